Source: an optimization exercise on an open RTL-to-GDS flow (aim: small area, a short achievable clock period and few clock cycles per item). Production flows keep margins and buffers that such runs may drop.
RTL that was checked went through simulation tests only; none was proved equivalent to the original.
The runs stand in the order in which they began. Some may have run side by side, so a run need not build on the results above it, and the first need not be the original design.
The series may have gaps, and a smaller design here may also do less where the tests do not look.
The RTL of runs 3, 4, 8, 9, 12 to 14, 19, 20, 22 and 23 was laid out without a check of its function.
Power and IR drop assume default switching activity.

### design/flow/run.sh
#!/bin/bash
# synth_recipe.tcl (not shown) runs the flow's synth.tcl, then flattens the netlist and writes it again
# the make line also repeats each setting of config.mk as NAME=value (left out here)
make -C /OpenROAD-flow-scripts/flow DESIGN_CONFIG=/design/flow/config.mk WORK_HOME=/design/flow/orfs CLKGATE_MAP_FILE= SYNTH_SCRIPT=/design/flow/synth_recipe.tcl finish
### design/flow/config.mk
export PLATFORM = sky130hd
export DESIGN_NAME = multiplier
export DESIGN_NICKNAME = multiplier
export VERILOG_FILES = /design/flow/design.v
export SDC_FILE = /design/flow/constraint.sdc
export NUM_CORES = 4
export LEC_CHECK = 0
export ABC_AREA = 1
export CAP_MARGIN = 20
export CORE_MARGIN = 2
export CORE_UTILIZATION = 40
export GPL_TIMING_DRIVEN = 0
export SLEW_MARGIN = 20
export SYNTH_HIERARCHICAL = 1
export SYNTH_MINIMUM_KEEP_SIZE = 0
### design/flow/constraint.sdc
create_clock -name core_clock -period 5.0 [get_ports {clk}]
set_input_delay 1.0000 -clock core_clock [delete_from_list [all_inputs] [get_ports {clk}]]
set_output_delay 1.0000 -clock core_clock [all_outputs]
set_load 0.01 [all_outputs]
### design/flow/design.v
module multiplier #(
    parameter WIDTH = 32
)(
    input  logic                   clk,
    input  logic                   rst_n,
    input  logic                   start,
    input  logic [WIDTH-1:0]       a,
    input  logic [WIDTH-1:0]       b,
    output logic [2*WIDTH-1:0]     result,
    output logic                   done
);
  wire [34:0] bz = {2'b00, b, 1'b0};
  wire [15:0] bo, bt, bn;
  wire [32:0] ax = {1'b0, a};
  wire [32:0] ax2 = {a, 1'b0};
  wire [32:0] bp [0:15];
  genvar gi;
  generate
    for (gi = 0; gi < 16; gi = gi + 1) begin : g_booth
      assign bo[gi] = bz[2*gi+1] ^ bz[2*gi];
      assign bt[gi] = (bz[2*gi+2] & ~bz[2*gi+1] & ~bz[2*gi]) | (~bz[2*gi+2] & bz[2*gi+1] & bz[2*gi]);
      assign bn[gi] = bz[2*gi+2];
      assign bp[gi] = ({33{bo[gi]}} & ax | {33{bt[gi]}} & ax2) ^ {33{bn[gi]}};
    end
  endgenerate
  wire s1_s0, s1_c0;
  mul_fa s1_u0 (.x(bn[1]), .y(bp[0][2]), .z(bp[1][0]), .s(s1_s0), .c(s1_c0));
  wire s1_s1, s1_c1;
  mul_fa s1_u1 (.x(bp[0][3]), .y(bp[1][1]), .z(s1_c0), .s(s1_s1), .c(s1_c1));
  wire s1_s2, s1_c2;
  mul_fa s1_u2 (.x(bn[2]), .y(bp[0][4]), .z(bp[1][2]), .s(s1_s2), .c(s1_c2));
  wire s1_s3, s1_c3;
  mul_fa s1_u3 (.x(bp[2][0]), .y(s1_s2), .z(s1_c1), .s(s1_s3), .c(s1_c3));
  wire s1_s4, s1_c4;
  mul_fa s1_u4 (.x(bp[0][5]), .y(bp[1][3]), .z(bp[2][1]), .s(s1_s4), .c(s1_c4));
  wire s1_s5, s1_c5;
  mul_fa s1_u5 (.x(s1_c2), .y(s1_s4), .z(s1_c3), .s(s1_s5), .c(s1_c5));
  wire s1_s6, s1_c6;
  mul_fa s1_u6 (.x(bn[3]), .y(bp[0][6]), .z(bp[1][4]), .s(s1_s6), .c(s1_c6));
  wire s1_s7, s1_c7;
  mul_fa s1_u7 (.x(bp[2][2]), .y(bp[3][0]), .z(s1_c4), .s(s1_s7), .c(s1_c7));
  wire s1_s8, s1_c8;
  mul_fa s1_u8 (.x(s1_s6), .y(s1_s7), .z(s1_c5), .s(s1_s8), .c(s1_c8));
  wire s1_s9, s1_c9;
  mul_fa s1_u9 (.x(bp[0][7]), .y(bp[1][5]), .z(bp[2][3]), .s(s1_s9), .c(s1_c9));
  wire s1_s10, s1_c10;
  mul_fa s1_u10 (.x(bp[3][1]), .y(s1_c6), .z(s1_s9), .s(s1_s10), .c(s1_c10));
  wire s1_s11, s1_c11;
  mul_fa s1_u11 (.x(bn[4]), .y(bp[0][8]), .z(bp[1][6]), .s(s1_s11), .c(s1_c11));
  wire s1_s12, s1_c12;
  mul_fa s1_u12 (.x(bp[2][4]), .y(bp[3][2]), .z(bp[4][0]), .s(s1_s12), .c(s1_c12));
  wire s1_s13, s1_c13;
  mul_fa s1_u13 (.x(s1_c9), .y(s1_s11), .z(s1_s12), .s(s1_s13), .c(s1_c13));
  wire s1_s14, s1_c14;
  mul_fa s1_u14 (.x(bp[0][9]), .y(bp[1][7]), .z(bp[2][5]), .s(s1_s14), .c(s1_c14));
  wire s1_s15, s1_c15;
  mul_fa s1_u15 (.x(bp[3][3]), .y(bp[4][1]), .z(s1_c11), .s(s1_s15), .c(s1_c15));
  wire s1_s16, s1_c16;
  mul_fa s1_u16 (.x(s1_c12), .y(s1_s14), .z(s1_c13), .s(s1_s16), .c(s1_c16));
  wire s1_s17, s1_c17;
  mul_fa s1_u17 (.x(bn[5]), .y(bp[0][10]), .z(bp[1][8]), .s(s1_s17), .c(s1_c17));
  wire s1_s18, s1_c18;
  mul_fa s1_u18 (.x(bp[2][6]), .y(bp[3][4]), .z(bp[4][2]), .s(s1_s18), .c(s1_c18));
  wire s1_s19, s1_c19;
  mul_fa s1_u19 (.x(bp[5][0]), .y(s1_c14), .z(s1_s17), .s(s1_s19), .c(s1_c19));
  wire s1_s20, s1_c20;
  mul_fa s1_u20 (.x(s1_s18), .y(s1_c15), .z(s1_s19), .s(s1_s20), .c(s1_c20));
  wire s1_s21, s1_c21;
  mul_fa s1_u21 (.x(bp[0][11]), .y(bp[1][9]), .z(bp[2][7]), .s(s1_s21), .c(s1_c21));
  wire s1_s22, s1_c22;
  mul_fa s1_u22 (.x(bp[3][5]), .y(bp[4][3]), .z(bp[5][1]), .s(s1_s22), .c(s1_c22));
  wire s1_s23, s1_c23;
  mul_fa s1_u23 (.x(s1_c17), .y(s1_c18), .z(s1_s21), .s(s1_s23), .c(s1_c23));
  wire s1_s24, s1_c24;
  mul_fa s1_u24 (.x(s1_s22), .y(s1_c19), .z(s1_s23), .s(s1_s24), .c(s1_c24));
  wire s1_s25, s1_c25;
  mul_fa s1_u25 (.x(bn[6]), .y(bp[0][12]), .z(bp[1][10]), .s(s1_s25), .c(s1_c25));
  wire s1_s26, s1_c26;
  mul_fa s1_u26 (.x(bp[2][8]), .y(bp[3][6]), .z(bp[4][4]), .s(s1_s26), .c(s1_c26));
  wire s1_s27, s1_c27;
  mul_fa s1_u27 (.x(bp[5][2]), .y(bp[6][0]), .z(s1_c21), .s(s1_s27), .c(s1_c27));
  wire s1_s28, s1_c28;
  mul_fa s1_u28 (.x(s1_c22), .y(s1_s25), .z(s1_s26), .s(s1_s28), .c(s1_c28));
  wire s1_s29, s1_c29;
  mul_fa s1_u29 (.x(s1_c23), .y(s1_s27), .z(s1_s28), .s(s1_s29), .c(s1_c29));
  wire s1_s30, s1_c30;
  mul_fa s1_u30 (.x(bp[0][13]), .y(bp[1][11]), .z(bp[2][9]), .s(s1_s30), .c(s1_c30));
  wire s1_s31, s1_c31;
  mul_fa s1_u31 (.x(bp[3][7]), .y(bp[4][5]), .z(bp[5][3]), .s(s1_s31), .c(s1_c31));
  wire s1_s32, s1_c32;
  mul_fa s1_u32 (.x(bp[6][1]), .y(s1_c25), .z(s1_c26), .s(s1_s32), .c(s1_c32));
  wire s1_s33, s1_c33;
  mul_fa s1_u33 (.x(s1_s30), .y(s1_s31), .z(s1_c27), .s(s1_s33), .c(s1_c33));
  wire s1_s34, s1_c34;
  mul_fa s1_u34 (.x(s1_c28), .y(s1_s32), .z(s1_s33), .s(s1_s34), .c(s1_c34));
  wire s1_s35, s1_c35;
  mul_fa s1_u35 (.x(bn[7]), .y(bp[0][14]), .z(bp[1][12]), .s(s1_s35), .c(s1_c35));
  wire s1_s36, s1_c36;
  mul_fa s1_u36 (.x(bp[2][10]), .y(bp[3][8]), .z(bp[4][6]), .s(s1_s36), .c(s1_c36));
  wire s1_s37, s1_c37;
  mul_fa s1_u37 (.x(bp[5][4]), .y(bp[6][2]), .z(bp[7][0]), .s(s1_s37), .c(s1_c37));
  wire s1_s38, s1_c38;
  mul_fa s1_u38 (.x(s1_c30), .y(s1_c31), .z(s1_s35), .s(s1_s38), .c(s1_c38));
  wire s1_s39, s1_c39;
  mul_fa s1_u39 (.x(s1_s36), .y(s1_s37), .z(s1_c32), .s(s1_s39), .c(s1_c39));
  wire s1_s40, s1_c40;
  mul_fa s1_u40 (.x(s1_s38), .y(s1_c33), .z(s1_s39), .s(s1_s40), .c(s1_c40));
  wire s1_s41, s1_c41;
  mul_fa s1_u41 (.x(bp[0][15]), .y(bp[1][13]), .z(bp[2][11]), .s(s1_s41), .c(s1_c41));
  wire s1_s42, s1_c42;
  mul_fa s1_u42 (.x(bp[3][9]), .y(bp[4][7]), .z(bp[5][5]), .s(s1_s42), .c(s1_c42));
  wire s1_s43, s1_c43;
  mul_fa s1_u43 (.x(bp[6][3]), .y(bp[7][1]), .z(s1_c35), .s(s1_s43), .c(s1_c43));
  wire s1_s44, s1_c44;
  mul_fa s1_u44 (.x(s1_c36), .y(s1_c37), .z(s1_s41), .s(s1_s44), .c(s1_c44));
  wire s1_s45, s1_c45;
  mul_fa s1_u45 (.x(s1_s42), .y(s1_c38), .z(s1_s43), .s(s1_s45), .c(s1_c45));
  wire s1_s46, s1_c46;
  mul_fa s1_u46 (.x(s1_s44), .y(s1_c39), .z(s1_s45), .s(s1_s46), .c(s1_c46));
  wire s1_s47, s1_c47;
  mul_fa s1_u47 (.x(bn[8]), .y(bp[0][16]), .z(bp[1][14]), .s(s1_s47), .c(s1_c47));
  wire s1_s48, s1_c48;
  mul_fa s1_u48 (.x(bp[2][12]), .y(bp[3][10]), .z(bp[4][8]), .s(s1_s48), .c(s1_c48));
  wire s1_s49, s1_c49;
  mul_fa s1_u49 (.x(bp[5][6]), .y(bp[6][4]), .z(bp[7][2]), .s(s1_s49), .c(s1_c49));
  wire s1_s50, s1_c50;
  mul_fa s1_u50 (.x(bp[8][0]), .y(s1_c41), .z(s1_c42), .s(s1_s50), .c(s1_c50));
  wire s1_s51, s1_c51;
  mul_fa s1_u51 (.x(s1_s47), .y(s1_s48), .z(s1_s49), .s(s1_s51), .c(s1_c51));
  wire s1_s52, s1_c52;
  mul_fa s1_u52 (.x(s1_c43), .y(s1_c44), .z(s1_s50), .s(s1_s52), .c(s1_c52));
  wire s1_s53, s1_c53;
  mul_fa s1_u53 (.x(s1_s51), .y(s1_c45), .z(s1_s52), .s(s1_s53), .c(s1_c53));
  wire s1_s54, s1_c54;
  mul_fa s1_u54 (.x(bp[0][17]), .y(bp[1][15]), .z(bp[2][13]), .s(s1_s54), .c(s1_c54));
  wire s1_s55, s1_c55;
  mul_fa s1_u55 (.x(bp[3][11]), .y(bp[4][9]), .z(bp[5][7]), .s(s1_s55), .c(s1_c55));
  wire s1_s56, s1_c56;
  mul_fa s1_u56 (.x(bp[6][5]), .y(bp[7][3]), .z(bp[8][1]), .s(s1_s56), .c(s1_c56));
  wire s1_s57, s1_c57;
  mul_fa s1_u57 (.x(s1_c47), .y(s1_c48), .z(s1_c49), .s(s1_s57), .c(s1_c57));
  wire s1_s58, s1_c58;
  mul_fa s1_u58 (.x(s1_s54), .y(s1_s55), .z(s1_s56), .s(s1_s58), .c(s1_c58));
  wire s1_s59, s1_c59;
  mul_fa s1_u59 (.x(s1_c50), .y(s1_c51), .z(s1_s57), .s(s1_s59), .c(s1_c59));
  wire s1_s60, s1_c60;
  mul_fa s1_u60 (.x(s1_s58), .y(s1_c52), .z(s1_s59), .s(s1_s60), .c(s1_c60));
  wire s1_s61, s1_c61;
  mul_fa s1_u61 (.x(bn[9]), .y(bp[0][18]), .z(bp[1][16]), .s(s1_s61), .c(s1_c61));
  wire s1_s62, s1_c62;
  mul_fa s1_u62 (.x(bp[2][14]), .y(bp[3][12]), .z(bp[4][10]), .s(s1_s62), .c(s1_c62));
  wire s1_s63, s1_c63;
  mul_fa s1_u63 (.x(bp[5][8]), .y(bp[6][6]), .z(bp[7][4]), .s(s1_s63), .c(s1_c63));
  wire s1_s64, s1_c64;
  mul_fa s1_u64 (.x(bp[8][2]), .y(bp[9][0]), .z(s1_c54), .s(s1_s64), .c(s1_c64));
  wire s1_s65, s1_c65;
  mul_fa s1_u65 (.x(s1_c55), .y(s1_c56), .z(s1_s61), .s(s1_s65), .c(s1_c65));
  wire s1_s66, s1_c66;
  mul_fa s1_u66 (.x(s1_s62), .y(s1_s63), .z(s1_c57), .s(s1_s66), .c(s1_c66));
  wire s1_s67, s1_c67;
  mul_fa s1_u67 (.x(s1_c58), .y(s1_s64), .z(s1_s65), .s(s1_s67), .c(s1_c67));
  wire s1_s68, s1_c68;
  mul_fa s1_u68 (.x(s1_c59), .y(s1_s66), .z(s1_s67), .s(s1_s68), .c(s1_c68));
  wire s1_s69, s1_c69;
  mul_fa s1_u69 (.x(bp[0][19]), .y(bp[1][17]), .z(bp[2][15]), .s(s1_s69), .c(s1_c69));
  wire s1_s70, s1_c70;
  mul_fa s1_u70 (.x(bp[3][13]), .y(bp[4][11]), .z(bp[5][9]), .s(s1_s70), .c(s1_c70));
  wire s1_s71, s1_c71;
  mul_fa s1_u71 (.x(bp[6][7]), .y(bp[7][5]), .z(bp[8][3]), .s(s1_s71), .c(s1_c71));
  wire s1_s72, s1_c72;
  mul_fa s1_u72 (.x(bp[9][1]), .y(s1_c61), .z(s1_c62), .s(s1_s72), .c(s1_c72));
  wire s1_s73, s1_c73;
  mul_fa s1_u73 (.x(s1_c63), .y(s1_s69), .z(s1_s70), .s(s1_s73), .c(s1_c73));
  wire s1_s74, s1_c74;
  mul_fa s1_u74 (.x(s1_s71), .y(s1_c64), .z(s1_c65), .s(s1_s74), .c(s1_c74));
  wire s1_s75, s1_c75;
  mul_fa s1_u75 (.x(s1_s72), .y(s1_s73), .z(s1_c66), .s(s1_s75), .c(s1_c75));
  wire s1_s76, s1_c76;
  mul_fa s1_u76 (.x(s1_c67), .y(s1_s74), .z(s1_s75), .s(s1_s76), .c(s1_c76));
  wire s1_s77, s1_c77;
  mul_fa s1_u77 (.x(bn[10]), .y(bp[0][20]), .z(bp[10][0]), .s(s1_s77), .c(s1_c77));
  wire s1_s78, s1_c78;
  mul_fa s1_u78 (.x(bp[1][18]), .y(bp[2][16]), .z(bp[3][14]), .s(s1_s78), .c(s1_c78));
  wire s1_s79, s1_c79;
  mul_fa s1_u79 (.x(bp[4][12]), .y(bp[5][10]), .z(bp[6][8]), .s(s1_s79), .c(s1_c79));
  wire s1_s80, s1_c80;
  mul_fa s1_u80 (.x(bp[7][6]), .y(bp[8][4]), .z(bp[9][2]), .s(s1_s80), .c(s1_c80));
  wire s1_s81, s1_c81;
  mul_fa s1_u81 (.x(s1_c69), .y(s1_c70), .z(s1_c71), .s(s1_s81), .c(s1_c81));
  wire s1_s82, s1_c82;
  mul_fa s1_u82 (.x(s1_s77), .y(s1_s78), .z(s1_s79), .s(s1_s82), .c(s1_c82));
  wire s1_s83, s1_c83;
  mul_fa s1_u83 (.x(s1_s80), .y(s1_c72), .z(s1_c73), .s(s1_s83), .c(s1_c83));
  wire s1_s84, s1_c84;
  mul_fa s1_u84 (.x(s1_s81), .y(s1_s82), .z(s1_c74), .s(s1_s84), .c(s1_c84));
  wire s1_s85, s1_c85;
  mul_fa s1_u85 (.x(s1_s83), .y(s1_c75), .z(s1_s84), .s(s1_s85), .c(s1_c85));
  wire s1_s86, s1_c86;
  mul_fa s1_u86 (.x(bp[0][21]), .y(bp[10][1]), .z(bp[1][19]), .s(s1_s86), .c(s1_c86));
  wire s1_s87, s1_c87;
  mul_fa s1_u87 (.x(bp[2][17]), .y(bp[3][15]), .z(bp[4][13]), .s(s1_s87), .c(s1_c87));
  wire s1_s88, s1_c88;
  mul_fa s1_u88 (.x(bp[5][11]), .y(bp[6][9]), .z(bp[7][7]), .s(s1_s88), .c(s1_c88));
  wire s1_s89, s1_c89;
  mul_fa s1_u89 (.x(bp[8][5]), .y(bp[9][3]), .z(s1_c77), .s(s1_s89), .c(s1_c89));
  wire s1_s90, s1_c90;
  mul_fa s1_u90 (.x(s1_c78), .y(s1_c79), .z(s1_c80), .s(s1_s90), .c(s1_c90));
  wire s1_s91, s1_c91;
  mul_fa s1_u91 (.x(s1_s86), .y(s1_s87), .z(s1_s88), .s(s1_s91), .c(s1_c91));
  wire s1_s92, s1_c92;
  mul_fa s1_u92 (.x(s1_c81), .y(s1_c82), .z(s1_s89), .s(s1_s92), .c(s1_c92));
  wire s1_s93, s1_c93;
  mul_fa s1_u93 (.x(s1_s90), .y(s1_s91), .z(s1_c83), .s(s1_s93), .c(s1_c93));
  wire s1_s94, s1_c94;
  mul_fa s1_u94 (.x(s1_s92), .y(s1_c84), .z(s1_s93), .s(s1_s94), .c(s1_c94));
  wire s1_s95, s1_c95;
  mul_fa s1_u95 (.x(bn[11]), .y(bp[0][22]), .z(bp[10][2]), .s(s1_s95), .c(s1_c95));
  wire s1_s96, s1_c96;
  mul_fa s1_u96 (.x(bp[11][0]), .y(bp[1][20]), .z(bp[2][18]), .s(s1_s96), .c(s1_c96));
  wire s1_s97, s1_c97;
  mul_fa s1_u97 (.x(bp[3][16]), .y(bp[4][14]), .z(bp[5][12]), .s(s1_s97), .c(s1_c97));
  wire s1_s98, s1_c98;
  mul_fa s1_u98 (.x(bp[6][10]), .y(bp[7][8]), .z(bp[8][6]), .s(s1_s98), .c(s1_c98));
  wire s1_s99, s1_c99;
  mul_fa s1_u99 (.x(bp[9][4]), .y(s1_c86), .z(s1_c87), .s(s1_s99), .c(s1_c99));
  wire s1_s100, s1_c100;
  mul_fa s1_u100 (.x(s1_c88), .y(s1_s95), .z(s1_s96), .s(s1_s100), .c(s1_c100));
  wire s1_s101, s1_c101;
  mul_fa s1_u101 (.x(s1_s97), .y(s1_s98), .z(s1_c89), .s(s1_s101), .c(s1_c101));
  wire s1_s102, s1_c102;
  mul_fa s1_u102 (.x(s1_c90), .y(s1_c91), .z(s1_s99), .s(s1_s102), .c(s1_c102));
  wire s1_s103, s1_c103;
  mul_fa s1_u103 (.x(s1_s100), .y(s1_c92), .z(s1_s101), .s(s1_s103), .c(s1_c103));
  wire s1_s104, s1_c104;
  mul_fa s1_u104 (.x(s1_s102), .y(s1_c93), .z(s1_s103), .s(s1_s104), .c(s1_c104));
  wire s1_s105, s1_c105;
  mul_fa s1_u105 (.x(bp[0][23]), .y(bp[10][3]), .z(bp[11][1]), .s(s1_s105), .c(s1_c105));
  wire s1_s106, s1_c106;
  mul_fa s1_u106 (.x(bp[1][21]), .y(bp[2][19]), .z(bp[3][17]), .s(s1_s106), .c(s1_c106));
  wire s1_s107, s1_c107;
  mul_fa s1_u107 (.x(bp[4][15]), .y(bp[5][13]), .z(bp[6][11]), .s(s1_s107), .c(s1_c107));
  wire s1_s108, s1_c108;
  mul_fa s1_u108 (.x(bp[7][9]), .y(bp[8][7]), .z(bp[9][5]), .s(s1_s108), .c(s1_c108));
  wire s1_s109, s1_c109;
  mul_fa s1_u109 (.x(s1_c95), .y(s1_c96), .z(s1_c97), .s(s1_s109), .c(s1_c109));
  wire s1_s110, s1_c110;
  mul_fa s1_u110 (.x(s1_c98), .y(s1_s105), .z(s1_s106), .s(s1_s110), .c(s1_c110));
  wire s1_s111, s1_c111;
  mul_fa s1_u111 (.x(s1_s107), .y(s1_s108), .z(s1_c99), .s(s1_s111), .c(s1_c111));
  wire s1_s112, s1_c112;
  mul_fa s1_u112 (.x(s1_c100), .y(s1_s109), .z(s1_s110), .s(s1_s112), .c(s1_c112));
  wire s1_s113, s1_c113;
  mul_fa s1_u113 (.x(s1_c101), .y(s1_c102), .z(s1_s111), .s(s1_s113), .c(s1_c113));
  wire s1_s114, s1_c114;
  mul_fa s1_u114 (.x(s1_s112), .y(s1_c103), .z(s1_s113), .s(s1_s114), .c(s1_c114));
  wire s1_s115, s1_c115;
  mul_fa s1_u115 (.x(bn[12]), .y(bp[0][24]), .z(bp[10][4]), .s(s1_s115), .c(s1_c115));
  wire s1_s116, s1_c116;
  mul_fa s1_u116 (.x(bp[11][2]), .y(bp[12][0]), .z(bp[1][22]), .s(s1_s116), .c(s1_c116));
  wire s1_s117, s1_c117;
  mul_fa s1_u117 (.x(bp[2][20]), .y(bp[3][18]), .z(bp[4][16]), .s(s1_s117), .c(s1_c117));
  wire s1_s118, s1_c118;
  mul_fa s1_u118 (.x(bp[5][14]), .y(bp[6][12]), .z(bp[7][10]), .s(s1_s118), .c(s1_c118));
  wire s1_s119, s1_c119;
  mul_fa s1_u119 (.x(bp[8][8]), .y(bp[9][6]), .z(s1_c105), .s(s1_s119), .c(s1_c119));
  wire s1_s120, s1_c120;
  mul_fa s1_u120 (.x(s1_c106), .y(s1_c107), .z(s1_c108), .s(s1_s120), .c(s1_c120));
  wire s1_s121, s1_c121;
  mul_fa s1_u121 (.x(s1_s115), .y(s1_s116), .z(s1_s117), .s(s1_s121), .c(s1_c121));
  wire s1_s122, s1_c122;
  mul_fa s1_u122 (.x(s1_s118), .y(s1_c109), .z(s1_c110), .s(s1_s122), .c(s1_c122));
  wire s1_s123, s1_c123;
  mul_fa s1_u123 (.x(s1_s119), .y(s1_s120), .z(s1_s121), .s(s1_s123), .c(s1_c123));
  wire s1_s124, s1_c124;
  mul_fa s1_u124 (.x(s1_c111), .y(s1_c112), .z(s1_s122), .s(s1_s124), .c(s1_c124));
  wire s1_s125, s1_c125;
  mul_fa s1_u125 (.x(s1_s123), .y(s1_c113), .z(s1_s124), .s(s1_s125), .c(s1_c125));
  wire s1_s126, s1_c126;
  mul_fa s1_u126 (.x(bp[0][25]), .y(bp[10][5]), .z(bp[11][3]), .s(s1_s126), .c(s1_c126));
  wire s1_s127, s1_c127;
  mul_fa s1_u127 (.x(bp[12][1]), .y(bp[1][23]), .z(bp[2][21]), .s(s1_s127), .c(s1_c127));
  wire s1_s128, s1_c128;
  mul_fa s1_u128 (.x(bp[3][19]), .y(bp[4][17]), .z(bp[5][15]), .s(s1_s128), .c(s1_c128));
  wire s1_s129, s1_c129;
  mul_fa s1_u129 (.x(bp[6][13]), .y(bp[7][11]), .z(bp[8][9]), .s(s1_s129), .c(s1_c129));
  wire s1_s130, s1_c130;
  mul_fa s1_u130 (.x(bp[9][7]), .y(s1_c115), .z(s1_c116), .s(s1_s130), .c(s1_c130));
  wire s1_s131, s1_c131;
  mul_fa s1_u131 (.x(s1_c117), .y(s1_c118), .z(s1_s126), .s(s1_s131), .c(s1_c131));
  wire s1_s132, s1_c132;
  mul_fa s1_u132 (.x(s1_s127), .y(s1_s128), .z(s1_s129), .s(s1_s132), .c(s1_c132));
  wire s1_s133, s1_c133;
  mul_fa s1_u133 (.x(s1_c119), .y(s1_c120), .z(s1_c121), .s(s1_s133), .c(s1_c133));
  wire s1_s134, s1_c134;
  mul_fa s1_u134 (.x(s1_s130), .y(s1_s131), .z(s1_s132), .s(s1_s134), .c(s1_c134));
  wire s1_s135, s1_c135;
  mul_fa s1_u135 (.x(s1_c122), .y(s1_c123), .z(s1_s133), .s(s1_s135), .c(s1_c135));
  wire s1_s136, s1_c136;
  mul_fa s1_u136 (.x(s1_s134), .y(s1_c124), .z(s1_s135), .s(s1_s136), .c(s1_c136));
  wire s1_s137, s1_c137;
  mul_fa s1_u137 (.x(bn[13]), .y(bp[0][26]), .z(bp[10][6]), .s(s1_s137), .c(s1_c137));
  wire s1_s138, s1_c138;
  mul_fa s1_u138 (.x(bp[11][4]), .y(bp[12][2]), .z(bp[13][0]), .s(s1_s138), .c(s1_c138));
  wire s1_s139, s1_c139;
  mul_fa s1_u139 (.x(bp[1][24]), .y(bp[2][22]), .z(bp[3][20]), .s(s1_s139), .c(s1_c139));
  wire s1_s140, s1_c140;
  mul_fa s1_u140 (.x(bp[4][18]), .y(bp[5][16]), .z(bp[6][14]), .s(s1_s140), .c(s1_c140));
  wire s1_s141, s1_c141;
  mul_fa s1_u141 (.x(bp[7][12]), .y(bp[8][10]), .z(bp[9][8]), .s(s1_s141), .c(s1_c141));
  wire s1_s142, s1_c142;
  mul_fa s1_u142 (.x(s1_c126), .y(s1_c127), .z(s1_c128), .s(s1_s142), .c(s1_c142));
  wire s1_s143, s1_c143;
  mul_fa s1_u143 (.x(s1_c129), .y(s1_s137), .z(s1_s138), .s(s1_s143), .c(s1_c143));
  wire s1_s144, s1_c144;
  mul_fa s1_u144 (.x(s1_s139), .y(s1_s140), .z(s1_s141), .s(s1_s144), .c(s1_c144));
  wire s1_s145, s1_c145;
  mul_fa s1_u145 (.x(s1_c130), .y(s1_c131), .z(s1_c132), .s(s1_s145), .c(s1_c145));
  wire s1_s146, s1_c146;
  mul_fa s1_u146 (.x(s1_s142), .y(s1_s143), .z(s1_s144), .s(s1_s146), .c(s1_c146));
  wire s1_s147, s1_c147;
  mul_fa s1_u147 (.x(s1_c133), .y(s1_c134), .z(s1_s145), .s(s1_s147), .c(s1_c147));
  wire s1_s148, s1_c148;
  mul_fa s1_u148 (.x(s1_s146), .y(s1_c135), .z(s1_s147), .s(s1_s148), .c(s1_c148));
  wire s1_s149, s1_c149;
  mul_fa s1_u149 (.x(bp[0][27]), .y(bp[10][7]), .z(bp[11][5]), .s(s1_s149), .c(s1_c149));
  wire s1_s150, s1_c150;
  mul_fa s1_u150 (.x(bp[12][3]), .y(bp[13][1]), .z(bp[1][25]), .s(s1_s150), .c(s1_c150));
  wire s1_s151, s1_c151;
  mul_fa s1_u151 (.x(bp[2][23]), .y(bp[3][21]), .z(bp[4][19]), .s(s1_s151), .c(s1_c151));
  wire s1_s152, s1_c152;
  mul_fa s1_u152 (.x(bp[5][17]), .y(bp[6][15]), .z(bp[7][13]), .s(s1_s152), .c(s1_c152));
  wire s1_s153, s1_c153;
  mul_fa s1_u153 (.x(bp[8][11]), .y(bp[9][9]), .z(s1_c137), .s(s1_s153), .c(s1_c153));
  wire s1_s154, s1_c154;
  mul_fa s1_u154 (.x(s1_c138), .y(s1_c139), .z(s1_c140), .s(s1_s154), .c(s1_c154));
  wire s1_s155, s1_c155;
  mul_fa s1_u155 (.x(s1_c141), .y(s1_s149), .z(s1_s150), .s(s1_s155), .c(s1_c155));
  wire s1_s156, s1_c156;
  mul_fa s1_u156 (.x(s1_s151), .y(s1_s152), .z(s1_c142), .s(s1_s156), .c(s1_c156));
  wire s1_s157, s1_c157;
  mul_fa s1_u157 (.x(s1_c143), .y(s1_c144), .z(s1_s153), .s(s1_s157), .c(s1_c157));
  wire s1_s158, s1_c158;
  mul_fa s1_u158 (.x(s1_s154), .y(s1_s155), .z(s1_c145), .s(s1_s158), .c(s1_c158));
  wire s1_s159, s1_c159;
  mul_fa s1_u159 (.x(s1_s156), .y(s1_c146), .z(s1_s157), .s(s1_s159), .c(s1_c159));
  wire s1_s160, s1_c160;
  mul_fa s1_u160 (.x(s1_c147), .y(s1_s158), .z(s1_s159), .s(s1_s160), .c(s1_c160));
  wire s1_s161, s1_c161;
  mul_fa s1_u161 (.x(bn[14]), .y(bp[0][28]), .z(bp[10][8]), .s(s1_s161), .c(s1_c161));
  wire s1_s162, s1_c162;
  mul_fa s1_u162 (.x(bp[11][6]), .y(bp[12][4]), .z(bp[13][2]), .s(s1_s162), .c(s1_c162));
  wire s1_s163, s1_c163;
  mul_fa s1_u163 (.x(bp[14][0]), .y(bp[1][26]), .z(bp[2][24]), .s(s1_s163), .c(s1_c163));
  wire s1_s164, s1_c164;
  mul_fa s1_u164 (.x(bp[3][22]), .y(bp[4][20]), .z(bp[5][18]), .s(s1_s164), .c(s1_c164));
  wire s1_s165, s1_c165;
  mul_fa s1_u165 (.x(bp[6][16]), .y(bp[7][14]), .z(bp[8][12]), .s(s1_s165), .c(s1_c165));
  wire s1_s166, s1_c166;
  mul_fa s1_u166 (.x(bp[9][10]), .y(s1_c149), .z(s1_c150), .s(s1_s166), .c(s1_c166));
  wire s1_s167, s1_c167;
  mul_fa s1_u167 (.x(s1_c151), .y(s1_c152), .z(s1_s161), .s(s1_s167), .c(s1_c167));
  wire s1_s168, s1_c168;
  mul_fa s1_u168 (.x(s1_s162), .y(s1_s163), .z(s1_s164), .s(s1_s168), .c(s1_c168));
  wire s1_s169, s1_c169;
  mul_fa s1_u169 (.x(s1_s165), .y(s1_c153), .z(s1_c154), .s(s1_s169), .c(s1_c169));
  wire s1_s170, s1_c170;
  mul_fa s1_u170 (.x(s1_c155), .y(s1_s166), .z(s1_s167), .s(s1_s170), .c(s1_c170));
  wire s1_s171, s1_c171;
  mul_fa s1_u171 (.x(s1_s168), .y(s1_c156), .z(s1_c157), .s(s1_s171), .c(s1_c171));
  wire s1_s172, s1_c172;
  mul_fa s1_u172 (.x(s1_s169), .y(s1_s170), .z(s1_c158), .s(s1_s172), .c(s1_c172));
  wire s1_s173, s1_c173;
  mul_fa s1_u173 (.x(bp[0][29]), .y(bp[10][9]), .z(bp[11][7]), .s(s1_s173), .c(s1_c173));
  wire s1_s174, s1_c174;
  mul_fa s1_u174 (.x(bp[12][5]), .y(bp[13][3]), .z(bp[14][1]), .s(s1_s174), .c(s1_c174));
  wire s1_s175, s1_c175;
  mul_fa s1_u175 (.x(bp[1][27]), .y(bp[2][25]), .z(bp[3][23]), .s(s1_s175), .c(s1_c175));
  wire s1_s176, s1_c176;
  mul_fa s1_u176 (.x(bp[4][21]), .y(bp[5][19]), .z(bp[6][17]), .s(s1_s176), .c(s1_c176));
  wire s1_s177, s1_c177;
  mul_fa s1_u177 (.x(bp[7][15]), .y(bp[8][13]), .z(bp[9][11]), .s(s1_s177), .c(s1_c177));
  wire s1_s178, s1_c178;
  mul_fa s1_u178 (.x(s1_c161), .y(s1_c162), .z(s1_c163), .s(s1_s178), .c(s1_c178));
  wire s1_s179, s1_c179;
  mul_fa s1_u179 (.x(s1_c164), .y(s1_c165), .z(s1_s173), .s(s1_s179), .c(s1_c179));
  wire s1_s180, s1_c180;
  mul_fa s1_u180 (.x(s1_s174), .y(s1_s175), .z(s1_s176), .s(s1_s180), .c(s1_c180));
  wire s1_s181, s1_c181;
  mul_fa s1_u181 (.x(s1_s177), .y(s1_c166), .z(s1_c167), .s(s1_s181), .c(s1_c181));
  wire s1_s182, s1_c182;
  mul_fa s1_u182 (.x(s1_c168), .y(s1_s178), .z(s1_s179), .s(s1_s182), .c(s1_c182));
  wire s1_s183, s1_c183;
  mul_fa s1_u183 (.x(s1_s180), .y(s1_c169), .z(s1_c170), .s(s1_s183), .c(s1_c183));
  wire s1_s184, s1_c184;
  mul_fa s1_u184 (.x(s1_s181), .y(s1_s182), .z(s1_c171), .s(s1_s184), .c(s1_c184));
  wire s1_s185, s1_c185;
  mul_fa s1_u185 (.x(bn[15]), .y(bp[0][30]), .z(bp[10][10]), .s(s1_s185), .c(s1_c185));
  wire s1_s186, s1_c186;
  mul_fa s1_u186 (.x(bp[11][8]), .y(bp[12][6]), .z(bp[13][4]), .s(s1_s186), .c(s1_c186));
  wire s1_s187, s1_c187;
  mul_fa s1_u187 (.x(bp[14][2]), .y(bp[15][0]), .z(bp[1][28]), .s(s1_s187), .c(s1_c187));
  wire s1_s188, s1_c188;
  mul_fa s1_u188 (.x(bp[2][26]), .y(bp[3][24]), .z(bp[4][22]), .s(s1_s188), .c(s1_c188));
  wire s1_s189, s1_c189;
  mul_fa s1_u189 (.x(bp[5][20]), .y(bp[6][18]), .z(bp[7][16]), .s(s1_s189), .c(s1_c189));
  wire s1_s190, s1_c190;
  mul_fa s1_u190 (.x(bp[8][14]), .y(bp[9][12]), .z(s1_c173), .s(s1_s190), .c(s1_c190));
  wire s1_s191, s1_c191;
  mul_fa s1_u191 (.x(s1_c174), .y(s1_c175), .z(s1_c176), .s(s1_s191), .c(s1_c191));
  wire s1_s192, s1_c192;
  mul_fa s1_u192 (.x(s1_c177), .y(s1_s185), .z(s1_s186), .s(s1_s192), .c(s1_c192));
  wire s1_s193, s1_c193;
  mul_fa s1_u193 (.x(s1_s187), .y(s1_s188), .z(s1_s189), .s(s1_s193), .c(s1_c193));
  wire s1_s194, s1_c194;
  mul_fa s1_u194 (.x(s1_c178), .y(s1_c179), .z(s1_c180), .s(s1_s194), .c(s1_c194));
  wire s1_s195, s1_c195;
  mul_fa s1_u195 (.x(s1_s190), .y(s1_s191), .z(s1_s192), .s(s1_s195), .c(s1_c195));
  wire s1_s196, s1_c196;
  mul_fa s1_u196 (.x(s1_s193), .y(s1_c181), .z(s1_c182), .s(s1_s196), .c(s1_c196));
  wire s1_s197, s1_c197;
  mul_fa s1_u197 (.x(s1_s194), .y(s1_s195), .z(s1_c183), .s(s1_s197), .c(s1_c197));
  wire s1_s198, s1_c198;
  mul_fa s1_u198 (.x(bp[0][31]), .y(bp[10][11]), .z(bp[11][9]), .s(s1_s198), .c(s1_c198));
  wire s1_s199, s1_c199;
  mul_fa s1_u199 (.x(bp[12][7]), .y(bp[13][5]), .z(bp[14][3]), .s(s1_s199), .c(s1_c199));
  wire s1_s200, s1_c200;
  mul_fa s1_u200 (.x(bp[15][1]), .y(bp[1][29]), .z(bp[2][27]), .s(s1_s200), .c(s1_c200));
  wire s1_s201, s1_c201;
  mul_fa s1_u201 (.x(bp[3][25]), .y(bp[4][23]), .z(bp[5][21]), .s(s1_s201), .c(s1_c201));
  wire s1_s202, s1_c202;
  mul_fa s1_u202 (.x(bp[6][19]), .y(bp[7][17]), .z(bp[8][15]), .s(s1_s202), .c(s1_c202));
  wire s1_s203, s1_c203;
  mul_fa s1_u203 (.x(bp[9][13]), .y(s1_c185), .z(s1_c186), .s(s1_s203), .c(s1_c203));
  wire s1_s204, s1_c204;
  mul_fa s1_u204 (.x(s1_c187), .y(s1_c188), .z(s1_c189), .s(s1_s204), .c(s1_c204));
  wire s1_s205, s1_c205;
  mul_fa s1_u205 (.x(s1_s198), .y(s1_s199), .z(s1_s200), .s(s1_s205), .c(s1_c205));
  wire s1_s206, s1_c206;
  mul_fa s1_u206 (.x(s1_s201), .y(s1_s202), .z(s1_c190), .s(s1_s206), .c(s1_c206));
  wire s1_s207, s1_c207;
  mul_fa s1_u207 (.x(s1_c191), .y(s1_c192), .z(s1_c193), .s(s1_s207), .c(s1_c207));
  wire s1_s208, s1_c208;
  mul_fa s1_u208 (.x(s1_s203), .y(s1_s204), .z(s1_s205), .s(s1_s208), .c(s1_c208));
  wire s1_s209, s1_c209;
  mul_fa s1_u209 (.x(s1_c194), .y(s1_s206), .z(s1_c195), .s(s1_s209), .c(s1_c209));
  wire s1_s210, s1_c210;
  mul_fa s1_u210 (.x(s1_s207), .y(s1_s208), .z(s1_c196), .s(s1_s210), .c(s1_c210));
  wire s1_s211, s1_c211;
  mul_fa s1_u211 (.x((a[0] & b[31])), .y(bp[0][32]), .z(bp[10][12]), .s(s1_s211), .c(s1_c211));
  wire s1_s212, s1_c212;
  mul_fa s1_u212 (.x(bp[11][10]), .y(bp[12][8]), .z(bp[13][6]), .s(s1_s212), .c(s1_c212));
  wire s1_s213, s1_c213;
  mul_fa s1_u213 (.x(bp[14][4]), .y(bp[15][2]), .z(bp[1][30]), .s(s1_s213), .c(s1_c213));
  wire s1_s214, s1_c214;
  mul_fa s1_u214 (.x(bp[2][28]), .y(bp[3][26]), .z(bp[4][24]), .s(s1_s214), .c(s1_c214));
  wire s1_s215, s1_c215;
  mul_fa s1_u215 (.x(bp[5][22]), .y(bp[6][20]), .z(bp[7][18]), .s(s1_s215), .c(s1_c215));
  wire s1_s216, s1_c216;
  mul_fa s1_u216 (.x(bp[8][16]), .y(bp[9][14]), .z(s1_c198), .s(s1_s216), .c(s1_c216));
  wire s1_s217, s1_c217;
  mul_fa s1_u217 (.x(s1_c199), .y(s1_c200), .z(s1_c201), .s(s1_s217), .c(s1_c217));
  wire s1_s218, s1_c218;
  mul_fa s1_u218 (.x(s1_c202), .y(s1_s211), .z(s1_s212), .s(s1_s218), .c(s1_c218));
  wire s1_s219, s1_c219;
  mul_fa s1_u219 (.x(s1_s213), .y(s1_s214), .z(s1_s215), .s(s1_s219), .c(s1_c219));
  wire s1_s220, s1_c220;
  mul_fa s1_u220 (.x(s1_c203), .y(s1_c204), .z(s1_c205), .s(s1_s220), .c(s1_c220));
  wire s1_s221, s1_c221;
  mul_fa s1_u221 (.x(s1_s216), .y(s1_s217), .z(s1_s218), .s(s1_s221), .c(s1_c221));
  wire s1_s222, s1_c222;
  mul_fa s1_u222 (.x(s1_s219), .y(s1_c206), .z(s1_c207), .s(s1_s222), .c(s1_c222));
  wire s1_s223, s1_c223;
  mul_fa s1_u223 (.x(s1_c208), .y(s1_s220), .z(s1_s221), .s(s1_s223), .c(s1_c223));
  wire s1_s224, s1_c224;
  mul_fa s1_u224 (.x(s1_c209), .y(s1_s222), .z(s1_s223), .s(s1_s224), .c(s1_c224));
  wire s1_s225, s1_c225;
  mul_fa s1_u225 (.x(1'b1), .y((a[1] & b[31])), .z(bp[10][13]), .s(s1_s225), .c(s1_c225));
  wire s1_s226, s1_c226;
  mul_fa s1_u226 (.x(bp[11][11]), .y(bp[12][9]), .z(bp[13][7]), .s(s1_s226), .c(s1_c226));
  wire s1_s227, s1_c227;
  mul_fa s1_u227 (.x(bp[14][5]), .y(bp[15][3]), .z(bp[1][31]), .s(s1_s227), .c(s1_c227));
  wire s1_s228, s1_c228;
  mul_fa s1_u228 (.x(bp[2][29]), .y(bp[3][27]), .z(bp[4][25]), .s(s1_s228), .c(s1_c228));
  wire s1_s229, s1_c229;
  mul_fa s1_u229 (.x(bp[5][23]), .y(bp[6][21]), .z(bp[7][19]), .s(s1_s229), .c(s1_c229));
  wire s1_s230, s1_c230;
  mul_fa s1_u230 (.x(bp[8][17]), .y(bp[9][15]), .z(~bn[0]), .s(s1_s230), .c(s1_c230));
  wire s1_s231, s1_c231;
  mul_fa s1_u231 (.x(s1_c211), .y(s1_c212), .z(s1_c213), .s(s1_s231), .c(s1_c231));
  wire s1_s232, s1_c232;
  mul_fa s1_u232 (.x(s1_c214), .y(s1_c215), .z(s1_s225), .s(s1_s232), .c(s1_c232));
  wire s1_s233, s1_c233;
  mul_fa s1_u233 (.x(s1_s226), .y(s1_s227), .z(s1_s228), .s(s1_s233), .c(s1_c233));
  wire s1_s234, s1_c234;
  mul_fa s1_u234 (.x(s1_s229), .y(s1_s230), .z(s1_c216), .s(s1_s234), .c(s1_c234));
  wire s1_s235, s1_c235;
  mul_fa s1_u235 (.x(s1_c217), .y(s1_c218), .z(s1_c219), .s(s1_s235), .c(s1_c235));
  wire s1_s236, s1_c236;
  mul_fa s1_u236 (.x(s1_s231), .y(s1_s232), .z(s1_s233), .s(s1_s236), .c(s1_c236));
  wire s1_s237, s1_c237;
  mul_fa s1_u237 (.x(s1_c220), .y(s1_s234), .z(s1_c221), .s(s1_s237), .c(s1_c237));
  wire s1_s238, s1_c238;
  mul_fa s1_u238 (.x(s1_s235), .y(s1_s236), .z(s1_c222), .s(s1_s238), .c(s1_c238));
  wire s1_s239, s1_c239;
  mul_fa s1_u239 (.x(1'b1), .y((a[2] & b[31])), .z(bp[10][14]), .s(s1_s239), .c(s1_c239));
  wire s1_s240, s1_c240;
  mul_fa s1_u240 (.x(bp[11][12]), .y(bp[12][10]), .z(bp[13][8]), .s(s1_s240), .c(s1_c240));
  wire s1_s241, s1_c241;
  mul_fa s1_u241 (.x(bp[14][6]), .y(bp[15][4]), .z(bp[1][32]), .s(s1_s241), .c(s1_c241));
  wire s1_s242, s1_c242;
  mul_fa s1_u242 (.x(bp[2][30]), .y(bp[3][28]), .z(bp[4][26]), .s(s1_s242), .c(s1_c242));
  wire s1_s243, s1_c243;
  mul_fa s1_u243 (.x(bp[5][24]), .y(bp[6][22]), .z(bp[7][20]), .s(s1_s243), .c(s1_c243));
  wire s1_s244, s1_c244;
  mul_fa s1_u244 (.x(bp[8][18]), .y(bp[9][16]), .z(s1_c225), .s(s1_s244), .c(s1_c244));
  wire s1_s245, s1_c245;
  mul_fa s1_u245 (.x(s1_c226), .y(s1_c227), .z(s1_c228), .s(s1_s245), .c(s1_c245));
  wire s1_s246, s1_c246;
  mul_fa s1_u246 (.x(s1_c229), .y(s1_c230), .z(s1_s239), .s(s1_s246), .c(s1_c246));
  wire s1_s247, s1_c247;
  mul_fa s1_u247 (.x(s1_s240), .y(s1_s241), .z(s1_s242), .s(s1_s247), .c(s1_c247));
  wire s1_s248, s1_c248;
  mul_fa s1_u248 (.x(s1_s243), .y(s1_c231), .z(s1_c232), .s(s1_s248), .c(s1_c248));
  wire s1_s249, s1_c249;
  mul_fa s1_u249 (.x(s1_c233), .y(s1_s244), .z(s1_s245), .s(s1_s249), .c(s1_c249));
  wire s1_s250, s1_c250;
  mul_fa s1_u250 (.x(s1_s246), .y(s1_s247), .z(s1_c234), .s(s1_s250), .c(s1_c250));
  wire s1_s251, s1_c251;
  mul_fa s1_u251 (.x(s1_c235), .y(s1_c236), .z(s1_s248), .s(s1_s251), .c(s1_c251));
  wire s1_s252, s1_c252;
  mul_fa s1_u252 (.x(s1_s249), .y(s1_s250), .z(s1_c237), .s(s1_s252), .c(s1_c252));
  wire s1_s253, s1_c253;
  mul_fa s1_u253 (.x((a[3] & b[31])), .y(bp[10][15]), .z(bp[11][13]), .s(s1_s253), .c(s1_c253));
  wire s1_s254, s1_c254;
  mul_fa s1_u254 (.x(bp[12][11]), .y(bp[13][9]), .z(bp[14][7]), .s(s1_s254), .c(s1_c254));
  wire s1_s255, s1_c255;
  mul_fa s1_u255 (.x(bp[15][5]), .y(bp[2][31]), .z(bp[3][29]), .s(s1_s255), .c(s1_c255));
  wire s1_s256, s1_c256;
  mul_fa s1_u256 (.x(bp[4][27]), .y(bp[5][25]), .z(bp[6][23]), .s(s1_s256), .c(s1_c256));
  wire s1_s257, s1_c257;
  mul_fa s1_u257 (.x(bp[7][21]), .y(bp[8][19]), .z(bp[9][17]), .s(s1_s257), .c(s1_c257));
  wire s1_s258, s1_c258;
  mul_fa s1_u258 (.x(~bn[1]), .y(s1_c239), .z(s1_c240), .s(s1_s258), .c(s1_c258));
  wire s1_s259, s1_c259;
  mul_fa s1_u259 (.x(s1_c241), .y(s1_c242), .z(s1_c243), .s(s1_s259), .c(s1_c259));
  wire s1_s260, s1_c260;
  mul_fa s1_u260 (.x(s1_s253), .y(s1_s254), .z(s1_s255), .s(s1_s260), .c(s1_c260));
  wire s1_s261, s1_c261;
  mul_fa s1_u261 (.x(s1_s256), .y(s1_s257), .z(s1_c244), .s(s1_s261), .c(s1_c261));
  wire s1_s262, s1_c262;
  mul_fa s1_u262 (.x(s1_c245), .y(s1_c246), .z(s1_c247), .s(s1_s262), .c(s1_c262));
  wire s1_s263, s1_c263;
  mul_fa s1_u263 (.x(s1_s258), .y(s1_s259), .z(s1_s260), .s(s1_s263), .c(s1_c263));
  wire s1_s264, s1_c264;
  mul_fa s1_u264 (.x(s1_c248), .y(s1_c249), .z(s1_s261), .s(s1_s264), .c(s1_c264));
  wire s1_s265, s1_c265;
  mul_fa s1_u265 (.x(s1_s262), .y(s1_s263), .z(s1_c250), .s(s1_s265), .c(s1_c265));
  wire s1_s266, s1_c266;
  mul_fa s1_u266 (.x(1'b1), .y((a[4] & b[31])), .z(bp[10][16]), .s(s1_s266), .c(s1_c266));
  wire s1_s267, s1_c267;
  mul_fa s1_u267 (.x(bp[11][14]), .y(bp[12][12]), .z(bp[13][10]), .s(s1_s267), .c(s1_c267));
  wire s1_s268, s1_c268;
  mul_fa s1_u268 (.x(bp[14][8]), .y(bp[15][6]), .z(bp[2][32]), .s(s1_s268), .c(s1_c268));
  wire s1_s269, s1_c269;
  mul_fa s1_u269 (.x(bp[3][30]), .y(bp[4][28]), .z(bp[5][26]), .s(s1_s269), .c(s1_c269));
  wire s1_s270, s1_c270;
  mul_fa s1_u270 (.x(bp[6][24]), .y(bp[7][22]), .z(bp[8][20]), .s(s1_s270), .c(s1_c270));
  wire s1_s271, s1_c271;
  mul_fa s1_u271 (.x(bp[9][18]), .y(s1_c253), .z(s1_c254), .s(s1_s271), .c(s1_c271));
  wire s1_s272, s1_c272;
  mul_fa s1_u272 (.x(s1_c255), .y(s1_c256), .z(s1_c257), .s(s1_s272), .c(s1_c272));
  wire s1_s273, s1_c273;
  mul_fa s1_u273 (.x(s1_s266), .y(s1_s267), .z(s1_s268), .s(s1_s273), .c(s1_c273));
  wire s1_s274, s1_c274;
  mul_fa s1_u274 (.x(s1_s269), .y(s1_s270), .z(s1_c258), .s(s1_s274), .c(s1_c274));
  wire s1_s275, s1_c275;
  mul_fa s1_u275 (.x(s1_c259), .y(s1_c260), .z(s1_s271), .s(s1_s275), .c(s1_c275));
  wire s1_s276, s1_c276;
  mul_fa s1_u276 (.x(s1_s272), .y(s1_s273), .z(s1_c261), .s(s1_s276), .c(s1_c276));
  wire s1_s277, s1_c277;
  mul_fa s1_u277 (.x(s1_c262), .y(s1_s274), .z(s1_c263), .s(s1_s277), .c(s1_c277));
  wire s1_s278, s1_c278;
  mul_fa s1_u278 (.x(s1_s275), .y(s1_s276), .z(s1_c264), .s(s1_s278), .c(s1_c278));
  wire s1_s279, s1_c279;
  mul_fa s1_u279 (.x((a[5] & b[31])), .y(bp[10][17]), .z(bp[11][15]), .s(s1_s279), .c(s1_c279));
  wire s1_s280, s1_c280;
  mul_fa s1_u280 (.x(bp[12][13]), .y(bp[13][11]), .z(bp[14][9]), .s(s1_s280), .c(s1_c280));
  wire s1_s281, s1_c281;
  mul_fa s1_u281 (.x(bp[15][7]), .y(bp[3][31]), .z(bp[4][29]), .s(s1_s281), .c(s1_c281));
  wire s1_s282, s1_c282;
  mul_fa s1_u282 (.x(bp[5][27]), .y(bp[6][25]), .z(bp[7][23]), .s(s1_s282), .c(s1_c282));
  wire s1_s283, s1_c283;
  mul_fa s1_u283 (.x(bp[8][21]), .y(bp[9][19]), .z(~bn[2]), .s(s1_s283), .c(s1_c283));
  wire s1_s284, s1_c284;
  mul_fa s1_u284 (.x(s1_c266), .y(s1_c267), .z(s1_c268), .s(s1_s284), .c(s1_c284));
  wire s1_s285, s1_c285;
  mul_fa s1_u285 (.x(s1_c269), .y(s1_c270), .z(s1_s279), .s(s1_s285), .c(s1_c285));
  wire s1_s286, s1_c286;
  mul_fa s1_u286 (.x(s1_s280), .y(s1_s281), .z(s1_s282), .s(s1_s286), .c(s1_c286));
  wire s1_s287, s1_c287;
  mul_fa s1_u287 (.x(s1_s283), .y(s1_c271), .z(s1_c272), .s(s1_s287), .c(s1_c287));
  wire s1_s288, s1_c288;
  mul_fa s1_u288 (.x(s1_c273), .y(s1_s284), .z(s1_s285), .s(s1_s288), .c(s1_c288));
  wire s1_s289, s1_c289;
  mul_fa s1_u289 (.x(s1_s286), .y(s1_c274), .z(s1_c275), .s(s1_s289), .c(s1_c289));
  wire s1_s290, s1_c290;
  mul_fa s1_u290 (.x(s1_s287), .y(s1_s288), .z(s1_c276), .s(s1_s290), .c(s1_c290));
  wire s1_s291, s1_c291;
  mul_fa s1_u291 (.x(1'b1), .y((a[6] & b[31])), .z(bp[10][18]), .s(s1_s291), .c(s1_c291));
  wire s1_s292, s1_c292;
  mul_fa s1_u292 (.x(bp[11][16]), .y(bp[12][14]), .z(bp[13][12]), .s(s1_s292), .c(s1_c292));
  wire s1_s293, s1_c293;
  mul_fa s1_u293 (.x(bp[14][10]), .y(bp[15][8]), .z(bp[3][32]), .s(s1_s293), .c(s1_c293));
  wire s1_s294, s1_c294;
  mul_fa s1_u294 (.x(bp[4][30]), .y(bp[5][28]), .z(bp[6][26]), .s(s1_s294), .c(s1_c294));
  wire s1_s295, s1_c295;
  mul_fa s1_u295 (.x(bp[7][24]), .y(bp[8][22]), .z(bp[9][20]), .s(s1_s295), .c(s1_c295));
  wire s1_s296, s1_c296;
  mul_fa s1_u296 (.x(s1_c279), .y(s1_c280), .z(s1_c281), .s(s1_s296), .c(s1_c296));
  wire s1_s297, s1_c297;
  mul_fa s1_u297 (.x(s1_c282), .y(s1_c283), .z(s1_s291), .s(s1_s297), .c(s1_c297));
  wire s1_s298, s1_c298;
  mul_fa s1_u298 (.x(s1_s292), .y(s1_s293), .z(s1_s294), .s(s1_s298), .c(s1_c298));
  wire s1_s299, s1_c299;
  mul_fa s1_u299 (.x(s1_s295), .y(s1_c284), .z(s1_c285), .s(s1_s299), .c(s1_c299));
  wire s1_s300, s1_c300;
  mul_fa s1_u300 (.x(s1_c286), .y(s1_s296), .z(s1_s297), .s(s1_s300), .c(s1_c300));
  wire s1_s301, s1_c301;
  mul_fa s1_u301 (.x(s1_s298), .y(s1_c287), .z(s1_c288), .s(s1_s301), .c(s1_c301));
  wire s1_s302, s1_c302;
  mul_fa s1_u302 (.x(s1_s299), .y(s1_s300), .z(s1_c289), .s(s1_s302), .c(s1_c302));
  wire s1_s303, s1_c303;
  mul_fa s1_u303 (.x((a[7] & b[31])), .y(bp[10][19]), .z(bp[11][17]), .s(s1_s303), .c(s1_c303));
  wire s1_s304, s1_c304;
  mul_fa s1_u304 (.x(bp[12][15]), .y(bp[13][13]), .z(bp[14][11]), .s(s1_s304), .c(s1_c304));
  wire s1_s305, s1_c305;
  mul_fa s1_u305 (.x(bp[15][9]), .y(bp[4][31]), .z(bp[5][29]), .s(s1_s305), .c(s1_c305));
  wire s1_s306, s1_c306;
  mul_fa s1_u306 (.x(bp[6][27]), .y(bp[7][25]), .z(bp[8][23]), .s(s1_s306), .c(s1_c306));
  wire s1_s307, s1_c307;
  mul_fa s1_u307 (.x(bp[9][21]), .y(~bn[3]), .z(s1_c291), .s(s1_s307), .c(s1_c307));
  wire s1_s308, s1_c308;
  mul_fa s1_u308 (.x(s1_c292), .y(s1_c293), .z(s1_c294), .s(s1_s308), .c(s1_c308));
  wire s1_s309, s1_c309;
  mul_fa s1_u309 (.x(s1_c295), .y(s1_s303), .z(s1_s304), .s(s1_s309), .c(s1_c309));
  wire s1_s310, s1_c310;
  mul_fa s1_u310 (.x(s1_s305), .y(s1_s306), .z(s1_c296), .s(s1_s310), .c(s1_c310));
  wire s1_s311, s1_c311;
  mul_fa s1_u311 (.x(s1_c297), .y(s1_c298), .z(s1_s307), .s(s1_s311), .c(s1_c311));
  wire s1_s312, s1_c312;
  mul_fa s1_u312 (.x(s1_s308), .y(s1_s309), .z(s1_c299), .s(s1_s312), .c(s1_c312));
  wire s1_s313, s1_c313;
  mul_fa s1_u313 (.x(s1_s310), .y(s1_c300), .z(s1_s311), .s(s1_s313), .c(s1_c313));
  wire s1_s314, s1_c314;
  mul_fa s1_u314 (.x(s1_c301), .y(s1_s312), .z(s1_s313), .s(s1_s314), .c(s1_c314));
  wire s1_s315, s1_c315;
  mul_fa s1_u315 (.x(1'b1), .y((a[8] & b[31])), .z(bp[10][20]), .s(s1_s315), .c(s1_c315));
  wire s1_s316, s1_c316;
  mul_fa s1_u316 (.x(bp[11][18]), .y(bp[12][16]), .z(bp[13][14]), .s(s1_s316), .c(s1_c316));
  wire s1_s317, s1_c317;
  mul_fa s1_u317 (.x(bp[14][12]), .y(bp[15][10]), .z(bp[4][32]), .s(s1_s317), .c(s1_c317));
  wire s1_s318, s1_c318;
  mul_fa s1_u318 (.x(bp[5][30]), .y(bp[6][28]), .z(bp[7][26]), .s(s1_s318), .c(s1_c318));
  wire s1_s319, s1_c319;
  mul_fa s1_u319 (.x(bp[8][24]), .y(bp[9][22]), .z(s1_c303), .s(s1_s319), .c(s1_c319));
  wire s1_s320, s1_c320;
  mul_fa s1_u320 (.x(s1_c304), .y(s1_c305), .z(s1_c306), .s(s1_s320), .c(s1_c320));
  wire s1_s321, s1_c321;
  mul_fa s1_u321 (.x(s1_s315), .y(s1_s316), .z(s1_s317), .s(s1_s321), .c(s1_c321));
  wire s1_s322, s1_c322;
  mul_fa s1_u322 (.x(s1_s318), .y(s1_c307), .z(s1_c308), .s(s1_s322), .c(s1_c322));
  wire s1_s323, s1_c323;
  mul_fa s1_u323 (.x(s1_c309), .y(s1_s319), .z(s1_s320), .s(s1_s323), .c(s1_c323));
  wire s1_s324, s1_c324;
  mul_fa s1_u324 (.x(s1_s321), .y(s1_c310), .z(s1_c311), .s(s1_s324), .c(s1_c324));
  wire s1_s325, s1_c325;
  mul_fa s1_u325 (.x(s1_s322), .y(s1_s323), .z(s1_c312), .s(s1_s325), .c(s1_c325));
  wire s1_s326, s1_c326;
  mul_fa s1_u326 (.x((a[9] & b[31])), .y(bp[10][21]), .z(bp[11][19]), .s(s1_s326), .c(s1_c326));
  wire s1_s327, s1_c327;
  mul_fa s1_u327 (.x(bp[12][17]), .y(bp[13][15]), .z(bp[14][13]), .s(s1_s327), .c(s1_c327));
  wire s1_s328, s1_c328;
  mul_fa s1_u328 (.x(bp[15][11]), .y(bp[5][31]), .z(bp[6][29]), .s(s1_s328), .c(s1_c328));
  wire s1_s329, s1_c329;
  mul_fa s1_u329 (.x(bp[7][27]), .y(bp[8][25]), .z(bp[9][23]), .s(s1_s329), .c(s1_c329));
  wire s1_s330, s1_c330;
  mul_fa s1_u330 (.x(~bn[4]), .y(s1_c315), .z(s1_c316), .s(s1_s330), .c(s1_c330));
  wire s1_s331, s1_c331;
  mul_fa s1_u331 (.x(s1_c317), .y(s1_c318), .z(s1_s326), .s(s1_s331), .c(s1_c331));
  wire s1_s332, s1_c332;
  mul_fa s1_u332 (.x(s1_s327), .y(s1_s328), .z(s1_s329), .s(s1_s332), .c(s1_c332));
  wire s1_s333, s1_c333;
  mul_fa s1_u333 (.x(s1_c319), .y(s1_c320), .z(s1_c321), .s(s1_s333), .c(s1_c333));
  wire s1_s334, s1_c334;
  mul_fa s1_u334 (.x(s1_s330), .y(s1_s331), .z(s1_s332), .s(s1_s334), .c(s1_c334));
  wire s1_s335, s1_c335;
  mul_fa s1_u335 (.x(s1_c322), .y(s1_c323), .z(s1_s333), .s(s1_s335), .c(s1_c335));
  wire s1_s336, s1_c336;
  mul_fa s1_u336 (.x(s1_s334), .y(s1_c324), .z(s1_s335), .s(s1_s336), .c(s1_c336));
  wire s1_s337, s1_c337;
  mul_fa s1_u337 (.x(1'b1), .y((a[10] & b[31])), .z(bp[10][22]), .s(s1_s337), .c(s1_c337));
  wire s1_s338, s1_c338;
  mul_fa s1_u338 (.x(bp[11][20]), .y(bp[12][18]), .z(bp[13][16]), .s(s1_s338), .c(s1_c338));
  wire s1_s339, s1_c339;
  mul_fa s1_u339 (.x(bp[14][14]), .y(bp[15][12]), .z(bp[5][32]), .s(s1_s339), .c(s1_c339));
  wire s1_s340, s1_c340;
  mul_fa s1_u340 (.x(bp[6][30]), .y(bp[7][28]), .z(bp[8][26]), .s(s1_s340), .c(s1_c340));
  wire s1_s341, s1_c341;
  mul_fa s1_u341 (.x(bp[9][24]), .y(s1_c326), .z(s1_c327), .s(s1_s341), .c(s1_c341));
  wire s1_s342, s1_c342;
  mul_fa s1_u342 (.x(s1_c328), .y(s1_c329), .z(s1_s337), .s(s1_s342), .c(s1_c342));
  wire s1_s343, s1_c343;
  mul_fa s1_u343 (.x(s1_s338), .y(s1_s339), .z(s1_s340), .s(s1_s343), .c(s1_c343));
  wire s1_s344, s1_c344;
  mul_fa s1_u344 (.x(s1_c330), .y(s1_c331), .z(s1_c332), .s(s1_s344), .c(s1_c344));
  wire s1_s345, s1_c345;
  mul_fa s1_u345 (.x(s1_s341), .y(s1_s342), .z(s1_s343), .s(s1_s345), .c(s1_c345));
  wire s1_s346, s1_c346;
  mul_fa s1_u346 (.x(s1_c333), .y(s1_c334), .z(s1_s344), .s(s1_s346), .c(s1_c346));
  wire s1_s347, s1_c347;
  mul_fa s1_u347 (.x(s1_s345), .y(s1_c335), .z(s1_s346), .s(s1_s347), .c(s1_c347));
  wire s1_s348, s1_c348;
  mul_fa s1_u348 (.x((a[11] & b[31])), .y(bp[10][23]), .z(bp[11][21]), .s(s1_s348), .c(s1_c348));
  wire s1_s349, s1_c349;
  mul_fa s1_u349 (.x(bp[12][19]), .y(bp[13][17]), .z(bp[14][15]), .s(s1_s349), .c(s1_c349));
  wire s1_s350, s1_c350;
  mul_fa s1_u350 (.x(bp[15][13]), .y(bp[6][31]), .z(bp[7][29]), .s(s1_s350), .c(s1_c350));
  wire s1_s351, s1_c351;
  mul_fa s1_u351 (.x(bp[8][27]), .y(bp[9][25]), .z(~bn[5]), .s(s1_s351), .c(s1_c351));
  wire s1_s352, s1_c352;
  mul_fa s1_u352 (.x(s1_c337), .y(s1_c338), .z(s1_c339), .s(s1_s352), .c(s1_c352));
  wire s1_s353, s1_c353;
  mul_fa s1_u353 (.x(s1_c340), .y(s1_s348), .z(s1_s349), .s(s1_s353), .c(s1_c353));
  wire s1_s354, s1_c354;
  mul_fa s1_u354 (.x(s1_s350), .y(s1_s351), .z(s1_c341), .s(s1_s354), .c(s1_c354));
  wire s1_s355, s1_c355;
  mul_fa s1_u355 (.x(s1_c342), .y(s1_c343), .z(s1_s352), .s(s1_s355), .c(s1_c355));
  wire s1_s356, s1_c356;
  mul_fa s1_u356 (.x(s1_s353), .y(s1_c344), .z(s1_s354), .s(s1_s356), .c(s1_c356));
  wire s1_s357, s1_c357;
  mul_fa s1_u357 (.x(s1_c345), .y(s1_s355), .z(s1_c346), .s(s1_s357), .c(s1_c357));
  wire s1_s358, s1_c358;
  mul_fa s1_u358 (.x(1'b1), .y((a[12] & b[31])), .z(bp[10][24]), .s(s1_s358), .c(s1_c358));
  wire s1_s359, s1_c359;
  mul_fa s1_u359 (.x(bp[11][22]), .y(bp[12][20]), .z(bp[13][18]), .s(s1_s359), .c(s1_c359));
  wire s1_s360, s1_c360;
  mul_fa s1_u360 (.x(bp[14][16]), .y(bp[15][14]), .z(bp[6][32]), .s(s1_s360), .c(s1_c360));
  wire s1_s361, s1_c361;
  mul_fa s1_u361 (.x(bp[7][30]), .y(bp[8][28]), .z(bp[9][26]), .s(s1_s361), .c(s1_c361));
  wire s1_s362, s1_c362;
  mul_fa s1_u362 (.x(s1_c348), .y(s1_c349), .z(s1_c350), .s(s1_s362), .c(s1_c362));
  wire s1_s363, s1_c363;
  mul_fa s1_u363 (.x(s1_c351), .y(s1_s358), .z(s1_s359), .s(s1_s363), .c(s1_c363));
  wire s1_s364, s1_c364;
  mul_fa s1_u364 (.x(s1_s360), .y(s1_s361), .z(s1_c352), .s(s1_s364), .c(s1_c364));
  wire s1_s365, s1_c365;
  mul_fa s1_u365 (.x(s1_c353), .y(s1_s362), .z(s1_s363), .s(s1_s365), .c(s1_c365));
  wire s1_s366, s1_c366;
  mul_fa s1_u366 (.x(s1_c354), .y(s1_c355), .z(s1_s364), .s(s1_s366), .c(s1_c366));
  wire s1_s367, s1_c367;
  mul_fa s1_u367 (.x(s1_s365), .y(s1_c356), .z(s1_s366), .s(s1_s367), .c(s1_c367));
  wire s1_s368, s1_c368;
  mul_fa s1_u368 (.x((a[13] & b[31])), .y(bp[10][25]), .z(bp[11][23]), .s(s1_s368), .c(s1_c368));
  wire s1_s369, s1_c369;
  mul_fa s1_u369 (.x(bp[12][21]), .y(bp[13][19]), .z(bp[14][17]), .s(s1_s369), .c(s1_c369));
  wire s1_s370, s1_c370;
  mul_fa s1_u370 (.x(bp[15][15]), .y(bp[7][31]), .z(bp[8][29]), .s(s1_s370), .c(s1_c370));
  wire s1_s371, s1_c371;
  mul_fa s1_u371 (.x(bp[9][27]), .y(~bn[6]), .z(s1_c358), .s(s1_s371), .c(s1_c371));
  wire s1_s372, s1_c372;
  mul_fa s1_u372 (.x(s1_c359), .y(s1_c360), .z(s1_c361), .s(s1_s372), .c(s1_c372));
  wire s1_s373, s1_c373;
  mul_fa s1_u373 (.x(s1_s368), .y(s1_s369), .z(s1_s370), .s(s1_s373), .c(s1_c373));
  wire s1_s374, s1_c374;
  mul_fa s1_u374 (.x(s1_c362), .y(s1_c363), .z(s1_s371), .s(s1_s374), .c(s1_c374));
  wire s1_s375, s1_c375;
  mul_fa s1_u375 (.x(s1_s372), .y(s1_s373), .z(s1_c364), .s(s1_s375), .c(s1_c375));
  wire s1_s376, s1_c376;
  mul_fa s1_u376 (.x(s1_c365), .y(s1_s374), .z(s1_s375), .s(s1_s376), .c(s1_c376));
  wire s1_s377, s1_c377;
  mul_fa s1_u377 (.x(1'b1), .y((a[14] & b[31])), .z(bp[10][26]), .s(s1_s377), .c(s1_c377));
  wire s1_s378, s1_c378;
  mul_fa s1_u378 (.x(bp[11][24]), .y(bp[12][22]), .z(bp[13][20]), .s(s1_s378), .c(s1_c378));
  wire s1_s379, s1_c379;
  mul_fa s1_u379 (.x(bp[14][18]), .y(bp[15][16]), .z(bp[7][32]), .s(s1_s379), .c(s1_c379));
  wire s1_s380, s1_c380;
  mul_fa s1_u380 (.x(bp[8][30]), .y(bp[9][28]), .z(s1_c368), .s(s1_s380), .c(s1_c380));
  wire s1_s381, s1_c381;
  mul_fa s1_u381 (.x(s1_c369), .y(s1_c370), .z(s1_s377), .s(s1_s381), .c(s1_c381));
  wire s1_s382, s1_c382;
  mul_fa s1_u382 (.x(s1_s378), .y(s1_s379), .z(s1_c371), .s(s1_s382), .c(s1_c382));
  wire s1_s383, s1_c383;
  mul_fa s1_u383 (.x(s1_c372), .y(s1_c373), .z(s1_s380), .s(s1_s383), .c(s1_c383));
  wire s1_s384, s1_c384;
  mul_fa s1_u384 (.x(s1_s381), .y(s1_c374), .z(s1_s382), .s(s1_s384), .c(s1_c384));
  wire s1_s385, s1_c385;
  mul_fa s1_u385 (.x(s1_s383), .y(s1_c375), .z(s1_s384), .s(s1_s385), .c(s1_c385));
  wire s1_s386, s1_c386;
  mul_fa s1_u386 (.x((a[15] & b[31])), .y(bp[10][27]), .z(bp[11][25]), .s(s1_s386), .c(s1_c386));
  wire s1_s387, s1_c387;
  mul_fa s1_u387 (.x(bp[12][23]), .y(bp[13][21]), .z(bp[14][19]), .s(s1_s387), .c(s1_c387));
  wire s1_s388, s1_c388;
  mul_fa s1_u388 (.x(bp[15][17]), .y(bp[8][31]), .z(bp[9][29]), .s(s1_s388), .c(s1_c388));
  wire s1_s389, s1_c389;
  mul_fa s1_u389 (.x(~bn[7]), .y(s1_c377), .z(s1_c378), .s(s1_s389), .c(s1_c389));
  wire s1_s390, s1_c390;
  mul_fa s1_u390 (.x(s1_c379), .y(s1_s386), .z(s1_s387), .s(s1_s390), .c(s1_c390));
  wire s1_s391, s1_c391;
  mul_fa s1_u391 (.x(s1_s388), .y(s1_c380), .z(s1_c381), .s(s1_s391), .c(s1_c391));
  wire s1_s392, s1_c392;
  mul_fa s1_u392 (.x(s1_s389), .y(s1_s390), .z(s1_c382), .s(s1_s392), .c(s1_c392));
  wire s1_s393, s1_c393;
  mul_fa s1_u393 (.x(s1_c383), .y(s1_s391), .z(s1_s392), .s(s1_s393), .c(s1_c393));
  wire s1_s394, s1_c394;
  mul_fa s1_u394 (.x(1'b1), .y((a[16] & b[31])), .z(bp[10][28]), .s(s1_s394), .c(s1_c394));
  wire s1_s395, s1_c395;
  mul_fa s1_u395 (.x(bp[11][26]), .y(bp[12][24]), .z(bp[13][22]), .s(s1_s395), .c(s1_c395));
  wire s1_s396, s1_c396;
  mul_fa s1_u396 (.x(bp[14][20]), .y(bp[15][18]), .z(bp[8][32]), .s(s1_s396), .c(s1_c396));
  wire s1_s397, s1_c397;
  mul_fa s1_u397 (.x(bp[9][30]), .y(s1_c386), .z(s1_c387), .s(s1_s397), .c(s1_c397));
  wire s1_s398, s1_c398;
  mul_fa s1_u398 (.x(s1_c388), .y(s1_s394), .z(s1_s395), .s(s1_s398), .c(s1_c398));
  wire s1_s399, s1_c399;
  mul_fa s1_u399 (.x(s1_s396), .y(s1_c389), .z(s1_c390), .s(s1_s399), .c(s1_c399));
  wire s1_s400, s1_c400;
  mul_fa s1_u400 (.x(s1_s397), .y(s1_s398), .z(s1_c391), .s(s1_s400), .c(s1_c400));
  wire s1_s401, s1_c401;
  mul_fa s1_u401 (.x(s1_s399), .y(s1_c392), .z(s1_s400), .s(s1_s401), .c(s1_c401));
  wire s1_s402, s1_c402;
  mul_fa s1_u402 (.x((a[17] & b[31])), .y(bp[10][29]), .z(bp[11][27]), .s(s1_s402), .c(s1_c402));
  wire s1_s403, s1_c403;
  mul_fa s1_u403 (.x(bp[12][25]), .y(bp[13][23]), .z(bp[14][21]), .s(s1_s403), .c(s1_c403));
  wire s1_s404, s1_c404;
  mul_fa s1_u404 (.x(bp[15][19]), .y(bp[9][31]), .z(~bn[8]), .s(s1_s404), .c(s1_c404));
  wire s1_s405, s1_c405;
  mul_fa s1_u405 (.x(s1_c394), .y(s1_c395), .z(s1_c396), .s(s1_s405), .c(s1_c405));
  wire s1_s406, s1_c406;
  mul_fa s1_u406 (.x(s1_s402), .y(s1_s403), .z(s1_s404), .s(s1_s406), .c(s1_c406));
  wire s1_s407, s1_c407;
  mul_fa s1_u407 (.x(s1_c397), .y(s1_c398), .z(s1_s405), .s(s1_s407), .c(s1_c407));
  wire s1_s408, s1_c408;
  mul_fa s1_u408 (.x(s1_s406), .y(s1_c399), .z(s1_s407), .s(s1_s408), .c(s1_c408));
  wire s1_s409, s1_c409;
  mul_fa s1_u409 (.x(1'b1), .y((a[18] & b[31])), .z(bp[10][30]), .s(s1_s409), .c(s1_c409));
  wire s1_s410, s1_c410;
  mul_fa s1_u410 (.x(bp[11][28]), .y(bp[12][26]), .z(bp[13][24]), .s(s1_s410), .c(s1_c410));
  wire s1_s411, s1_c411;
  mul_fa s1_u411 (.x(bp[14][22]), .y(bp[15][20]), .z(bp[9][32]), .s(s1_s411), .c(s1_c411));
  wire s1_s412, s1_c412;
  mul_fa s1_u412 (.x(s1_c402), .y(s1_c403), .z(s1_c404), .s(s1_s412), .c(s1_c412));
  wire s1_s413, s1_c413;
  mul_fa s1_u413 (.x(s1_s409), .y(s1_s410), .z(s1_s411), .s(s1_s413), .c(s1_c413));
  wire s1_s414, s1_c414;
  mul_fa s1_u414 (.x(s1_c405), .y(s1_c406), .z(s1_s412), .s(s1_s414), .c(s1_c414));
  wire s1_s415, s1_c415;
  mul_fa s1_u415 (.x(s1_s413), .y(s1_c407), .z(s1_s414), .s(s1_s415), .c(s1_c415));
  wire s1_s416, s1_c416;
  mul_fa s1_u416 (.x((a[19] & b[31])), .y(bp[10][31]), .z(bp[11][29]), .s(s1_s416), .c(s1_c416));
  wire s1_s417, s1_c417;
  mul_fa s1_u417 (.x(bp[12][27]), .y(bp[13][25]), .z(bp[14][23]), .s(s1_s417), .c(s1_c417));
  wire s1_s418, s1_c418;
  mul_fa s1_u418 (.x(bp[15][21]), .y(~bn[9]), .z(s1_c409), .s(s1_s418), .c(s1_c418));
  wire s1_s419, s1_c419;
  mul_fa s1_u419 (.x(s1_c410), .y(s1_c411), .z(s1_s416), .s(s1_s419), .c(s1_c419));
  wire s1_s420, s1_c420;
  mul_fa s1_u420 (.x(s1_s417), .y(s1_c412), .z(s1_c413), .s(s1_s420), .c(s1_c420));
  wire s1_s421, s1_c421;
  mul_fa s1_u421 (.x(s1_s418), .y(s1_s419), .z(s1_c414), .s(s1_s421), .c(s1_c421));
  wire s1_s422, s1_c422;
  mul_fa s1_u422 (.x(s1_s420), .y(s1_c415), .z(s1_s421), .s(s1_s422), .c(s1_c422));
  wire s1_s423, s1_c423;
  mul_fa s1_u423 (.x(1'b1), .y((a[20] & b[31])), .z(bp[10][32]), .s(s1_s423), .c(s1_c423));
  wire s1_s424, s1_c424;
  mul_fa s1_u424 (.x(bp[11][30]), .y(bp[12][28]), .z(bp[13][26]), .s(s1_s424), .c(s1_c424));
  wire s1_s425, s1_c425;
  mul_fa s1_u425 (.x(bp[14][24]), .y(bp[15][22]), .z(s1_c416), .s(s1_s425), .c(s1_c425));
  wire s1_s426, s1_c426;
  mul_fa s1_u426 (.x(s1_c417), .y(s1_s423), .z(s1_s424), .s(s1_s426), .c(s1_c426));
  wire s1_s427, s1_c427;
  mul_fa s1_u427 (.x(s1_c418), .y(s1_c419), .z(s1_s425), .s(s1_s427), .c(s1_c427));
  wire s1_s428, s1_c428;
  mul_fa s1_u428 (.x(s1_s426), .y(s1_c420), .z(s1_s427), .s(s1_s428), .c(s1_c428));
  wire s1_s429, s1_c429;
  mul_fa s1_u429 (.x((a[21] & b[31])), .y(bp[11][31]), .z(bp[12][29]), .s(s1_s429), .c(s1_c429));
  wire s1_s430, s1_c430;
  mul_fa s1_u430 (.x(bp[13][27]), .y(bp[14][25]), .z(bp[15][23]), .s(s1_s430), .c(s1_c430));
  wire s1_s431, s1_c431;
  mul_fa s1_u431 (.x(~bn[10]), .y(s1_c423), .z(s1_c424), .s(s1_s431), .c(s1_c431));
  wire s1_s432, s1_c432;
  mul_fa s1_u432 (.x(s1_s429), .y(s1_s430), .z(s1_c425), .s(s1_s432), .c(s1_c432));
  wire s1_s433, s1_c433;
  mul_fa s1_u433 (.x(s1_c426), .y(s1_s431), .z(s1_c427), .s(s1_s433), .c(s1_c433));
  wire s1_s434, s1_c434;
  mul_fa s1_u434 (.x(s1_s432), .y(s1_c428), .z(s1_s433), .s(s1_s434), .c(s1_c434));
  wire s1_s435, s1_c435;
  mul_fa s1_u435 (.x(1'b1), .y((a[22] & b[31])), .z(bp[11][32]), .s(s1_s435), .c(s1_c435));
  wire s1_s436, s1_c436;
  mul_fa s1_u436 (.x(bp[12][30]), .y(bp[13][28]), .z(bp[14][26]), .s(s1_s436), .c(s1_c436));
  wire s1_s437, s1_c437;
  mul_fa s1_u437 (.x(bp[15][24]), .y(s1_c429), .z(s1_c430), .s(s1_s437), .c(s1_c437));
  wire s1_s438, s1_c438;
  mul_fa s1_u438 (.x(s1_s435), .y(s1_s436), .z(s1_c431), .s(s1_s438), .c(s1_c438));
  wire s1_s439, s1_c439;
  mul_fa s1_u439 (.x(s1_s437), .y(s1_c432), .z(s1_s438), .s(s1_s439), .c(s1_c439));
  wire s1_s440, s1_c440;
  mul_fa s1_u440 (.x((a[23] & b[31])), .y(bp[12][31]), .z(bp[13][29]), .s(s1_s440), .c(s1_c440));
  wire s1_s441, s1_c441;
  mul_fa s1_u441 (.x(bp[14][27]), .y(bp[15][25]), .z(~bn[11]), .s(s1_s441), .c(s1_c441));
  wire s1_s442, s1_c442;
  mul_fa s1_u442 (.x(s1_c435), .y(s1_c436), .z(s1_s440), .s(s1_s442), .c(s1_c442));
  wire s1_s443, s1_c443;
  mul_fa s1_u443 (.x(s1_s441), .y(s1_c437), .z(s1_s442), .s(s1_s443), .c(s1_c443));
  wire s1_s444, s1_c444;
  mul_fa s1_u444 (.x(s1_c438), .y(s1_s443), .z(s1_c439), .s(s1_s444), .c(s1_c444));
  wire s1_s445, s1_c445;
  mul_fa s1_u445 (.x(1'b1), .y((a[24] & b[31])), .z(bp[12][32]), .s(s1_s445), .c(s1_c445));
  wire s1_s446, s1_c446;
  mul_fa s1_u446 (.x(bp[13][30]), .y(bp[14][28]), .z(bp[15][26]), .s(s1_s446), .c(s1_c446));
  wire s1_s447, s1_c447;
  mul_fa s1_u447 (.x(s1_c440), .y(s1_c441), .z(s1_s445), .s(s1_s447), .c(s1_c447));
  wire s1_s448, s1_c448;
  mul_fa s1_u448 (.x(s1_s446), .y(s1_c442), .z(s1_s447), .s(s1_s448), .c(s1_c448));
  wire s1_s449, s1_c449;
  mul_fa s1_u449 (.x((a[25] & b[31])), .y(bp[13][31]), .z(bp[14][29]), .s(s1_s449), .c(s1_c449));
  wire s1_s450, s1_c450;
  mul_fa s1_u450 (.x(bp[15][27]), .y(~bn[12]), .z(s1_c445), .s(s1_s450), .c(s1_c450));
  wire s1_s451, s1_c451;
  mul_fa s1_u451 (.x(s1_c446), .y(s1_s449), .z(s1_c447), .s(s1_s451), .c(s1_c451));
  wire s1_s452, s1_c452;
  mul_fa s1_u452 (.x(s1_s450), .y(s1_c448), .z(s1_s451), .s(s1_s452), .c(s1_c452));
  wire s1_s453, s1_c453;
  mul_fa s1_u453 (.x(1'b1), .y((a[26] & b[31])), .z(bp[13][32]), .s(s1_s453), .c(s1_c453));
  wire s1_s454, s1_c454;
  mul_fa s1_u454 (.x(bp[14][30]), .y(bp[15][28]), .z(s1_c449), .s(s1_s454), .c(s1_c454));
  wire s1_s455, s1_c455;
  mul_fa s1_u455 (.x(s1_s453), .y(s1_c450), .z(s1_s454), .s(s1_s455), .c(s1_c455));
  wire s1_s456, s1_c456;
  mul_fa s1_u456 (.x(s1_c451), .y(s1_s455), .z(s1_c452), .s(s1_s456), .c(s1_c456));
  wire s1_s457, s1_c457;
  mul_fa s1_u457 (.x((a[27] & b[31])), .y(bp[14][31]), .z(bp[15][29]), .s(s1_s457), .c(s1_c457));
  wire s1_s458, s1_c458;
  mul_fa s1_u458 (.x(~bn[13]), .y(s1_c453), .z(s1_s457), .s(s1_s458), .c(s1_c458));
  wire s1_s459, s1_c459;
  mul_fa s1_u459 (.x(s1_c454), .y(s1_s458), .z(s1_c455), .s(s1_s459), .c(s1_c459));
  wire s1_s460, s1_c460;
  mul_fa s1_u460 (.x(1'b1), .y((a[28] & b[31])), .z(bp[14][32]), .s(s1_s460), .c(s1_c460));
  wire s1_s461, s1_c461;
  mul_fa s1_u461 (.x(bp[15][30]), .y(s1_c457), .z(s1_s460), .s(s1_s461), .c(s1_c461));
  wire s1_s462, s1_c462;
  mul_fa s1_u462 (.x(s1_c458), .y(s1_s461), .z(s1_c459), .s(s1_s462), .c(s1_c462));
  wire s1_s463, s1_c463;
  mul_fa s1_u463 (.x((a[29] & b[31])), .y(bp[15][31]), .z(~bn[14]), .s(s1_s463), .c(s1_c463));
  wire s1_s464, s1_c464;
  mul_fa s1_u464 (.x(s1_c460), .y(s1_s463), .z(s1_c461), .s(s1_s464), .c(s1_c464));
  wire s1_s465, s1_c465;
  mul_fa s1_u465 (.x(1'b1), .y((a[30] & b[31])), .z(bp[15][32]), .s(s1_s465), .c(s1_c465));
  wire s1_s466, s1_c466;
  mul_fa s1_u466 (.x(s1_c463), .y(s1_s465), .z(s1_c464), .s(s1_s466), .c(s1_c466));
  wire s1_s467, s1_c467;
  mul_fa s1_u467 (.x((a[31] & b[31])), .y(~bn[15]), .z(s1_c465), .s(s1_s467), .c(s1_c467));
  logic r0_0;
  logic r0_1;
  logic r1_0;
  logic r2_0;
  logic r3_0;
  logic r4_0;
  logic r5_0;
  logic r6_0;
  logic r7_0;
  logic r7_1;
  logic r7_2;
  logic r8_0;
  logic r8_1;
  logic r9_0;
  logic r9_1;
  logic r10_0;
  logic r10_1;
  logic r11_0;
  logic r11_1;
  logic r12_0;
  logic r12_1;
  logic r13_0;
  logic r13_1;
  logic r14_0;
  logic r14_1;
  logic r15_0;
  logic r15_1;
  logic r16_0;
  logic r16_1;
  logic r17_0;
  logic r17_1;
  logic r18_0;
  logic r18_1;
  logic r19_0;
  logic r19_1;
  logic r20_0;
  logic r20_1;
  logic r21_0;
  logic r21_1;
  logic r22_0;
  logic r22_1;
  logic r23_0;
  logic r23_1;
  logic r24_0;
  logic r24_1;
  logic r25_0;
  logic r25_1;
  logic r26_0;
  logic r26_1;
  logic r27_0;
  logic r27_1;
  logic r28_0;
  logic r28_1;
  logic r28_2;
  logic r28_3;
  logic r29_0;
  logic r29_1;
  logic r29_2;
  logic r30_0;
  logic r30_1;
  logic r30_2;
  logic r31_0;
  logic r31_1;
  logic r31_2;
  logic r32_0;
  logic r32_1;
  logic r33_0;
  logic r33_1;
  logic r33_2;
  logic r33_3;
  logic r34_0;
  logic r34_1;
  logic r34_2;
  logic r35_0;
  logic r35_1;
  logic r35_2;
  logic r35_3;
  logic r36_0;
  logic r36_1;
  logic r36_2;
  logic r37_0;
  logic r37_1;
  logic r37_2;
  logic r37_3;
  logic r38_0;
  logic r38_1;
  logic r38_2;
  logic r39_0;
  logic r39_1;
  logic r40_0;
  logic r40_1;
  logic r40_2;
  logic r40_3;
  logic r41_0;
  logic r41_1;
  logic r42_0;
  logic r42_1;
  logic r43_0;
  logic r43_1;
  logic r43_2;
  logic r44_0;
  logic r44_1;
  logic r45_0;
  logic r45_1;
  logic r45_2;
  logic r46_0;
  logic r46_1;
  logic r47_0;
  logic r47_1;
  logic r47_2;
  logic r48_0;
  logic r48_1;
  logic r49_0;
  logic r49_1;
  logic r49_2;
  logic r50_0;
  logic r50_1;
  logic r51_0;
  logic r52_0;
  logic r52_1;
  logic r52_2;
  logic r53_0;
  logic r54_0;
  logic r54_1;
  logic r54_2;
  logic r55_0;
  logic r56_0;
  logic r56_1;
  logic r56_2;
  logic r57_0;
  logic r58_0;
  logic r59_0;
  logic r59_1;
  logic r60_0;
  logic r61_0;
  logic r61_1;
  logic r62_0;
  logic r63_0;
  logic r63_1;
  always_ff @(posedge clk) begin
    if (start) begin
      r0_0 <= bn[0];
      r0_1 <= bp[0][0];
      r1_0 <= bp[0][1];
      r2_0 <= s1_s0;
      r3_0 <= s1_s1;
      r4_0 <= s1_s3;
      r5_0 <= s1_s5;
      r6_0 <= s1_s8;
      r7_0 <= s1_c7;
      r7_1 <= s1_s10;
      r7_2 <= s1_c8;
      r8_0 <= s1_c10;
      r8_1 <= s1_s13;
      r9_0 <= s1_s15;
      r9_1 <= s1_s16;
      r10_0 <= s1_c16;
      r10_1 <= s1_s20;
      r11_0 <= s1_c20;
      r11_1 <= s1_s24;
      r12_0 <= s1_c24;
      r12_1 <= s1_s29;
      r13_0 <= s1_c29;
      r13_1 <= s1_s34;
      r14_0 <= s1_c34;
      r14_1 <= s1_s40;
      r15_0 <= s1_c40;
      r15_1 <= s1_s46;
      r16_0 <= s1_c46;
      r16_1 <= s1_s53;
      r17_0 <= s1_c53;
      r17_1 <= s1_s60;
      r18_0 <= s1_c60;
      r18_1 <= s1_s68;
      r19_0 <= s1_c68;
      r19_1 <= s1_s76;
      r20_0 <= s1_c76;
      r20_1 <= s1_s85;
      r21_0 <= s1_c85;
      r21_1 <= s1_s94;
      r22_0 <= s1_c94;
      r22_1 <= s1_s104;
      r23_0 <= s1_c104;
      r23_1 <= s1_s114;
      r24_0 <= s1_c114;
      r24_1 <= s1_s125;
      r25_0 <= s1_c125;
      r25_1 <= s1_s136;
      r26_0 <= s1_c136;
      r26_1 <= s1_s148;
      r27_0 <= s1_c148;
      r27_1 <= s1_s160;
      r28_0 <= s1_c159;
      r28_1 <= s1_s171;
      r28_2 <= s1_s172;
      r28_3 <= s1_c160;
      r29_0 <= s1_s183;
      r29_1 <= s1_c172;
      r29_2 <= s1_s184;
      r30_0 <= s1_s196;
      r30_1 <= s1_c184;
      r30_2 <= s1_s197;
      r31_0 <= s1_s209;
      r31_1 <= s1_c197;
      r31_2 <= s1_s210;
      r32_0 <= s1_c210;
      r32_1 <= s1_s224;
      r33_0 <= s1_c223;
      r33_1 <= s1_s237;
      r33_2 <= s1_s238;
      r33_3 <= s1_c224;
      r34_0 <= s1_s251;
      r34_1 <= s1_c238;
      r34_2 <= s1_s252;
      r35_0 <= s1_c251;
      r35_1 <= s1_s264;
      r35_2 <= s1_s265;
      r35_3 <= s1_c252;
      r36_0 <= s1_s277;
      r36_1 <= s1_c265;
      r36_2 <= s1_s278;
      r37_0 <= s1_c277;
      r37_1 <= s1_s289;
      r37_2 <= s1_c278;
      r37_3 <= s1_s290;
      r38_0 <= s1_s301;
      r38_1 <= s1_c290;
      r38_2 <= s1_s302;
      r39_0 <= s1_c302;
      r39_1 <= s1_s314;
      r40_0 <= s1_c313;
      r40_1 <= s1_s324;
      r40_2 <= s1_s325;
      r40_3 <= s1_c314;
      r41_0 <= s1_c325;
      r41_1 <= s1_s336;
      r42_0 <= s1_c336;
      r42_1 <= s1_s347;
      r43_0 <= s1_s356;
      r43_1 <= s1_c347;
      r43_2 <= s1_s357;
      r44_0 <= s1_c357;
      r44_1 <= s1_s367;
      r45_0 <= s1_c366;
      r45_1 <= s1_c367;
      r45_2 <= s1_s376;
      r46_0 <= s1_c376;
      r46_1 <= s1_s385;
      r47_0 <= s1_c384;
      r47_1 <= s1_c385;
      r47_2 <= s1_s393;
      r48_0 <= s1_c393;
      r48_1 <= s1_s401;
      r49_0 <= s1_c400;
      r49_1 <= s1_s408;
      r49_2 <= s1_c401;
      r50_0 <= s1_c408;
      r50_1 <= s1_s415;
      r51_0 <= s1_s422;
      r52_0 <= s1_c421;
      r52_1 <= s1_s428;
      r52_2 <= s1_c422;
      r53_0 <= s1_s434;
      r54_0 <= s1_c433;
      r54_1 <= s1_s439;
      r54_2 <= s1_c434;
      r55_0 <= s1_s444;
      r56_0 <= s1_c443;
      r56_1 <= s1_s448;
      r56_2 <= s1_c444;
      r57_0 <= s1_s452;
      r58_0 <= s1_s456;
      r59_0 <= s1_c456;
      r59_1 <= s1_s459;
      r60_0 <= s1_s462;
      r61_0 <= s1_c462;
      r61_1 <= s1_s464;
      r62_0 <= s1_s466;
      r63_0 <= s1_c466;
      r63_1 <= s1_s467;
    end
  end
  wire s2_s468 = r28_0 ^ r28_1;
  wire s2_c468 = r28_0 & r28_1;
  wire s2_s469 = r29_0 ^ r29_1;
  wire s2_c469 = r29_0 & r29_1;
  wire s2_s470 = r30_0 ^ r30_1;
  wire s2_c470 = r30_0 & r30_1;
  wire s2_s471 = r31_0 ^ r31_1;
  wire s2_c471 = r31_0 & r31_1;
  wire s2_s472 = r33_0 ^ r33_1;
  wire s2_c472 = r33_0 & r33_1;
  wire s2_s473 = r34_0 ^ r34_1;
  wire s2_c473 = r34_0 & r34_1;
  wire s2_s474, s2_c474;
  mul_fa s2_u474 (.x(r35_0), .y(r35_1), .z(r35_2), .s(s2_s474), .c(s2_c474));
  wire s2_s475 = r36_0 ^ r36_1;
  wire s2_c475 = r36_0 & r36_1;
  wire s2_s476, s2_c476;
  mul_fa s2_u476 (.x(r37_0), .y(r37_1), .z(r37_2), .s(s2_s476), .c(s2_c476));
  wire s2_s477 = r38_0 ^ r38_1;
  wire s2_c477 = r38_0 & r38_1;
  wire s2_s478 = r40_0 ^ r40_1;
  wire s2_c478 = r40_0 & r40_1;
  wire s2_s479 = r7_0 ^ r7_1;
  wire s2_c479 = r7_0 & r7_1;
  wire s2_s480 = r8_0 ^ r8_1;
  wire s2_c480 = r8_0 & r8_1;
  wire s2_s481 = r9_0 ^ r9_1;
  wire s2_c481 = r9_0 & r9_1;
  wire s2_s482 = r10_0 ^ r10_1;
  wire s2_c482 = r10_0 & r10_1;
  wire s2_s483 = r11_0 ^ r11_1;
  wire s2_c483 = r11_0 & r11_1;
  wire s2_s484 = r12_0 ^ r12_1;
  wire s2_c484 = r12_0 & r12_1;
  wire s2_s485 = r13_0 ^ r13_1;
  wire s2_c485 = r13_0 & r13_1;
  wire s2_s486 = r14_0 ^ r14_1;
  wire s2_c486 = r14_0 & r14_1;
  wire s2_s487 = r15_0 ^ r15_1;
  wire s2_c487 = r15_0 & r15_1;
  wire s2_s488 = r16_0 ^ r16_1;
  wire s2_c488 = r16_0 & r16_1;
  wire s2_s489 = r17_0 ^ r17_1;
  wire s2_c489 = r17_0 & r17_1;
  wire s2_s490 = r18_0 ^ r18_1;
  wire s2_c490 = r18_0 & r18_1;
  wire s2_s491 = r19_0 ^ r19_1;
  wire s2_c491 = r19_0 & r19_1;
  wire s2_s492 = r20_0 ^ r20_1;
  wire s2_c492 = r20_0 & r20_1;
  wire s2_s493 = r21_0 ^ r21_1;
  wire s2_c493 = r21_0 & r21_1;
  wire s2_s494 = r22_0 ^ r22_1;
  wire s2_c494 = r22_0 & r22_1;
  wire s2_s495 = r23_0 ^ r23_1;
  wire s2_c495 = r23_0 & r23_1;
  wire s2_s496 = r24_0 ^ r24_1;
  wire s2_c496 = r24_0 & r24_1;
  wire s2_s497 = r25_0 ^ r25_1;
  wire s2_c497 = r25_0 & r25_1;
  wire s2_s498 = r26_0 ^ r26_1;
  wire s2_c498 = r26_0 & r26_1;
  wire s2_s499 = r27_0 ^ r27_1;
  wire s2_c499 = r27_0 & r27_1;
  wire s2_s500, s2_c500;
  mul_fa s2_u500 (.x(s2_s468), .y(r28_2), .z(r28_3), .s(s2_s500), .c(s2_c500));
  wire s2_s501, s2_c501;
  mul_fa s2_u501 (.x(s2_s469), .y(r29_2), .z(s2_c468), .s(s2_s501), .c(s2_c501));
  wire s2_s502, s2_c502;
  mul_fa s2_u502 (.x(s2_s470), .y(r30_2), .z(s2_c469), .s(s2_s502), .c(s2_c502));
  wire s2_s503, s2_c503;
  mul_fa s2_u503 (.x(s2_s471), .y(r31_2), .z(s2_c470), .s(s2_s503), .c(s2_c503));
  wire s2_s504, s2_c504;
  mul_fa s2_u504 (.x(r32_0), .y(r32_1), .z(s2_c471), .s(s2_s504), .c(s2_c504));
  wire s2_s505, s2_c505;
  mul_fa s2_u505 (.x(s2_s472), .y(r33_2), .z(r33_3), .s(s2_s505), .c(s2_c505));
  wire s2_s506, s2_c506;
  mul_fa s2_u506 (.x(s2_s473), .y(r34_2), .z(s2_c472), .s(s2_s506), .c(s2_c506));
  wire s2_s507, s2_c507;
  mul_fa s2_u507 (.x(s2_s474), .y(r35_3), .z(s2_c473), .s(s2_s507), .c(s2_c507));
  wire s2_s508, s2_c508;
  mul_fa s2_u508 (.x(s2_s475), .y(r36_2), .z(s2_c474), .s(s2_s508), .c(s2_c508));
  wire s2_s509, s2_c509;
  mul_fa s2_u509 (.x(s2_s476), .y(r37_3), .z(s2_c475), .s(s2_s509), .c(s2_c509));
  wire s2_s510, s2_c510;
  mul_fa s2_u510 (.x(s2_s477), .y(r38_2), .z(s2_c476), .s(s2_s510), .c(s2_c510));
  wire s2_s511, s2_c511;
  mul_fa s2_u511 (.x(r39_0), .y(r39_1), .z(s2_c477), .s(s2_s511), .c(s2_c511));
  wire s2_s512, s2_c512;
  mul_fa s2_u512 (.x(s2_s478), .y(r40_2), .z(r40_3), .s(s2_s512), .c(s2_c512));
  wire s2_s513, s2_c513;
  mul_fa s2_u513 (.x(r41_0), .y(r41_1), .z(s2_c478), .s(s2_s513), .c(s2_c513));
  wire s2_s514 = r42_0 ^ r42_1;
  wire s2_c514 = r42_0 & r42_1;
  wire s2_s515, s2_c515;
  mul_fa s2_u515 (.x(r43_0), .y(r43_1), .z(r43_2), .s(s2_s515), .c(s2_c515));
  wire s2_s516 = r44_0 ^ r44_1;
  wire s2_c516 = r44_0 & r44_1;
  wire s2_s517, s2_c517;
  mul_fa s2_u517 (.x(r45_0), .y(r45_1), .z(r45_2), .s(s2_s517), .c(s2_c517));
  wire s2_s518 = r46_0 ^ r46_1;
  wire s2_c518 = r46_0 & r46_1;
  wire s2_s519, s2_c519;
  mul_fa s2_u519 (.x(r47_0), .y(r47_1), .z(r47_2), .s(s2_s519), .c(s2_c519));
  wire s2_s520 = r48_0 ^ r48_1;
  wire s2_c520 = r48_0 & r48_1;
  wire s2_s521, s2_c521;
  mul_fa s2_u521 (.x(r49_0), .y(r49_1), .z(r49_2), .s(s2_s521), .c(s2_c521));
  wire s2_s522 = r50_0 ^ r50_1;
  wire s2_c522 = r50_0 & r50_1;
  wire s2_s523 = r52_0 ^ r52_1;
  wire s2_c523 = r52_0 & r52_1;
  wire s2_s524 = r54_0 ^ r54_1;
  wire s2_c524 = r54_0 & r54_1;
  wire s2_s525 = r56_0 ^ r56_1;
  wire s2_c525 = r56_0 & r56_1;
  wire [63:0] row0 = {r63_0, r62_0, r61_0, r60_0, r59_0, r58_0, r57_0, s2_s525, r55_0, s2_s524, r53_0, s2_s523, r51_0, s2_s522, s2_s521, s2_s520, s2_s519, s2_s518, s2_s517, s2_s516, s2_s515, s2_s514, s2_s513, s2_s512, s2_s511, s2_s510, s2_s509, s2_s508, s2_s507, s2_s506, s2_s505, s2_s504, s2_s503, s2_s502, s2_s501, s2_s500, s2_s499, s2_s498, s2_s497, s2_s496, s2_s495, s2_s494, s2_s493, s2_s492, s2_s491, s2_s490, s2_s489, s2_s488, s2_s487, s2_s486, s2_s485, s2_s484, s2_s483, s2_s482, s2_s481, s2_s480, s2_s479, r6_0, r5_0, r4_0, r3_0, r2_0, r1_0, r0_0};
  wire [63:0] row1 = {r63_1, 1'b0, r61_1, 1'b0, r59_1, 1'b0, s2_c525, r56_2, s2_c524, r54_2, s2_c523, r52_2, s2_c522, s2_c521, s2_c520, s2_c519, s2_c518, s2_c517, s2_c516, s2_c515, s2_c514, s2_c513, s2_c512, s2_c511, s2_c510, s2_c509, s2_c508, s2_c507, s2_c506, s2_c505, s2_c504, s2_c503, s2_c502, s2_c501, s2_c500, s2_c499, s2_c498, s2_c497, s2_c496, s2_c495, s2_c494, s2_c493, s2_c492, s2_c491, s2_c490, s2_c489, s2_c488, s2_c487, s2_c486, s2_c485, s2_c484, s2_c483, s2_c482, s2_c481, s2_c480, s2_c479, r7_2, 1'b0, 1'b0, 1'b0, 1'b0, 1'b0, 1'b0, r0_1};
  wire [63:0] g0 = row0 & row1;
  wire [63:0] p0 = row0 ^ row1;
  wire bg0 = g0[1] | (p0[1] & g0[0]);
  wire bpp0 = p0[1] & p0[0];
  wire bg1 = g0[3] | (p0[3] & g0[2]);
  wire bpp1 = p0[3] & p0[2];
  wire bg2 = g0[5] | (p0[5] & g0[4]);
  wire bpp2 = p0[5] & p0[4];
  wire bg3 = g0[7] | (p0[7] & g0[6]);
  wire bpp3 = p0[7] & p0[6];
  wire bg4 = g0[9] | (p0[9] & g0[8]);
  wire bpp4 = p0[9] & p0[8];
  wire bg5 = g0[11] | (p0[11] & g0[10]);
  wire bpp5 = p0[11] & p0[10];
  wire bg6 = g0[13] | (p0[13] & g0[12]);
  wire bpp6 = p0[13] & p0[12];
  wire bg7 = g0[15] | (p0[15] & g0[14]);
  wire bpp7 = p0[15] & p0[14];
  wire bg8 = g0[17] | (p0[17] & g0[16]);
  wire bpp8 = p0[17] & p0[16];
  wire bg9 = g0[19] | (p0[19] & g0[18]);
  wire bpp9 = p0[19] & p0[18];
  wire bg10 = g0[21] | (p0[21] & g0[20]);
  wire bpp10 = p0[21] & p0[20];
  wire bg11 = g0[23] | (p0[23] & g0[22]);
  wire bpp11 = p0[23] & p0[22];
  wire bg12 = g0[25] | (p0[25] & g0[24]);
  wire bpp12 = p0[25] & p0[24];
  wire bg13 = g0[27] | (p0[27] & g0[26]);
  wire bpp13 = p0[27] & p0[26];
  wire bg14 = g0[29] | (p0[29] & g0[28]);
  wire bpp14 = p0[29] & p0[28];
  wire bg15 = g0[31] | (p0[31] & g0[30]);
  wire bpp15 = p0[31] & p0[30];
  wire bg16 = g0[33] | (p0[33] & g0[32]);
  wire bpp16 = p0[33] & p0[32];
  wire bg17 = g0[35] | (p0[35] & g0[34]);
  wire bpp17 = p0[35] & p0[34];
  wire bg18 = g0[37] | (p0[37] & g0[36]);
  wire bpp18 = p0[37] & p0[36];
  wire bg19 = g0[39] | (p0[39] & g0[38]);
  wire bpp19 = p0[39] & p0[38];
  wire bg20 = g0[41] | (p0[41] & g0[40]);
  wire bpp20 = p0[41] & p0[40];
  wire bg21 = g0[43] | (p0[43] & g0[42]);
  wire bpp21 = p0[43] & p0[42];
  wire bg22 = g0[45] | (p0[45] & g0[44]);
  wire bpp22 = p0[45] & p0[44];
  wire bg23 = g0[47] | (p0[47] & g0[46]);
  wire bpp23 = p0[47] & p0[46];
  wire bg24 = g0[49] | (p0[49] & g0[48]);
  wire bpp24 = p0[49] & p0[48];
  wire bg25 = g0[51] | (p0[51] & g0[50]);
  wire bpp25 = p0[51] & p0[50];
  wire bg26 = g0[53] | (p0[53] & g0[52]);
  wire bpp26 = p0[53] & p0[52];
  wire bg27 = g0[55] | (p0[55] & g0[54]);
  wire bpp27 = p0[55] & p0[54];
  wire bg28 = g0[57] | (p0[57] & g0[56]);
  wire bpp28 = p0[57] & p0[56];
  wire bg29 = g0[59] | (p0[59] & g0[58]);
  wire bpp29 = p0[59] & p0[58];
  wire bg30 = g0[61] | (p0[61] & g0[60]);
  wire bpp30 = p0[61] & p0[60];
  wire bg31 = g0[63] | (p0[63] & g0[62]);
  wire bpp31 = p0[63] & p0[62];
  wire bg32 = bg1 | (bpp1 & bg0);
  wire bpp32 = bpp1 & bpp0;
  wire bg33 = bg3 | (bpp3 & bg2);
  wire bpp33 = bpp3 & bpp2;
  wire bg34 = bg5 | (bpp5 & bg4);
  wire bpp34 = bpp5 & bpp4;
  wire bg35 = bg7 | (bpp7 & bg6);
  wire bpp35 = bpp7 & bpp6;
  wire bg36 = bg9 | (bpp9 & bg8);
  wire bpp36 = bpp9 & bpp8;
  wire bg37 = bg11 | (bpp11 & bg10);
  wire bpp37 = bpp11 & bpp10;
  wire bg38 = bg13 | (bpp13 & bg12);
  wire bpp38 = bpp13 & bpp12;
  wire bg39 = bg15 | (bpp15 & bg14);
  wire bpp39 = bpp15 & bpp14;
  wire bg40 = bg17 | (bpp17 & bg16);
  wire bpp40 = bpp17 & bpp16;
  wire bg41 = bg19 | (bpp19 & bg18);
  wire bpp41 = bpp19 & bpp18;
  wire bg42 = bg21 | (bpp21 & bg20);
  wire bpp42 = bpp21 & bpp20;
  wire bg43 = bg23 | (bpp23 & bg22);
  wire bpp43 = bpp23 & bpp22;
  wire bg44 = bg25 | (bpp25 & bg24);
  wire bpp44 = bpp25 & bpp24;
  wire bg45 = bg27 | (bpp27 & bg26);
  wire bpp45 = bpp27 & bpp26;
  wire bg46 = bg29 | (bpp29 & bg28);
  wire bpp46 = bpp29 & bpp28;
  wire bg47 = bg31 | (bpp31 & bg30);
  wire bpp47 = bpp31 & bpp30;
  wire bg48 = bg33 | (bpp33 & bg32);
  wire bpp48 = bpp33 & bpp32;
  wire bg49 = bg35 | (bpp35 & bg34);
  wire bpp49 = bpp35 & bpp34;
  wire bg50 = bg37 | (bpp37 & bg36);
  wire bpp50 = bpp37 & bpp36;
  wire bg51 = bg39 | (bpp39 & bg38);
  wire bpp51 = bpp39 & bpp38;
  wire bg52 = bg41 | (bpp41 & bg40);
  wire bpp52 = bpp41 & bpp40;
  wire bg53 = bg43 | (bpp43 & bg42);
  wire bpp53 = bpp43 & bpp42;
  wire bg54 = bg45 | (bpp45 & bg44);
  wire bpp54 = bpp45 & bpp44;
  wire bg55 = bg47 | (bpp47 & bg46);
  wire bpp55 = bpp47 & bpp46;
  wire bg56 = bg49 | (bpp49 & bg48);
  wire bpp56 = bpp49 & bpp48;
  wire bg57 = bg51 | (bpp51 & bg50);
  wire bpp57 = bpp51 & bpp50;
  wire bg58 = bg53 | (bpp53 & bg52);
  wire bpp58 = bpp53 & bpp52;
  wire bg59 = bg55 | (bpp55 & bg54);
  wire bpp59 = bpp55 & bpp54;
  wire bg60 = bg57 | (bpp57 & bg56);
  wire bpp60 = bpp57 & bpp56;
  wire bg61 = bg59 | (bpp59 & bg58);
  wire bpp61 = bpp59 & bpp58;
  wire bg62 = bg61 | (bpp61 & bg60);
  wire bpp62 = bpp61 & bpp60;
  wire bg63 = bg58 | (bpp58 & bg60);
  wire bpp63 = bpp58 & bpp60;
  wire bg64 = bg50 | (bpp50 & bg56);
  wire bpp64 = bpp50 & bpp56;
  wire bg65 = bg52 | (bpp52 & bg60);
  wire bpp65 = bpp52 & bpp60;
  wire bg66 = bg54 | (bpp54 & bg63);
  wire bpp66 = bpp54 & bpp63;
  wire bg67 = bg34 | (bpp34 & bg48);
  wire bpp67 = bpp34 & bpp48;
  wire bg68 = bg36 | (bpp36 & bg56);
  wire bpp68 = bpp36 & bpp56;
  wire bg69 = bg38 | (bpp38 & bg64);
  wire bpp69 = bpp38 & bpp64;
  wire bg70 = bg40 | (bpp40 & bg60);
  wire bpp70 = bpp40 & bpp60;
  wire bg71 = bg42 | (bpp42 & bg65);
  wire bpp71 = bpp42 & bpp65;
  wire bg72 = bg44 | (bpp44 & bg63);
  wire bpp72 = bpp44 & bpp63;
  wire bg73 = bg46 | (bpp46 & bg66);
  wire bpp73 = bpp46 & bpp66;
  wire bg74 = bg2 | (bpp2 & bg32);
  wire bpp74 = bpp2 & bpp32;
  wire bg75 = bg4 | (bpp4 & bg48);
  wire bpp75 = bpp4 & bpp48;
  wire bg76 = bg6 | (bpp6 & bg67);
  wire bpp76 = bpp6 & bpp67;
  wire bg77 = bg8 | (bpp8 & bg56);
  wire bpp77 = bpp8 & bpp56;
  wire bg78 = bg10 | (bpp10 & bg68);
  wire bpp78 = bpp10 & bpp68;
  wire bg79 = bg12 | (bpp12 & bg64);
  wire bpp79 = bpp12 & bpp64;
  wire bg80 = bg14 | (bpp14 & bg69);
  wire bpp80 = bpp14 & bpp69;
  wire bg81 = bg16 | (bpp16 & bg60);
  wire bpp81 = bpp16 & bpp60;
  wire bg82 = bg18 | (bpp18 & bg70);
  wire bpp82 = bpp18 & bpp70;
  wire bg83 = bg20 | (bpp20 & bg65);
  wire bpp83 = bpp20 & bpp65;
  wire bg84 = bg22 | (bpp22 & bg71);
  wire bpp84 = bpp22 & bpp71;
  wire bg85 = bg24 | (bpp24 & bg63);
  wire bpp85 = bpp24 & bpp63;
  wire bg86 = bg26 | (bpp26 & bg72);
  wire bpp86 = bpp26 & bpp72;
  wire bg87 = bg28 | (bpp28 & bg66);
  wire bpp87 = bpp28 & bpp66;
  wire bg88 = bg30 | (bpp30 & bg73);
  wire bpp88 = bpp30 & bpp73;
  wire bg89 = g0[2] | (p0[2] & bg0);
  wire bpp89 = p0[2] & bpp0;
  wire bg90 = g0[4] | (p0[4] & bg32);
  wire bpp90 = p0[4] & bpp32;
  wire bg91 = g0[6] | (p0[6] & bg74);
  wire bpp91 = p0[6] & bpp74;
  wire bg92 = g0[8] | (p0[8] & bg48);
  wire bpp92 = p0[8] & bpp48;
  wire bg93 = g0[10] | (p0[10] & bg75);
  wire bpp93 = p0[10] & bpp75;
  wire bg94 = g0[12] | (p0[12] & bg67);
  wire bpp94 = p0[12] & bpp67;
  wire bg95 = g0[14] | (p0[14] & bg76);
  wire bpp95 = p0[14] & bpp76;
  wire bg96 = g0[16] | (p0[16] & bg56);
  wire bpp96 = p0[16] & bpp56;
  wire bg97 = g0[18] | (p0[18] & bg77);
  wire bpp97 = p0[18] & bpp77;
  wire bg98 = g0[20] | (p0[20] & bg68);
  wire bpp98 = p0[20] & bpp68;
  wire bg99 = g0[22] | (p0[22] & bg78);
  wire bpp99 = p0[22] & bpp78;
  wire bg100 = g0[24] | (p0[24] & bg64);
  wire bpp100 = p0[24] & bpp64;
  wire bg101 = g0[26] | (p0[26] & bg79);
  wire bpp101 = p0[26] & bpp79;
  wire bg102 = g0[28] | (p0[28] & bg69);
  wire bpp102 = p0[28] & bpp69;
  wire bg103 = g0[30] | (p0[30] & bg80);
  wire bpp103 = p0[30] & bpp80;
  wire bg104 = g0[32] | (p0[32] & bg60);
  wire bpp104 = p0[32] & bpp60;
  wire bg105 = g0[34] | (p0[34] & bg81);
  wire bpp105 = p0[34] & bpp81;
  wire bg106 = g0[36] | (p0[36] & bg70);
  wire bpp106 = p0[36] & bpp70;
  wire bg107 = g0[38] | (p0[38] & bg82);
  wire bpp107 = p0[38] & bpp82;
  wire bg108 = g0[40] | (p0[40] & bg65);
  wire bpp108 = p0[40] & bpp65;
  wire bg109 = g0[42] | (p0[42] & bg83);
  wire bpp109 = p0[42] & bpp83;
  wire bg110 = g0[44] | (p0[44] & bg71);
  wire bpp110 = p0[44] & bpp71;
  wire bg111 = g0[46] | (p0[46] & bg84);
  wire bpp111 = p0[46] & bpp84;
  wire bg112 = g0[48] | (p0[48] & bg63);
  wire bpp112 = p0[48] & bpp63;
  wire bg113 = g0[50] | (p0[50] & bg85);
  wire bpp113 = p0[50] & bpp85;
  wire bg114 = g0[52] | (p0[52] & bg72);
  wire bpp114 = p0[52] & bpp72;
  wire bg115 = g0[54] | (p0[54] & bg86);
  wire bpp115 = p0[54] & bpp86;
  wire bg116 = g0[56] | (p0[56] & bg66);
  wire bpp116 = p0[56] & bpp66;
  wire bg117 = g0[58] | (p0[58] & bg87);
  wire bpp117 = p0[58] & bpp87;
  wire bg118 = g0[60] | (p0[60] & bg73);
  wire bpp118 = p0[60] & bpp73;
  wire bg119 = g0[62] | (p0[62] & bg88);
  wire bpp119 = p0[62] & bpp88;
  assign result[0] = p0[0];
  mul_xor u_x1 (.x(p0[1]), .y(g0[0]), .s(result[1]));
  mul_xor u_x2 (.x(p0[2]), .y(bg0), .s(result[2]));
  mul_xor u_x3 (.x(p0[3]), .y(bg89), .s(result[3]));
  mul_xor u_x4 (.x(p0[4]), .y(bg32), .s(result[4]));
  mul_xor u_x5 (.x(p0[5]), .y(bg90), .s(result[5]));
  mul_xor u_x6 (.x(p0[6]), .y(bg74), .s(result[6]));
  mul_xor u_x7 (.x(p0[7]), .y(bg91), .s(result[7]));
  mul_xor u_x8 (.x(p0[8]), .y(bg48), .s(result[8]));
  mul_xor u_x9 (.x(p0[9]), .y(bg92), .s(result[9]));
  mul_xor u_x10 (.x(p0[10]), .y(bg75), .s(result[10]));
  mul_xor u_x11 (.x(p0[11]), .y(bg93), .s(result[11]));
  mul_xor u_x12 (.x(p0[12]), .y(bg67), .s(result[12]));
  mul_xor u_x13 (.x(p0[13]), .y(bg94), .s(result[13]));
  mul_xor u_x14 (.x(p0[14]), .y(bg76), .s(result[14]));
  mul_xor u_x15 (.x(p0[15]), .y(bg95), .s(result[15]));
  mul_xor u_x16 (.x(p0[16]), .y(bg56), .s(result[16]));
  mul_xor u_x17 (.x(p0[17]), .y(bg96), .s(result[17]));
  mul_xor u_x18 (.x(p0[18]), .y(bg77), .s(result[18]));
  mul_xor u_x19 (.x(p0[19]), .y(bg97), .s(result[19]));
  mul_xor u_x20 (.x(p0[20]), .y(bg68), .s(result[20]));
  mul_xor u_x21 (.x(p0[21]), .y(bg98), .s(result[21]));
  mul_xor u_x22 (.x(p0[22]), .y(bg78), .s(result[22]));
  mul_xor u_x23 (.x(p0[23]), .y(bg99), .s(result[23]));
  mul_xor u_x24 (.x(p0[24]), .y(bg64), .s(result[24]));
  mul_xor u_x25 (.x(p0[25]), .y(bg100), .s(result[25]));
  mul_xor u_x26 (.x(p0[26]), .y(bg79), .s(result[26]));
  mul_xor u_x27 (.x(p0[27]), .y(bg101), .s(result[27]));
  mul_xor u_x28 (.x(p0[28]), .y(bg69), .s(result[28]));
  mul_xor u_x29 (.x(p0[29]), .y(bg102), .s(result[29]));
  mul_xor u_x30 (.x(p0[30]), .y(bg80), .s(result[30]));
  mul_xor u_x31 (.x(p0[31]), .y(bg103), .s(result[31]));
  mul_xor u_x32 (.x(p0[32]), .y(bg60), .s(result[32]));
  mul_xor u_x33 (.x(p0[33]), .y(bg104), .s(result[33]));
  mul_xor u_x34 (.x(p0[34]), .y(bg81), .s(result[34]));
  mul_xor u_x35 (.x(p0[35]), .y(bg105), .s(result[35]));
  mul_xor u_x36 (.x(p0[36]), .y(bg70), .s(result[36]));
  mul_xor u_x37 (.x(p0[37]), .y(bg106), .s(result[37]));
  mul_xor u_x38 (.x(p0[38]), .y(bg82), .s(result[38]));
  mul_xor u_x39 (.x(p0[39]), .y(bg107), .s(result[39]));
  mul_xor u_x40 (.x(p0[40]), .y(bg65), .s(result[40]));
  mul_xor u_x41 (.x(p0[41]), .y(bg108), .s(result[41]));
  mul_xor u_x42 (.x(p0[42]), .y(bg83), .s(result[42]));
  mul_xor u_x43 (.x(p0[43]), .y(bg109), .s(result[43]));
  mul_xor u_x44 (.x(p0[44]), .y(bg71), .s(result[44]));
  mul_xor u_x45 (.x(p0[45]), .y(bg110), .s(result[45]));
  mul_xor u_x46 (.x(p0[46]), .y(bg84), .s(result[46]));
  mul_xor u_x47 (.x(p0[47]), .y(bg111), .s(result[47]));
  mul_xor u_x48 (.x(p0[48]), .y(bg63), .s(result[48]));
  mul_xor u_x49 (.x(p0[49]), .y(bg112), .s(result[49]));
  mul_xor u_x50 (.x(p0[50]), .y(bg85), .s(result[50]));
  mul_xor u_x51 (.x(p0[51]), .y(bg113), .s(result[51]));
  mul_xor u_x52 (.x(p0[52]), .y(bg72), .s(result[52]));
  mul_xor u_x53 (.x(p0[53]), .y(bg114), .s(result[53]));
  mul_xor u_x54 (.x(p0[54]), .y(bg86), .s(result[54]));
  mul_xor u_x55 (.x(p0[55]), .y(bg115), .s(result[55]));
  mul_xor u_x56 (.x(p0[56]), .y(bg66), .s(result[56]));
  mul_xor u_x57 (.x(p0[57]), .y(bg116), .s(result[57]));
  mul_xor u_x58 (.x(p0[58]), .y(bg87), .s(result[58]));
  mul_xor u_x59 (.x(p0[59]), .y(bg117), .s(result[59]));
  mul_xor u_x60 (.x(p0[60]), .y(bg73), .s(result[60]));
  mul_xor u_x61 (.x(p0[61]), .y(bg118), .s(result[61]));
  mul_xor u_x62 (.x(p0[62]), .y(bg88), .s(result[62]));
  mul_xor u_x63 (.x(p0[63]), .y(bg119), .s(result[63]));
  always_ff @(posedge clk or negedge rst_n) begin
    if (!rst_n) done <= 1'b0;
    else        done <= start;
  end
endmodule
module mul_fa (
    input  logic x,
    input  logic y,
    input  logic z,
    output logic s,
    output logic c
);
  assign s = x ^ y ^ z;
  assign c = (x & y) | (x & z) | (y & z);
endmodule
module mul_xor (
    input  logic x,
    input  logic y,
    output logic s
);
  assign s = x ^ y;
endmodule
==> results of run 1 <==
==> cell usage after synthesis (all sizes together) <==
master	instances
xor2	513
o22ai	496
fa	488
nand2	377
inv	281
clkbuf	200
edfxtp	139
ha	92
nor2	67
buf	62
a21oi	29
a21o	23
o21ai	20
nand3	12
nand4	7
a31o	5
o21bai	5
a21boi	2
nor3	2
a211oi	1
a31oi	1
clkinv	1
conb	1
dfrtp	1
nor3b	1
==> final timing paths <==
check	cells past startpoint	to	from	slack (ns)
max in group asynchronous	1	done	rst_n	4.26
max	10	r32_1	a[15]	-0.07
min in group core_clock	1	r0_0	b[1]	0.92
min	1	done	rst_n	0.64
==> cells by family after synthesis <==
kind of cell | Yosys count
xor+xnor | 513
other cells | 1
buf+inv | 544
fa+ha+maj | 580
simple gates | 466
flops | 140
compound gates | 582
==> per-stage QoR <==
step	utilization [%]	worst slack, ns	hold WS (ns)
floorplan	-	0.1723	0.7044
global placement	44.11	-1.668	1.155
detailed placement	44.16	-1.627	1.153
CTS	46.85	-0.1475	0.6120
global route	47.84	-0.2197	0.6224
finish	47.84	-0.07391	0.6444
==> repair_timing <==
action	4_1_cts	5_1_grt
setup buffers	34	16
resized for setup	376	280
endpoints found under the setup margin	136	80
pin swaps	21	45
cloned	0	1
==> critical path, delay by kind of cell <==
family                     cells  cell delay [ns]
adders and majority gates      5             2.53
buffers and inverters          3             1.34
AOI/OAI and AO/OA              1             0.22
xor gates and xnor gates       1             0.21
==> modules after synthesis (local to each module, per instance) <==
module      cells  copies in the design  flops+latches  cell area, sq um
multiplier   2023                     1            140             16280
mul_xor         5                    63              0             18.77
mul_fa          1                   488              0             20.02
==> report_power, final <==
group / internal (W) / switching, W / total [W]
Sequential: 0.00283 / 0.000229 / 0.00305
Clock: 0.000646 / 0.000584 / 0.00123
Combinational: 0.00919 / 0.0108 / 0.0200
==> routing by layer <==
metal | vias to the layer above | track usage (%)
met2 | 1420 | 47.75
met4 | 0 | 16.61
met1 | 11540 | 40.02
li1 | 9749 | -
met5 | - | 0
met3 | 344 | 6.307
==> cell type report <==
cell class | count | area (sq um)
clock buffer | 17 | 425.4
buffer | 260 | 1695
sequential | 140 | 4199
inverter | 282 | 1062
multi-input combinational | 2157 | 21850
clock inverter | 15 | 126.4
fill | 6487 | 35090
tap | 873 | 1092
timing repair buffer | 181 | 1734
==> load_flow_metrics.sql, run 1 <==
INSERT INTO impl_metrics (metric_group, metric, value, unit) VALUES
('synthesis', 'synth-compound-area-share', '13.39', '%'),
('sta', 'grt_setup_unrepaired', 'yes', ''),
('critical_path', 'cp_slowest_stage_delay', '0.61', 'ns'),
('run_status', 'outcome', 'complete, but fails checks', ''),
('global_route', 'grt.total_usage', '30.60', '%'),
('die', 'die_height', '264.9', 'um'),
('cells_and_area', 'layoutNonFillerInstCount', '3925', ''),
('drt', 'met2_wirelength', '48230', 'um'),
('critical_path', 'crit_path_cells', 'clkdlybuf4s50_1, inv_1, buf_1, o22ai_1, xor2_1, fa_1, fa_2, fa_1, fa_1, fa_1', ''),
('die', 'initial_util', '40.48', '%'),
('drt', 'wirelength_met1', '41130', 'um'),
('run_status', 'failed_layout_checks', 'setup timing', ''),
('synthesis', 'mappedNetlistArea', '0.02724', 'sq mm'),
('cells_and_area', 'antenna-diode-count', '0', ''),
('die', 'die_area', '0.07019', 'sq mm'),
('cells_and_area', 'commonest_cells_after_routing_fill_and_taps_aside', 'sky130_fd_sc_hd__xor2_1, sky130_fd_sc_hd__o22ai_1, sky130_fd_sc_hd__fa_1', ''),
('synthesis', 'flop_and_latch_count_out_of_synthesis', '140', ''),
('sta', 'layout_setup_ws', '-0.07391', 'ns'),
('die', 'rows', '95', ''),
('placed_design', 'place.gp.congestion', '1.050', ''),
('drt', 'drc_errors', '0', ''),
('synthesis', 'synth_top_area_share', '35.87', '%'),
('critical_path', 'crit_type', 'in -> reg', ''),
('pwr', 'cellLeakagePower', '14.13', 'nW'),
('drt', 'totalWireLength', '106300', 'um'),
('placed_design', 'numPortBuffers', '129', ''),
('critical_path', 'required', '5.23', 'ns'),
('global_route', 'number_of_global_route_vias_before_repair', '23930', ''),
('critical_path', 'timing.critical_path.from_type', 'primary input', ''),
('critical_path', 'crit_path_max_fanout', '10', ''),
('cts', 'clock_tree.htree_level_count', '4', ''),
('critical_path', 'path_common_cell', 'sky130_fd_sc_hd__fa_1', ''),
('sta', 'relSlewSlack', '33.41', '%'),
('synthesis', 'synthCells', '2826', ''),
('global_route', 'antenna_violations_before_repair', '0', ''),
('placed_design', 'post-dp-hpwl', '83400', 'um'),
('global_route', 'grt_max_degree', '75', ''),
('synthesis', 'yosys_warnings', '7', ''),
('drt', 'post_drt_wl_per_cell', '27.07', 'um'),
('pwr', 'power_density', '754.1', 'mW/mm^2'),
('synthesis', 'synth_xor_area_share', '16.50', '%'),
('sta', 'drv_slew', '0', ''),
('cts', 'cts-hold-fix-buffers', '0', ''),
('sta', 'setup-violations-final', '2', ''),
('drt', 'antenna_left', '0', ''),
('cts', 'ctsRootBufferMaster', 'sky130_fd_sc_hd__clkbuf_16', ''),
('global_route', 'grt_first_pass_wirelength', '155300', 'um'),
('critical_path', 'end_kind', 'register', ''),
('drt', 'post_drt_via_cell_ratio', '5.873', ''),
('cells_and_area', 'most_common_library_cell_in_the_layout_ignoring_fill_and_taps', 'sky130_fd_sc_hd__xor2_1', ''),
('sta', 'post-route-min-period', '5.074', 'ns'),
('synthesis', 'synth_adder_area_share', '40.10', '%'),
('drt', 'initial_drc_count', '2583', ''),
('sta', 'timing_hold_violations_final', '0', ''),
('synthesis', 'syn_area_per_cell', '9.638', 'sq um'),
('sta', 'timing_worst_slew_pin_value', '0.9989', 'ns'),
('synthesis', 'seq_area_frac_synth', '15.42', '%'),
('drt', 'vias', '23050', ''),
('synthesis', 'synth_top_area_cell', 'sky130_fd_sc_hd__fa_1', ''),
('cts', 'clk_pin_slew', '0.07', 'ns'),
('pwr', 'design_power_total', '0.02427', 'W'),
('synthesis', 'synth.top_cells.by_area', 'sky130_fd_sc_hd__fa_1, sky130_fd_sc_hd__xor2_1, sky130_fd_sc_hd__edfxtp_1', ''),
('critical_path', 'arrival', '5.31', 'ns'),
('die', 'core_region_area', '0.06728', 'sq mm'),
('run', 'max_cap_viol_count', '0', ''),
('sta', 'max_clock_freq', '197.1', 'MHz'),
('cells_and_area', 'post_route_design_area', '0.03219', 'sq mm'),
('sta', 'final.setup.tns', '-0.09329', 'ns'),
('cells_and_area', 'fin_nets', '3686', ''),
('placed_design', 'post_dp_cell_area', '0.02971', 'sq mm'),
('sta', 'timing.final.crit_share', '101.5', '%');
Testbench counts, summed over its fixed seeds: cycles 1,280, items 1,280.
==> run 2, diff against run 1 <==
--- a/design/flow/config.mk
+++ b/design/flow/config.mk
@@ -11,3 +11,2 @@
 export CORE_UTILIZATION = 40
-export GPL_TIMING_DRIVEN = 0
 export SLEW_MARGIN = 20
==> run 2 against run 1 <==
The run now finishes clean. Highest routed layer is now met5. Count of clock-buffer cells in the layout unchanged. First-iteration DRC count down 4.1%. Critical endpoint is now r51_0. Die area unchanged. Design area up 1.5%. Non-clock buffer count down 5. Clock power up 8%. Power up 0.90%. Sequential share of layout area down 0.19 points. Cell count down 0.13%. Critical path depth up 3. Worst hold slack better by 0.0023 ns.
==> load_flow_metrics.sql, run 2 <==
INSERT INTO impl_metrics (metric_group, metric, value, unit) VALUES
('sta', 'timing.final.crit_share', '98.70', '%'),
('pwr', 'comb_power_share', '82.0', '%'),
('critical_path', 'end_kind', 'register', ''),
('die', 'die_area', '0.07019', 'sq mm'),
('cells_and_area', 'antenna-diode-count', '0', ''),
('synthesis', 'synth_edf_count', '139', ''),
('synthesis', 'flop_and_latch_count_out_of_synthesis', '140', ''),
('placed_design', 'numPortBuffers', '131', ''),
('cts', 'clk_path_buf_depth', '2', ''),
('die', 'rows', '95', ''),
('synthesis', 'async_reset_ff_share', '0.7143', '%'),
('global_route', 'antenna_violations_before_repair', '2', ''),
('pwr', 'p_sw', '0.01171', 'W'),
('synthesis', 'synthCells', '2826', ''),
('die', 'die_height', '264.9', 'um'),
('sta', 'max_clock_freq', '202.6', 'MHz'),
('cts', 'cts_num_sinks', '140', ''),
('synthesis', 'synth_top_area_cell', 'sky130_fd_sc_hd__fa_1', ''),
('global_route', 'grt_overflow_total', '0', ''),
('sta', 'grt_setup_unrepaired', 'yes', ''),
('die', 'initial_util', '40.48', '%'),
('critical_path', 'timing.critical_path.from_type', 'primary input', ''),
('sta', 'timing_hold_violations_final', '0', ''),
('cells_and_area', 'finalCoreUtilization', '48.56', '%'),
('synthesis', 'ys.flop_type', 'sky130_fd_sc_hd__edfxtp_1', ''),
('sta', 'final.setup.tns', '0', 'ns'),
('critical_path', 'required', '5.24', 'ns'),
('synthesis', 'mappedNetlistArea', '0.02724', 'sq mm'),
('drt', 'post_drt_via_cell_ratio', '5.881', ''),
('cells_and_area', 'fin_nets', '3682', ''),
('synthesis', 'synth.top_cells.by_area', 'sky130_fd_sc_hd__fa_1, sky130_fd_sc_hd__xor2_1, sky130_fd_sc_hd__edfxtp_1', ''),
('cts', 'cts_made_buffers', '17', ''),
('cts', 'clock_tree.htree_level_count', '4', ''),
('sta', 'relSlewSlack', '46.94', '%'),
('drt', 'vias', '23050', ''),
('drt', 'post_drt_wl_per_cell', '25.27', 'um'),
('drt', 'drc_errors', '0', ''),
('drt', 'initial_drc_count', '2478', ''),
('pwr', 'power.share.clock', '5.4', '%'),
('pwr', 'cellLeakagePower', '14.44', 'nW'),
('die', 'io-pin-count', '132', ''),
('cells_and_area', 'area_growth_syn_to_layout', '19.96', '%'),
('pwr', 'seq_power_share', '12.6', '%'),
('drt', 'antenna_left', '0', ''),
('sta', 'post-route-min-period', '4.935', 'ns'),
('global_route', 'grt.total_usage', '28.68', '%'),
('synthesis', 'seq_area_frac_synth', '15.42', '%'),
('pwr', 'power_density', '749.6', 'mW/mm^2'),
('run_status', 'outcome', 'complete, no violations', ''),
('critical_path', 'arrival', '5.17', 'ns'),
('synthesis', 'synth_top_area_share', '35.87', '%'),
('synthesis', 'syn_area_per_cell', '9.638', 'sq um'),
('cells_and_area', 'final.fill_count', '6162', ''),
('critical_path', 'crit_type', 'in -> reg', ''),
('drt', 'drt_pre_antenna_iters', '6', ''),
('sta', 'timing_worst_slew_pin_value', '0.7959', 'ns'),
('synthesis', 'yosys.cell_types.count', '35', ''),
('cells_and_area', 'commonest_cells_after_routing_fill_and_taps_aside', 'sky130_fd_sc_hd__xor2_1, sky130_fd_sc_hd__o22ai_1, sky130_fd_sc_hd__fa_1', ''),
('die', 'fp.dieW', '264.9', 'um'),
('global_route', 'grt_max_degree', '75', ''),
('hold_path', 'hp-class', 'in -> async', ''),
('cts', 'clk_pin_slew', '0.06', 'ns'),
('cts', 'cts_tree', 'yes', ''),
('cts', 'ctsRootBufferMaster', 'sky130_fd_sc_hd__clkbuf_16', ''),
('critical_path', 'crit_path_max_fanout', '20', ''),
('synthesis', 'yosysMostFrequentCell', 'sky130_fd_sc_hd__xor2_1', ''),
('global_route', 'number_of_global_route_vias_before_repair', '24230', ''),
('pwr', 'internal-power', '0.01278', 'W'),
('cells_and_area', 'layout-drive-gt1-share', '14.54', '%'),
('sta', 'drv_slew', '0', ''),
('pwr', 'power_switching_share', '47.81', '%'),
('sta', 'setup-violations-final', '0', ''),
('run', 'max_cap_viol_count', '0', ''),
('cells_and_area', 'most_common_library_cell_in_the_layout_ignoring_fill_and_taps', 'sky130_fd_sc_hd__xor2_1', ''),
('pwr', 'worst_ir_drop_vdd', '0.9157', 'mV'),
('drt', 'totalWireLength', '99040', 'um'),
('placed_design', 'post-dp-hpwl', '73780', 'um'),
('synthesis', 'yosys_warnings', '7', ''),
('placed_design', 'place.gp.congestion', '0.9857', ''),
('global_route', 'grt_first_pass_wirelength', '149900', 'um'),
('synthesis', 'netlist_top_cells_count', 'sky130_fd_sc_hd__xor2_1, sky130_fd_sc_hd__o22ai_1, sky130_fd_sc_hd__fa_1', ''),
('die', 'core_region_area', '0.06728', 'sq mm');
-- run 2: cell counts after synthesis --
Identical to the previous run, type by type.
-- run 2: cell families after synthesis --
group | synth area share [%]
AND/OR/NAND/NOR | 6.997
flip-flops | 15.42
buffers and inverters | 7.594
AO/OA/AOI/OAI | 13.39
XOR/XNOR | 16.50
adder cells (fa/ha/maj) | 40.10
other | 0.01377
-- run 2: critical path: stages --
cell and delay [ns]:
sky130_fd_sc_hd__clkdlybuf4s50_1 0.59, sky130_fd_sc_hd__nor2_4 0.12, sky130_fd_sc_hd__nor2_4 0.19, sky130_fd_sc_hd__inv_1 0.09, sky130_fd_sc_hd__buf_12 0.18, sky130_fd_sc_hd__buf_4 0.18
sky130_fd_sc_hd__o22ai_1 0.22, sky130_fd_sc_hd__xor2_1 0.22, sky130_fd_sc_hd__fa_1 0.47, sky130_fd_sc_hd__fa_1 0.44, sky130_fd_sc_hd__fa_1 0.49, sky130_fd_sc_hd__fa_1 0.57
sky130_fd_sc_hd__fa_1 0.41
-- run 2: final timing paths --
| path | cells past startpoint | slack (ns) | endpoint | startpoint |
|---|---|---|---|---|
| setup / recovery | 13 | 0.07 | r51_0 | b[22] |
| max in group asynchronous | 1 | 4.26 | done | rst_n |
| hold / removal | 1 | 0.65 | done | rst_n |
| min in group core_clock | 1 | 1.01 | r56_2 | start |
-- run 2: metrics by stage --
step | instances | area [sq um] | setup WS, ns | power [W] | hold WS (ns)
2_1_floorplan | 2841 | 27290 | 0.1723 | 0.01507 | 0.7044
3_3_place_gp | 3878 | 31700 | -0.7328 | 0.02190 | 1.154
3_5_place_dp | 3878 | 31710 | -0.5586 | 0.02247 | 1.153
4_1_cts | 3912 | 32410 | -0.01144 | 0.02411 | 0.5899
5_1_grt | 3920 | 32670 | -0.08992 | 0.02729 | 0.6267
6_report | 3920 | 32670 | 0.06509 | 0.02449 | 0.6467
-- run 2: final cells by class --
| type | count | area (sq um) | area share (%) |
|---|---|---|---|
| clock buffers | 17 | 425.4 | 1.302 |
| flip-flops and latches | 140 | 4199 | 12.85 |
| well taps | 873 | 1092 | 3.343 |
| multi-input cells | 2158 | 21440 | 65.62 |
| inverters | 282 | 1059 | 3.240 |
| clock inverters | 14 | 143.9 | 0.4404 |
| repair buffers | 436 | 4313 | 13.20 |
-- run 2: metal layers --
metal  part of all wire [%]  global-route usage (%)
met5                 0.0091                       0
met1                     38                   36.28
met3                    9.6                   7.125
met4                    5.5                   13.24
met2                     47                   46.34
-- run 2: per-module statistics from Yosys (local to each module, per instance) --
module,flip-flops and latches,copies in the design
multiplier,140,1
mul_fa,0,488
mul_xor,0,63
-- run 2: repair_timing --
item | 4_1_cts | 5_1_grt
gates cloned | 0 | 1
gates resized for setup | 59 | 54
buffers inserted | 3 | 7
setup endpoints to repair | 31 | 41
hold buffers | 0 | 0
pin swaps | 11 | 29
-- run 2: power by group through the flow --
stage / Combinational [W] / Clock (W) / Sequential (W)
2_1_floorplan: 0.0120 / 0 / 0.00302
3_3_place_gp: 0.0188 / 0 / 0.00311
3_5_place_dp: 0.0194 / 0 / 0.00312
4_1_cts: 0.0196 / 0.00138 / 0.00310
5_1_grt: 0.0227 / 0.00141 / 0.00315
6_report: 0.0201 / 0.00133 / 0.00309
==> run 3, diff against run 2 <==
--- a/design/flow/design.v
+++ b/design/flow/design.v
@@ -475,4 +475,4 @@
   mul_fa s1_u224 (.x(s1_c209), .y(s1_s222), .z(s1_s223), .s(s1_s224), .c(s1_c224));
-  wire s1_s225, s1_c225;
-  mul_fa s1_u225 (.x(1'b1), .y((a[1] & b[31])), .z(bp[10][13]), .s(s1_s225), .c(s1_c225));
+  wire s1_s225 = ~((a[1] & b[31]) ^ bp[10][13]);
+  wire s1_c225 = (a[1] & b[31]) | bp[10][13];
   wire s1_s226, s1_c226;
@@ -503,4 +503,4 @@
   mul_fa s1_u238 (.x(s1_s235), .y(s1_s236), .z(s1_c222), .s(s1_s238), .c(s1_c238));
-  wire s1_s239, s1_c239;
-  mul_fa s1_u239 (.x(1'b1), .y((a[2] & b[31])), .z(bp[10][14]), .s(s1_s239), .c(s1_c239));
+  wire s1_s239 = ~((a[2] & b[31]) ^ bp[10][14]);
+  wire s1_c239 = (a[2] & b[31]) | bp[10][14];
   wire s1_s240, s1_c240;
@@ -557,4 +557,4 @@
   mul_fa s1_u265 (.x(s1_s262), .y(s1_s263), .z(s1_c250), .s(s1_s265), .c(s1_c265));
-  wire s1_s266, s1_c266;
-  mul_fa s1_u266 (.x(1'b1), .y((a[4] & b[31])), .z(bp[10][16]), .s(s1_s266), .c(s1_c266));
+  wire s1_s266 = ~((a[4] & b[31]) ^ bp[10][16]);
+  wire s1_c266 = (a[4] & b[31]) | bp[10][16];
   wire s1_s267, s1_c267;
@@ -607,4 +607,4 @@
   mul_fa s1_u290 (.x(s1_s287), .y(s1_s288), .z(s1_c276), .s(s1_s290), .c(s1_c290));
-  wire s1_s291, s1_c291;
-  mul_fa s1_u291 (.x(1'b1), .y((a[6] & b[31])), .z(bp[10][18]), .s(s1_s291), .c(s1_c291));
+  wire s1_s291 = ~((a[6] & b[31]) ^ bp[10][18]);
+  wire s1_c291 = (a[6] & b[31]) | bp[10][18];
   wire s1_s292, s1_c292;
@@ -655,4 +655,4 @@
   mul_fa s1_u314 (.x(s1_c301), .y(s1_s312), .z(s1_s313), .s(s1_s314), .c(s1_c314));
-  wire s1_s315, s1_c315;
-  mul_fa s1_u315 (.x(1'b1), .y((a[8] & b[31])), .z(bp[10][20]), .s(s1_s315), .c(s1_c315));
+  wire s1_s315 = ~((a[8] & b[31]) ^ bp[10][20]);
+  wire s1_c315 = (a[8] & b[31]) | bp[10][20];
   wire s1_s316, s1_c316;
@@ -699,4 +699,4 @@
   mul_fa s1_u336 (.x(s1_s334), .y(s1_c324), .z(s1_s335), .s(s1_s336), .c(s1_c336));
-  wire s1_s337, s1_c337;
-  mul_fa s1_u337 (.x(1'b1), .y((a[10] & b[31])), .z(bp[10][22]), .s(s1_s337), .c(s1_c337));
+  wire s1_s337 = ~((a[10] & b[31]) ^ bp[10][22]);
+  wire s1_c337 = (a[10] & b[31]) | bp[10][22];
   wire s1_s338, s1_c338;
@@ -741,4 +741,4 @@
   mul_fa s1_u357 (.x(s1_c345), .y(s1_s355), .z(s1_c346), .s(s1_s357), .c(s1_c357));
-  wire s1_s358, s1_c358;
-  mul_fa s1_u358 (.x(1'b1), .y((a[12] & b[31])), .z(bp[10][24]), .s(s1_s358), .c(s1_c358));
+  wire s1_s358 = ~((a[12] & b[31]) ^ bp[10][24]);
+  wire s1_c358 = (a[12] & b[31]) | bp[10][24];
   wire s1_s359, s1_c359;
@@ -779,4 +779,4 @@
   mul_fa s1_u376 (.x(s1_c365), .y(s1_s374), .z(s1_s375), .s(s1_s376), .c(s1_c376));
-  wire s1_s377, s1_c377;
-  mul_fa s1_u377 (.x(1'b1), .y((a[14] & b[31])), .z(bp[10][26]), .s(s1_s377), .c(s1_c377));
+  wire s1_s377 = ~((a[14] & b[31]) ^ bp[10][26]);
+  wire s1_c377 = (a[14] & b[31]) | bp[10][26];
   wire s1_s378, s1_c378;
@@ -813,4 +813,4 @@
   mul_fa s1_u393 (.x(s1_c383), .y(s1_s391), .z(s1_s392), .s(s1_s393), .c(s1_c393));
-  wire s1_s394, s1_c394;
-  mul_fa s1_u394 (.x(1'b1), .y((a[16] & b[31])), .z(bp[10][28]), .s(s1_s394), .c(s1_c394));
+  wire s1_s394 = ~((a[16] & b[31]) ^ bp[10][28]);
+  wire s1_c394 = (a[16] & b[31]) | bp[10][28];
   wire s1_s395, s1_c395;
@@ -843,4 +843,4 @@
   mul_fa s1_u408 (.x(s1_s406), .y(s1_c399), .z(s1_s407), .s(s1_s408), .c(s1_c408));
-  wire s1_s409, s1_c409;
-  mul_fa s1_u409 (.x(1'b1), .y((a[18] & b[31])), .z(bp[10][30]), .s(s1_s409), .c(s1_c409));
+  wire s1_s409 = ~((a[18] & b[31]) ^ bp[10][30]);
+  wire s1_c409 = (a[18] & b[31]) | bp[10][30];
   wire s1_s410, s1_c410;
@@ -871,4 +871,4 @@
   mul_fa s1_u422 (.x(s1_s420), .y(s1_c415), .z(s1_s421), .s(s1_s422), .c(s1_c422));
-  wire s1_s423, s1_c423;
-  mul_fa s1_u423 (.x(1'b1), .y((a[20] & b[31])), .z(bp[10][32]), .s(s1_s423), .c(s1_c423));
+  wire s1_s423 = ~((a[20] & b[31]) ^ bp[10][32]);
+  wire s1_c423 = (a[20] & b[31]) | bp[10][32];
   wire s1_s424, s1_c424;
@@ -895,4 +895,4 @@
   mul_fa s1_u434 (.x(s1_s432), .y(s1_c428), .z(s1_s433), .s(s1_s434), .c(s1_c434));
-  wire s1_s435, s1_c435;
-  mul_fa s1_u435 (.x(1'b1), .y((a[22] & b[31])), .z(bp[11][32]), .s(s1_s435), .c(s1_c435));
+  wire s1_s435 = ~((a[22] & b[31]) ^ bp[11][32]);
+  wire s1_c435 = (a[22] & b[31]) | bp[11][32];
   wire s1_s436, s1_c436;
@@ -915,4 +915,4 @@
   mul_fa s1_u444 (.x(s1_c438), .y(s1_s443), .z(s1_c439), .s(s1_s444), .c(s1_c444));
-  wire s1_s445, s1_c445;
-  mul_fa s1_u445 (.x(1'b1), .y((a[24] & b[31])), .z(bp[12][32]), .s(s1_s445), .c(s1_c445));
+  wire s1_s445 = ~((a[24] & b[31]) ^ bp[12][32]);
+  wire s1_c445 = (a[24] & b[31]) | bp[12][32];
   wire s1_s446, s1_c446;
@@ -931,4 +931,4 @@
   mul_fa s1_u452 (.x(s1_s450), .y(s1_c448), .z(s1_s451), .s(s1_s452), .c(s1_c452));
-  wire s1_s453, s1_c453;
-  mul_fa s1_u453 (.x(1'b1), .y((a[26] & b[31])), .z(bp[13][32]), .s(s1_s453), .c(s1_c453));
+  wire s1_s453 = ~((a[26] & b[31]) ^ bp[13][32]);
+  wire s1_c453 = (a[26] & b[31]) | bp[13][32];
   wire s1_s454, s1_c454;
@@ -945,4 +945,4 @@
   mul_fa s1_u459 (.x(s1_c454), .y(s1_s458), .z(s1_c455), .s(s1_s459), .c(s1_c459));
-  wire s1_s460, s1_c460;
-  mul_fa s1_u460 (.x(1'b1), .y((a[28] & b[31])), .z(bp[14][32]), .s(s1_s460), .c(s1_c460));
+  wire s1_s460 = ~((a[28] & b[31]) ^ bp[14][32]);
+  wire s1_c460 = (a[28] & b[31]) | bp[14][32];
   wire s1_s461, s1_c461;
@@ -955,4 +955,4 @@
   mul_fa s1_u464 (.x(s1_c460), .y(s1_s463), .z(s1_c461), .s(s1_s464), .c(s1_c464));
-  wire s1_s465, s1_c465;
-  mul_fa s1_u465 (.x(1'b1), .y((a[30] & b[31])), .z(bp[15][32]), .s(s1_s465), .c(s1_c465));
+  wire s1_s465 = ~((a[30] & b[31]) ^ bp[15][32]);
+  wire s1_c465 = (a[30] & b[31]) | bp[15][32];
   wire s1_s466, s1_c466;
==> run 3 against run 2 <==
Combinational power is essentially flat. Power grew 0.20%. Clock power grew 4%. Sequential cell count is the same. Synthesized area shrank 0.22%. Cell count grew 0.18%. Setup slack gained 0.034 ns. Critical endpoint is now result[63]. Largest cell class unchanged.
==> load_flow_metrics.sql, run 3 <==
INSERT INTO impl_metrics (metric_group, metric, value, unit) VALUES
('cts', 'clock_tree.htree_level_count', '4', ''),
('drt', 'totalWireLength', '99020', 'um'),
('drt', 'vias', '22900', ''),
('critical_path', 'crit_type', 'reg -> out', ''),
('global_route', 'grt.total_usage', '28.81', '%'),
('cells_and_area', 'layout-drive-gt1-share', '14.87', '%'),
('sta', 'max_clock_freq', '204.0', 'MHz'),
('placed_design', 'post-dp-hpwl', '72650', 'um'),
('drt', 'drt_pre_antenna_iters', '6', ''),
('sta', 'setup-violations-final', '0', ''),
('die', 'rows', '95', ''),
('cts', 'cts_num_sinks', '140', ''),
('critical_path', 'crit_path_max_fanout', '5', ''),
('synthesis', 'synth_top_area_share', '34.77', '%'),
('pwr', 'p_sw', '0.01176', 'W'),
('cts', 'clk_pin_slew', '0.07', 'ns'),
('cts', 'cts-hold-fix-buffers', '0', ''),
('hold_path', 'hp-class', 'in -> async', ''),
('cts', 'clk_path_buf_depth', '2', ''),
('global_route', 'grt_first_pass_wirelength', '149900', 'um'),
('critical_path', 'timing.critical_path.from_type', 'register', ''),
('synthesis', 'seq_area_frac_synth', '15.45', '%'),
('synthesis', 'netlist_top_cells_count', 'sky130_fd_sc_hd__xor2_1, sky130_fd_sc_hd__o22ai_1, sky130_fd_sc_hd__fa_1', ''),
('cells_and_area', 'antenna-diode-count', '0', ''),
('placed_design', 'dp.cells', '3888', ''),
('global_route', 'grt_max_degree', '74', ''),
('die', 'core_region_area', '0.06728', 'sq mm'),
('pwr', 'power.share.clock', '5.6', '%'),
('cells_and_area', 'area_growth_syn_to_layout', '20.16', '%'),
('placed_design', 'numPortBuffers', '131', ''),
('drt', 'post_drt_wl_per_cell', '25.21', 'um'),
('synthesis', 'synth_top_area_cell', 'sky130_fd_sc_hd__fa_1', ''),
('cells_and_area', 'most_common_library_cell_in_the_layout_ignoring_fill_and_taps', 'sky130_fd_sc_hd__xor2_1', ''),
('sta', 'grt_setup_unrepaired', 'yes', ''),
('sta', 'post-route-min-period', '4.901', 'ns'),
('critical_path', 'required', '4.00', 'ns'),
('cells_and_area', 'layoutNonFillerInstCount', '3927', ''),
('die', 'io-pin-count', '132', ''),
('critical_path', 'end_kind', 'primary output', ''),
('cts', 'cts_tree', 'yes', ''),
('pwr', 'power_density', '751.4', 'mW/mm^2'),
('pwr', 'worst_ir_drop_vdd', '0.7501', 'mV'),
('critical_path', 'critical-path-slowest-cell', 'sky130_fd_sc_hd__fa_2', ''),
('drt', 'antenna_left', '0', ''),
('synthesis', 'synth.top_cells.by_area', 'sky130_fd_sc_hd__fa_1, sky130_fd_sc_hd__xor2_1, sky130_fd_sc_hd__edfxtp_1', ''),
('cells_and_area', 'fin_nets', '3688', ''),
('critical_path', 'cp_slowest_stage_delay', '0.59', 'ns'),
('die', 'die_area', '0.07004', 'sq mm'),
('synthesis', 'ys.flop_type', 'sky130_fd_sc_hd__edfxtp_1', ''),
('synthesis', 'yosys.cell_types.count', '36', ''),
('run_status', 'outcome', 'complete, no violations', ''),
('critical_path', 'path_common_cell', 'sky130_fd_sc_hd__nand2_4', ''),
('drt', 'initial_drc_count', '2362', ''),
('pwr', 'internal-power', '0.01278', 'W'),
('sta', 'timing.final.crit_share', '98.02', '%'),
('pwr', 'power_switching_share', '47.93', '%'),
('synthesis', 'mappedNetlistArea', '0.02718', 'sq mm'),
('synthesis', 'synthCells', '2836', ''),
('synthesis', 'flop_and_latch_count_out_of_synthesis', '140', ''),
('run', 'max_cap_viol_count', '0', ''),
('placed_design', 'place.gp.congestion', '0.9771', ''),
('sta', 'timing_worst_slew_pin_value', '0.7722', 'ns'),
('critical_path', 'arrival', '3.90', 'ns'),
('cells_and_area', 'commonest_cells_after_routing_fill_and_taps_aside', 'sky130_fd_sc_hd__xor2_1, sky130_fd_sc_hd__o22ai_1, sky130_fd_sc_hd__fa_1', ''),
('synthesis', 'syn_area_per_cell', '9.583', 'sq um'),
('cells_and_area', 'finalCoreUtilization', '48.54', '%'),
('pwr', 'seq_power_share', '12.6', '%'),
('synthesis', 'async_reset_ff_share', '0.7143', '%'),
('sta', 'timing_hold_violations_final', '0', ''),
('cts', 'ctsRootBufferMaster', 'sky130_fd_sc_hd__clkbuf_16', ''),
('critical_path', 'crit_path_cells', 'fa_2, fa_2, ha_4, nand2_4, nor2_4, nand4_1, nor3_2, nand2_4, nand2_8, nand2_4, nand2_8, nand2_4, nand2_4, nand2_2, a21oi_2, inv_1, nand2_1, nand2_1, clkbuf_2', ''),
('global_route', 'antenna_violations_before_repair', '0', ''),
('synthesis', 'yosys_warnings', '7', ''),
('pwr', 'cellLeakagePower', '14.50', 'nW'),
('drt', 'post_drt_via_cell_ratio', '5.831', ''),
('global_route', 'grt_overflow_total', '0', ''),
('synthesis', 'synth_edf_count', '139', ''),
('sta', 'drv_slew', '0', ''),
('die', 'fp.dieW', '264.7', 'um'),
('synthesis', 'yosysMostFrequentCell', 'sky130_fd_sc_hd__xor2_1', ''),
('sta', 'relSlewSlack', '48.52', '%'),
('pwr', 'comb_power_share', '81.8', '%'),
('drt', 'drc_errors', '0', ''),
('die', 'initial_util', '40.40', '%'),
('die', 'die_height', '264.7', 'um'),
('global_route', 'number_of_global_route_vias_before_repair', '24230', ''),
('cts', 'cts_made_buffers', '17', '');
-- run 3: cell types whose count changed in the layout (fill, tap and decap cells not counted), sizes merged, moves of 10 or more --
| cell | before | now |
|---|---|---|
| ha | 92 | 108 |
| inv | 286 | 310 |
| buf | 326 | 336 |
| fa | 488 | 472 |
| nand2 | 377 | 363 |
| conb | 16 | 0 |
-- run 3: cells by family after synthesis --
group	synth area share, %
adders and majority gates	39.74
xor gates and xnor gates	16.69
DFF	15.45
and+or+nand+nor	6.874
buffers and inverters	7.863
AOI/OAI and AO/OA	13.38
-- run 3: critical path: cells and delay by family, from the launching register on --
family / cells / cell delay, ns
compound gates: 1 / 0.15
fa+ha+maj: 3 / 1.35
flops: 1 / 0.41
simple gates: 13 / 1.30
buf+inv: 2 / 0.17
-- run 3: stage by stage --
step,instance area (sq um),setup WS (ns),total power (W),TNS (ns),hold WS (ns)
global route,32660,-0.1198,0.02719,-0.2720,0.6037
detailed placement,31800,-0.5586,0.02252,-18.28,1.154
global placement,31800,-0.4897,0.02196,-16.88,1.153
floorplan,27180,0.1846,0.01502,0,0.7044
finish,32660,0.09912,0.02454,0,0.6275
CTS,32540,-0.1635,0.02441,-0.2341,0.5846
-- run 3: layout make-up --
type / count / area [sq um]
fill: 6188 / 34620
multi-input combinational: 2134 / 21150
timing repair buffer: 447 / 4483
sequential: 140 / 4199
inverter: 301 / 1130
tap: 873 / 1092
clock buffer: 17 / 425.4
clock inverter: 15 / 176.4
-- run 3: worst max-delay path by stage --
stage / to / slack (ns) / cells past startpoint / start
2_1_floorplan: r32_1 / 0.18 / 12 / b[19]
3_3_place_gp: r27_1 / -0.49 / 11 / b[18]
3_5_place_dp: r51_0 / -0.56 / 11 / b[18]
4_1_cts: result[63] / -0.16 / 19 / r37_1
5_1_grt: result[55] / -0.12 / 20 / r37_0
6_report: result[63] / 0.1 / 19 / r37_0
-- run 3: timing repair --
action	in CTS	in global routing
gates cloned	0	0
setup buffers	2	5
gates resized for setup	59	40
endpoints found under the setup margin	30	40
pin swaps	8	16
-- run 3: routing by layer --
metal  part of all wire (%)  track usage [%]
met4                    5.6            14.74
met2                     47            46.11
met1                     39            36.40
met5                      0                0
met3                    9.2            6.986
-- run 3: power by group through the flow --
stage	Sequential (W)	Clock, W	Combinational, W
CTS	0.00309	0.00143	0.0199
floorplan	0.00301	0	0.0120
global placement	0.00310	0	0.0189
global route	0.00315	0.00146	0.0226
finish	0.00308	0.00138	0.0201
detailed placement	0.00312	0	0.0194
-- run 3: modules after synthesis, one instance, submodules excluded --
| module | flip-flops and latches | cells inside |
|---|---|---|
| multiplier | 140 | 2049 |
| mul_xor | 0 | 5 |
| mul_fa | 0 | 1 |
==> run 4, diff against run 3 <==
--- a/design/flow/config.mk
+++ b/design/flow/config.mk
@@ -10,3 +10,3 @@
 export CORE_MARGIN = 2
-export CORE_UTILIZATION = 40
+export CORE_UTILIZATION = 60
 export SLEW_MARGIN = 20
==> run 4 against run 3 <==
Highest routed layer is now met5. Critical path type unchanged. Non-clock buffer count down 5. Still clean on timing, DRC and antenna. Critical path depth down 2. First-iteration DRC count up 20%. Power up 1.0%. Combinational power about the same. Sequential power about the same. Sequential share of layout area up 0.16 points. Sequential cell count unchanged. Largest cell class unchanged.
==> load_flow_metrics.sql, run 4 <==
INSERT INTO impl_metrics (metric_group, metric, value, unit) VALUES
('synthesis', 'synth_top_area_share', '34.77', '%'),
('synthesis', 'muxShareOfSynthArea', '0', '%'),
('synthesis', 'ys.flop_type', 'sky130_fd_sc_hd__edfxtp_1', ''),
('cts', 'ctsRootBufferMaster', 'sky130_fd_sc_hd__clkbuf_16', ''),
('placed_design', 'post-dp-hpwl', '70560', 'um'),
('pwr', 'worst_ir_drop_vdd', '1.394', 'mV'),
('cells_and_area', 'seq_area', '0.004199', 'sq mm'),
('synthesis', 'async_reset_ff_share', '0.7143', '%'),
('die', 'core_region_area', '0.04451', 'sq mm'),
('cts', 'clock_tree.htree_level_count', '4', ''),
('drt', 'antenna_left', '0', ''),
('pwr', 'power.share.clock', '5.4', '%'),
('synthesis', 'seq_area_frac_synth', '15.45', '%'),
('critical_path', 'critical-path-slowest-cell', 'sky130_fd_sc_hd__fa_2', ''),
('cells_and_area', 'antenna-diode-count', '0', ''),
('drt', 'vias', '23380', ''),
('global_route', 'number_of_global_route_vias_before_repair', '24610', ''),
('pwr', 'internal-power', '0.01283', 'W'),
('sta', 'timing.final.crit_share', '98.46', '%'),
('global_route', 'grt.total_usage', '41.62', '%'),
('pwr', 'cellLeakagePower', '14.47', 'nW'),
('global_route', 'grt_first_pass_wirelength', '144400', 'um'),
('synthesis', 'yosys.cell_types.count', '36', ''),
('die', 'fp.dieW', '216.8', 'um'),
('synthesis', 'yosys_warnings', '7', ''),
('cts', 'cts-hold-fix-buffers', '0', ''),
('hold_path', 'hp-class', 'in -> async', ''),
('run', 'max_cap_viol_count', '0', ''),
('synthesis', 'yosys.area_share.simple', '6.874', '%'),
('sta', 'max_clock_freq', '203.1', 'MHz'),
('critical_path', 'required', '4.00', 'ns'),
('synthesis', 'syn_area_per_cell', '9.583', 'sq um'),
('pwr', 'seq_power_share', '12.5', '%'),
('cells_and_area', 'layout-drive-gt1-share', '14.79', '%'),
('drt', 'post_drt_wl_per_cell', '26.15', 'um'),
('synthesis', 'synth_top_family_by_area', 'adder cells', ''),
('synthesis', 'synth.top_cells.by_area', 'sky130_fd_sc_hd__fa_1, sky130_fd_sc_hd__xor2_1, sky130_fd_sc_hd__edfxtp_1', ''),
('critical_path', 'arrival', '3.92', 'ns'),
('critical_path', 'end_kind', 'primary output', ''),
('pwr', 'power_density', '768.7', 'mW/mm^2'),
('die', 'die_height', '216.8', 'um'),
('placed_design', 'place.gp.congestion', '0.9964', ''),
('cells_and_area', 'area_growth_syn_to_layout', '18.69', '%'),
('synthesis', 'synth_top_area_cell', 'sky130_fd_sc_hd__fa_1', ''),
('die', 'rows', '77', ''),
('drt', 'detailroute.wirelength.met3', '10490', 'um'),
('drt', 'highest_routing_layer_actually_used', 'met5', ''),
('die', 'die_area', '0.04701', 'sq mm'),
('sta', 'final.hold.worst_slack', '0.6403', 'ns'),
('cells_and_area', 'fin_nets', '3683', ''),
('cts', 'cts_made_buffers', '17', ''),
('sta', 'drv_slew', '0', ''),
('drt', 'post_drt_via_cell_ratio', '6.420', ''),
('pwr', 'comb_power_share', '82.1', '%'),
('placed_design', 'numPortBuffers', '131', ''),
('drt', 'met2_wirelength', '44860', 'um'),
('critical_path', 'cp_slowest_stage_delay', '0.62', 'ns'),
('cells_and_area', 'commonest_cells_after_routing_fill_and_taps_aside', 'sky130_fd_sc_hd__xor2_1, sky130_fd_sc_hd__o22ai_1, sky130_fd_sc_hd__fa_1', ''),
('sta', 'setup-violations-final', '0', ''),
('cells_and_area', 'final.fill_count', '3261', ''),
('synthesis', 'synth_edf_count', '139', ''),
('synthesis', 'synthCells', '2836', ''),
('sta', 'post-route-min-period', '4.923', 'ns'),
('die', 'initial_util', '61.06', '%'),
('critical_path', 'path_common_cell', 'sky130_fd_sc_hd__nand2_1', ''),
('critical_path', 'timing.critical_path.from_type', 'register', ''),
('pwr', 'power_switching_share', '48.27', '%'),
('cts', 'cts_tree', 'yes', ''),
('cts', 'cts_num_sinks', '140', ''),
('synthesis', 'mappedNetlistArea', '0.02718', 'sq mm'),
('cells_and_area', 'most_common_library_cell_in_the_layout_ignoring_fill_and_taps', 'sky130_fd_sc_hd__xor2_1', ''),
('cts', 'clk_path_buf_depth', '2', ''),
('synthesis', 'netlist_top_cells_count', 'sky130_fd_sc_hd__xor2_1, sky130_fd_sc_hd__o22ai_1, sky130_fd_sc_hd__fa_1', ''),
('global_route', 'grt_max_degree', '83', ''),
('cts', 'clk_pin_slew', '0.06', 'ns'),
('sta', 'relSlewSlack', '50.89', '%'),
('drt', 'wirelength_met1', '33290', 'um'),
('synthesis', 'synth-compound-area-share', '13.38', '%'),
('synthesis', 'synth_xor_area_share', '16.69', '%'),
('drt', 'initial_drc_count', '2828', ''),
('run_status', 'outcome', 'complete, no violations', ''),
('drt', 'totalWireLength', '95200', 'um'),
('global_route', 'antenna_violations_before_repair', '2', ''),
('drt', 'drc_errors', '0', ''),
('pwr', 'p_sw', '0.01197', 'W'),
('cells_and_area', 'multi_input_area', '0.02118', 'sq mm'),
('pwr', 'design_power_total', '0.02480', 'W'),
('critical_path', 'critPathLaunch', 'r31_0', ''),
('drt', 'drt_pre_antenna_iters', '7', ''),
('synthesis', 'yosysMostFrequentCell', 'sky130_fd_sc_hd__xor2_1', ''),
('critical_path', 'crit_type', 'reg -> out', ''),
('critical_path', 'crit_path_max_fanout', '4', ''),
('cells_and_area', 'finalCoreUtilization', '72.47', '%'),
('synthesis', 'synth_adder_area_share', '39.74', '%'),
('die', 'io-pin-count', '132', ''),
('synthesis', 'flop_and_latch_count_out_of_synthesis', '140', ''),
('critical_path', 'crit_path_cells', 'ha_4, fa_2, ha_4, nand2_1, nor2_1, nor2_1, nand2_1, a21oi_4, nand2_8, nand2_1, nand3_4, nand2_2, nand2_2, inv_1, nand2_1, nand2_1, clkdlybuf4s50_1', ''),
('global_route', 'grt_overflow_total', '0', ''),
('sta', 'grt_setup_unrepaired', 'yes', ''),
('sta', 'timing_worst_slew_pin_value', '0.7367', 'ns'),
('sta', 'timing_hold_violations_final', '0', '');
-- run 4: changes by cell type in the layout (fill, tap and decap cells not counted), moves of 3 or more --
cell,previous run,this run
sky130_fd_sc_hd__buf_4,240,237
sky130_fd_sc_hd__nand2_4,10,7
sky130_fd_sc_hd__clkdlybuf4s50_1,90,87
sky130_fd_sc_hd__clkbuf_2,7,10
sky130_fd_sc_hd__inv_8,3,0
sky130_fd_sc_hd__buf_12,74,71
sky130_fd_sc_hd__inv_6,6,3
-- run 4: repair_timing --
| action | in CTS | in global routing |
|---|---|---|
| pin swaps | 5 | 19 |
| setup endpoints to repair | 28 | 22 |
| buffers inserted | 4 | 1 |
| gates resized for setup | 48 | 61 |
-- run 4: worst max-delay path: cells and delay by family, from the launching register on --
kind,cells,cell delay (ns)
buf+inv,2,0.57
compound gates,1,0.18
simple gates,11,1.13
fa+ha+maj,3,1.12
flops,1,0.42
-- run 4: per-stage QoR --
step                      std cells  TNS (ns)  setup WS, ns  instance area, sq um
final                          3641         0       0.07717                 32260
after global routing           3641   -0.5682       -0.1311                 32260
after CTS                      3640  -0.03426      -0.02777                 32130
after detailed placement       3604    -9.083       -0.2862                 31390
after global placement         3604    -6.248       -0.2376                 31390
after floorplan                2836         0        0.1846                 27180
-- run 4: final cells by class --
cell class | count | share of cell area (%)
clock buffer | 19 | 1.342
clock inverter | 13 | 0.5120
inverter | 301 | 3.503
multi-input combinational | 2134 | 65.68
sequential | 140 | 13.02
tap | 592 | 2.296
timing repair buffer | 442 | 13.65
-- run 4: per-module statistics from Yosys (local to each module, per instance) --
module      cell area [sq um]  times used  cells inside  flops+latches
mul_fa                  20.02         472             1              0
mul_xor                 18.77          63             5              0
multiplier              16550           1          2049            140
-- run 4: metal layers --
layer,GRT usage (%),vias to the layer above
li1,-,9804
met1,49.62,11490
met2,67.26,1610
met3,12.24,470
met4,24.52,4
met5,0,-
-- run 4: power by group through the flow --
stage	combinational (W)	clock (W)	sequential (W)
2_1_floorplan	0.0120	0	0.00301
3_3_place_gp	0.0186	0	0.00308
3_5_place_dp	0.0194	0	0.00311
4_1_cts	0.0198	0.00136	0.00310
5_1_grt	0.0226	0.00140	0.00316
6_report	0.0204	0.00134	0.00309
-- run 4: worst max path at each step --
| stage | slack [ns] | to |
|---|---|---|
| 2_1_floorplan | 0.18 | r32_1 |
| 3_3_place_gp | -0.24 | r25_1 |
| 3_5_place_dp | -0.29 | r27_1 |
| 4_1_cts | -0.03 | result[63] |
| 5_1_grt | -0.13 | result[62] |
| 6_report | 0.08 | result[44] |
-- run 4: cell families after synthesis --
| logic type | count (synthesis) |
|---|---|
| compound gates | 580 |
| fa+ha+maj | 580 |
| buf+inv | 562 |
| xor+xnor | 518 |
| simple gates | 456 |
| flops | 140 |
==> run 5: too many edits to list; what changed since run 4 <==
design/flow/design.v: 1689 -> 1687 lines; modules unchanged: 2
  multiplier: edited, 1672 -> 1670 lines, shown in part
==> module multiplier, changes in run 5, first 29 of 1777 lines <==
@@ -48,915 +48,917 @@
   wire s1_s11, s1_c11;
-  mul_fa s1_u11 (.x(bn[4]), .y(bp[0][8]), .z(bp[1][6]), .s(s1_s11), .c(s1_c11));
+  mul_fa s1_u11 (.x(s1_c7), .y(s1_s10), .z(s1_c8), .s(s1_s11), .c(s1_c11));
   wire s1_s12, s1_c12;
-  mul_fa s1_u12 (.x(bp[2][4]), .y(bp[3][2]), .z(bp[4][0]), .s(s1_s12), .c(s1_c12));
+  mul_fa s1_u12 (.x(bn[4]), .y(bp[0][8]), .z(bp[1][6]), .s(s1_s12), .c(s1_c12));
   wire s1_s13, s1_c13;
-  mul_fa s1_u13 (.x(s1_c9), .y(s1_s11), .z(s1_s12), .s(s1_s13), .c(s1_c13));
+  mul_fa s1_u13 (.x(bp[2][4]), .y(bp[3][2]), .z(bp[4][0]), .s(s1_s13), .c(s1_c13));
   wire s1_s14, s1_c14;
-  mul_fa s1_u14 (.x(bp[0][9]), .y(bp[1][7]), .z(bp[2][5]), .s(s1_s14), .c(s1_c14));
+  mul_fa s1_u14 (.x(s1_c9), .y(s1_s12), .z(s1_s13), .s(s1_s14), .c(s1_c14));
   wire s1_s15, s1_c15;
-  mul_fa s1_u15 (.x(bp[3][3]), .y(bp[4][1]), .z(s1_c11), .s(s1_s15), .c(s1_c15));
+  mul_fa s1_u15 (.x(bp[0][9]), .y(bp[1][7]), .z(bp[2][5]), .s(s1_s15), .c(s1_c15));
   wire s1_s16, s1_c16;
-  mul_fa s1_u16 (.x(s1_c12), .y(s1_s14), .z(s1_c13), .s(s1_s16), .c(s1_c16));
+  mul_fa s1_u16 (.x(bp[3][3]), .y(bp[4][1]), .z(s1_c12), .s(s1_s16), .c(s1_c16));
   wire s1_s17, s1_c17;
-  mul_fa s1_u17 (.x(bn[5]), .y(bp[0][10]), .z(bp[1][8]), .s(s1_s17), .c(s1_c17));
+  mul_fa s1_u17 (.x(s1_c13), .y(s1_s15), .z(s1_c14), .s(s1_s17), .c(s1_c17));
   wire s1_s18, s1_c18;
-  mul_fa s1_u18 (.x(bp[2][6]), .y(bp[3][4]), .z(bp[4][2]), .s(s1_s18), .c(s1_c18));
+  mul_fa s1_u18 (.x(bn[5]), .y(bp[0][10]), .z(bp[1][8]), .s(s1_s18), .c(s1_c18));
   wire s1_s19, s1_c19;
-  mul_fa s1_u19 (.x(bp[5][0]), .y(s1_c14), .z(s1_s17), .s(s1_s19), .c(s1_c19));
+  mul_fa s1_u19 (.x(bp[2][6]), .y(bp[3][4]), .z(bp[4][2]), .s(s1_s19), .c(s1_c19));
   wire s1_s20, s1_c20;
--- a/design/flow/config.mk
+++ b/design/flow/config.mk
@@ -10,3 +10,3 @@
 export CORE_MARGIN = 2
-export CORE_UTILIZATION = 60
+export CORE_UTILIZATION = 40
 export SLEW_MARGIN = 20
==> run 5 against run 4 <==
Critical path depth is 2 higher. Largest cell class unchanged. Sequential power hardly changed. Maximum frequency up 1.8%. Still clean. Setup slack better by 0.086 ns.
==> load_flow_metrics.sql, run 5 <==
INSERT INTO impl_metrics (metric_group, metric, value, unit) VALUES
('hold_path', 'hp-class', 'in -> async', ''),
('synthesis', 'mappedNetlistArea', '0.02713', 'sq mm'),
('sta', 'timing_worst_slew_pin_value', '0.8003', 'ns'),
('cts', 'cts_tree', 'yes', ''),
('sta', 'setup-violations-final', '0', ''),
('critical_path', 'required', '4.00', 'ns'),
('drt', 'post_drt_via_cell_ratio', '5.823', ''),
('drt', 'antenna_left', '0', ''),
('sta', 'grt_setup_unrepaired', 'yes', ''),
('drt', 'totalWireLength', '97710', 'um'),
('drt', 'detailroute.wirelength.met3', '8347', 'um'),
('synthesis', 'yosys_warnings', '7', ''),
('cells_and_area', 'final.fill_count', '6189', ''),
('critical_path', 'path_common_cell', 'sky130_fd_sc_hd__nand2_4', ''),
('run_status', 'outcome', 'complete, no violations', ''),
('cells_and_area', 'finalCoreUtilization', '48.45', '%'),
('drt', 'drt_pre_antenna_iters', '8', ''),
('cells_and_area', 'layout-drive-gt1-share', '14.34', '%'),
('cells_and_area', 'multi_input_area', '0.02115', 'sq mm'),
('critical_path', 'timing.critical_path.from_type', 'register', ''),
('die', 'initial_util', '40.40', '%'),
('cells_and_area', 'seq_area', '0.004169', 'sq mm'),
('critical_path', 'arrival', '3.84', 'ns'),
('cts', 'clock_tree.htree_level_count', '4', ''),
('pwr', 'cellLeakagePower', '14.43', 'nW'),
('die', 'core_region_area', '0.06716', 'sq mm'),
('cts', 'clk_pin_slew', '0.07', 'ns'),
('die', 'die_area', '0.06992', 'sq mm'),
('drt', 'wirelength_met1', '37970', 'um'),
('synthesis', 'synth_top_area_share', '34.90', '%'),
('critical_path', 'end_kind', 'primary output', ''),
('die', 'fp.dieW', '264.4', 'um'),
('sta', 'post-route-min-period', '4.836', 'ns'),
('synthesis', 'synth_top_area_cell', 'sky130_fd_sc_hd__fa_1', ''),
('global_route', 'antenna_violations_before_repair', '2', ''),
('cts', 'cts_num_sinks', '139', ''),
('global_route', 'grt_overflow_total', '0', ''),
('drt', 'met2_wirelength', '46180', 'um'),
('placed_design', 'place.gp.congestion', '0.9789', ''),
('cells_and_area', 'area_growth_syn_to_layout', '19.94', '%'),
('global_route', 'grt_first_pass_wirelength', '148000', 'um'),
('synthesis', 'yosys.cell_types.count', '33', ''),
('sta', 'timing.final.crit_share', '96.73', '%'),
('synthesis', 'netlist_top_cells_count', 'sky130_fd_sc_hd__xor2_1, sky130_fd_sc_hd__o22ai_1, sky130_fd_sc_hd__fa_1', ''),
('placed_design', 'numPortBuffers', '131', ''),
('sta', 'drv_slew', '0', ''),
('drt', 'drc_errors', '0', ''),
('synthesis', 'flop_and_latch_count_out_of_synthesis', '139', ''),
('pwr', 'power_density', '748.4', 'mW/mm^2'),
('sta', 'relSlewSlack', '46.65', '%'),
('placed_design', 'post-dp-hpwl', '72810', 'um'),
('cts', 'clk_path_buf_depth', '2', ''),
('sta', 'timing_hold_violations_final', '0', ''),
('die', 'io-pin-count', '132', ''),
('critical_path', 'crit_path_cells', 'ha_4, fa_2, ha_4, a21o_1, nor2_4, nand2_4, a21oi_4, nand2_8, buf_4, nand2_4, nand2_8, nand2_4, nand2_8, nand2_4, nand2_4, inv_1, nand2_1, nand2_1, dlygate4sd2_1', ''),
('synthesis', 'synthCells', '2835', ''),
('cells_and_area', 'layoutNonFillerInstCount', '3914', ''),
('synthesis', 'seq_area_frac_synth', '15.37', '%'),
('synthesis', 'syn_area_per_cell', '9.570', 'sq um'),
('drt', 'vias', '22790', ''),
('cells_and_area', 'commonest_cells_after_routing_fill_and_taps_aside', 'sky130_fd_sc_hd__xor2_1, sky130_fd_sc_hd__o22ai_1, sky130_fd_sc_hd__fa_1', ''),
('critical_path', 'crit_type', 'reg -> out', ''),
('pwr', 'worst_ir_drop_vdd', '0.7281', 'mV'),
('critical_path', 'crit_path_max_fanout', '6', ''),
('critical_path', 'critical-path-slowest-cell', 'sky130_fd_sc_hd__fa_2', ''),
('placed_design', 'dp.cells', '3871', ''),
('drt', 'post_drt_wl_per_cell', '24.96', 'um'),
('sta', 'max_clock_freq', '206.8', 'MHz'),
('cts', 'ctsRootBufferMaster', 'sky130_fd_sc_hd__clkbuf_16', ''),
('cells_and_area', 'most_common_library_cell_in_the_layout_ignoring_fill_and_taps', 'sky130_fd_sc_hd__xor2_1', ''),
('cells_and_area', 'post_route_design_area', '0.03254', 'sq mm'),
('cts', 'cts_made_buffers', '17', ''),
('synthesis', 'yosysMostFrequentCell', 'sky130_fd_sc_hd__xor2_1', ''),
('global_route', 'grt_max_degree', '76', ''),
('sta', 'final.setup.tns', '0', 'ns'),
('cells_and_area', 'fin_nets', '3673', ''),
('placed_design', 'post_dp_cell_area', '0.03163', 'sq mm'),
('global_route', 'number_of_global_route_vias_before_repair', '23870', ''),
('synthesis', 'synth_edf_count', '138', ''),
('global_route', 'grt.total_usage', '28.38', '%'),
('synthesis', 'ys.flop_type', 'sky130_fd_sc_hd__edfxtp_1', ''),
('critical_path', 'cp_slowest_stage_delay', '0.64', 'ns'),
('synthesis', 'async_reset_ff_share', '0.7194', '%'),
('die', 'rows', '95', ''),
('die', 'die_height', '264.4', 'um'),
('drt', 'highest_routing_layer_actually_used', 'met5', ''),
('run', 'max_cap_viol_count', '0', ''),
('synthesis', 'synth.top_cells.by_area', 'sky130_fd_sc_hd__fa_1, sky130_fd_sc_hd__xor2_1, sky130_fd_sc_hd__edfxtp_1', ''),
('drt', 'initial_drc_count', '2455', '');
run 5: cell types whose count changed after synthesis, moves of 3 or more:
cell,before,now
sky130_fd_sc_hd__a21o_2,4,0
sky130_fd_sc_hd__buf_1,37,43
sky130_fd_sc_hd__clkbuf_1,204,198
sky130_fd_sc_hd__inv_1,301,304
sky130_fd_sc_hd__nand2_4,10,6
run 5: worst max-delay path: cells and delay by family, from the launching register on:
family / cells / cell delay (ns)
buffers and inverters: 3 / 0.50
AOI/OAI and AO/OA: 2 / 0.37
and+or+nand+nor: 11 / 0.89
adders and majority gates: 3 / 1.13
DFF: 1 / 0.42
run 5: final cells by class:
class | instances | area share (%)
sequential | 139 | 12.81
antenna | 1 | 0.007691
multi-input combinational | 2131 | 64.99
inverter | 304 | 3.507
timing repair buffer | 434 | 13.45
tap | 873 | 3.357
clock buffer | 18 | 1.350
clock inverter | 14 | 0.5230
run 5: through the flow:
stage / hold WS (ns) / setup WS [ns] / power [W]
final: 0.6255 / 0.1635 / 0.02435
after global routing: 0.6048 / -0.08758 / 0.02709
after CTS: 0.5975 / -0.01482 / 0.02405
after detailed placement: 1.152 / -0.5378 / 0.02227
after global placement: 1.153 / -0.5224 / 0.02176
after floorplan: 0.7044 / 0.1846 / 0.01497
run 5: worst max-delay path by stage:
stage           from  depth (start not counted)  slack, ns          to
3_5_place_dp   b[18]                         10      -0.54       r27_1
6_report       r31_0                         19       0.16  result[60]
4_1_cts        r37_0                         19      -0.01  result[63]
2_1_floorplan  b[19]                         12       0.18       r32_1
3_3_place_gp   b[18]                         11      -0.52       r39_1
5_1_grt        r28_1                         22      -0.09  result[63]
run 5: modules after synthesis (local to each module, per instance):
| module | area [sq um] | cells |
|---|---|---|
| mul_fa | 20.02 | 1 |
| multiplier | 16480 | 2047 |
| mul_xor | 18.77 | 5 |
run 5: power by group:
group          internal [W]  leakage [nW]  switching, W  total [W]
sequential          0.00282          1.36      0.000268    0.00308
clock              0.000794         0.288      0.000596    0.00139
combinational       0.00923          12.8        0.0106     0.0199
run 5: what timing repair did:
action	CTS	global route
hold buffers	0	0
pin swaps	9	12
setup buffers	3	7
resized for setup	64	33
setup endpoints to repair	30	56
run 5: logic make-up after synthesis:
family	count (synthesis)	share of synthesized area (%)
adders and majority gates	579	39.79
AOI/OAI and AO/OA	577	13.33
buffers and inverters	565	7.919
xor gates and xnor gates	518	16.72
and+or+nand+nor	457	6.867
DFF	139	15.37
run 5: metal layers:
layer / vias up / GRT usage, %
li1: 9786 / -
met1: 11360 / 35.91
met2: 1312 / 46.08
met3: 327 / 6.066
met4: 2 / 14.24
met5: - / 0
Testbench counts for the RTL of run 5, summed over its fixed seeds: cycles 1,280, items 1,280.
==> run 6, diff against run 5 <==
--- a/design/flow/config.mk
+++ b/design/flow/config.mk
@@ -11,2 +11,3 @@
 export CORE_UTILIZATION = 40
+export SETUP_SLACK_MARGIN = 0.3
 export SLEW_MARGIN = 20
==> run 6 against run 5 <==
Sequential share of layout area shrank 0.43 points. Design area grew 3.5%. Synthesized area is the same. Non-clock buffer count grew 53. Critical path depth is the same. Critical endpoint is now result[63]. Highest routed layer unchanged.
==> load_flow_metrics.sql, run 6 <==
INSERT INTO impl_metrics (metric_group, metric, value, unit) VALUES
('cts', 'ctsRootBufferMaster', 'sky130_fd_sc_hd__clkbuf_16', ''),
('sta', 'timing_worst_slew_pin_value', '0.8447', 'ns'),
('cts', 'clk_path_buf_depth', '2', ''),
('cells_and_area', 'layout-drive-gt1-share', '20.30', '%'),
('sta', 'relSlewSlack', '43.50', '%'),
('pwr', 'cellLeakagePower', '14.89', 'nW'),
('sta', 'drv_slew', '0', ''),
('cts', 'cts_made_buffers', '17', ''),
('synthesis', 'mappedNetlistArea', '0.02713', 'sq mm'),
('placed_design', 'post-dp-hpwl', '74310', 'um'),
('drt', 'initial_drc_count', '1782', ''),
('global_route', 'number_of_global_route_vias_before_repair', '23910', ''),
('synthesis', 'seq_area_frac_synth', '15.37', '%'),
('critical_path', 'worstSetupPathDepth', '19', ''),
('sta', 'post-route-min-period', '4.949', 'ns'),
('cells_and_area', 'finalCoreUtilization', '50.13', '%'),
('sta', 'timing.final.crit_share', '98.99', '%'),
('global_route', 'grt_overflow_total', '0', ''),
('synthesis', 'synthCells', '2835', ''),
('die', 'die_height', '264.4', 'um'),
('synthesis', 'yosysMostFrequentCell', 'sky130_fd_sc_hd__xor2_1', ''),
('synthesis', 'async_reset_ff_share', '0.7194', '%'),
('critical_path', 'arrival', '3.95', 'ns'),
('cells_and_area', 'area_growth_syn_to_layout', '24.09', '%'),
('critical_path', 'required', '4.00', 'ns'),
('run', 'max_cap_viol_count', '0', ''),
('cts', 'clock_tree.htree_level_count', '4', ''),
('drt', 'antenna_left', '0', ''),
('die', 'io-pin-count', '132', ''),
('critical_path', 'crit_type', 'reg -> out', ''),
('cells_and_area', 'commonest_cells_after_routing_fill_and_taps_aside', 'sky130_fd_sc_hd__xor2_1, sky130_fd_sc_hd__o22ai_1, sky130_fd_sc_hd__fa_1', ''),
('critical_path', 'cp_slowest_stage_delay', '0.55', 'ns'),
('global_route', 'grt_max_degree', '74', ''),
('die', 'fp.dieW', '264.4', 'um'),
('drt', 'vias', '22850', ''),
('synthesis', 'flop_and_latch_count_out_of_synthesis', '139', ''),
('placed_design', 'numPortBuffers', '131', ''),
('drt', 'drt_pre_antenna_iters', '6', ''),
('sta', 'max_clock_freq', '202.0', 'MHz'),
('sta', 'final.setup.tns', '0', 'ns'),
('synthesis', 'ys.flop_type', 'sky130_fd_sc_hd__edfxtp_1', ''),
('critical_path', 'end_kind', 'primary output', ''),
('die', 'core_region_area', '0.06716', 'sq mm'),
('global_route', 'antenna_violations_before_repair', '1', ''),
('cts', 'clk_pin_slew', '0.06', 'ns'),
('global_route', 'grt_first_pass_wirelength', '147300', 'um'),
('die', 'initial_util', '40.40', '%'),
('synthesis', 'synth_top_area_cell', 'sky130_fd_sc_hd__fa_1', ''),
('pwr', 'power_density', '760.8', 'mW/mm^2'),
('critical_path', 'timing.critical_path.max_delay_family', 'adder cells', ''),
('cells_and_area', 'antenna-diode-count', '0', ''),
('cells_and_area', 'final.fill_count', '6077', ''),
('drt', 'totalWireLength', '97900', 'um'),
('synthesis', 'yosys.cell_types.count', '33', ''),
('critical_path', 'crit_path_max_fanout', '4', ''),
('die', 'rows', '95', ''),
('critical_path', 'critical-path-slowest-cell', 'sky130_fd_sc_hd__fa_1', ''),
('run_status', 'outcome', 'complete, no violations', ''),
('synthesis', 'yosys_warnings', '7', ''),
('cells_and_area', 'fin_nets', '3726', ''),
('cts', 'cts_num_sinks', '139', ''),
('placed_design', 'place.gp.congestion', '0.9842', ''),
('pwr', 'worst_ir_drop_vdd', '0.8283', 'mV'),
('synthesis', 'netlist_top_cells_count', 'sky130_fd_sc_hd__xor2_1, sky130_fd_sc_hd__o22ai_1, sky130_fd_sc_hd__fa_1', ''),
('critical_path', 'timing.critical_path.from_type', 'register', ''),
('critical_path', 'crit_path_cells', 'fa_1, fa_1, ha_4, nand2_4, inv_2, nand4_1, nor3_2, nand2_2, nand2_8, nand2_4, nand2_8, nand2_4, nand2_4, nand2_4, a21oi_2, inv_1, nand2_1, nand2_1, buf_2', ''),
('critical_path', 'path_common_cell', 'sky130_fd_sc_hd__nand2_4', ''),
('cts', 'cts_tree', 'yes', ''),
('synthesis', 'syn_area_per_cell', '9.570', 'sq um'),
('drt', 'post_drt_via_cell_ratio', '5.760', ''),
('drt', 'drc_errors', '0', ''),
('sta', 'setup-violations-final', '0', ''),
('synthesis', 'synth.top_cells.by_area', 'sky130_fd_sc_hd__fa_1, sky130_fd_sc_hd__xor2_1, sky130_fd_sc_hd__edfxtp_1', ''),
('cells_and_area', 'most_common_library_cell_in_the_layout_ignoring_fill_and_taps', 'sky130_fd_sc_hd__xor2_1', ''),
('drt', 'post_drt_wl_per_cell', '24.69', 'um'),
('die', 'die_area', '0.06992', 'sq mm'),
('sta', 'grt_setup_unrepaired', 'yes', ''),
('global_route', 'grt.total_usage', '28.29', '%'),
('cells_and_area', 'multi_input_area', '0.02170', 'sq mm'),
('hold_path', 'hp-class', 'in -> async', ''),
('cells_and_area', 'seq_area', '0.004169', 'sq mm'),
('sta', 'timing_hold_violations_final', '0', ''),
('synthesis', 'synth_edf_count', '138', ''),
('synthesis', 'synth_top_area_share', '34.90', '%'),
('critical_path', 'critical_path.n_buffers_inverters', '3', '');
==> run 6: Yosys stat by module (local to each module, per instance) <==
module	cells	cell area, sq um	flops+latches	copies in the design
mul_xor	5	18.77	0	63
multiplier	2047	16480	139	1
mul_fa	1	20.02	0	473
==> run 6: timing repair <==
action                     4_1_cts  5_1_grt
resized for setup              151      176
setup endpoints to repair       80       77
pin swaps                       46       97
setup buffers                   13       22
hold buffers                     0        0
==> run 6: worst max-delay path by stage <==
stage          startpoint          to
6_report            r35_0  result[63]
5_1_grt             r35_0  result[63]
4_1_cts             r37_0  result[51]
3_5_place_dp        b[18]       r51_0
3_3_place_gp        b[18]       r27_1
2_1_floorplan       b[25]       r32_1
==> run 6: area by class of cell <==
cell class | count | share of cell area, %
Multi-Input combinational cell | 2131 | 64.45
Timing Repair Buffer | 487 | 14.82
Sequential cell | 139 | 12.38
Inverter | 304 | 3.404
Tap cell | 873 | 3.245
Clock buffer | 19 | 1.345
Clock inverter | 13 | 0.3531
==> run 6: report_power, final <==
| part | total, W | switching, W | internal [W] |
|---|---|---|---|
| registers | 0.00308 | 0.000267 | 0.00282 |
| logic | 0.0212 | 0.0113 | 0.00989 |
| clock network | 0.00129 | 0.000585 | 0.000709 |
==> run 6: per-stage QoR <==
stage	power [W]	hold WS, ns	setup WS (ns)	std cells	area, sq um
2_1_floorplan	0.01498	0.7044	0.2719	2835	27220
3_3_place_gp	0.02181	1.151	-0.6391	3899	32050
3_5_place_dp	0.02230	1.151	-0.6249	3899	32050
4_1_cts	0.02439	0.6111	0.0005205	3944	32960
5_1_grt	0.02827	0.6102	-0.1579	3966	33660
6_report	0.02561	0.6358	0.05058	3966	33660
==> run 6: routing by layer <==
layer  global-route usage [%]  vias up  share of wire, %
met2                    46.91     1168                48
met5                        0        -             0.012
met3                    6.001      288               8.2
li1                         -     9877                 -
met4                    12.32        2               4.7
met1                    35.72    11510                39
==> run 6: kinds of logic after synthesis <==
family                     after synthesis  synth area share (%)
AOI/OAI and AO/OA                      577                 13.33
adders and majority gates              579                 39.79
buffers and inverters                  565                 7.919
DFF                                    139                 15.37
and+or+nand+nor                        457                 6.867
xor gates and xnor gates               518                 16.72
==> run 7, diff against run 6 <==
==> design/flow/flow/run.sh (new file) <==
#!/bin/bash
# The standard layout (standard.sh, unchanged synthesis), except that
# the input and output ports are buffered with sky130_fd_sc_hd__buf_2 cells
# instead of the delay cells that buffer_ports picks by default.
set -o pipefail
export BUFFER_PORTS_ARGS="-buffer_cell sky130_fd_sc_hd__buf_2"
bash standard.sh > standard.log 2>&1
==> design/flow/standard.sh (new file) <==
#!/bin/bash
# synth_recipe.tcl (not shown) runs the flow's synth.tcl, then flattens the netlist and writes it again
# the make line also repeats each setting of config.mk as NAME=value (left out here)
make -C /OpenROAD-flow-scripts/flow DESIGN_CONFIG=/design/flow/config.mk WORK_HOME=/design/flow/orfs CLKGATE_MAP_FILE= SYNTH_SCRIPT=/design/flow/synth_recipe.tcl "${@:-finish}"
--- a/design/flow/config.mk
+++ b/design/flow/config.mk
@@ -11,3 +11,2 @@
 export CORE_UTILIZATION = 40
-export SETUP_SLACK_MARGIN = 0.3
 export SLEW_MARGIN = 20
removed: design/flow/run.sh
==> run 7 against run 6 <==
Still clean. Global-route usage fell by 0.69 points. Count of clock-buffer cells in the layout fell by 2. Sequential cell count did not move. Sequential share of layout area rose by 1.2 points. Clock power barely moved. Wire length fell by 2.8%. Via count fell by 0.65%. Non-clock buffer count fell by 194. Core utilization fell by 4.3 points. Design area fell by 8.6%. Critical path type unchanged. Critical endpoint is now result[62].
==> load_flow_metrics.sql, run 7 <==
INSERT INTO impl_metrics (metric_group, metric, value, unit) VALUES
('run_status', 'outcome', 'complete, no violations', ''),
('synthesis', 'ys.flop_type', 'sky130_fd_sc_hd__edfxtp_1', ''),
('pwr', 'power_density', '741.6', 'mW/mm^2'),
('global_route', 'antenna_violations_before_repair', '0', ''),
('sta', 'max_clock_freq', '206.0', 'MHz'),
('cells_and_area', 'most_common_library_cell_in_the_layout_ignoring_fill_and_taps', 'sky130_fd_sc_hd__xor2_1', ''),
('critical_path', 'crit_type', 'reg -> out', ''),
('die', 'die_height', '264.4', 'um'),
('sta', 'timing_worst_slew_pin_value', '0.7584', 'ns'),
('die', 'io-pin-count', '132', ''),
('sta', 'relSlewSlack', '49.44', '%'),
('drt', 'totalWireLength', '95120', 'um'),
('synthesis', 'seq_area_frac_synth', '15.37', '%'),
('synthesis', 'async_reset_ff_share', '0.7194', '%'),
('run', 'max_cap_viol_count', '0', ''),
('critical_path', 'critical_path.n_buffers_inverters', '2', ''),
('synthesis', 'synth_top_area_share', '34.90', '%'),
('cells_and_area', 'commonest_cells_after_routing_fill_and_taps_aside', 'sky130_fd_sc_hd__xor2_1, sky130_fd_sc_hd__o22ai_1, sky130_fd_sc_hd__fa_1', ''),
('cts', 'clk_pin_slew', '0.07', 'ns'),
('global_route', 'number_of_global_route_vias_before_repair', '23660', ''),
('synthesis', 'mappedNetlistArea', '0.02713', 'sq mm'),
('synthesis', 'flop_and_latch_count_out_of_synthesis', '139', ''),
('synthesis', 'syn_area_per_cell', '9.570', 'sq um'),
('sta', 'grt_setup_unrepaired', 'yes', ''),
('die', 'initial_util', '40.40', '%'),
('synthesis', 'yosys.cell_types.count', '33', ''),
('cts', 'clock_tree.htree_level_count', '4', ''),
('pwr', 'comb_power_share', '80.8', '%'),
('sta', 'post-route-min-period', '4.855', 'ns'),
('sta', 'layout_setup_ws', '0.1449', 'ns'),
('pwr', 'internal-power', '0.01143', 'W'),
('critical_path', 'timing.critical_path.max_delay_family', 'adder cells', ''),
('sta', 'setup-violations-final', '0', ''),
('die', 'die_area', '0.06992', 'sq mm'),
('critical_path', 'timing.critical_path.from_type', 'register', ''),
('cts', 'cts_tree', 'yes', ''),
('global_route', 'grt.total_usage', '27.59', '%'),
('placed_design', 'place.gp.congestion', '0.9411', ''),
('sta', 'timing.final.crit_share', '97.10', '%'),
('cells_and_area', 'area_growth_syn_to_layout', '13.39', '%'),
('sta', 'timing_hold_violations_final', '0', ''),
('sta', 'final.setup.tns', '0', 'ns'),
('pwr', 'design_power_total', '0.02281', 'W'),
('synthesis', 'synth.top_cells.by_area', 'sky130_fd_sc_hd__fa_1, sky130_fd_sc_hd__xor2_1, sky130_fd_sc_hd__edfxtp_1', ''),
('drt', 'vias', '22700', ''),
('pwr', 'seq_power_share', '13.5', '%'),
('critical_path', 'end_kind', 'primary output', ''),
('pwr', 'power_switching_share', '49.90', '%'),
('drt', 'antenna_left', '0', ''),
('cells_and_area', 'layout-drive-gt1-share', '13.49', '%'),
('critical_path', 'path_common_cell', 'sky130_fd_sc_hd__nand2_4', ''),
('placed_design', 'numPortBuffers', '131', ''),
('critical_path', 'arrival', '3.86', 'ns'),
('critical_path', 'critical-path-slowest-cell', 'sky130_fd_sc_hd__fa_1', ''),
('synthesis', 'yosys_warnings', '7', ''),
('cts', 'cts-hold-fix-buffers', '0', ''),
('synthesis', 'synth_top_area_cell', 'sky130_fd_sc_hd__fa_1', ''),
('placed_design', 'pre_cts_ws', '0.02660', 'ns'),
('synthesis', 'netlist_top_cells_count', 'sky130_fd_sc_hd__xor2_1, sky130_fd_sc_hd__o22ai_1, sky130_fd_sc_hd__fa_1', ''),
('sta', 'drv_slew', '0', ''),
('global_route', 'grt_first_pass_wirelength', '145000', 'um'),
('die', 'rows', '95', ''),
('synthesis', 'yosysMostFrequentCell', 'sky130_fd_sc_hd__xor2_1', ''),
('drt', 'initial_drc_count', '2531', ''),
('cts', 'ctsRootBufferMaster', 'sky130_fd_sc_hd__clkbuf_16', ''),
('global_route', 'grt_overflow_total', '0', ''),
('pwr', 'power.share.clock', '5.7', '%'),
('hold_path', 'hp-class', 'in -> async', ''),
('global_route', 'grt_max_degree', '68', ''),
('synthesis', 'synth_edf_count', '138', ''),
('pwr', 'p_sw', '0.01139', 'W'),
('critical_path', 'crit_path_cells', 'fa_1, fa_1, ha_4, a21oi_2, nor2_1, nor3_2, nand2_2, a21oi_4, nand2_8, nand2_4, nand2_8, nand2_4, nand2_4, nand2_4, nand2_1, inv_1, nand2_1, nand2_1, buf_2', ''),
('pwr', 'cellLeakagePower', '13.68', 'nW'),
('cells_and_area', 'fin_nets', '3532', ''),
('pwr', 'worst_ir_drop_vdd', '0.6567', 'mV'),
('critical_path', 'cp_slowest_stage_delay', '0.57', 'ns'),
('cts', 'clk_path_buf_depth', '2', ''),
('die', 'core_region_area', '0.06716', 'sq mm'),
('drt', 'drc_errors', '0', ''),
('drt', 'post_drt_via_cell_ratio', '6.015', ''),
('cts', 'cts_made_buffers', '17', ''),
('drt', 'post_drt_wl_per_cell', '25.21', 'um'),
('drt', 'drt_pre_antenna_iters', '8', ''),
('placed_design', 'post-dp-hpwl', '67150', 'um'),
('die', 'fp.dieW', '264.4', 'um'),
('synthesis', 'synthCells', '2835', ''),
('cts', 'cts_num_sinks', '139', ''),
('critical_path', 'crit_path_max_fanout', '4', ''),
('critical_path', 'required', '4.00', 'ns');
==> run 7: cell type report <==
type / instances / area [sq um]
diodes: 1 / 2.502
clock buffers: 17 / 425.4
clock inverters: 15 / 160.2
fillers: 6248 / 36390
inverters: 304 / 1141
multi-input cells: 2131 / 21080
flip-flops and latches: 139 / 4169
well taps: 873 / 1092
repair buffers: 293 / 2691
==> run 7: repair_timing <==
action	CTS	global route
setup endpoints to repair	13	10
gates resized for setup	14	22
pin swaps	9	16
setup buffers	3	4
==> run 7: worst paths after layout <==
path	startpoint	endpoint	depth (start not counted)
min in group core_clock	b[1]	r0_0	1
max in group asynchronous	rst_n	done	1
worst max-delay path	r37_1	result[62]	19
worst min-delay path	rst_n	done	1
==> run 7: layer usage <==
metal | vias up | share of wire, % | track usage (%)
li1 | 9508 | - | -
met1 | 11250 | 39 | 35.17
met2 | 1543 | 47 | 44.22
met5 | - | 0 | 0
met3 | 398 | 9.3 | 5.787
met4 | 0 | 5.6 | 14.60
==> run 7: cells by family after synthesis <==
kind of cell,Yosys count,share of synthesized area (%)
xor gates and xnor gates,518,16.72
buffers and inverters,565,7.919
DFF,139,15.37
adders and majority gates,579,39.79
and+or+nand+nor,457,6.867
AOI/OAI and AO/OA,577,13.33
==> run 7: through the flow <==
stage | hold WS (ns) | instances | cell area (sq um) | util, %
3_5_place_dp | 0.7758 | 3733 | 29920 | 44.55
3_3_place_gp | 0.7756 | 3733 | 29920 | 44.55
2_1_floorplan | 0.7044 | 2835 | 27130 | -
5_1_grt | 0.2373 | 3772 | 30760 | 45.80
4_1_cts | 0.2090 | 3768 | 30610 | 45.58
6_report | 0.2604 | 3773 | 30760 | 45.81
==> run 7: power by group through the flow <==
stage                     clock network (W)  logic [W]  registers [W]
final                               0.00131     0.0184        0.00307
after floorplan                           0     0.0120        0.00301
after CTS                           0.00136     0.0182        0.00308
after global placement                    0     0.0172        0.00308
after detailed placement                  0     0.0176        0.00310
after global routing                0.00139     0.0210        0.00313
==> run 7: modules after synthesis, one instance, submodules excluded <==
module,cells,times used
mul_fa,1,473
mul_xor,5,63
multiplier,2047,1
## Run 8: large edit since run 7, in outline
design/flow/design.v: 1687 -> 1709 lines; modules unchanged: 2
  multiplier: edited, 1670 -> 1672 lines, shown in part
  mul_faf: new, 12 lines
  mul_maj: new, 8 lines
==> module multiplier, changes in run 8, first 29 of 1777 lines <==
@@ -48,917 +48,915 @@
   wire s1_s11, s1_c11;
-  mul_fa s1_u11 (.x(s1_c7), .y(s1_s10), .z(s1_c8), .s(s1_s11), .c(s1_c11));
+  mul_fa s1_u11 (.x(bn[4]), .y(bp[0][8]), .z(bp[1][6]), .s(s1_s11), .c(s1_c11));
   wire s1_s12, s1_c12;
-  mul_fa s1_u12 (.x(bn[4]), .y(bp[0][8]), .z(bp[1][6]), .s(s1_s12), .c(s1_c12));
+  mul_fa s1_u12 (.x(bp[2][4]), .y(bp[3][2]), .z(bp[4][0]), .s(s1_s12), .c(s1_c12));
   wire s1_s13, s1_c13;
-  mul_fa s1_u13 (.x(bp[2][4]), .y(bp[3][2]), .z(bp[4][0]), .s(s1_s13), .c(s1_c13));
+  mul_fa s1_u13 (.x(s1_c9), .y(s1_s11), .z(s1_s12), .s(s1_s13), .c(s1_c13));
   wire s1_s14, s1_c14;
-  mul_fa s1_u14 (.x(s1_c9), .y(s1_s12), .z(s1_s13), .s(s1_s14), .c(s1_c14));
+  mul_fa s1_u14 (.x(bp[0][9]), .y(bp[1][7]), .z(bp[2][5]), .s(s1_s14), .c(s1_c14));
   wire s1_s15, s1_c15;
-  mul_fa s1_u15 (.x(bp[0][9]), .y(bp[1][7]), .z(bp[2][5]), .s(s1_s15), .c(s1_c15));
+  mul_fa s1_u15 (.x(bp[3][3]), .y(bp[4][1]), .z(s1_c11), .s(s1_s15), .c(s1_c15));
   wire s1_s16, s1_c16;
-  mul_fa s1_u16 (.x(bp[3][3]), .y(bp[4][1]), .z(s1_c12), .s(s1_s16), .c(s1_c16));
+  mul_fa s1_u16 (.x(s1_c12), .y(s1_s14), .z(s1_c13), .s(s1_s16), .c(s1_c16));
   wire s1_s17, s1_c17;
-  mul_fa s1_u17 (.x(s1_c13), .y(s1_s15), .z(s1_c14), .s(s1_s17), .c(s1_c17));
+  mul_fa s1_u17 (.x(bn[5]), .y(bp[0][10]), .z(bp[1][8]), .s(s1_s17), .c(s1_c17));
   wire s1_s18, s1_c18;
-  mul_fa s1_u18 (.x(bn[5]), .y(bp[0][10]), .z(bp[1][8]), .s(s1_s18), .c(s1_c18));
+  mul_fa s1_u18 (.x(bp[2][6]), .y(bp[3][4]), .z(bp[4][2]), .s(s1_s18), .c(s1_c18));
   wire s1_s19, s1_c19;
-  mul_fa s1_u19 (.x(bp[2][6]), .y(bp[3][4]), .z(bp[4][2]), .s(s1_s19), .c(s1_c19));
+  mul_fa s1_u19 (.x(bp[5][0]), .y(s1_c14), .z(s1_s17), .s(s1_s19), .c(s1_c19));
   wire s1_s20, s1_c20;
==> module mul_faf as of run 8 <==
module mul_faf (
    input  logic x,
    input  logic y,
    input  logic z,
    output logic s,
    output logic c
);
  logic p;
  mul_xor u_p (.x(x), .y(y), .s(p));
  mul_xor u_s (.x(p), .y(z), .s(s));
  mul_maj u_c (.x(x), .y(y), .z(z), .c(c));
endmodule
==> module mul_maj as of run 8 <==
module mul_maj (
    input  logic x,
    input  logic y,
    input  logic z,
    output logic c
);
  assign c = (x & y) | (z & (x | y));
endmodule
--- a/design/flow/config.mk
+++ b/design/flow/config.mk
@@ -11,2 +11,3 @@
 export CORE_UTILIZATION = 40
+export GPL_TIMING_DRIVEN = 0
 export SLEW_MARGIN = 20
==> run 8 against run 7 <==
Now fails the layout checks on setup timing. Clock power rose by 3%. Combinational power fell by 2%. Setup slack lost 0.23 ns. Design area is 2.0% lower. Cell count rose by 2.7%. Critical path depth fell by 9. Count of clock-buffer cells in the layout stayed put. Core utilization shrank 0.98 points. Critical endpoint is now r32_0.
==> load_flow_metrics.sql, run 8 <==
INSERT INTO impl_metrics (metric_group, metric, value, unit) VALUES
('placed_design', 'pre_cts_ws', '-1.324', 'ns'),
('placed_design', 'dp.cells', '3840', ''),
('drt', 'post_drt_via_cell_ratio', '5.875', ''),
('die', 'io-pin-count', '132', ''),
('global_route', 'grt.total_usage', '30.95', '%'),
('cells_and_area', 'commonest_cells_after_routing_fill_and_taps_aside', 'sky130_fd_sc_hd__xor2_1, sky130_fd_sc_hd__o22ai_1, sky130_fd_sc_hd__fa_1', ''),
('synthesis', 'yosysMostFrequentCell', 'sky130_fd_sc_hd__xor2_1', ''),
('hold_path', 'hp-class', 'in -> async', ''),
('cts', 'cts_made_buffers', '17', ''),
('cells_and_area', 'area_growth_syn_to_layout', '10.98', '%'),
('drt', 'vias', '22770', ''),
('cts', 'clk_path_buf_depth', '2', ''),
('die', 'initial_util', '40.40', '%'),
('global_route', 'grt_overflow_total', '0', ''),
('critical_path', 'end_kind', 'register', ''),
('cells_and_area', 'most_common_library_cell_in_the_layout_ignoring_fill_and_taps', 'sky130_fd_sc_hd__xor2_1', ''),
('cts', 'clk_pin_slew', '0.06', 'ns'),
('drt', 'drt_pre_antenna_iters', '5', ''),
('cells_and_area', 'layoutNonFillerInstCount', '3876', ''),
('critical_path', 'required', '5.17', 'ns'),
('synthesis', 'seq_area_frac_synth', '15.45', '%'),
('die', 'die_height', '264.7', 'um'),
('global_route', 'number_of_global_route_vias_before_repair', '23010', ''),
('synthesis', 'synth_top_area_share', '34.77', '%'),
('placed_design', 'place.gp.congestion', '1.031', ''),
('sta', 'timing_worst_slew_pin_value', '1.088', 'ns'),
('synthesis', 'mappedNetlistArea', '0.02718', 'sq mm'),
('synthesis', 'flop_and_latch_count_out_of_synthesis', '140', ''),
('run', 'max_cap_viol_count', '0', ''),
('global_route', 'antenna_violations_before_repair', '1', ''),
('cells_and_area', 'fin_nets', '3637', ''),
('synthesis', 'async_reset_ff_share', '0.7143', '%'),
('sta', 'relSlewSlack', '27.48', '%'),
('cts', 'clock_tree.htree_level_count', '4', ''),
('sta', 'max_clock_freq', '196.7', 'MHz'),
('run_status', 'failed_layout_checks', 'setup timing', ''),
('global_route', 'grt_first_pass_wirelength', '155500', 'um'),
('critical_path', 'timing.critical_path.from_type', 'primary input', ''),
('synthesis', 'synth_edf_count', '139', ''),
('sta', 'grt_setup_unrepaired', 'yes', ''),
('synthesis', 'netlist_top_cells_count', 'sky130_fd_sc_hd__xor2_1, sky130_fd_sc_hd__o22ai_1, sky130_fd_sc_hd__fa_1', ''),
('placed_design', 'post-dp-hpwl', '85050', 'um'),
('die', 'rows', '95', ''),
('pwr', 'cellLeakagePower', '13.26', 'nW'),
('drt', 'initial_drc_count', '2725', ''),
('die', 'fp.dieW', '264.7', 'um'),
('cells_and_area', 'antenna-diode-count', '0', ''),
('cts', 'cts_tree', 'yes', ''),
('sta', 'layout_setup_ws', '-0.08421', 'ns'),
('critical_path', 'crit_type', 'in -> reg', ''),
('synthesis', 'yosys_warnings', '7', ''),
('sta', 'post-route-min-period', '5.084', 'ns'),
('synthesis', 'synth_top_area_cell', 'sky130_fd_sc_hd__fa_1', ''),
('pwr', 'worst_ir_drop_vdd', '0.6699', 'mV'),
('synthesis', 'synth.top_cells.by_area', 'sky130_fd_sc_hd__fa_1, sky130_fd_sc_hd__xor2_1, sky130_fd_sc_hd__edfxtp_1', ''),
('sta', 'timing_hold_violations_final', '0', ''),
('placed_design', 'numPortBuffers', '130', ''),
('drt', 'drc_errors', '0', ''),
('cts', 'ctsRootBufferMaster', 'sky130_fd_sc_hd__clkbuf_16', ''),
('sta', 'setup-violations-final', '7', ''),
('sta', 'timing.final.crit_share', '101.7', '%'),
('die', 'die_area', '0.07004', 'sq mm'),
('synthesis', 'yosys.cell_types.count', '36', ''),
('drt', 'totalWireLength', '106900', 'um'),
('critical_path', 'arrival', '5.25', 'ns'),
('synthesis', 'ys.flop_type', 'sky130_fd_sc_hd__edfxtp_1', ''),
('critical_path', 'crit_path_max_fanout', '10', ''),
('global_route', 'grt_max_degree', '74', ''),
('placed_design', 'post_dp_cell_area', '0.02896', 'sq mm'),
('sta', 'drv_slew', '0', ''),
('run_status', 'outcome', 'complete, but fails checks', ''),
('die', 'core_region_area', '0.06728', 'sq mm'),
('pwr', 'power_density', '741.4', 'mW/mm^2'),
('drt', 'post_drt_wl_per_cell', '27.58', 'um'),
('drt', 'antenna_left', '0', ''),
('synthesis', 'synthCells', '2836', ''),
('synthesis', 'syn_area_per_cell', '9.583', 'sq um'),
('cells_and_area', 'post_route_design_area', '0.03016', 'sq mm'),
('cells_and_area', 'layout-drive-gt1-share', '11.75', '%'),
('cts', 'cts_num_sinks', '140', ''),
('sta', 'final.setup.tns', '-0.2667', 'ns');
-- run 8: routing by layer --
layer	vias up	global-route usage, %	share of wire (%)
met5	-	0	0.013
met4	2	17.06	6.4
met3	352	7.812	10
met2	1455	47.40	44
met1	11270	40.26	39
li1	9690	-	-
-- run 8: where the power goes --
group | total, W | switching [W] | internal (W)
Clock | 0.00135 | 0.000566 | 0.000789
Combinational | 0.0180 | 0.0104 | 0.00757
Sequential | 0.00304 | 0.000227 | 0.00282
Total | 0.0224 | 0.0112 | 0.0112
-- run 8: path summary, 6_finish.rpt --
path	from	end	slack, ns	cells past startpoint
max in group asynchronous	rst_n	done	4.64	1
min	rst_n	done	0.28	1
max	a[15]	r32_0	-0.08	10
min in group core_clock	b[1]	r0_0	0.88	1
-- run 8: what timing repair did --
action / 4_1_cts / 5_1_grt
setup endpoints to repair: 91 / 68
hold buffers: 0 / 0
buffers inserted: 2 / 6
resized for setup: 83 / 146
cloned: 0 / 0
pin swaps: 5 / 8
-- run 8: Yosys stat by module, one instance, submodules excluded --
module      area, sq um  copies in the design  flip-flops and latches  cells inside
mul_xor           18.77                    63                       0             5
multiplier        16550                     1                     140          2049
mul_fa            20.02                   472                       0             1
-- run 8: cell type report --
cell class	instances	area (sq um)
fill	6569	37120
multi-input combinational	2134	21220
sequential	140	4199
buffer	257	1135
inverter	301	1130
tap	873	1092
timing repair buffer	139	769.5
clock buffer	17	425.4
clock inverter	15	186.4
-- run 8: kinds of logic (layout without fill, tap and decap cells) --
group                      count (synthesis)  after routing  synth area share, %
AOI/OAI and AO/OA                        580            580                13.38
adders and majority gates                580            580                39.74
DFF                                      140            140                15.45
and+or+nand+nor                          456            456                6.874
buffers and inverters                    562            729                7.863
xor gates and xnor gates                 518            518                16.69
-- run 8: through the flow --
step                      utilization [%]  hold slack, ns  total power [W]
after floorplan                         -          0.7044          0.01500
after global placement              42.99          0.7752          0.02027
after detailed placement            43.04          0.7759          0.02060
after CTS                           44.32          0.2118          0.02234
after global routing                44.83          0.2448          0.02517
final                               44.83          0.2763          0.02236
-- run 8: critical path, stage by stage --
cell                       delay, ns
sky130_fd_sc_hd__buf_2          0.12
sky130_fd_sc_hd__inv_1          0.29
sky130_fd_sc_hd__clkbuf_1       0.82
sky130_fd_sc_hd__o22ai_1        0.30
sky130_fd_sc_hd__xor2_1         0.23
sky130_fd_sc_hd__fa_1           0.54
sky130_fd_sc_hd__fa_1           0.47
sky130_fd_sc_hd__fa_1           0.44
sky130_fd_sc_hd__fa_1           0.45
sky130_fd_sc_hd__fa_1           0.58
==> run 9: too many edits to list; what changed since run 8 <==
design/flow/design.v: 1709 -> 1671 lines; modules unchanged: 4
  multiplier: edited, 1672 -> 1634 lines, shown in part
==> module multiplier, changes in run 9, first 29 of 1981 lines <==
@@ -48,915 +48,953 @@
   wire s1_s11, s1_c11;
-  mul_fa s1_u11 (.x(bn[4]), .y(bp[0][8]), .z(bp[1][6]), .s(s1_s11), .c(s1_c11));
+  mul_fa s1_u11 (.x(s1_c7), .y(s1_s10), .z(s1_c8), .s(s1_s11), .c(s1_c11));
   wire s1_s12, s1_c12;
-  mul_fa s1_u12 (.x(bp[2][4]), .y(bp[3][2]), .z(bp[4][0]), .s(s1_s12), .c(s1_c12));
+  mul_fa s1_u12 (.x(bn[4]), .y(bp[0][8]), .z(bp[1][6]), .s(s1_s12), .c(s1_c12));
   wire s1_s13, s1_c13;
-  mul_fa s1_u13 (.x(s1_c9), .y(s1_s11), .z(s1_s12), .s(s1_s13), .c(s1_c13));
+  mul_fa s1_u13 (.x(bp[2][4]), .y(bp[3][2]), .z(bp[4][0]), .s(s1_s13), .c(s1_c13));
   wire s1_s14, s1_c14;
-  mul_fa s1_u14 (.x(bp[0][9]), .y(bp[1][7]), .z(bp[2][5]), .s(s1_s14), .c(s1_c14));
+  mul_fa s1_u14 (.x(s1_c9), .y(s1_s12), .z(s1_s13), .s(s1_s14), .c(s1_c14));
   wire s1_s15, s1_c15;
-  mul_fa s1_u15 (.x(bp[3][3]), .y(bp[4][1]), .z(s1_c11), .s(s1_s15), .c(s1_c15));
+  mul_fa s1_u15 (.x(bp[0][9]), .y(bp[1][7]), .z(bp[2][5]), .s(s1_s15), .c(s1_c15));
   wire s1_s16, s1_c16;
-  mul_fa s1_u16 (.x(s1_c12), .y(s1_s14), .z(s1_c13), .s(s1_s16), .c(s1_c16));
+  mul_fa s1_u16 (.x(bp[3][3]), .y(bp[4][1]), .z(s1_c12), .s(s1_s16), .c(s1_c16));
   wire s1_s17, s1_c17;
-  mul_fa s1_u17 (.x(bn[5]), .y(bp[0][10]), .z(bp[1][8]), .s(s1_s17), .c(s1_c17));
+  mul_fa s1_u17 (.x(s1_c13), .y(s1_s15), .z(s1_c14), .s(s1_s17), .c(s1_c17));
   wire s1_s18, s1_c18;
-  mul_fa s1_u18 (.x(bp[2][6]), .y(bp[3][4]), .z(bp[4][2]), .s(s1_s18), .c(s1_c18));
+  mul_fa s1_u18 (.x(bn[5]), .y(bp[0][10]), .z(bp[1][8]), .s(s1_s18), .c(s1_c18));
   wire s1_s19, s1_c19;
-  mul_fa s1_u19 (.x(bp[5][0]), .y(s1_c14), .z(s1_s17), .s(s1_s19), .c(s1_c19));
+  mul_fa s1_u19 (.x(bp[2][6]), .y(bp[3][4]), .z(bp[4][2]), .s(s1_s19), .c(s1_c19));
   wire s1_s20, s1_c20;
--- a/design/flow/config.mk
+++ b/design/flow/config.mk
@@ -11,3 +11,2 @@
 export CORE_UTILIZATION = 40
-export GPL_TIMING_DRIVEN = 0
 export SLEW_MARGIN = 20
==> run 9 against run 8 <==
The run now finishes clean. Count of clock-buffer cells in the layout rose by 1. Design area rose by 4.5%. First-iteration DRC count fell by 27%. Critical path type unchanged. Critical endpoint is now r34_1. Largest cell class unchanged. Largest power group unchanged.
==> load_flow_metrics.sql, run 9 <==
INSERT INTO impl_metrics (metric_group, metric, value, unit) VALUES
('hold_path', 'hp-class', 'in -> async', ''),
('cells_and_area', 'commonest_cells_after_routing_fill_and_taps_aside', 'sky130_fd_sc_hd__xor2_1, sky130_fd_sc_hd__o22ai_1, sky130_fd_sc_hd__fa_1', ''),
('pwr', 'power_density', '676.7', 'mW/mm^2'),
('cells_and_area', 'post_route_design_area', '0.03151', 'sq mm'),
('drt', 'drc_errors', '0', ''),
('placed_design', 'numPortBuffers', '131', ''),
('global_route', 'grt_overflow_total', '0', ''),
('sta', 'relSlewSlack', '36.67', '%'),
('pwr', 'worst_ir_drop_vdd', '0.4800', 'mV'),
('drt', 'vias', '22580', ''),
('sta', 'grt_setup_unrepaired', 'yes', ''),
('drt', 'drt_pre_antenna_iters', '6', ''),
('cells_and_area', 'most_common_library_cell_in_the_layout_ignoring_fill_and_taps', 'sky130_fd_sc_hd__xor2_1', ''),
('synthesis', 'yosys.cell_types.count', '36', ''),
('global_route', 'grt_max_degree', '122', ''),
('pwr', 'design_power_total', '0.02132', 'W'),
('critical_path', 'crit_type', 'in -> reg', ''),
('cells_and_area', 'area_growth_syn_to_layout', '18.62', '%'),
('cts', 'cts-hold-fix-buffers', '0', ''),
('sta', 'timing_worst_slew_pin_value', '0.9499', 'ns'),
('synthesis', 'seq_area_frac_synth', '13.66', '%'),
('synthesis', 'synth_edf_count', '120', ''),
('placed_design', 'pre_cts_ws', '-0.6685', 'ns'),
('die', 'rows', '94', ''),
('sta', 'timing.final.crit_share', '98.14', '%'),
('sta', 'final.hold.worst_slack', '0.2626', 'ns'),
('pwr', 'cellLeakagePower', '14.34', 'nW'),
('placed_design', 'place.gp.congestion', '0.9844', ''),
('placed_design', 'post_dp_cell_area', '0.03088', 'sq mm'),
('pwr', 'comb_power_share', '80.0', '%'),
('pwr', 'p_sw', '0.01042', 'W'),
('run_status', 'outcome', 'complete, no violations', ''),
('placed_design', 'dp.cells', '3892', ''),
('critical_path', 'critical-path-slowest-cell', 'sky130_fd_sc_hd__fa_1', ''),
('global_route', 'met2_usage', '46.78', '%'),
('pwr', 'power_switching_share', '48.85', '%'),
('critical_path', 'required', '5.24', 'ns'),
('critical_path', 'critical_path.n_buffers_inverters', '4', ''),
('synthesis', 'async_reset_ff_share', '0.8264', '%'),
('synthesis', 'flop_and_latch_count_out_of_synthesis', '121', ''),
('cells_and_area', 'layout-drive-gt1-share', '18.23', '%'),
('synthesis', 'syn_area_per_cell', '9.455', 'sq um'),
('synthesis', 'netlist_top_cells_count', 'sky130_fd_sc_hd__xor2_1, sky130_fd_sc_hd__o22ai_1, sky130_fd_sc_hd__fa_1', ''),
('critical_path', 'arrival', '5.14', 'ns'),
('cells_and_area', 'seq_area', '0.003628', 'sq mm'),
('cts', 'cts_tree', 'yes', ''),
('die', 'die_area', '0.06848', 'sq mm'),
('die', 'initial_util', '40.40', '%'),
('cts', 'clk_path_buf_depth', '2', ''),
('drt', 'post_drt_wl_per_cell', '24.37', 'um'),
('die', 'die_height', '261.7', 'um'),
('cts', 'ctsRootBufferMaster', 'sky130_fd_sc_hd__clkbuf_16', ''),
('critical_path', 'end_kind', 'register', ''),
('synthesis', 'synth.top_cells.by_area', 'sky130_fd_sc_hd__fa_1, sky130_fd_sc_hd__xor2_1, sky130_fd_sc_hd__edfxtp_1', ''),
('cells_and_area', 'final.fill_count', '6097', ''),
('die', 'core_region_area', '0.06575', 'sq mm'),
('run', 'max_cap_viol_count', '0', ''),
('cells_and_area', 'layoutNonFillerInstCount', '3928', ''),
('critical_path', 'timing.critical_path.max_delay_family', 'adder cells', ''),
('global_route', 'grt.total_usage', '28.42', '%'),
('critical_path', 'timing.critical_path.from_type', 'primary input', ''),
('synthesis', 'yosysMostFrequentCell', 'sky130_fd_sc_hd__xor2_1', ''),
('die', 'io-pin-count', '132', ''),
('drt', 'initial_drc_count', '1979', ''),
('cts', 'clock_tree.htree_level_count', '4', ''),
('synthesis', 'yosys_warnings', '7', ''),
('placed_design', 'post-dp-hpwl', '75130', 'um'),
('drt', 'post_drt_via_cell_ratio', '5.747', ''),
('critical_path', 'crit_path_max_fanout', '14', ''),
('die', 'fp.dieW', '261.7', 'um'),
('synthesis', 'ys.flop_type', 'sky130_fd_sc_hd__edfxtp_1', ''),
('global_route', 'groute.layer.met1.usage', '36.17', '%'),
('synthesis', 'synth_top_area_share', '35.88', '%'),
('pwr', 'power.share.clock', '6.0', '%'),
('cts', 'cts_made_buffers', '17', ''),
('critical_path', 'cp_slowest_stage_delay', '0.57', 'ns'),
('pwr', 'seq_power_share', '14.0', '%'),
('sta', 'timing_hold_violations_final', '0', ''),
('drt', 'antenna_left', '0', ''),
('cts', 'clk_pin_slew', '0.06', 'ns'),
('synthesis', 'mappedNetlistArea', '0.02656', 'sq mm'),
('global_route', 'busiest_layer', 'met2', ''),
('critical_path', 'crit_path_cells', 'buf_2, nor2_1, nor2_1, inv_1, buf_12, buf_12, o22ai_1, xor2_1, fa_1, fa_1, fa_1, fa_1, fa_1, fa_1', ''),
('pwr', 'internal-power', '0.01091', 'W'),
('global_route', 'antenna_violations_before_repair', '3', ''),
('cells_and_area', 'multi_input_area', '0.02087', 'sq mm'),
('synthesis', 'synth_top_area_cell', 'sky130_fd_sc_hd__fa_1', ''),
('sta', 'layout_setup_ws', '0.09297', 'ns'),
('cells_and_area', 'fin_nets', '3691', ''),
('sta', 'max_clock_freq', '203.8', 'MHz'),
('drt', 'totalWireLength', '95710', 'um'),
('global_route', 'grt_first_pass_wirelength', '143500', 'um'),
('sta', 'setup-violations-final', '0', ''),
('synthesis', 'synthCells', '2809', ''),
('global_route', 'number_of_global_route_vias_before_repair', '23210', ''),
('sta', 'drv_slew', '0', ''),
('cts', 'cts_num_sinks', '121', ''),
('critical_path', 'path_common_cell', 'sky130_fd_sc_hd__fa_1', ''),
('sta', 'post-route-min-period', '4.907', 'ns'),
('global_route', 'globalRouteMet3Util', '5.334', '%');
run 9: cell count changes in the layout (fill, tap and decap cells not counted), sizes merged, moves of 2 or more:
cell    before  now
a21oi       33   30
diode        0    3
o21ai       13   11
fa         472  476
nand2      363  358
buf        199  479
a21o        25   23
clkinv       4    8
a21boi       2    5
edfxtp     139  120
ha         108  100
clkbuf     214   20
run 9: power by group through the flow:
stage | sequential (W) | clock [W] | combinational [W]
after global placement | 0.00299 | 0 | 0.0165
after floorplan | 0.00292 | 0 | 0.0115
after global routing | 0.00304 | 0.00135 | 0.0193
final | 0.00298 | 0.00128 | 0.0171
after CTS | 0.00299 | 0.00131 | 0.0173
after detailed placement | 0.00301 | 0 | 0.0171
run 9: final cells by class:
class,count,area share [%]
Inverter,303,3.610
Clock inverter,14,0.4726
Tap cell,864,3.431
Sequential cell,121,11.52
Multi-Input combinational cell,2124,66.23
Antenna cell,3,0.02383
Timing Repair Buffer,481,13.36
Clock buffer,18,1.362
run 9: through the flow:
step                util, %  setup TNS [ns]
finish                47.92               0
global placement      46.98          -19.04
floorplan                 -        -0.04304
global route          47.91       -0.005229
detailed placement    46.98          -18.65
CTS                   47.87               0
run 9: per-module statistics from Yosys, one instance, submodules excluded:
module      cells inside  flip-flops and latches  copies in the design  area (sq um)
mul_fa                 1                       0                   476         20.02
mul_xor                5                       0                    63         18.77
multiplier          2018                     121                     1         15850
run 9: cells by family (layout without fill, tap and decap cells):
group	Yosys count	count (layout)	synth area share [%]
AND/OR/NAND/NOR	453	453	6.963
flip-flops	121	121	13.66
other	0	3	0
AO/OA/AOI/OAI	577	577	13.63
adder cells (fa/ha/maj)	576	576	40.59
buffers and inverters	564	816	8.074
XOR/XNOR	518	518	17.08
run 9: timing repair:
item                       CTS  global route
pin swaps                    0             2
setup endpoints to repair    3             7
setup buffers                0             1
resized for setup            1            10
run 9: path summary, 6_finish.rpt:
path | start | end | slack (ns) | cells after the start
worst max-delay path | b[11] | r34_1 | 0.09 | 14
worst min-delay path | rst_n | done | 0.26 | 1
max in group asynchronous | rst_n | done | 4.66 | 1
min in group core_clock | b[1] | r0_0 | 0.84 | 2
run 9: metal layers:
metal | wire length (um) | vias up
met3 | 7122 | 283
met5 | 0 | -
met4 | 5072 | 0
met2 | 45750 | 1220
met1 | 37760 | 11310
li1 | - | 9760
==> run 10, diff against run 9 <==
==> design/flow/design.v: back to that of run 5 <==
==> design/flow/flow/run.sh (replaced) <==
#!/bin/bash
# The standard layout (standard.sh, unchanged synthesis), except that
# the input and output ports are buffered with sky130_fd_sc_hd__buf_2 cells
# instead of the delay cells that buffer_ports picks by default, and that
# after global routing the gates off the critical paths are sized down again
# (ORFS's power recovery).
set -o pipefail
export BUFFER_PORTS_ARGS="-buffer_cell sky130_fd_sc_hd__buf_2"
export RECOVER_POWER=100
bash standard.sh > standard.log 2>&1
==> run 10 against run 9 <==
The layout now fails its checks (capacitance limit, slew limit). Combinational power is 7% higher. Maximum frequency grew 0.68%. Power increased by 6.5%. Via count up 0.40%. Sequential power up 3%. Core utilization decreased by 2.3 points. Non-clock buffer count decreased by 188. Global-route usage is 0.83 points lower. Synthesized cell count up 0.93%. Critical path depth up 5. Synthesized area grew 2.1%. Clock power about the same. Critical path type is now reg -> out. Largest power group unchanged.
==> load_flow_metrics.sql, run 10 <==
INSERT INTO impl_metrics (metric_group, metric, value, unit) VALUES
('run_status', 'outcome', 'complete, but fails checks', ''),
('run_status', 'failed_layout_checks', 'capacitance limit, slew limit', ''),
('cells_and_area', 'commonest_cells_after_routing_fill_and_taps_aside', 'sky130_fd_sc_hd__xor2_1, sky130_fd_sc_hd__o22ai_1, sky130_fd_sc_hd__fa_1', ''),
('cts', 'cts_tree', 'yes', ''),
('sta', 'drv_slew', '68', ''),
('critical_path', 'cp_slowest_stage_delay', '0.57', 'ns'),
('global_route', 'grt_overflow_total', '0', ''),
('sta', 'setup-violations-final', '0', ''),
('synthesis', 'flop_and_latch_count_out_of_synthesis', '139', ''),
('synthesis', 'synthCells', '2835', ''),
('cells_and_area', 'layout-drive-gt1-share', '11.90', '%'),
('placed_design', 'numPortBuffers', '131', ''),
('pwr', 'design_power_total', '0.02270', 'W'),
('cts', 'cts-hold-fix-buffers', '0', ''),
('synthesis', 'async_reset_ff_share', '0.7194', '%'),
('placed_design', 'pre_cts_ws', '0.02660', 'ns'),
('synthesis', 'yosys.cell_types.count', '33', ''),
('sta', 'grt_setup_unrepaired', 'yes', ''),
('critical_path', 'crit_path_cells', 'fa_1, fa_1, ha_4, a21oi_2, nor2_1, nor3_2, nand2_1, a21oi_4, nand2_8, nand2_4, nand2_8, nand2_4, nand2_4, nand2_4, nand2_1, inv_1, nand2_1, nand2_1, buf_2', ''),
('cells_and_area', 'area_growth_syn_to_layout', '13.00', '%'),
('drt', 'antenna_left', '0', ''),
('critical_path', 'critical-path-slowest-cell', 'sky130_fd_sc_hd__fa_1', ''),
('drt', 'drc_errors', '0', ''),
('cts', 'clock_tree.htree_level_count', '4', ''),
('synthesis', 'synth.top_cells.by_area', 'sky130_fd_sc_hd__fa_1, sky130_fd_sc_hd__xor2_1, sky130_fd_sc_hd__edfxtp_1', ''),
('drt', 'initial_drc_count', '2687', ''),
('sta', 'post-route-min-period', '4.874', 'ns'),
('critical_path', 'critical_path.n_buffers_inverters', '2', ''),
('global_route', 'groute.layer.met1.usage', '35.17', '%'),
('drt', 'drt_pre_antenna_iters', '6', ''),
('critical_path', 'crit_type', 'reg -> out', ''),
('die', 'rows', '95', ''),
('sta', 'timing.final.crit_share', '97.48', '%'),
('die', 'initial_util', '40.40', '%'),
('critical_path', 'end_kind', 'primary output', ''),
('critical_path', 'crit_path_max_fanout', '4', ''),
('synthesis', 'mappedNetlistArea', '0.02713', 'sq mm'),
('sta', 'layout_setup_ws', '0.1260', 'ns'),
('die', 'fp.dieW', '264.4', 'um'),
('cts', 'clk_path_buf_depth', '2', ''),
('sta', 'relSlewSlack', '-167.2', '%'),
('hold_path', 'hp-class', 'in -> async', ''),
('cells_and_area', 'finalCoreUtilization', '45.65', '%'),
('global_route', 'grt_max_degree', '68', ''),
('sta', 'timing_hold_violations_final', '0', ''),
('critical_path', 'timing.critical_path.from_type', 'register', ''),
('cts', 'cts_made_buffers', '17', ''),
('synthesis', 'synth_top_area_cell', 'sky130_fd_sc_hd__fa_1', ''),
('placed_design', 'place.gp.congestion', '0.9411', ''),
('global_route', 'grt_first_pass_wirelength', '145000', 'um'),
('critical_path', 'timing.critical_path.max_delay_family', 'adder cells', ''),
('critical_path', 'arrival', '3.87', 'ns'),
('drt', 'post_drt_wl_per_cell', '25.21', 'um'),
('cells_and_area', 'fin_nets', '3532', ''),
('drt', 'totalWireLength', '95130', 'um'),
('sta', 'max_clock_freq', '205.2', 'MHz'),
('synthesis', 'seq_area_frac_synth', '15.37', '%'),
('global_route', 'busiest_layer', 'met2', ''),
('synthesis', 'ys.flop_type', 'sky130_fd_sc_hd__edfxtp_1', ''),
('die', 'die_area', '0.06992', 'sq mm'),
('die', 'core_region_area', '0.06716', 'sq mm'),
('pwr', 'worst_ir_drop_vdd', '0.6563', 'mV'),
('synthesis', 'yosys_warnings', '7', ''),
('global_route', 'number_of_global_route_vias_before_repair', '23660', ''),
('synthesis', 'syn_area_per_cell', '9.570', 'sq um'),
('synthesis', 'synth_top_area_share', '34.90', '%'),
('die', 'io-pin-count', '132', ''),
('pwr', 'power_density', '740.4', 'mW/mm^2'),
('global_route', 'met2_usage', '44.22', '%'),
('critical_path', 'required', '4.00', 'ns'),
('sta', 'timing_worst_slew_pin_value', '4.009', 'ns'),
('cts', 'clk_pin_slew', '0.07', 'ns'),
('cells_and_area', 'most_common_library_cell_in_the_layout_ignoring_fill_and_taps', 'sky130_fd_sc_hd__xor2_1', ''),
('cts', 'ctsRootBufferMaster', 'sky130_fd_sc_hd__clkbuf_16', ''),
('drt', 'vias', '22670', ''),
('pwr', 'cellLeakagePower', '13.55', 'nW'),
('synthesis', 'yosysMostFrequentCell', 'sky130_fd_sc_hd__xor2_1', ''),
('placed_design', 'post-dp-hpwl', '67150', 'um'),
('die', 'die_height', '264.4', 'um'),
('drt', 'post_drt_via_cell_ratio', '6.007', ''),
('global_route', 'globalRouteMet3Util', '5.787', '%'),
('cells_and_area', 'final.fill_count', '6266', ''),
('synthesis', 'netlist_top_cells_count', 'sky130_fd_sc_hd__xor2_1, sky130_fd_sc_hd__o22ai_1, sky130_fd_sc_hd__fa_1', ''),
('global_route', 'antenna_violations_before_repair', '0', ''),
('run', 'max_cap_viol_count', '1', ''),
('global_route', 'grt.total_usage', '27.59', '%'),
('cts', 'cts_num_sinks', '139', ''),
('synthesis', 'synth_edf_count', '138', '');
run 10: cell types whose count changed in the layout (fill, tap and decap cells not counted), sizes merged, moves of 4 or more:
cell    previous run  this run
buf              479       255
clkbuf            20        55
edfxtp           120       138
ha               100       106
inv              305       309
run 10: where the power goes:
part	total [W]	leakage (nW)	switching, W	internal (W)
logic	0.0183	11.9	0.0105	0.00778
clock network	0.00131	0.279	0.000614	0.000699
registers	0.00307	1.36	0.000253	0.00282
run 10: through the flow:
step / TNS, ns / cell area [sq um] / cells / hold slack, ns
floorplan: 0 / 27130 / 2835 / 0.7044
global placement: 0 / 29920 / 3733 / 0.7756
detailed placement: 0 / 29920 / 3733 / 0.7758
CTS: -0.009648 / 30610 / 3768 / 0.2090
global route: -0.5595 / 30650 / 3772 / 0.2373
finish: 0 / 30660 / 3773 / 0.2621
run 10: repair_timing:
item                                    4_1_cts  5_1_grt
endpoints found under the setup margin       13       10
buffers inserted                              3        4
resized for setup                            14       22
pin swaps                                     9       16
hold endpoints to repair                      0        0
run 10: per-module statistics from Yosys, one instance, submodules excluded:
module / flops+latches / copies in the design / cells
mul_fa: 0 / 473 / 1
mul_xor: 0 / 63 / 5
multiplier: 139 / 1 / 2047
run 10: kinds of logic after synthesis:
kind of cell,count (synthesis),share of synthesized area (%)
adder cells (fa/ha/maj),579,39.79
AND/OR/NAND/NOR,457,6.867
XOR/XNOR,518,16.72
flip-flops,139,15.37
AO/OA/AOI/OAI,577,13.33
buffers and inverters,565,7.919
run 10: final cells by class:
type	count	area [sq um]	area share, %
sequential	139	4169	13.60
clock buffer	17	425.4	1.388
clock inverter	15	160.2	0.5224
multi-input combinational	2131	21050	68.67
inverter	304	1141	3.722
timing repair buffer	293	2613	8.522
tap	873	1092	3.563
antenna	1	2.502	0.008163
run 10: worst paths after layout:
kind                       slack (ns)   from    endpoint  depth (start not counted)
max                              0.13  r37_1  result[62]                         19
min                              0.26  rst_n        done                          1
max in group asynchronous        4.66  rst_n        done                          1
min in group core_clock          0.82   b[1]        r0_0                          1
run 10: metal layers:
| metal | part of all wire (%) | wire length [um] |
|---|---|---|
| met3 | 9.4 | 8972 |
| met1 | 38 | 36520 |
| met4 | 5.5 | 5257 |
| met5 | 0 | 0 |
| met2 | 47 | 44380 |
Testbench counts for the RTL of run 10, summed over its fixed seeds: cycles 1,280, items 1,280.
==> run 11, diff against run 10 <==
==> design/flow/flow/run.sh (replaced) <==
#!/bin/bash
# The standard layout (standard.sh, unchanged synthesis), except that
# the input and output ports are buffered with sky130_fd_sc_hd__buf_1 cells
# instead of the delay cells that buffer_ports picks by default.
set -o pipefail
export BUFFER_PORTS_ARGS="-buffer_cell sky130_fd_sc_hd__buf_1"
bash standard.sh > standard.log 2>&1
==> run 11 against run 10 <==
Now clean on timing, DRC and antenna. Sequential cell count did not move. Power rose by 1.5%. Setup slack improved by 0.020 ns. Non-clock buffer count rose by 20. Count of clock-buffer cells in the layout rose by 1. Synthesized area did not move. Clock power rose by 11%. Combinational power barely moved. Global-route usage rose by 0.82 points. Worst hold slack got worse by 0.021 ns. Sequential power barely moved. Maximum frequency rose by 0.41%. Largest cell class unchanged.
==> load_flow_metrics.sql, run 11 <==
INSERT INTO impl_metrics (metric_group, metric, value, unit) VALUES
('run_status', 'outcome', 'complete, no violations', ''),
('drt', 'vias', '22720', ''),
('sta', 'layout_setup_ws', '0.1460', 'ns'),
('sta', 'setup-violations-final', '0', ''),
('synthesis', 'async_reset_ff_share', '0.7194', '%'),
('synthesis', 'yosys_warnings', '7', ''),
('cts', 'cts_tree', 'yes', ''),
('pwr', 'power_density', '745.8', 'mW/mm^2'),
('cts', 'ctsRootBufferMaster', 'sky130_fd_sc_hd__clkbuf_16', ''),
('cells_and_area', 'post_route_design_area', '0.03090', 'sq mm'),
('sta', 'post-route-min-period', '4.854', 'ns'),
('drt', 'wirelength_met1', '36180', 'um'),
('cells_and_area', 'multi_input_area', '0.02110', 'sq mm'),
('sta', 'drv_slew', '0', ''),
('synthesis', 'netlist_top_cells_count', 'sky130_fd_sc_hd__xor2_1, sky130_fd_sc_hd__o22ai_1, sky130_fd_sc_hd__fa_1', ''),
('sta', 'grt_setup_unrepaired', 'yes', ''),
('hold_path', 'hp-class', 'in -> async', ''),
('sta', 'max_clock_freq', '206.0', 'MHz'),
('cts', 'cts_num_sinks', '139', ''),
('placed_design', 'post_dp_cell_area', '0.02994', 'sq mm'),
('die', 'die_area', '0.06992', 'sq mm'),
('critical_path', 'crit_path_cells', 'fa_2, fa_1, ha_4, nand2_4, nor2_4, nand4_1, nor3_2, nand2_2, nand2_8, nand2_8, nand2_8, nand2_4, nand2_4, nand2_4, a21oi_4, inv_1, nand2_1, nand2_1, buf_2', ''),
('global_route', 'grt_max_degree', '140', ''),
('drt', 'highest_routing_layer_actually_used', 'met5', ''),
('synthesis', 'synthCells', '2835', ''),
('drt', 'drt_pre_antenna_iters', '6', ''),
('critical_path', 'arrival', '3.85', 'ns'),
('sta', 'timing_worst_slew_pin_value', '0.9475', 'ns'),
('die', 'initial_util', '40.40', '%'),
('cts', 'cts_made_buffers', '17', ''),
('cells_and_area', 'layout-drive-gt1-share', '10.48', '%'),
('cts', 'clk_pin_slew', '0.07', 'ns'),
('synthesis', 'flop_and_latch_count_out_of_synthesis', '139', ''),
('critical_path', 'timing.critical_path.from_type', 'register', ''),
('drt', 'post_drt_via_cell_ratio', '5.990', ''),
('synthesis', 'ys.flop_type', 'sky130_fd_sc_hd__edfxtp_1', ''),
('run', 'max_cap_viol_count', '0', ''),
('drt', 'detailroute.wirelength.met3', '10190', 'um'),
('global_route', 'antenna_violations_before_repair', '3', ''),
('cells_and_area', 'fin_nets', '3552', ''),
('pwr', 'worst_ir_drop_vdd', '0.6466', 'mV'),
('synthesis', 'syn_area_per_cell', '9.570', 'sq um'),
('cells_and_area', 'final.fill_count', '6292', ''),
('critical_path', 'end_kind', 'primary output', ''),
('global_route', 'grt_overflow_total', '0', ''),
('drt', 'post_drt_wl_per_cell', '25.78', 'um'),
('synthesis', 'yosysMostFrequentCell', 'sky130_fd_sc_hd__xor2_1', ''),
('cells_and_area', 'seq_area', '0.004169', 'sq mm'),
('synthesis', 'synth_edf_count', '138', ''),
('die', 'die_height', '264.4', 'um'),
('synthesis', 'yosys.cell_types.count', '33', ''),
('global_route', 'grt.total_usage', '28.41', '%'),
('placed_design', 'place.gp.congestion', '0.9707', ''),
('synthesis', 'synth_top_area_share', '34.90', '%'),
('cts', 'cts-hold-fix-buffers', '0', ''),
('die', 'core_region_area', '0.06716', 'sq mm'),
('placed_design', 'post-dp-hpwl', '68600', 'um'),
('sta', 'relSlewSlack', '36.83', '%'),
('placed_design', 'numPortBuffers', '131', ''),
('cells_and_area', 'most_common_library_cell_in_the_layout_ignoring_fill_and_taps', 'sky130_fd_sc_hd__xor2_1', ''),
('cells_and_area', 'commonest_cells_after_routing_fill_and_taps_aside', 'sky130_fd_sc_hd__xor2_1, sky130_fd_sc_hd__o22ai_1, sky130_fd_sc_hd__fa_1', ''),
('drt', 'drc_errors', '0', ''),
('placed_design', 'pre_cts_ws', '-0.1942', 'ns'),
('pwr', 'cellLeakagePower', '13.50', 'nW'),
('critical_path', 'crit_type', 'reg -> out', ''),
('cts', 'clk_path_buf_depth', '2', ''),
('critical_path', 'required', '4.00', 'ns'),
('critical_path', 'path_common_cell', 'sky130_fd_sc_hd__nand2_4', ''),
('global_route', 'grt_first_pass_wirelength', '148100', 'um'),
('die', 'rows', '95', ''),
('synthesis', 'synth.top_cells.by_area', 'sky130_fd_sc_hd__fa_1, sky130_fd_sc_hd__xor2_1, sky130_fd_sc_hd__edfxtp_1', ''),
('critical_path', 'critical-path-slowest-cell', 'sky130_fd_sc_hd__fa_2', ''),
('sta', 'timing.final.crit_share', '97.08', '%'),
('cts', 'clock_tree.htree_level_count', '4', ''),
('critical_path', 'crit_path_max_fanout', '4', ''),
('synthesis', 'seq_area_frac_synth', '15.37', '%'),
('die', 'io-pin-count', '132', ''),
('sta', 'timing_hold_violations_final', '0', ''),
('global_route', 'number_of_global_route_vias_before_repair', '23760', ''),
('cells_and_area', 'area_growth_syn_to_layout', '13.89', '%'),
('drt', 'antenna_left', '0', ''),
('drt', 'totalWireLength', '97770', 'um'),
('drt', 'met2_wirelength', '45570', 'um'),
('die', 'fp.dieW', '264.4', 'um'),
('synthesis', 'synth_top_area_cell', 'sky130_fd_sc_hd__fa_1', ''),
('drt', 'initial_drc_count', '2533', ''),
('critical_path', 'cp_slowest_stage_delay', '0.58', 'ns'),
('synthesis', 'mappedNetlistArea', '0.02713', 'sq mm');
run 11: cell counts after synthesis:
Identical to the previous run, type by type.
run 11: metal layers:
layer / vias up / track usage [%]
met5: - / 0
met2: 1527 / 45.31
met1: 11270 / 35.14
li1: 9534 / -
met3: 391 / 7.209
met4: 4 / 16.19
run 11: worst max-delay path, delay by kind of cell, from the launching register on:
kind            cells  cell delay [ns]
flops               1             0.40
simple gates       13             1.25
fa+ha+maj           3             1.35
buf+inv             2             0.18
compound gates      1             0.14
run 11: layout make-up:
| type | count | area share, % |
|---|---|---|
| diodes | 1 | 0.008099 |
| clock inverters | 14 | 0.6601 |
| repair buffers | 313 | 8.901 |
| clock buffers | 18 | 1.421 |
| flip-flops and latches | 139 | 13.49 |
| multi-input cells | 2131 | 68.29 |
| well taps | 873 | 3.535 |
| inverters | 304 | 3.693 |
run 11: cells by family after synthesis:
group | Yosys count | synth area share [%]
AOI/OAI and AO/OA | 577 | 13.33
xor gates and xnor gates | 518 | 16.72
adders and majority gates | 579 | 39.79
buffers and inverters | 565 | 7.919
DFF | 139 | 15.37
and+or+nand+nor | 457 | 6.867
run 11: worst paths after layout:
path / endpoint / from
max: result[63] / r37_1
min: done / rst_n
max in group asynchronous: done / rst_n
min in group core_clock: r0_0 / b[1]
run 11: metrics by stage:
step / std cells / setup TNS (ns) / hold WS, ns / total power [W] / util [%]
after floorplan: 2835 / 0 / 0.7044 / 0.01497 / -
after global placement: 3749 / -20.76 / 0.7634 / 0.01999 / 44.55
after detailed placement: 3750 / -2.744 / 0.7652 / 0.02061 / 44.59
after CTS: 3786 / 0 / 0.2063 / 0.02261 / 45.71
after global routing: 3792 / -0.1682 / 0.2292 / 0.02569 / 46.00
final: 3793 / 0 / 0.2414 / 0.02304 / 46.01
run 11: per-module statistics from Yosys (local to each module, per instance):
module | cells inside | area, sq um | copies in the design
mul_xor | 5 | 18.77 | 63
mul_fa | 1 | 20.02 | 473
multiplier | 2047 | 16480 | 1
run 11: repair_timing:
action / CTS / global route
pin swaps: 8 / 23
gates resized for setup: 18 / 28
cloned: 0 / 0
endpoints found under the setup margin: 7 / 15
buffers inserted: 4 / 6
run 11: power by group:
group / switching [W] / total [W] / leakage, nW / internal [W]
Combinational: 0.0107 / 0.0185 / 11.8 / 0.00775
Clock: 0.000606 / 0.00146 / 0.305 / 0.000856
Sequential: 0.000281 / 0.00310 / 1.36 / 0.00282
## Run 12: large edit since run 11, in outline
design/flow/design.v: 1687 -> 1679 lines; modules unchanged: 2
  multiplier: edited, 1670 -> 1642 lines, shown in part
  mul_faf: new, 12 lines
  mul_maj: new, 8 lines
==> module multiplier, changes in run 12, first 27 of 1387 lines <==
@@ -374,519 +374,519 @@
   wire s1_s174, s1_c174;
-  mul_fa s1_u174 (.x(bp[0][29]), .y(bp[10][9]), .z(bp[11][7]), .s(s1_s174), .c(s1_c174));
+  mul_fa s1_u174 (.x(s1_c160), .y(s1_s172), .z(s1_s173), .s(s1_s174), .c(s1_c174));
   wire s1_s175, s1_c175;
-  mul_fa s1_u175 (.x(bp[12][5]), .y(bp[13][3]), .z(bp[14][1]), .s(s1_s175), .c(s1_c175));
+  mul_fa s1_u175 (.x(bp[0][29]), .y(bp[10][9]), .z(bp[11][7]), .s(s1_s175), .c(s1_c175));
   wire s1_s176, s1_c176;
-  mul_fa s1_u176 (.x(bp[1][27]), .y(bp[2][25]), .z(bp[3][23]), .s(s1_s176), .c(s1_c176));
+  mul_fa s1_u176 (.x(bp[12][5]), .y(bp[13][3]), .z(bp[14][1]), .s(s1_s176), .c(s1_c176));
   wire s1_s177, s1_c177;
-  mul_fa s1_u177 (.x(bp[4][21]), .y(bp[5][19]), .z(bp[6][17]), .s(s1_s177), .c(s1_c177));
+  mul_fa s1_u177 (.x(bp[1][27]), .y(bp[2][25]), .z(bp[3][23]), .s(s1_s177), .c(s1_c177));
   wire s1_s178, s1_c178;
-  mul_fa s1_u178 (.x(bp[7][15]), .y(bp[8][13]), .z(bp[9][11]), .s(s1_s178), .c(s1_c178));
+  mul_fa s1_u178 (.x(bp[4][21]), .y(bp[5][19]), .z(bp[6][17]), .s(s1_s178), .c(s1_c178));
   wire s1_s179, s1_c179;
-  mul_fa s1_u179 (.x(s1_c162), .y(s1_c163), .z(s1_c164), .s(s1_s179), .c(s1_c179));
+  mul_fa s1_u179 (.x(bp[7][15]), .y(bp[8][13]), .z(bp[9][11]), .s(s1_s179), .c(s1_c179));
   wire s1_s180, s1_c180;
-  mul_fa s1_u180 (.x(s1_c165), .y(s1_c166), .z(s1_s174), .s(s1_s180), .c(s1_c180));
+  mul_fa s1_u180 (.x(s1_c162), .y(s1_c163), .z(s1_c164), .s(s1_s180), .c(s1_c180));
   wire s1_s181, s1_c181;
-  mul_fa s1_u181 (.x(s1_s175), .y(s1_s176), .z(s1_s177), .s(s1_s181), .c(s1_c181));
+  mul_fa s1_u181 (.x(s1_c165), .y(s1_c166), .z(s1_s175), .s(s1_s181), .c(s1_c181));
   wire s1_s182, s1_c182;
-  mul_fa s1_u182 (.x(s1_s178), .y(s1_c167), .z(s1_c168), .s(s1_s182), .c(s1_c182));
==> module mul_faf as of run 12 <==
module mul_faf (
    input  logic x,
    input  logic y,
    input  logic z,
    output logic s,
    output logic c
);
  logic p;
  mul_xor u_p (.x(x), .y(y), .s(p));
  mul_xor u_s (.x(p), .y(z), .s(s));
  mul_maj u_c (.x(x), .y(y), .z(z), .c(c));
endmodule
==> module mul_maj as of run 12 <==
module mul_maj (
    input  logic x,
    input  logic y,
    input  logic z,
    output logic c
);
  assign c = (x & y) | (z & (x | y));
endmodule
==> design/flow/flow/run.sh (replaced) <==
#!/bin/bash
# The standard layout (standard.sh, unchanged synthesis), except that
# the input and output ports are buffered with sky130_fd_sc_hd__buf_2 cells
# instead of the delay cells that buffer_ports picks by default.
set -o pipefail
export BUFFER_PORTS_ARGS="-buffer_cell sky130_fd_sc_hd__buf_2"
bash standard.sh > standard.log 2>&1
==> run 12 against run 11 <==
Design area up 2.1%. Critical path depth down 7. Synthesized area down 1.7%. Wire length down 2.6%. Critical endpoint is now r28_1.
==> load_flow_metrics.sql, run 12 <==
INSERT INTO impl_metrics (metric_group, metric, value, unit) VALUES
('synthesis', 'seq_area_frac_synth', '14.05', '%'),
('synthesis', 'async_reset_ff_share', '0.8000', '%'),
('cts', 'ctsRootBufferMaster', 'sky130_fd_sc_hd__clkbuf_16', ''),
('critical_path', 'end_kind', 'register', ''),
('global_route', 'number_of_global_route_vias_before_repair', '23970', ''),
('sta', 'grt_setup_unrepaired', 'no', ''),
('die', 'initial_util', '40.51', '%'),
('sta', 'timing_hold_violations_final', '0', ''),
('sta', 'timing.final.crit_share', '97.54', '%'),
('critical_path', 'arrival', '5.09', 'ns'),
('sta', 'setup-violations-final', '0', ''),
('hold_path', 'hp-class', 'in -> async', ''),
('placed_design', 'numPortBuffers', '131', ''),
('die', 'core_region_area', '0.06586', 'sq mm'),
('global_route', 'antenna_violations_before_repair', '2', ''),
('cts', 'cts-hold-fix-buffers', '0', ''),
('sta', 'timing_worst_slew_pin_value', '0.7622', 'ns'),
('placed_design', 'post-dp-hpwl', '73380', 'um'),
('pwr', 'p_sw', '0.01061', 'W'),
('critical_path', 'path_common_cell', 'sky130_fd_sc_hd__fa_1', ''),
('cells_and_area', 'antenna-diode-count', '0', ''),
('cts', 'cts_num_sinks', '125', ''),
('die', 'rows', '94', ''),
('synthesis', 'synthCells', '2813', ''),
('pwr', 'cellLeakagePower', '14.28', 'nW'),
('sta', 'max_clock_freq', '205.0', 'MHz'),
('cts', 'clk_path_buf_depth', '2', ''),
('cts', 'cts_made_buffers', '17', ''),
('pwr', 'power.share.clock', '6.1', '%'),
('die', 'die_height', '262.3', 'um'),
('run_status', 'outcome', 'complete, no violations', ''),
('critical_path', 'crit_path_max_fanout', '12', ''),
('synthesis', 'synth.top_cells.by_area', 'sky130_fd_sc_hd__fa_1, sky130_fd_sc_hd__xor2_1, sky130_fd_sc_hd__edfxtp_1', ''),
('critical_path', 'required', '5.22', 'ns'),
('pwr', 'power_switching_share', '48.95', '%'),
('drt', 'drc_errors', '0', ''),
('cells_and_area', 'most_common_library_cell_in_the_layout_ignoring_fill_and_taps', 'sky130_fd_sc_hd__xor2_1', ''),
('die', 'die_area', '0.06878', 'sq mm'),
('pwr', 'internal-power', '0.01106', 'W'),
('drt', 'post_drt_via_cell_ratio', '5.773', ''),
('drt', 'vias', '22590', ''),
('synthesis', 'yosys.cell_types.count', '35', ''),
('synthesis', 'synth_edf_count', '124', ''),
('synthesis', 'ys.flop_type', 'sky130_fd_sc_hd__edfxtp_1', ''),
('drt', 'antenna_left', '0', ''),
('global_route', 'grt_first_pass_wirelength', '145700', 'um'),
('cts', 'clock_tree.htree_level_count', '4', ''),
('die', 'fp.dieW', '262.3', 'um'),
('sta', 'post-route-min-period', '4.877', 'ns'),
('cells_and_area', 'final.fill_count', '6121', ''),
('critical_path', 'critical-path-slowest-cell', 'sky130_fd_sc_hd__fa_1', ''),
('global_route', 'grt.total_usage', '27.84', '%'),
('global_route', 'grt_max_degree', '68', ''),
('cells_and_area', 'layout-drive-gt1-share', '18.30', '%'),
('placed_design', 'pre_cts_ws', '-0.5569', 'ns'),
('drt', 'initial_drc_count', '1942', ''),
('sta', 'final.hold.worst_slack', '0.2800', 'ns'),
('pwr', 'comb_power_share', '80.1', '%'),
('critical_path', 'crit_path_cells', 'buf_2, nor2_1, a21oi_4, buf_4, o22ai_1, xor2_1, fa_1, fa_1, fa_1, fa_1, fa_1, fa_1', ''),
('critical_path', 'crit_type', 'in -> reg', ''),
('pwr', 'seq_power_share', '13.8', '%'),
('synthesis', 'flop_and_latch_count_out_of_synthesis', '125', ''),
('synthesis', 'synth_top_area_cell', 'sky130_fd_sc_hd__fa_1', ''),
('sta', 'layout_setup_ws', '0.1229', 'ns'),
('critical_path', 'timing.critical_path.max_delay_family', 'adder cells', ''),
('sta', 'relSlewSlack', '49.01', '%'),
('pwr', 'design_power_total', '0.02167', 'W'),
('global_route', 'grt_overflow_total', '0', ''),
('cts', 'clk_pin_slew', '0.06', 'ns'),
('synthesis', 'synth_top_area_share', '35.72', '%'),
('synthesis', 'yosys_warnings', '7', ''),
('drt', 'totalWireLength', '95220', 'um'),
('synthesis', 'syn_area_per_cell', '9.485', 'sq um'),
('critical_path', 'cp_slowest_stage_delay', '0.56', 'ns'),
('pwr', 'power_density', '686.7', 'mW/mm^2'),
('synthesis', 'mappedNetlistArea', '0.02668', 'sq mm'),
('pwr', 'worst_ir_drop_vdd', '0.5731', 'mV'),
('die', 'io-pin-count', '132', ''),
('critical_path', 'critical_path.n_buffers_inverters', '2', ''),
('critical_path', 'timing.critical_path.from_type', 'primary input', ''),
('cts', 'cts_tree', 'yes', ''),
('sta', 'drv_slew', '0', ''),
('run', 'max_cap_viol_count', '0', ''),
('synthesis', 'netlist_top_cells_count', 'sky130_fd_sc_hd__xor2_1, sky130_fd_sc_hd__o22ai_1, sky130_fd_sc_hd__fa_1', ''),
('placed_design', 'place.gp.congestion', '0.9885', ''),
('cells_and_area', 'area_growth_syn_to_layout', '18.26', '%'),
('drt', 'drt_pre_antenna_iters', '6', ''),
('cells_and_area', 'commonest_cells_after_routing_fill_and_taps_aside', 'sky130_fd_sc_hd__xor2_1, sky130_fd_sc_hd__o22ai_1, sky130_fd_sc_hd__fa_1', ''),
('cells_and_area', 'fin_nets', '3679', ''),
('drt', 'post_drt_wl_per_cell', '24.33', 'um'),
('synthesis', 'yosysMostFrequentCell', 'sky130_fd_sc_hd__xor2_1', '');
[run 12: cell count changes in the layout (fill, tap and decap cells not counted), moves of 3 or more]
cell,previous run,this run
sky130_fd_sc_hd__buf_1,106,0
sky130_fd_sc_hd__buf_2,4,130
sky130_fd_sc_hd__nand2_1,343,339
sky130_fd_sc_hd__nand2_4,5,8
sky130_fd_sc_hd__buf_4,113,269
sky130_fd_sc_hd__edfxtp_1,138,124
sky130_fd_sc_hd__clkbuf_2,20,0
sky130_fd_sc_hd__ha_4,8,2
sky130_fd_sc_hd__inv_6,7,2
sky130_fd_sc_hd__buf_12,68,65
[run 12: cell families after synthesis]
family | synth area share (%)
AOI/OAI and AO/OA | 13.57
DFF | 14.05
xor gates and xnor gates | 17.00
and+or+nand+nor | 6.931
adders and majority gates | 40.41
buffers and inverters | 8.038
[run 12: Yosys stat by module (local to each module, per instance)]
| module | cells | flip-flops and latches |
|---|---|---|
| multiplier | 2022 | 125 |
| mul_fa | 1 | 0 |
| mul_xor | 5 | 0 |
[run 12: cell type report]
type / instances / area, sq um / area share, %
Tap cell: 864 / 1081 / 3.426
Sequential cell: 125 / 3749 / 11.88
Clock inverter: 13 / 166.4 / 0.5274
Multi-Input combinational cell: 2124 / 21000 / 66.57
Clock buffer: 19 / 432.9 / 1.372
Inverter: 303 / 1137 / 3.605
Timing Repair Buffer: 465 / 3983 / 12.62
[run 12: how the worst max path moves through the flow]
stage	start	endpoint	slack, ns	depth (start not counted)
global route	r31_1	result[47]	0.009	21
finish	b[11]	r28_1	0.12	12
detailed placement	b[9]	r28_1	-0.56	13
CTS	r31_1	result[63]	0.003	19
floorplan	b[21]	r54_0	-0.03	13
global placement	b[9]	r29_1	-0.56	12
[run 12: power by group through the flow]
stage | clock network (W) | logic, W | registers, W
global route | 0.00140 | 0.0198 | 0.00305
finish | 0.00132 | 0.0174 | 0.00299
detailed placement | 0 | 0.0172 | 0.00302
global placement | 0 | 0.0166 | 0.00301
CTS | 0.00135 | 0.0175 | 0.00300
floorplan | 0 | 0.0115 | 0.00293
[run 12: what timing repair did]
action	CTS	global route
endpoints found under the setup margin	17	17
buffers inserted	0	2
pin swaps	0	7
gates resized for setup	12	20
gates cloned	0	0
[run 12: layer usage]
metal | wire length [um] | part of all wire, % | global-route usage [%]
met3 | 8779 | 9.2 | 6.514
met5 | 25 | 0.026 | 0
met2 | 45510 | 48 | 46.20
met1 | 36380 | 38 | 34.59
met4 | 4518 | 4.7 | 12.22
[run 12: metrics by stage]
stage,cells,utilization [%],area [sq um],TNS (ns)
after floorplan,2813,-,26840,-0.1157
after global placement,3879,46.74,30780,-14.83
after detailed placement,3879,46.74,30780,-15.20
after CTS,3911,47.75,31450,0
after global routing,3913,47.90,31550,0
final,3913,47.90,31550,0
==> run 13: too many edits to list; what changed since run 12 <==
design/flow/design.v: 1679 -> 1687 lines; modules unchanged: 4
  multiplier: edited, 1642 -> 1650 lines, shown in part
==> module multiplier, changes in run 13, first 29 of 1880 lines <==
@@ -48,381 +48,381 @@
   wire s1_s11, s1_c11;
-  mul_fa s1_u11 (.x(s1_c7), .y(s1_s10), .z(s1_c8), .s(s1_s11), .c(s1_c11));
+  mul_fa s1_u11 (.x(bn[4]), .y(bp[0][8]), .z(bp[1][6]), .s(s1_s11), .c(s1_c11));
   wire s1_s12, s1_c12;
-  mul_fa s1_u12 (.x(bn[4]), .y(bp[0][8]), .z(bp[1][6]), .s(s1_s12), .c(s1_c12));
+  mul_fa s1_u12 (.x(bp[2][4]), .y(bp[3][2]), .z(bp[4][0]), .s(s1_s12), .c(s1_c12));
   wire s1_s13, s1_c13;
-  mul_fa s1_u13 (.x(bp[2][4]), .y(bp[3][2]), .z(bp[4][0]), .s(s1_s13), .c(s1_c13));
+  mul_fa s1_u13 (.x(s1_c9), .y(s1_s11), .z(s1_s12), .s(s1_s13), .c(s1_c13));
   wire s1_s14, s1_c14;
-  mul_fa s1_u14 (.x(s1_c9), .y(s1_s12), .z(s1_s13), .s(s1_s14), .c(s1_c14));
+  mul_fa s1_u14 (.x(bp[0][9]), .y(bp[1][7]), .z(bp[2][5]), .s(s1_s14), .c(s1_c14));
   wire s1_s15, s1_c15;
-  mul_fa s1_u15 (.x(bp[0][9]), .y(bp[1][7]), .z(bp[2][5]), .s(s1_s15), .c(s1_c15));
+  mul_fa s1_u15 (.x(bp[3][3]), .y(bp[4][1]), .z(s1_c11), .s(s1_s15), .c(s1_c15));
   wire s1_s16, s1_c16;
-  mul_fa s1_u16 (.x(bp[3][3]), .y(bp[4][1]), .z(s1_c12), .s(s1_s16), .c(s1_c16));
+  mul_fa s1_u16 (.x(s1_c12), .y(s1_s14), .z(s1_c13), .s(s1_s16), .c(s1_c16));
   wire s1_s17, s1_c17;
-  mul_fa s1_u17 (.x(s1_c13), .y(s1_s15), .z(s1_c14), .s(s1_s17), .c(s1_c17));
+  mul_fa s1_u17 (.x(bn[5]), .y(bp[0][10]), .z(bp[1][8]), .s(s1_s17), .c(s1_c17));
   wire s1_s18, s1_c18;
-  mul_fa s1_u18 (.x(bn[5]), .y(bp[0][10]), .z(bp[1][8]), .s(s1_s18), .c(s1_c18));
+  mul_fa s1_u18 (.x(bp[2][6]), .y(bp[3][4]), .z(bp[4][2]), .s(s1_s18), .c(s1_c18));
   wire s1_s19, s1_c19;
-  mul_fa s1_u19 (.x(bp[2][6]), .y(bp[3][4]), .z(bp[4][2]), .s(s1_s19), .c(s1_c19));
+  mul_fa s1_u19 (.x(bp[5][0]), .y(s1_c14), .z(s1_s17), .s(s1_s19), .c(s1_c19));
   wire s1_s20, s1_c20;
==> run 13 against run 12 <==
First-iteration DRC count increased by 28%. Non-clock buffer count is 22 lower. Maximum frequency rose by 0.68%. Via count increased by 1.3%. Sequential cell count grew 4. Highest routed layer unchanged. Power down 0.84%. Global-route usage rose by 1.7 points. Largest power group unchanged. Cell count decreased by 0.23%. Worst hold slack worse by 0.015 ns. Sequential power barely moved.
==> load_flow_metrics.sql, run 13 <==
INSERT INTO impl_metrics (metric_group, metric, value, unit) VALUES
('run_status', 'outcome', 'complete, no violations', ''),
('sta', 'grt_setup_unrepaired', 'no', ''),
('synthesis', 'synth_edf_count', '128', ''),
('global_route', 'grt_max_degree', '68', ''),
('pwr', 'power_density', '684.5', 'mW/mm^2'),
('critical_path', 'critical-path-slowest-cell', 'sky130_fd_sc_hd__fa_1', ''),
('placed_design', 'post-dp-hpwl', '78200', 'um'),
('global_route', 'number_of_global_route_vias_before_repair', '24090', ''),
('cells_and_area', 'post_route_design_area', '0.03139', 'sq mm'),
('cts', 'ctsRootBufferMaster', 'sky130_fd_sc_hd__clkbuf_16', ''),
('global_route', 'grt.total_usage', '29.53', '%'),
('drt', 'post_drt_via_cell_ratio', '5.860', ''),
('synthesis', 'syn_area_per_cell', '9.499', 'sq um'),
('drt', 'drt_pre_antenna_iters', '6', ''),
('critical_path', 'cp_slowest_stage_delay', '0.55', 'ns'),
('sta', 'setup-violations-final', '0', ''),
('drt', 'totalWireLength', '101100', 'um'),
('die', 'core_region_area', '0.06610', 'sq mm'),
('die', 'die_height', '263.0', 'um'),
('die', 'die_area', '0.06917', 'sq mm'),
('synthesis', 'yosysMostFrequentCell', 'sky130_fd_sc_hd__xor2_1', ''),
('synthesis', 'yosys.cell_types.count', '35', ''),
('synthesis', 'synth.top_cells.by_area', 'sky130_fd_sc_hd__fa_1, sky130_fd_sc_hd__xor2_1, sky130_fd_sc_hd__edfxtp_1', ''),
('pwr', 'power.share.clock', '6.3', '%'),
('drt', 'post_drt_wl_per_cell', '25.91', 'um'),
('global_route', 'grt_first_pass_wirelength', '151900', 'um'),
('die', 'rows', '94', ''),
('placed_design', 'post_dp_cell_area', '0.03077', 'sq mm'),
('global_route', 'antenna_violations_before_repair', '3', ''),
('drt', 'initial_drc_count', '2480', ''),
('placed_design', 'numPortBuffers', '131', ''),
('pwr', 'internal-power', '0.01090', 'W'),
('sta', 'timing_hold_violations_final', '0', ''),
('critical_path', 'crit_type', 'in -> reg', ''),
('synthesis', 'yosys_warnings', '7', ''),
('critical_path', 'crit_path_max_fanout', '7', ''),
('sta', 'max_clock_freq', '206.4', 'MHz'),
('cts', 'cts_num_sinks', '129', ''),
('placed_design', 'place.gp.congestion', '0.9959', ''),
('pwr', 'worst_ir_drop_vdd', '0.5372', 'mV'),
('synthesis', 'synth_top_area_cell', 'sky130_fd_sc_hd__fa_1', ''),
('cells_and_area', 'most_common_library_cell_in_the_layout_ignoring_fill_and_taps', 'sky130_fd_sc_hd__xor2_1', ''),
('drt', 'drc_errors', '0', ''),
('cells_and_area', 'final.fill_count', '6268', ''),
('synthesis', 'seq_area_frac_synth', '14.42', '%'),
('pwr', 'p_sw', '0.01059', 'W'),
('sta', 'timing_worst_slew_pin_value', '0.7025', 'ns'),
('cts', 'cts_tree', 'yes', ''),
('drt', 'detailroute.wirelength.met3', '8992', 'um'),
('cells_and_area', 'fin_nets', '3673', ''),
('cells_and_area', 'layout-drive-gt1-share', '17.05', '%'),
('die', 'initial_util', '40.60', '%'),
('synthesis', 'mappedNetlistArea', '0.02683', 'sq mm'),
('cts', 'cts_made_buffers', '17', ''),
('cts', 'clk_pin_slew', '0.06', 'ns'),
('run', 'max_cap_viol_count', '0', ''),
('global_route', 'grt_overflow_total', '0', ''),
('cells_and_area', 'finalCoreUtilization', '47.48', '%'),
('critical_path', 'path_common_cell', 'sky130_fd_sc_hd__fa_1', ''),
('sta', 'post-route-min-period', '4.844', 'ns'),
('sta', 'drv_slew', '0', ''),
('drt', 'met2_wirelength', '46330', 'um'),
('cts', 'clk_path_buf_depth', '2', ''),
('die', 'fp.dieW', '263.0', 'um'),
('cts', 'clock_tree.htree_level_count', '4', ''),
('pwr', 'power_switching_share', '49.28', '%'),
('synthesis', 'netlist_top_cells_count', 'sky130_fd_sc_hd__xor2_1, sky130_fd_sc_hd__o22ai_1, sky130_fd_sc_hd__fa_1', ''),
('synthesis', 'synthCells', '2825', ''),
('pwr', 'design_power_total', '0.02149', 'W'),
('drt', 'highest_routing_layer_actually_used', 'met5', ''),
('cells_and_area', 'area_growth_syn_to_layout', '16.96', '%'),
('critical_path', 'critPathLaunch', 'b[11]', ''),
('drt', 'antenna_left', '0', ''),
('pwr', 'seq_power_share', '14.0', '%'),
('critical_path', 'end_kind', 'register', ''),
('pwr', 'cellLeakagePower', '14.26', 'nW'),
('synthesis', 'async_reset_ff_share', '0.7752', '%'),
('die', 'io-pin-count', '132', ''),
('hold_path', 'hp-class', 'in -> async', ''),
('synthesis', 'synth_top_area_share', '35.21', '%'),
('critical_path', 'worst_setup_path_endpoint', 'r33_1', ''),
('critical_path', 'arrival', '5.08', 'ns'),
('critical_path', 'timing.critical_path.from_type', 'primary input', ''),
('sta', 'final.setup.tns', '0', 'ns'),
('synthesis', 'ys.flop_type', 'sky130_fd_sc_hd__edfxtp_1', ''),
('critical_path', 'required', '5.23', 'ns'),
('drt', 'vias', '22880', ''),
('sta', 'relSlewSlack', '53.17', '%'),
('drt', 'wirelength_met1', '39840', 'um'),
('cells_and_area', 'commonest_cells_after_routing_fill_and_taps_aside', 'sky130_fd_sc_hd__xor2_1, sky130_fd_sc_hd__o22ai_1, sky130_fd_sc_hd__fa_1', ''),
('pwr', 'comb_power_share', '79.6', '%'),
('sta', 'timing.final.crit_share', '96.88', '%'),
('synthesis', 'flop_and_latch_count_out_of_synthesis', '129', ''),
('critical_path', 'crit_path_cells', 'buf_2, nand2_1, inv_1, nor2_1, inv_1, buf_4, o22ai_1, xor2_1, fa_1, fa_1, fa_1, fa_1, fa_1, fa_1', '');
==> run 13: cell types whose count changed after synthesis, moves of 3 or more <==
cell,delta
sky130_fd_sc_hd__edfxtp_1,+4
sky130_fd_sc_hd__o21ai_0,+4
sky130_fd_sc_hd__nand2_2,+3
sky130_fd_sc_hd__ha_1,+8
sky130_fd_sc_hd__a21oi_1,+3
sky130_fd_sc_hd__fa_1,-4
==> run 13: kinds of logic (layout without fill, tap and decap cells) <==
logic type | count (synthesis) | after routing | synth area share (%)
AO/OA/AOI/OAI | 580 | 580 | 13.53
XOR/XNOR | 518 | 518 | 16.91
adder cells (fa/ha/maj) | 580 | 580 | 40.25
buffers and inverters | 562 | 776 | 7.964
flip-flops | 129 | 129 | 14.42
other | 0 | 1 | 0
AND/OR/NAND/NOR | 456 | 456 | 6.933
==> run 13: critical path: cells and delay by family <==
family	cells	cell delay, ns
compound gates	1	0.19
xor+xnor	1	0.24
fa+ha+maj	6	2.78
buf+inv	4	0.64
simple gates	2	0.21
==> run 13: layout make-up <==
type	instances	area, sq um	area share (%)
Clock buffer	17	425.4	1.355
Antenna cell	1	2.502	0.007973
Multi-Input combinational cell	2134	20890	66.56
Clock inverter	15	181.4	0.5780
Sequential cell	129	3869	12.33
Tap cell	864	1081	3.444
Timing Repair Buffer	443	3807	12.13
Inverter	301	1130	3.600
==> run 13: what timing repair did <==
action,in CTS,in global routing
endpoints found under the hold margin,0,0
hold buffers,0,0
cloned,0,0
gates resized for setup,0,3
endpoints found under the setup margin,6,11
buffers inserted,1,0
pin swaps,1,0
==> run 13: per-module statistics from Yosys, one instance, submodules excluded <==
module	cells inside	flip-flops and latches	times used
multiplier	2038	129	1
mul_fa	1	0	472
mul_xor	5	0	63
==> run 13: worst min-delay path by stage <==
stage / startpoint / end / slack [ns] / cells past startpoint
global placement: rst_n / done / 0.77 / 1
finish: rst_n / done / 0.26 / 1
floorplan: rst_n / done / 0.70 / 0
CTS: rst_n / done / 0.23 / 1
global route: rst_n / done / 0.24 / 1
detailed placement: rst_n / done / 0.78 / 1
==> run 13: power by group through the flow <==
stage	registers [W]	logic (W)	clock network (W)
final	0.00302	0.0171	0.00136
after global routing	0.00308	0.0195	0.00143
after CTS	0.00303	0.0174	0.00139
after detailed placement	0.00305	0.0173	0
after global placement	0.00304	0.0166	0
after floorplan	0.00297	0.0116	0
==> run 13: metal layers <==
| metal | global-route usage (%) | vias to the layer above |
|---|---|---|
| met5 | 0 | - |
| met2 | 46.68 | 1362 |
| met1 | 37.86 | 11470 |
| met4 | 15.97 | 2 |
| met3 | 6.435 | 292 |
| li1 | - | 9752 |
==> run 13: stage by stage <==
step                      setup slack [ns]  std cells  hold WS (ns)
after floorplan                   -0.02456       2825        0.7044
after detailed placement           -0.5062       3870        0.7763
final                               0.1558       3904        0.2646
after global placement             -0.4567       3870        0.7749
after CTS                          0.02955       3903        0.2277
after global routing               0.02653       3904        0.2418
==> run 14: too many edits to list; what changed since run 13 <==
design/flow/design.v: 1687 -> 1853 lines; modules unchanged: 4
  multiplier: edited, 1650 -> 1816 lines, shown in part
==> module multiplier, changes in run 14, first 27 of 1854 lines <==
@@ -372,341 +372,341 @@
   wire s1_s173, s1_c173;
-  mul_fa s1_u173 (.x(s1_c159), .y(s1_s171), .z(s1_s172), .s(s1_s173), .c(s1_c173));
+  mul_fa s1_u173 (.x(bp[0][29]), .y(bp[10][9]), .z(bp[11][7]), .s(s1_s173), .c(s1_c173));
   wire s1_s174, s1_c174;
-  mul_fa s1_u174 (.x(bp[0][29]), .y(bp[10][9]), .z(bp[11][7]), .s(s1_s174), .c(s1_c174));
+  mul_fa s1_u174 (.x(bp[12][5]), .y(bp[13][3]), .z(bp[14][1]), .s(s1_s174), .c(s1_c174));
   wire s1_s175, s1_c175;
-  mul_fa s1_u175 (.x(bp[12][5]), .y(bp[13][3]), .z(bp[14][1]), .s(s1_s175), .c(s1_c175));
+  mul_fa s1_u175 (.x(bp[1][27]), .y(bp[2][25]), .z(bp[3][23]), .s(s1_s175), .c(s1_c175));
   wire s1_s176, s1_c176;
-  mul_fa s1_u176 (.x(bp[1][27]), .y(bp[2][25]), .z(bp[3][23]), .s(s1_s176), .c(s1_c176));
+  mul_fa s1_u176 (.x(bp[4][21]), .y(bp[5][19]), .z(bp[6][17]), .s(s1_s176), .c(s1_c176));
   wire s1_s177, s1_c177;
-  mul_fa s1_u177 (.x(bp[4][21]), .y(bp[5][19]), .z(bp[6][17]), .s(s1_s177), .c(s1_c177));
+  mul_fa s1_u177 (.x(bp[7][15]), .y(bp[8][13]), .z(bp[9][11]), .s(s1_s177), .c(s1_c177));
   wire s1_s178, s1_c178;
-  mul_fa s1_u178 (.x(bp[7][15]), .y(bp[8][13]), .z(bp[9][11]), .s(s1_s178), .c(s1_c178));
+  mul_fa s1_u178 (.x(s1_c161), .y(s1_c162), .z(s1_c163), .s(s1_s178), .c(s1_c178));
   wire s1_s179, s1_c179;
-  mul_fa s1_u179 (.x(s1_c161), .y(s1_c162), .z(s1_c163), .s(s1_s179), .c(s1_c179));
+  mul_fa s1_u179 (.x(s1_c164), .y(s1_c165), .z(s1_s173), .s(s1_s179), .c(s1_c179));
   wire s1_s180, s1_c180;
-  mul_fa s1_u180 (.x(s1_c164), .y(s1_c165), .z(s1_s174), .s(s1_s180), .c(s1_c180));
+  mul_fa s1_u180 (.x(s1_s174), .y(s1_s175), .z(s1_s176), .s(s1_s180), .c(s1_c180));
   wire s1_s181, s1_c181;
-  mul_fa s1_u181 (.x(s1_s175), .y(s1_s176), .z(s1_s177), .s(s1_s181), .c(s1_c181));
==> run 14 against run 13 <==
Still clean. Cell count grew 3.0%. Critical path depth shrank 2. Maximum frequency increased by 0.40%. Sequential cell count is 11 higher. Wire length shrank 7.1%. Sequential share of layout area increased by 1.2 points. Combinational power grew 9%. Via count rose by 2.1%. Global-route usage down 3.6 points. Sequential power is 2% higher. Die area rose by 5.1%. Critical path type unchanged. Critical endpoint is now r51_0.
==> load_flow_metrics.sql, run 14 <==
INSERT INTO impl_metrics (metric_group, metric, value, unit) VALUES
('synthesis', 'yosysMostFrequentCell', 'sky130_fd_sc_hd__xor2_1', ''),
('sta', 'timing_hold_violations_final', '0', ''),
('critical_path', 'arrival', '5.07', 'ns'),
('global_route', 'grt_first_pass_wirelength', '143500', 'um'),
('cells_and_area', 'layout-drive-gt1-share', '11.36', '%'),
('cells_and_area', 'area_growth_syn_to_layout', '10.16', '%'),
('synthesis', 'synth_top_area_cell', 'sky130_fd_sc_hd__fa_1', ''),
('global_route', 'grt_overflow_total', '0', ''),
('drt', 'post_drt_via_cell_ratio', '5.809', ''),
('placed_design', 'numPortBuffers', '131', ''),
('sta', 'timing.final.crit_share', '96.50', '%'),
('drt', 'drc_errors', '0', ''),
('pwr', 'seq_power_share', '13.3', '%'),
('die', 'die_height', '269.6', 'um'),
('pwr', 'comb_power_share', '81.2', '%'),
('pwr', 'worst_ir_drop_vdd', '0.5513', 'mV'),
('drt', 'initial_drc_count', '2616', ''),
('placed_design', 'post-dp-hpwl', '65850', 'um'),
('sta', 'setup-violations-final', '0', ''),
('pwr', 'design_power_total', '0.02303', 'W'),
('sta', 'relSlewSlack', '26.74', '%'),
('pwr', 'power_density', '740.6', 'mW/mm^2'),
('run', 'max_cap_viol_count', '0', ''),
('pwr', 'internal-power', '0.01096', 'W'),
('run_status', 'outcome', 'complete, no violations', ''),
('synthesis', 'syn_area_per_cell', '9.230', 'sq um'),
('critical_path', 'required', '5.24', 'ns'),
('global_route', 'number_of_global_route_vias_before_repair', '23570', ''),
('synthesis', 'ys.flop_type', 'sky130_fd_sc_hd__edfxtp_1', ''),
('pwr', 'p_sw', '0.01206', 'W'),
('synthesis', 'synth_edf_count', '139', ''),
('die', 'fp.dieW', '269.6', 'um'),
('critical_path', 'crit_type', 'in -> reg', ''),
('sta', 'grt_setup_unrepaired', 'no', ''),
('drt', 'antenna_left', '0', ''),
('cts', 'clock_tree.htree_level_count', '4', ''),
('sta', 'max_clock_freq', '207.3', 'MHz'),
('drt', 'totalWireLength', '93950', 'um'),
('global_route', 'antenna_violations_before_repair', '3', ''),
('cts', 'cts_num_sinks', '140', ''),
('sta', 'drv_slew', '0', ''),
('drt', 'post_drt_wl_per_cell', '23.35', 'um'),
('synthesis', 'synthCells', '3058', ''),
('synthesis', 'synth_top_area_share', '33.48', '%'),
('hold_path', 'hp-class', 'in -> async', ''),
('global_route', 'grt_max_degree', '79', ''),
('cells_and_area', 'commonest_cells_after_routing_fill_and_taps_aside', 'sky130_fd_sc_hd__xor2_1, sky130_fd_sc_hd__o22ai_1, sky130_fd_sc_hd__nand2_1', ''),
('synthesis', 'synth.top_cells.by_area', 'sky130_fd_sc_hd__fa_1, sky130_fd_sc_hd__xor2_1, sky130_fd_sc_hd__edfxtp_1', ''),
('die', 'die_area', '0.07270', 'sq mm'),
('cts', 'clk_path_buf_depth', '2', ''),
('pwr', 'power_switching_share', '52.38', '%'),
('cells_and_area', 'finalCoreUtilization', '44.47', '%'),
('synthesis', 'seq_area_frac_synth', '14.88', '%'),
('die', 'rows', '97', ''),
('sta', 'post-route-min-period', '4.825', 'ns'),
('critical_path', 'crit_path_max_fanout', '15', ''),
('cts', 'clk_pin_slew', '0.07', 'ns'),
('die', 'initial_util', '40.37', '%'),
('cts', 'ctsRootBufferMaster', 'sky130_fd_sc_hd__clkbuf_16', ''),
('synthesis', 'async_reset_ff_share', '0.7143', '%'),
('sta', 'timing_worst_slew_pin_value', '1.099', 'ns'),
('synthesis', 'yosys.cell_types.count', '33', ''),
('synthesis', 'mappedNetlistArea', '0.02822', 'sq mm'),
('synthesis', 'flop_and_latch_count_out_of_synthesis', '140', ''),
('sta', 'final.setup.tns', '0', 'ns'),
('drt', 'drt_pre_antenna_iters', '6', ''),
('synthesis', 'netlist_top_cells_count', 'sky130_fd_sc_hd__xor2_1, sky130_fd_sc_hd__o22ai_1, sky130_fd_sc_hd__nand2_1', ''),
('critical_path', 'end_kind', 'register', ''),
('pwr', 'power.share.clock', '5.5', '%'),
('cells_and_area', 'most_common_library_cell_in_the_layout_ignoring_fill_and_taps', 'sky130_fd_sc_hd__xor2_1', ''),
('die', 'core_region_area', '0.06991', 'sq mm'),
('cts', 'cts_tree', 'yes', ''),
('critical_path', 'timing.critical_path.from_type', 'primary input', ''),
('cts', 'cts_made_buffers', '17', ''),
('pwr', 'cellLeakagePower', '13.80', 'nW'),
('synthesis', 'yosys_warnings', '7', ''),
('placed_design', 'place.gp.congestion', '0.9144', ''),
('cells_and_area', 'fin_nets', '3716', ''),
('drt', 'vias', '23370', ''),
('die', 'io-pin-count', '132', ''),
('global_route', 'grt.total_usage', '25.93', '%');
==> run 14: changes by cell type after synthesis, moves of 8 or more <==
cell                       change
sky130_fd_sc_hd__inv_1        +20
sky130_fd_sc_hd__inv_2        +13
sky130_fd_sc_hd__edfxtp_1     +11
sky130_fd_sc_hd__buf_2       +113
sky130_fd_sc_hd__nand2_4       -8
sky130_fd_sc_hd__nand4_1       -8
sky130_fd_sc_hd__buf_4        +19
sky130_fd_sc_hd__a21oi_1      +12
sky130_fd_sc_hd__nor2_2        +9
sky130_fd_sc_hd__nor2_1       +26
sky130_fd_sc_hd__clkbuf_1    -128
sky130_fd_sc_hd__a21o_1       -18
sky130_fd_sc_hd__nand2_1     +137
sky130_fd_sc_hd__a21oi_2      +16
==> run 14: repair_timing <==
action                     4_1_cts  5_1_grt
setup endpoints to repair        0       14
setup buffers                    0        1
gates resized for setup          0        2
hold buffers                     0        0
==> run 14: layout make-up <==
type | count | area (sq um)
repair buffers | 261 | 2389
clock buffers | 17 | 425.4
well taps | 940 | 1176
diodes | 1 | 2.502
inverters | 334 | 1254
fillers | 6841 | 38820
flip-flops and latches | 140 | 4199
clock inverters | 15 | 146.4
multi-input cells | 2315 | 21500
==> run 14: Yosys stat by module, one instance, submodules excluded <==
module      area, sq um  copies in the design
mul_xor           18.77                    63
mul_fa            20.02                   472
multiplier        17590                     1
==> run 14: worst paths after layout <==
path                       startpoint  endpoint  slack (ns)  depth (start not counted)
setup / recovery                b[29]     r51_0        0.18                         12
max in group asynchronous       rst_n      done        4.65                          1
hold / removal                  rst_n      done        0.26                          1
min in group core_clock          b[0]      r0_1        0.90                          3
==> run 14: power groups by stage <==
stage,logic [W],clock network [W],registers (W)
4_1_cts,0.0189,0.00132,0.00308
5_1_grt,0.0215,0.00135,0.00314
3_3_place_gp,0.0184,0,0.00310
6_report,0.0187,0.00126,0.00307
2_1_floorplan,0.0131,0,0.00301
3_5_place_dp,0.0189,0,0.00311
==> run 14: metrics by stage <==
step           std cells  area [sq um]  hold slack (ns)  setup WS, ns
6_report            4023         31090           0.2633        0.1751
5_1_grt             4023         31090           0.2314      0.002886
4_1_cts             4021         31050           0.2083        0.1391
3_5_place_dp        3989         30480           0.7749       -0.3615
3_3_place_gp        3989         30480           0.7757       -0.3017
2_1_floorplan       3058         28220           0.7044        0.3980
==> run 14: per-layer routing <==
metal | up-vias | track usage [%] | wire length, um
met1 | 11520 | 33.63 | 36610
met5 | - | 0 | 13
met3 | 311 | 7.543 | 10510
met4 | 2 | 13.65 | 5341
met2 | 1481 | 39.23 | 41480
li1 | 10050 | - | -
==> run 14: kinds of logic (layout without fill, tap and decap cells) <==
family | count (synthesis) | after routing | share of synthesized area [%]
flops | 140 | 140 | 14.88
xor+xnor | 513 | 513 | 15.92
compound gates | 590 | 590 | 13.02
simple gates | 632 | 632 | 8.919
fa+ha+maj | 580 | 580 | 38.27
buf+inv | 603 | 627 | 9.003
other cells | 0 | 1 | 0
==> run 14: worst max-delay path, stage by stage <==
cell and delay (ns):
sky130_fd_sc_hd__buf_2 0.12, sky130_fd_sc_hd__nand2_1 0.12, sky130_fd_sc_hd__nor2_1 0.06, sky130_fd_sc_hd__a21oi_2 0.78
sky130_fd_sc_hd__buf_4 0.32, sky130_fd_sc_hd__o22ai_1 0.10, sky130_fd_sc_hd__xor2_1 0.18, sky130_fd_sc_hd__fa_1 0.48
sky130_fd_sc_hd__fa_1 0.51, sky130_fd_sc_hd__fa_1 0.44, sky130_fd_sc_hd__fa_1 0.46, sky130_fd_sc_hd__fa_1 0.49
==> run 15, diff against run 14 <==
==> design/flow/design.v: back to that of run 5 <==
--- a/design/flow/config.mk
+++ b/design/flow/config.mk
@@ -11,2 +11,3 @@
 export CORE_UTILIZATION = 40
+export PLACE_DENSITY = 0.75
 export SLEW_MARGIN = 20
==> run 15 against run 14 <==
Still clean. Synthesized cell count down 7.3%. Sequential cell count down 1. Critical path depth up 7. Wire length down 3.8%. Synthesized area down 3.9%. Sequential power about the same. Setup slack worse by 0.068 ns. Design area down 1.5%. Core utilization up 1.1 points. Sequential share of layout area up 0.11 points. Largest power group unchanged.
==> load_flow_metrics.sql, run 15 <==
INSERT INTO impl_metrics (metric_group, metric, value, unit) VALUES
('run_status', 'outcome', 'complete, no violations', ''),
('cells_and_area', 'area_growth_syn_to_layout', '12.86', '%'),
('critical_path', 'worstSetupPathDepth', '19', ''),
('cts', 'clk_pin_slew', '0.07', 'ns'),
('synthesis', 'flop_and_latch_count_out_of_synthesis', '139', ''),
('cells_and_area', 'multi_input_area', '0.02108', 'sq mm'),
('sta', 'setup-violations-final', '0', ''),
('synthesis', 'async_reset_ff_share', '0.7194', '%'),
('sta', 'relSlewSlack', '47.28', '%'),
('synthesis', 'seq_area_frac_synth', '15.37', '%'),
('synthesis', 'yosys.cell_types.count', '33', ''),
('critical_path', 'cp_slowest_stage_delay', '0.57', 'ns'),
('drt', 'antenna_left', '0', ''),
('critical_path', 'timing.critical_path.max_delay_family', 'adder cells', ''),
('cells_and_area', 'layoutNonFillerInstCount', '3761', ''),
('synthesis', 'ys.flop_type', 'sky130_fd_sc_hd__edfxtp_1', ''),
('cells_and_area', 'fin_nets', '3516', ''),
('pwr', 'power_density', '753.6', 'mW/mm^2'),
('critical_path', 'required', '4.00', 'ns'),
('cts', 'clock_tree.htree_level_count', '4', ''),
('sta', 'post-route-min-period', '4.893', 'ns'),
('synthesis', 'netlist_top_cells_count', 'sky130_fd_sc_hd__xor2_1, sky130_fd_sc_hd__o22ai_1, sky130_fd_sc_hd__fa_1', ''),
('placed_design', 'place.gp.congestion', '1.000', ''),
('drt', 'totalWireLength', '90410', 'um'),
('critical_path', 'crit_type', 'reg -> out', ''),
('global_route', 'grt_overflow_total', '0', ''),
('critical_path', 'timing.critical_path.from_type', 'register', ''),
('sta', 'grt_setup_unrepaired', 'yes', ''),
('sta', 'drv_slew', '0', ''),
('synthesis', 'synth.top_cells.by_area', 'sky130_fd_sc_hd__fa_1, sky130_fd_sc_hd__xor2_1, sky130_fd_sc_hd__edfxtp_1', ''),
('drt', 'drt_pre_antenna_iters', '6', ''),
('synthesis', 'synth_edf_count', '138', ''),
('cells_and_area', 'finalCoreUtilization', '45.59', '%'),
('cells_and_area', 'most_common_library_cell_in_the_layout_ignoring_fill_and_taps', 'sky130_fd_sc_hd__xor2_1', ''),
('sta', 'timing_hold_violations_final', '0', ''),
('sta', 'max_clock_freq', '204.4', 'MHz'),
('synthesis', 'yosysMostFrequentCell', 'sky130_fd_sc_hd__xor2_1', ''),
('drt', 'post_drt_wl_per_cell', '24.04', 'um'),
('cts', 'cts_num_sinks', '139', ''),
('synthesis', 'synth_top_area_share', '34.90', '%'),
('drt', 'drc_errors', '0', ''),
('global_route', 'grt.total_usage', '26.06', '%'),
('die', 'rows', '95', ''),
('critical_path', 'path_common_cell', 'sky130_fd_sc_hd__nand2_4', ''),
('global_route', 'grt_first_pass_wirelength', '137900', 'um'),
('sta', 'layout_setup_ws', '0.1068', 'ns'),
('sta', 'timing_worst_slew_pin_value', '0.7882', 'ns'),
('cts', 'clk_path_buf_depth', '2', ''),
('critical_path', 'crit_path_cells', 'fa_1, fa_1, ha_4, a21oi_4, nor2_2, nor3_2, nand2_1, a21oi_4, nand2_8, nand2_4, nand2_8, nand2_4, nand2_4, nand2_4, nand2_2, inv_2, nand2_1, nand2_1, buf_2', ''),
('cts', 'cts_tree', 'yes', ''),
('synthesis', 'synth_top_area_cell', 'sky130_fd_sc_hd__fa_1', ''),
('critical_path', 'end_kind', 'primary output', ''),
('global_route', 'antenna_violations_before_repair', '8', ''),
('critical_path', 'critical_path.n_buffers_inverters', '2', ''),
('drt', 'vias', '22910', ''),
('placed_design', 'pre_cts_ws', '-0.05342', 'ns'),
('synthesis', 'synthCells', '2835', ''),
('die', 'io-pin-count', '132', ''),
('synthesis', 'syn_area_per_cell', '9.570', 'sq um'),
('die', 'fp.dieW', '264.4', 'um'),
('sta', 'timing.final.crit_share', '97.86', '%'),
('cts', 'ctsRootBufferMaster', 'sky130_fd_sc_hd__clkbuf_16', ''),
('pwr', 'cellLeakagePower', '13.59', 'nW'),
('run', 'max_cap_viol_count', '0', ''),
('hold_path', 'hp-class', 'in -> async', ''),
('die', 'die_height', '264.4', 'um'),
('global_route', 'number_of_global_route_vias_before_repair', '23250', ''),
('pwr', 'worst_ir_drop_vdd', '0.8443', 'mV'),
('critical_path', 'critical-path-slowest-cell', 'sky130_fd_sc_hd__fa_1', ''),
('sta', 'final.hold.worst_slack', '0.2487', 'ns'),
('drt', 'post_drt_via_cell_ratio', '6.092', ''),
('die', 'die_area', '0.06992', 'sq mm'),
('cells_and_area', 'commonest_cells_after_routing_fill_and_taps_aside', 'sky130_fd_sc_hd__xor2_1, sky130_fd_sc_hd__o22ai_1, sky130_fd_sc_hd__fa_1', ''),
('placed_design', 'numPortBuffers', '131', ''),
('critical_path', 'crit_path_max_fanout', '5', ''),
('cells_and_area', 'seq_area', '0.004169', 'sq mm'),
('synthesis', 'yosys_warnings', '7', ''),
('cells_and_area', 'final.fill_count', '6061', ''),
('placed_design', 'dp.cells', '3717', ''),
('cells_and_area', 'layout-drive-gt1-share', '13.08', '%'),
('die', 'initial_util', '40.40', '%'),
('placed_design', 'post-dp-hpwl', '62790', 'um'),
('sta', 'final.setup.tns', '0', 'ns'),
('die', 'core_region_area', '0.06716', 'sq mm'),
('drt', 'initial_drc_count', '3249', ''),
('cts', 'cts_made_buffers', '17', ''),
('critical_path', 'arrival', '3.89', 'ns'),
('synthesis', 'mappedNetlistArea', '0.02713', 'sq mm'),
('global_route', 'grt_max_degree', '74', '');
run 15: cell types whose count changed after synthesis, moves of 17 or more:
cell	previous run	this run
sky130_fd_sc_hd__nor2_1	96	70
sky130_fd_sc_hd__clkbuf_1	70	198
sky130_fd_sc_hd__nand2_1	485	350
sky130_fd_sc_hd__inv_1	321	304
sky130_fd_sc_hd__buf_2	132	19
sky130_fd_sc_hd__buf_4	20	1
run 15: area by class of cell:
| type | count | area share, % |
|---|---|---|
| sequential | 139 | 13.62 |
| tap | 873 | 3.567 |
| multi-input combinational | 2131 | 68.85 |
| antenna | 5 | 0.04086 |
| clock buffer | 18 | 1.402 |
| timing repair buffer | 277 | 8.193 |
| clock inverter | 14 | 0.6007 |
| inverter | 304 | 3.727 |
run 15: path summary, 6_finish.rpt:
path,to,slack [ns],from
max,result[62],0.11,r37_1
min,done,0.25,rst_n
max in group asynchronous,done,4.67,rst_n
min in group core_clock,r2_0,0.98,b[3]
run 15: timing repair:
action                     in CTS  in global routing
hold buffers                    0                  0
buffers inserted                4                  3
setup endpoints to repair       6                 14
hold endpoints to repair        0                  0
cloned                          0                  0
pin swaps                       8                 21
gates resized for setup        10                 29
run 15: where the power goes:
group	internal (W)	switching (W)	leakage, nW	total [W]
registers	0.00282	0.000263	1.36	0.00308
logic	0.00798	0.0106	11.9	0.0186
clock network	0.000793	0.000599	0.298	0.00139
run 15: stage by stage:
step / total power, W / cell area [sq um]
floorplan: 0.01497 / 27130
global placement: 0.02012 / 29710
detailed placement: 0.02074 / 29710
CTS: 0.02263 / 30430
global route: 0.02556 / 30610
finish: 0.02307 / 30620
run 15: kinds of logic (layout without fill, tap and decap cells):
| logic type | after synthesis | after routing | share of synthesized area, % |
|---|---|---|---|
| xor+xnor | 518 | 518 | 16.72 |
| other cells | 0 | 5 | 0 |
| buf+inv | 565 | 613 | 7.919 |
| compound gates | 577 | 577 | 13.33 |
| simple gates | 457 | 457 | 6.867 |
| flops | 139 | 139 | 15.37 |
| fa+ha+maj | 579 | 579 | 39.79 |
run 15: Yosys stat by module, one instance, submodules excluded:
module	times used	area [sq um]
mul_fa	473	20.02
mul_xor	63	18.77
multiplier	1	16480
run 15: metal layers:
| layer | up-vias | GRT usage, % | part of all wire (%) |
|---|---|---|---|
| li1 | 9472 | - | - |
| met1 | 11040 | 30.82 | 34 |
| met2 | 1870 | 40.87 | 46 |
| met5 | - | 0.4158 | 0.12 |
| met3 | 519 | 10.24 | 14 |
| met4 | 12 | 13.85 | 6.1 |
Testbench counts for the RTL of run 15, summed over its fixed seeds: cycles 1,280, items 1,280.
==> run 16, diff against run 15 <==
--- a/design/flow/config.mk
+++ b/design/flow/config.mk
@@ -10,4 +10,3 @@
 export CORE_MARGIN = 2
-export CORE_UTILIZATION = 40
-export PLACE_DENSITY = 0.75
+export CORE_UTILIZATION = 55
 export SLEW_MARGIN = 20
==> run 16 against run 15 <==
Combinational power down 2%. Worst hold slack improved by 0.021 ns. Power down 1.5%. Largest power group unchanged. Setup slack worse by 0.0077 ns. Via count down 0.50%. Core utilization rose by 17 points. Still clean on timing, DRC and antenna.
==> load_flow_metrics.sql, run 16 <==
INSERT INTO impl_metrics (metric_group, metric, value, unit) VALUES
('run_status', 'outcome', 'complete, no violations', ''),
('critical_path', 'timing.critical_path.from_type', 'register', ''),
('synthesis', 'seq_area_frac_synth', '15.37', '%'),
('die', 'rows', '81', ''),
('pwr', 'power_density', '746.9', 'mW/mm^2'),
('drt', 'vias', '22800', ''),
('cts', 'cts_tree', 'yes', ''),
('sta', 'drv_slew', '0', ''),
('global_route', 'number_of_global_route_vias_before_repair', '23270', ''),
('critical_path', 'end_kind', 'primary output', ''),
('placed_design', 'place.gp.congestion', '0.9543', ''),
('cts', 'ctsRootBufferMaster', 'sky130_fd_sc_hd__clkbuf_16', ''),
('synthesis', 'flop_and_latch_count_out_of_synthesis', '139', ''),
('placed_design', 'numPortBuffers', '131', ''),
('drt', 'post_drt_via_cell_ratio', '6.411', ''),
('global_route', 'groute.layer.met1.usage', '47.44', '%'),
('global_route', 'busiest_layer', 'met2', ''),
('die', 'die_height', '226.1', 'um'),
('sta', 'timing.final.crit_share', '98.02', '%'),
('hold_path', 'hp-class', 'in -> async', ''),
('critical_path', 'crit_type', 'reg -> out', ''),
('global_route', 'grt_first_pass_wirelength', '140100', 'um'),
('synthesis', 'synth_edf_count', '138', ''),
('cells_and_area', 'final.fill_count', '4169', ''),
('sta', 'timing_worst_slew_pin_value', '0.7975', 'ns'),
('die', 'io-pin-count', '132', ''),
('sta', 'timing_hold_violations_final', '0', ''),
('global_route', 'antenna_violations_before_repair', '1', ''),
('cells_and_area', 'commonest_cells_after_routing_fill_and_taps_aside', 'sky130_fd_sc_hd__xor2_1, sky130_fd_sc_hd__o22ai_1, sky130_fd_sc_hd__fa_1', ''),
('cells_and_area', 'fin_nets', '3525', ''),
('cts', 'cts_made_buffers', '17', ''),
('synthesis', 'syn_area_per_cell', '9.570', 'sq um'),
('sta', 'grt_setup_unrepaired', 'yes', ''),
('critical_path', 'crit_path_max_fanout', '5', ''),
('pwr', 'cellLeakagePower', '13.65', 'nW'),
('synthesis', 'synth.top_cells.by_area', 'sky130_fd_sc_hd__fa_1, sky130_fd_sc_hd__xor2_1, sky130_fd_sc_hd__edfxtp_1', ''),
('synthesis', 'synth_top_area_cell', 'sky130_fd_sc_hd__fa_1', ''),
('synthesis', 'synth_top_area_share', '34.90', '%'),
('cells_and_area', 'area_growth_syn_to_layout', '12.21', '%'),
('drt', 'post_drt_wl_per_cell', '25.99', 'um'),
('synthesis', 'ys.flop_type', 'sky130_fd_sc_hd__edfxtp_1', ''),
('synthesis', 'async_reset_ff_share', '0.7194', '%'),
('synthesis', 'mappedNetlistArea', '0.02713', 'sq mm'),
('drt', 'totalWireLength', '92440', 'um'),
('sta', 'post-route-min-period', '4.901', 'ns'),
('cells_and_area', 'finalCoreUtilization', '62.32', '%'),
('global_route', 'globalRouteMet3Util', '10.19', '%'),
('synthesis', 'yosys_warnings', '7', ''),
('cts', 'clock_tree.htree_level_count', '4', ''),
('sta', 'max_clock_freq', '204.0', 'MHz'),
('drt', 'drt_pre_antenna_iters', '9', ''),
('global_route', 'grt.total_usage', '37.30', '%'),
('critical_path', 'required', '4.00', 'ns'),
('cts', 'clk_path_buf_depth', '2', ''),
('synthesis', 'netlist_top_cells_count', 'sky130_fd_sc_hd__xor2_1, sky130_fd_sc_hd__o22ai_1, sky130_fd_sc_hd__fa_1', ''),
('drt', 'initial_drc_count', '2574', ''),
('global_route', 'met2_usage', '59.08', '%'),
('synthesis', 'yosys.cell_types.count', '33', ''),
('synthesis', 'synthCells', '2835', ''),
('global_route', 'grt_max_degree', '67', ''),
('cts', 'cts_num_sinks', '139', ''),
('cells_and_area', 'most_common_library_cell_in_the_layout_ignoring_fill_and_taps', 'sky130_fd_sc_hd__xor2_1', ''),
('synthesis', 'yosysMostFrequentCell', 'sky130_fd_sc_hd__xor2_1', ''),
('drt', 'drc_errors', '0', ''),
('die', 'die_area', '0.05112', 'sq mm'),
('sta', 'final.setup.tns', '0', 'ns'),
('critical_path', 'arrival', '3.90', 'ns'),
('cells_and_area', 'antenna-diode-count', '0', ''),
('die', 'initial_util', '55.54', '%'),
('run', 'max_cap_viol_count', '0', ''),
('die', 'fp.dieW', '226.1', 'um'),
('placed_design', 'post-dp-hpwl', '63630', 'um'),
('sta', 'relSlewSlack', '46.83', '%'),
('cts', 'clk_pin_slew', '0.06', 'ns'),
('die', 'core_region_area', '0.04885', 'sq mm'),
('drt', 'antenna_left', '0', ''),
('global_route', 'grt_overflow_total', '0', ''),
('cts', 'cts-hold-fix-buffers', '0', ''),
('pwr', 'worst_ir_drop_vdd', '0.9345', 'mV'),
('cells_and_area', 'layout-drive-gt1-share', '13.17', '%'),
('sta', 'setup-violations-final', '0', ''),
('pwr', 'design_power_total', '0.02274', 'W');
==> run 16: kinds of logic after synthesis <==
kind of cell	after synthesis	synth area share, %
adders and majority gates	579	39.79
AOI/OAI and AO/OA	577	13.33
and+or+nand+nor	457	6.867
DFF	139	15.37
buffers and inverters	565	7.919
xor gates and xnor gates	518	16.72
==> run 16: per-layer routing <==
layer / wire [um] / up-vias
met5: 13 / -
met4: 4686 / 2
met3: 10690 / 395
met2: 43190 / 1679
met1: 33860 / 11250
li1: - / 9470
==> run 16: final timing paths <==
kind                       startpoint         end  slack (ns)  cells past startpoint
setup / recovery                r37_0  result[63]         0.1                     19
max in group asynchronous       rst_n        done        4.65                      1
hold / removal                  rst_n        done        0.27                      1
min in group core_clock          b[1]        r0_0        0.75                      1
==> run 16: worst max-delay path, cell delays in order, from the launching register on <==
cell,delay (ns)
sky130_fd_sc_hd__edfxtp_1,0.41
sky130_fd_sc_hd__fa_2,0.49
sky130_fd_sc_hd__fa_2,0.61
sky130_fd_sc_hd__ha_4,0.23
sky130_fd_sc_hd__a21oi_4,0.15
sky130_fd_sc_hd__nor2_2,0.05
sky130_fd_sc_hd__nor3_2,0.24
sky130_fd_sc_hd__nand2_1,0.15
sky130_fd_sc_hd__a21oi_2,0.20
sky130_fd_sc_hd__nand2_4,0.13
sky130_fd_sc_hd__nand2_4,0.10
sky130_fd_sc_hd__nand2_4,0.08
sky130_fd_sc_hd__nand2_4,0.11
sky130_fd_sc_hd__nand2_4,0.06
sky130_fd_sc_hd__nand2_4,0.08
sky130_fd_sc_hd__a21oi_4,0.05
sky130_fd_sc_hd__inv_1,0.05
sky130_fd_sc_hd__nand2_1,0.04
sky130_fd_sc_hd__nand2_1,0.05
sky130_fd_sc_hd__buf_2,0.12
==> run 16: timing repair <==
| action | CTS | global route |
|---|---|---|
| setup buffers | 1 | 2 |
| gates resized for setup | 6 | 27 |
| endpoints found under the setup margin | 9 | 13 |
| pin swaps | 1 | 12 |
==> run 16: layout make-up <==
class / count / area, sq um / area share, %
repair buffers: 286 / 2620 / 8.607
multi-input cells: 2131 / 21040 / 69.11
clock inverters: 10 / 188.9 / 0.6206
clock buffers: 22 / 454.2 / 1.492
well taps: 664 / 830.8 / 2.729
flip-flops and latches: 139 / 4169 / 13.70
inverters: 304 / 1141 / 3.748
==> run 16: Yosys stat by module, one instance, submodules excluded <==
module,flops+latches,cells inside
mul_xor,0,5
mul_fa,0,1
multiplier,139,2047
==> run 16: report_power, final <==
group / total, W / internal [W] / switching [W]
combinational: 0.0182 / 0.00778 / 0.0105
clock: 0.00143 / 0.000897 / 0.000531
sequential: 0.00307 / 0.00282 / 0.000257
==> run 16: stage by stage <==
step	cells	worst slack (ns)	cell area [sq um]	hold WS [ns]
finish	3556	0.09910	30440	0.2697
floorplan	2835	0.1846	27130	0.7044
CTS	3554	0.003371	30280	0.2225
global route	3556	-0.09315	30440	0.2404
detailed placement	3521	0.01817	29610	0.7757
global placement	3521	0.02220	29610	0.7742
==> run 17, diff against run 16 <==
--- a/design/flow/config.mk
+++ b/design/flow/config.mk
@@ -10,3 +10,4 @@
 export CORE_MARGIN = 2
-export CORE_UTILIZATION = 55
+export CORE_UTILIZATION = 40
+export CTS_BUF_LIST = sky130_fd_sc_hd__clkbuf_4 sky130_fd_sc_hd__clkbuf_8
 export SLEW_MARGIN = 20
==> run 17 against run 16 <==
Sequential cell count did not move. Non-clock buffer count rose by 10. Worst hold slack got worse by 0.094 ns. Count of clock-buffer cells in the layout fell by 5. Power rose by 0.17%. Clock power fell by 31%. Die area rose by 37%. Critical path type unchanged. Largest power group unchanged.
==> load_flow_metrics.sql, run 17 <==
INSERT INTO impl_metrics (metric_group, metric, value, unit) VALUES
('run', 'max_cap_viol_count', '0', ''),
('cts', 'cts_made_buffers', '17', ''),
('pwr', 'comb_power_share', '82.2', '%'),
('synthesis', 'yosysMostFrequentCell', 'sky130_fd_sc_hd__xor2_1', ''),
('critical_path', 'timing.critical_path.from_type', 'register', ''),
('pwr', 'power_density', '743.2', 'mW/mm^2'),
('pwr', 'cellLeakagePower', '13.61', 'nW'),
('synthesis', 'seq_area_frac_synth', '15.37', '%'),
('drt', 'antenna_left', '0', ''),
('placed_design', 'post-dp-hpwl', '67150', 'um'),
('global_route', 'groute.layer.met1.usage', '35.12', '%'),
('die', 'die_height', '264.4', 'um'),
('drt', 'drt_pre_antenna_iters', '6', ''),
('global_route', 'number_of_global_route_vias_before_repair', '23720', ''),
('die', 'rows', '95', ''),
('global_route', 'globalRouteMet3Util', '5.862', '%'),
('global_route', 'grt.total_usage', '27.60', '%'),
('drt', 'totalWireLength', '95060', 'um'),
('global_route', 'grt_max_degree', '68', ''),
('synthesis', 'async_reset_ff_share', '0.7194', '%'),
('critical_path', 'crit_path_max_fanout', '4', ''),
('die', 'io-pin-count', '132', ''),
('synthesis', 'synth_top_area_cell', 'sky130_fd_sc_hd__fa_1', ''),
('global_route', 'grt_overflow_total', '0', ''),
('pwr', 'power.share.clock', '4.3', '%'),
('synthesis', 'synthCells', '2835', ''),
('sta', 'max_clock_freq', '202.2', 'MHz'),
('cells_and_area', 'area_growth_syn_to_layout', '12.95', '%'),
('cts', 'cts_tree', 'yes', ''),
('drt', 'initial_drc_count', '2733', ''),
('sta', 'timing_hold_violations_final', '0', ''),
('cts', 'ctsRootBufferMaster', 'sky130_fd_sc_hd__clkbuf_8', ''),
('pwr', 'p_sw', '0.01144', 'W'),
('cts', 'clk_pin_slew', '0.10', 'ns'),
('sta', 'timing_worst_slew_pin_value', '0.7536', 'ns'),
('pwr', 'power_switching_share', '50.24', '%'),
('cells_and_area', 'commonest_cells_after_routing_fill_and_taps_aside', 'sky130_fd_sc_hd__xor2_1, sky130_fd_sc_hd__o22ai_1, sky130_fd_sc_hd__fa_1', ''),
('synthesis', 'ys.flop_type', 'sky130_fd_sc_hd__edfxtp_1', ''),
('pwr', 'internal-power', '0.01133', 'W'),
('critical_path', 'required', '4.00', 'ns'),
('hold_path', 'hp-class', 'in -> async', ''),
('cells_and_area', 'final.fill_count', '6284', ''),
('sta', 'post-route-min-period', '4.946', 'ns'),
('die', 'core_region_area', '0.06716', 'sq mm'),
('sta', 'timing.final.crit_share', '98.92', '%'),
('synthesis', 'syn_area_per_cell', '9.570', 'sq um'),
('sta', 'setup-violations-final', '0', ''),
('synthesis', 'synth.top_cells.by_area', 'sky130_fd_sc_hd__fa_1, sky130_fd_sc_hd__xor2_1, sky130_fd_sc_hd__edfxtp_1', ''),
('placed_design', 'pre_cts_ws', '0.02660', 'ns'),
('drt', 'post_drt_via_cell_ratio', '5.992', ''),
('global_route', 'busiest_layer', 'met2', ''),
('synthesis', 'yosys.cell_types.count', '33', ''),
('cts', 'cts-hold-fix-buffers', '0', ''),
('cells_and_area', 'seq_area', '0.004169', 'sq mm'),
('sta', 'grt_setup_unrepaired', 'yes', ''),
('placed_design', 'numPortBuffers', '131', ''),
('global_route', 'met2_usage', '44.30', '%'),
('synthesis', 'synth_edf_count', '138', ''),
('pwr', 'seq_power_share', '13.5', '%'),
('pwr', 'worst_ir_drop_vdd', '0.6829', 'mV'),
('die', 'fp.dieW', '264.4', 'um'),
('synthesis', 'yosys_warnings', '7', ''),
('cells_and_area', 'layout-drive-gt1-share', '13.85', '%'),
('critical_path', 'crit_type', 'reg -> out', ''),
('synthesis', 'netlist_top_cells_count', 'sky130_fd_sc_hd__xor2_1, sky130_fd_sc_hd__o22ai_1, sky130_fd_sc_hd__fa_1', ''),
('critical_path', 'end_kind', 'primary output', ''),
('placed_design', 'place.gp.congestion', '0.9411', ''),
('sta', 'relSlewSlack', '49.76', '%'),
('pwr', 'design_power_total', '0.02277', 'W'),
('cells_and_area', 'post_route_design_area', '0.03064', 'sq mm'),
('placed_design', 'post_dp_cell_area', '0.02992', 'sq mm'),
('sta', 'drv_slew', '0', ''),
('cts', 'clock_tree.htree_level_count', '4', ''),
('critical_path', 'arrival', '3.95', 'ns'),
('die', 'die_area', '0.06992', 'sq mm'),
('synthesis', 'mappedNetlistArea', '0.02713', 'sq mm'),
('cts', 'clk_path_buf_depth', '2', ''),
('global_route', 'antenna_violations_before_repair', '0', ''),
('cells_and_area', 'most_common_library_cell_in_the_layout_ignoring_fill_and_taps', 'sky130_fd_sc_hd__xor2_1', ''),
('synthesis', 'flop_and_latch_count_out_of_synthesis', '139', ''),
('cells_and_area', 'multi_input_area', '0.02113', 'sq mm'),
('global_route', 'grt_first_pass_wirelength', '145100', 'um'),
('run_status', 'outcome', 'complete, no violations', ''),
('cts', 'cts_num_sinks', '139', ''),
('sta', 'final.hold.worst_slack', '0.1755', 'ns'),
('drt', 'post_drt_wl_per_cell', '25.18', 'um'),
('cells_and_area', 'fin_nets', '3535', ''),
('drt', 'vias', '22620', ''),
('drt', 'drc_errors', '0', ''),
('sta', 'layout_setup_ws', '0.05380', 'ns'),
('synthesis', 'synth_top_area_share', '34.90', '%'),
('die', 'initial_util', '40.40', '%');
## run 17: cell types whose count changed in the layout (fill, tap and decap cells not counted), moves of 3 or more
cell / delta
sky130_fd_sc_hd__buf_4: +8
sky130_fd_sc_hd__clkbuf_16: -17
sky130_fd_sc_hd__clkbuf_8: +16
sky130_fd_sc_hd__clkbuf_1: -4
sky130_fd_sc_hd__inv_8: +3
sky130_fd_sc_hd__bufinv_16: -4
sky130_fd_sc_hd__nand2_2: +6
sky130_fd_sc_hd__ha_4: +4
sky130_fd_sc_hd__ha_1: -3
sky130_fd_sc_hd__nand2_1: -7
## run 17: Yosys stat by module, one instance, submodules excluded
module      times used  flops+latches  cells inside  cell area (sq um)
multiplier           1            139          2047              16480
mul_xor             63              0             5              18.77
mul_fa             473              0             1              20.02
## run 17: worst max-delay path by stage
stage | start | endpoint | slack [ns] | cells after the start
2_1_floorplan | b[19] | r32_1 | 0.18 | 12
3_3_place_gp | b[3] | r32_0 | 0.02 | 14
3_5_place_dp | b[21] | r24_1 | 0.03 | 12
4_1_cts | r37_2 | result[55] | -0.11 | 19
5_1_grt | r37_1 | result[63] | -0.18 | 19
6_report | r37_1 | result[57] | 0.05 | 17
## run 17: worst max-delay path, cell delays in order (launching register included)
cell                       delay [ns]
sky130_fd_sc_hd__edfxtp_1        0.40
sky130_fd_sc_hd__fa_1            0.57
sky130_fd_sc_hd__fa_1            0.46
sky130_fd_sc_hd__ha_4            0.26
sky130_fd_sc_hd__a21oi_2         0.16
sky130_fd_sc_hd__nor2_1          0.07
sky130_fd_sc_hd__nor3_2          0.27
sky130_fd_sc_hd__nand2_2         0.12
sky130_fd_sc_hd__a21oi_4         0.20
sky130_fd_sc_hd__nand2_8         0.10
sky130_fd_sc_hd__nand2_4         0.10
sky130_fd_sc_hd__nand2_8         0.07
sky130_fd_sc_hd__buf_4           0.16
sky130_fd_sc_hd__a21o_1          0.16
sky130_fd_sc_hd__inv_1           0.05
sky130_fd_sc_hd__nand2_1         0.04
sky130_fd_sc_hd__nand2_1         0.05
sky130_fd_sc_hd__buf_2           0.12
## run 17: power by group through the flow
stage	clock [W]	sequential (W)	combinational (W)
after floorplan	0	0.00301	0.0120
after detailed placement	0	0.00310	0.0176
after global routing	0.00106	0.00313	0.0212
after global placement	0	0.00308	0.0172
after CTS	0.00103	0.00308	0.0184
final	0.000983	0.00307	0.0187
## run 17: final cells by class
cell class | instances | area share (%)
inverter | 304 | 3.724
tap | 873 | 3.564
antenna | 1 | 0.008166
multi-input combinational | 2131 | 68.94
timing repair buffer | 296 | 8.876
clock inverter | 15 | 0.5226
clock buffer | 17 | 0.7635
sequential | 139 | 13.60
## run 17: kinds of logic after synthesis
| kind of cell | synth area share (%) |
|---|---|
| buf+inv | 7.919 |
| compound gates | 13.33 |
| simple gates | 6.867 |
| fa+ha+maj | 39.79 |
| flops | 15.37 |
| xor+xnor | 16.72 |
## run 17: stage by stage
stage	cells	setup TNS, ns	util, %
2_1_floorplan	2835	0	-
3_3_place_gp	3733	0	44.55
3_5_place_dp	3733	0	44.55
4_1_cts	3771	-0.5918	45.40
5_1_grt	3775	-1.382	45.63
6_report	3776	0	45.63
## run 17: what timing repair did
| item | 4_1_cts | 5_1_grt |
|---|---|---|
| buffers inserted | 6 | 4 |
| setup endpoints to repair | 20 | 15 |
| hold endpoints to repair | 0 | 0 |
| gates resized for setup | 21 | 24 |
| pin swaps | 15 | 20 |
## run 17: layer usage
| metal | up-vias | wire length [um] |
|---|---|---|
| met4 | 0 | 5090 |
| met5 | - | 0 |
| li1 | 9496 | - |
| met1 | 11250 | 36300 |
| met2 | 1520 | 44430 |
| met3 | 356 | 9246 |
==> run 18, diff against run 17 <==
--- a/design/flow/config.mk
+++ b/design/flow/config.mk
@@ -11,3 +11,3 @@
 export CORE_UTILIZATION = 40
-export CTS_BUF_LIST = sky130_fd_sc_hd__clkbuf_4 sky130_fd_sc_hd__clkbuf_8
+export GPL_ROUTABILITY_DRIVEN = 0
 export SLEW_MARGIN = 20
==> run 18 against run 17 <==
Still clean. Core utilization barely moved. Critical path type unchanged. First-iteration DRC count grew 6.9%. Largest cell class unchanged. Wire length is 3.4% lower. Global-route usage shrank 1.0 points. Via count grew 0.61%. Critical endpoint is now result[63]. Count of clock-buffer cells in the layout unchanged.
==> load_flow_metrics.sql, run 18 <==
INSERT INTO impl_metrics (metric_group, metric, value, unit) VALUES
('synthesis', 'seq_area_frac_synth', '15.37', '%'),
('cells_and_area', 'fin_nets', '3520', ''),
('drt', 'drc_errors', '0', ''),
('synthesis', 'synth_top_area_share', '34.90', '%'),
('placed_design', 'pre_cts_ws', '0.02755', 'ns'),
('critical_path', 'crit_path_max_fanout', '4', ''),
('critical_path', 'critical-path-slowest-cell', 'sky130_fd_sc_hd__fa_1', ''),
('synthesis', 'synth_adder_area_share', '39.79', '%'),
('critical_path', 'critPathLaunch', 'r37_1', ''),
('synthesis', 'yosys_warnings', '7', ''),
('cts', 'cts_made_buffers', '17', ''),
('cts', 'clock_tree.htree_level_count', '4', ''),
('critical_path', 'crit_path_cells', 'fa_1, fa_1, ha_4, nand2_2, nor2_4, nand4_1, buf_6, nor3_4, nand2_2, nand2_8, nand2_4, nand2_8, nand2_4, nand2_4, nand2_4, a21oi_2, inv_1, nand2_1, nand2_1, buf_2', ''),
('global_route', 'grt_first_pass_wirelength', '140900', 'um'),
('die', 'io-pin-count', '132', ''),
('pwr', 'p_sw', '0.01139', 'W'),
('sta', 'relSlewSlack', '49.45', '%'),
('critical_path', 'worst_setup_path_endpoint', 'result[63]', ''),
('cts', 'cts_num_sinks', '139', ''),
('synthesis', 'muxShareOfSynthArea', '0', '%'),
('sta', 'grt_setup_unrepaired', 'yes', ''),
('cts', 'clk_pin_slew', '0.06', 'ns'),
('pwr', 'comb_power_share', '80.8', '%'),
('pwr', 'seq_power_share', '13.4', '%'),
('sta', 'timing.final.crit_share', '97.61', '%'),
('pwr', 'power_density', '744.2', 'mW/mm^2'),
('sta', 'timing_hold_violations_final', '0', ''),
('drt', 'totalWireLength', '91800', 'um'),
('cts', 'cts_tree', 'yes', ''),
('synthesis', 'ys.flop_type', 'sky130_fd_sc_hd__edfxtp_1', ''),
('pwr', 'power.share.clock', '5.8', '%'),
('synthesis', 'synth_top_area_cell', 'sky130_fd_sc_hd__fa_1', ''),
('synthesis', 'yosys.area_share.simple', '6.867', '%'),
('sta', 'post-route-min-period', '4.880', 'ns'),
('cts', 'clk_path_buf_depth', '2', ''),
('pwr', 'design_power_total', '0.02279', 'W'),
('drt', 'initial_drc_count', '2921', ''),
('synthesis', 'synth_xor_area_share', '16.72', '%'),
('drt', 'drt_pre_antenna_iters', '6', ''),
('die', 'die_area', '0.06992', 'sq mm'),
('cells_and_area', 'layout-drive-gt1-share', '13.09', '%'),
('drt', 'post_drt_wl_per_cell', '24.38', 'um'),
('placed_design', 'numPortBuffers', '131', ''),
('cells_and_area', 'post_route_design_area', '0.03063', 'sq mm'),
('cells_and_area', 'commonest_cells_after_routing_fill_and_taps_aside', 'sky130_fd_sc_hd__xor2_1, sky130_fd_sc_hd__o22ai_1, sky130_fd_sc_hd__fa_1', ''),
('drt', 'antenna_left', '0', ''),
('die', 'fp.dieW', '264.4', 'um'),
('critical_path', 'arrival', '3.88', 'ns'),
('critical_path', 'crit_type', 'reg -> out', ''),
('die', 'core_region_area', '0.06716', 'sq mm'),
('synthesis', 'synth-compound-area-share', '13.33', '%'),
('hold_path', 'hp-class', 'in -> async', ''),
('sta', 'setup-violations-final', '0', ''),
('pwr', 'cellLeakagePower', '13.62', 'nW'),
('synthesis', 'flop_and_latch_count_out_of_synthesis', '139', ''),
('synthesis', 'yosys.cell_types.count', '33', ''),
('synthesis', 'yosysMostFrequentCell', 'sky130_fd_sc_hd__xor2_1', ''),
('global_route', 'grt_overflow_total', '0', ''),
('cts', 'ctsRootBufferMaster', 'sky130_fd_sc_hd__clkbuf_16', ''),
('critical_path', 'cp_slowest_stage_delay', '0.57', 'ns'),
('global_route', 'grt.total_usage', '26.57', '%'),
('global_route', 'grt_max_degree', '74', ''),
('run', 'max_cap_viol_count', '0', ''),
('placed_design', 'post-dp-hpwl', '64630', 'um'),
('sta', 'timing_worst_slew_pin_value', '0.7583', 'ns'),
('synthesis', 'synth_top_family_by_area', 'adder cells', ''),
('synthesis', 'synthCells', '2835', ''),
('pwr', 'internal-power', '0.01140', 'W'),
('sta', 'drv_slew', '0', ''),
('drt', 'post_drt_via_cell_ratio', '6.046', ''),
('synthesis', 'synth.top_cells.by_area', 'sky130_fd_sc_hd__fa_1, sky130_fd_sc_hd__xor2_1, sky130_fd_sc_hd__edfxtp_1', ''),
('placed_design', 'post_dp_cell_area', '0.02978', 'sq mm'),
('cells_and_area', 'most_common_library_cell_in_the_layout_ignoring_fill_and_taps', 'sky130_fd_sc_hd__xor2_1', ''),
('sta', 'final.hold.worst_slack', '0.2583', 'ns'),
('sta', 'layout_setup_ws', '0.1196', 'ns'),
('synthesis', 'synth_edf_count', '138', ''),
('sta', 'max_clock_freq', '204.9', 'MHz'),
('run_status', 'outcome', 'complete, no violations', ''),
('critical_path', 'timing.critical_path.from_type', 'register', ''),
('critical_path', 'path_common_cell', 'sky130_fd_sc_hd__nand2_4', ''),
('die', 'die_height', '264.4', 'um'),
('pwr', 'power_switching_share', '49.97', '%'),
('pwr', 'worst_ir_drop_vdd', '0.6063', 'mV'),
('critical_path', 'required', '4.00', 'ns'),
('die', 'rows', '95', ''),
('sta', 'final.setup.tns', '0', 'ns'),
('synthesis', 'mappedNetlistArea', '0.02713', 'sq mm'),
('synthesis', 'async_reset_ff_share', '0.7194', '%'),
('drt', 'vias', '22760', ''),
('global_route', 'antenna_violations_before_repair', '1', ''),
('global_route', 'number_of_global_route_vias_before_repair', '23270', ''),
('synthesis', 'netlist_top_cells_count', 'sky130_fd_sc_hd__xor2_1, sky130_fd_sc_hd__o22ai_1, sky130_fd_sc_hd__fa_1', ''),
('die', 'initial_util', '40.40', '%'),
('synthesis', 'syn_area_per_cell', '9.570', 'sq um'),
('cells_and_area', 'area_growth_syn_to_layout', '12.89', '%'),
('critical_path', 'end_kind', 'primary output', '');
==> run 18: how the worst min path moves through the flow <==
stage	to	cells after the start	slack, ns	startpoint
final	done	1	0.26	rst_n
after global routing	done	1	0.22	rst_n
after CTS	done	1	0.22	rst_n
after detailed placement	done	1	0.78	rst_n
after global placement	done	1	0.78	rst_n
after floorplan	done	0	0.70	rst_n
==> run 18: per-layer routing <==
| layer | wire length [um] | global-route usage, % | vias to the layer above |
|---|---|---|---|
| met5 | 0 | 0 | - |
| met4 | 5195 | 13.64 | 0 |
| met3 | 10180 | 7.088 | 424 |
| met2 | 42180 | 41.85 | 1688 |
| met1 | 34250 | 33.66 | 11190 |
| li1 | - | - | 9461 |
==> run 18: cell families after synthesis <==
logic type | count (synthesis)
fa+ha+maj | 579
compound gates | 577
buf+inv | 565
xor+xnor | 518
simple gates | 457
flops | 139
==> run 18: power groups by stage <==
stage          clock, W  combinational, W  sequential (W)
2_1_floorplan         0            0.0120         0.00301
3_3_place_gp          0            0.0173         0.00307
3_5_place_dp          0            0.0177         0.00309
4_1_cts         0.00136            0.0182         0.00306
5_1_grt         0.00140            0.0210         0.00313
6_report        0.00131            0.0184         0.00306
==> run 18: critical path: cells and delay by family, from the launching register on <==
kind	cells	cell delay (ns)
compound gates	1	0.14
fa+ha+maj	3	1.36
buf+inv	3	0.33
flops	1	0.39
simple gates	13	1.14
==> run 18: per-module statistics from Yosys, one instance, submodules excluded <==
module	area, sq um	cells inside	flops+latches
mul_fa	20.02	1	0
multiplier	16480	2047	139
mul_xor	18.77	5	0
==> run 18: per-stage QoR <==
stage / utilization (%) / cells
CTS: 45.36 / 3755
floorplan: - / 2835
finish: 45.60 / 3765
global route: 45.59 / 3760
global placement: 44.35 / 3721
detailed placement: 44.35 / 3721
==> run 18: area by class of cell <==
class	instances	area, sq um
Timing Repair Buffer	281	2567
Clock inverter	15	155.1
Multi-Input combinational cell	2131	21060
Fill cell	6247	36530
Antenna cell	5	12.51
Tap cell	873	1092
Clock buffer	17	425.4
Inverter	304	1141
Sequential cell	139	4169
==> run 18: repair_timing <==
action                                  4_1_cts  5_1_grt
endpoints found under the hold margin         0        0
endpoints found under the setup margin        9       15
hold buffers                                  0        0
pin swaps                                     8       17
cloned                                        0        0
resized for setup                            13       21
buffers inserted                              2        5
--- run 19: outline of the changes from run 18 ---
design/flow/design.v: 1687 -> 1703 lines; modules unchanged: 2
  multiplier: edited, 1670 -> 1666 lines, shown in part
  mul_faf: new, 12 lines
  mul_maj: new, 8 lines
==> module multiplier, changes in run 19, first 36 of 1504 lines <==
@@ -26,3 +26,3 @@
   wire s1_s0, s1_c0;
-  mul_fa s1_u0 (.x(bn[1]), .y(bp[0][2]), .z(bp[1][0]), .s(s1_s0), .c(s1_c0));
+  mul_fa s1_u0 (.x(bp[0][2]), .y(bn[1]), .z(bp[1][0]), .s(s1_s0), .c(s1_c0));
   wire s1_s1, s1_c1;
@@ -30,3 +30,3 @@
   wire s1_s2, s1_c2;
-  mul_fa s1_u2 (.x(bn[2]), .y(bp[0][4]), .z(bp[1][2]), .s(s1_s2), .c(s1_c2));
+  mul_fa s1_u2 (.x(bp[0][4]), .y(bp[1][2]), .z(bn[2]), .s(s1_s2), .c(s1_c2));
   wire s1_s3, s1_c3;
@@ -38,5 +38,5 @@
   wire s1_s6, s1_c6;
-  mul_fa s1_u6 (.x(bn[3]), .y(bp[0][6]), .z(bp[1][4]), .s(s1_s6), .c(s1_c6));
+  mul_fa s1_u6 (.x(bp[0][6]), .y(bp[1][4]), .z(bp[2][2]), .s(s1_s6), .c(s1_c6));
   wire s1_s7, s1_c7;
-  mul_fa s1_u7 (.x(bp[2][2]), .y(bp[3][0]), .z(s1_c4), .s(s1_s7), .c(s1_c7));
+  mul_fa s1_u7 (.x(bn[3]), .y(bp[3][0]), .z(s1_c4), .s(s1_s7), .c(s1_c7));
   wire s1_s8, s1_c8;
@@ -50,5 +50,5 @@
   wire s1_s12, s1_c12;
-  mul_fa s1_u12 (.x(bn[4]), .y(bp[0][8]), .z(bp[1][6]), .s(s1_s12), .c(s1_c12));
+  mul_fa s1_u12 (.x(bp[0][8]), .y(bp[1][6]), .z(bp[2][4]), .s(s1_s12), .c(s1_c12));
   wire s1_s13, s1_c13;
-  mul_fa s1_u13 (.x(bp[2][4]), .y(bp[3][2]), .z(bp[4][0]), .s(s1_s13), .c(s1_c13));
+  mul_fa s1_u13 (.x(bp[3][2]), .y(bn[4]), .z(bp[4][0]), .s(s1_s13), .c(s1_c13));
   wire s1_s14, s1_c14;
@@ -62,5 +62,5 @@
   wire s1_s18, s1_c18;
-  mul_fa s1_u18 (.x(bn[5]), .y(bp[0][10]), .z(bp[1][8]), .s(s1_s18), .c(s1_c18));
+  mul_fa s1_u18 (.x(bp[0][10]), .y(bp[1][8]), .z(bp[2][6]), .s(s1_s18), .c(s1_c18));
   wire s1_s19, s1_c19;
-  mul_fa s1_u19 (.x(bp[2][6]), .y(bp[3][4]), .z(bp[4][2]), .s(s1_s19), .c(s1_c19));
+  mul_fa s1_u19 (.x(bp[3][4]), .y(bp[4][2]), .z(bn[5]), .s(s1_s19), .c(s1_c19));
   wire s1_s20, s1_c20;
@@ -78,7 +78,7 @@
   wire s1_s26, s1_c26;
==> module mul_faf as of run 19 <==
module mul_faf (
    input  logic x,
    input  logic y,
    input  logic z,
    output logic s,
    output logic c
);
  logic p;
  mul_xor u_p (.x(x), .y(y), .s(p));
  mul_xor u_s (.x(p), .y(z), .s(s));
  mul_maj u_c (.x(x), .y(y), .z(z), .c(c));
endmodule
==> module mul_maj as of run 19 <==
module mul_maj (
    input  logic x,
    input  logic y,
    input  logic z,
    output logic c
);
  assign c = (x & y) | (z & (x | y));
endmodule
--- a/design/flow/config.mk
+++ b/design/flow/config.mk
@@ -11,3 +11,2 @@
 export CORE_UTILIZATION = 40
-export GPL_ROUTABILITY_DRIVEN = 0
 export SLEW_MARGIN = 20
==> run 19 against run 18 <==
Sequential power is essentially flat. Power grew 0.98%. Cell count grew 2.9%. Count of clock-buffer cells in the layout is the same. Wire length grew 5.4%. Critical path type unchanged. Design area grew 1.3%. Highest routed layer unchanged. Core utilization grew 0.61 points. Worst hold slack gained 0.0041 ns. Via count shrank 1.6%. Combinational power is essentially flat.
==> load_flow_metrics.sql, run 19 <==
INSERT INTO impl_metrics (metric_group, metric, value, unit) VALUES
('synthesis', 'flop_and_latch_count_out_of_synthesis', '137', ''),
('die', 'die_area', '0.07003', 'sq mm'),
('critical_path', 'required', '4.00', 'ns'),
('pwr', 'comb_power_share', '80.6', '%'),
('synthesis', 'ys.flop_type', 'sky130_fd_sc_hd__edfxtp_1', ''),
('drt', 'post_drt_wl_per_cell', '24.99', 'um'),
('cells_and_area', 'fin_nets', '3631', ''),
('sta', 'setup-violations-final', '0', ''),
('critical_path', 'end_kind', 'primary output', ''),
('synthesis', 'synth_top_area_share', '34.92', '%'),
('synthesis', 'yosysMostFrequentCell', 'sky130_fd_sc_hd__xor2_1', ''),
('cts', 'clock_tree.htree_level_count', '4', ''),
('critical_path', 'arrival', '3.92', 'ns'),
('sta', 'timing_worst_slew_pin_value', '0.7282', 'ns'),
('die', 'die_height', '264.6', 'um'),
('cts', 'cts_made_buffers', '17', ''),
('pwr', 'power_density', '741.6', 'mW/mm^2'),
('cells_and_area', 'area_growth_syn_to_layout', '14.22', '%'),
('pwr', 'seq_power_share', '13.3', '%'),
('drt', 'drc_errors', '0', ''),
('drt', 'initial_drc_count', '2074', ''),
('synthesis', 'syn_area_per_cell', '9.507', 'sq um'),
('cts', 'clk_pin_slew', '0.07', 'ns'),
('cts', 'cts_tree', 'yes', ''),
('synthesis', 'mappedNetlistArea', '0.02717', 'sq mm'),
('pwr', 'power_switching_share', '49.93', '%'),
('placed_design', 'place.gp.congestion', '0.9675', ''),
('sta', 'max_clock_freq', '203.4', 'MHz'),
('sta', 'timing_hold_violations_final', '0', ''),
('sta', 'drv_slew', '0', ''),
('sta', 'relSlewSlack', '51.29', '%'),
('pwr', 'power.share.clock', '6.1', '%'),
('die', 'rows', '95', ''),
('critical_path', 'crit_type', 'reg -> out', ''),
('global_route', 'number_of_global_route_vias_before_repair', '23800', ''),
('drt', 'post_drt_via_cell_ratio', '5.785', ''),
('cts', 'clk_path_buf_depth', '2', ''),
('cts', 'ctsRootBufferMaster', 'sky130_fd_sc_hd__clkbuf_16', ''),
('synthesis', 'synth.top_cells.by_area', 'sky130_fd_sc_hd__fa_1, sky130_fd_sc_hd__xor2_1, sky130_fd_sc_hd__edfxtp_1', ''),
('global_route', 'antenna_violations_before_repair', '3', ''),
('sta', 'final.hold.worst_slack', '0.2624', 'ns'),
('cells_and_area', 'final.fill_count', '6275', ''),
('critical_path', 'crit_path_max_fanout', '4', ''),
('synthesis', 'synth_edf_count', '136', ''),
('critical_path', 'timing.critical_path.from_type', 'register', ''),
('drt', 'drt_pre_antenna_iters', '5', ''),
('sta', 'grt_setup_unrepaired', 'yes', ''),
('cells_and_area', 'layoutNonFillerInstCount', '3873', ''),
('drt', 'antenna_left', '0', ''),
('die', 'io-pin-count', '132', ''),
('placed_design', 'post-dp-hpwl', '74660', 'um'),
('synthesis', 'async_reset_ff_share', '0.7299', '%'),
('die', 'initial_util', '40.46', '%'),
('cts', 'cts_num_sinks', '137', ''),
('sta', 'post-route-min-period', '4.916', 'ns'),
('synthesis', 'seq_area_frac_synth', '15.12', '%'),
('synthesis', 'yosys.cell_types.count', '35', ''),
('global_route', 'grt_max_degree', '76', ''),
('drt', 'totalWireLength', '96770', 'um'),
('global_route', 'grt_overflow_total', '0', ''),
('synthesis', 'yosys_warnings', '7', ''),
('cells_and_area', 'most_common_library_cell_in_the_layout_ignoring_fill_and_taps', 'sky130_fd_sc_hd__xor2_1', ''),
('pwr', 'worst_ir_drop_vdd', '0.5457', 'mV'),
('synthesis', 'synth_top_area_cell', 'sky130_fd_sc_hd__fa_1', ''),
('run_status', 'outcome', 'complete, no violations', ''),
('die', 'core_region_area', '0.06716', 'sq mm'),
('drt', 'vias', '22410', ''),
('global_route', 'grt_first_pass_wirelength', '147500', 'um'),
('pwr', 'internal-power', '0.01152', 'W'),
('run', 'max_cap_viol_count', '0', ''),
('pwr', 'p_sw', '0.01149', 'W'),
('pwr', 'cellLeakagePower', '14.08', 'nW'),
('pwr', 'design_power_total', '0.02302', 'W'),
('global_route', 'grt.total_usage', '28.24', '%'),
('synthesis', 'netlist_top_cells_count', 'sky130_fd_sc_hd__xor2_1, sky130_fd_sc_hd__o22ai_1, sky130_fd_sc_hd__fa_1', ''),
('sta', 'timing.final.crit_share', '98.32', '%'),
('placed_design', 'numPortBuffers', '131', ''),
('cells_and_area', 'commonest_cells_after_routing_fill_and_taps_aside', 'sky130_fd_sc_hd__xor2_1, sky130_fd_sc_hd__o22ai_1, sky130_fd_sc_hd__fa_1', ''),
('die', 'fp.dieW', '264.6', 'um'),
('hold_path', 'hp-class', 'in -> async', ''),
('cells_and_area', 'layout-drive-gt1-share', '15.41', '%'),
('placed_design', 'dp.cells', '3832', ''),
('synthesis', 'synthCells', '2858', '');
[run 19: cells by family (layout without fill, tap and decap cells)]
| logic type | Yosys count | in the layout | share of synthesized area (%) |
|---|---|---|---|
| AOI/OAI and AO/OA | 585 | 585 | 13.48 |
| xor gates and xnor gates | 513 | 513 | 16.54 |
| adders and majority gates | 578 | 578 | 39.71 |
| buffers and inverters | 590 | 731 | 8.293 |
| DFF | 137 | 137 | 15.12 |
| other | 0 | 1 | 0 |
| and+or+nand+nor | 455 | 455 | 6.857 |
[run 19: final timing paths]
kind / cells past startpoint / end / startpoint / slack, ns
setup / recovery: 19 / result[63] / r37_1 / 0.08
hold / removal: 1 / done / rst_n / 0.26
max in group asynchronous: 1 / done / rst_n / 4.66
min in group core_clock: 2 / r0_0 / b[1] / 0.93
[run 19: metal layers]
layer | track usage (%) | vias to the layer above | part of all wire [%]
met3 | 5.016 | 244 | 7.2
met1 | 35.16 | 11380 | 39
li1 | - | 9688 | -
met4 | 15.46 | 0 | 5.9
met5 | 0 | - | 0
met2 | 46.71 | 1091 | 48
[run 19: modules after synthesis, one instance, submodules excluded]
module      times used  cells inside  area (sq um)
multiplier           1          2069         16500
mul_fa             474             1         20.02
mul_xor             63             5         18.77
[run 19: timing repair]
| item | 4_1_cts | 5_1_grt |
|---|---|---|
| endpoints found under the setup margin | 5 | 15 |
| buffers inserted | 2 | 6 |
| cloned | 0 | 0 |
| gates resized for setup | 6 | 20 |
| hold endpoints to repair | 0 | 0 |
| pin swaps | 6 | 19 |
| hold buffers | 0 | 0 |
[run 19: layout make-up]
cell class | instances | area [sq um] | area share (%)
multi-input combinational | 2131 | 20980 | 67.59
antenna | 1 | 2.502 | 0.008063
tap | 873 | 1092 | 3.520
clock buffer | 17 | 425.4 | 1.371
sequential | 137 | 4109 | 13.24
clock inverter | 15 | 197.7 | 0.6370
timing repair buffer | 371 | 2999 | 9.664
inverter | 328 | 1231 | 3.967
[run 19: power groups by stage]
| stage | Sequential (W) | Clock (W) | Combinational (W) |
|---|---|---|---|
| 2_1_floorplan | 0.00301 | 0 | 0.0119 |
| 3_3_place_gp | 0.00308 | 0 | 0.0176 |
| 3_5_place_dp | 0.00309 | 0 | 0.0180 |
| 4_1_cts | 0.00307 | 0.00144 | 0.0184 |
| 5_1_grt | 0.00313 | 0.00148 | 0.0210 |
| 6_report | 0.00306 | 0.00140 | 0.0186 |
[run 19: critical path, stage by stage, from the launching register on]
cell and delay, ns:
sky130_fd_sc_hd__edfxtp_1 0.40, sky130_fd_sc_hd__fa_1 0.57, sky130_fd_sc_hd__fa_1 0.46, sky130_fd_sc_hd__ha_4 0.31, sky130_fd_sc_hd__nand2_4 0.05, sky130_fd_sc_hd__nor2_4 0.11
sky130_fd_sc_hd__nand4_1 0.22, sky130_fd_sc_hd__nor3_2 0.26, sky130_fd_sc_hd__nand2_4 0.10, sky130_fd_sc_hd__nand2_8 0.13, sky130_fd_sc_hd__nand2_4 0.07, sky130_fd_sc_hd__nand2_4 0.09
sky130_fd_sc_hd__nand2_4 0.06, sky130_fd_sc_hd__nand2_4 0.09, sky130_fd_sc_hd__nand2_4 0.05, sky130_fd_sc_hd__a21oi_2 0.14, sky130_fd_sc_hd__inv_1 0.05, sky130_fd_sc_hd__nand2_1 0.06
sky130_fd_sc_hd__nand2_2 0.07, sky130_fd_sc_hd__buf_6 0.12
[run 19: through the flow]
stage | worst slack, ns | TNS [ns] | util, % | area (sq um)
final | 0.08378 | 0 | 46.21 | 31030
after global routing | -0.1393 | -0.5020 | 46.21 | 31030
after CTS | 0.01401 | 0 | 46.03 | 30910
after detailed placement | -0.1554 | -1.021 | 45.01 | 30230
after global placement | -0.1059 | -0.2560 | 45.01 | 30230
after floorplan | 0.007523 | 0 | - | 27180
--- run 20: outline of the changes from run 19 ---
design/flow/design.v: 1703 -> 1687 lines; modules unchanged: 4
  multiplier: edited, 1666 -> 1650 lines, shown in part
==> module multiplier, changes in run 20, first 29 of 1930 lines <==
@@ -48,327 +48,327 @@
   wire s1_s11, s1_c11;
-  mul_fa s1_u11 (.x(s1_c7), .y(s1_s10), .z(s1_c8), .s(s1_s11), .c(s1_c11));
+  mul_fa s1_u11 (.x(bp[0][8]), .y(bp[1][6]), .z(bp[2][4]), .s(s1_s11), .c(s1_c11));
   wire s1_s12, s1_c12;
-  mul_fa s1_u12 (.x(bp[0][8]), .y(bp[1][6]), .z(bp[2][4]), .s(s1_s12), .c(s1_c12));
+  mul_fa s1_u12 (.x(bp[3][2]), .y(bn[4]), .z(bp[4][0]), .s(s1_s12), .c(s1_c12));
   wire s1_s13, s1_c13;
-  mul_fa s1_u13 (.x(bp[3][2]), .y(bn[4]), .z(bp[4][0]), .s(s1_s13), .c(s1_c13));
+  mul_fa s1_u13 (.x(s1_c9), .y(s1_s11), .z(s1_s12), .s(s1_s13), .c(s1_c13));
   wire s1_s14, s1_c14;
-  mul_fa s1_u14 (.x(s1_c9), .y(s1_s12), .z(s1_s13), .s(s1_s14), .c(s1_c14));
+  mul_fa s1_u14 (.x(bp[0][9]), .y(bp[1][7]), .z(bp[2][5]), .s(s1_s14), .c(s1_c14));
   wire s1_s15, s1_c15;
-  mul_fa s1_u15 (.x(bp[0][9]), .y(bp[1][7]), .z(bp[2][5]), .s(s1_s15), .c(s1_c15));
+  mul_fa s1_u15 (.x(bp[3][3]), .y(bp[4][1]), .z(s1_c11), .s(s1_s15), .c(s1_c15));
   wire s1_s16, s1_c16;
-  mul_fa s1_u16 (.x(bp[3][3]), .y(bp[4][1]), .z(s1_c12), .s(s1_s16), .c(s1_c16));
+  mul_fa s1_u16 (.x(s1_c12), .y(s1_s14), .z(s1_c13), .s(s1_s16), .c(s1_c16));
   wire s1_s17, s1_c17;
-  mul_fa s1_u17 (.x(s1_c13), .y(s1_s15), .z(s1_c14), .s(s1_s17), .c(s1_c17));
+  mul_fa s1_u17 (.x(bp[0][10]), .y(bp[1][8]), .z(bp[2][6]), .s(s1_s17), .c(s1_c17));
   wire s1_s18, s1_c18;
-  mul_fa s1_u18 (.x(bp[0][10]), .y(bp[1][8]), .z(bp[2][6]), .s(s1_s18), .c(s1_c18));
+  mul_fa s1_u18 (.x(bp[3][4]), .y(bp[4][2]), .z(bn[5]), .s(s1_s18), .c(s1_c18));
   wire s1_s19, s1_c19;
-  mul_fa s1_u19 (.x(bp[3][4]), .y(bp[4][2]), .z(bn[5]), .s(s1_s19), .c(s1_c19));
+  mul_fa s1_u19 (.x(bp[5][0]), .y(s1_c14), .z(s1_s17), .s(s1_s19), .c(s1_c19));
   wire s1_s20, s1_c20;
==> run 20 against run 19 <==
Still clean on timing, DRC and antenna. Setup slack improved by 0.057 ns. Cell count rose by 1.3%. Combinational power fell by 8%. Synthesized cell count barely moved. First-iteration DRC count rose by 22%. Wire length rose by 0.40%. Largest cell class unchanged.
==> load_flow_metrics.sql, run 20 <==
INSERT INTO impl_metrics (metric_group, metric, value, unit) VALUES
('global_route', 'grt.total_usage', '28.31', '%'),
('sta', 'timing.final.crit_share', '97.18', '%'),
('critical_path', 'required', '5.22', 'ns'),
('cells_and_area', 'layout-drive-gt1-share', '16.75', '%'),
('placed_design', 'post-dp-hpwl', '76060', 'um'),
('cells_and_area', 'most_common_library_cell_in_the_layout_ignoring_fill_and_taps', 'sky130_fd_sc_hd__xor2_1', ''),
('synthesis', 'ys.flop_type', 'sky130_fd_sc_hd__edfxtp_1', ''),
('sta', 'setup-violations-final', '0', ''),
('hold_path', 'hp-class', 'in -> async', ''),
('sta', 'drv_slew', '0', ''),
('cts', 'cts-hold-fix-buffers', '0', ''),
('global_route', 'number_of_global_route_vias_before_repair', '23640', ''),
('critical_path', 'timing.critical_path.from_type', 'primary input', ''),
('placed_design', 'place.gp.congestion', '1.024', ''),
('cts', 'cts_tree', 'yes', ''),
('sta', 'timing_worst_slew_pin_value', '0.7876', 'ns'),
('pwr', 'cellLeakagePower', '14.35', 'nW'),
('pwr', 'worst_ir_drop_vdd', '0.4031', 'mV'),
('synthesis', 'synth_edf_count', '128', ''),
('die', 'fp.dieW', '263.7', 'um'),
('pwr', 'p_sw', '0.01060', 'W'),
('critical_path', 'arrival', '5.08', 'ns'),
('cts', 'cts_made_buffers', '17', ''),
('drt', 'antenna_left', '0', ''),
('pwr', 'power_density', '688.1', 'mW/mm^2'),
('global_route', 'grt_first_pass_wirelength', '146800', 'um'),
('cells_and_area', 'seq_area', '0.003869', 'sq mm'),
('synthesis', 'synth_top_area_share', '35.02', '%'),
('cts', 'clk_pin_slew', '0.07', 'ns'),
('cts', 'ctsRootBufferMaster', 'sky130_fd_sc_hd__clkbuf_16', ''),
('cts', 'clk_path_buf_depth', '2', ''),
('die', 'io-pin-count', '132', ''),
('run', 'max_cap_viol_count', '0', ''),
('critical_path', 'crit_path_max_fanout', '13', ''),
('critical_path', 'critical-path-slowest-cell', 'sky130_fd_sc_hd__fa_1', ''),
('sta', 'post-route-min-period', '4.859', 'ns'),
('synthesis', 'synth_top_area_cell', 'sky130_fd_sc_hd__fa_1', ''),
('cts', 'clock_tree.htree_level_count', '4', ''),
('cts', 'cts_num_sinks', '129', ''),
('drt', 'drt_pre_antenna_iters', '6', ''),
('global_route', 'antenna_violations_before_repair', '3', ''),
('cells_and_area', 'commonest_cells_after_routing_fill_and_taps_aside', 'sky130_fd_sc_hd__xor2_1, sky130_fd_sc_hd__o22ai_1, sky130_fd_sc_hd__fa_1', ''),
('pwr', 'power.share.clock', '6.6', '%'),
('synthesis', 'netlist_top_cells_count', 'sky130_fd_sc_hd__xor2_1, sky130_fd_sc_hd__o22ai_1, sky130_fd_sc_hd__fa_1', ''),
('synthesis', 'async_reset_ff_share', '0.7752', '%'),
('critical_path', 'cp_slowest_stage_delay', '0.55', 'ns'),
('global_route', 'grt_overflow_total', '0', ''),
('drt', 'initial_drc_count', '2529', ''),
('cells_and_area', 'final.fill_count', '6232', ''),
('run_status', 'outcome', 'complete, no violations', ''),
('synthesis', 'seq_area_frac_synth', '14.34', '%'),
('sta', 'final.setup.tns', '0', 'ns'),
('synthesis', 'synthCells', '2857', ''),
('pwr', 'comb_power_share', '79.4', '%'),
('critical_path', 'crit_path_cells', 'buf_2, nand2_1, nor2_1, a21oi_2, buf_12, o22ai_1, xor2_2, fa_1, buf_4, fa_1, fa_1, fa_1, fa_1, fa_1', ''),
('die', 'core_region_area', '0.06692', 'sq mm'),
('sta', 'grt_setup_unrepaired', 'no', ''),
('sta', 'max_clock_freq', '205.8', 'MHz'),
('cells_and_area', 'area_growth_syn_to_layout', '16.43', '%'),
('drt', 'vias', '22940', ''),
('die', 'rows', '95', ''),
('cells_and_area', 'multi_input_area', '0.02094', 'sq mm'),
('drt', 'drc_errors', '0', ''),
('sta', 'relSlewSlack', '47.32', '%'),
('synthesis', 'yosys.cell_types.count', '36', ''),
('synthesis', 'yosysMostFrequentCell', 'sky130_fd_sc_hd__xor2_1', ''),
('die', 'initial_util', '40.32', '%'),
('drt', 'post_drt_wl_per_cell', '24.75', 'um'),
('synthesis', 'flop_and_latch_count_out_of_synthesis', '129', ''),
('drt', 'post_drt_via_cell_ratio', '5.844', ''),
('critical_path', 'end_kind', 'register', ''),
('pwr', 'seq_power_share', '14.0', '%'),
('drt', 'totalWireLength', '97160', 'um'),
('die', 'die_area', '0.06955', 'sq mm'),
('synthesis', 'yosys_warnings', '7', ''),
('cells_and_area', 'post_route_design_area', '0.03142', 'sq mm'),
('pwr', 'power_switching_share', '49.01', '%'),
('die', 'die_height', '263.7', 'um'),
('synthesis', 'syn_area_per_cell', '9.445', 'sq um'),
('critical_path', 'path_common_cell', 'sky130_fd_sc_hd__fa_1', ''),
('cells_and_area', 'fin_nets', '3686', ''),
('synthesis', 'mappedNetlistArea', '0.02698', 'sq mm'),
('global_route', 'grt_max_degree', '72', ''),
('placed_design', 'post_dp_cell_area', '0.03076', 'sq mm'),
('critical_path', 'crit_type', 'in -> reg', ''),
('sta', 'timing_hold_violations_final', '0', ''),
('synthesis', 'synth.top_cells.by_area', 'sky130_fd_sc_hd__fa_1, sky130_fd_sc_hd__xor2_1, sky130_fd_sc_hd__edfxtp_1', ''),
('pwr', 'internal-power', '0.01102', 'W'),
('placed_design', 'numPortBuffers', '131', '');
==> run 20: critical path, delay by kind of cell <==
kind / cells / cell delay [ns]
simple gates: 2 / 0.25
buf+inv: 3 / 0.46
compound gates: 2 / 0.30
fa+ha+maj: 6 / 2.82
xor+xnor: 1 / 0.24
==> run 20: per-module statistics from Yosys, one instance, submodules excluded <==
| module | area, sq um | cells inside |
|---|---|---|
| mul_fa | 20.02 | 1 |
| multiplier | 16350 | 2070 |
| mul_xor | 18.77 | 5 |
==> run 20: path summary, 6_finish.rpt <==
check / to / cells after the start / start / slack, ns
setup / recovery: r30_1 / 14 / b[3] / 0.14
min in group core_clock: r0_0 / 1 / b[1] / 0.81
hold / removal: done / 1 / rst_n / 0.27
max in group asynchronous: done / 1 / rst_n / 4.64
==> run 20: layout make-up <==
type | instances | area share [%]
multi-input combinational | 2141 | 66.64
sequential | 129 | 12.31
tap | 873 | 3.477
antenna | 1 | 0.007965
clock buffer | 17 | 1.354
inverter | 325 | 3.883
timing repair buffer | 425 | 11.65
clock inverter | 14 | 0.6770
==> run 20: cells by family (layout without fill, tap and decap cells) <==
family | Yosys count | count (layout) | share of synthesized area [%]
AO/OA/AOI/OAI | 583 | 583 | 13.53
buffers and inverters | 587 | 781 | 8.384
adder cells (fa/ha/maj) | 580 | 580 | 40.03
XOR/XNOR | 513 | 513 | 16.65
flip-flops | 129 | 129 | 14.34
other | 0 | 1 | 0
AND/OR/NAND/NOR | 465 | 465 | 7.076
==> run 20: repair_timing <==
action                                  in CTS  in global routing
endpoints found under the setup margin       0                  4
resized for setup                            0                  4
buffers inserted                             0                  0
==> run 20: stage by stage <==
stage,util (%),std cells,setup WS (ns),hold slack [ns],total power (W)
floorplan,-,2857,-0.03646,0.7044,0.01470
global placement,45.97,3893,-0.3647,0.7763,0.01989
detailed placement,45.97,3893,-0.4001,0.7757,0.02045
CTS,46.93,3924,0.1392,0.2332,0.02199
global route,46.94,3924,0.005886,0.2466,0.02430
finish,46.95,3925,0.1411,0.2747,0.02162
==> run 20: power by group through the flow <==
| stage | registers, W | logic, W | clock network (W) |
|---|---|---|---|
| after global placement | 0.00304 | 0.0168 | 0 |
| after floorplan | 0.00298 | 0.0117 | 0 |
| after global routing | 0.00309 | 0.0197 | 0.00150 |
| after detailed placement | 0.00306 | 0.0174 | 0 |
| final | 0.00303 | 0.0172 | 0.00143 |
| after CTS | 0.00304 | 0.0175 | 0.00147 |
==> run 20: metal layers <==
metal	global-route usage (%)	share of wire, %
met1	36.80	40
met2	44.55	46
met3	6.889	9.0
met4	13.34	5.1
met5	0	0.013
## Run 21: large edit since run 20, in outline
design/flow/design.v: 1687 -> 1709 lines; modules unchanged: 4
  multiplier: edited, 1650 -> 1672 lines, shown in part
==> module multiplier, changes in run 21, first 27 of 1231 lines <==
@@ -372,341 +372,341 @@
   wire s1_s173, s1_c173;
-  mul_fa s1_u173 (.x(s1_s171), .y(s1_c159), .z(s1_s172), .s(s1_s173), .c(s1_c173));
+  mul_fa s1_u173 (.x(bp[0][29]), .y(bp[1][27]), .z(bp[2][25]), .s(s1_s173), .c(s1_c173));
   wire s1_s174, s1_c174;
-  mul_fa s1_u174 (.x(bp[0][29]), .y(bp[1][27]), .z(bp[2][25]), .s(s1_s174), .c(s1_c174));
+  mul_fa s1_u174 (.x(bp[3][23]), .y(bp[4][21]), .z(bp[5][19]), .s(s1_s174), .c(s1_c174));
   wire s1_s175, s1_c175;
-  mul_fa s1_u175 (.x(bp[3][23]), .y(bp[4][21]), .z(bp[5][19]), .s(s1_s175), .c(s1_c175));
+  mul_fa s1_u175 (.x(bp[6][17]), .y(bp[7][15]), .z(bp[8][13]), .s(s1_s175), .c(s1_c175));
   wire s1_s176, s1_c176;
-  mul_fa s1_u176 (.x(bp[6][17]), .y(bp[7][15]), .z(bp[8][13]), .s(s1_s176), .c(s1_c176));
+  mul_fa s1_u176 (.x(bp[9][11]), .y(bp[10][9]), .z(bp[11][7]), .s(s1_s176), .c(s1_c176));
   wire s1_s177, s1_c177;
-  mul_fa s1_u177 (.x(bp[9][11]), .y(bp[10][9]), .z(bp[11][7]), .s(s1_s177), .c(s1_c177));
+  mul_fa s1_u177 (.x(bp[12][5]), .y(bp[13][3]), .z(bp[14][1]), .s(s1_s177), .c(s1_c177));
   wire s1_s178, s1_c178;
-  mul_fa s1_u178 (.x(bp[12][5]), .y(bp[13][3]), .z(bp[14][1]), .s(s1_s178), .c(s1_c178));
+  mul_fa s1_u178 (.x(s1_c161), .y(s1_c162), .z(s1_c163), .s(s1_s178), .c(s1_c178));
   wire s1_s179, s1_c179;
-  mul_fa s1_u179 (.x(s1_c161), .y(s1_c162), .z(s1_c163), .s(s1_s179), .c(s1_c179));
+  mul_fa s1_u179 (.x(s1_c164), .y(s1_c165), .z(s1_s173), .s(s1_s179), .c(s1_c179));
   wire s1_s180, s1_c180;
-  mul_fa s1_u180 (.x(s1_c164), .y(s1_c165), .z(s1_s174), .s(s1_s180), .c(s1_c180));
+  mul_fa s1_u180 (.x(s1_s174), .y(s1_s175), .z(s1_s176), .s(s1_s180), .c(s1_c180));
   wire s1_s181, s1_c181;
-  mul_fa s1_u181 (.x(s1_s175), .y(s1_s176), .z(s1_s177), .s(s1_s181), .c(s1_c181));
==> run 21 against run 20 <==
Still clean. Cell count decreased by 3.1%. Sequential share of layout area increased by 1.3 points. Combinational power increased by 9.9%. Worst hold slack improved by 0.0021 ns.
==> load_flow_metrics.sql, run 21 <==
INSERT INTO impl_metrics (metric_group, metric, value, unit) VALUES
('run_status', 'outcome', 'complete, no violations', ''),
('sta', 'final.hold.worst_slack', '0.2768', 'ns'),
('synthesis', 'ys.flop_type', 'sky130_fd_sc_hd__edfxtp_1', ''),
('cells_and_area', 'commonest_cells_after_routing_fill_and_taps_aside', 'sky130_fd_sc_hd__xor2_1, sky130_fd_sc_hd__o22ai_1, sky130_fd_sc_hd__fa_1', ''),
('critical_path', 'end_kind', 'primary output', ''),
('global_route', 'grt_overflow_total', '0', ''),
('cts', 'ctsRootBufferMaster', 'sky130_fd_sc_hd__clkbuf_16', ''),
('placed_design', 'post-dp-hpwl', '66320', 'um'),
('sta', 'max_clock_freq', '207.9', 'MHz'),
('synthesis', 'yosysMostFrequentCell', 'sky130_fd_sc_hd__xor2_1', ''),
('cts', 'cts_num_sinks', '140', ''),
('cts', 'clk_path_buf_depth', '2', ''),
('die', 'die_area', '0.07037', 'sq mm'),
('critical_path', 'required', '4.00', 'ns'),
('run', 'max_cap_viol_count', '0', ''),
('pwr', 'cellLeakagePower', '13.80', 'nW'),
('pwr', 'internal-power', '0.01158', 'W'),
('die', 'io-pin-count', '132', ''),
('cells_and_area', 'area_growth_syn_to_layout', '12.77', '%'),
('synthesis', 'synth_top_area_cell', 'sky130_fd_sc_hd__fa_1', ''),
('hold_path', 'hp-class', 'in -> async', ''),
('die', 'core_region_area', '0.06740', 'sq mm'),
('sta', 'setup-violations-final', '0', ''),
('synthesis', 'netlist_top_cells_count', 'sky130_fd_sc_hd__xor2_1, sky130_fd_sc_hd__o22ai_1, sky130_fd_sc_hd__fa_1', ''),
('synthesis', 'flop_and_latch_count_out_of_synthesis', '140', ''),
('drt', 'drc_errors', '0', ''),
('synthesis', 'syn_area_per_cell', '9.521', 'sq um'),
('global_route', 'number_of_global_route_vias_before_repair', '22910', ''),
('cells_and_area', 'layout-drive-gt1-share', '13.55', '%'),
('cts', 'cts-hold-fix-buffers', '0', ''),
('drt', 'post_drt_wl_per_cell', '23.42', 'um'),
('synthesis', 'async_reset_ff_share', '0.7143', '%'),
('sta', 'timing_hold_violations_final', '0', ''),
('synthesis', 'seq_area_frac_synth', '15.38', '%'),
('drt', 'totalWireLength', '89050', 'um'),
('global_route', 'antenna_violations_before_repair', '3', ''),
('pwr', 'power_switching_share', '50.12', '%'),
('pwr', 'p_sw', '0.01163', 'W'),
('pwr', 'power_density', '753.9', 'mW/mm^2'),
('cells_and_area', 'antenna-diode-count', '0', ''),
('cts', 'cts_tree', 'yes', ''),
('placed_design', 'numPortBuffers', '131', ''),
('drt', 'drt_pre_antenna_iters', '6', ''),
('die', 'die_height', '265.3', 'um'),
('synthesis', 'synth_edf_count', '139', ''),
('synthesis', 'yosys_warnings', '7', ''),
('cells_and_area', 'most_common_library_cell_in_the_layout_ignoring_fill_and_taps', 'sky130_fd_sc_hd__xor2_1', ''),
('sta', 'drv_slew', '0', ''),
('drt', 'vias', '22110', ''),
('sta', 'grt_setup_unrepaired', 'yes', ''),
('die', 'initial_util', '40.51', '%'),
('global_route', 'grt_first_pass_wirelength', '137600', 'um'),
('die', 'fp.dieW', '265.3', 'um'),
('sta', 'post-route-min-period', '4.809', 'ns'),
('synthesis', 'yosys.cell_types.count', '34', ''),
('sta', 'relSlewSlack', '50.16', '%'),
('pwr', 'worst_ir_drop_vdd', '0.9157', 'mV'),
('drt', 'initial_drc_count', '2152', ''),
('die', 'rows', '95', ''),
('drt', 'post_drt_via_cell_ratio', '5.816', ''),
('sta', 'timing_worst_slew_pin_value', '0.7475', 'ns'),
('synthesis', 'synth.top_cells.by_area', 'sky130_fd_sc_hd__fa_1, sky130_fd_sc_hd__xor2_1, sky130_fd_sc_hd__edfxtp_1', ''),
('cells_and_area', 'fin_nets', '3563', ''),
('sta', 'layout_setup_ws', '0.1909', 'ns'),
('sta', 'final.setup.tns', '0', 'ns'),
('synthesis', 'mappedNetlistArea', '0.02730', 'sq mm'),
('pwr', 'seq_power_share', '13.3', '%'),
('critical_path', 'timing.critical_path.from_type', 'register', ''),
('synthesis', 'synthCells', '2868', ''),
('critical_path', 'crit_path_max_fanout', '5', ''),
('pwr', 'comb_power_share', '81.3', '%'),
('critical_path', 'crit_type', 'reg -> out', ''),
('pwr', 'power.share.clock', '5.4', '%'),
('placed_design', 'place.gp.congestion', '0.9699', ''),
('global_route', 'grt.total_usage', '25.75', '%'),
('global_route', 'grt_max_degree', '74', ''),
('cells_and_area', 'layoutNonFillerInstCount', '3802', ''),
('cts', 'clk_pin_slew', '0.07', 'ns'),
('synthesis', 'synth_top_area_share', '34.61', '%'),
('drt', 'antenna_left', '0', ''),
('sta', 'timing.final.crit_share', '96.18', '%'),
('placed_design', 'pre_cts_ws', '0.03057', 'ns'),
('cts', 'cts_made_buffers', '17', ''),
('cts', 'clock_tree.htree_level_count', '4', ''),
('placed_design', 'dp.cells', '3763', ''),
('critical_path', 'arrival', '3.81', 'ns');
-- run 21: cell count changes in the layout (fill, tap and decap cells not counted), moves of 5 or more --
cell / change
sky130_fd_sc_hd__buf_4: -131
sky130_fd_sc_hd__bufinv_16: -5
sky130_fd_sc_hd__edfxtp_1: +11
sky130_fd_sc_hd__ha_1: -6
sky130_fd_sc_hd__ha_4: +6
sky130_fd_sc_hd__nand2_1: -9
sky130_fd_sc_hd__nand2_2: +5
-- run 21: routing by layer --
metal | global-route usage (%) | vias up | wire [um]
li1 | - | 9559 | -
met1 | 33.55 | 11120 | 35340
met2 | 41.69 | 1189 | 42280
met3 | 6.027 | 238 | 8000
met4 | 9.788 | 6 | 3400
met5 | 0 | - | 33
-- run 21: metrics by stage --
stage | area (sq um) | total power, W | utilization [%]
2_1_floorplan | 27300 | 0.01507 | -
3_3_place_gp | 29970 | 0.02051 | 44.47
3_5_place_dp | 29970 | 0.02110 | 44.47
4_1_cts | 30610 | 0.02281 | 45.42
5_1_grt | 30790 | 0.02582 | 45.69
6_report | 30790 | 0.02322 | 45.69
-- run 21: power by group through the flow --
stage	Sequential, W	Clock (W)	Combinational (W)
CTS	0.00309	0.00130	0.0184
detailed placement	0.00311	0	0.0180
finish	0.00308	0.00125	0.0189
global placement	0.00310	0	0.0174
floorplan	0.00302	0	0.0121
global route	0.00315	0.00133	0.0213
-- run 21: final timing paths --
kind	startpoint	to	depth (start not counted)
max	r37_1	result[63]	19
min	rst_n	done	1
max in group asynchronous	rst_n	done	1
min in group core_clock	start	r54_0	1
-- run 21: repair_timing --
item                       in CTS  in global routing
setup buffers                   2                  5
pin swaps                       5                 22
gates resized for setup        13                 28
setup endpoints to repair      17                 10
-- run 21: cell type report --
cell class,instances,area [sq um]
Tap cell,873,1092
Multi-Input combinational cell,2141,21110
Timing Repair Buffer,291,2614
Clock inverter,15,127.6
Clock buffer,17,425.4
Fill cell,6278,36600
Sequential cell,140,4199
Inverter,325,1220
-- run 21: critical path, cell delays in order, from the launching register on --
cell and delay (ns):
sky130_fd_sc_hd__edfxtp_1 0.39, sky130_fd_sc_hd__fa_1 0.57, sky130_fd_sc_hd__fa_1 0.46, sky130_fd_sc_hd__ha_4 0.33
sky130_fd_sc_hd__nand2_4 0.06, sky130_fd_sc_hd__nor2_4 0.08, sky130_fd_sc_hd__nand4_1 0.19, sky130_fd_sc_hd__nor3_2 0.23
sky130_fd_sc_hd__nand2_4 0.09, sky130_fd_sc_hd__nand2_8 0.12, sky130_fd_sc_hd__nand2_4 0.07, sky130_fd_sc_hd__nand2_8 0.09
sky130_fd_sc_hd__nand2_4 0.07, sky130_fd_sc_hd__nand2_4 0.09, sky130_fd_sc_hd__nand2_4 0.05, sky130_fd_sc_hd__a21oi_2 0.14
sky130_fd_sc_hd__inv_1 0.05, sky130_fd_sc_hd__nand2_1 0.05, sky130_fd_sc_hd__nand2_1 0.04, sky130_fd_sc_hd__buf_2 0.13
-- run 21: logic make-up (layout without fill, tap and decap cells) --
logic type | after synthesis | after routing | synth area share (%)
buffers and inverters | 587 | 648 | 8.285
AO/OA/AOI/OAI | 583 | 583 | 13.36
adder cells (fa/ha/maj) | 580 | 580 | 39.55
flip-flops | 140 | 140 | 15.38
XOR/XNOR | 513 | 513 | 16.46
AND/OR/NAND/NOR | 465 | 465 | 6.965
-- run 21: per-module statistics from Yosys (local to each module, per instance) --
| module | flip-flops and latches | cell area [sq um] |
|---|---|---|
| multiplier | 140 | 16670 |
| mul_xor | 0 | 18.77 |
| mul_fa | 0 | 20.02 |
Testbench counts for the RTL of run 21, summed over its fixed seeds: cycles 1,280, items 1,280.
==> run 22, diff against run 21 <==
--- a/design/flow/design.v
+++ b/design/flow/design.v
@@ -1427,178 +1427,322 @@
   wire bpp31 = p0[63] & p0[62];
-  wire bg32 = bg1 | (bpp1 & bg0);
-  wire bpp32 = bpp1 & bpp0;
-  wire bg33 = bg3 | (bpp3 & bg2);
-  wire bpp33 = bpp3 & bpp2;
-  wire bg34 = bg5 | (bpp5 & bg4);
-  wire bpp34 = bpp5 & bpp4;
-  wire bg35 = bg7 | (bpp7 & bg6);
-  wire bpp35 = bpp7 & bpp6;
-  wire bg36 = bg9 | (bpp9 & bg8);
-  wire bpp36 = bpp9 & bpp8;
-  wire bg37 = bg11 | (bpp11 & bg10);
-  wire bpp37 = bpp11 & bpp10;
-  wire bg38 = bg13 | (bpp13 & bg12);
-  wire bpp38 = bpp13 & bpp12;
-  wire bg39 = bg15 | (bpp15 & bg14);
-  wire bpp39 = bpp15 & bpp14;
-  wire bg40 = bg17 | (bpp17 & bg16);
-  wire bpp40 = bpp17 & bpp16;
-  wire bg41 = bg19 | (bpp19 & bg18);
-  wire bpp41 = bpp19 & bpp18;
-  wire bg42 = bg21 | (bpp21 & bg20);
-  wire bpp42 = bpp21 & bpp20;
-  wire bg43 = bg23 | (bpp23 & bg22);
-  wire bpp43 = bpp23 & bpp22;
-  wire bg44 = bg25 | (bpp25 & bg24);
-  wire bpp44 = bpp25 & bpp24;
-  wire bg45 = bg27 | (bpp27 & bg26);
-  wire bpp45 = bpp27 & bpp26;
-  wire bg46 = bg29 | (bpp29 & bg28);
-  wire bpp46 = bpp29 & bpp28;
-  wire bg47 = bg31 | (bpp31 & bg30);
-  wire bpp47 = bpp31 & bpp30;
-  wire bg48 = bg33 | (bpp33 & bg32);
-  wire bpp48 = bpp33 & bpp32;
-  wire bg49 = bg35 | (bpp35 & bg34);
-  wire bpp49 = bpp35 & bpp34;
-  wire bg50 = bg37 | (bpp37 & bg36);
-  wire bpp50 = bpp37 & bpp36;
-  wire bg51 = bg39 | (bpp39 & bg38);
-  wire bpp51 = bpp39 & bpp38;
-  wire bg52 = bg41 | (bpp41 & bg40);
-  wire bpp52 = bpp41 & bpp40;
-  wire bg53 = bg43 | (bpp43 & bg42);
-  wire bpp53 = bpp43 & bpp42;
-  wire bg54 = bg45 | (bpp45 & bg44);
-  wire bpp54 = bpp45 & bpp44;
-  wire bg55 = bg47 | (bpp47 & bg46);
-  wire bpp55 = bpp47 & bpp46;
-  wire bg56 = bg49 | (bpp49 & bg48);
-  wire bpp56 = bpp49 & bpp48;
-  wire bg57 = bg51 | (bpp51 & bg50);
-  wire bpp57 = bpp51 & bpp50;
-  wire bg58 = bg53 | (bpp53 & bg52);
-  wire bpp58 = bpp53 & bpp52;
-  wire bg59 = bg55 | (bpp55 & bg54);
-  wire bpp59 = bpp55 & bpp54;
-  wire bg60 = bg57 | (bpp57 & bg56);
-  wire bpp60 = bpp57 & bpp56;
-  wire bg61 = bg59 | (bpp59 & bg58);
-  wire bpp61 = bpp59 & bpp58;
-  wire bg62 = bg61 | (bpp61 & bg60);
-  wire bpp62 = bpp61 & bpp60;
-  wire bg63 = bg58 | (bpp58 & bg60);
-  wire bpp63 = bpp58 & bpp60;
-  wire bg64 = bg50 | (bpp50 & bg56);
-  wire bpp64 = bpp50 & bpp56;
-  wire bg65 = bg52 | (bpp52 & bg60);
-  wire bpp65 = bpp52 & bpp60;
-  wire bg66 = bg54 | (bpp54 & bg63);
-  wire bpp66 = bpp54 & bpp63;
-  wire bg67 = bg34 | (bpp34 & bg48);
-  wire bpp67 = bpp34 & bpp48;
-  wire bg68 = bg36 | (bpp36 & bg56);
-  wire bpp68 = bpp36 & bpp56;
-  wire bg69 = bg38 | (bpp38 & bg64);
-  wire bpp69 = bpp38 & bpp64;
-  wire bg70 = bg40 | (bpp40 & bg60);
-  wire bpp70 = bpp40 & bpp60;
-  wire bg71 = bg42 | (bpp42 & bg65);
-  wire bpp71 = bpp42 & bpp65;
-  wire bg72 = bg44 | (bpp44 & bg63);
-  wire bpp72 = bpp44 & bpp63;
-  wire bg73 = bg46 | (bpp46 & bg66);
-  wire bpp73 = bpp46 & bpp66;
-  wire bg74 = bg2 | (bpp2 & bg32);
-  wire bpp74 = bpp2 & bpp32;
-  wire bg75 = bg4 | (bpp4 & bg48);
-  wire bpp75 = bpp4 & bpp48;
-  wire bg76 = bg6 | (bpp6 & bg67);
-  wire bpp76 = bpp6 & bpp67;
-  wire bg77 = bg8 | (bpp8 & bg56);
-  wire bpp77 = bpp8 & bpp56;
-  wire bg78 = bg10 | (bpp10 & bg68);
-  wire bpp78 = bpp10 & bpp68;
-  wire bg79 = bg12 | (bpp12 & bg64);
-  wire bpp79 = bpp12 & bpp64;
-  wire bg80 = bg14 | (bpp14 & bg69);
-  wire bpp80 = bpp14 & bpp69;
-  wire bg81 = bg16 | (bpp16 & bg60);
-  wire bpp81 = bpp16 & bpp60;
-  wire bg82 = bg18 | (bpp18 & bg70);
-  wire bpp82 = bpp18 & bpp70;
-  wire bg83 = bg20 | (bpp20 & bg65);
-  wire bpp83 = bpp20 & bpp65;
-  wire bg84 = bg22 | (bpp22 & bg71);
-  wire bpp84 = bpp22 & bpp71;
-  wire bg85 = bg24 | (bpp24 & bg63);
-  wire bpp85 = bpp24 & bpp63;
-  wire bg86 = bg26 | (bpp26 & bg72);
-  wire bpp86 = bpp26 & bpp72;
-  wire bg87 = bg28 | (bpp28 & bg66);
-  wire bpp87 = bpp28 & bpp66;
-  wire bg88 = bg30 | (bpp30 & bg73);
-  wire bpp88 = bpp30 & bpp73;
-  wire bg89 = g0[2] | (p0[2] & bg0);
-  wire bpp89 = p0[2] & bpp0;
-  wire bg90 = g0[4] | (p0[4] & bg32);
-  wire bpp90 = p0[4] & bpp32;
-  wire bg91 = g0[6] | (p0[6] & bg74);
-  wire bpp91 = p0[6] & bpp74;
-  wire bg92 = g0[8] | (p0[8] & bg48);
-  wire bpp92 = p0[8] & bpp48;
-  wire bg93 = g0[10] | (p0[10] & bg75);
-  wire bpp93 = p0[10] & bpp75;
-  wire bg94 = g0[12] | (p0[12] & bg67);
-  wire bpp94 = p0[12] & bpp67;
-  wire bg95 = g0[14] | (p0[14] & bg76);
-  wire bpp95 = p0[14] & bpp76;
-  wire bg96 = g0[16] | (p0[16] & bg56);
-  wire bpp96 = p0[16] & bpp56;
-  wire bg97 = g0[18] | (p0[18] & bg77);
-  wire bpp97 = p0[18] & bpp77;
-  wire bg98 = g0[20] | (p0[20] & bg68);
-  wire bpp98 = p0[20] & bpp68;
-  wire bg99 = g0[22] | (p0[22] & bg78);
-  wire bpp99 = p0[22] & bpp78;
-  wire bg100 = g0[24] | (p0[24] & bg64);
-  wire bpp100 = p0[24] & bpp64;
-  wire bg101 = g0[26] | (p0[26] & bg79);
-  wire bpp101 = p0[26] & bpp79;
-  wire bg102 = g0[28] | (p0[28] & bg69);
-  wire bpp102 = p0[28] & bpp69;
-  wire bg103 = g0[30] | (p0[30] & bg80);
-  wire bpp103 = p0[30] & bpp80;
-  wire bg104 = g0[32] | (p0[32] & bg60);
-  wire bpp104 = p0[32] & bpp60;
-  wire bg105 = g0[34] | (p0[34] & bg81);
-  wire bpp105 = p0[34] & bpp81;
-  wire bg106 = g0[36] | (p0[36] & bg70);
-  wire bpp106 = p0[36] & bpp70;
-  wire bg107 = g0[38] | (p0[38] & bg82);
-  wire bpp107 = p0[38] & bpp82;
-  wire bg108 = g0[40] | (p0[40] & bg65);
-  wire bpp108 = p0[40] & bpp65;
-  wire bg109 = g0[42] | (p0[42] & bg83);
-  wire bpp109 = p0[42] & bpp83;
-  wire bg110 = g0[44] | (p0[44] & bg71);
-  wire bpp110 = p0[44] & bpp71;
-  wire bg111 = g0[46] | (p0[46] & bg84);
-  wire bpp111 = p0[46] & bpp84;
-  wire bg112 = g0[48] | (p0[48] & bg63);
-  wire bpp112 = p0[48] & bpp63;
-  wire bg113 = g0[50] | (p0[50] & bg85);
-  wire bpp113 = p0[50] & bpp85;
-  wire bg114 = g0[52] | (p0[52] & bg72);
-  wire bpp114 = p0[52] & bpp72;
-  wire bg115 = g0[54] | (p0[54] & bg86);
-  wire bpp115 = p0[54] & bpp86;
-  wire bg116 = g0[56] | (p0[56] & bg66);
-  wire bpp116 = p0[56] & bpp66;
-  wire bg117 = g0[58] | (p0[58] & bg87);
-  wire bpp117 = p0[58] & bpp87;
-  wire bg118 = g0[60] | (p0[60] & bg73);
-  wire bpp118 = p0[60] & bpp73;
-  wire bg119 = g0[62] | (p0[62] & bg88);
-  wire bpp119 = p0[62] & bpp88;
+  wire bg32 = g0[2] | (p0[2] & bg0);
+  wire bpp32 = p0[2] & bpp0;
+  wire bg33 = bg1 | (bpp1 & bg0);
+  wire bpp33 = bpp1 & bpp0;
+  wire bg34 = g0[6] | (p0[6] & bg2);
+  wire bpp34 = p0[6] & bpp2;
+  wire bg35 = bg3 | (bpp3 & bg2);
+  wire bpp35 = bpp3 & bpp2;
+  wire bg36 = g0[10] | (p0[10] & bg4);
+  wire bpp36 = p0[10] & bpp4;
+  wire bg37 = bg5 | (bpp5 & bg4);
+  wire bpp37 = bpp5 & bpp4;
+  wire bg38 = g0[14] | (p0[14] & bg6);
+  wire bpp38 = p0[14] & bpp6;
+  wire bg39 = bg7 | (bpp7 & bg6);
+  wire bpp39 = bpp7 & bpp6;
+  wire bg40 = g0[18] | (p0[18] & bg8);
+  wire bpp40 = p0[18] & bpp8;
+  wire bg41 = bg9 | (bpp9 & bg8);
+  wire bpp41 = bpp9 & bpp8;
+  wire bg42 = g0[22] | (p0[22] & bg10);
+  wire bpp42 = p0[22] & bpp10;
+  wire bg43 = bg11 | (bpp11 & bg10);
+  wire bpp43 = bpp11 & bpp10;
+  wire bg44 = g0[26] | (p0[26] & bg12);
+  wire bpp44 = p0[26] & bpp12;
+  wire bg45 = bg13 | (bpp13 & bg12);
+  wire bpp45 = bpp13 & bpp12;
+  wire bg46 = g0[30] | (p0[30] & bg14);
+  wire bpp46 = p0[30] & bpp14;
+  wire bg47 = bg15 | (bpp15 & bg14);
+  wire bpp47 = bpp15 & bpp14;
+  wire bg48 = g0[34] | (p0[34] & bg16);
+  wire bpp48 = p0[34] & bpp16;
+  wire bg49 = bg17 | (bpp17 & bg16);
+  wire bpp49 = bpp17 & bpp16;
+  wire bg50 = g0[38] | (p0[38] & bg18);
+  wire bpp50 = p0[38] & bpp18;
+  wire bg51 = bg19 | (bpp19 & bg18);
+  wire bpp51 = bpp19 & bpp18;
+  wire bg52 = g0[42] | (p0[42] & bg20);
+  wire bpp52 = p0[42] & bpp20;
+  wire bg53 = bg21 | (bpp21 & bg20);
+  wire bpp53 = bpp21 & bpp20;
+  wire bg54 = g0[46] | (p0[46] & bg22);
+  wire bpp54 = p0[46] & bpp22;
+  wire bg55 = bg23 | (bpp23 & bg22);
+  wire bpp55 = bpp23 & bpp22;
+  wire bg56 = g0[50] | (p0[50] & bg24);
+  wire bpp56 = p0[50] & bpp24;
+  wire bg57 = bg25 | (bpp25 & bg24);
+  wire bpp57 = bpp25 & bpp24;
+  wire bg58 = g0[54] | (p0[54] & bg26);
+  wire bpp58 = p0[54] & bpp26;
+  wire bg59 = bg27 | (bpp27 & bg26);
+  wire bpp59 = bpp27 & bpp26;
+  wire bg60 = g0[58] | (p0[58] & bg28);
+  wire bpp60 = p0[58] & bpp28;
+  wire bg61 = bg29 | (bpp29 & bg28);
+  wire bpp61 = bpp29 & bpp28;
+  wire bg62 = g0[62] | (p0[62] & bg30);
+  wire bpp62 = p0[62] & bpp30;
+  wire bg63 = bg31 | (bpp31 & bg30);
+  wire bpp63 = bpp31 & bpp30;
+  wire bg64 = g0[4] | (p0[4] & bg33);
+  wire bpp64 = p0[4] & bpp33;
+  wire bg65 = bg2 | (bpp2 & bg33);
+  wire bpp65 = bpp2 & bpp33;
+  wire bg66 = bg34 | (bpp34 & bg33);
+  wire bpp66 = bpp34 & bpp33;
+  wire bg67 = bg35 | (bpp35 & bg33);
+  wire bpp67 = bpp35 & bpp33;
+  wire bg68 = g0[12] | (p0[12] & bg37);
+  wire bpp68 = p0[12] & bpp37;
+  wire bg69 = bg6 | (bpp6 & bg37);
+  wire bpp69 = bpp6 & bpp37;
+  wire bg70 = bg38 | (bpp38 & bg37);
+  wire bpp70 = bpp38 & bpp37;
+  wire bg71 = bg39 | (bpp39 & bg37);
+  wire bpp71 = bpp39 & bpp37;
+  wire bg72 = g0[20] | (p0[20] & bg41);
+  wire bpp72 = p0[20] & bpp41;
+  wire bg73 = bg10 | (bpp10 & bg41);
+  wire bpp73 = bpp10 & bpp41;
+  wire bg74 = bg42 | (bpp42 & bg41);
+  wire bpp74 = bpp42 & bpp41;
+  wire bg75 = bg43 | (bpp43 & bg41);
+  wire bpp75 = bpp43 & bpp41;
+  wire bg76 = g0[28] | (p0[28] & bg45);
+  wire bpp76 = p0[28] & bpp45;
+  wire bg77 = bg14 | (bpp14 & bg45);
+  wire bpp77 = bpp14 & bpp45;
+  wire bg78 = bg46 | (bpp46 & bg45);
+  wire bpp78 = bpp46 & bpp45;
+  wire bg79 = bg47 | (bpp47 & bg45);
+  wire bpp79 = bpp47 & bpp45;
+  wire bg80 = g0[36] | (p0[36] & bg49);
+  wire bpp80 = p0[36] & bpp49;
+  wire bg81 = bg18 | (bpp18 & bg49);
+  wire bpp81 = bpp18 & bpp49;
+  wire bg82 = bg50 | (bpp50 & bg49);
+  wire bpp82 = bpp50 & bpp49;
+  wire bg83 = bg51 | (bpp51 & bg49);
+  wire bpp83 = bpp51 & bpp49;
+  wire bg84 = g0[44] | (p0[44] & bg53);
+  wire bpp84 = p0[44] & bpp53;
+  wire bg85 = bg22 | (bpp22 & bg53);
+  wire bpp85 = bpp22 & bpp53;
+  wire bg86 = bg54 | (bpp54 & bg53);
+  wire bpp86 = bpp54 & bpp53;
+  wire bg87 = bg55 | (bpp55 & bg53);
+  wire bpp87 = bpp55 & bpp53;
+  wire bg88 = g0[52] | (p0[52] & bg57);
+  wire bpp88 = p0[52] & bpp57;
+  wire bg89 = bg26 | (bpp26 & bg57);
+  wire bpp89 = bpp26 & bpp57;
+  wire bg90 = bg58 | (bpp58 & bg57);
+  wire bpp90 = bpp58 & bpp57;
+  wire bg91 = bg59 | (bpp59 & bg57);
+  wire bpp91 = bpp59 & bpp57;
+  wire bg92 = g0[60] | (p0[60] & bg61);
+  wire bpp92 = p0[60] & bpp61;
+  wire bg93 = bg30 | (bpp30 & bg61);
+  wire bpp93 = bpp30 & bpp61;
+  wire bg94 = bg62 | (bpp62 & bg61);
+  wire bpp94 = bpp62 & bpp61;
+  wire bg95 = bg63 | (bpp63 & bg61);
+  wire bpp95 = bpp63 & bpp61;
+  wire bg96 = g0[8] | (p0[8] & bg67);
+  wire bpp96 = p0[8] & bpp67;
+  wire bg97 = bg4 | (bpp4 & bg67);
+  wire bpp97 = bpp4 & bpp67;
+  wire bg98 = bg36 | (bpp36 & bg67);
+  wire bpp98 = bpp36 & bpp67;
+  wire bg99 = bg37 | (bpp37 & bg67);
+  wire bpp99 = bpp37 & bpp67;
+  wire bg100 = bg68 | (bpp68 & bg67);
+  wire bpp100 = bpp68 & bpp67;
+  wire bg101 = bg69 | (bpp69 & bg67);
+  wire bpp101 = bpp69 & bpp67;
+  wire bg102 = bg70 | (bpp70 & bg67);
+  wire bpp102 = bpp70 & bpp67;
+  wire bg103 = bg71 | (bpp71 & bg67);
+  wire bpp103 = bpp71 & bpp67;
+  wire bg104 = g0[24] | (p0[24] & bg75);
+  wire bpp104 = p0[24] & bpp75;
+  wire bg105 = bg12 | (bpp12 & bg75);
+  wire bpp105 = bpp12 & bpp75;
+  wire bg106 = bg44 | (bpp44 & bg75);
+  wire bpp106 = bpp44 & bpp75;
+  wire bg107 = bg45 | (bpp45 & bg75);
+  wire bpp107 = bpp45 & bpp75;
+  wire bg108 = bg76 | (bpp76 & bg75);
+  wire bpp108 = bpp76 & bpp75;
+  wire bg109 = bg77 | (bpp77 & bg75);
+  wire bpp109 = bpp77 & bpp75;
+  wire bg110 = bg78 | (bpp78 & bg75);
+  wire bpp110 = bpp78 & bpp75;
+  wire bg111 = bg79 | (bpp79 & bg75);
+  wire bpp111 = bpp79 & bpp75;
+  wire bg112 = g0[40] | (p0[40] & bg83);
+  wire bpp112 = p0[40] & bpp83;
+  wire bg113 = bg20 | (bpp20 & bg83);
+  wire bpp113 = bpp20 & bpp83;
+  wire bg114 = bg52 | (bpp52 & bg83);
+  wire bpp114 = bpp52 & bpp83;
+  wire bg115 = bg53 | (bpp53 & bg83);
+  wire bpp115 = bpp53 & bpp83;
+  wire bg116 = bg84 | (bpp84 & bg83);
+  wire bpp116 = bpp84 & bpp83;
+  wire bg117 = bg85 | (bpp85 & bg83);
+  wire bpp117 = bpp85 & bpp83;
+  wire bg118 = bg86 | (bpp86 & bg83);
+  wire bpp118 = bpp86 & bpp83;
+  wire bg119 = bg87 | (bpp87 & bg83);
+  wire bpp119 = bpp87 & bpp83;
+  wire bg120 = g0[56] | (p0[56] & bg91);
+  wire bpp120 = p0[56] & bpp91;
+  wire bg121 = bg28 | (bpp28 & bg91);
+  wire bpp121 = bpp28 & bpp91;
+  wire bg122 = bg60 | (bpp60 & bg91);
+  wire bpp122 = bpp60 & bpp91;
+  wire bg123 = bg61 | (bpp61 & bg91);
+  wire bpp123 = bpp61 & bpp91;
+  wire bg124 = bg92 | (bpp92 & bg91);
+  wire bpp124 = bpp92 & bpp91;
+  wire bg125 = bg93 | (bpp93 & bg91);
+  wire bpp125 = bpp93 & bpp91;
+  wire bg126 = bg94 | (bpp94 & bg91);
+  wire bpp126 = bpp94 & bpp91;
+  wire bg127 = bg95 | (bpp95 & bg91);
+  wire bpp127 = bpp95 & bpp91;
+  wire bg128 = g0[16] | (p0[16] & bg103);
+  wire bpp128 = p0[16] & bpp103;
+  wire bg129 = bg8 | (bpp8 & bg103);
+  wire bpp129 = bpp8 & bpp103;
+  wire bg130 = bg40 | (bpp40 & bg103);
+  wire bpp130 = bpp40 & bpp103;
+  wire bg131 = bg41 | (bpp41 & bg103);
+  wire bpp131 = bpp41 & bpp103;
+  wire bg132 = bg72 | (bpp72 & bg103);
+  wire bpp132 = bpp72 & bpp103;
+  wire bg133 = bg73 | (bpp73 & bg103);
+  wire bpp133 = bpp73 & bpp103;
+  wire bg134 = bg74 | (bpp74 & bg103);
+  wire bpp134 = bpp74 & bpp103;
+  wire bg135 = bg75 | (bpp75 & bg103);
+  wire bpp135 = bpp75 & bpp103;
+  wire bg136 = bg104 | (bpp104 & bg103);
+  wire bpp136 = bpp104 & bpp103;
+  wire bg137 = bg105 | (bpp105 & bg103);
+  wire bpp137 = bpp105 & bpp103;
+  wire bg138 = bg106 | (bpp106 & bg103);
+  wire bpp138 = bpp106 & bpp103;
+  wire bg139 = bg107 | (bpp107 & bg103);
+  wire bpp139 = bpp107 & bpp103;
+  wire bg140 = bg108 | (bpp108 & bg103);
+  wire bpp140 = bpp108 & bpp103;
+  wire bg141 = bg109 | (bpp109 & bg103);
+  wire bpp141 = bpp109 & bpp103;
+  wire bg142 = bg110 | (bpp110 & bg103);
+  wire bpp142 = bpp110 & bpp103;
+  wire bg143 = bg111 | (bpp111 & bg103);
+  wire bpp143 = bpp111 & bpp103;
+  wire bg144 = g0[48] | (p0[48] & bg119);
+  wire bpp144 = p0[48] & bpp119;
+  wire bg145 = bg24 | (bpp24 & bg119);
+  wire bpp145 = bpp24 & bpp119;
+  wire bg146 = bg56 | (bpp56 & bg119);
+  wire bpp146 = bpp56 & bpp119;
+  wire bg147 = bg57 | (bpp57 & bg119);
+  wire bpp147 = bpp57 & bpp119;
+  wire bg148 = bg88 | (bpp88 & bg119);
+  wire bpp148 = bpp88 & bpp119;
+  wire bg149 = bg89 | (bpp89 & bg119);
+  wire bpp149 = bpp89 & bpp119;
+  wire bg150 = bg90 | (bpp90 & bg119);
+  wire bpp150 = bpp90 & bpp119;
+  wire bg151 = bg91 | (bpp91 & bg119);
+  wire bpp151 = bpp91 & bpp119;
+  wire bg152 = bg120 | (bpp120 & bg119);
+  wire bpp152 = bpp120 & bpp119;
+  wire bg153 = bg121 | (bpp121 & bg119);
+  wire bpp153 = bpp121 & bpp119;
+  wire bg154 = bg122 | (bpp122 & bg119);
+  wire bpp154 = bpp122 & bpp119;
+  wire bg155 = bg123 | (bpp123 & bg119);
+  wire bpp155 = bpp123 & bpp119;
+  wire bg156 = bg124 | (bpp124 & bg119);
+  wire bpp156 = bpp124 & bpp119;
+  wire bg157 = bg125 | (bpp125 & bg119);
+  wire bpp157 = bpp125 & bpp119;
+  wire bg158 = bg126 | (bpp126 & bg119);
+  wire bpp158 = bpp126 & bpp119;
+  wire bg159 = bg127 | (bpp127 & bg119);
+  wire bpp159 = bpp127 & bpp119;
+  wire bg160 = g0[32] | (p0[32] & bg143);
+  wire bpp160 = p0[32] & bpp143;
+  wire bg161 = bg16 | (bpp16 & bg143);
+  wire bpp161 = bpp16 & bpp143;
+  wire bg162 = bg48 | (bpp48 & bg143);
+  wire bpp162 = bpp48 & bpp143;
+  wire bg163 = bg49 | (bpp49 & bg143);
+  wire bpp163 = bpp49 & bpp143;
+  wire bg164 = bg80 | (bpp80 & bg143);
+  wire bpp164 = bpp80 & bpp143;
+  wire bg165 = bg81 | (bpp81 & bg143);
+  wire bpp165 = bpp81 & bpp143;
+  wire bg166 = bg82 | (bpp82 & bg143);
+  wire bpp166 = bpp82 & bpp143;
+  wire bg167 = bg83 | (bpp83 & bg143);
+  wire bpp167 = bpp83 & bpp143;
+  wire bg168 = bg112 | (bpp112 & bg143);
+  wire bpp168 = bpp112 & bpp143;
+  wire bg169 = bg113 | (bpp113 & bg143);
+  wire bpp169 = bpp113 & bpp143;
+  wire bg170 = bg114 | (bpp114 & bg143);
+  wire bpp170 = bpp114 & bpp143;
+  wire bg171 = bg115 | (bpp115 & bg143);
+  wire bpp171 = bpp115 & bpp143;
+  wire bg172 = bg116 | (bpp116 & bg143);
+  wire bpp172 = bpp116 & bpp143;
+  wire bg173 = bg117 | (bpp117 & bg143);
+  wire bpp173 = bpp117 & bpp143;
+  wire bg174 = bg118 | (bpp118 & bg143);
+  wire bpp174 = bpp118 & bpp143;
+  wire bg175 = bg119 | (bpp119 & bg143);
+  wire bpp175 = bpp119 & bpp143;
+  wire bg176 = bg144 | (bpp144 & bg143);
+  wire bpp176 = bpp144 & bpp143;
+  wire bg177 = bg145 | (bpp145 & bg143);
+  wire bpp177 = bpp145 & bpp143;
+  wire bg178 = bg146 | (bpp146 & bg143);
+  wire bpp178 = bpp146 & bpp143;
+  wire bg179 = bg147 | (bpp147 & bg143);
+  wire bpp179 = bpp147 & bpp143;
+  wire bg180 = bg148 | (bpp148 & bg143);
+  wire bpp180 = bpp148 & bpp143;
+  wire bg181 = bg149 | (bpp149 & bg143);
+  wire bpp181 = bpp149 & bpp143;
+  wire bg182 = bg150 | (bpp150 & bg143);
+  wire bpp182 = bpp150 & bpp143;
+  wire bg183 = bg151 | (bpp151 & bg143);
+  wire bpp183 = bpp151 & bpp143;
+  wire bg184 = bg152 | (bpp152 & bg143);
+  wire bpp184 = bpp152 & bpp143;
+  wire bg185 = bg153 | (bpp153 & bg143);
+  wire bpp185 = bpp153 & bpp143;
+  wire bg186 = bg154 | (bpp154 & bg143);
+  wire bpp186 = bpp154 & bpp143;
+  wire bg187 = bg155 | (bpp155 & bg143);
+  wire bpp187 = bpp155 & bpp143;
+  wire bg188 = bg156 | (bpp156 & bg143);
+  wire bpp188 = bpp156 & bpp143;
+  wire bg189 = bg157 | (bpp157 & bg143);
+  wire bpp189 = bpp157 & bpp143;
+  wire bg190 = bg158 | (bpp158 & bg143);
+  wire bpp190 = bpp158 & bpp143;
+  wire bg191 = bg159 | (bpp159 & bg143);
+  wire bpp191 = bpp159 & bpp143;
   assign result[0] = p0[0];
@@ -1606,63 +1750,63 @@
   mul_xor u_x2 (.x(p0[2]), .y(bg0), .s(result[2]));
-  mul_xor u_x3 (.x(p0[3]), .y(bg89), .s(result[3]));
-  mul_xor u_x4 (.x(p0[4]), .y(bg32), .s(result[4]));
-  mul_xor u_x5 (.x(p0[5]), .y(bg90), .s(result[5]));
-  mul_xor u_x6 (.x(p0[6]), .y(bg74), .s(result[6]));
-  mul_xor u_x7 (.x(p0[7]), .y(bg91), .s(result[7]));
-  mul_xor u_x8 (.x(p0[8]), .y(bg48), .s(result[8]));
-  mul_xor u_x9 (.x(p0[9]), .y(bg92), .s(result[9]));
-  mul_xor u_x10 (.x(p0[10]), .y(bg75), .s(result[10]));
-  mul_xor u_x11 (.x(p0[11]), .y(bg93), .s(result[11]));
-  mul_xor u_x12 (.x(p0[12]), .y(bg67), .s(result[12]));
-  mul_xor u_x13 (.x(p0[13]), .y(bg94), .s(result[13]));
-  mul_xor u_x14 (.x(p0[14]), .y(bg76), .s(result[14]));
-  mul_xor u_x15 (.x(p0[15]), .y(bg95), .s(result[15]));
-  mul_xor u_x16 (.x(p0[16]), .y(bg56), .s(result[16]));
-  mul_xor u_x17 (.x(p0[17]), .y(bg96), .s(result[17]));
-  mul_xor u_x18 (.x(p0[18]), .y(bg77), .s(result[18]));
-  mul_xor u_x19 (.x(p0[19]), .y(bg97), .s(result[19]));
-  mul_xor u_x20 (.x(p0[20]), .y(bg68), .s(result[20]));
-  mul_xor u_x21 (.x(p0[21]), .y(bg98), .s(result[21]));
-  mul_xor u_x22 (.x(p0[22]), .y(bg78), .s(result[22]));
-  mul_xor u_x23 (.x(p0[23]), .y(bg99), .s(result[23]));
-  mul_xor u_x24 (.x(p0[24]), .y(bg64), .s(result[24]));
-  mul_xor u_x25 (.x(p0[25]), .y(bg100), .s(result[25]));
-  mul_xor u_x26 (.x(p0[26]), .y(bg79), .s(result[26]));
-  mul_xor u_x27 (.x(p0[27]), .y(bg101), .s(result[27]));
-  mul_xor u_x28 (.x(p0[28]), .y(bg69), .s(result[28]));
-  mul_xor u_x29 (.x(p0[29]), .y(bg102), .s(result[29]));
-  mul_xor u_x30 (.x(p0[30]), .y(bg80), .s(result[30]));
-  mul_xor u_x31 (.x(p0[31]), .y(bg103), .s(result[31]));
-  mul_xor u_x32 (.x(p0[32]), .y(bg60), .s(result[32]));
-  mul_xor u_x33 (.x(p0[33]), .y(bg104), .s(result[33]));
-  mul_xor u_x34 (.x(p0[34]), .y(bg81), .s(result[34]));
-  mul_xor u_x35 (.x(p0[35]), .y(bg105), .s(result[35]));
-  mul_xor u_x36 (.x(p0[36]), .y(bg70), .s(result[36]));
-  mul_xor u_x37 (.x(p0[37]), .y(bg106), .s(result[37]));
-  mul_xor u_x38 (.x(p0[38]), .y(bg82), .s(result[38]));
-  mul_xor u_x39 (.x(p0[39]), .y(bg107), .s(result[39]));
-  mul_xor u_x40 (.x(p0[40]), .y(bg65), .s(result[40]));
-  mul_xor u_x41 (.x(p0[41]), .y(bg108), .s(result[41]));
-  mul_xor u_x42 (.x(p0[42]), .y(bg83), .s(result[42]));
-  mul_xor u_x43 (.x(p0[43]), .y(bg109), .s(result[43]));
-  mul_xor u_x44 (.x(p0[44]), .y(bg71), .s(result[44]));
-  mul_xor u_x45 (.x(p0[45]), .y(bg110), .s(result[45]));
-  mul_xor u_x46 (.x(p0[46]), .y(bg84), .s(result[46]));
-  mul_xor u_x47 (.x(p0[47]), .y(bg111), .s(result[47]));
-  mul_xor u_x48 (.x(p0[48]), .y(bg63), .s(result[48]));
-  mul_xor u_x49 (.x(p0[49]), .y(bg112), .s(result[49]));
-  mul_xor u_x50 (.x(p0[50]), .y(bg85), .s(result[50]));
-  mul_xor u_x51 (.x(p0[51]), .y(bg113), .s(result[51]));
-  mul_xor u_x52 (.x(p0[52]), .y(bg72), .s(result[52]));
-  mul_xor u_x53 (.x(p0[53]), .y(bg114), .s(result[53]));
-  mul_xor u_x54 (.x(p0[54]), .y(bg86), .s(result[54]));
-  mul_xor u_x55 (.x(p0[55]), .y(bg115), .s(result[55]));
-  mul_xor u_x56 (.x(p0[56]), .y(bg66), .s(result[56]));
-  mul_xor u_x57 (.x(p0[57]), .y(bg116), .s(result[57]));
-  mul_xor u_x58 (.x(p0[58]), .y(bg87), .s(result[58]));
-  mul_xor u_x59 (.x(p0[59]), .y(bg117), .s(result[59]));
-  mul_xor u_x60 (.x(p0[60]), .y(bg73), .s(result[60]));
-  mul_xor u_x61 (.x(p0[61]), .y(bg118), .s(result[61]));
-  mul_xor u_x62 (.x(p0[62]), .y(bg88), .s(result[62]));
-  mul_xor u_x63 (.x(p0[63]), .y(bg119), .s(result[63]));
+  mul_xor u_x3 (.x(p0[3]), .y(bg32), .s(result[3]));
+  mul_xor u_x4 (.x(p0[4]), .y(bg33), .s(result[4]));
+  mul_xor u_x5 (.x(p0[5]), .y(bg64), .s(result[5]));
+  mul_xor u_x6 (.x(p0[6]), .y(bg65), .s(result[6]));
+  mul_xor u_x7 (.x(p0[7]), .y(bg66), .s(result[7]));
+  mul_xor u_x8 (.x(p0[8]), .y(bg67), .s(result[8]));
+  mul_xor u_x9 (.x(p0[9]), .y(bg96), .s(result[9]));
+  mul_xor u_x10 (.x(p0[10]), .y(bg97), .s(result[10]));
+  mul_xor u_x11 (.x(p0[11]), .y(bg98), .s(result[11]));
+  mul_xor u_x12 (.x(p0[12]), .y(bg99), .s(result[12]));
+  mul_xor u_x13 (.x(p0[13]), .y(bg100), .s(result[13]));
+  mul_xor u_x14 (.x(p0[14]), .y(bg101), .s(result[14]));
+  mul_xor u_x15 (.x(p0[15]), .y(bg102), .s(result[15]));
+  mul_xor u_x16 (.x(p0[16]), .y(bg103), .s(result[16]));
+  mul_xor u_x17 (.x(p0[17]), .y(bg128), .s(result[17]));
+  mul_xor u_x18 (.x(p0[18]), .y(bg129), .s(result[18]));
+  mul_xor u_x19 (.x(p0[19]), .y(bg130), .s(result[19]));
+  mul_xor u_x20 (.x(p0[20]), .y(bg131), .s(result[20]));
+  mul_xor u_x21 (.x(p0[21]), .y(bg132), .s(result[21]));
+  mul_xor u_x22 (.x(p0[22]), .y(bg133), .s(result[22]));
+  mul_xor u_x23 (.x(p0[23]), .y(bg134), .s(result[23]));
+  mul_xor u_x24 (.x(p0[24]), .y(bg135), .s(result[24]));
+  mul_xor u_x25 (.x(p0[25]), .y(bg136), .s(result[25]));
+  mul_xor u_x26 (.x(p0[26]), .y(bg137), .s(result[26]));
+  mul_xor u_x27 (.x(p0[27]), .y(bg138), .s(result[27]));
+  mul_xor u_x28 (.x(p0[28]), .y(bg139), .s(result[28]));
+  mul_xor u_x29 (.x(p0[29]), .y(bg140), .s(result[29]));
+  mul_xor u_x30 (.x(p0[30]), .y(bg141), .s(result[30]));
+  mul_xor u_x31 (.x(p0[31]), .y(bg142), .s(result[31]));
+  mul_xor u_x32 (.x(p0[32]), .y(bg143), .s(result[32]));
+  mul_xor u_x33 (.x(p0[33]), .y(bg160), .s(result[33]));
+  mul_xor u_x34 (.x(p0[34]), .y(bg161), .s(result[34]));
+  mul_xor u_x35 (.x(p0[35]), .y(bg162), .s(result[35]));
+  mul_xor u_x36 (.x(p0[36]), .y(bg163), .s(result[36]));
+  mul_xor u_x37 (.x(p0[37]), .y(bg164), .s(result[37]));
+  mul_xor u_x38 (.x(p0[38]), .y(bg165), .s(result[38]));
+  mul_xor u_x39 (.x(p0[39]), .y(bg166), .s(result[39]));
+  mul_xor u_x40 (.x(p0[40]), .y(bg167), .s(result[40]));
+  mul_xor u_x41 (.x(p0[41]), .y(bg168), .s(result[41]));
+  mul_xor u_x42 (.x(p0[42]), .y(bg169), .s(result[42]));
+  mul_xor u_x43 (.x(p0[43]), .y(bg170), .s(result[43]));
+  mul_xor u_x44 (.x(p0[44]), .y(bg171), .s(result[44]));
+  mul_xor u_x45 (.x(p0[45]), .y(bg172), .s(result[45]));
+  mul_xor u_x46 (.x(p0[46]), .y(bg173), .s(result[46]));
+  mul_xor u_x47 (.x(p0[47]), .y(bg174), .s(result[47]));
+  mul_xor u_x48 (.x(p0[48]), .y(bg175), .s(result[48]));
+  mul_xor u_x49 (.x(p0[49]), .y(bg176), .s(result[49]));
+  mul_xor u_x50 (.x(p0[50]), .y(bg177), .s(result[50]));
+  mul_xor u_x51 (.x(p0[51]), .y(bg178), .s(result[51]));
+  mul_xor u_x52 (.x(p0[52]), .y(bg179), .s(result[52]));
+  mul_xor u_x53 (.x(p0[53]), .y(bg180), .s(result[53]));
+  mul_xor u_x54 (.x(p0[54]), .y(bg181), .s(result[54]));
+  mul_xor u_x55 (.x(p0[55]), .y(bg182), .s(result[55]));
+  mul_xor u_x56 (.x(p0[56]), .y(bg183), .s(result[56]));
+  mul_xor u_x57 (.x(p0[57]), .y(bg184), .s(result[57]));
+  mul_xor u_x58 (.x(p0[58]), .y(bg185), .s(result[58]));
+  mul_xor u_x59 (.x(p0[59]), .y(bg186), .s(result[59]));
+  mul_xor u_x60 (.x(p0[60]), .y(bg187), .s(result[60]));
+  mul_xor u_x61 (.x(p0[61]), .y(bg188), .s(result[61]));
+  mul_xor u_x62 (.x(p0[62]), .y(bg189), .s(result[62]));
+  mul_xor u_x63 (.x(p0[63]), .y(bg190), .s(result[63]));
   always_ff @(posedge clk or negedge rst_n) begin
==> run 22 against run 21 <==
Largest power group unchanged. Combinational power is essentially flat. Critical path type unchanged. Global-route usage shrank 0.99 points. Critical path depth shrank 4.
==> load_flow_metrics.sql, run 22 <==
INSERT INTO impl_metrics (metric_group, metric, value, unit) VALUES
('cells_and_area', 'multi_input_area', '0.02174', 'sq mm'),
('synthesis', 'synth.top_cells.by_area', 'sky130_fd_sc_hd__fa_1, sky130_fd_sc_hd__xor2_1, sky130_fd_sc_hd__edfxtp_1', ''),
('drt', 'vias', '22830', ''),
('drt', 'drc_errors', '0', ''),
('die', 'fp.dieW', '271.3', 'um'),
('synthesis', 'seq_area_frac_synth', '14.70', '%'),
('sta', 'setup-violations-final', '0', ''),
('run_status', 'outcome', 'complete, no violations', ''),
('drt', 'totalWireLength', '89460', 'um'),
('synthesis', 'mappedNetlistArea', '0.02857', 'sq mm'),
('cts', 'ctsRootBufferMaster', 'sky130_fd_sc_hd__clkbuf_16', ''),
('placed_design', 'place.gp.congestion', '0.9165', ''),
('sta', 'max_clock_freq', '210.6', 'MHz'),
('die', 'io-pin-count', '132', ''),
('drt', 'drt_pre_antenna_iters', '7', ''),
('cells_and_area', 'area_growth_syn_to_layout', '10.34', '%'),
('critical_path', 'required', '4.00', 'ns'),
('global_route', 'globalRouteMet3Util', '5.962', '%'),
('cells_and_area', 'final.fill_count', '6759', ''),
('run', 'max_cap_viol_count', '0', ''),
('global_route', 'antenna_violations_before_repair', '5', ''),
('die', 'die_height', '271.3', 'um'),
('die', 'core_region_area', '0.07039', 'sq mm'),
('synthesis', 'synth_edf_count', '139', ''),
('pwr', 'power_switching_share', '52.04', '%'),
('cts', 'cts_num_sinks', '140', ''),
('sta', 'final.hold.worst_slack', '0.2599', 'ns'),
('synthesis', 'async_reset_ff_share', '0.7143', '%'),
('cts', 'post_cts_buffers', '0', ''),
('cts', 'cts_tree', 'yes', ''),
('global_route', 'busiest_layer', 'met2', ''),
('synthesis', 'synth_top_area_cell', 'sky130_fd_sc_hd__fa_1', ''),
('die', 'rows', '97', ''),
('critical_path', 'end_kind', 'primary output', ''),
('cells_and_area', 'most_common_library_cell_in_the_layout_ignoring_fill_and_taps', 'sky130_fd_sc_hd__xor2_1', ''),
('sta', 'drv_slew', '0', ''),
('global_route', 'grt_first_pass_wirelength', '140200', 'um'),
('synthesis', 'ys.flop_type', 'sky130_fd_sc_hd__edfxtp_1', ''),
('critical_path', 'critPathLaunch', 'r30_0', ''),
('global_route', 'number_of_global_route_vias_before_repair', '23430', ''),
('cts', 'clk_pin_slew', '0.07', 'ns'),
('synthesis', 'synthCells', '3075', ''),
('synthesis', 'syn_area_per_cell', '9.291', 'sq um'),
('cells_and_area', 'finalCoreUtilization', '44.78', '%'),
('sta', 'final.setup.tns', '0', 'ns'),
('pwr', 'power_density', '735.8', 'mW/mm^2'),
('drt', 'antenna_left', '0', ''),
('sta', 'timing.final.crit_share', '94.99', '%'),
('placed_design', 'post-dp-hpwl', '64410', 'um'),
('cells_and_area', 'fin_nets', '3748', ''),
('cts', 'cts-hold-fix-buffers', '0', ''),
('global_route', 'met2_usage', '39.52', '%'),
('pwr', 'internal-power', '0.01112', 'W'),
('drt', 'post_drt_via_cell_ratio', '5.629', ''),
('synthesis', 'netlist_top_cells_count', 'sky130_fd_sc_hd__xor2_1, sky130_fd_sc_hd__nand2_1, sky130_fd_sc_hd__fa_1', ''),
('cells_and_area', 'commonest_cells_after_routing_fill_and_taps_aside', 'sky130_fd_sc_hd__xor2_1, sky130_fd_sc_hd__nand2_1, sky130_fd_sc_hd__fa_1', ''),
('pwr', 'worst_ir_drop_vdd', '0.6275', 'mV'),
('placed_design', 'dp.cells', '4022', ''),
('cells_and_area', 'layoutNonFillerInstCount', '4056', ''),
('pwr', 'design_power_total', '0.02319', 'W'),
('die', 'die_area', '0.07358', 'sq mm'),
('cts', 'clk_path_buf_depth', '2', ''),
('placed_design', 'numPortBuffers', '131', ''),
('sta', 'relSlewSlack', '48.46', '%'),
('sta', 'grt_setup_unrepaired', 'no', ''),
('drt', 'post_drt_wl_per_cell', '22.06', 'um'),
('die', 'initial_util', '40.59', '%'),
('sta', 'post-route-min-period', '4.749', 'ns'),
('synthesis', 'yosys_warnings', '7', ''),
('cells_and_area', 'seq_area', '0.004199', 'sq mm'),
('synthesis', 'synth_top_area_share', '33.07', '%'),
('critical_path', 'crit_path_max_fanout', '33', ''),
('global_route', 'groute.layer.met1.usage', '32.09', '%'),
('pwr', 'cellLeakagePower', '14.07', 'nW'),
('pwr', 'p_sw', '0.01207', 'W'),
('global_route', 'grt_overflow_total', '0', ''),
('global_route', 'grt.total_usage', '24.76', '%'),
('pwr', 'seq_power_share', '13.3', '%'),
('hold_path', 'hp-class', 'in -> async', ''),
('global_route', 'grt_max_degree', '72', ''),
('sta', 'timing_worst_slew_pin_value', '0.7731', 'ns'),
('synthesis', 'yosysMostFrequentCell', 'sky130_fd_sc_hd__xor2_1', ''),
('cts', 'cts-resized-gates', '0', ''),
('critical_path', 'timing.critical_path.from_type', 'register', ''),
('critical_path', 'arrival', '3.75', 'ns'),
('pwr', 'power.share.clock', '5.7', '%'),
('synthesis', 'yosys.cell_types.count', '33', ''),
('critical_path', 'crit_type', 'reg -> out', ''),
('pwr', 'comb_power_share', '81.0', '%'),
('sta', 'timing_hold_violations_final', '0', ''),
('cells_and_area', 'layout-drive-gt1-share', '13.26', '%'),
('drt', 'initial_drc_count', '2336', ''),
('cts', 'clock_tree.htree_level_count', '4', ''),
('synthesis', 'flop_and_latch_count_out_of_synthesis', '140', ''),
('cts', 'cts_made_buffers', '17', '');
[run 22: area by class of cell]
cell class / instances / share of cell area [%]
antenna: 2 / 0.01588
clock buffer: 18 / 1.361
clock inverter: 14 / 0.4604
inverter: 352 / 4.191
multi-input combinational: 2315 / 68.96
sequential: 140 / 13.32
tap: 940 / 3.731
timing repair buffer: 275 / 7.958
[run 22: how the worst max path moves through the flow]
stage               cells after the start         end  slack [ns]
finish                                 15  result[63]        0.25
global route                           15  result[53]        0.01
CTS                                    15  result[51]        0.13
detailed placement                     11       r41_1        0.06
global placement                       11       r27_1        0.10
floorplan                              12       r27_1        0.40
[run 22: cells by family (layout without fill, tap and decap cells)]
logic type | after synthesis | after routing | share of synthesized area, %
other | 0 | 2 | 0
buffers and inverters | 620 | 659 | 9.249
XOR/XNOR | 513 | 513 | 15.73
flip-flops | 140 | 140 | 14.70
AO/OA/AOI/OAI | 589 | 589 | 13.42
adder cells (fa/ha/maj) | 580 | 580 | 37.80
AND/OR/NAND/NOR | 633 | 633 | 9.104
[run 22: layer usage]
metal  wire length, um  vias up
met5                31        -
met4              3776        6
met3              8611      251
met2             42020     1203
met1             35020    11250
li1                  -    10120
[run 22: modules after synthesis (local to each module, per instance)]
module	flops+latches	area, sq um	times used
mul_fa	0	20.02	472
mul_xor	0	18.77	63
multiplier	140	17940	1
[run 22: per-stage QoR]
step | worst slack, ns | cell area, sq um
after CTS | 0.1275 | 31510
after global placement | 0.1039 | 30930
after global routing | 0.01094 | 31520
final | 0.2507 | 31520
after detailed placement | 0.06357 | 30930
after floorplan | 0.3964 | 28570
[run 22: power groups by stage]
stage | clock (W) | sequential (W) | combinational, W
after floorplan | 0 | 0.00302 | 0.0132
after global placement | 0 | 0.00312 | 0.0187
after detailed placement | 0 | 0.00312 | 0.0190
after CTS | 0.00135 | 0.00310 | 0.0191
after global routing | 0.00138 | 0.00316 | 0.0217
final | 0.00131 | 0.00309 | 0.0188
[run 22: critical path, stage by stage (launching register included)]
cell                       delay (ns)
sky130_fd_sc_hd__edfxtp_1        0.45
sky130_fd_sc_hd__ha_1            0.31
sky130_fd_sc_hd__fa_1            0.60
sky130_fd_sc_hd__ha_1            0.41
sky130_fd_sc_hd__nand2_1         0.09
sky130_fd_sc_hd__nor2_1          0.14
sky130_fd_sc_hd__nand2_1         0.09
sky130_fd_sc_hd__nor2_1          0.13
sky130_fd_sc_hd__nand2_2         0.08
sky130_fd_sc_hd__nand2_4         0.41
sky130_fd_sc_hd__nand2_1         0.10
sky130_fd_sc_hd__nand2_1         0.14
sky130_fd_sc_hd__inv_1           0.05
sky130_fd_sc_hd__nand2_1         0.05
sky130_fd_sc_hd__nand2_1         0.04
sky130_fd_sc_hd__buf_2           0.13
--- run 23: outline of the changes from run 22 ---
design/flow/design.v: 1853 -> 1693 lines; modules unchanged: 4
  multiplier: edited, 1816 -> 1656 lines, shown in part
==> module multiplier, changes in run 23, first 27 of 1853 lines <==
@@ -372,591 +372,607 @@
   wire s1_s173, s1_c173;
-  mul_fa s1_u173 (.x(bp[0][29]), .y(bp[1][27]), .z(bp[2][25]), .s(s1_s173), .c(s1_c173));
+  mul_fa s1_u173 (.x(s1_s171), .y(s1_c159), .z(s1_s172), .s(s1_s173), .c(s1_c173));
   wire s1_s174, s1_c174;
-  mul_fa s1_u174 (.x(bp[3][23]), .y(bp[4][21]), .z(bp[5][19]), .s(s1_s174), .c(s1_c174));
+  mul_fa s1_u174 (.x(bp[0][29]), .y(bp[1][27]), .z(bp[2][25]), .s(s1_s174), .c(s1_c174));
   wire s1_s175, s1_c175;
-  mul_fa s1_u175 (.x(bp[6][17]), .y(bp[7][15]), .z(bp[8][13]), .s(s1_s175), .c(s1_c175));
+  mul_fa s1_u175 (.x(bp[3][23]), .y(bp[4][21]), .z(bp[5][19]), .s(s1_s175), .c(s1_c175));
   wire s1_s176, s1_c176;
-  mul_fa s1_u176 (.x(bp[9][11]), .y(bp[10][9]), .z(bp[11][7]), .s(s1_s176), .c(s1_c176));
+  mul_fa s1_u176 (.x(bp[6][17]), .y(bp[7][15]), .z(bp[8][13]), .s(s1_s176), .c(s1_c176));
   wire s1_s177, s1_c177;
-  mul_fa s1_u177 (.x(bp[12][5]), .y(bp[13][3]), .z(bp[14][1]), .s(s1_s177), .c(s1_c177));
+  mul_fa s1_u177 (.x(bp[9][11]), .y(bp[10][9]), .z(bp[11][7]), .s(s1_s177), .c(s1_c177));
   wire s1_s178, s1_c178;
-  mul_fa s1_u178 (.x(s1_c161), .y(s1_c162), .z(s1_c163), .s(s1_s178), .c(s1_c178));
+  mul_fa s1_u178 (.x(bp[12][5]), .y(bp[13][3]), .z(bp[14][1]), .s(s1_s178), .c(s1_c178));
   wire s1_s179, s1_c179;
-  mul_fa s1_u179 (.x(s1_c164), .y(s1_c165), .z(s1_s173), .s(s1_s179), .c(s1_c179));
+  mul_fa s1_u179 (.x(s1_c161), .y(s1_c162), .z(s1_c163), .s(s1_s179), .c(s1_c179));
   wire s1_s180, s1_c180;
-  mul_fa s1_u180 (.x(s1_s174), .y(s1_s175), .z(s1_s176), .s(s1_s180), .c(s1_c180));
+  mul_fa s1_u180 (.x(s1_c164), .y(s1_c165), .z(s1_s174), .s(s1_s180), .c(s1_c180));
   wire s1_s181, s1_c181;
-  mul_fa s1_u181 (.x(s1_s177), .y(s1_c166), .z(s1_s178), .s(s1_s181), .c(s1_c181));
==> run 23 against run 22 <==
Combinational power shrank 4%. Global-route usage is 3.5 points higher. Non-clock buffer count up 137. Sequential power is 2% lower. Maximum frequency down 1.4%. Synthesized cell count is 7.1% lower. Sequential cell count is 8 lower. Count of clock-buffer cells in the layout unchanged. Worst hold slack got worse by 0.013 ns. Critical path depth did not move. Wire length is 8.1% higher. First-iteration DRC count shrank 4.4%. Largest power group unchanged.
==> load_flow_metrics.sql, run 23 <==
INSERT INTO impl_metrics (metric_group, metric, value, unit) VALUES
('synthesis', 'yosys_warnings', '7', ''),
('global_route', 'busiest_layer', 'met2', ''),
('pwr', 'power_density', '717.6', 'mW/mm^2'),
('synthesis', 'synth.top_cells.by_area', 'sky130_fd_sc_hd__fa_1, sky130_fd_sc_hd__xor2_1, sky130_fd_sc_hd__edfxtp_1', ''),
('die', 'die_area', '0.06975', 'sq mm'),
('cts', 'clk_pin_slew', '0.07', 'ns'),
('pwr', 'power.share.clock', '6.4', '%'),
('critical_path', 'critical-path-slowest-cell', 'sky130_fd_sc_hd__fa_1', ''),
('cells_and_area', 'final.fill_count', '6333', ''),
('critical_path', 'end_kind', 'register', ''),
('synthesis', 'synthCells', '2858', ''),
('pwr', 'cellLeakagePower', '14.31', 'nW'),
('sta', 'timing_hold_violations_final', '0', ''),
('die', 'io-pin-count', '132', ''),
('drt', 'vias', '22500', ''),
('synthesis', 'seq_area_frac_synth', '14.63', '%'),
('synthesis', 'synth_edf_count', '131', ''),
('sta', 'relSlewSlack', '56.38', '%'),
('pwr', 'seq_power_share', '13.5', '%'),
('cts', 'clock_tree.htree_level_count', '4', ''),
('cts', 'ctsRootBufferMaster', 'sky130_fd_sc_hd__clkbuf_16', ''),
('cells_and_area', 'layout-drive-gt1-share', '16.28', '%'),
('cts', 'clk_path_buf_depth', '2', ''),
('sta', 'timing_worst_slew_pin_value', '0.6520', 'ns'),
('critical_path', 'arrival', '5.07', 'ns'),
('synthesis', 'synth_top_family_by_area', 'adder cells', ''),
('critical_path', 'crit_type', 'in -> reg', ''),
('drt', 'post_drt_wl_per_cell', '24.70', 'um'),
('cells_and_area', 'commonest_cells_after_routing_fill_and_taps_aside', 'sky130_fd_sc_hd__xor2_1, sky130_fd_sc_hd__o22ai_1, sky130_fd_sc_hd__fa_1', ''),
('cells_and_area', 'layoutNonFillerInstCount', '3917', ''),
('synthesis', 'synth-compound-area-share', '13.53', '%'),
('placed_design', 'dp.cells', '3878', ''),
('die', 'core_region_area', '0.06704', 'sq mm'),
('drt', 'initial_drc_count', '2234', ''),
('synthesis', 'netlist_top_cells_count', 'sky130_fd_sc_hd__xor2_1, sky130_fd_sc_hd__o22ai_1, sky130_fd_sc_hd__fa_1', ''),
('synthesis', 'syn_area_per_cell', '9.469', 'sq um'),
('cts', 'cts-hold-fix-buffers', '0', ''),
('critical_path', 'path_common_cell', 'sky130_fd_sc_hd__fa_1', ''),
('critical_path', 'crit_path_max_fanout', '8', ''),
('synthesis', 'yosysMostFrequentCell', 'sky130_fd_sc_hd__xor2_1', ''),
('global_route', 'globalRouteMet3Util', '6.180', '%'),
('run', 'max_cap_viol_count', '0', ''),
('die', 'rows', '95', ''),
('pwr', 'power_switching_share', '50.19', '%'),
('synthesis', 'mappedNetlistArea', '0.02706', 'sq mm'),
('placed_design', 'numPortBuffers', '131', ''),
('global_route', 'grt.total_usage', '28.22', '%'),
('die', 'initial_util', '40.37', '%'),
('drt', 'post_drt_via_cell_ratio', '5.743', ''),
('synthesis', 'synth_top_area_share', '34.92', '%'),
('placed_design', 'post-dp-hpwl', '75510', 'um'),
('placed_design', 'place.gp.congestion', '0.9861', ''),
('global_route', 'grt_max_degree', '76', ''),
('die', 'fp.dieW', '264.1', 'um'),
('cts', 'cts_tree', 'yes', ''),
('sta', 'timing.final.crit_share', '96.31', '%'),
('synthesis', 'synth_xor_area_share', '16.60', '%'),
('run_status', 'outcome', 'complete, no violations', ''),
('synthesis', 'ys.flop_type', 'sky130_fd_sc_hd__edfxtp_1', ''),
('sta', 'grt_setup_unrepaired', 'no', ''),
('pwr', 'worst_ir_drop_vdd', '0.4170', 'mV'),
('sta', 'post-route-min-period', '4.815', 'ns'),
('global_route', 'antenna_violations_before_repair', '5', ''),
('drt', 'drt_pre_antenna_iters', '6', ''),
('global_route', 'grt_first_pass_wirelength', '146200', 'um'),
('sta', 'max_clock_freq', '207.7', 'MHz'),
('synthesis', 'synth_adder_area_share', '39.91', '%'),
('drt', 'totalWireLength', '96740', 'um'),
('drt', 'drc_errors', '0', ''),
('synthesis', 'async_reset_ff_share', '0.7576', '%'),
('synthesis', 'synth_top_area_cell', 'sky130_fd_sc_hd__fa_1', ''),
('global_route', 'number_of_global_route_vias_before_repair', '23630', ''),
('global_route', 'met2_usage', '46.03', '%'),
('drt', 'antenna_left', '0', ''),
('hold_path', 'hp-class', 'in -> async', ''),
('critical_path', 'crit_path_cells', 'buf_2, nand2_1, inv_1, nor2_2, clkinvlp_4, buf_4, buf_4, o22ai_1, xor2_1, fa_1, fa_1, fa_1, fa_1, fa_1, fa_1', ''),
('global_route', 'grt_overflow_total', '0', ''),
('cells_and_area', 'most_common_library_cell_in_the_layout_ignoring_fill_and_taps', 'sky130_fd_sc_hd__xor2_1', ''),
('critical_path', 'timing.critical_path.from_type', 'primary input', ''),
('critical_path', 'critical_path.n_buffers_inverters', '5', ''),
('cells_and_area', 'fin_nets', '3674', ''),
('synthesis', 'yosys.cell_types.count', '36', ''),
('critical_path', 'required', '5.25', 'ns'),
('critical_path', 'cp_slowest_stage_delay', '0.55', 'ns'),
('pwr', 'p_sw', '0.01132', 'W'),
('critical_path', 'timing.critical_path.max_delay_family', 'adder cells', ''),
('sta', 'drv_slew', '0', ''),
('die', 'die_height', '264.1', 'um'),
('pwr', 'internal-power', '0.01123', 'W'),
('cells_and_area', 'area_growth_syn_to_layout', '16.12', '%'),
('pwr', 'comb_power_share', '80.1', '%'),
('global_route', 'groute.layer.met1.usage', '34.53', '%'),
('cts', 'cts_made_buffers', '17', ''),
('synthesis', 'flop_and_latch_count_out_of_synthesis', '132', ''),
('sta', 'setup-violations-final', '0', ''),
('synthesis', 'muxShareOfSynthArea', '0', '%'),
('synthesis', 'yosys.area_share.simple', '6.972', '%'),
('cells_and_area', 'finalCoreUtilization', '46.87', '%'),
('cts', 'cts_num_sinks', '132', '');
==> run 23: what timing repair did <==
item | CTS | global route
endpoints found under the hold margin | 0 | 0
setup endpoints to repair | 3 | 19
setup buffers | 0 | 3
gates cloned | 0 | 0
resized for setup | 2 | 9
==> run 23: worst paths after layout <==
path | startpoint | cells after the start | endpoint | slack, ns
min in group core_clock | b[1] | 2 | r0_0 | 0.81
min | rst_n | 1 | done | 0.25
max | b[11] | 15 | r28_1 | 0.18
max in group asynchronous | rst_n | 1 | done | 4.67
==> run 23: power groups by stage <==
stage	clock network (W)	logic, W	registers [W]
after global routing	0.00151	0.0204	0.00311
final	0.00145	0.0181	0.00304
after detailed placement	0	0.0180	0.00307
after CTS	0.00149	0.0182	0.00305
after floorplan	0	0.0118	0.00299
after global placement	0	0.0175	0.00306
==> run 23: routing by layer <==
metal	share of wire, %	routed length [um]	vias up
met5	0.047	45	-
met4	6.0	5820	8
met3	8.7	8399	291
met2	47	45730	1228
met1	38	36750	11190
li1	-	-	9775
==> run 23: cell type report <==
class                      count  area [sq um]  area share [%]
multi-input combinational   2139         20950           66.67
sequential                   132          3959           12.60
timing repair buffer         412          3560           11.33
inverter                     325          1224           3.894
tap                          873          1092           3.476
clock buffer                  18         429.2           1.366
clock inverter                14         200.2          0.6371
antenna                        4         10.01         0.03185
==> run 23: kinds of logic (layout without fill, tap and decap cells) <==
family | after synthesis | after routing
AOI/OAI and AO/OA | 585 | 585
xor gates and xnor gates | 513 | 513
adders and majority gates | 580 | 580
buffers and inverters | 587 | 769
DFF | 132 | 132
other | 0 | 4
and+or+nand+nor | 461 | 461
==> run 23: per-module statistics from Yosys (local to each module, per instance) <==
module / cells inside / times used / flip-flops and latches
multiplier: 2071 / 1 / 132
mul_fa: 1 / 472 / 0
mul_xor: 5 / 63 / 0
==> run 23: metrics by stage <==
step                power (W)  worst slack, ns  hold WS, ns  area, sq um    TNS, ns
floorplan             0.01474        -0.002709       0.7044        27150  -0.002709
global placement      0.02058          -0.4453       0.7771        30710     -9.908
detailed placement    0.02109          -0.4177       0.7749        30710     -9.260
CTS                   0.02270          0.01021       0.2086        31350          0
global route          0.02498          0.01486       0.2354        31410          0
finish                0.02255           0.1847       0.2472        31420          0

-- what the ideal ports hide --
The flow's constraints put no driver on any port. The routed layouts listed below were extracted and timed again, unchanged, in two steps. Step 1 sets driving cells, clkbuf_16 on the clock port and buf_2 on the other inputs (assumed; they add their load-dependent delay and slew). Step 2 adds t to the input delays and takes it off the output delays; t is the mean of the earliest and latest rising clock arrival at the registers after step 1. Input paths then give back, and output paths get back, about the clock's delay inside the block. Three values: ideal ports, drivers, drivers and shift; two values: the first two.
run | shift t [ns] | setup WS [ns] | hold WS [ns] | worst slew at a driven data input, ns
run 1 | 0.554 | -0.074 / -0.037 / -0.590 | 0.644 / 0.604 / 1.158 | 0.07
run 2 | 0.560 | 0.065 / 0.053 / -0.453 | 0.647 / 0.605 / 1.165 | 0.17
run 3 | 0.565 | 0.099 / 0.036 / -0.377 | 0.627 / 0.592 / 1.157 | 0.08
run 4 | 0.553 | 0.077 / 0.017 / -0.336 | 0.640 / 0.608 / 1.161 | 0.17
run 5 | 0.568 | 0.164 / 0.100 / -0.364 | 0.625 / 0.587 / 1.154 | 0.17
run 6 | 0.555 | 0.051 / -0.012 / -0.156 | 0.636 / 0.598 / 1.153 | 0.12
run 7 | 0.552 | 0.145 / 0.084 / -0.042 | 0.260 / 0.223 / 0.775 | 0.16
run 8 | 0.548 | -0.084 / -0.044 / -0.593 | 0.276 / 0.233 / 0.782 | 0.08
run 9 | 0.553 | 0.093 / 0.014 / -0.539 | 0.263 / 0.225 / 0.778 | 0.18
run 10 | 0.550 | 0.126 / 0.065 / -0.366 | 0.262 / 0.225 / 0.776 | 0.17
run 11 | 0.567 | 0.146 / 0.081 / -0.340 | 0.241 / 0.201 / 0.768 | 0.17
run 12 | 0.545 | 0.123 / 0.083 / -0.462 | 0.280 / 0.245 / 0.790 | 0.18
run 13 | 0.562 | 0.156 / 0.143 / -0.406 | 0.265 / 0.224 / 0.786 | 0.11
run 14 | 0.556 | 0.175 / 0.122 / -0.434 | 0.263 / 0.228 / 0.784 | 0.19
run 15 | 0.573 | 0.107 / 0.044 / -0.208 | 0.249 / 0.212 / 0.785 | 0.18
run 16 | 0.551 | 0.099 / 0.038 / -0.063 | 0.270 / 0.233 / 0.784 | 0.07
run 17 | 0.627 | 0.054 / -0.001 / -0.078 | 0.175 / 0.144 / 0.771 | 0.18
run 18 | 0.563 | 0.120 / 0.058 / -0.054 | 0.258 / 0.220 / 0.783 | 0.18
run 19 | 0.557 | 0.084 / 0.022 / -0.216 | 0.262 / 0.225 / 0.782 | 0.22
run 20 | 0.548 | 0.141 / 0.130 / -0.417 | 0.275 / 0.233 / 0.780 | 0.20
run 21 | 0.542 | 0.191 / 0.130 / -0.066 | 0.277 / 0.243 / 0.785 | 0.17
run 22 | 0.568 | 0.251 / 0.185 / 0.003 | 0.260 / 0.214 / 0.782 | 0.16
run 23 | 0.571 | 0.185 / 0.156 / -0.391 | 0.247 / 0.208 / 0.779 | 0.20
The setup slack of run 9, which loses most, moves by -0.079 ns with the drivers and by -0.632 ns with both steps.
